This is an optimization exercise on Yosys and OpenROAD, whose aim is small area, not a production implementation. In this exercise RTL edits were held to simulation tests only and were not proved equivalent to the original. The runs stand in the order in which they began. Some may have run side by side, so a run need not build on the results above it, and the first need not be the original design. Not every run is shown, and edits may drop behaviour that the tests do not exercise.

--- design.v ---
`timescale 1ns / 1ps
module VGAnscreen(
	input clk,            
	output o_hsync,       
	output o_vsync,	      
	output [7:0] o_red,
	output [7:0] o_blue,
	output [7:0] o_green,
	output reg clkk,
	input start, 
	input reset, 
	input button0,  
	input button1,  
	output reg [3:0] temp_number,  
	output reg [3:0] number_to_store,  
	output reg [3:0] next_read,  
	output reg [3:0] readed_data,  
	output reg time_to_read,
	output reg [2:0] ct1,  
	output reg [2:0] ct2,  
	output reg [2:0] ct3,  
	output reg [2:0] ct4  
);
	reg [4:0] ct_start_low_noise;  
	reg [4:0] ct_start_high_noise;
	reg [4:0] ct_button0_low_noise;
	reg [4:0] ct_button0_high_noise;
	reg [4:0] ct_button1_low_noise;
	reg [4:0] ct_button1_high_noise;
	reg button0_is_pressed;  
	reg button1_is_pressed;  
	reg number_is_definite;  
	reg start_equal_0_ct_allower;  
	reg allow_for_input;  
	reg [1:0] buffer1 [0:5];  
	reg [1:0] buffer2 [0:5];  
	reg [1:0] buffer3 [0:5];  
	reg [1:0] buffer4 [0:5];  
	reg [2:0] ct_inp;  
	reg [2:0] i;
	reg [28:0] counter_read;
	reg [9:0] ct_dropped;
	reg [9:0] ct_dropped_buffer1;
	reg [9:0] ct_dropped_buffer2;
	reg [9:0] ct_dropped_buffer3;
	reg [9:0] ct_dropped_buffer4;
	reg [9:0] ct_received;
	reg [9:0] ct_received_buffer1;
	reg [9:0] ct_received_buffer2;
	reg [9:0] ct_received_buffer3;
	reg [9:0] ct_received_buffer4;
	reg [9:0] ct_transmitted;
	reg [9:0] ct_transmitted_buffer1;
	reg [9:0] ct_transmitted_buffer2;
	reg [9:0] ct_transmitted_buffer3;
	reg [9:0] ct_transmitted_buffer4;
	reg [5:0] weight1;
	reg [5:0] weight2;
	reg [5:0] weight3;
	reg [5:0] weight4;
	reg [9:0] ctx;   
	reg [9:0] cty;   
	reg [7:0] r_red;
	reg [7:0] r_blue;
	reg [7:0] r_green;
	localparam [11:0] x_b1 = 12'd240;
	localparam [11:0] x_b2 = 12'd320;
	localparam [11:0] x_b3 = 12'd400;
	localparam [11:0] x_b4 = 12'd480;
	localparam [11:0] y_b6 = 12'd155;
	localparam [11:0] y_b5 = 12'd195;
	localparam [11:0] y_b4 = 12'd235;
	localparam [11:0] y_b3 = 12'd275;
	localparam [11:0] y_b2 = 12'd315;
	localparam [11:0] y_b1 = 12'd355;
	localparam [11:0] x_br1 = 12'd576;
	localparam [11:0] x_br2 = 12'd616;
	localparam [11:0] x_br3 = 12'd656;
	localparam [11:0] x_br4 = 12'd696;
	localparam [11:0] x_brt = 12'd750;
	localparam [11:0] x_bi1 = 12'd561;
	localparam [11:0] x_bi2 = 12'd601;
	localparam [11:0] x_bi3 = 12'd641;
	localparam [11:0] x_bi4 = 12'd681;
	localparam [11:0] x_bit = 12'd735;
	localparam [11:0] y_t = 12'd140;
	localparam [11:0] y_r = 12'd220;
	localparam [11:0] y_d = 12'd300;
	wire [2:0] b1c1;
	reg pix_en;   
	always @(posedge clk)   
		begin
			if (reset == 1'd0)
				begin
					pix_en <= 1'b0;
					clkk <= 1'b0;
					ctx <= 10'd0;
					cty <= 10'd0;
				end
			else
				begin
					pix_en <= ~pix_en;
					if (pix_en)
						begin
							clkk <= ~clkk;
							if (ctx <  799)
								ctx <= ctx + 1;   
							else
								ctx <= 0;
							if (ctx == 799)   
								begin
									if (cty <  525)   
										cty <= cty + 1;
									else
										cty <= 0;
								end
						end
				end
		end   
	assign o_hsync = (ctx >=  0 && ctx <  96) ? 1:0;   
	assign o_vsync = (cty >=  0 && cty <  2) ? 1:0;    
	always @(posedge clk) begin
		if (reset == 1'd0) begin  
			allow_for_input <= 1'd0;
			button0_is_pressed <= 1'd0;
			button1_is_pressed <= 1'd0;
			ct1 <= 3'd6;
			ct2 <= 3'd6;
			ct3 <= 3'd6;
			ct4 <= 3'd6;
			weight1 <= 6'd19;
			weight2 <= 6'd21;
			weight3 <= 6'd23;
			weight4 <= 6'd24;
			ct_inp <= 3'd0;
			temp_number <= 4'b0100;
			readed_data <= 4'b0100;
			ct_start_low_noise <= 5'd0;
			ct_start_high_noise <= 5'd0;
			ct_button0_low_noise <= 5'd0;
			ct_button0_high_noise <= 5'd0;
			ct_button1_low_noise <= 5'd0;
			ct_button1_high_noise <= 5'd0;
			ct_dropped <= 10'd0;
			ct_dropped_buffer1 <= 10'd0;
			ct_dropped_buffer2 <= 10'd0;
			ct_dropped_buffer3 <= 10'd0;
			ct_dropped_buffer4 <= 10'd0;
			ct_received <= 10'd0;
			ct_received_buffer1 <= 10'd0;
			ct_received_buffer2 <= 10'd0;
			ct_received_buffer3 <= 10'd0;
			ct_received_buffer4 <= 10'd0;
			ct_transmitted <= 10'd24;
			ct_transmitted_buffer1 <= 10'd6;
			ct_transmitted_buffer2 <= 10'd6;
			ct_transmitted_buffer3 <= 10'd6;
			ct_transmitted_buffer4 <= 10'd6;
			time_to_read <= 1'b0;
			counter_read <= 0;
			number_is_definite = 1'd0;
			start_equal_0_ct_allower <= 1'b1;
			next_read <= 0;
			number_to_store <= 4'd0;
			buffer1[0] <= 2'd0;
			buffer1[1] <= 2'd0;
			buffer1[2] <= 2'd0;
			buffer1[3] <= 2'd0;
			buffer1[4] <= 2'd0;
			buffer1[5] <= 2'd0;
			buffer2[0] <= 2'd0;
			buffer2[1] <= 2'd0;
			buffer2[2] <= 2'd0;
			buffer2[3] <= 2'd0;
			buffer2[4] <= 2'd0;
			buffer2[5] <= 2'd0;
			buffer3[0] <= 2'd0;
			buffer3[1] <= 2'd0;
			buffer3[2] <= 2'd0;
			buffer3[3] <= 2'd0;
			buffer3[4] <= 2'd0;
			buffer3[5] <= 2'd0;
			buffer4[0] <= 2'd0;
			buffer4[1] <= 2'd0;
			buffer4[2] <= 2'd0;
			buffer4[3] <= 2'd0;
			buffer4[4] <= 2'd0;
			buffer4[5] <= 2'd0;
		end
		else begin
		if (reset == 1'd0) begin  
			ct_inp <= 3'd0;
			allow_for_input <= 1'd0;  
			button0_is_pressed <= 1'd0;  
			button1_is_pressed <= 1'd0;  
			ct_start_low_noise <= 0;
			ct_start_high_noise <= 0;
			start_equal_0_ct_allower <= 1;
		end
		else if (start == 1'd0 && reset == 1'd1) begin  
			if (ct_start_low_noise > 5) begin
				allow_for_input <= 1'd1;
				button0_is_pressed <= 1'd0;
				button1_is_pressed <= 1'd0;
				ct_inp <= 3'd0;
				ct_start_high_noise <= 0;
				ct_start_low_noise <= 0;
				start_equal_0_ct_allower <= 0;
			end
			else if (start_equal_0_ct_allower == 1'b1) begin 
				ct_start_low_noise <= ct_start_low_noise + 1;
			end
		end
		else if (start == 1'd1 && reset == 1'd1) begin  
			if (ct_start_high_noise > 5) begin
				ct_start_high_noise <= 0;
				ct_start_low_noise <= 0;
				start_equal_0_ct_allower <= 1;
			end
			else begin 
				ct_start_high_noise <= ct_start_high_noise + 1;
			end
		end
		if (ct_inp <= 3'd3 && allow_for_input == 1'd1 && reset == 1'd1) begin
				if (button0 == 1'd0 && button0_is_pressed == 1'd0) begin  
					if(ct_button0_low_noise > 5) begin
						temp_number[3'd3 - ct_inp] <= 1'd0;
						button0_is_pressed <= 1'd1; 
						ct_inp <= ct_inp + 3'd1;
						ct_button0_low_noise <= 0;
						start_equal_0_ct_allower <= 1;
					end
					else begin 
						ct_button0_low_noise <= ct_button0_low_noise + 1;
					end
				end 
				if (button1 == 1'd0 && button1_is_pressed == 1'd0) begin  
					if(ct_button1_low_noise > 5) begin	
						temp_number[3'd3 - ct_inp] <= 1'd1;
						button1_is_pressed <= 1'd1;
						ct_inp <= ct_inp + 3'd1;
						ct_button1_low_noise <= 0;
						start_equal_0_ct_allower <= 1;
					end
					else begin 
						ct_button1_low_noise <= ct_button1_low_noise + 1;
					end
				end 
				if (button0 == 1'd1 && button0_is_pressed == 1'd1) begin  
					if (ct_button0_high_noise > 5) begin
						ct_button0_high_noise <= 0;
						button0_is_pressed <= 1'd0;
					end
					else begin
						ct_button0_high_noise <= ct_button0_high_noise + 1;
					end
				end
				if (button1 == 1'd1 && button1_is_pressed == 1'd1) begin  
					if (ct_button1_high_noise > 5) begin
						ct_button1_high_noise <= 0;
						button1_is_pressed <= 1'd0;
					end
					else begin
						ct_button1_high_noise <= ct_button1_high_noise + 1;
					end
				end
		end
		else if (ct_inp == 3'd4 && reset == 1'd1 && number_is_definite == 1'd0) begin
			ct_transmitted <= ct_transmitted + 10'd1;
			if (temp_number[1:0] == 2'b00) begin
				number_to_store <= 4'd0;
				number_is_definite = 1'd1; 
			end
			else if (temp_number[1:0] == 2'b01) begin
				number_to_store <= 4'd1;
				number_is_definite = 1'd1;
			end
			else if (temp_number[1:0] == 2'b10) begin
				number_to_store <= 4'd2;
				number_is_definite = 1'd1;
			end
			else if (temp_number[1:0] == 2'b11) begin
				number_to_store <= 4'd3;
				number_is_definite = 1'd1;
			end
		end
		else if (ct_inp == 3'd4 && reset == 1'd1 && number_is_definite == 1'd1) begin  
			start_equal_0_ct_allower <= 1;
			if (temp_number[3:2] == 2'b00) begin  
				number_is_definite = 1'd0;
				ct_transmitted_buffer1 <= ct_transmitted_buffer1 + 1;
				if (ct1 <= 5) begin
					buffer1[ct1] <= number_to_store;  
					ct1 <= ct1 + 3'd1;
				end
				else if (ct1 == 6) begin
					ct1 <= 3'd6;  
					ct_dropped <= ct_dropped + 10'd1;
					ct_dropped_buffer1 <= ct_dropped_buffer1 + 1;
						for(i=3'd0; i < 3'd5; i=i+3'd1) 
							begin
								buffer1[i] <= buffer1[i + 3'd1];
							end						
						buffer1[5] <= number_to_store;
				end
				case(ct1)
					0: weight1 <= 6'd9;
					1: weight1 <= 6'd13;
					2: weight1 <= 6'd15;
					3: weight1 <= 6'd16;
					4: weight1 <= 6'd17;
					5: weight1 <= 6'd19;
				endcase
				if (ct3 == 3'd5 && ct1==3'd6) begin
					if (ct2 < 3'd5) begin
						weight1 <= 6'd20;
					end
					else begin
						weight3 <= 6'd20;
					end
				end
			end
			else if (temp_number[3:2] == 2'b01) begin  
				number_is_definite = 1'd0;
				ct_transmitted_buffer2 <= ct_transmitted_buffer2 + 1;
				if (ct2 <= 5) begin
					buffer2[ct2] <= number_to_store;   
					ct2 <= ct2 + 3'd1;
				end
				else if (ct2 == 6) begin
					ct_dropped <= ct_dropped + 10'd1;
					ct_dropped_buffer2 <= ct_dropped_buffer2 + 1;
						for(i=3'd0; i < 3'd5; i=i+3'd1) 
							begin
								buffer2[i] <= buffer2[i + 3'd1];
							end						
						buffer2[5] <= number_to_store;
				end
				case(ct2)
					0: weight2 <= 6'd6;
					1: weight2 <= 6'd8;
					2: weight2 <= 6'd12;
					3: weight2 <= 6'd14;
					4: weight2 <= 6'd18;
					5: weight2 <= 6'd21;
				endcase
				if (ct3 == 3'd5 && ct1 == 3'd6) begin
					if (ct2 < 3'd5) begin
						weight1 <= 6'd20;
					end
					else begin
						weight3 <= 6'd20;
					end
				end
			end
			else if (temp_number[3:2] == 2'b10) begin  
					number_is_definite = 1'd0;
					ct_transmitted_buffer3 <= ct_transmitted_buffer3 + 1;
					if (ct3 <= 5) begin
						buffer3[ct3] <= number_to_store;   
						ct3 <= ct3 + 3'd1;
					end
					else if (ct3 == 6) begin
						ct3 <= 3'd6;  
						ct_dropped <= ct_dropped + 10'd1;
						ct_dropped_buffer3 <= ct_dropped_buffer3 + 1;
							for(i=3'd0; i < 3'd5; i=i+3'd1) 
								begin
									buffer3[i] <= buffer3[i + 3'd1];
								end
						buffer3[5] <= number_to_store;
					end
					case(ct3)
						0: weight3 <= 6'd3;
						1: weight3 <= 6'd5;
						2: weight3 <= 6'd7;
						3: weight3 <= 6'd11;
						4: weight3 <= 6'd19;
						5: weight3 <= 6'd23;
					endcase
					if (ct3 == 3'd5 && ct1 == 3'd6) begin
						if (ct2 < 3'd5) begin
							weight1 <= 6'd20;
						end
						else begin
							weight3 <= 6'd20;
						end
					end
			end
			else if (temp_number[3:2] == 2'b11) begin  
				number_is_definite = 1'd0;
				ct_transmitted_buffer4 <= ct_transmitted_buffer4 + 1;
				if (ct4 <= 5) begin
					buffer4[ct4] <= number_to_store;   
					ct4 <= ct4 + 3'd1;
				end
				else if (ct4 == 6) begin
					ct4 <= 3'd6;  
					ct_dropped <= ct_dropped + 10'd1;
					ct_dropped_buffer4 <= ct_dropped_buffer4 + 1;
						for(i=3'd0; i < 3'd5; i=i+3'd1) 
								begin
									buffer4[i] <= buffer4[i + 3'd1];
								end
					buffer4[5] <= number_to_store;
				end
				case(ct4)
					0: weight4 <= 6'd1;
					1: weight4 <= 6'd2;
					2: weight4 <= 6'd4;
					3: weight4 <= 6'd10;
					4: weight4 <= 6'd22;
					5: weight4 <= 6'd24;
				endcase
			end
			ct_inp <= 3'd0;
			allow_for_input <= 1'd0;  
		end  
		if (1) begin
			if ((weight4 > weight3) && (weight4 > weight2) && (weight4 > weight1)) begin
				next_read[3:2] <= 4'd3;
				next_read[1:0] <= buffer4[0];
			end
			else if ((weight3 > weight4) && (weight3 > weight2) && (weight3 > weight1)) begin
				next_read[3:2] <= 4'd2;
				next_read[1:0] <= buffer3[0];
			end
			else if ((weight2 > weight4) && (weight2 > weight3) && (weight2 > weight1)) begin
				next_read[3:2] <= 4'd1;
				next_read[1:0] <= buffer2[0];
			end
			else if ((weight1 > weight4) && (weight1 > weight3) && (weight1 > weight2)) begin
				next_read[3:2] <= 4'd0;
				next_read[1:0] <= buffer1[0];
			end	
			else if ((weight1 == weight2) && (weight2 == weight3) && (weight3 == weight4)) begin
				next_read <= 0;
			end
			else if ((ct1 == 3'd0) && (ct2 == 3'd0) && (ct3 == 3'd0) && (ct4 == 3'd0))	begin  
				next_read <= 0;
			end
		end
		if (1) begin 
			if (counter_read < 2000) begin  
				counter_read <= counter_read + 1;
			end
			else if (counter_read >= 2000) begin  
				if (ct1 == 0 && ct2 == 0 && ct3 == 0 && ct4 == 0) begin
					time_to_read <= 0;
					counter_read <= 0;
				end
				else begin
					counter_read <= 0;
					readed_data [3:0] <= next_read [3:0];
					ct_received <= ct_received + 1;
					case(next_read[3:2])
						2'd0: begin
							if (ct1 >= 1)
								begin
									ct1 <= ct1 - 3'd1;
									ct_received_buffer1 <= ct_received_buffer1 + 1;
									for(i=3'd0; i < 3'd5; i=i+3'd1) 
								begin
									buffer1[i] <= buffer1[i + 3'd1];
								end
									case(ct1 - 1)
										0: weight1 <= 6'd0;
										1: weight1 <= 6'd9;
										2: weight1 <= 6'd13;
										3: weight1 <= 6'd15;
										4: weight1 <= 6'd16;
										5: weight1 <= 6'd17;
										6: weight1 <= 6'd19;
									endcase
								end
							end
						2'd1:begin
							if (ct2 >= 1)
							begin
								ct2 <= ct2 - 3'd1;
								ct_received_buffer2 <= ct_received_buffer2 + 1;
								for(i=3'd0; i < 3'd5; i=i+3'd1) 
								begin
									buffer2[i] <= buffer2[i + 3'd1];
								end
								case(ct2 - 1)
									0: weight2 <= 6'd0;
									1: weight2 <= 6'd6;
									2: weight2 <= 6'd8;
									3: weight2 <= 6'd12;
									4: weight2 <= 6'd14;
									5: weight2 <= 6'd18;
									6: weight2 <= 6'd21;
								endcase
								if (ct3 == 3'd5 && ct1 == 3'd6) 
								begin
									if (ct2 < 3'd6) begin
										weight1 <= 6'd20;
									end
									else begin
										weight3 <= 6'd20;
									end
								end
							end
						end
						2'd2:begin
						if (ct3 >= 1)
							begin
								ct3 <= ct3 - 3'd1;
								ct_received_buffer3 <= ct_received_buffer3 + 1;
								for(i=3'd0; i < 3'd5; i=i+3'd1) 
								begin
									buffer3[i] <= buffer3[i + 3'd1];
								end
								case(ct3-1)
									0: weight3 <= 6'd0;
									1: weight3 <= 6'd3;
									2: weight3 <= 6'd5;
									3: weight3 <= 6'd7;
									4: weight3 <= 6'd11;
									5: weight3 <= 6'd19;
									6: weight3 <= 6'd23;
								endcase
								if (ct3 == 3'd6 && ct1 == 3'd6) 
								begin
									if (ct2 < 3'd5) begin
										weight1 <= 6'd20;
									end
									else begin
										weight3 <= 6'd20;
									end
								end
							end
						end
						2'd3:begin
						if (ct4 >= 1)
							begin
								ct4 <= ct4 - 3'd1;
								ct_received_buffer4 <= ct_received_buffer4 + 1;
								for(i=3'd0; i < 3'd5; i=i+3'd1) 
								begin
									buffer4[i] <= buffer4[i + 3'd1];
								end
								case(ct4-1)
									0: weight4 <= 6'd0;
									1: weight4 <= 6'd1;
									2: weight4 <= 6'd2;
									3: weight4 <= 6'd4;
									4: weight4 <= 6'd10;
									5: weight4 <= 6'd22;
									6: weight4 <= 6'd24;
								endcase
							end
						end
					endcase
				end
			end
		end
		end   
	end
	always @ (posedge clk)
		begin
			if (cty < 70 || cty >= 480)
				begin             	
					r_red <= 8'd255;     
					r_blue <= 8'd255;
					r_green <= 8'd255;
				end
			else if ((ctx > 550) && (cty >= 70 || cty < 480) ) 						
				begin
					if ((cty < 102) && (cty >= 100) && (ctx < 775))								 
						begin
							r_red <= 8'd0;     
							r_blue <= 8'd0;																
							r_green <= 8'd0;
						end
					else if ((((ctx < 572) && (ctx >= 570)) 										 
								|| ((ctx < 612) && (ctx >= 610))
								|| ((ctx < 652) && (ctx >= 650))
								|| ((ctx < 692) && (ctx >= 690))
								|| ((ctx < 732) && (ctx >= 730)) ) && (cty < 400))
						begin
							r_red <= 8'd0;     
							r_blue <= 8'd0;															
							r_green <= 8'd0;
						end
					else if (((cty < 100) && (cty >= 70)) && (ctx >= 570)	)										 
						begin
							if ((((ctx < (570 + 22)) && (ctx >= (570 + 20))) && ((cty < (60 + 32)) && (cty >= (60 + 12)))))                  		 
								begin
									r_red <= 8'd0;     
									r_blue <= 8'd0;												
									r_green <= 8'd0;
								end
							else if ((((ctx < (610 + 26)) && (ctx >= (610 + 16))) && ((cty < (60 + 32)) && (cty >= (60 + 12))))                  		 
									&& (  ((cty < (60 + 14)) || (cty >= (60 + 30)) || ((cty < (60 + 24)) && (cty >= (60 + 22))) ) 						 
									|| (((cty < (60 + 24)) && (ctx >= (610 + 24))) || (((cty >= (60 + 22))) && (ctx < (610 + 18)))  ) ))					 
								begin
									r_red <= 8'd0;     
									r_blue <= 8'd0;												
									r_green <= 8'd0;
								end
							else if ((((ctx < (650 + 26)) && (ctx >= (650 + 16))) && ((cty < (60 + 32)) && (cty >= (60 + 12))))                  		 
								&& (  ((cty < (60 + 14)) || (cty >= (60 + 30)) || ((cty < (60 + 23)) && (cty >= (60 + 21))) ) 						 
								|| (ctx >= (650 + 24))) )																													 
								begin
									r_red <= 8'd0;     
									r_blue <= 8'd0;												
									r_green <= 8'd0;
								end
							else if ((((ctx < (690 + 26)) && (ctx >= (690 + 16))) && ((cty < (60 + 32)) && (cty >= (60 + 12))))       		 
								&& ( ((cty < (60 + 23)) && (cty >= (60 + 21)))					 
									|| (	((ctx < (690 + 18)) && (cty < (60 + 23)))																		 
									|| (ctx >= (690 + 24))	)  ))																										 
								begin
									r_red <= 8'd0;     
									r_blue <= 8'd0;												
									r_green <= 8'd0;
								end	
							else if ((((ctx < (730 + 26)) && (ctx >= (730 + 16))) && ((cty < (60 + 32)) && (cty >= (60 + 12))))       		 
										&& (  (cty < (60 + 14)) 																											 
											|| (((ctx < (730 + 22)) && (ctx >= (730 + 20))) && ((cty < (60 + 32)) && (cty >= (60 + 12))))	)  )																										 
								begin
									r_red <= 8'd0;     
									r_blue <= 8'd0;												
									r_green <= 8'd0;
								end
							else
								begin
									r_red <= 8'd255;     
									r_blue <= 8'd255;												
									r_green <= 8'd255;
								end			
						end
					else if (((ctx >= 550) && (ctx < 570))	&& ((cty >= 100) && (cty < 450)))																								 
						begin
							if (((ctx < (535 + 26)) && (ctx >= (535 + 16))) && ((cty < (140 + 32)) && (cty >= (140 + 12))))       		 
								begin
									if (  (cty < (140 + 14)) 																											 
										|| (((ctx < (535 + 22)) && (ctx >= (535 + 20))) && ((cty < (140 + 32)) && (cty >= (140 + 12))))	)  																										 
									begin
										r_red <= 8'd0;     
										r_blue <= 8'd0;												
										r_green <= 8'd0;
									end
									else 
										begin
											r_red <= 8'd255;     
											r_blue <= 8'd255;												
											r_green <= 8'd255;
										end
								end		
							else if ((((ctx < (535 + 26)) && (ctx >= (535 + 16))) && ((cty < (220 + 32)) && (cty >= (220 + 12))))                  			 
							&& (  (((cty == (220 + 14)) || (cty == (220 + 21))) && ((ctx >= (535 + 23))))																	 
							|| (((cty == (220 + 13)) || (cty == (220 + 22))) && ((ctx < (535 + 25)))) 																		 
							|| (((cty == (220 + 12)) || (cty == (220 + 23))) && ((ctx < (535 + 24))))																		 
							|| ((cty == (220 + 24)) && ((ctx >= (535 + 18)) && (ctx < (535 + 20))) )																		 
							|| ((cty == (220 + 25)) && ((ctx >= (535 + 18)) && (ctx < (535 + 21))) )																		 
							|| ((cty == (220 + 26)) && ((ctx >= (535 + 19)) && (ctx < (535 + 22))) )																		 
							|| ((cty == (220 + 27)) && ((ctx >= (535 + 20)) && (ctx < (535 + 23))) )																		 
							|| ((cty == (220 + 28)) && ((ctx >= (535 + 21)) && (ctx < (535 + 24))) )																		 
							|| ((cty == (220 + 29)) && ((ctx >= (535 + 22)) && (ctx < (535 + 25))) )																		 
							|| ((cty == (220 + 30)) && ((ctx >= (535 + 23)) && (ctx < (535 + 26))) )																		 
							|| ((cty == (220 + 31)) && ((ctx >= (535 + 24)) && (ctx < (535 + 26))) )																		 
							|| ((cty == (220 + 32)) && ((ctx >= (535 + 25)) && (ctx < (535 + 26))) )																		 
								|| ((ctx == (535 + 25)) && ((cty < (220 + 21)) && (cty >= (220 + 14))))																		 
								|| ((ctx == (535 + 24)) && ((cty < (220 + 22)) && (cty >= (220 + 13))))																		 
								|| (ctx < (535 + 18)) ))																																	 
								begin
									r_red <= 8'd0;     
									r_blue <= 8'd0;												
									r_green <= 8'd0;
								end
							else if ((((ctx < (535 + 26)) && (ctx >= (535 + 16))) && ((cty < (300 + 32)) && (cty >= (300 + 12))))                  				 
								&& (  (((cty == (300 + 12)) || (cty == (300 + 31))) && ((ctx < (535 + 24))) )																	 
								|| (((cty == (300 + 13)) || (cty == (300 + 30))) && ((ctx < (535 + 25))) ) 																		 
								|| (((cty == (300 + 14)) || (cty == (300 + 29))) && ((ctx >= (535 + 23))) )																		 
									|| ((ctx == (535 + 25)) && ((cty < (300 + 30)) && (cty >= (300 + 14))))																		 
									|| ((ctx == (535 + 24)) && ((cty < (300 + 31)) && (cty >= (300 + 13))))																		 
									|| (ctx < (535 + 18)) ))																																	 
								begin
									r_red <= 8'd0;     
									r_blue <= 8'd0;												
									r_green <= 8'd0;
								end
							else 
								begin
									r_red <= 8'd255;     
									r_blue <= 8'd255;												
									r_green <= 8'd255;
								end
						end
else  if ( ((ctx < (x_bit - 15 + 26)) && (ctx >= (x_bit - 15 + 16)) && ((cty < (y_t + 32)) && (cty >= (y_t+ 12))))  && 
((ct_transmitted < 300)&& (ct_transmitted >= 200)))
	begin
		if ((((ctx < (x_bit - 15 + 26)) && (ctx >= (x_bit - 15 + 16))) && ((cty < (y_t + 32)) && (cty >= (y_t + 12))))                  		 
			&& (  ((cty < (y_t + 14)) || (cty >= (y_t + 30)) || ((cty < (y_t + 24)) && (cty >= (y_t + 22))) ) 						 
			|| (((cty < (y_t + 24)) && (ctx >= (x_bit - 15 + 24))) || (((cty >= (y_t + 22))) && (ctx < (x_bit - 15 + 18)))  ) ))					 
			begin
				r_red <= 8'd0;     
				r_blue <= 8'd0;												
				r_green <= 8'd0;
			end
		else 
			begin
				r_red <= 8'd255;     
				r_blue <= 8'd255;		
				r_green <= 8'd255;
			end
	end
else  if ( ((ctx < (x_bit - 15 + 26)) && (ctx >= (x_bit - 15 + 16)) && ((cty < (y_t + 32)) && (cty >= (y_t+ 12))))  && 
((ct_transmitted < 200)&& (ct_transmitted >= 100)))
	begin
		if ((((ctx < (x_bit - 15 + 22)) && (ctx >= (x_bit - 15 + 20))) && ((cty < (y_t + 32)) && (cty >= (y_t + 12)))))                   
			begin
				r_red <= 8'd0;     
				r_blue <= 8'd0;												
				r_green <= 8'd0;
			end
		else 
			begin
				r_red <= 8'd255;     
				r_blue <= 8'd255;	  
				r_green <= 8'd255;
			end
	end
else  if ( ((ctx < (x_bit - 15 + 26)) && (ctx >= (x_bit - 15 + 16)) && ((cty < (y_t + 32)) && (cty >= (y_t+ 12))))  && 
((ct_transmitted < 100) && (ct_transmitted >= 0)))
	begin
		if ((((ctx < (x_bit - 15 + 26)) && (ctx >= (x_bit - 15 + 16))) && ((cty < (y_t + 32)) && (cty >= (y_t + 12))))                  	 
			&& (  ((cty < (y_t + 14)) || (cty >= (y_t + 30))) 																						 
				|| ((ctx < (x_bit - 15 + 18)) || (ctx >= (x_bit - 15 + 24)))  ))																					 
				begin
				r_red <= 8'd0;     
				r_blue <= 8'd0;												
				r_green <= 8'd0;
			end
		else
			begin
				r_red <= 8'd255;     
				r_blue <= 8'd255;	  
				r_green <= 8'd255;
			end
	end
else  if ( ((ctx < (x_bit - 15 + 26)) && (ctx >= (x_bit - 15 + 16)) && ((cty < (y_d + 32)) && (cty >= (y_d+ 12))))  && 
((ct_dropped < 300)&& (ct_dropped >= 200)))
	begin
		if ((((ctx < (x_bit - 15 + 26)) && (ctx >= (x_bit - 15 + 16))) && ((cty < (y_d + 32)) && (cty >= (y_d + 12))))                  		 
			&& (  ((cty < (y_d + 14)) || (cty >= (y_d + 30)) || ((cty < (y_d + 24)) && (cty >= (y_d + 22))) ) 						 
			|| (((cty < (y_d + 24)) && (ctx >= (x_bit - 15 + 24))) || (((cty >= (y_d + 22))) && (ctx < (x_bit - 15 + 18)))  ) ))					 
			begin
				r_red <= 8'd0;     
				r_blue <= 8'd0;												
				r_green <= 8'd0;
			end
		else 
			begin
				r_red <= 8'd255;     
				r_blue <= 8'd255;		
				r_green <= 8'd255;
			end
	end
else  if ( ((ctx < (x_bit - 15 + 26)) && (ctx >= (x_bit - 15 + 16)) && ((cty < (y_d + 32)) && (cty >= (y_d+ 12))))  && 
((ct_dropped < 200)&& (ct_dropped >= 100)))
	begin
		if ((((ctx < (x_bit - 15 + 22)) && (ctx >= (x_bit - 15 + 20))) && ((cty < (y_d + 32)) && (cty >= (y_d + 12)))))                   
			begin
				r_red <= 8'd0;     
				r_blue <= 8'd0;												
				r_green <= 8'd0;
			end
		else 
			begin
				r_red <= 8'd255;     
				r_blue <= 8'd255;	  
				r_green <= 8'd255;
			end
	end
else  if ( ((ctx < (x_bit - 15 + 26)) && (ctx >= (x_bit - 15 + 16)) && ((cty < (y_d + 32)) && (cty >= (y_d+ 12))))  && 
((ct_dropped < 100) && (ct_dropped >= 0)))
	begin
		if ((((ctx < (x_bit - 15 + 26)) && (ctx >= (x_bit - 15 + 16))) && ((cty < (y_d + 32)) && (cty >= (y_d + 12))))                  	 
			&& (  ((cty < (y_d + 14)) || (cty >= (y_d + 30))) 																						 
				|| ((ctx < (x_bit - 15 + 18)) || (ctx >= (x_bit - 15 + 24)))  ))																					 
				begin
				r_red <= 8'd0;     
				r_blue <= 8'd0;												
				r_green <= 8'd0;
			end
		else
			begin
				r_red <= 8'd255;     
				r_blue <= 8'd255;	  
				r_green <= 8'd255;
			end
	end
else  if ( ((ctx < (x_bit - 15 + 26)) && (ctx >= (x_bit - 15 + 16)) && ((cty < (y_r + 32)) && (cty >= (y_r+ 12))))  && 
((ct_received < 300)&& (ct_received >= 200)))
	begin
		if ((((ctx < (x_bit - 15 + 26)) && (ctx >= (x_bit - 15 + 16))) && ((cty < (y_r + 32)) && (cty >= (y_r + 12))))                  		 
			&& (  ((cty < (y_r + 14)) || (cty >= (y_r + 30)) || ((cty < (y_r + 24)) && (cty >= (y_r + 22))) ) 						 
			|| (((cty < (y_r + 24)) && (ctx >= (x_bit - 15 + 24))) || (((cty >= (y_r + 22))) && (ctx < (x_bit - 15 + 18)))  ) ))					 
			begin
				r_red <= 8'd0;     
				r_blue <= 8'd0;												
				r_green <= 8'd0;
			end
		else 
			begin
				r_red <= 8'd255;     
				r_blue <= 8'd255;		
				r_green <= 8'd255;
			end
	end
else  if ( ((ctx < (x_bit - 15 + 26)) && (ctx >= (x_bit - 15 + 16)) && ((cty < (y_r + 32)) && (cty >= (y_r+ 12))))  && 
((ct_received < 200)&& (ct_received >= 100)))
	begin
		if ((((ctx < (x_bit - 15 + 22)) && (ctx >= (x_bit - 15 + 20))) && ((cty < (y_r + 32)) && (cty >= (y_r + 12)))))                   
			begin
				r_red <= 8'd0;     
				r_blue <= 8'd0;												
				r_green <= 8'd0;
			end
		else 
			begin
				r_red <= 8'd255;     
				r_blue <= 8'd255;	  
				r_green <= 8'd255;
			end
	end
else  if ( ((ctx < (x_bit - 15 + 26)) && (ctx >= (x_bit - 15 + 16)) && ((cty < (y_r + 32)) && (cty >= (y_r+ 12))))  && 
((ct_received < 100) && (ct_received >= 0)))
	begin
		if ((((ctx < (x_bit - 15 + 26)) && (ctx >= (x_bit - 15 + 16))) && ((cty < (y_r + 32)) && (cty >= (y_r + 12))))                  	 
			&& (  ((cty < (y_r + 14)) || (cty >= (y_r + 30))) 																						 
				|| ((ctx < (x_bit - 15 + 18)) || (ctx >= (x_bit - 15 + 24)))  ))																					 
				begin
				r_red <= 8'd0;     
				r_blue <= 8'd0;												
				r_green <= 8'd0;
			end
		else
			begin
				r_red <= 8'd255;     
				r_blue <= 8'd255;	  
				r_green <= 8'd255;
			end
	end
else  if ( ((ctx < (x_bit + 26)) && (ctx >= (x_bit + 16)) && ((cty < (y_d + 32)) && (cty >= (y_d+ 12))))  && 
(ct_dropped >= 90 && ct_dropped < 100))
	begin
		if ((((ctx < (x_bit + 26)) && (ctx >= (x_bit + 16))) && ((cty < (y_d + 32)) && (cty >= (y_d + 12))))       		 
			&& (  ((cty < (y_d + 14)) || (cty >= (y_d + 30))) || ((cty < (y_d + 23)) && (cty >= (y_d + 21))) 			 
				|| (	((ctx < (x_bit + 18)) && (cty < (y_d + 23)))																			 
				|| (ctx >= (x_bit + 24))	)  ))																								 
			begin	
				r_red <= 8'd0;     
				r_blue <= 8'd0;												
				r_green <= 8'd0;
			end
		else
			begin
				r_red <= 8'd255;     
				r_blue <= 8'd255;									
				r_green <= 8'd255;
			end
	end
else  if ( ((ctx < (x_bit + 26)) && (ctx >= (x_bit + 16)) && ((cty < (y_d + 32)) && (cty >= (y_d+ 12))))  && 
((ct_dropped < 90)&& (ct_dropped >= 80)))
	begin
		if ((((ctx < (x_bit + 26)) && (ctx >= (x_bit + 16))) && ((cty < (y_d + 32)) && (cty >= (y_d + 12))))       		 
		&& (  ((cty < (y_d + 14)) || (cty >= (y_d + 30))) || ((cty < (y_d + 23)) && (cty >= (y_d + 21))) 				 
			|| (	(ctx < (x_bit + 18)) 																										 
			|| (ctx >= (x_bit + 24))	)  ))																									 
			begin			
				r_red <= 8'd0;     
				r_blue <= 8'd0;												
				r_green <= 8'd0;
			end
		else
			begin
				r_red <= 8'd255;     
				r_blue <= 8'd255;												
				r_green <= 8'd255;
			end
	end
else  if ( ((ctx < (x_bit + 26)) && (ctx >= (x_bit + 16)) && ((cty < (y_d + 32)) && (cty >= (y_d+ 12))))  && 
((ct_dropped < 80)&& (ct_dropped >= 70)))
	begin
		if ((((ctx < (x_bit + 26)) && (ctx >= (x_bit + 16))) && ((cty < (y_d + 32)) && (cty >= (y_d + 12))))       		 
			&& (  (cty < (y_d + 14)) 																										 
				|| (ctx >= (x_bit + 24))	)  )																								 
			begin
				r_red <= 8'd0;     
				r_blue <= 8'd0;												
				r_green <= 8'd0;
			end
		else
			begin
				r_red <= 8'd255;     
				r_blue <= 8'd255;												
				r_green <= 8'd255;
			end
	end
else  if ( ((ctx < (x_bit + 26)) && (ctx >= (x_bit + 16)) && ((cty < (y_d + 32)) && (cty >= (y_d+ 12))))  && 
((ct_dropped < 70)&& (ct_dropped >= 60)))
	begin
		if ((((ctx < (x_bit + 26)) && (ctx >= (x_bit + 16))) && ((cty < (y_d + 32)) && (cty >= (y_d + 12))))       		 
			&& (  ((cty < (y_d + 14)) || (cty >= (y_d + 30))) || ((cty < (y_d + 23)) && (cty >= (y_d + 21))) 			 
				|| (	(ctx < (x_bit + 18)) 																									 
				|| ((ctx >= (x_bit + 24)) &&(cty >= (y_d + 21)))	)  ))																	 
			begin
				r_red <= 8'd0;     
				r_blue <= 8'd0;												
				r_green <= 8'd0;
			end
		else
			begin
				r_red <= 8'd255;     
				r_blue <= 8'd255;	  
				r_green <= 8'd255;
			end
		end
else  if ( ((ctx < (x_bit + 26)) && (ctx >= (x_bit + 16)) && ((cty < (y_d + 32)) && (cty >= (y_d+ 12))))  && 
((ct_dropped < 60)&& (ct_dropped >= 50)))
	begin
		if ((((ctx < (x_bit + 26)) && (ctx >= (x_bit + 16))) && ((cty < (y_d + 32)) && (cty >= (y_d + 12))))       		 
			&& (  ((cty < (y_d + 14)) || (cty >= (y_d + 30))) || ((cty < (y_d + 23)) && (cty >= (y_d + 21))) 			 
				|| (	((ctx < (x_bit + 18)) && (cty < (y_d + 23)))																		 
				|| ((ctx >= (x_bit + 24)) &&(cty >= (y_d + 21)))	)  ))																	 
			begin
				r_red <= 8'd0;     
				r_blue <= 8'd0;												
				r_green <= 8'd0;
			end
		else
			begin
				r_red <= 8'd255;     
				r_blue <= 8'd255;												
				r_green <= 8'd255;
			end
   end
else  if ( ((ctx < (x_bit + 26)) && (ctx >= (x_bit + 16)) && ((cty < (y_d + 32)) && (cty >= (y_d+ 12))))  &&
((ct_dropped < 50)&& (ct_dropped >= 40)))
	begin
		if ((((ctx < (x_bit + 26)) && (ctx >= (x_bit + 16))) && ((cty < (y_d + 32)) && (cty >= (y_d + 12))))       		 
			&& ( ((cty < (y_d + 23)) && (cty >= (y_d + 21)))																			 
				|| (	((ctx < (x_bit + 18)) && (cty < (y_d + 23)))																		 
				|| (ctx >= (x_bit + 24))	)  ))																								 
			begin
				r_red <= 8'd0;     
				r_blue <= 8'd0;												
				r_green <= 8'd0;
			end
		else
			begin
				r_red <= 8'd255;     
				r_blue <= 8'd255;	  
				r_green <= 8'd255;
			end
	end
else  if ( ((ctx < (x_bit + 26)) && (ctx >= (x_bit + 16)) && ((cty < (y_d + 32)) && (cty >= (y_d+ 12))))  && 
((ct_dropped < 40)&& (ct_dropped >= 30)))
	begin
		if ((((ctx < (x_bit + 26)) && (ctx >= (x_bit + 16))) && ((cty < (y_d + 32)) && (cty >= (y_d + 12))))                  		 
			&& (  ((cty < (y_d + 14)) || (cty >= (y_d + 30)) || ((cty < (y_d + 23)) && (cty >= (y_d + 21))) ) 						 
			|| (ctx >= (x_bit + 24))) )																													 
			begin
				r_red <= 8'd0;     
				r_blue <= 8'd0;												
				r_green <= 8'd0;
			end
		else 
			begin
				r_red <= 8'd255;     
				r_blue <= 8'd255;												
				r_green <= 8'd255;
			end
	end
else  if ( ((ctx < (x_bit + 26)) && (ctx >= (x_bit + 16)) && ((cty < (y_d + 32)) && (cty >= (y_d+ 12))))  && 
((ct_dropped < 30)&& (ct_dropped >= 20)))
	begin
		if ((((ctx < (x_bit + 26)) && (ctx >= (x_bit + 16))) && ((cty < (y_d + 32)) && (cty >= (y_d + 12))))                  		 
			&& (  ((cty < (y_d + 14)) || (cty >= (y_d + 30)) || ((cty < (y_d + 24)) && (cty >= (y_d + 22))) ) 						 
			|| (((cty < (y_d + 24)) && (ctx >= (x_bit + 24))) || (((cty >= (y_d + 22))) && (ctx < (x_bit + 18)))  ) ))					 
			begin
				r_red <= 8'd0;     
				r_blue <= 8'd0;												
				r_green <= 8'd0;
			end
		else 
			begin
				r_red <= 8'd255;     
				r_blue <= 8'd255;		
				r_green <= 8'd255;
			end
	end
else  if ( ((ctx < (x_bit + 26)) && (ctx >= (x_bit + 16)) && ((cty < (y_d + 32)) && (cty >= (y_d+ 12))))  && 
((ct_dropped < 20)&& (ct_dropped >= 10)))
	begin
		if ((((ctx < (x_bit + 22)) && (ctx >= (x_bit + 20))) && ((cty < (y_d + 32)) && (cty >= (y_d + 12)))))                   
			begin
				r_red <= 8'd0;     
				r_blue <= 8'd0;												
				r_green <= 8'd0;
			end
		else 
			begin
				r_red <= 8'd255;     
				r_blue <= 8'd255;	  
				r_green <= 8'd255;
			end
	end
else  if ( ((ctx < (x_bit + 26)) && (ctx >= (x_bit + 16)) && ((cty < (y_d + 32)) && (cty >= (y_d+ 12))))  && 
((ct_dropped < 10)&& (ct_dropped >= 0)))
	begin
		if ((((ctx < (x_bit + 26)) && (ctx >= (x_bit + 16))) && ((cty < (y_d + 32)) && (cty >= (y_d + 12))))                  	 
			&& (  ((cty < (y_d + 14)) || (cty >= (y_d + 30))) 																						 
				|| ((ctx < (x_bit + 18)) || (ctx >= (x_bit + 24)))  ))																					 
				begin
				r_red <= 8'd0;     
				r_blue <= 8'd0;												
				r_green <= 8'd0;
			end
		else
			begin
				r_red <= 8'd255;     
				r_blue <= 8'd255;	  
				r_green <= 8'd255;
			end
	end
else  if ( ((ctx < (x_bit + 26)) && (ctx >= (x_bit + 16)) && ((cty < (y_r + 32)) && (cty >= (y_r+ 12))))  && 
(ct_received >= 90 && ct_received < 100))
	begin
		if ((((ctx < (x_bit + 26)) && (ctx >= (x_bit + 16))) && ((cty < (y_r + 32)) && (cty >= (y_r + 12))))       		 
			&& (  ((cty < (y_r + 14)) || (cty >= (y_r + 30))) || ((cty < (y_r + 23)) && (cty >= (y_r + 21))) 			 
				|| (	((ctx < (x_bit + 18)) && (cty < (y_r + 23)))																			 
				|| (ctx >= (x_bit + 24))	)  ))																								 
			begin	
				r_red <= 8'd0;     
				r_blue <= 8'd0;												
				r_green <= 8'd0;
			end
		else
			begin
				r_red <= 8'd255;     
				r_blue <= 8'd255;									
				r_green <= 8'd255;
			end
	end
else  if ( ((ctx < (x_bit + 26)) && (ctx >= (x_bit + 16)) && ((cty < (y_r + 32)) && (cty >= (y_r+ 12))))  && 
((ct_received < 90)&& (ct_received >= 80)))
	begin
		if ((((ctx < (x_bit + 26)) && (ctx >= (x_bit + 16))) && ((cty < (y_r + 32)) && (cty >= (y_r + 12))))       		 
		&& (  ((cty < (y_r + 14)) || (cty >= (y_r + 30))) || ((cty < (y_r + 23)) && (cty >= (y_r + 21))) 				 
			|| (	(ctx < (x_bit + 18)) 																										 
			|| (ctx >= (x_bit + 24))	)  ))																									 
			begin			
				r_red <= 8'd0;     
				r_blue <= 8'd0;												
				r_green <= 8'd0;
			end
		else
			begin
				r_red <= 8'd255;     
				r_blue <= 8'd255;												
				r_green <= 8'd255;
			end
	end
else  if ( ((ctx < (x_bit + 26)) && (ctx >= (x_bit + 16)) && ((cty < (y_r + 32)) && (cty >= (y_r+ 12))))  && 
((ct_received < 80)&& (ct_received >= 70)))
	begin
		if ((((ctx < (x_bit + 26)) && (ctx >= (x_bit + 16))) && ((cty < (y_r + 32)) && (cty >= (y_r + 12))))       		 
			&& (  (cty < (y_r + 14)) 																										 
				|| (ctx >= (x_bit + 24))	)  )																								 
			begin
				r_red <= 8'd0;     
				r_blue <= 8'd0;												
				r_green <= 8'd0;
			end
		else
			begin
				r_red <= 8'd255;     
				r_blue <= 8'd255;												
				r_green <= 8'd255;
			end
	end
else  if ( ((ctx < (x_bit + 26)) && (ctx >= (x_bit + 16)) && ((cty < (y_r + 32)) && (cty >= (y_r+ 12))))  && 
((ct_received < 70)&& (ct_received >= 60)))
	begin
		if ((((ctx < (x_bit + 26)) && (ctx >= (x_bit + 16))) && ((cty < (y_r + 32)) && (cty >= (y_r + 12))))       		 
			&& (  ((cty < (y_r + 14)) || (cty >= (y_r + 30))) || ((cty < (y_r + 23)) && (cty >= (y_r + 21))) 			 
				|| (	(ctx < (x_bit + 18)) 																									 
				|| ((ctx >= (x_bit + 24)) &&(cty >= (y_r + 21)))	)  ))																	 
			begin
				r_red <= 8'd0;     
				r_blue <= 8'd0;												
				r_green <= 8'd0;
			end
		else
			begin
				r_red <= 8'd255;     
				r_blue <= 8'd255;	  
				r_green <= 8'd255;
			end
		end
else  if ( ((ctx < (x_bit + 26)) && (ctx >= (x_bit + 16)) && ((cty < (y_r + 32)) && (cty >= (y_r+ 12))))  && 
((ct_received < 60)&& (ct_received >= 50)))
	begin
		if ((((ctx < (x_bit + 26)) && (ctx >= (x_bit + 16))) && ((cty < (y_r + 32)) && (cty >= (y_r + 12))))       		 
			&& (  ((cty < (y_r + 14)) || (cty >= (y_r + 30))) || ((cty < (y_r + 23)) && (cty >= (y_r + 21))) 			 
				|| (	((ctx < (x_bit + 18)) && (cty < (y_r + 23)))																		 
				|| ((ctx >= (x_bit + 24)) &&(cty >= (y_r + 21)))	)  ))																	 
			begin
				r_red <= 8'd0;     
				r_blue <= 8'd0;												
				r_green <= 8'd0;
			end
		else
			begin
				r_red <= 8'd255;     
				r_blue <= 8'd255;												
				r_green <= 8'd255;
			end
   end
else  if ( ((ctx < (x_bit + 26)) && (ctx >= (x_bit + 16)) && ((cty < (y_r + 32)) && (cty >= (y_r+ 12))))  &&
((ct_received < 50)&& (ct_received >= 40)))
	begin
		if ((((ctx < (x_bit + 26)) && (ctx >= (x_bit + 16))) && ((cty < (y_r + 32)) && (cty >= (y_r + 12))))       		 
			&& ( ((cty < (y_r + 23)) && (cty >= (y_r + 21)))																			 
				|| (	((ctx < (x_bit + 18)) && (cty < (y_r + 23)))																		 
				|| (ctx >= (x_bit + 24))	)  ))																								 
			begin
				r_red <= 8'd0;     
				r_blue <= 8'd0;												
				r_green <= 8'd0;
			end
		else
			begin
				r_red <= 8'd255;     
				r_blue <= 8'd255;	  
				r_green <= 8'd255;
			end
	end
else  if ( ((ctx < (x_bit + 26)) && (ctx >= (x_bit + 16)) && ((cty < (y_r + 32)) && (cty >= (y_r+ 12))))  && 
((ct_received < 40)&& (ct_received >= 30)))
	begin
		if ((((ctx < (x_bit + 26)) && (ctx >= (x_bit + 16))) && ((cty < (y_r + 32)) && (cty >= (y_r + 12))))                  		 
			&& (  ((cty < (y_r + 14)) || (cty >= (y_r + 30)) || ((cty < (y_r + 23)) && (cty >= (y_r + 21))) ) 						 
			|| (ctx >= (x_bit + 24))) )																													 
			begin
				r_red <= 8'd0;     
				r_blue <= 8'd0;												
				r_green <= 8'd0;
			end
		else 
			begin
				r_red <= 8'd255;     
				r_blue <= 8'd255;												
				r_green <= 8'd255;
			end
	end
else  if ( ((ctx < (x_bit + 26)) && (ctx >= (x_bit + 16)) && ((cty < (y_r + 32)) && (cty >= (y_r+ 12))))  && 
((ct_received < 30)&& (ct_received >= 20)))
	begin
		if ((((ctx < (x_bit + 26)) && (ctx >= (x_bit + 16))) && ((cty < (y_r + 32)) && (cty >= (y_r + 12))))                  		 
			&& (  ((cty < (y_r + 14)) || (cty >= (y_r + 30)) || ((cty < (y_r + 24)) && (cty >= (y_r + 22))) ) 						 
			|| (((cty < (y_r + 24)) && (ctx >= (x_bit + 24))) || (((cty >= (y_r + 22))) && (ctx < (x_bit + 18)))  ) ))					 
			begin
				r_red <= 8'd0;     
				r_blue <= 8'd0;												
				r_green <= 8'd0;
			end
		else 
			begin
				r_red <= 8'd255;     
				r_blue <= 8'd255;		
				r_green <= 8'd255;
			end
	end
else  if ( ((ctx < (x_bit + 26)) && (ctx >= (x_bit + 16)) && ((cty < (y_r + 32)) && (cty >= (y_r+ 12))))  && 
((ct_received < 20)&& (ct_received >= 10)))
	begin
		if ((((ctx < (x_bit + 22)) && (ctx >= (x_bit + 20))) && ((cty < (y_r + 32)) && (cty >= (y_r + 12)))))                   
			begin
				r_red <= 8'd0;     
				r_blue <= 8'd0;												
				r_green <= 8'd0;
			end
		else 
			begin
				r_red <= 8'd255;     
				r_blue <= 8'd255;	  
				r_green <= 8'd255;
			end
	end
else  if ( ((ctx < (x_bit + 26)) && (ctx >= (x_bit + 16)) && ((cty < (y_r + 32)) && (cty >= (y_r+ 12))))  && 
((ct_received < 10)&& (ct_received >= 0)))
	begin
		if ((((ctx < (x_bit + 26)) && (ctx >= (x_bit + 16))) && ((cty < (y_r + 32)) && (cty >= (y_r + 12))))                  	 
			&& (  ((cty < (y_r + 14)) || (cty >= (y_r + 30))) 																						 
				|| ((ctx < (x_bit + 18)) || (ctx >= (x_bit + 24)))  ))																					 
				begin
				r_red <= 8'd0;     
				r_blue <= 8'd0;												
				r_green <= 8'd0;
			end
		else
			begin
				r_red <= 8'd255;     
				r_blue <= 8'd255;	  
				r_green <= 8'd255;
			end
	end
else  if ( ((ctx < (x_bit + 26)) && (ctx >= (x_bit + 16)) && ((cty < (y_t + 32)) && (cty >= (y_t+ 12))))  && 
(ct_transmitted >= 90 && ct_transmitted < 100))
	begin
		if ((((ctx < (x_bit + 26)) && (ctx >= (x_bit + 16))) && ((cty < (y_t + 32)) && (cty >= (y_t + 12))))       		 
			&& (  ((cty < (y_t + 14)) || (cty >= (y_t + 30))) || ((cty < (y_t + 23)) && (cty >= (y_t + 21))) 			 
				|| (	((ctx < (x_bit + 18)) && (cty < (y_t + 23)))																			 
				|| (ctx >= (x_bit + 24))	)  ))																								 
			begin	
				r_red <= 8'd0;     
				r_blue <= 8'd0;												
				r_green <= 8'd0;
			end
		else
			begin
				r_red <= 8'd255;     
				r_blue <= 8'd255;									
				r_green <= 8'd255;
			end
	end
else  if ( ((ctx < (x_bit + 26)) && (ctx >= (x_bit + 16)) && ((cty < (y_t + 32)) && (cty >= (y_t+ 12))))  && 
((ct_transmitted < 90)&& (ct_transmitted >= 80)))
	begin
		if ((((ctx < (x_bit + 26)) && (ctx >= (x_bit + 16))) && ((cty < (y_t + 32)) && (cty >= (y_t + 12))))       		 
		&& (  ((cty < (y_t + 14)) || (cty >= (y_t + 30))) || ((cty < (y_t + 23)) && (cty >= (y_t + 21))) 				 
			|| (	(ctx < (x_bit + 18)) 																										 
			|| (ctx >= (x_bit + 24))	)  ))																									 
			begin			
				r_red <= 8'd0;     
				r_blue <= 8'd0;												
				r_green <= 8'd0;
			end
		else
			begin
				r_red <= 8'd255;     
				r_blue <= 8'd255;												
				r_green <= 8'd255;
			end
	end
else  if ( ((ctx < (x_bit + 26)) && (ctx >= (x_bit + 16)) && ((cty < (y_t + 32)) && (cty >= (y_t+ 12))))  && 
((ct_transmitted < 80)&& (ct_transmitted >= 70)))
	begin
		if ((((ctx < (x_bit + 26)) && (ctx >= (x_bit + 16))) && ((cty < (y_t + 32)) && (cty >= (y_t + 12))))       		 
			&& (  (cty < (y_t + 14)) 																										 
				|| (ctx >= (x_bit + 24))	)  )																								 
			begin
				r_red <= 8'd0;     
				r_blue <= 8'd0;												
				r_green <= 8'd0;
			end
		else
			begin
				r_red <= 8'd255;     
				r_blue <= 8'd255;												
				r_green <= 8'd255;
			end
	end
else  if ( ((ctx < (x_bit + 26)) && (ctx >= (x_bit + 16)) && ((cty < (y_t + 32)) && (cty >= (y_t+ 12))))  && 
((ct_transmitted < 70)&& (ct_transmitted >= 60)))
	begin
		if ((((ctx < (x_bit + 26)) && (ctx >= (x_bit + 16))) && ((cty < (y_t + 32)) && (cty >= (y_t + 12))))       		 
			&& (  ((cty < (y_t + 14)) || (cty >= (y_t + 30))) || ((cty < (y_t + 23)) && (cty >= (y_t + 21))) 			 
				|| (	(ctx < (x_bit + 18)) 																									 
				|| ((ctx >= (x_bit + 24)) &&(cty >= (y_t + 21)))	)  ))																	 
			begin
				r_red <= 8'd0;     
				r_blue <= 8'd0;												
				r_green <= 8'd0;
			end
		else
			begin
				r_red <= 8'd255;     
				r_blue <= 8'd255;	  
				r_green <= 8'd255;
			end
		end
else  if ( ((ctx < (x_bit + 26)) && (ctx >= (x_bit + 16)) && ((cty < (y_t + 32)) && (cty >= (y_t+ 12))))  && 
((ct_transmitted < 60)&& (ct_transmitted >= 50)))
	begin
		if ((((ctx < (x_bit + 26)) && (ctx >= (x_bit + 16))) && ((cty < (y_t + 32)) && (cty >= (y_t + 12))))       		 
			&& (  ((cty < (y_t + 14)) || (cty >= (y_t + 30))) || ((cty < (y_t + 23)) && (cty >= (y_t + 21))) 			 
				|| (	((ctx < (x_bit + 18)) && (cty < (y_t + 23)))																		 
				|| ((ctx >= (x_bit + 24)) &&(cty >= (y_t + 21)))	)  ))																	 
			begin
				r_red <= 8'd0;     
				r_blue <= 8'd0;												
				r_green <= 8'd0;
			end
		else
			begin
				r_red <= 8'd255;     
				r_blue <= 8'd255;												
				r_green <= 8'd255;
			end
   end
else  if ( ((ctx < (x_bit + 26)) && (ctx >= (x_bit + 16)) && ((cty < (y_t + 32)) && (cty >= (y_t+ 12))))  &&
((ct_transmitted < 50)&& (ct_transmitted >= 40)))
	begin
		if ((((ctx < (x_bit + 26)) && (ctx >= (x_bit + 16))) && ((cty < (y_t + 32)) && (cty >= (y_t + 12))))       		 
			&& ( ((cty < (y_t + 23)) && (cty >= (y_t + 21)))																			 
				|| (	((ctx < (x_bit + 18)) && (cty < (y_t + 23)))																		 
				|| (ctx >= (x_bit + 24))	)  ))																								 
			begin
				r_red <= 8'd0;     
				r_blue <= 8'd0;												
				r_green <= 8'd0;
			end
		else
			begin
				r_red <= 8'd255;     
				r_blue <= 8'd255;	  
				r_green <= 8'd255;
			end
	end
else  if ( ((ctx < (x_bit + 26)) && (ctx >= (x_bit + 16)) && ((cty < (y_t + 32)) && (cty >= (y_t+ 12))))  && 
((ct_transmitted < 40)&& (ct_transmitted >= 30)))
	begin
		if ((((ctx < (x_bit + 26)) && (ctx >= (x_bit + 16))) && ((cty < (y_t + 32)) && (cty >= (y_t + 12))))                  		 
			&& (  ((cty < (y_t + 14)) || (cty >= (y_t + 30)) || ((cty < (y_t + 23)) && (cty >= (y_t + 21))) ) 						 
			|| (ctx >= (x_bit + 24))) )																													 
			begin
				r_red <= 8'd0;     
				r_blue <= 8'd0;												
				r_green <= 8'd0;
			end
		else 
			begin
				r_red <= 8'd255;     
				r_blue <= 8'd255;												
				r_green <= 8'd255;
			end
	end
else  if ( ((ctx < (x_bit + 26)) && (ctx >= (x_bit + 16)) && ((cty < (y_t + 32)) && (cty >= (y_t+ 12))))  && 
((ct_transmitted < 30)&& (ct_transmitted >= 20)))
	begin
		if ((((ctx < (x_bit + 26)) && (ctx >= (x_bit + 16))) && ((cty < (y_t + 32)) && (cty >= (y_t + 12))))                  		 
			&& (  ((cty < (y_t + 14)) || (cty >= (y_t + 30)) || ((cty < (y_t + 24)) && (cty >= (y_t + 22))) ) 						 
			|| (((cty < (y_t + 24)) && (ctx >= (x_bit + 24))) || (((cty >= (y_t + 22))) && (ctx < (x_bit + 18)))  ) ))					 
			begin
				r_red <= 8'd0;     
				r_blue <= 8'd0;												
				r_green <= 8'd0;
			end
		else 
			begin
				r_red <= 8'd255;     
				r_blue <= 8'd255;		
				r_green <= 8'd255;
			end
	end
else  if ( ((ctx < (x_bit + 26)) && (ctx >= (x_bit + 16)) && ((cty < (y_t + 32)) && (cty >= (y_t+ 12))))  && 
((ct_transmitted < 20)&& (ct_transmitted >= 10)))
	begin
		if ((((ctx < (x_bit + 22)) && (ctx >= (x_bit + 20))) && ((cty < (y_t + 32)) && (cty >= (y_t + 12)))))                   
			begin
				r_red <= 8'd0;     
				r_blue <= 8'd0;												
				r_green <= 8'd0;
			end
		else 
			begin
				r_red <= 8'd255;     
				r_blue <= 8'd255;	  
				r_green <= 8'd255;
			end
	end
else  if ( ((ctx < (x_bit + 26)) && (ctx >= (x_bit + 16)) && ((cty < (y_t + 32)) && (cty >= (y_t+ 12))))  && 
((ct_transmitted < 10)&& (ct_transmitted >= 0)))
	begin
		if ((((ctx < (x_bit + 26)) && (ctx >= (x_bit + 16))) && ((cty < (y_t + 32)) && (cty >= (y_t + 12))))                  	 
			&& (  ((cty < (y_t + 14)) || (cty >= (y_t + 30))) 																						 
				|| ((ctx < (x_bit + 18)) || (ctx >= (x_bit + 24)))  ))																					 
				begin
				r_red <= 8'd0;     
				r_blue <= 8'd0;												
				r_green <= 8'd0;
			end
		else
			begin
				r_red <= 8'd255;     
				r_blue <= 8'd255;	  
				r_green <= 8'd255;
			end
	end
	else if ((((ctx < (x_bi1 + 26)) && (ctx >= (x_bi1 + 16))) && ((cty < (y_r + 32)) && (cty >= (y_r + 12)))) && (ct_received_buffer1 >= 90))
	begin
		if ((((ctx < (x_bi1 + 26)) && (ctx >= (x_bi1 + 16))) && ((cty < (y_r + 32)) && (cty >= (y_r + 12))))       		 
			&& (  ((cty < (y_r + 14)) || (cty >= (y_r + 30))) || ((cty < (y_r + 23)) && (cty >= (y_r + 21))) 			 
				|| (	((ctx < (x_bi1 + 18)) && (cty < (y_r + 23)))																		 
				|| (ctx >= (x_bi1 + 24))	)  ))																								 
			begin
				r_red <= 8'd0;     
				r_blue <= 8'd0;												
				r_green <= 8'd0;
			end
		else
			begin
				r_red <= 8'd255;     
				r_blue <= 8'd255;									
				r_green <= 8'd255;
			end
	end
else if ((((ctx < (x_bi1 + 26)) && (ctx >= (x_bi1 + 16))) && ((cty < (y_r + 32)) && (cty >= (y_r + 12)))) && ((ct_received_buffer1 < 90)&& (ct_received_buffer1 >= 80)))
	begin
		if ((((ctx < (x_bi1 + 26)) && (ctx >= (x_bi1 + 16))) && ((cty < (y_r + 32)) && (cty >= (y_r + 12))))       		 
		&& (  ((cty < (y_r + 14)) || (cty >= (y_r + 30))) || ((cty < (y_r + 23)) && (cty >= (y_r + 21))) 				 
			|| (	(ctx < (x_bi1 + 18)) 																										 
			|| (ctx >= (x_bi1 + 24))	)  ))																									 
			begin			
				r_red <= 8'd0;     
				r_blue <= 8'd0;												
				r_green <= 8'd0;
			end
		else
			begin
				r_red <= 8'd255;     
				r_blue <= 8'd255;												
				r_green <= 8'd255;
			end
	end
else if ((((ctx < (x_bi1 + 26)) && (ctx >= (x_bi1 + 16))) && ((cty < (y_r + 32)) && (cty >= (y_r + 12)))) && ((ct_received_buffer1 < 80)&& (ct_received_buffer1 >= 70)))
	begin
		if ((((ctx < (x_bi1 + 26)) && (ctx >= (x_bi1 + 16))) && ((cty < (y_r + 32)) && (cty >= (y_r + 12))))       		 
			&& (  (cty < (y_r + 14)) 																										 
				|| (ctx >= (x_bi1 + 24))	)  )																								 
			begin
				r_red <= 8'd0;     
				r_blue <= 8'd0;												
				r_green <= 8'd0;
			end
		else
			begin
				r_red <= 8'd255;     
				r_blue <= 8'd255;												
				r_green <= 8'd255;
			end
	end
else if ((((ctx < (x_bi1 + 26)) && (ctx >= (x_bi1 + 16))) && ((cty < (y_r + 32)) && (cty >= (y_r + 12)))) && ((ct_received_buffer1 < 70)&& (ct_received_buffer1 >= 60)))
	begin
		if ((((ctx < (x_bi1 + 26)) && (ctx >= (x_bi1 + 16))) && ((cty < (y_r + 32)) && (cty >= (y_r + 12))))       		 
			&& (  ((cty < (y_r + 14)) || (cty >= (y_r + 30))) || ((cty < (y_r + 23)) && (cty >= (y_r + 21))) 			 
				|| (	(ctx < (x_bi1 + 18)) 																									 
				|| ((ctx >= (x_bi1 + 24)) && (cty >= (y_r + 21)))	)  ))																	 
			begin
				r_red <= 8'd0;     
				r_blue <= 8'd0;												
				r_green <= 8'd0;
			end
		else
			begin
				r_red <= 8'd255;     
				r_blue <= 8'd255;	  
				r_green <= 8'd255;
			end
		end
else if ((((ctx < (x_bi1 + 26)) && (ctx >= (x_bi1 + 16))) && ((cty < (y_r + 32)) && (cty >= (y_r + 12)))) &&  
			((ct_received_buffer1 < 60)&& (ct_received_buffer1 >= 50)))
	begin
		if ((((ctx < (x_bi1 + 26)) && (ctx >= (x_bi1 + 16))) && ((cty < (y_r + 32)) && (cty >= (y_r + 12))))       		 
			&& (  ((cty < (y_r + 14)) || (cty >= (y_r + 30))) || ((cty < (y_r + 23)) && (cty >= (y_r + 21))) 			 
				|| (	((ctx < (x_bi1 + 18)) && (cty < (y_r + 23)))																		 
				|| ((ctx >= (x_bi1 + 24)) && (cty >= (y_r + 21)))	)  ))																	 
			begin
				r_red <= 8'd0;     
				r_blue <= 8'd0;												
				r_green <= 8'd0;
			end
		else
			begin
				r_red <= 8'd255;     
				r_blue <= 8'd255;												
				r_green <= 8'd255;
			end
   end
else if ((((ctx < (x_bi1 + 26)) && (ctx >= (x_bi1 + 16))) && ((cty < (y_r + 32)) && (cty >= (y_r + 12)))) && 
		((ct_received_buffer1 < 50)&& (ct_received_buffer1 >= 40)) )
	begin
		if ((((ctx < (x_bi1 + 26)) && (ctx >= (x_bi1 + 16))) && ((cty < (y_r + 32)) && (cty >= (y_r + 12))))       		 
			&& ( ((cty < (y_r + 23)) && (cty >= (y_r + 21)))																			 
				|| (	((ctx < (x_bi1 + 18)) && (cty < (y_r + 23)))																			 
				|| (ctx >= (x_bi1 + 24))	)  ))																								 
			begin
				r_red <= 8'd0;     
				r_blue <= 8'd0;												
				r_green <= 8'd0;
			end
		else
			begin
				r_red <= 8'd255;     
				r_blue <= 8'd255;	  
				r_green <= 8'd255;
			end
	end
else if ((((ctx < (x_bi1 + 26)) && (ctx >= (x_bi1 + 16))) && ((cty < (y_r + 32)) && (cty >= (y_r + 12)))) && 
			((ct_received_buffer1 < 40)&& (ct_received_buffer1 >= 30)) )
	begin
		if ((((ctx < (x_bi1 + 26)) && (ctx >= (x_bi1 + 16))) && ((cty < (y_r + 32)) && (cty >= (y_r + 12))))                  		 
			&& (  ((cty < (y_r + 14)) || (cty >= (y_r + 30)) || ((cty < (y_r + 23)) && (cty >= (y_r + 21))) ) 						 
			|| (ctx >= (x_bi1 + 24))) )																													 
			begin
				r_red <= 8'd0;     
				r_blue <= 8'd0;												
				r_green <= 8'd0;
			end
		else 
			begin
				r_red <= 8'd255;     
				r_blue <= 8'd255;												
				r_green <= 8'd255;
			end
	end
else if ((((ctx < (x_bi1 + 26)) && (ctx >= (x_bi1 + 16))) && ((cty < (y_r + 32)) && (cty >= (y_r + 12)))) && 
	((ct_received_buffer1 < 30)&& (ct_received_buffer1 >= 20)) )
	begin
		if ((((ctx < (x_bi1 + 26)) && (ctx >= (x_bi1 + 16))) && ((cty < (y_r + 32)) && (cty >= (y_r + 12))))                  		 
			&& (  ((cty < (y_r + 14)) || (cty >= (y_r + 30)) || ((cty < (y_r + 24)) && (cty >= (y_r + 22))) ) 						 
			|| (((cty < (y_r + 24)) && (ctx >= (x_bi1 + 24))) || (((cty >= (y_r + 22))) && (ctx < (x_bi1 + 18)))  ) ))					 
			begin
				r_red <= 8'd0;     
				r_blue <= 8'd0;												
				r_green <= 8'd0;
			end
		else 
			begin
				r_red <= 8'd255;     
				r_blue <= 8'd255;		
				r_green <= 8'd255;
			end
	end
else if ((((ctx < (x_bi1 + 26)) && (ctx >= (x_bi1 + 16))) && ((cty < (y_r + 32)) && (cty >= (y_r + 12)))) && 
			((ct_received_buffer1 < 20)&& (ct_received_buffer1 >= 10)) )
	begin
		if ((((ctx < (x_bi1 + 22)) && (ctx >= (x_bi1 + 20))) && ((cty < (y_r + 32)) && (cty >= (y_r + 12)))))                  		 
			begin
				r_red <= 8'd0;     
				r_blue <= 8'd0;												
				r_green <= 8'd0;
			end
		else 
			begin
				r_red <= 8'd255;     
				r_blue <= 8'd255;	  
				r_green <= 8'd255;
			end
	end
else if ((((ctx < (x_bi1 + 26)) && (ctx >= (x_bi1 + 16))) && ((cty < (y_r + 32)) && (cty >= (y_r + 12)))) && 
		((ct_received_buffer1 < 10)&& (ct_received_buffer1 >= 0)) )
	begin
		if ((((ctx < (x_bi1 + 26)) && (ctx >= (x_bi1 + 16))) && ((cty < (y_r + 32)) && (cty >= (y_r + 12))))                  			 
			&& (  ((cty < (y_r + 14)) || (cty >= (y_r + 30))) 																						 
				|| ((ctx < (x_bi1 + 18)) || (ctx >= (x_bi1 + 24)))  ))																					 
				begin
				r_red <= 8'd0;     
				r_blue <= 8'd0;												
				r_green <= 8'd0;
			end
		else 
			begin
				r_red <= 8'd255;     
				r_blue <= 8'd255;	  
				r_green <= 8'd255;
			end
	end
else if ( ((ctx < (x_bi2 + 26)) && (ctx >= (x_bi2 + 16)) && ((cty < (y_r + 32)) && (cty >= (y_r + 12)))) && 
	(ct_received_buffer2 >= 90))
	begin
		if ((((ctx < (x_bi2 + 26)) && (ctx >= (x_bi2 + 16))) && ((cty < (y_r + 32)) && (cty >= (y_r + 12))))       		 
			&& (  ((cty < (y_r + 14)) || (cty >= (y_r + 30))) || ((cty < (y_r + 23)) && (cty >= (y_r + 21))) 			 
				|| (	((ctx < (x_bi2 + 18)) &&  (cty < (y_r + 23)))																			 
				|| (ctx >= (x_bi2 + 24))	)  ))																								 
			begin	
				r_red <= 8'd0;     
				r_blue <= 8'd0;												
				r_green <= 8'd0;
			end
		else
			begin
				r_red <= 8'd255;     
				r_blue <= 8'd255;									
				r_green <= 8'd255;
			end
	end
else if ( ((ctx < (x_bi2 + 26)) && (ctx >= (x_bi2 + 16)) && ((cty < (y_r + 32)) && (cty >= (y_r + 12)))) &&
 ((ct_received_buffer2 < 90)&& (ct_received_buffer2 >= 80)))
	begin
		if ((((ctx < (x_bi2 + 26)) && (ctx >= (x_bi2 + 16))) && ((cty < (y_r + 32)) && (cty >= (y_r + 12))))       		 
		&& (  ((cty < (y_r + 14)) || (cty >= (y_r + 30))) || ((cty < (y_r + 23)) && (cty >= (y_r + 21))) 				 
			|| (	(ctx < (x_bi2 + 18)) 																										 
			|| (ctx >= (x_bi2 + 24))	)  ))																									 
			begin			
				r_red <= 8'd0;     
				r_blue <= 8'd0;												
				r_green <= 8'd0;
			end
		else
			begin
				r_red <= 8'd255;     
				r_blue <= 8'd255;												
				r_green <= 8'd255;
			end
	end
else if ( ((ctx < (x_bi2 + 26)) && (ctx >= (x_bi2 + 16)) && ((cty < (y_r + 32)) && (cty >= (y_r + 12)))) && 
((ct_received_buffer2 < 80)&& (ct_received_buffer2 >= 70)))
	begin
		if ((((ctx < (x_bi2 + 26)) && (ctx >= (x_bi2 + 16))) && ((cty < (y_r + 32)) && (cty >= (y_r + 12))))       		 
			&& (  (cty < (y_r + 14)) 																										 
				|| (ctx >= (x_bi2 + 24))	)  )																								 
			begin
				r_red <= 8'd0;     
				r_blue <= 8'd0;												
				r_green <= 8'd0;
			end
		else
			begin
				r_red <= 8'd255;     
				r_blue <= 8'd255;												
				r_green <= 8'd255;
			end
	end
else if ( ((ctx < (x_bi2 + 26)) && (ctx >= (x_bi2 + 16)) && ((cty < (y_r + 32)) && (cty >= (y_r + 12)))) &&
((ct_received_buffer2 < 70)&& (ct_received_buffer2 >= 60)))
	begin
		if ((((ctx < (x_bi2 + 26)) && (ctx >= (x_bi2 + 16))) && ((cty < (y_r + 32)) && (cty >= (y_r + 12))))       		 
			&& (  ((cty < (y_r + 14)) || (cty >= (y_r + 30))) || ((cty < (y_r + 23)) && (cty >= (y_r + 21))) 			 
				|| (	(ctx < (x_bi2 + 18)) 																									 
				|| ((ctx >= (x_bi2 + 24)) && (cty >= (y_r + 21)))	)  ))																	 
			begin
				r_red <= 8'd0;     
				r_blue <= 8'd0;												
				r_green <= 8'd0;
			end
		else
			begin
				r_red <= 8'd255;     
				r_blue <= 8'd255;	  
				r_green <= 8'd255;
			end
		end
else if ( ((ctx < (x_bi2 + 26)) && (ctx >= (x_bi2 + 16)) && ((cty < (y_r + 32)) && (cty >= (y_r + 12)))) && 
((ct_received_buffer2 < 60)&& (ct_received_buffer2 >= 50)))
	begin
		if ((((ctx < (x_bi2 + 26)) && (ctx >= (x_bi2 + 16))) && ((cty < (y_r + 32)) && (cty >= (y_r + 12))))       		 
			&& (  ((cty < (y_r + 14)) || (cty >= (y_r + 30))) || ((cty < (y_r + 23)) && (cty >= (y_r + 21))) 			 
				|| (	((ctx < (x_bi2 + 18)) && (cty < (y_r + 23)))																		 
				|| ((ctx >= (x_bi2 + 24)) &&(cty >= (y_r + 21)))	)  ))																	 
			begin
				r_red <= 8'd0;     
				r_blue <= 8'd0;												
				r_green <= 8'd0;
			end
		else
			begin
				r_red <= 8'd255;     
				r_blue <= 8'd255;												
				r_green <= 8'd255;
			end
   end
else if ( ((ctx < (x_bi2 + 26)) && (ctx >= (x_bi2 + 16)) && ((cty < (y_r + 32)) && (cty >= (y_r + 12)))) && 
((ct_received_buffer2 < 50)&& (ct_received_buffer2 >= 40)))
	begin
		if ((((ctx < (x_bi2 + 26)) && (ctx >= (x_bi2 + 16))) && ((cty < (y_r + 32)) && (cty >= (y_r + 12))))       		 
			&& ( ((cty < (y_r + 23)) && (cty >= (y_r + 21)))																			 
				|| (	((ctx < (x_bi2 + 18)) && (cty < (y_r + 23)))																			 
				|| (ctx >= (x_bi2 + 24))	)  ))																								 
			begin
				r_red <= 8'd0;     
				r_blue <= 8'd0;												
				r_green <= 8'd0;
			end
		else
			begin
				r_red <= 8'd255;     
				r_blue <= 8'd255;	  
				r_green <= 8'd255;
			end
	end
else if ( ((ctx < (x_bi2 + 26)) && (ctx >= (x_bi2 + 16)) && ((cty < (y_r + 32)) && (cty >= (y_r + 12)))) && 
((ct_received_buffer2 < 40)&& (ct_received_buffer2 >= 30)))
	begin
		if ((((ctx < (x_bi2 + 26)) && (ctx >= (x_bi2 + 16))) && ((cty < (y_r + 32)) && (cty >= (y_r + 12))))                  		 
			&& (  ((cty < (y_r + 14)) || (cty >= (y_r + 30)) || ((cty < (y_r + 23)) && (cty >= (y_r + 21))) ) 						 
			|| (ctx >= (x_bi2 + 24))) )																													 
			begin
				r_red <= 8'd0;     
				r_blue <= 8'd0;												
				r_green <= 8'd0;
			end
		else 
			begin
				r_red <= 8'd255;     
				r_blue <= 8'd255;												
				r_green <= 8'd255;
			end
	end
else if ( ((ctx < (x_bi2 + 26)) && (ctx >= (x_bi2 + 16)) && ((cty < (y_r + 32)) && (cty >= (y_r + 12)))) && 
((ct_received_buffer2 < 30)&& (ct_received_buffer2 >= 20)))
	begin
		if ((((ctx < (x_bi2 + 26)) && (ctx >= (x_bi2 + 16))) && ((cty < (y_r + 32)) && (cty >= (y_r + 12))))                  		 
			&& (  ((cty < (y_r + 14)) || (cty >= (y_r + 30)) || ((cty < (y_r + 24)) && (cty >= (y_r + 22))) ) 						 
			|| (((cty < (y_r + 24)) && (ctx >= (x_bi2 + 24))) || (((cty >= (y_r + 22))) && (ctx < (x_bi2 + 18)))  ) ))					 
			begin
				r_red <= 8'd0;     
				r_blue <= 8'd0;												
				r_green <= 8'd0;
			end
		else 
			begin
				r_red <= 8'd255;     
				r_blue <= 8'd255;		
				r_green <= 8'd255;
			end
	end
else if ( ((ctx < (x_bi2 + 26)) && (ctx >= (x_bi2 + 16)) && ((cty < (y_r + 32)) && (cty >= (y_r + 12)))) && 
((ct_received_buffer2 < 20)&& (ct_received_buffer2 >= 10)))
	begin
		if ((((ctx < (x_bi2 + 22)) && (ctx >= (x_bi2 + 20))) && ((cty < (y_r + 32)) && (cty >= (y_r + 12)))))                  		 
			begin
				r_red <= 8'd0;     
				r_blue <= 8'd0;												
				r_green <= 8'd0;
			end
		else 
			begin
				r_red <= 8'd255;     
				r_blue <= 8'd255;	  
				r_green <= 8'd255;
			end
	end
else if ( ((ctx < (x_bi2 + 26)) && (ctx >= (x_bi2 + 16)) && ((cty < (y_r + 32)) && (cty >= (y_r + 12)))) && 
((ct_received_buffer2 < 10)&& (ct_received_buffer2 >= 0)))
	begin
		if ((((ctx < (x_bi2 + 26)) && (ctx >= (x_bi2 + 16))) && ((cty < (y_r + 32)) && (cty >= (y_r + 12))))                  			 
			&& (  ((cty < (y_r + 14)) || (cty >= (y_r + 30))) 																						 
				|| ((ctx < (x_bi2 + 18)) || (ctx >= (x_bi2 + 24)))  ))																					 
				begin
				r_red <= 8'd0;     
				r_blue <= 8'd0;												
				r_green <= 8'd0;
			end
		else 
			begin
				r_red <= 8'd255;     
				r_blue <= 8'd255;	  
				r_green <= 8'd255;
			end
	end
else if ( ((ctx < (x_bi3 + 26)) && (ctx >= (x_bi3 + 16)) && ((cty < (y_r + 32)) && (cty >= (y_r + 12)))) &&
(ct_received_buffer3 >= 90))
	begin
		if ((((ctx < (x_bi3 + 26)) && (ctx >= (x_bi3 + 16))) && ((cty < (y_r + 32)) && (cty >= (y_r + 12))))       		 
			&& (  ((cty < (y_r + 14)) || (cty >= (y_r + 30))) || ((cty < (y_r + 23)) && (cty >= (y_r + 21))) 			 
				|| (	((ctx < (x_bi3 + 18)) &&  (cty < (y_r + 23)))																		 
				|| (ctx >= (x_bi3 + 24))	)  ))																								 
			begin	
				r_red <= 8'd0;     
				r_blue <= 8'd0;												
				r_green <= 8'd0;
			end
		else
			begin
				r_red <= 8'd255;     
				r_blue <= 8'd255;									
				r_green <= 8'd255;
			end
	end
else if ( ((ctx < (x_bi3 + 26)) && (ctx >= (x_bi3 + 16)) && ((cty < (y_r + 32)) && (cty >= (y_r + 12)))) && 
((ct_received_buffer3 < 90)&& (ct_received_buffer3 >= 80)))
	begin
		if ((((ctx < (x_bi3 + 26)) && (ctx >= (x_bi3 + 16))) && ((cty < (y_r + 32)) && (cty >= (y_r + 12))))       		 
		&& (  ((cty < (y_r + 14)) || (cty >= (y_r + 30))) || ((cty < (y_r + 23)) && (cty >= (y_r + 21))) 				 
			|| (	(ctx < (x_bi3 + 18)) 																										 
			|| (ctx >= (x_bi3 + 24))	)  ))																									 
			begin			
				r_red <= 8'd0;     
				r_blue <= 8'd0;												
				r_green <= 8'd0;
			end
		else
			begin
				r_red <= 8'd255;     
				r_blue <= 8'd255;												
				r_green <= 8'd255;
			end
	end
else if ( ((ctx < (x_bi3 + 26)) && (ctx >= (x_bi3 + 16)) && ((cty < (y_r + 32)) && (cty >= (y_r + 12)))) &&
((ct_received_buffer3 < 80)&& (ct_received_buffer3 >= 70)))
	begin
		if ((((ctx < (x_bi3 + 26)) && (ctx >= (x_bi3 + 16))) && ((cty < (y_r + 32)) && (cty >= (y_r + 12))))       		 
			&& (  (cty < (y_r + 14)) 																										 
				|| (ctx >= (x_bi3 + 24))	)  )																								 
			begin
				r_red <= 8'd0;     
				r_blue <= 8'd0;												
				r_green <= 8'd0;
			end
		else
			begin
				r_red <= 8'd255;     
				r_blue <= 8'd255;												
				r_green <= 8'd255;
			end
	end
else if ( ((ctx < (x_bi3 + 26)) && (ctx >= (x_bi3 + 16)) && ((cty < (y_r + 32)) && (cty >= (y_r + 12)))) && 
((ct_received_buffer3 < 70)&& (ct_received_buffer3 >= 60)))
	begin
		if ((((ctx < (x_bi3 + 26)) && (ctx >= (x_bi3 + 16))) && ((cty < (y_r + 32)) && (cty >= (y_r + 12))))       		 
			&& (  ((cty < (y_r + 14)) || (cty >= (y_r + 30))) || ((cty < (y_r + 23)) && (cty >= (y_r + 21))) 			 
				|| (	(ctx < (x_bi3 + 18)) 																									 
				|| ((ctx >= (x_bi3 + 24)) &&(cty >= (y_r + 21)))	)  ))																	 
			begin
				r_red <= 8'd0;     
				r_blue <= 8'd0;												
				r_green <= 8'd0;
			end
		else
			begin
				r_red <= 8'd255;     
				r_blue <= 8'd255;	  
				r_green <= 8'd255;
			end
		end
else if ( ((ctx < (x_bi3 + 26)) && (ctx >= (x_bi3 + 16)) && ((cty < (y_r + 32)) && (cty >= (y_r + 12)))) &&
((ct_received_buffer3 < 60)&& (ct_received_buffer3 >= 50)))
	begin
		if ((((ctx < (x_bi3 + 26)) && (ctx >= (x_bi3 + 16))) && ((cty < (y_r + 32)) && (cty >= (y_r + 12))))       		 
			&& (  ((cty < (y_r + 14)) || (cty >= (y_r + 30))) || ((cty < (y_r + 23)) && (cty >= (y_r + 21))) 			 
				|| (	((ctx < (x_bi3 + 18)) && (cty < (y_r + 23)))																		 
				|| ((ctx >= (x_bi3 + 24)) &&(cty >= (y_r + 21)))	)  ))																	 
			begin
				r_red <= 8'd0;     
				r_blue <= 8'd0;												
				r_green <= 8'd0;
			end
		else
			begin
				r_red <= 8'd255;     
				r_blue <= 8'd255;												
				r_green <= 8'd255;
			end
   end
else if ( ((ctx < (x_bi3 + 26)) && (ctx >= (x_bi3 + 16)) && ((cty < (y_r + 32)) && (cty >= (y_r + 12)))) &&
((ct_received_buffer3 < 50)&& (ct_received_buffer3 >= 40)))
	begin
		if ((((ctx < (x_bi3 + 26)) && (ctx >= (x_bi3 + 16))) && ((cty < (y_r + 32)) && (cty >= (y_r + 12))))       		 
			&& ( ((cty < (y_r + 23)) && (cty >= (y_r + 21)))																			 
				|| (	((ctx < (x_bi3 + 18)) && (cty < (y_r + 23)))																			 
				|| (ctx >= (x_bi3 + 24))	)  ))																								 
			begin
				r_red <= 8'd0;     
				r_blue <= 8'd0;												
				r_green <= 8'd0;
			end
		else
			begin
				r_red <= 8'd255;     
				r_blue <= 8'd255;	  
				r_green <= 8'd255;
			end
	end
else if ( ((ctx < (x_bi3 + 26)) && (ctx >= (x_bi3 + 16)) && ((cty < (y_r + 32)) && (cty >= (y_r + 12)))) && 
((ct_received_buffer3 < 40)&& (ct_received_buffer3 >= 30)))
	begin
		if ((((ctx < (x_bi3 + 26)) && (ctx >= (x_bi3 + 16))) && ((cty < (y_r + 32)) && (cty >= (y_r + 12))))                  		 
			&& (  ((cty < (y_r + 14)) || (cty >= (y_r + 30)) || ((cty < (y_r + 23)) && (cty >= (y_r + 21))) ) 						 
			|| (ctx >= (x_bi3 + 24))) )																													 
			begin
				r_red <= 8'd0;     
				r_blue <= 8'd0;												
				r_green <= 8'd0;
			end
		else 
			begin
				r_red <= 8'd255;     
				r_blue <= 8'd255;												
				r_green <= 8'd255;
			end
	end
else if ( ((ctx < (x_bi3 + 26)) && (ctx >= (x_bi3 + 16)) && ((cty < (y_r + 32)) && (cty >= (y_r + 12)))) &&
((ct_received_buffer3 < 30)&& (ct_received_buffer3 >= 20)))
	begin
		if ((((ctx < (x_bi3 + 26)) && (ctx >= (x_bi3 + 16))) && ((cty < (y_r + 32)) && (cty >= (y_r + 12))))                  		 
			&& (  ((cty < (y_r + 14)) || (cty >= (y_r + 30)) || ((cty < (y_r + 24)) && (cty >= (y_r + 22))) ) 						 
			|| (((cty < (y_r + 24)) && (ctx >= (x_bi3 + 24))) || (((cty >= (y_r + 22))) && (ctx < (x_bi3 + 18)))  ) ))					 
			begin
				r_red <= 8'd0;     
				r_blue <= 8'd0;												
				r_green <= 8'd0;
			end
		else 
			begin
				r_red <= 8'd255;     
				r_blue <= 8'd255;		
				r_green <= 8'd255;
			end
	end
else if ( ((ctx < (x_bi3 + 26)) && (ctx >= (x_bi3 + 16)) && ((cty < (y_r + 32)) && (cty >= (y_r + 12)))) &&
((ct_received_buffer3 < 20)&& (ct_received_buffer3 >= 10)))
	begin
		if ((((ctx < (x_bi3 + 22)) && (ctx >= (x_bi3 + 20))) && ((cty < (y_r + 32)) && (cty >= (y_r + 12)))))                  		 
			begin
				r_red <= 8'd0;     
				r_blue <= 8'd0;												
				r_green <= 8'd0;
			end
		else 
			begin
				r_red <= 8'd255;     
				r_blue <= 8'd255;	  
				r_green <= 8'd255;
			end
	end
else if ( ((ctx < (x_bi3 + 26)) && (ctx >= (x_bi3 + 16)) && ((cty < (y_r + 32)) && (cty >= (y_r + 12)))) && 
((ct_received_buffer3 < 10)&& (ct_received_buffer3 >= 0)))
	begin
		if ((((ctx < (x_bi3 + 26)) && (ctx >= (x_bi3 + 16))) && ((cty < (y_r + 32)) && (cty >= (y_r + 12))))                  			 
			&& (  ((cty < (y_r + 14)) || (cty >= (y_r + 30))) 																						 
				|| ((ctx < (x_bi3 + 18)) || (ctx >= (x_bi3 + 24)))  ))																					 
				begin
				r_red <= 8'd0;     
				r_blue <= 8'd0;												
				r_green <= 8'd0;
			end
		else 
			begin
				r_red <= 8'd255;     
				r_blue <= 8'd255;	  
				r_green <= 8'd255;
			end
	end
else if ( ((ctx < (x_bi4 + 26)) && (ctx >= (x_bi4 + 16)) && ((cty < (y_r + 32)) && (cty >= (y_r + 12))))
&& (ct_received_buffer4 >= 90))
	begin
		if ((((ctx < (x_bi4 + 26)) && (ctx >= (x_bi4 + 16))) && ((cty < (y_r + 32)) && (cty >= (y_r + 12))))       		 
			&& (  ((cty < (y_r + 14)) || (cty >= (y_r + 30))) || ((cty < (y_r + 23)) && (cty >= (y_r + 21))) 			 
				|| (	((ctx < (x_bi4 + 18)) &&  (cty < (y_r + 23)))																			 
				|| (ctx >= (x_bi4 + 24))	)  ))																								 
			begin	
				r_red <= 8'd0;     
				r_blue <= 8'd0;												
				r_green <= 8'd0;
			end
		else
			begin
				r_red <= 8'd255;     
				r_blue <= 8'd255;									
				r_green <= 8'd255;
			end
	end
else if ( ((ctx < (x_bi4 + 26)) && (ctx >= (x_bi4 + 16)) && ((cty < (y_r + 32)) && (cty >= (y_r + 12))))
&& ((ct_received_buffer4 < 90)&& (ct_received_buffer4 >= 80)))
	begin
		if ((((ctx < (x_bi4 + 26)) && (ctx >= (x_bi4 + 16))) && ((cty < (y_r + 32)) && (cty >= (y_r + 12))))       		 
		&& (  ((cty < (y_r + 14)) || (cty >= (y_r + 30))) || ((cty < (y_r + 23)) && (cty >= (y_r + 21))) 				 
			|| (	(ctx < (x_bi4 + 18)) 																										 
			|| (ctx >= (x_bi4 + 24))	)  ))																									 
			begin			
				r_red <= 8'd0;     
				r_blue <= 8'd0;												
				r_green <= 8'd0;
			end
		else
			begin
				r_red <= 8'd255;     
				r_blue <= 8'd255;												
				r_green <= 8'd255;
			end
	end
else if ( ((ctx < (x_bi4 + 26)) && (ctx >= (x_bi4 + 16)) && ((cty < (y_r + 32)) && (cty >= (y_r + 12))))
&& ((ct_received_buffer4 < 80)&& (ct_received_buffer4 >= 70)))
	begin
		if ((((ctx < (x_bi4 + 26)) && (ctx >= (x_bi4 + 16))) && ((cty < (y_r + 32)) && (cty >= (y_r + 12))))       		 
			&& (  (cty < (y_r + 14)) 																										 
				|| (ctx >= (x_bi4 + 24))	)  )																								 
			begin
				r_red <= 8'd0;     
				r_blue <= 8'd0;												
				r_green <= 8'd0;
			end
		else
			begin
				r_red <= 8'd255;     
				r_blue <= 8'd255;												
				r_green <= 8'd255;
			end
	end
else if ( ((ctx < (x_bi4 + 26)) && (ctx >= (x_bi4 + 16)) && ((cty < (y_r + 32)) && (cty >= (y_r + 12))))
&&((ct_received_buffer4 < 70)&& (ct_received_buffer4 >= 60)))
	begin
		if ((((ctx < (x_bi4 + 26)) && (ctx >= (x_bi4 + 16))) && ((cty < (y_r + 32)) && (cty >= (y_r + 12))))       		 
			&& (  ((cty < (y_r + 14)) || (cty >= (y_r + 30))) || ((cty < (y_r + 23)) && (cty >= (y_r + 21))) 			 
				|| (	(ctx < (x_bi4 + 18)) 																									 
				|| ((ctx >= (x_bi4 + 24)) &&(cty >= (y_r + 21)))	)  ))																	 
			begin
				r_red <= 8'd0;     
				r_blue <= 8'd0;												
				r_green <= 8'd0;
			end
		else
			begin
				r_red <= 8'd255;     
				r_blue <= 8'd255;	  
				r_green <= 8'd255;
			end
		end
else if ( ((ctx < (x_bi4 + 26)) && (ctx >= (x_bi4 + 16)) && ((cty < (y_r + 32)) && (cty >= (y_r + 12))))
&& ((ct_received_buffer4 < 60)&& (ct_received_buffer4 >= 50)))
	begin
		if ((((ctx < (x_bi4 + 26)) && (ctx >= (x_bi4 + 16))) && ((cty < (y_r + 32)) && (cty >= (y_r + 12))))       		 
			&& (  ((cty < (y_r + 14)) || (cty >= (y_r + 30))) || ((cty < (y_r + 23)) && (cty >= (y_r + 21))) 			 
				|| (	((ctx < (x_bi4 + 18)) && (cty < (y_r + 23)))																		 
				|| ((ctx >= (x_bi4 + 24)) &&(cty >= (y_r + 21)))	)  ))																	 
			begin
				r_red <= 8'd0;     
				r_blue <= 8'd0;												
				r_green <= 8'd0;
			end
		else
			begin
				r_red <= 8'd255;     
				r_blue <= 8'd255;												
				r_green <= 8'd255;
			end
   end
else if ( ((ctx < (x_bi4 + 26)) && (ctx >= (x_bi4 + 16)) && ((cty < (y_r + 32)) && (cty >= (y_r + 12))))
&& ((ct_received_buffer4 < 50)&& (ct_received_buffer4 >= 40)))
	begin
		if ((((ctx < (x_bi4 + 26)) && (ctx >= (x_bi4 + 16))) && ((cty < (y_r + 32)) && (cty >= (y_r + 12))))       		 
			&& ( ((cty < (y_r + 23)) && (cty >= (y_r + 21)))																			 
				|| (	((ctx < (x_bi4 + 18)) && (cty < (y_r + 23)))																				 
				|| (ctx >= (x_bi4 + 24))	)  ))																								 
			begin
				r_red <= 8'd0;     
				r_blue <= 8'd0;												
				r_green <= 8'd0;
			end
		else
			begin
				r_red <= 8'd255;     
				r_blue <= 8'd255;	  
				r_green <= 8'd255;
			end
	end
else if ( ((ctx < (x_bi4 + 26)) && (ctx >= (x_bi4 + 16)) && ((cty < (y_r + 32)) && (cty >= (y_r + 12))))
&& ((ct_received_buffer4 < 40)&& (ct_received_buffer4 >= 30)))
	begin
		if ((((ctx < (x_bi4 + 26)) && (ctx >= (x_bi4 + 16))) && ((cty < (y_r + 32)) && (cty >= (y_r + 12))))                  		 
			&& (  ((cty < (y_r + 14)) || (cty >= (y_r + 30)) || ((cty < (y_r + 23)) && (cty >= (y_r + 21))) ) 						 
			|| (ctx >= (x_bi4 + 24))) )																													 
			begin
				r_red <= 8'd0;     
				r_blue <= 8'd0;												
				r_green <= 8'd0;
			end
		else 
			begin
				r_red <= 8'd255;     
				r_blue <= 8'd255;												
				r_green <= 8'd255;
			end
	end
else if ( ((ctx < (x_bi4 + 26)) && (ctx >= (x_bi4 + 16)) && ((cty < (y_r + 32)) && (cty >= (y_r + 12))))
&& ((ct_received_buffer4 < 30)&& (ct_received_buffer4 >= 20)))
	begin
		if ((((ctx < (x_bi4 + 26)) && (ctx >= (x_bi4 + 16))) && ((cty < (y_r + 32)) && (cty >= (y_r + 12))))                  		 
			&& (  ((cty < (y_r + 14)) || (cty >= (y_r + 30)) || ((cty < (y_r + 24)) && (cty >= (y_r + 22))) ) 						 
			|| (((cty < (y_r + 24)) && (ctx >= (x_bi4 + 24))) || (((cty >= (y_r + 22))) && (ctx < (x_bi4 + 18)))  ) ))					 
			begin
				r_red <= 8'd0;     
				r_blue <= 8'd0;												
				r_green <= 8'd0;
			end
		else 
			begin
				r_red <= 8'd255;     
				r_blue <= 8'd255;		
				r_green <= 8'd255;
			end
	end
else if ( ((ctx < (x_bi4 + 26)) && (ctx >= (x_bi4 + 16)) && ((cty < (y_r + 32)) && (cty >= (y_r + 12))))
&& ((ct_received_buffer4 < 20)&& (ct_received_buffer4 >= 10)))
	begin
		if ((((ctx < (x_bi4 + 22)) && (ctx >= (x_bi4 + 20))) && ((cty < (y_r + 32)) && (cty >= (y_r + 12)))))                  		 
			begin
				r_red <= 8'd0;     
				r_blue <= 8'd0;												
				r_green <= 8'd0;
			end
		else 
			begin
				r_red <= 8'd255;     
				r_blue <= 8'd255;	  
				r_green <= 8'd255;
			end
	end
else if ( ((ctx < (x_bi4 + 26)) && (ctx >= (x_bi4 + 16)) && ((cty < (y_r + 32)) && (cty >= (y_r + 12))))
&& ((ct_received_buffer4 < 10)&& (ct_received_buffer4 >= 0)))
	begin
		if ((((ctx < (x_bi4 + 26)) && (ctx >= (x_bi4 + 16))) && ((cty < (y_r + 32)) && (cty >= (y_r + 12))))                  			 
			&& (  ((cty < (y_r + 14)) || (cty >= (y_r + 30))) 																						 
				|| ((ctx < (x_bi4 + 18)) || (ctx >= (x_bi4 + 24)))  ))																					 
				begin
				r_red <= 8'd0;     
				r_blue <= 8'd0;												
				r_green <= 8'd0;
			end
		else 
			begin
				r_red <= 8'd255;     
				r_blue <= 8'd255;	  
				r_green <= 8'd255;
			end
	end
else  if (((ctx < (x_bi1 + 26)) && (ctx >= (x_bi1 + 16)) && ((cty < (y_t + 32)) && (cty >= (y_t+ 12)))) &&
  (ct_transmitted_buffer1 >= 90))
	begin
		if ((((ctx < (x_bi1 + 26)) && (ctx >= (x_bi1 + 16))) && ((cty < (y_t + 32)) && (cty >= (y_t + 12))))       		 
			&& (  ((cty < (y_t + 14)) || (cty >= (y_t + 30))) || ((cty < (y_t + 23)) && (cty >= (y_t + 21))) 			 
				|| (	((ctx < (x_bi1 + 18)) &&  (cty < (y_t + 23)))																			 
				|| (ctx >= (x_bi1 + 24))	)  ))																								 
			begin	
				r_red <= 8'd0;     
				r_blue <= 8'd0;												
				r_green <= 8'd0;
			end
		else
			begin
				r_red <= 8'd255;     
				r_blue <= 8'd255;									
				r_green <= 8'd255;
			end
	end
else  if (((ctx < (x_bi1 + 26)) && (ctx >= (x_bi1 + 16)) && ((cty < (y_t + 32)) && (cty >= (y_t+ 12)))) && 
((ct_transmitted_buffer1 < 90)&& (ct_transmitted_buffer1 >= 80)))
	begin
		if ((((ctx < (x_bi1 + 26)) && (ctx >= (x_bi1 + 16))) && ((cty < (y_t + 32)) && (cty >= (y_t + 12))))       		 
		&& (  ((cty < (y_t + 14)) || (cty >= (y_t + 30))) || ((cty < (y_t + 23)) && (cty >= (y_t + 21))) 				 
			|| (	(ctx < (x_bi1 + 18)) 																										 
			|| (ctx >= (x_bi1 + 24))	)  ))																									 
			begin			
				r_red <= 8'd0;     
				r_blue <= 8'd0;												
				r_green <= 8'd0;
			end
		else
			begin
				r_red <= 8'd255;     
				r_blue <= 8'd255;												
				r_green <= 8'd255;
			end
	end
else  if (((ctx < (x_bi1 + 26)) && (ctx >= (x_bi1 + 16)) && ((cty < (y_t + 32)) && (cty >= (y_t+ 12))))
 && ((ct_transmitted_buffer1 < 80)&& (ct_transmitted_buffer1 >= 70)))
	begin
		if ((((ctx < (x_bi1 + 26)) && (ctx >= (x_bi1 + 16))) && ((cty < (y_t + 32)) && (cty >= (y_t + 12))))       		 
			&& (  (cty < (y_t + 14)) 																										 
				|| (ctx >= (x_bi1 + 24))	)  )																							 
			begin
				r_red <= 8'd0;     
				r_blue <= 8'd0;												
				r_green <= 8'd0;
			end
		else
			begin
				r_red <= 8'd255;     
				r_blue <= 8'd255;												
				r_green <= 8'd255;
			end
	end
else  if (((ctx < (x_bi1 + 26)) && (ctx >= (x_bi1 + 16)) && ((cty < (y_t + 32)) && (cty >= (y_t+ 12)))) &&  
((ct_transmitted_buffer1 < 70)&& (ct_transmitted_buffer1 >= 60)))
	begin
		if ((((ctx < (x_bi1 + 26)) && (ctx >= (x_bi1 + 16))) && ((cty < (y_t + 32)) && (cty >= (y_t + 12))))       		 
			&& (  ((cty < (y_t + 14)) || (cty >= (y_t + 30))) || ((cty < (y_t + 23)) && (cty >= (y_t + 21))) 			 
				|| (	(ctx < (x_bi1 + 18)) 																									 
				|| ((ctx >= (x_bi1 + 24)) && (cty >= (y_t + 21)))	)  ))																	 
			begin
				r_red <= 8'd0;     
				r_blue <= 8'd0;												
				r_green <= 8'd0;
			end
		else
			begin
				r_red <= 8'd255;     
				r_blue <= 8'd255;	  
				r_green <= 8'd255;
			end
		end
else  if (((ctx < (x_bi1 + 26)) && (ctx >= (x_bi1 + 16)) && ((cty < (y_t + 32)) && (cty >= (y_t+ 12)))) && 
((ct_transmitted_buffer1 < 60)&& (ct_transmitted_buffer1 >= 50)))
	begin
		if ((((ctx < (x_bi1 + 26)) && (ctx >= (x_bi1 + 16))) && ((cty < (y_t + 32)) && (cty >= (y_t + 12))))       		 
			&& (  ((cty < (y_t + 14)) || (cty >= (y_t + 30))) || ((cty < (y_t + 23)) && (cty >= (y_t + 21))) 			 
				|| (	((ctx < (x_bi1 + 18)) && (cty < (y_t + 23)))																		 
				|| ((ctx >= (x_bi1 + 24)) &&(cty >= (y_t + 21)))	)  ))																	 
			begin
				r_red <= 8'd0;     
				r_blue <= 8'd0;												
				r_green <= 8'd0;
			end
		else
			begin
				r_red <= 8'd255;     
				r_blue <= 8'd255;												
				r_green <= 8'd255;
			end
   end
else  if (((ctx < (x_bi1 + 26)) && (ctx >= (x_bi1 + 16)) && ((cty < (y_t + 32)) && (cty >= (y_t+ 12)))) &&  
((ct_transmitted_buffer1 < 50)&& (ct_transmitted_buffer1 >= 40)))
	begin
		if ((((ctx < (x_bi1 + 26)) && (ctx >= (x_bi1 + 16))) && ((cty < (y_t + 32)) && (cty >= (y_t + 12))))       		 
			&& ( ((cty < (y_t + 23)) && (cty >= (y_t + 21)))																			 
				|| 	((ctx < (x_bi1 + 18)) && (cty < (y_t + 23)))																																					 
				|| (ctx >= (x_bi1 + 24))	)  )																								 
			begin
				r_red <= 8'd0;     
				r_blue <= 8'd0;												
				r_green <= 8'd0;
			end
		else
			begin
				r_red <= 8'd255;     
				r_blue <= 8'd255;	  
				r_green <= 8'd255;
			end
	end
else  if (((ctx < (x_bi1 + 26)) && (ctx >= (x_bi1 + 16)) && ((cty < (y_t + 32)) && (cty >= (y_t+ 12)))) &&  
((ct_transmitted_buffer1 < 40)&& (ct_transmitted_buffer1 >= 30)))
	begin
		if ((((ctx < (x_bi1 + 26)) && (ctx >= (x_bi1 + 16))) && ((cty < (y_t + 32)) && (cty >= (y_t + 12))))                  		 
			&& (  ((cty < (y_t + 14)) || (cty >= (y_t + 30)) || ((cty < (y_t + 23)) && (cty >= (y_t + 21))) ) 						 
			|| (ctx >= (x_bi1 + 24))) )																													 
			begin
				r_red <= 8'd0;     
				r_blue <= 8'd0;												
				r_green <= 8'd0;
			end
		else 
			begin
				r_red <= 8'd255;     
				r_blue <= 8'd255;												
				r_green <= 8'd255;
			end
	end
else  if (((ctx < (x_bi1 + 26)) && (ctx >= (x_bi1 + 16)) && ((cty < (y_t + 32)) && (cty >= (y_t+ 12)))) &&  
((ct_transmitted_buffer1 < 30)&& (ct_transmitted_buffer1 >= 20)))
	begin
		if ((((ctx < (x_bi1 + 26)) && (ctx >= (x_bi1 + 16))) && ((cty < (y_t + 32)) && (cty >= (y_t + 12))))                  		 
			&& (  ((cty < (y_t + 14)) || (cty >= (y_t + 30)) || ((cty < (y_t + 24)) && (cty >= (y_t + 22))) ) 						 
			|| (((cty < (y_t + 24)) && (ctx >= (x_bi1 + 24))) || (((cty >= (y_t + 22))) && (ctx < (x_bi1 + 18)))  ) ))					 
			begin
				r_red <= 8'd0;     
				r_blue <= 8'd0;												
				r_green <= 8'd0;
			end
		else 
			begin
				r_red <= 8'd255;     
				r_blue <= 8'd255;		
				r_green <= 8'd255;
			end
	end
else  if (((ctx < (x_bi1 + 26)) && (ctx >= (x_bi1 + 16)) && ((cty < (y_t + 32)) && (cty >= (y_t+ 12)))) &&  
((ct_transmitted_buffer1 < 20)&& (ct_transmitted_buffer1 >= 10)))
	begin
		if ((((ctx < (x_bi1 + 22)) && (ctx >= (x_bi1 + 20))) && ((cty < (y_t + 32)) && (cty >= (y_t + 12)))))                  		 
			begin
				r_red <= 8'd0;     
				r_blue <= 8'd0;												
				r_green <= 8'd0;
			end
		else 
			begin
				r_red <= 8'd255;     
				r_blue <= 8'd255;	  
				r_green <= 8'd255;
			end
	end
else  if (((ctx < (x_bi1 + 26)) && (ctx >= (x_bi1 + 16)) && ((cty < (y_t + 32)) && (cty >= (y_t+ 12)))) &&  
((ct_transmitted_buffer1 < 10)&& (ct_transmitted_buffer1 >= 0)))
	begin
		if ((((ctx < (x_bi1 + 26)) && (ctx >= (x_bi1 + 16))) && ((cty < (y_t + 32)) && (cty >= (y_t + 12))))                  			 
			&& (  ((cty < (y_t + 14)) || (cty >= (y_t + 30))) 																						 
				|| ((ctx < (x_bi1 + 18)) || (ctx >= (x_bi1 + 24)))  ))																					 
				begin
				r_red <= 8'd0;     
				r_blue <= 8'd0;												
				r_green <= 8'd0;
			end
		else 
			begin
				r_red <= 8'd255;     
				r_blue <= 8'd255;	  
				r_green <= 8'd255;
			end
	end
else  if (  ((ctx < (x_bi2 + 26)) && (ctx >= (x_bi2 + 16)) && ((cty < (y_t + 32)) && (cty >= (y_t+ 12))))  && 
(ct_transmitted_buffer2 >= 90))
	begin
		if ((((ctx < (x_bi2 + 26)) && (ctx >= (x_bi2 + 16))) && ((cty < (y_t + 32)) && (cty >= (y_t + 12))))       		 
			&& (  ((cty < (y_t + 14)) || (cty >= (y_t + 30))) || ((cty < (y_t + 23)) && (cty >= (y_t + 21))) 			 
				|| (	((ctx < (x_bi2 + 18)) &&  (cty < (y_t + 23)))																		 
				|| (ctx >= (x_bi2 + 24))	)  ))																								 
			begin	
				r_red <= 8'd0;     
				r_blue <= 8'd0;												
				r_green <= 8'd0;
			end
		else
			begin
				r_red <= 8'd255;     
				r_blue <= 8'd255;									
				r_green <= 8'd255;
			end
	end
else  if (  ((ctx < (x_bi2 + 26)) && (ctx >= (x_bi2 + 16)) && ((cty < (y_t + 32)) && (cty >= (y_t+ 12))))  &&
((ct_transmitted_buffer2 < 90)&& (ct_transmitted_buffer2 >= 80)))
	begin
		if ((((ctx < (x_bi2 + 26)) && (ctx >= (x_bi2 + 16))) && ((cty < (y_t + 32)) && (cty >= (y_t + 12))))       		 
		&& (  ((cty < (y_t + 14)) || (cty >= (y_t + 30))) || ((cty < (y_t + 23)) && (cty >= (y_t + 21))) 				 
			|| (	(ctx < (x_bi2 + 18)) 																										 
			|| (ctx >= (x_bi2 + 24))	)  ))																									 
			begin			
				r_red <= 8'd0;     
				r_blue <= 8'd0;												
				r_green <= 8'd0;
			end
		else
			begin
				r_red <= 8'd255;     
				r_blue <= 8'd255;												
				r_green <= 8'd255;
			end
	end
else  if (  ((ctx < (x_bi2 + 26)) && (ctx >= (x_bi2 + 16)) && ((cty < (y_t + 32)) && (cty >= (y_t+ 12))))  && 
((ct_transmitted_buffer2 < 80)&& (ct_transmitted_buffer2 >= 70)))
	begin
		if ((((ctx < (x_bi2 + 26)) && (ctx >= (x_bi2 + 16))) && ((cty < (y_t + 32)) && (cty >= (y_t + 12))))       		 
			&& (  (cty < (y_t + 14)) 																										 
				|| (ctx >= (x_bi2 + 24))	)  )																							 
			begin
				r_red <= 8'd0;     
				r_blue <= 8'd0;												
				r_green <= 8'd0;
			end
		else
			begin
				r_red <= 8'd255;     
				r_blue <= 8'd255;												
				r_green <= 8'd255;
			end
	end
else  if (  ((ctx < (x_bi2 + 26)) && (ctx >= (x_bi2 + 16)) && ((cty < (y_t + 32)) && (cty >= (y_t+ 12))))  &&
((ct_transmitted_buffer2 < 70)&& (ct_transmitted_buffer2 >= 60)))
	begin
		if ((((ctx < (x_bi2 + 26)) && (ctx >= (x_bi2 + 16))) && ((cty < (y_t + 32)) && (cty >= (y_t + 12))))       		 
			&& (  ((cty < (y_t + 14)) || (cty >= (y_t + 30))) || ((cty < (y_t + 23)) && (cty >= (y_t + 21))) 			 
				|| (	(ctx < (x_bi2 + 18)) 																									 
				|| ((ctx >= (x_bi2 + 24)) && (cty >= (y_t + 21)))	)  ))																	 
			begin
				r_red <= 8'd0;     
				r_blue <= 8'd0;												
				r_green <= 8'd0;
			end
		else
			begin
				r_red <= 8'd255;     
				r_blue <= 8'd255;	  
				r_green <= 8'd255;
			end
		end
else  if (  ((ctx < (x_bi2 + 26)) && (ctx >= (x_bi2 + 16)) && ((cty < (y_t + 32)) && (cty >= (y_t+ 12))))  && 
((ct_transmitted_buffer2 < 60)&& (ct_transmitted_buffer2 >= 50)))
	begin
		if ((((ctx < (x_bi2 + 26)) && (ctx >= (x_bi2 + 16))) && ((cty < (y_t + 32)) && (cty >= (y_t + 12))))       		 
			&& (  ((cty < (y_t + 14)) || (cty >= (y_t + 30))) || ((cty < (y_t + 23)) && (cty >= (y_t + 21))) 			 
				|| (	((ctx < (x_bi2 + 18)) && (cty < (y_t + 23)))																		 
				|| ((ctx >= (x_bi2 + 24)) &&(cty >= (y_t + 21)))	)  ))																	 
			begin
				r_red <= 8'd0;     
				r_blue <= 8'd0;												
				r_green <= 8'd0;
			end
		else
			begin
				r_red <= 8'd255;     
				r_blue <= 8'd255;												
				r_green <= 8'd255;
			end
   end
else  if (  ((ctx < (x_bi2 + 26)) && (ctx >= (x_bi2 + 16)) && ((cty < (y_t + 32)) && (cty >= (y_t+ 12))))  && 
((ct_transmitted_buffer2 < 50)&& (ct_transmitted_buffer2 >= 40)))
	begin
		if ((((ctx < (x_bi2 + 26)) && (ctx >= (x_bi2 + 16))) && ((cty < (y_t + 32)) && (cty >= (y_t + 12))))       		 
			&& ( ((cty < (y_t + 23)) && (cty >= (y_t + 21)))																			 
				|| (	((ctx < (x_bi2 + 18)) && (cty < (y_t + 23)))																		 
				|| (ctx >= (x_bi2 + 24))	)  ))																								 
			begin
				r_red <= 8'd0;     
				r_blue <= 8'd0;												
				r_green <= 8'd0;
			end
		else
			begin
				r_red <= 8'd255;     
				r_blue <= 8'd255;	  
				r_green <= 8'd255;
			end
	end
else  if (  ((ctx < (x_bi2 + 26)) && (ctx >= (x_bi2 + 16)) && ((cty < (y_t + 32)) && (cty >= (y_t+ 12))))  && 
((ct_transmitted_buffer2 < 40)&& (ct_transmitted_buffer2 >= 30)))
	begin
		if ((((ctx < (x_bi2 + 26)) && (ctx >= (x_bi2 + 16))) && ((cty < (y_t + 32)) && (cty >= (y_t + 12))))                  		 
			&& (  ((cty < (y_t + 14)) || (cty >= (y_t + 30)) || ((cty < (y_t + 23)) && (cty >= (y_t + 21))) ) 						 
			|| (ctx >= (x_bi2 + 24))) )																													 
			begin
				r_red <= 8'd0;     
				r_blue <= 8'd0;												
				r_green <= 8'd0;
			end
		else 
			begin
				r_red <= 8'd255;     
				r_blue <= 8'd255;												
				r_green <= 8'd255;
			end
	end
else  if (  ((ctx < (x_bi2 + 26)) && (ctx >= (x_bi2 + 16)) && ((cty < (y_t + 32)) && (cty >= (y_t+ 12))))  && 
((ct_transmitted_buffer2 < 30)&& (ct_transmitted_buffer2 >= 20)))
	begin
		if ((((ctx < (x_bi2 + 26)) && (ctx >= (x_bi2 + 16))) && ((cty < (y_t + 32)) && (cty >= (y_t + 12))))                  		 
			&& (  ((cty < (y_t + 14)) || (cty >= (y_t + 30)) || ((cty < (y_t + 24)) && (cty >= (y_t + 22))) ) 						 
			|| (((cty < (y_t + 24)) && (ctx >= (x_bi2 + 24))) || (((cty >= (y_t + 22))) && (ctx < (x_bi2 + 18)))  ) ))					 
			begin
				r_red <= 8'd0;     
				r_blue <= 8'd0;												
				r_green <= 8'd0;
			end
		else 
			begin
				r_red <= 8'd255;     
				r_blue <= 8'd255;		
				r_green <= 8'd255;
			end
	end
else  if (  ((ctx < (x_bi2 + 26)) && (ctx >= (x_bi2 + 16)) && ((cty < (y_t + 32)) && (cty >= (y_t+ 12))))  && 
((ct_transmitted_buffer2 < 20)&& (ct_transmitted_buffer2 >= 10)))
	begin
		if ((((ctx < (x_bi2 + 22)) && (ctx >= (x_bi2 + 20))) && ((cty < (y_t + 32)) && (cty >= (y_t + 12)))))                  		 
			begin
				r_red <= 8'd0;     
				r_blue <= 8'd0;												
				r_green <= 8'd0;
			end
		else 
			begin
				r_red <= 8'd255;     
				r_blue <= 8'd255;	  
				r_green <= 8'd255;
			end
	end
else  if (  ((ctx < (x_bi2 + 26)) && (ctx >= (x_bi2 + 16)) && ((cty < (y_t + 32)) && (cty >= (y_t+ 12))))  && 
((ct_transmitted_buffer2 < 10)&& (ct_transmitted_buffer2 >= 0)))
	begin
		if ((((ctx < (x_bi2 + 26)) && (ctx >= (x_bi2 + 16))) && ((cty < (y_t + 32)) && (cty >= (y_t + 12))))                  			 
			&& (  ((cty < (y_t + 14)) || (cty >= (y_t + 30))) 																						 
				|| ((ctx < (x_bi2 + 18)) || (ctx >= (x_bi2 + 24)))  ))																					 
				begin
				r_red <= 8'd0;     
				r_blue <= 8'd0;												
				r_green <= 8'd0;
			end
		else 
			begin
				r_red <= 8'd255;     
				r_blue <= 8'd255;	  
				r_green <= 8'd255;
			end
	end
else  if ( ((ctx < (x_bi3 + 26)) && (ctx >= (x_bi3 + 16)) && ((cty < (y_t + 32)) && (cty >= (y_t+ 12))))  && 
(ct_transmitted_buffer3 >= 90))
	begin
		if ((((ctx < (x_bi3 + 26)) && (ctx >= (x_bi3 + 16))) && ((cty < (y_t + 32)) && (cty >= (y_t + 12))))       		 
			&& (  ((cty < (y_t + 14)) || (cty >= (y_t + 30))) || ((cty < (y_t + 23)) && (cty >= (y_t + 21))) 			 
				|| (	((ctx < (x_bi3 + 18)) &&  (cty < (y_t + 23)))																		 
				|| (ctx >= (x_bi3 + 24))	)  ))																								 
			begin	
				r_red <= 8'd0;     
				r_blue <= 8'd0;												
				r_green <= 8'd0;
			end
		else
			begin
				r_red <= 8'd255;     
				r_blue <= 8'd255;									
				r_green <= 8'd255;
			end
	end
else  if ( ((ctx < (x_bi3 + 26)) && (ctx >= (x_bi3 + 16)) && ((cty < (y_t + 32)) && (cty >= (y_t+ 12))))  && 
((ct_transmitted_buffer3 < 90)&& (ct_transmitted_buffer3 >= 80)))
	begin
		if ((((ctx < (x_bi3 + 26)) && (ctx >= (x_bi3 + 16))) && ((cty < (y_t + 32)) && (cty >= (y_t + 12))))       		 
		&& (  ((cty < (y_t + 14)) || (cty >= (y_t + 30))) || ((cty < (y_t + 23)) && (cty >= (y_t + 21))) 				 
			|| (	(ctx < (x_bi3 + 18)) 																										 
			|| (ctx >= (x_bi3 + 24))	)  ))																									 
			begin			
				r_red <= 8'd0;     
				r_blue <= 8'd0;												
				r_green <= 8'd0;
			end
		else
			begin
				r_red <= 8'd255;     
				r_blue <= 8'd255;												
				r_green <= 8'd255;
			end
	end
else  if ( ((ctx < (x_bi3 + 26)) && (ctx >= (x_bi3 + 16)) && ((cty < (y_t + 32)) && (cty >= (y_t+ 12))))  &&
((ct_transmitted_buffer3 < 80)&& (ct_transmitted_buffer3 >= 70)))
	begin
		if ((((ctx < (x_bi3 + 26)) && (ctx >= (x_bi3 + 16))) && ((cty < (y_t + 32)) && (cty >= (y_t + 12))))       		 
			&& (  (cty < (y_t + 14)) 																										 
				|| (ctx >= (x_bi3 + 24))	)  )																								 
			begin
				r_red <= 8'd0;     
				r_blue <= 8'd0;												
				r_green <= 8'd0;
			end
		else
			begin
				r_red <= 8'd255;     
				r_blue <= 8'd255;												
				r_green <= 8'd255;
			end
	end
else  if ( ((ctx < (x_bi3 + 26)) && (ctx >= (x_bi3 + 16)) && ((cty < (y_t + 32)) && (cty >= (y_t+ 12))))  && 
((ct_transmitted_buffer3 < 70)&& (ct_transmitted_buffer3 >= 60)))
	begin
		if ((((ctx < (x_bi3 + 26)) && (ctx >= (x_bi3 + 16))) && ((cty < (y_t + 32)) && (cty >= (y_t + 12))))       		 
			&& (  ((cty < (y_t + 14)) || (cty >= (y_t + 30))) || ((cty < (y_t + 23)) && (cty >= (y_t + 21))) 			 
				|| (	(ctx < (x_bi3 + 18)) 																									 
				|| ((ctx >= (x_bi3 + 24)) && (cty >= (y_t + 21)))	)  ))																	 
			begin
				r_red <= 8'd0;     
				r_blue <= 8'd0;												
				r_green <= 8'd0;
			end
		else
			begin
				r_red <= 8'd255;     
				r_blue <= 8'd255;	  
				r_green <= 8'd255;
			end
		end
else  if ( ((ctx < (x_bi3 + 26)) && (ctx >= (x_bi3 + 16)) && ((cty < (y_t + 32)) && (cty >= (y_t+ 12))))  && 
((ct_transmitted_buffer3 < 60)&& (ct_transmitted_buffer3 >= 50)))
	begin
		if ((((ctx < (x_bi3 + 26)) && (ctx >= (x_bi3 + 16))) && ((cty < (y_t + 32)) && (cty >= (y_t + 12))))       		 
			&& (  ((cty < (y_t + 14)) || (cty >= (y_t + 30))) || ((cty < (y_t + 23)) && (cty >= (y_t + 21))) 			 
				|| (	((ctx < (x_bi3 + 18)) && (cty < (y_t + 23)))																	 
				|| ((ctx >= (x_bi3 + 24)) &&(cty >= (y_t + 21)))	)  ))																	 
			begin
				r_red <= 8'd0;     
				r_blue <= 8'd0;												
				r_green <= 8'd0;
			end
		else
			begin
				r_red <= 8'd255;     
				r_blue <= 8'd255;												
				r_green <= 8'd255;
			end
   end
else  if ( ((ctx < (x_bi3 + 26)) && (ctx >= (x_bi3 + 16)) && ((cty < (y_t + 32)) && (cty >= (y_t+ 12))))  && 
((ct_transmitted_buffer3 < 50)&& (ct_transmitted_buffer3 >= 40)))
	begin
		if ((((ctx < (x_bi3 + 26)) && (ctx >= (x_bi3 + 16))) && ((cty < (y_t + 32)) && (cty >= (y_t + 12))))       		 
			&& ( ((cty < (y_t + 23)) && (cty >= (y_t + 21)))																			 
				|| (	((ctx < (x_bi3 + 18)) && (cty < (y_t + 23)))																		 
				|| (ctx >= (x_bi3 + 24))	)  ))																								 
			begin
				r_red <= 8'd0;     
				r_blue <= 8'd0;												
				r_green <= 8'd0;
			end
		else
			begin
				r_red <= 8'd255;     
				r_blue <= 8'd255;	  
				r_green <= 8'd255;
			end
	end
else  if ( ((ctx < (x_bi3 + 26)) && (ctx >= (x_bi3 + 16)) && ((cty < (y_t + 32)) && (cty >= (y_t+ 12))))  && 
((ct_transmitted_buffer3 < 40)&& (ct_transmitted_buffer3 >= 30)))
	begin
		if ((((ctx < (x_bi3 + 26)) && (ctx >= (x_bi3 + 16))) && ((cty < (y_t + 32)) && (cty >= (y_t + 12))))                  		 
			&& (  ((cty < (y_t + 14)) || (cty >= (y_t + 30)) || ((cty < (y_t + 23)) && (cty >= (y_t + 21))) ) 						 
			|| (ctx >= (x_bi3 + 24))) )																													 
			begin
				r_red <= 8'd0;     
				r_blue <= 8'd0;												
				r_green <= 8'd0;
			end
		else 
			begin
				r_red <= 8'd255;     
				r_blue <= 8'd255;												
				r_green <= 8'd255;
			end
	end
else  if ( ((ctx < (x_bi3 + 26)) && (ctx >= (x_bi3 + 16)) && ((cty < (y_t + 32)) && (cty >= (y_t+ 12))))  && 
((ct_transmitted_buffer3 < 30)&& (ct_transmitted_buffer3 >= 20)))
	begin
		if ((((ctx < (x_bi3 + 26)) && (ctx >= (x_bi3 + 16))) && ((cty < (y_t + 32)) && (cty >= (y_t + 12))))                  		 
			&& (  ((cty < (y_t + 14)) || (cty >= (y_t + 30)) || ((cty < (y_t + 24)) && (cty >= (y_t + 22))) ) 						 
			|| (((cty < (y_t + 24)) && (ctx >= (x_bi3 + 24))) || (((cty >= (y_t + 22))) && (ctx < (x_bi3 + 18)))  ) ))					 
			begin
				r_red <= 8'd0;     
				r_blue <= 8'd0;												
				r_green <= 8'd0;
			end
		else 
			begin
				r_red <= 8'd255;     
				r_blue <= 8'd255;		
				r_green <= 8'd255;
			end
	end
else  if ( ((ctx < (x_bi3 + 26)) && (ctx >= (x_bi3 + 16)) && ((cty < (y_t + 32)) && (cty >= (y_t+ 12))))  && 
((ct_transmitted_buffer3 < 20)&& (ct_transmitted_buffer3 >= 10)))
	begin
		if ((((ctx < (x_bi3 + 22)) && (ctx >= (x_bi3 + 20))) && ((cty < (y_t + 32)) && (cty >= (y_t + 12)))))                  		 
			begin
				r_red <= 8'd0;     
				r_blue <= 8'd0;												
				r_green <= 8'd0;
			end
		else 
			begin
				r_red <= 8'd255;     
				r_blue <= 8'd255;	  
				r_green <= 8'd255;
			end
	end
else  if ( ((ctx < (x_bi3 + 26)) && (ctx >= (x_bi3 + 16)) && ((cty < (y_t + 32)) && (cty >= (y_t+ 12))))  && 
((ct_transmitted_buffer3 < 10)&& (ct_transmitted_buffer3 >= 0)))
	begin
		if ((((ctx < (x_bi3 + 26)) && (ctx >= (x_bi3 + 16))) && ((cty < (y_t + 32)) && (cty >= (y_t + 12))))                  			 
			&& (  ((cty < (y_t + 14)) || (cty >= (y_t + 30))) 																						 
				|| ((ctx < (x_bi3 + 18)) || (ctx >= (x_bi3 + 24)))  ))																					 
				begin
				r_red <= 8'd0;     
				r_blue <= 8'd0;												
				r_green <= 8'd0;
			end
		else 
			begin
				r_red <= 8'd255;     
				r_blue <= 8'd255;	  
				r_green <= 8'd255;
			end
	end
else  if ( ((ctx < (x_bi4 + 26)) && (ctx >= (x_bi4 + 16)) && ((cty < (y_t + 32)) && (cty >= (y_t+ 12))))  && 
(ct_transmitted_buffer4 >= 90))
	begin
		if ((((ctx < (x_bi4 + 26)) && (ctx >= (x_bi4 + 16))) && ((cty < (y_t + 32)) && (cty >= (y_t + 12))))       		 
			&& (  ((cty < (y_t + 14)) || (cty >= (y_t + 30))) || ((cty < (y_t + 23)) && (cty >= (y_t + 21))) 			 
				|| (	((ctx < (x_bi4 + 18)) &&  (cty < (y_t + 23)))																		 
				|| (ctx >= (x_bi4 + 24))	)  ))																								 
			begin	
				r_red <= 8'd0;     
				r_blue <= 8'd0;												
				r_green <= 8'd0;
			end
		else
			begin
				r_red <= 8'd255;     
				r_blue <= 8'd255;									
				r_green <= 8'd255;
			end
	end
else  if ( ((ctx < (x_bi4 + 26)) && (ctx >= (x_bi4 + 16)) && ((cty < (y_t + 32)) && (cty >= (y_t+ 12))))  &&
((ct_transmitted_buffer4 < 90)&& (ct_transmitted_buffer4 >= 80)))
	begin
		if ((((ctx < (x_bi4 + 26)) && (ctx >= (x_bi4 + 16))) && ((cty < (y_t + 32)) && (cty >= (y_t + 12))))       		 
		&& (  ((cty < (y_t + 14)) || (cty >= (y_t + 30))) || ((cty < (y_t + 23)) && (cty >= (y_t + 21))) 				 
			|| (	(ctx < (x_bi4 + 18)) 																										 
			|| (ctx >= (x_bi4 + 24))	)  ))																									 
			begin			
				r_red <= 8'd0;     
				r_blue <= 8'd0;												
				r_green <= 8'd0;
			end
		else
			begin
				r_red <= 8'd255;     
				r_blue <= 8'd255;												
				r_green <= 8'd255;
			end
	end
else  if ( ((ctx < (x_bi4 + 26)) && (ctx >= (x_bi4 + 16)) && ((cty < (y_t + 32)) && (cty >= (y_t+ 12))))  &&
((ct_transmitted_buffer4 < 80)&& (ct_transmitted_buffer4 >= 70)))
	begin
		if ((((ctx < (x_bi4 + 26)) && (ctx >= (x_bi4 + 16))) && ((cty < (y_t + 32)) && (cty >= (y_t + 12))))       		 
			&& (  (cty < (y_t + 14)) 																										 
				|| (ctx >= (x_bi4 + 24))	)  )																								 
			begin
				r_red <= 8'd0;     
				r_blue <= 8'd0;												
				r_green <= 8'd0;
			end
		else
			begin
				r_red <= 8'd255;     
				r_blue <= 8'd255;												
				r_green <= 8'd255;
			end
	end
else  if ( ((ctx < (x_bi4 + 26)) && (ctx >= (x_bi4 + 16)) && ((cty < (y_t + 32)) && (cty >= (y_t+ 12))))  && 
((ct_transmitted_buffer4 < 70)&& (ct_transmitted_buffer4 >= 60)))
	begin
		if ((((ctx < (x_bi4 + 26)) && (ctx >= (x_bi4 + 16))) && ((cty < (y_t + 32)) && (cty >= (y_t + 12))))       		 
			&& (  ((cty < (y_t + 14)) || (cty >= (y_t + 30))) || ((cty < (y_t + 23)) && (cty >= (y_t + 21))) 			 
				|| (	(ctx < (x_bi4 + 18)) 																									 
				|| ((ctx >= (x_bi4 + 24)) && (cty >= (y_t + 21)))	)  ))																	 
			begin
				r_red <= 8'd0;     
				r_blue <= 8'd0;												
				r_green <= 8'd0;
			end
		else
			begin
				r_red <= 8'd255;     
				r_blue <= 8'd255;	  
				r_green <= 8'd255;
			end
		end
else  if ( ((ctx < (x_bi4 + 26)) && (ctx >= (x_bi4 + 16)) && ((cty < (y_t + 32)) && (cty >= (y_t+ 12))))  && 
((ct_transmitted_buffer4 < 60)&& (ct_transmitted_buffer4 >= 50)))
	begin
		if ((((ctx < (x_bi4 + 26)) && (ctx >= (x_bi4 + 16))) && ((cty < (y_t + 32)) && (cty >= (y_t + 12))))       		 
			&& (  ((cty < (y_t + 14)) || (cty >= (y_t + 30))) || ((cty < (y_t + 23)) && (cty >= (y_t + 21))) 			 
				|| (	((ctx < (x_bi4 + 18)) && (cty < (y_t + 23)))																		 
				|| ((ctx >= (x_bi4 + 24)) &&(cty >= (y_t + 21)))	)  ))																	 
			begin
				r_red <= 8'd0;     
				r_blue <= 8'd0;												
				r_green <= 8'd0;
			end
		else
			begin
				r_red <= 8'd255;     
				r_blue <= 8'd255;												
				r_green <= 8'd255;
			end
   end
else  if ( ((ctx < (x_bi4 + 26)) && (ctx >= (x_bi4 + 16)) && ((cty < (y_t + 32)) && (cty >= (y_t+ 12))))  && 
((ct_transmitted_buffer4 < 50)&& (ct_transmitted_buffer4 >= 40)))
	begin
		if ((((ctx < (x_bi4 + 26)) && (ctx >= (x_bi4 + 16))) && ((cty < (y_t + 32)) && (cty >= (y_t + 12))))       		 
			&& ( ((cty < (y_t + 23)) && (cty >= (y_t + 21)))																			 
				|| (	((ctx < (x_bi4 + 18)) && (cty < (y_t + 23)))																		 
				|| (ctx >= (x_bi4 + 24))	)  ))																								 
			begin
				r_red <= 8'd0;     
				r_blue <= 8'd0;												
				r_green <= 8'd0;
			end
		else
			begin
				r_red <= 8'd255;     
				r_blue <= 8'd255;	  
				r_green <= 8'd255;
			end
	end
else  if ( ((ctx < (x_bi4 + 26)) && (ctx >= (x_bi4 + 16)) && ((cty < (y_t + 32)) && (cty >= (y_t+ 12))))  && 
((ct_transmitted_buffer4 < 40)&& (ct_transmitted_buffer4 >= 30)))
	begin
		if ((((ctx < (x_bi4 + 26)) && (ctx >= (x_bi4 + 16))) && ((cty < (y_t + 32)) && (cty >= (y_t + 12))))                  		 
			&& (  ((cty < (y_t + 14)) || (cty >= (y_t + 30)) || ((cty < (y_t + 23)) && (cty >= (y_t + 21))) ) 						 
			|| (ctx >= (x_bi4 + 24))) )																													 
			begin
				r_red <= 8'd0;     
				r_blue <= 8'd0;												
				r_green <= 8'd0;
			end
		else 
			begin
				r_red <= 8'd255;     
				r_blue <= 8'd255;												
				r_green <= 8'd255;
			end
	end
else  if ( ((ctx < (x_bi4 + 26)) && (ctx >= (x_bi4 + 16)) && ((cty < (y_t + 32)) && (cty >= (y_t+ 12))))  &&
((ct_transmitted_buffer4 < 30)&& (ct_transmitted_buffer4 >= 20)))
	begin
		if ((((ctx < (x_bi4 + 26)) && (ctx >= (x_bi4 + 16))) && ((cty < (y_t + 32)) && (cty >= (y_t + 12))))                  		 
			&& (  ((cty < (y_t + 14)) || (cty >= (y_t + 30)) || ((cty < (y_t + 24)) && (cty >= (y_t + 22))) ) 						 
			|| (((cty < (y_t + 24)) && (ctx >= (x_bi4 + 24))) || (((cty >= (y_t + 22))) && (ctx < (x_bi4 + 18)))  ) ))					 
			begin
				r_red <= 8'd0;     
				r_blue <= 8'd0;												
				r_green <= 8'd0;
			end
		else 
			begin
				r_red <= 8'd255;     
				r_blue <= 8'd255;		
				r_green <= 8'd255;
			end
	end
else  if ( ((ctx < (x_bi4 + 26)) && (ctx >= (x_bi4 + 16)) && ((cty < (y_t + 32)) && (cty >= (y_t+ 12))))  && 
((ct_transmitted_buffer4 < 20)&& (ct_transmitted_buffer4 >= 10)))
	begin
		if ((((ctx < (x_bi4 + 22)) && (ctx >= (x_bi4 + 20))) && ((cty < (y_t + 32)) && (cty >= (y_t + 12)))))                  		 
			begin
				r_red <= 8'd0;     
				r_blue <= 8'd0;												
				r_green <= 8'd0;
			end
		else 
			begin
				r_red <= 8'd255;     
				r_blue <= 8'd255;	  
				r_green <= 8'd255;
			end
	end
else  if ( ((ctx < (x_bi4 + 26)) && (ctx >= (x_bi4 + 16)) && ((cty < (y_t + 32)) && (cty >= (y_t+ 12))))  && 
((ct_transmitted_buffer4 < 10)&& (ct_transmitted_buffer4 >= 0)))
	begin
		if ((((ctx < (x_bi4 + 26)) && (ctx >= (x_bi4 + 16))) && ((cty < (y_t + 32)) && (cty >= (y_t + 12))))                  			 
			&& (  ((cty < (y_t + 14)) || (cty >= (y_t + 30))) 																						 
				|| ((ctx < (x_bi4 + 18)) || (ctx >= (x_bi4 + 24)))  ))																					 
				begin
				r_red <= 8'd0;     
				r_blue <= 8'd0;												
				r_green <= 8'd0;
			end
		else 
			begin
				r_red <= 8'd255;     
				r_blue <= 8'd255;	  
				r_green <= 8'd255;
			end
	end
else  if (  ((ctx < (x_bi1 + 26)) && (ctx >= (x_bi1 + 16)) && ((cty < (y_d + 32)) && (cty >= (y_d+ 12))))  &&  
(ct_dropped_buffer1 >= 90))
	begin
		if ((((ctx < (x_bi1 + 26)) && (ctx >= (x_bi1 + 16))) && ((cty < (y_d + 32)) && (cty >= (y_d + 12))))       		 
			&& (  ((cty < (y_d + 14)) || (cty >= (y_d + 30))) || ((cty < (y_d + 23)) && (cty >= (y_d + 21))) 			 
				|| (	((ctx < (x_bi1 + 18)) &&  (cty < (y_d + 23)))																		 
				|| (ctx >= (x_bi1 + 24))	)  ))																								 
			begin	
				r_red <= 8'd0;     
				r_blue <= 8'd0;												
				r_green <= 8'd0;
			end
		else
			begin
				r_red <= 8'd255;     
				r_blue <= 8'd255;									
				r_green <= 8'd255;
			end
	end
else  if (  ((ctx < (x_bi1 + 26)) && (ctx >= (x_bi1 + 16)) && ((cty < (y_d + 32)) && (cty >= (y_d+ 12))))  &&
((ct_dropped_buffer1 < 90)&& (ct_dropped_buffer1 >= 80)))
	begin
		if ((((ctx < (x_bi1 + 26)) && (ctx >= (x_bi1 + 16))) && ((cty < (y_d + 32)) && (cty >= (y_d + 12))))       		 
		&& (  ((cty < (y_d + 14)) || (cty >= (y_d + 30))) || ((cty < (y_d + 23)) && (cty >= (y_d + 21))) 				 
			|| (	(ctx < (x_bi1 + 18)) 																										 
			|| (ctx >= (x_bi1 + 24))	)  ))																									 
			begin			
				r_red <= 8'd0;     
				r_blue <= 8'd0;												
				r_green <= 8'd0;
			end
		else
			begin
				r_red <= 8'd255;     
				r_blue <= 8'd255;												
				r_green <= 8'd255;
			end
	end
else  if (  ((ctx < (x_bi1 + 26)) && (ctx >= (x_bi1 + 16)) && ((cty < (y_d + 32)) && (cty >= (y_d+ 12))))  && 
((ct_dropped_buffer1 < 80)&& (ct_dropped_buffer1 >= 70)))
	begin
		if ((((ctx < (x_bi1 + 26)) && (ctx >= (x_bi1 + 16))) && ((cty < (y_d + 32)) && (cty >= (y_d + 12))))       		 
			&& (  (cty < (y_d + 14)) 																										 
				|| (ctx >= (x_bi1 + 24))	)  )																								 
			begin
				r_red <= 8'd0;     
				r_blue <= 8'd0;												
				r_green <= 8'd0;
			end
		else
			begin
				r_red <= 8'd255;     
				r_blue <= 8'd255;												
				r_green <= 8'd255;
			end
	end
else  if (  ((ctx < (x_bi1 + 26)) && (ctx >= (x_bi1 + 16)) && ((cty < (y_d + 32)) && (cty >= (y_d+ 12))))  && 
((ct_dropped_buffer1 < 70)&& (ct_dropped_buffer1 >= 60)))
	begin
		if ((((ctx < (x_bi1 + 26)) && (ctx >= (x_bi1 + 16))) && ((cty < (y_d + 32)) && (cty >= (y_d + 12))))       		 
			&& (  ((cty < (y_d + 14)) || (cty >= (y_d + 30))) || ((cty < (y_d + 23)) && (cty >= (y_d + 21))) 			 
				|| (	(ctx < (x_bi1 + 18)) 																									 
				|| ((ctx >= (x_bi1 + 24)) && (cty >= (y_d + 21)))	)  ))																	 
			begin
				r_red <= 8'd0;     
				r_blue <= 8'd0;												
				r_green <= 8'd0;
			end
		else
			begin
				r_red <= 8'd255;     
				r_blue <= 8'd255;	  
				r_green <= 8'd255;
			end
		end
else  if (  ((ctx < (x_bi1 + 26)) && (ctx >= (x_bi1 + 16)) && ((cty < (y_d + 32)) && (cty >= (y_d+ 12))))  && 
((ct_dropped_buffer1 < 60)&& (ct_dropped_buffer1 >= 50)))
	begin
		if ((((ctx < (x_bi1 + 26)) && (ctx >= (x_bi1 + 16))) && ((cty < (y_d + 32)) && (cty >= (y_d + 12))))       		 
			&& (  ((cty < (y_d + 14)) || (cty >= (y_d + 30))) || ((cty < (y_d + 23)) && (cty >= (y_d + 21))) 			 
				|| (	((ctx < (x_bi1 + 18)) && (cty < (y_d + 23)))																		 
				|| ((ctx >= (x_bi1 + 24)) &&(cty >= (y_d + 21)))	)  ))																	 
			begin
				r_red <= 8'd0;     
				r_blue <= 8'd0;												
				r_green <= 8'd0;
			end
		else
			begin
				r_red <= 8'd255;     
				r_blue <= 8'd255;												
				r_green <= 8'd255;
			end
   end
else  if (  ((ctx < (x_bi1 + 26)) && (ctx >= (x_bi1 + 16)) && ((cty < (y_d + 32)) && (cty >= (y_d+ 12))))  && 
((ct_dropped_buffer1 < 50)&& (ct_dropped_buffer1 >= 40)))
	begin
		if ((((ctx < (x_bi1 + 26)) && (ctx >= (x_bi1 + 16))) && ((cty < (y_d + 32)) && (cty >= (y_d + 12))))       		 
			&& ( ((cty < (y_d + 23)) && (cty >= (y_d + 21)))																			 
				|| (	((ctx < (x_bi1 + 18)) && (cty < (y_d + 23)))																		 
				|| (ctx >= (x_bi1 + 24))	)  ))																								 
			begin
				r_red <= 8'd0;     
				r_blue <= 8'd0;												
				r_green <= 8'd0;
			end
		else
			begin
				r_red <= 8'd255;     
				r_blue <= 8'd255;	  
				r_green <= 8'd255;
			end
	end
else  if (  ((ctx < (x_bi1 + 26)) && (ctx >= (x_bi1 + 16)) && ((cty < (y_d + 32)) && (cty >= (y_d+ 12))))  && 
((ct_dropped_buffer1 < 40)&& (ct_dropped_buffer1 >= 30)))
	begin
		if ((((ctx < (x_bi1 + 26)) && (ctx >= (x_bi1 + 16))) && ((cty < (y_d + 32)) && (cty >= (y_d + 12))))                  		 
			&& (  ((cty < (y_d + 14)) || (cty >= (y_d + 30)) || ((cty < (y_d + 23)) && (cty >= (y_d + 21))) ) 						 
			|| (ctx >= (x_bi1 + 24))) )																													 
			begin
				r_red <= 8'd0;     
				r_blue <= 8'd0;												
				r_green <= 8'd0;
			end
		else 
			begin
				r_red <= 8'd255;     
				r_blue <= 8'd255;												
				r_green <= 8'd255;
			end
	end
else  if (  ((ctx < (x_bi1 + 26)) && (ctx >= (x_bi1 + 16)) && ((cty < (y_d + 32)) && (cty >= (y_d+ 12))))  &&
((ct_dropped_buffer1 < 30)&& (ct_dropped_buffer1 >= 20)))
	begin
		if ((((ctx < (x_bi1 + 26)) && (ctx >= (x_bi1 + 16))) && ((cty < (y_d + 32)) && (cty >= (y_d + 12))))                  		 
			&& (  ((cty < (y_d + 14)) || (cty >= (y_d + 30)) || ((cty < (y_d + 24)) && (cty >= (y_d + 22))) ) 						 
			|| (((cty < (y_d + 24)) && (ctx >= (x_bi1 + 24))) || (((cty >= (y_d + 22))) && (ctx < (x_bi1 + 18)))  ) ))					 
			begin
				r_red <= 8'd0;     
				r_blue <= 8'd0;												
				r_green <= 8'd0;
			end
		else 
			begin
				r_red <= 8'd255;     
				r_blue <= 8'd255;		
				r_green <= 8'd255;
			end
	end
else  if (  ((ctx < (x_bi1 + 26)) && (ctx >= (x_bi1 + 16)) && ((cty < (y_d + 32)) && (cty >= (y_d+ 12))))  && 
((ct_dropped_buffer1 < 20)&& (ct_dropped_buffer1 >= 10)))
	begin
		if ((((ctx < (x_bi1 + 22)) && (ctx >= (x_bi1 + 20))) && ((cty < (y_d + 32)) && (cty >= (y_d + 12)))))                  		 
			begin
				r_red <= 8'd0;     
				r_blue <= 8'd0;												
				r_green <= 8'd0;
			end
		else 
			begin
				r_red <= 8'd255;     
				r_blue <= 8'd255;	  
				r_green <= 8'd255;
			end
	end
else  if (  ((ctx < (x_bi1 + 26)) && (ctx >= (x_bi1 + 16)) && ((cty < (y_d + 32)) && (cty >= (y_d+ 12))))  && 
((ct_dropped_buffer1 < 10)&& (ct_dropped_buffer1 >= 0)))
	begin
		if ((((ctx < (x_bi1 + 26)) && (ctx >= (x_bi1 + 16))) && ((cty < (y_d + 32)) && (cty >= (y_d + 12))))                  			 
			&& (  ((cty < (y_d + 14)) || (cty >= (y_d + 30))) 																						 
				|| ((ctx < (x_bi1 + 18)) || (ctx >= (x_bi1 + 24)))  ))																					 
				begin
				r_red <= 8'd0;     
				r_blue <= 8'd0;												
				r_green <= 8'd0;
			end
		else 
			begin
				r_red <= 8'd255;     
				r_blue <= 8'd255;	  
				r_green <= 8'd255;
			end
	end
else if (((ctx < (x_bi2 + 26)) && (ctx >= (x_bi2 + 16)) && ((cty < (y_d + 32)) && (cty >= (y_d+ 12)))) && 
(ct_dropped_buffer2 >= 90))
	begin
		if ((((ctx < (x_bi2 + 26)) && (ctx >= (x_bi2 + 16))) && ((cty < (y_d + 32)) && (cty >= (y_d + 12))))       		 
			&& (  ((cty < (y_d + 14)) || (cty >= (y_d + 30))) || ((cty < (y_d + 23)) && (cty >= (y_d + 21))) 			 
				|| (	((ctx < (x_bi2 + 18)) && (cty < (y_d + 23)))																			 
				|| (ctx >= (x_bi2 + 24))	)  ))																								 
			begin	
				r_red <= 8'd0;     
				r_blue <= 8'd0;												
				r_green <= 8'd0;
			end
		else
			begin
				r_red <= 8'd255;     
				r_blue <= 8'd255;									
				r_green <= 8'd255;
			end
	end
else  if ( ((ctx < (x_bi2 + 26)) && (ctx >= (x_bi2 + 16)) && ((cty < (y_d + 32)) && (cty >= (y_d+ 12))))  && 
((ct_dropped_buffer2 < 90)&& (ct_dropped_buffer2 >= 80)))
	begin
		if ((((ctx < (x_bi2 + 26)) && (ctx >= (x_bi2 + 16))) && ((cty < (y_d + 32)) && (cty >= (y_d + 12))))       		 
		&& (  ((cty < (y_d + 14)) || (cty >= (y_d + 30))) || ((cty < (y_d + 23)) && (cty >= (y_d + 21))) 				 
			|| (	(ctx < (x_bi2 + 18)) 																										 
			|| (ctx >= (x_bi2 + 24))	)  ))																									 
			begin			
				r_red <= 8'd0;     
				r_blue <= 8'd0;												
				r_green <= 8'd0;
			end
		else
			begin
				r_red <= 8'd255;     
				r_blue <= 8'd255;												
				r_green <= 8'd255;
			end
	end
else  if ( ((ctx < (x_bi2 + 26)) && (ctx >= (x_bi2 + 16)) && ((cty < (y_d + 32)) && (cty >= (y_d+ 12))))  && 
((ct_dropped_buffer2 < 80)&& (ct_dropped_buffer2 >= 70)))
	begin
		if ((((ctx < (x_bi2 + 26)) && (ctx >= (x_bi2 + 16))) && ((cty < (y_d + 32)) && (cty >= (y_d + 12))))       		 
			&& (  (cty < (y_d + 14)) 																										 
				|| (ctx >= (x_bi2 + 24))	)  )																								 
			begin
				r_red <= 8'd0;     
				r_blue <= 8'd0;												
				r_green <= 8'd0;
			end
		else
			begin
				r_red <= 8'd255;     
				r_blue <= 8'd255;												
				r_green <= 8'd255;
			end
	end
else  if ( ((ctx < (x_bi2 + 26)) && (ctx >= (x_bi2 + 16)) && ((cty < (y_d + 32)) && (cty >= (y_d+ 12))))  && 
((ct_dropped_buffer2 < 70)&& (ct_dropped_buffer2 >= 60)))
	begin
		if ((((ctx < (x_bi2 + 26)) && (ctx >= (x_bi2 + 16))) && ((cty < (y_d + 32)) && (cty >= (y_d + 12))))       		 
			&& (  ((cty < (y_d + 14)) || (cty >= (y_d + 30))) || ((cty < (y_d + 23)) && (cty >= (y_d + 21))) 			 
				|| (	(ctx < (x_bi2 + 18)) 																									 
				|| ((ctx >= (x_bi2 + 24)) && (cty >= (y_d + 21)))	)  ))																	 
			begin
				r_red <= 8'd0;     
				r_blue <= 8'd0;												
				r_green <= 8'd0;
			end
		else
			begin
				r_red <= 8'd255;     
				r_blue <= 8'd255;	  
				r_green <= 8'd255;
			end
		end
else  if ( ((ctx < (x_bi2 + 26)) && (ctx >= (x_bi2 + 16)) && ((cty < (y_d + 32)) && (cty >= (y_d+ 12))))  && 
((ct_dropped_buffer2 < 60)&& (ct_dropped_buffer2 >= 50)))
	begin
		if ((((ctx < (x_bi2 + 26)) && (ctx >= (x_bi2 + 16))) && ((cty < (y_d + 32)) && (cty >= (y_d + 12))))       		 
			&& (  ((cty < (y_d + 14)) || (cty >= (y_d + 30))) || ((cty < (y_d + 23)) && (cty >= (y_d + 21))) 			 
				|| (	((ctx < (x_bi2 + 18)) && (cty < (y_d + 23)))																		 
				|| ((ctx >= (x_bi2 + 24)) &&(cty >= (y_d + 21)))	)  ))																	 
			begin
				r_red <= 8'd0;     
				r_blue <= 8'd0;												
				r_green <= 8'd0;
			end
		else
			begin
				r_red <= 8'd255;     
				r_blue <= 8'd255;												
				r_green <= 8'd255;
			end
   end
else  if ( ((ctx < (x_bi2 + 26)) && (ctx >= (x_bi2 + 16)) && ((cty < (y_d + 32)) && (cty >= (y_d+ 12))))  && 
((ct_dropped_buffer2 < 50)&& (ct_dropped_buffer2 >= 40)))
	begin
		if ((((ctx < (x_bi2 + 26)) && (ctx >= (x_bi2 + 16))) && ((cty < (y_d + 32)) && (cty >= (y_d + 12))))       		 
			&& ( ((cty < (y_d + 23)) && (cty >= (y_d + 21)))																			 
				|| (	((ctx < (x_bi2 + 18)) && (cty < (y_d + 23)))																		 
				|| (ctx >= (x_bi2 + 24))	)  ))																								 
			begin
				r_red <= 8'd0;     
				r_blue <= 8'd0;												
				r_green <= 8'd0;
			end
		else
			begin
				r_red <= 8'd255;     
				r_blue <= 8'd255;	  
				r_green <= 8'd255;
			end
	end
else  if ( ((ctx < (x_bi2 + 26)) && (ctx >= (x_bi2 + 16)) && ((cty < (y_d + 32)) && (cty >= (y_d+ 12))))  && 
((ct_dropped_buffer2 < 40)&& (ct_dropped_buffer2 >= 30)))
	begin
		if ((((ctx < (x_bi2 + 26)) && (ctx >= (x_bi2 + 16))) && ((cty < (y_d + 32)) && (cty >= (y_d + 12))))                  		 
			&& (  ((cty < (y_d + 14)) || (cty >= (y_d + 30)) || ((cty < (y_d + 23)) && (cty >= (y_d + 21))) ) 						 
			|| (ctx >= (x_bi2 + 24))) )																													 
			begin
				r_red <= 8'd0;     
				r_blue <= 8'd0;												
				r_green <= 8'd0;
			end
		else 
			begin
				r_red <= 8'd255;     
				r_blue <= 8'd255;												
				r_green <= 8'd255;
			end
	end
else  if ( ((ctx < (x_bi2 + 26)) && (ctx >= (x_bi2 + 16)) && ((cty < (y_d + 32)) && (cty >= (y_d+ 12))))  && 
((ct_dropped_buffer2 < 30)&& (ct_dropped_buffer2 >= 20)))
	begin
		if ((((ctx < (x_bi2 + 26)) && (ctx >= (x_bi2 + 16))) && ((cty < (y_d + 32)) && (cty >= (y_d + 12))))                  		 
			&& (  ((cty < (y_d + 14)) || (cty >= (y_d + 30)) || ((cty < (y_d + 24)) && (cty >= (y_d + 22))) ) 						 
			|| (((cty < (y_d + 24)) && (ctx >= (x_bi2 + 24))) || (((cty >= (y_d + 22))) && (ctx < (x_bi2 + 18)))  ) ))					 
			begin
				r_red <= 8'd0;     
				r_blue <= 8'd0;												
				r_green <= 8'd0;
			end
		else 
			begin
				r_red <= 8'd255;     
				r_blue <= 8'd255;		
				r_green <= 8'd255;
			end
	end
else  if ( ((ctx < (x_bi2 + 26)) && (ctx >= (x_bi2 + 16)) && ((cty < (y_d + 32)) && (cty >= (y_d+ 12))))  && 
((ct_dropped_buffer2 < 20)&& (ct_dropped_buffer2 >= 10)))
	begin
		if ((((ctx < (x_bi2 + 22)) && (ctx >= (x_bi2 + 20))) && ((cty < (y_d + 32)) && (cty >= (y_d + 12)))))                  		 
			begin
				r_red <= 8'd0;     
				r_blue <= 8'd0;												
				r_green <= 8'd0;
			end
		else 
			begin
				r_red <= 8'd255;     
				r_blue <= 8'd255;	  
				r_green <= 8'd255;
			end
	end
else  if ( ((ctx < (x_bi2 + 26)) && (ctx >= (x_bi2 + 16)) && ((cty < (y_d + 32)) && (cty >= (y_d+ 12))))  && 
((ct_dropped_buffer2 < 10)&& (ct_dropped_buffer2 >= 0)))
	begin
		if ((((ctx < (x_bi2 + 26)) && (ctx >= (x_bi2 + 16))) && ((cty < (y_d + 32)) && (cty >= (y_d + 12))))                  			 
			&& (  ((cty < (y_d + 14)) || (cty >= (y_d + 30))) 																						 
				|| ((ctx < (x_bi2 + 18)) || (ctx >= (x_bi2 + 24)))  ))																					 
				begin
				r_red <= 8'd0;     
				r_blue <= 8'd0;												
				r_green <= 8'd0;
			end
		else
			begin
				r_red <= 8'd255;     
				r_blue <= 8'd255;	  
				r_green <= 8'd255;
			end
	end
else  if (((ctx < (x_bi3 + 26)) && (ctx >= (x_bi3 + 16)) && ((cty < (y_d + 32)) && (cty >= (y_d+ 12))))  &&  
(ct_dropped_buffer3 >= 90))
	begin
		if ((((ctx < (x_bi3 + 26)) && (ctx >= (x_bi3 + 16))) && ((cty < (y_d + 32)) && (cty >= (y_d + 12))))       		 
			&& (  ((cty < (y_d + 14)) || (cty >= (y_d + 30))) || ((cty < (y_d + 23)) && (cty >= (y_d + 21))) 			 
				|| (	((ctx < (x_bi3 + 18)) && (cty < (y_d + 23)))																			 
				|| (ctx >= (x_bi3 + 24))	)  ))																								 
			begin	
				r_red <= 8'd0;     
				r_blue <= 8'd0;												
				r_green <= 8'd0;
			end
		else
			begin
				r_red <= 8'd255;     
				r_blue <= 8'd255;									
				r_green <= 8'd255;
			end
	end
else  if (((ctx < (x_bi3 + 26)) && (ctx >= (x_bi3 + 16)) && ((cty < (y_d + 32)) && (cty >= (y_d+ 12))))  && 
((ct_dropped_buffer3 < 90)&& (ct_dropped_buffer3 >= 80)))
	begin
		if ((((ctx < (x_bi3 + 26)) && (ctx >= (x_bi3 + 16))) && ((cty < (y_d + 32)) && (cty >= (y_d + 12))))       		 
		&& (  ((cty < (y_d + 14)) || (cty >= (y_d + 30))) || ((cty < (y_d + 23)) && (cty >= (y_d + 21))) 				 
			|| (	(ctx < (x_bi3 + 18)) 																										 
			|| (ctx >= (x_bi3 + 24))	)  ))																									 
			begin			
				r_red <= 8'd0;     
				r_blue <= 8'd0;												
				r_green <= 8'd0;
			end
		else
			begin
				r_red <= 8'd255;     
				r_blue <= 8'd255;												
				r_green <= 8'd255;
			end
	end
else  if (((ctx < (x_bi3 + 26)) && (ctx >= (x_bi3 + 16)) && ((cty < (y_d + 32)) && (cty >= (y_d+ 12))))  && 
((ct_dropped_buffer3 < 80)&& (ct_dropped_buffer3 >= 70)))
	begin
		if ((((ctx < (x_bi3 + 26)) && (ctx >= (x_bi3 + 16))) && ((cty < (y_d + 32)) && (cty >= (y_d + 12))))       		 
			&& (  (cty < (y_d + 14)) 																										 
				|| (ctx >= (x_bi3 + 24))	)  )																								 
			begin
				r_red <= 8'd0;     
				r_blue <= 8'd0;												
				r_green <= 8'd0;
			end
		else
			begin
				r_red <= 8'd255;     
				r_blue <= 8'd255;												
				r_green <= 8'd255;
			end
	end
else  if (((ctx < (x_bi3 + 26)) && (ctx >= (x_bi3 + 16)) && ((cty < (y_d + 32)) && (cty >= (y_d+ 12))))  && 
((ct_dropped_buffer3 < 70)&& (ct_dropped_buffer3 >= 60)))
	begin
		if ((((ctx < (x_bi3 + 26)) && (ctx >= (x_bi3 + 16))) && ((cty < (y_d + 32)) && (cty >= (y_d + 12))))       		 
			&& (  ((cty < (y_d + 14)) || (cty >= (y_d + 30))) || ((cty < (y_d + 23)) && (cty >= (y_d + 21))) 			 
				|| (	(ctx < (x_bi3 + 18)) 																									 
				|| ((ctx >= (x_bi3 + 24)) && (cty >= (y_d + 21)))	)  ))																	 
			begin
				r_red <= 8'd0;     
				r_blue <= 8'd0;												
				r_green <= 8'd0;
			end
		else
			begin
				r_red <= 8'd255;     
				r_blue <= 8'd255;	  
				r_green <= 8'd255;
			end
		end
else  if (((ctx < (x_bi3 + 26)) && (ctx >= (x_bi3 + 16)) && ((cty < (y_d + 32)) && (cty >= (y_d+ 12))))  && 
((ct_dropped_buffer3 < 60)&& (ct_dropped_buffer3 >= 50)))
	begin
		if ((((ctx < (x_bi3 + 26)) && (ctx >= (x_bi3 + 16))) && ((cty < (y_d + 32)) && (cty >= (y_d + 12))))       		 
			&& (  ((cty < (y_d + 14)) || (cty >= (y_d + 30))) || ((cty < (y_d + 23)) && (cty >= (y_d + 21))) 			 
				|| (	((ctx < (x_bi3 + 18)) && (cty < (y_d + 23)))																		 
				|| ((ctx >= (x_bi3 + 24)) &&(cty >= (y_d + 21)))	)  ))																	 
			begin
				r_red <= 8'd0;     
				r_blue <= 8'd0;												
				r_green <= 8'd0;
			end
		else
			begin
				r_red <= 8'd255;     
				r_blue <= 8'd255;												
				r_green <= 8'd255;
			end
   end
else  if (((ctx < (x_bi3 + 26)) && (ctx >= (x_bi3 + 16)) && ((cty < (y_d + 32)) && (cty >= (y_d+ 12))))  &&
((ct_dropped_buffer3 < 50)&& (ct_dropped_buffer3 >= 40)))
	begin
		if ((((ctx < (x_bi3 + 26)) && (ctx >= (x_bi3 + 16))) && ((cty < (y_d + 32)) && (cty >= (y_d + 12))))       		 
			&& ( ((cty < (y_d + 23)) && (cty >= (y_d + 21)))																			 
				|| (	((ctx < (x_bi3 + 18)) && (cty < (y_d + 23)))																		 
				|| (ctx >= (x_bi3 + 24))	)  ))																								 
			begin
				r_red <= 8'd0;     
				r_blue <= 8'd0;												
				r_green <= 8'd0;
			end
		else
			begin
				r_red <= 8'd255;     
				r_blue <= 8'd255;	  
				r_green <= 8'd255;
			end
	end
else  if (((ctx < (x_bi3 + 26)) && (ctx >= (x_bi3 + 16)) && ((cty < (y_d + 32)) && (cty >= (y_d+ 12))))  && 
((ct_dropped_buffer3 < 40)&& (ct_dropped_buffer3 >= 30)))
	begin
		if ((((ctx < (x_bi3 + 26)) && (ctx >= (x_bi3 + 16))) && ((cty < (y_d + 32)) && (cty >= (y_d + 12))))                  		 
			&& (  ((cty < (y_d + 14)) || (cty >= (y_d + 30)) || ((cty < (y_d + 23)) && (cty >= (y_d + 21))) ) 						 
			|| (ctx >= (x_bi3 + 24))) )																													 
			begin
				r_red <= 8'd0;     
				r_blue <= 8'd0;												
				r_green <= 8'd0;
			end
		else 
			begin
				r_red <= 8'd255;     
				r_blue <= 8'd255;												
				r_green <= 8'd255;
			end
	end
else  if (((ctx < (x_bi3 + 26)) && (ctx >= (x_bi3 + 16)) && ((cty < (y_d + 32)) && (cty >= (y_d+ 12))))  && 
((ct_dropped_buffer3 < 30)&& (ct_dropped_buffer3 >= 20)))
	begin
		if ((((ctx < (x_bi3 + 26)) && (ctx >= (x_bi3 + 16))) && ((cty < (y_d + 32)) && (cty >= (y_d + 12))))                  		 
			&& (  ((cty < (y_d + 14)) || (cty >= (y_d + 30)) || ((cty < (y_d + 24)) && (cty >= (y_d + 22))) ) 						 
			|| (((cty < (y_d + 24)) && (ctx >= (x_bi3 + 24))) || (((cty >= (y_d + 22))) && (ctx < (x_bi3 + 18)))  ) ))					 
			begin
				r_red <= 8'd0;     
				r_blue <= 8'd0;												
				r_green <= 8'd0;
			end
		else 
			begin
				r_red <= 8'd255;     
				r_blue <= 8'd255;		
				r_green <= 8'd255;
			end
	end
else  if (((ctx < (x_bi3 + 26)) && (ctx >= (x_bi3 + 16)) && ((cty < (y_d + 32)) && (cty >= (y_d+ 12))))  && 
((ct_dropped_buffer3 < 20)&& (ct_dropped_buffer3 >= 10)))
	begin
		if ((((ctx < (x_bi3 + 22)) && (ctx >= (x_bi3 + 20))) && ((cty < (y_d + 32)) && (cty >= (y_d + 12)))))                  		 
			begin
				r_red <= 8'd0;     
				r_blue <= 8'd0;												
				r_green <= 8'd0;
			end
		else 
			begin
				r_red <= 8'd255;     
				r_blue <= 8'd255;	  
				r_green <= 8'd255;
			end
	end
else  if (((ctx < (x_bi3 + 26)) && (ctx >= (x_bi3 + 16)) && ((cty < (y_d + 32)) && (cty >= (y_d+ 12))))  && 
((ct_dropped_buffer3 < 10)&& (ct_dropped_buffer3 >= 0)))
	begin
		if ((((ctx < (x_bi3 + 26)) && (ctx >= (x_bi3 + 16))) && ((cty < (y_d + 32)) && (cty >= (y_d + 12))))                  			 
			&& (  ((cty < (y_d + 14)) || (cty >= (y_d + 30))) 																						 
				|| ((ctx < (x_bi3 + 18)) || (ctx >= (x_bi3 + 24)))  ))																					 
				begin
				r_red <= 8'd0;     
				r_blue <= 8'd0;												
				r_green <= 8'd0;
			end
		else 
			begin
				r_red <= 8'd255;     
				r_blue <= 8'd255;	  
				r_green <= 8'd255;
			end
	end
else  if ( ((ctx < (x_bi4 + 26)) && (ctx >= (x_bi4 + 16)) && ((cty < (y_d + 32)) && (cty >= (y_d+ 12))))  && 
(ct_dropped_buffer4 >= 90))
	begin
		if ((((ctx < (x_bi4 + 26)) && (ctx >= (x_bi4 + 16))) && ((cty < (y_d + 32)) && (cty >= (y_d + 12))))       		 
			&& (  ((cty < (y_d + 14)) || (cty >= (y_d + 30))) || ((cty < (y_d + 23)) && (cty >= (y_d + 21))) 			 
				|| (	((ctx < (x_bi4 + 18)) && (cty < (y_d + 23)))																			 
				|| (ctx >= (x_bi4 + 24))	)  ))																								 
			begin	
				r_red <= 8'd0;     
				r_blue <= 8'd0;												
				r_green <= 8'd0;
			end
		else
			begin
				r_red <= 8'd255;     
				r_blue <= 8'd255;									
				r_green <= 8'd255;
			end
	end
else  if ( ((ctx < (x_bi4 + 26)) && (ctx >= (x_bi4 + 16)) && ((cty < (y_d + 32)) && (cty >= (y_d+ 12))))  && 
((ct_dropped_buffer4 < 90)&& (ct_dropped_buffer4 >= 80)))
	begin
		if ((((ctx < (x_bi4 + 26)) && (ctx >= (x_bi4 + 16))) && ((cty < (y_d + 32)) && (cty >= (y_d + 12))))       		 
		&& (  ((cty < (y_d + 14)) || (cty >= (y_d + 30))) || ((cty < (y_d + 23)) && (cty >= (y_d + 21))) 				 
			|| (	(ctx < (x_bi4 + 18)) 																										 
			|| (ctx >= (x_bi4 + 24))	)  ))																									 
			begin			
				r_red <= 8'd0;     
				r_blue <= 8'd0;												
				r_green <= 8'd0;
			end
		else
			begin
				r_red <= 8'd255;     
				r_blue <= 8'd255;												
				r_green <= 8'd255;
			end
	end
else  if ( ((ctx < (x_bi4 + 26)) && (ctx >= (x_bi4 + 16)) && ((cty < (y_d + 32)) && (cty >= (y_d+ 12))))  && 
((ct_dropped_buffer4 < 80)&& (ct_dropped_buffer4 >= 70)))
	begin
		if ((((ctx < (x_bi4 + 26)) && (ctx >= (x_bi4 + 16))) && ((cty < (y_d + 32)) && (cty >= (y_d + 12))))       		 
			&& (  (cty < (y_d + 14)) 																										 
				|| (ctx >= (x_bi4 + 24))	)  )																								 
			begin
				r_red <= 8'd0;     
				r_blue <= 8'd0;												
				r_green <= 8'd0;
			end
		else
			begin
				r_red <= 8'd255;     
				r_blue <= 8'd255;												
				r_green <= 8'd255;
			end
	end
else  if ( ((ctx < (x_bi4 + 26)) && (ctx >= (x_bi4 + 16)) && ((cty < (y_d + 32)) && (cty >= (y_d+ 12))))  && 
((ct_dropped_buffer4 < 70)&& (ct_dropped_buffer4 >= 60)))
	begin
		if ((((ctx < (x_bi4 + 26)) && (ctx >= (x_bi4 + 16))) && ((cty < (y_d + 32)) && (cty >= (y_d + 12))))       		 
			&& (  ((cty < (y_d + 14)) || (cty >= (y_d + 30))) || ((cty < (y_d + 23)) && (cty >= (y_d + 21))) 			 
				|| (	(ctx < (x_bi4 + 18)) 																									 
				|| ((ctx >= (x_bi4 + 24)) &&(cty >= (y_d + 21)))	)  ))																	 
			begin
				r_red <= 8'd0;     
				r_blue <= 8'd0;												
				r_green <= 8'd0;
			end
		else
			begin
				r_red <= 8'd255;     
				r_blue <= 8'd255;	  
				r_green <= 8'd255;
			end
		end
else  if ( ((ctx < (x_bi4 + 26)) && (ctx >= (x_bi4 + 16)) && ((cty < (y_d + 32)) && (cty >= (y_d+ 12))))  && 
((ct_dropped_buffer4 < 60)&& (ct_dropped_buffer4 >= 50)))
	begin
		if ((((ctx < (x_bi4 + 26)) && (ctx >= (x_bi4 + 16))) && ((cty < (y_d + 32)) && (cty >= (y_d + 12))))       		 
			&& (  ((cty < (y_d + 14)) || (cty >= (y_d + 30))) || ((cty < (y_d + 23)) && (cty >= (y_d + 21))) 			 
				|| (	((ctx < (x_bi4 + 18)) && (cty < (y_d + 23)))																		 
				|| ((ctx >= (x_bi4 + 24)) &&(cty >= (y_d + 21)))	)  ))																	 
			begin
				r_red <= 8'd0;     
				r_blue <= 8'd0;												
				r_green <= 8'd0;
			end
		else
			begin
				r_red <= 8'd255;     
				r_blue <= 8'd255;												
				r_green <= 8'd255;
			end
   end
else  if ( ((ctx < (x_bi4 + 26)) && (ctx >= (x_bi4 + 16)) && ((cty < (y_d + 32)) && (cty >= (y_d+ 12))))  &&
((ct_dropped_buffer4 < 50)&& (ct_dropped_buffer4 >= 40)))
	begin
		if ((((ctx < (x_bi4 + 26)) && (ctx >= (x_bi4 + 16))) && ((cty < (y_d + 32)) && (cty >= (y_d + 12))))       		 
			&& ( ((cty < (y_d + 23)) && (cty >= (y_d + 21)))																			 
				|| (	((ctx < (x_bi4 + 18)) && (cty < (y_d + 23)))																		 
				|| (ctx >= (x_bi4 + 24))	)  ))																								 
			begin
				r_red <= 8'd0;     
				r_blue <= 8'd0;												
				r_green <= 8'd0;
			end
		else
			begin
				r_red <= 8'd255;     
				r_blue <= 8'd255;	  
				r_green <= 8'd255;
			end
	end
else  if ( ((ctx < (x_bi4 + 26)) && (ctx >= (x_bi4 + 16)) && ((cty < (y_d + 32)) && (cty >= (y_d+ 12))))  && 
((ct_dropped_buffer4 < 40)&& (ct_dropped_buffer4 >= 30)))
	begin
		if ((((ctx < (x_bi4 + 26)) && (ctx >= (x_bi4 + 16))) && ((cty < (y_d + 32)) && (cty >= (y_d + 12))))                  		 
			&& (  ((cty < (y_d + 14)) || (cty >= (y_d + 30)) || ((cty < (y_d + 23)) && (cty >= (y_d + 21))) ) 						 
			|| (ctx >= (x_bi4 + 24))) )																													 
			begin
				r_red <= 8'd0;     
				r_blue <= 8'd0;												
				r_green <= 8'd0;
			end
		else 
			begin
				r_red <= 8'd255;     
				r_blue <= 8'd255;												
				r_green <= 8'd255;
			end
	end
else  if ( ((ctx < (x_bi4 + 26)) && (ctx >= (x_bi4 + 16)) && ((cty < (y_d + 32)) && (cty >= (y_d+ 12))))  && 
((ct_dropped_buffer4 < 30)&& (ct_dropped_buffer4 >= 20)))
	begin
		if ((((ctx < (x_bi4 + 26)) && (ctx >= (x_bi4 + 16))) && ((cty < (y_d + 32)) && (cty >= (y_d + 12))))                  		 
			&& (  ((cty < (y_d + 14)) || (cty >= (y_d + 30)) || ((cty < (y_d + 24)) && (cty >= (y_d + 22))) ) 						 
			|| (((cty < (y_d + 24)) && (ctx >= (x_bi4 + 24))) || (((cty >= (y_d + 22))) && (ctx < (x_bi4 + 18)))  ) ))					 
			begin
				r_red <= 8'd0;     
				r_blue <= 8'd0;												
				r_green <= 8'd0;
			end
		else 
			begin
				r_red <= 8'd255;     
				r_blue <= 8'd255;		
				r_green <= 8'd255;
			end
	end
else  if ( ((ctx < (x_bi4 + 26)) && (ctx >= (x_bi4 + 16)) && ((cty < (y_d + 32)) && (cty >= (y_d+ 12))))  && 
((ct_dropped_buffer4 < 20)&& (ct_dropped_buffer4 >= 10)))
	begin
		if ((((ctx < (x_bi4 + 22)) && (ctx >= (x_bi4 + 20))) && ((cty < (y_d + 32)) && (cty >= (y_d + 12)))))                   
			begin
				r_red <= 8'd0;     
				r_blue <= 8'd0;												
				r_green <= 8'd0;
			end
		else 
			begin
				r_red <= 8'd255;     
				r_blue <= 8'd255;	  
				r_green <= 8'd255;
			end
	end
else  if ( ((ctx < (x_bi4 + 26)) && (ctx >= (x_bi4 + 16)) && ((cty < (y_d + 32)) && (cty >= (y_d+ 12))))  && 
((ct_dropped_buffer4 < 10)&& (ct_dropped_buffer4 >= 0)))
	begin
		if ((((ctx < (x_bi4 + 26)) && (ctx >= (x_bi4 + 16))) && ((cty < (y_d + 32)) && (cty >= (y_d + 12))))                  	 
			&& (  ((cty < (y_d + 14)) || (cty >= (y_d + 30))) 																						 
				|| ((ctx < (x_bi4 + 18)) || (ctx >= (x_bi4 + 24)))  ))																					 
				begin
				r_red <= 8'd0;     
				r_blue <= 8'd0;												
				r_green <= 8'd0;
			end
		else
			begin
				r_red <= 8'd255;     
				r_blue <= 8'd255;	  
				r_green <= 8'd255;
			end
	end
else if ((((ctx < (x_brt + 26)) && (ctx >= (x_brt + 16))) && ((cty < (y_r + 32)) && (cty >= (y_r + 12)))) && ((ct_received == 10'd9) ||(ct_received == 10'd19) || (ct_received == 10'd29) 
	|| (ct_received == 10'd39) || (ct_received == 10'd49) || (ct_received == 10'd59) 
	|| (ct_received == 10'd69) || (ct_received == 10'd79) || (ct_received == 10'd89) 
	|| (ct_received == 10'd99)))
	begin
		if ((((ctx < (x_brt + 26)) && (ctx >= (x_brt + 16))) && ((cty < (y_r + 32)) && (cty >= (y_r + 12))))       		 
			&& (  ((cty < (y_r + 14)) || (cty >= (y_r + 30))) || ((cty < (y_r + 23)) && (cty >= (y_r + 21))) 			 
				|| (	((ctx < (x_brt + 18)) && (cty < (y_r + 23)))																		 
				|| (ctx >= (x_brt + 24))	)  ))																								 
			begin
				r_red <= 8'd0;     
				r_blue <= 8'd0;												
				r_green <= 8'd0;
			end
		else
			begin
				r_red <= 8'd255;     
				r_blue <= 8'd255;									
				r_green <= 8'd255;
			end
	end
else if ((((ctx < (x_brt + 26)) && (ctx >= (x_brt + 16))) && ((cty < (y_r + 32)) && (cty >= (y_r + 12)))) && ((ct_received == 10'd8) ||(ct_received == 10'd18) || (ct_received == 10'd28) 
	|| (ct_received == 10'd38) || (ct_received == 10'd48) || (ct_received == 10'd58) 
	|| (ct_received == 10'd68) || (ct_received == 10'd78) || (ct_received == 10'd88) 
	|| (ct_received == 10'd98)))
	begin
		if ((((ctx < (x_brt + 26)) && (ctx >= (x_brt + 16))) && ((cty < (y_r + 32)) && (cty >= (y_r + 12))))       		 
		&& (  ((cty < (y_r + 14)) || (cty >= (y_r + 30))) || ((cty < (y_r + 23)) && (cty >= (y_r + 21))) 				 
			|| (	(ctx < (x_brt + 18)) 																										 
			|| (ctx >= (x_brt + 24))	)  ))																									 
			begin			
				r_red <= 8'd0;     
				r_blue <= 8'd0;												
				r_green <= 8'd0;
			end
		else
			begin
				r_red <= 8'd255;     
				r_blue <= 8'd255;												
				r_green <= 8'd255;
			end
	end
else if ((((ctx < (x_brt + 26)) && (ctx >= (x_brt + 16))) && ((cty < (y_r + 32)) && (cty >= (y_r + 12)))) && ((ct_received == 10'd7) ||(ct_received == 10'd17) || (ct_received == 10'd27) 
	|| (ct_received == 10'd37) || (ct_received == 10'd47) || (ct_received == 10'd57) 
	|| (ct_received == 10'd67) || (ct_received == 10'd77) || (ct_received == 10'd87) 
	|| (ct_received == 10'd97)) )
	begin
		if ((((ctx < (x_brt + 26)) && (ctx >= (x_brt + 16))) && ((cty < (y_r + 32)) && (cty >= (y_r + 12))))       		 
			&& (  (cty < (y_r + 14)) 																									 
				|| (ctx >= (x_brt + 24))	)  )																								 
			begin
				r_red <= 8'd0;     
				r_blue <= 8'd0;												
				r_green <= 8'd0;
			end
		else
			begin
				r_red <= 8'd255;     
				r_blue <= 8'd255;												
				r_green <= 8'd255;
			end
	end
else if ((((ctx < (x_brt + 26)) && (ctx >= (x_brt + 16))) && ((cty < (y_r + 32)) && (cty >= (y_r + 12)))) && ((ct_received == 10'd6) ||(ct_received == 10'd16) || (ct_received == 10'd26) 
	|| (ct_received == 10'd36) || (ct_received == 10'd46) || (ct_received == 10'd56) 
	|| (ct_received == 10'd66) || (ct_received == 10'd76) || (ct_received == 10'd86) 
	|| (ct_received == 10'd96)) )
	begin
		if ((((ctx < (x_brt + 26)) && (ctx >= (x_brt + 16))) && ((cty < (y_r + 32)) && (cty >= (y_r + 12))))       		 
			&& (  ((cty < (y_r + 14)) || (cty >= (y_r + 30))) || ((cty < (y_r + 23)) && (cty >= (y_r + 21))) 			 
				|| (	(ctx < (x_brt + 18)) 																									 
				|| ((ctx >= (x_brt + 24)) && (cty >= (y_r + 21)))	)  ))																	 
			begin
				r_red <= 8'd0;     
				r_blue <= 8'd0;												
				r_green <= 8'd0;
			end
		else
			begin
				r_red <= 8'd255;     
				r_blue <= 8'd255;	  
				r_green <= 8'd255;
			end
		end
else if ((((ctx < (x_brt + 26)) && (ctx >= (x_brt + 16))) && ((cty < (y_r + 32)) && (cty >= (y_r + 12)))) && ((ct_received == 10'd5) ||(ct_received == 10'd15) || (ct_received == 10'd25) 
	|| (ct_received == 10'd35) || (ct_received == 10'd45) || (ct_received == 10'd55) 
	|| (ct_received == 10'd65) || (ct_received == 10'd75) || (ct_received == 10'd85) 
	|| (ct_received == 10'd95)) )
	begin
		if ((((ctx < (x_brt + 26)) && (ctx >= (x_brt + 16))) && ((cty < (y_r + 32)) && (cty >= (y_r + 12))))       		 
			&& (  ((cty < (y_r + 14)) || (cty >= (y_r + 30))) || ((cty < (y_r + 23)) && (cty >= (y_r + 21))) 			 
				|| (	((ctx < (x_brt + 18)) && 	(cty < (y_r + 23)))																	 
				|| ((ctx >= (x_brt + 24)) && (cty >= (y_r + 21)))	)  ))																	 
			begin
				r_red <= 8'd0;     
				r_blue <= 8'd0;												
				r_green <= 8'd0;
			end
		else
			begin
				r_red <= 8'd255;     
				r_blue <= 8'd255;												
				r_green <= 8'd255;
			end
   end
else if ((((ctx < (x_brt + 26)) && (ctx >= (x_brt + 16))) && ((cty < (y_r + 32)) && (cty >= (y_r + 12)))) && ((ct_received == 10'd4) ||(ct_received == 10'd14) || (ct_received == 10'd24) 
	|| (ct_received == 10'd34) || (ct_received == 10'd44) || (ct_received == 10'd54) 
	|| (ct_received == 10'd64) || (ct_received == 10'd74) || (ct_received == 10'd84) 
	|| (ct_received == 10'd94)) )
	begin
		if ((((ctx < (x_brt + 26)) && (ctx >= (x_brt + 16))) && ((cty < (y_r + 32)) && (cty >= (y_r + 12))))       		 
			&& ( ((cty < (y_r + 23)) && (cty >= (y_r + 21)))																			 
				|| (	((ctx < (x_brt + 18)) && (cty < (y_r + 23)))																			 
				|| (ctx >= (x_brt + 24))	)  ))																								 
			begin
				r_red <= 8'd0;     
				r_blue <= 8'd0;												
				r_green <= 8'd0;
			end
		else
			begin
				r_red <= 8'd255;     
				r_blue <= 8'd255;	  
				r_green <= 8'd255;
			end
	end
else if ((((ctx < (x_brt + 26)) && (ctx >= (x_brt + 16))) && ((cty < (y_r + 32)) && (cty >= (y_r + 12)))) && ((ct_received == 10'd3) ||(ct_received == 10'd13) || (ct_received == 10'd23) 
	|| (ct_received == 10'd33) || (ct_received == 10'd43) || (ct_received == 10'd53) 
	|| (ct_received == 10'd63) || (ct_received == 10'd73) || (ct_received == 10'd83) 
	|| (ct_received == 10'd93)) )
	begin
		if ((((ctx < (x_brt + 26)) && (ctx >= (x_brt + 16))) && ((cty < (y_r + 32)) && (cty >= (y_r + 12))))                  		 
			&& (  ((cty < (y_r + 14)) || (cty >= (y_r + 30)) || ((cty < (y_r + 23)) && (cty >= (y_r + 21))) ) 						 
			|| (ctx >= (x_brt + 24))) )																													 
			begin
				r_red <= 8'd0;     
				r_blue <= 8'd0;												
				r_green <= 8'd0;
			end
		else 
			begin
				r_red <= 8'd255;     
				r_blue <= 8'd255;												
				r_green <= 8'd255;
			end
	end
else if ((((ctx < (x_brt + 26)) && (ctx >= (x_brt + 16))) && ((cty < (y_r + 32)) && (cty >= (y_r + 12)))) && ((ct_received == 10'd2) ||(ct_received == 10'd12) || (ct_received == 10'd22) 
	|| (ct_received == 10'd32) || (ct_received == 10'd42) || (ct_received == 10'd52) 
	|| (ct_received == 10'd62) || (ct_received == 10'd72) || (ct_received == 10'd82) 
	|| (ct_received == 10'd92)) )
	begin
		if ((((ctx < (x_brt + 26)) && (ctx >= (x_brt + 16))) && ((cty < (y_r + 32)) && (cty >= (y_r + 12))))                  		 
			&& (  ((cty < (y_r + 14)) || (cty >= (y_r + 30)) || ((cty < (y_r + 24)) && (cty >= (y_r + 22))) ) 						 
			|| (((cty < (y_r + 24)) && (ctx >= (x_brt + 24))) || (((cty >= (y_r + 22))) && (ctx < (x_brt + 18)))  ) ))					 
			begin
				r_red <= 8'd0;     
				r_blue <= 8'd0;												
				r_green <= 8'd0;
			end
		else 
			begin
				r_red <= 8'd255;     
				r_blue <= 8'd255;		
				r_green <= 8'd255;
			end
	end
else if ((((ctx < (x_brt + 26)) && (ctx >= (x_brt + 16))) && ((cty < (y_r + 32)) && (cty >= (y_r + 12)))) && ((ct_received == 10'd1) ||(ct_received == 10'd11) || (ct_received == 10'd21) 
	|| (ct_received == 10'd31) || (ct_received == 10'd41) || (ct_received == 10'd51) 
	|| (ct_received == 10'd61) || (ct_received == 10'd71) || (ct_received == 10'd81) 
	|| (ct_received == 10'd91)) )
	begin
		if ((((ctx < (x_brt + 22)) && (ctx >= (x_brt + 20))) && ((cty < (y_r + 32)) && (cty >= (y_r + 12)))))                  		 
			begin
				r_red <= 8'd0;     
				r_blue <= 8'd0;												
				r_green <= 8'd0;
			end
		else 
			begin
				r_red <= 8'd255;     
				r_blue <= 8'd255;	  
				r_green <= 8'd255;
			end
	end
else if ((((ctx < (x_brt + 26)) && (ctx >= (x_brt + 16))) && ((cty < (y_r + 32)) && (cty >= (y_r + 12)))) && ((ct_received == 10'd0) ||(ct_received == 10'd10) || (ct_received == 10'd20) 
	|| (ct_received == 10'd30) || (ct_received == 10'd40) || (ct_received == 10'd50) 
	|| (ct_received == 10'd60) || (ct_received == 10'd70) || (ct_received == 10'd80) 
	|| (ct_received == 10'd90)) )
	begin
		if ((((ctx < (x_brt + 26)) && (ctx >= (x_brt + 16))) && ((cty < (y_r + 32)) && (cty >= (y_r + 12))))                  			 
			&& (  ((cty < (y_r + 14)) || (cty >= (y_r + 30))) 																						 
				|| ((ctx < (x_brt + 18)) || (ctx >= (x_brt + 24)))  ))																					 
				begin
				r_red <= 8'd0;     
				r_blue <= 8'd0;												
				r_green <= 8'd0;
			end
		else 
			begin
				r_red <= 8'd255;     
				r_blue <= 8'd255;	  
				r_green <= 8'd255;
			end
	end
else  if (((ctx < (x_brt + 26)) && (ctx >= (x_brt + 16)) && ((cty < (y_t + 32)) && (cty >= (y_t+ 12)))) &&  ((ct_transmitted == 10'd9) ||(ct_transmitted == 10'd19) || (ct_transmitted == 10'd29) 
	|| (ct_transmitted == 10'd39) || (ct_transmitted == 10'd49) || (ct_transmitted == 10'd59) 
	|| (ct_transmitted == 10'd69) || (ct_transmitted == 10'd79) || (ct_transmitted == 10'd89) 
	|| (ct_transmitted == 10'd99)))
	begin
		if ((((ctx < (x_brt + 26)) && (ctx >= (x_brt + 16))) && ((cty < (y_t + 32)) && (cty >= (y_t + 12))))       		 
			&& (  ((cty < (y_t + 14)) || (cty >= (y_t + 30))) || ((cty < (y_t + 23)) && (cty >= (y_t + 21))) 			 
				|| (	((ctx < (x_brt + 18)) && (cty < (y_t + 23)))																		 
				|| (ctx >= (x_brt + 24))	)  ))																								 
			begin	
				r_red <= 8'd0;     
				r_blue <= 8'd0;												
				r_green <= 8'd0;
			end
		else
			begin
				r_red <= 8'd255;     
				r_blue <= 8'd255;									
				r_green <= 8'd255;
			end
	end
else  if (((ctx < (x_brt + 26)) && (ctx >= (x_brt + 16)) && ((cty < (y_t + 32)) && (cty >= (y_t+ 12)))) && ((ct_transmitted == 10'd8) ||(ct_transmitted == 10'd18) || (ct_transmitted == 10'd28) 
	|| (ct_transmitted == 10'd38) || (ct_transmitted == 10'd48) || (ct_transmitted == 10'd58) 
	|| (ct_transmitted == 10'd68) || (ct_transmitted == 10'd78) || (ct_transmitted == 10'd88) 
	|| (ct_transmitted == 10'd98)))
	begin
		if ((((ctx < (x_brt + 26)) && (ctx >= (x_brt + 16))) && ((cty < (y_t + 32)) && (cty >= (y_t + 12))))       		 
		&& (  ((cty < (y_t + 14)) || (cty >= (y_t + 30))) || ((cty < (y_t + 23)) && (cty >= (y_t + 21))) 				 
			|| (	(ctx < (x_brt + 18)) 																										 
			|| (ctx >= (x_brt + 24))	)  ))																									 
			begin			
				r_red <= 8'd0;     
				r_blue <= 8'd0;												
				r_green <= 8'd0;
			end
		else
			begin
				r_red <= 8'd255;     
				r_blue <= 8'd255;												
				r_green <= 8'd255;
			end
	end
else  if (((ctx < (x_brt + 26)) && (ctx >= (x_brt + 16)) && ((cty < (y_t + 32)) && (cty >= (y_t+ 12)))) &&  ((ct_transmitted == 10'd7) ||(ct_transmitted == 10'd17) || (ct_transmitted == 10'd27) 
	|| (ct_transmitted == 10'd37) || (ct_transmitted == 10'd47) || (ct_transmitted == 10'd57) 
	|| (ct_transmitted == 10'd67) || (ct_transmitted == 10'd77) || (ct_transmitted == 10'd87) 
	|| (ct_transmitted == 10'd97)) )
	begin
		if ((((ctx < (x_brt + 26)) && (ctx >= (x_brt + 16))) && ((cty < (y_t + 32)) && (cty >= (y_t + 12))))       		 
			&& (  (cty < (y_t + 14)) 																										 
				|| (ctx >= (x_brt + 24))	)  )																							 
			begin
				r_red <= 8'd0;     
				r_blue <= 8'd0;												
				r_green <= 8'd0;
			end
		else
			begin
				r_red <= 8'd255;     
				r_blue <= 8'd255;												
				r_green <= 8'd255;
			end
	end
else  if (((ctx < (x_brt + 26)) && (ctx >= (x_brt + 16)) && ((cty < (y_t + 32)) && (cty >= (y_t+ 12)))) &&  ((ct_transmitted == 10'd6) ||(ct_transmitted == 10'd16) || (ct_transmitted == 10'd26) 
	|| (ct_transmitted == 10'd36) || (ct_transmitted == 10'd46) || (ct_transmitted == 10'd56) 
	|| (ct_transmitted == 10'd66) || (ct_transmitted == 10'd76) || (ct_transmitted == 10'd86) 
	|| (ct_transmitted == 10'd96))) 
	begin
		if ((((ctx < (x_brt + 26)) && (ctx >= (x_brt + 16))) && ((cty < (y_t + 32)) && (cty >= (y_t + 12))))       		 
			&& (  ((cty < (y_t + 14)) || (cty >= (y_t + 30))) || ((cty < (y_t + 23)) && (cty >= (y_t + 21))) 			 
				|| (	(ctx < (x_brt + 18)) 																									 
				|| ((ctx >= (x_brt + 24)) &&(cty >= (y_t + 21)))	)  ))																	 
			begin
				r_red <= 8'd0;     
				r_blue <= 8'd0;												
				r_green <= 8'd0;
			end
		else
			begin
				r_red <= 8'd255;     
				r_blue <= 8'd255;	  
				r_green <= 8'd255;
			end
		end
else  if (((ctx < (x_brt + 26)) && (ctx >= (x_brt + 16)) && ((cty < (y_t + 32)) && (cty >= (y_t+ 12)))) &&  ((ct_transmitted == 10'd5) ||(ct_transmitted == 10'd15) || (ct_transmitted == 10'd25) 
	|| (ct_transmitted == 10'd35) || (ct_transmitted == 10'd45) || (ct_transmitted == 10'd55) 
	|| (ct_transmitted == 10'd65) || (ct_transmitted == 10'd75) || (ct_transmitted == 10'd85) 
	|| (ct_transmitted == 10'd95)) )
	begin
		if ((((ctx < (x_brt + 26)) && (ctx >= (x_brt + 16))) && ((cty < (y_t + 32)) && (cty >= (y_t + 12))))       		 
			&& (  ((cty < (y_t + 14)) || (cty >= (y_t + 30))) || ((cty < (y_t + 23)) && (cty >= (y_t + 21))) 			 
				|| (	((ctx < (x_brt + 18)) && (cty < (y_t + 23)))																		 
				|| ((ctx >= (x_brt + 24)) &&(cty >= (y_t + 21)))	)  ))																	 
			begin
				r_red <= 8'd0;     
				r_blue <= 8'd0;												
				r_green <= 8'd0;
			end
		else
			begin
				r_red <= 8'd255;     
				r_blue <= 8'd255;												
				r_green <= 8'd255;
			end
   end
else  if (((ctx < (x_brt + 26)) && (ctx >= (x_brt + 16)) && ((cty < (y_t + 32)) && (cty >= (y_t+ 12)))) &&  ((ct_transmitted == 10'd4) ||(ct_transmitted == 10'd14) || (ct_transmitted == 10'd24) 
	|| (ct_transmitted == 10'd34) || (ct_transmitted == 10'd44) || (ct_transmitted == 10'd54) 
	|| (ct_transmitted == 10'd64) || (ct_transmitted == 10'd74) || (ct_transmitted == 10'd84) 
	|| (ct_transmitted == 10'd94)) )
	begin
		if ((((ctx < (x_brt + 26)) && (ctx >= (x_brt + 16))) && ((cty < (y_t + 32)) && (cty >= (y_t + 12))))       		 
			&& ( ((cty < (y_t + 23)) && (cty >= (y_t + 21)))																			 
				|| 	((ctx < (x_brt + 18)) && (cty < (y_t + 23)))																																					 
				|| (ctx >= (x_brt + 24))	)  )																								 
			begin
				r_red <= 8'd0;     
				r_blue <= 8'd0;												
				r_green <= 8'd0;
			end
		else
			begin
				r_red <= 8'd255;     
				r_blue <= 8'd255;	  
				r_green <= 8'd255;
			end
	end
else  if (((ctx < (x_brt + 26)) && (ctx >= (x_brt + 16)) && ((cty < (y_t + 32)) && (cty >= (y_t+ 12)))) &&  ((ct_transmitted == 10'd3) ||(ct_transmitted == 10'd13) || (ct_transmitted == 10'd23) 
	|| (ct_transmitted == 10'd33) || (ct_transmitted == 10'd43) || (ct_transmitted == 10'd53) 
	|| (ct_transmitted == 10'd63) || (ct_transmitted == 10'd73) || (ct_transmitted == 10'd83) 
	|| (ct_transmitted == 10'd93)) )
	begin
		if ((((ctx < (x_brt + 26)) && (ctx >= (x_brt + 16))) && ((cty < (y_t + 32)) && (cty >= (y_t + 12))))                  		 
			&& (  ((cty < (y_t + 14)) || (cty >= (y_t + 30)) || ((cty < (y_t + 23)) && (cty >= (y_t + 21))) ) 						 
			|| (ctx >= (x_brt + 24))) )																													 
			begin
				r_red <= 8'd0;     
				r_blue <= 8'd0;												
				r_green <= 8'd0;
			end
		else 
			begin
				r_red <= 8'd255;     
				r_blue <= 8'd255;												
				r_green <= 8'd255;
			end
	end
else  if (((ctx < (x_brt + 26)) && (ctx >= (x_brt + 16)) && ((cty < (y_t + 32)) && (cty >= (y_t+ 12)))) &&  ((ct_transmitted == 10'd2) ||(ct_transmitted == 10'd12) || (ct_transmitted == 10'd22) 
	|| (ct_transmitted == 10'd32) || (ct_transmitted == 10'd42) || (ct_transmitted == 10'd52) 
	|| (ct_transmitted == 10'd62) || (ct_transmitted == 10'd72) || (ct_transmitted == 10'd82) 
	|| (ct_transmitted == 10'd92)) )
	begin
		if ((((ctx < (x_brt + 26)) && (ctx >= (x_brt + 16))) && ((cty < (y_t + 32)) && (cty >= (y_t + 12))))                  		 
			&& (  ((cty < (y_t + 14)) || (cty >= (y_t + 30)) || ((cty < (y_t + 24)) && (cty >= (y_t + 22))) ) 						 
			|| (((cty < (y_t + 24)) && (ctx >= (x_brt + 24))) || (((cty >= (y_t + 22))) && (ctx < (x_brt + 18)))  ) ))					 
			begin
				r_red <= 8'd0;     
				r_blue <= 8'd0;												
				r_green <= 8'd0;
			end
		else 
			begin
				r_red <= 8'd255;     
				r_blue <= 8'd255;		
				r_green <= 8'd255;
			end
	end
else  if (((ctx < (x_brt + 26)) && (ctx >= (x_brt + 16)) && ((cty < (y_t + 32)) && (cty >= (y_t+ 12)))) &&  ((ct_transmitted == 10'd1) ||(ct_transmitted == 10'd11) || (ct_transmitted == 10'd21) 
	|| (ct_transmitted == 10'd31) || (ct_transmitted == 10'd41) || (ct_transmitted == 10'd51) 
	|| (ct_transmitted == 10'd61) || (ct_transmitted == 10'd71) || (ct_transmitted == 10'd81) 
	|| (ct_transmitted == 10'd91))) 
	begin
		if ((((ctx < (x_brt + 22)) && (ctx >= (x_brt + 20))) && ((cty < (y_t + 32)) && (cty >= (y_t + 12)))))                  		 
			begin
				r_red <= 8'd0;     
				r_blue <= 8'd0;												
				r_green <= 8'd0;
			end
		else 
			begin
				r_red <= 8'd255;     
				r_blue <= 8'd255;	  
				r_green <= 8'd255;
			end
	end
else  if (((ctx < (x_brt + 26)) && (ctx >= (x_brt + 16)) && ((cty < (y_t + 32)) && (cty >= (y_t+ 12)))) &&  ((ct_transmitted == 10'd0) ||(ct_transmitted == 10'd10) || (ct_transmitted == 10'd20) 
	|| (ct_transmitted == 10'd30) || (ct_transmitted == 10'd40) || (ct_transmitted == 10'd50) 
	|| (ct_transmitted == 10'd60) || (ct_transmitted == 10'd70) || (ct_transmitted == 10'd80) 
	|| (ct_transmitted == 10'd90))) 
	begin
		if ((((ctx < (x_brt + 26)) && (ctx >= (x_brt + 16))) && ((cty < (y_t + 32)) && (cty >= (y_t + 12))))                  			 
			&& (  ((cty < (y_t + 14)) || (cty >= (y_t + 30))) 																						 
				|| ((ctx < (x_brt + 18)) || (ctx >= (x_brt + 24)))  ))																					 
				begin
				r_red <= 8'd0;     
				r_blue <= 8'd0;												
				r_green <= 8'd0;
			end
		else 
			begin
				r_red <= 8'd255;     
				r_blue <= 8'd255;	  
				r_green <= 8'd255;
			end
	end
else  if (  ((ctx < (x_brt + 26)) && (ctx >= (x_brt + 16)) && ((cty < (y_d + 32)) && (cty >= (y_d+ 12))))  &&  ((ct_dropped == 10'd9) ||(ct_dropped == 10'd19) || (ct_dropped == 10'd29) 
	|| (ct_dropped == 10'd39) || (ct_dropped == 10'd49) || (ct_dropped == 10'd59) 
	|| (ct_dropped == 10'd69) || (ct_dropped == 10'd79) || (ct_dropped == 10'd89) 
	|| (ct_dropped == 10'd99)) )
	begin
		if ((((ctx < (x_brt + 26)) && (ctx >= (x_brt + 16))) && ((cty < (y_d + 32)) && (cty >= (y_d + 12))))       		 
			&& (  ((cty < (y_d + 14)) || (cty >= (y_d + 30))) || ((cty < (y_d + 23)) && (cty >= (y_d + 21))) 			 
				|| (	((ctx < (x_brt + 18)) && (cty < (y_d + 23)))																		 
				|| (ctx >= (x_brt + 24))	)  ))																								 
			begin	
				r_red <= 8'd0;     
				r_blue <= 8'd0;												
				r_green <= 8'd0;
			end
		else
			begin
				r_red <= 8'd255;     
				r_blue <= 8'd255;									
				r_green <= 8'd255;
			end
	end
else  if (  ((ctx < (x_brt + 26)) && (ctx >= (x_brt + 16)) && ((cty < (y_d + 32)) && (cty >= (y_d+ 12))))  && ((ct_dropped == 10'd8) ||(ct_dropped == 10'd18) || (ct_dropped == 10'd28) 
	|| (ct_dropped == 10'd38) || (ct_dropped == 10'd48) || (ct_dropped == 10'd58) 
	|| (ct_dropped == 10'd68) || (ct_dropped == 10'd78) || (ct_dropped == 10'd88) 
	|| (ct_dropped == 10'd98)) )
	begin
		if ((((ctx < (x_brt + 26)) && (ctx >= (x_brt + 16))) && ((cty < (y_d + 32)) && (cty >= (y_d + 12))))       		 
		&& (  ((cty < (y_d + 14)) || (cty >= (y_d + 30))) || ((cty < (y_d + 23)) && (cty >= (y_d + 21))) 				 
			|| (	(ctx < (x_brt + 18)) 																										 
			|| (ctx >= (x_brt + 24))	)  ))																									 
			begin			
				r_red <= 8'd0;     
				r_blue <= 8'd0;												
				r_green <= 8'd0;
			end
		else
			begin
				r_red <= 8'd255;     
				r_blue <= 8'd255;												
				r_green <= 8'd255;
			end
	end
else  if (  ((ctx < (x_brt + 26)) && (ctx >= (x_brt + 16)) && ((cty < (y_d + 32)) && (cty >= (y_d+ 12))))  && ((ct_dropped == 10'd7) ||(ct_dropped == 10'd17) || (ct_dropped == 10'd27) 
	|| (ct_dropped == 10'd37) || (ct_dropped == 10'd47) || (ct_dropped == 10'd57) 
	|| (ct_dropped == 10'd67) || (ct_dropped == 10'd77) || (ct_dropped == 10'd87) 
	|| (ct_dropped == 10'd97)) )
	begin
		if ((((ctx < (x_brt + 26)) && (ctx >= (x_brt + 16))) && ((cty < (y_d + 32)) && (cty >= (y_d + 12))))       		 
			&& (  (cty < (y_d + 14)) 																										 
				|| (ctx >= (x_brt + 24))	)  )																								 
			begin
				r_red <= 8'd0;     
				r_blue <= 8'd0;												
				r_green <= 8'd0;
			end
		else
			begin
				r_red <= 8'd255;     
				r_blue <= 8'd255;												
				r_green <= 8'd255;
			end
	end
else  if (  ((ctx < (x_brt + 26)) && (ctx >= (x_brt + 16)) && ((cty < (y_d + 32)) && (cty >= (y_d+ 12))))  && ((ct_dropped == 10'd6) ||(ct_dropped == 10'd16) || (ct_dropped == 10'd26) 
	|| (ct_dropped == 10'd36) || (ct_dropped == 10'd46) || (ct_dropped == 10'd56) 
	|| (ct_dropped == 10'd66) || (ct_dropped == 10'd76) || (ct_dropped == 10'd86) 
	|| (ct_dropped == 10'd96)) )
	begin
		if ((((ctx < (x_brt + 26)) && (ctx >= (x_brt + 16))) && ((cty < (y_d + 32)) && (cty >= (y_d + 12))))       		 
			&& (  ((cty < (y_d + 14)) || (cty >= (y_d + 30))) || ((cty < (y_d + 23)) && (cty >= (y_d + 21))) 			 
				|| (	(ctx < (x_brt + 18)) 																									 
				|| ((ctx >= (x_brt + 24)) &&(cty >= (y_d + 21)))	)  ))																	 
			begin
				r_red <= 8'd0;     
				r_blue <= 8'd0;												
				r_green <= 8'd0;
			end
		else
			begin
				r_red <= 8'd255;     
				r_blue <= 8'd255;	  
				r_green <= 8'd255;
			end
		end
else  if (  ((ctx < (x_brt + 26)) && (ctx >= (x_brt + 16)) && ((cty < (y_d + 32)) && (cty >= (y_d+ 12))))  && ((ct_dropped == 10'd5) ||(ct_dropped == 10'd15) || (ct_dropped == 10'd25) 
	|| (ct_dropped == 10'd35) || (ct_dropped == 10'd45) || (ct_dropped == 10'd55) 
	|| (ct_dropped == 10'd65) || (ct_dropped == 10'd75) || (ct_dropped == 10'd85) 
	|| (ct_dropped == 10'd95)) )
	begin
		if ((((ctx < (x_brt + 26)) && (ctx >= (x_brt + 16))) && ((cty < (y_d + 32)) && (cty >= (y_d + 12))))       		 
			&& (  ((cty < (y_d + 14)) || (cty >= (y_d + 30))) || ((cty < (y_d + 23)) && (cty >= (y_d + 21))) 			 
				|| (	((ctx < (x_brt + 18)) && (cty < (y_d + 23)))																		 
				|| ((ctx >= (x_brt + 24)) &&(cty >= (y_d + 21)))	)  ))																	 
			begin
				r_red <= 8'd0;     
				r_blue <= 8'd0;												
				r_green <= 8'd0;
			end
		else
			begin
				r_red <= 8'd255;     
				r_blue <= 8'd255;												
				r_green <= 8'd255;
			end
   end
else  if (  ((ctx < (x_brt + 26)) && (ctx >= (x_brt + 16)) && ((cty < (y_d + 32)) && (cty >= (y_d+ 12))))  && ((ct_dropped == 10'd4) ||(ct_dropped == 10'd14) || (ct_dropped == 10'd24) 
	|| (ct_dropped == 10'd34) || (ct_dropped == 10'd44) || (ct_dropped == 10'd54) 
	|| (ct_dropped == 10'd64) || (ct_dropped == 10'd74) || (ct_dropped == 10'd84) 
	|| (ct_dropped == 10'd94)) )
	begin
		if ((((ctx < (x_brt + 26)) && (ctx >= (x_brt + 16))) && ((cty < (y_d + 32)) && (cty >= (y_d + 12))))       		 
			&& ( ((cty < (y_d + 23)) && (cty >= (y_d + 21)))																			 
				|| (	((ctx < (x_brt + 18)) && (cty < (y_d + 23)))																		 
				|| (ctx >= (x_brt + 24))	)  ))																								 
			begin
				r_red <= 8'd0;     
				r_blue <= 8'd0;												
				r_green <= 8'd0;
			end
		else
			begin
				r_red <= 8'd255;     
				r_blue <= 8'd255;	  
				r_green <= 8'd255;
			end
	end
else  if (  ((ctx < (x_brt + 26)) && (ctx >= (x_brt + 16)) && ((cty < (y_d + 32)) && (cty >= (y_d+ 12))))  && ((ct_dropped == 10'd3) ||(ct_dropped == 10'd13) || (ct_dropped == 10'd23) 
	|| (ct_dropped == 10'd33) || (ct_dropped == 10'd43) || (ct_dropped == 10'd53) 
	|| (ct_dropped == 10'd63) || (ct_dropped == 10'd73) || (ct_dropped == 10'd83) 
	|| (ct_dropped == 10'd93)) )
	begin
		if ((((ctx < (x_brt + 26)) && (ctx >= (x_brt + 16))) && ((cty < (y_d + 32)) && (cty >= (y_d + 12))))                  		 
			&& (  ((cty < (y_d + 14)) || (cty >= (y_d + 30)) || ((cty < (y_d + 23)) && (cty >= (y_d + 21))) ) 						 
			|| (ctx >= (x_brt + 24))) )																													 
			begin
				r_red <= 8'd0;     
				r_blue <= 8'd0;												
				r_green <= 8'd0;
			end
		else 
			begin
				r_red <= 8'd255;     
				r_blue <= 8'd255;												
				r_green <= 8'd255;
			end
	end
else  if (  ((ctx < (x_brt + 26)) && (ctx >= (x_brt + 16)) && ((cty < (y_d + 32)) && (cty >= (y_d+ 12))))  && ((ct_dropped == 10'd2) ||(ct_dropped == 10'd12) || (ct_dropped == 10'd22) 
	|| (ct_dropped == 10'd32) || (ct_dropped == 10'd42) || (ct_dropped == 10'd52) 
	|| (ct_dropped == 10'd62) || (ct_dropped == 10'd72) || (ct_dropped == 10'd82) 
	|| (ct_dropped == 10'd92)) )
	begin
		if ((((ctx < (x_brt + 26)) && (ctx >= (x_brt + 16))) && ((cty < (y_d + 32)) && (cty >= (y_d + 12))))                  		 
			&& (  ((cty < (y_d + 14)) || (cty >= (y_d + 30)) || ((cty < (y_d + 24)) && (cty >= (y_d + 22))) ) 						 
			|| (((cty < (y_d + 24)) && (ctx >= (x_brt + 24))) || (((cty >= (y_d + 22))) && (ctx < (x_brt + 18)))  ) ))					 
			begin
				r_red <= 8'd0;     
				r_blue <= 8'd0;												
				r_green <= 8'd0;
			end
		else 
			begin
				r_red <= 8'd255;     
				r_blue <= 8'd255;		
				r_green <= 8'd255;
			end
	end
else  if (  ((ctx < (x_brt + 26)) && (ctx >= (x_brt + 16)) && ((cty < (y_d + 32)) && (cty >= (y_d+ 12))))  && ((ct_dropped == 10'd1) ||(ct_dropped == 10'd11) || (ct_dropped == 10'd21) 
	|| (ct_dropped == 10'd31) || (ct_dropped == 10'd41) || (ct_dropped == 10'd51) 
	|| (ct_dropped == 10'd61) || (ct_dropped == 10'd71) || (ct_dropped == 10'd81) 
	|| (ct_dropped == 10'd91)) )
	begin
		if ((((ctx < (x_brt + 22)) && (ctx >= (x_brt + 20))) && ((cty < (y_d + 32)) && (cty >= (y_d + 12)))))                  		 
			begin
				r_red <= 8'd0;     
				r_blue <= 8'd0;												
				r_green <= 8'd0;
			end
		else 
			begin
				r_red <= 8'd255;     
				r_blue <= 8'd255;	  
				r_green <= 8'd255;
			end
	end
else  if (  ((ctx < (x_brt + 26)) && (ctx >= (x_brt + 16)) && ((cty < (y_d + 32)) && (cty >= (y_d+ 12))))  && ((ct_dropped == 10'd0) ||(ct_dropped == 10'd10) || (ct_dropped == 10'd20) 
	|| (ct_dropped == 10'd30) || (ct_dropped == 10'd40) || (ct_dropped == 10'd50) 
	|| (ct_dropped == 10'd60) || (ct_dropped == 10'd70) || (ct_dropped == 10'd80) 
	|| (ct_dropped == 10'd90)) )
	begin
		if ((((ctx < (x_brt + 26)) && (ctx >= (x_brt + 16))) && ((cty < (y_d + 32)) && (cty >= (y_d + 12))))                  			 
			&& (  ((cty < (y_d + 14)) || (cty >= (y_d + 30))) 																						 
				|| ((ctx < (x_brt + 18)) || (ctx >= (x_brt + 24)))  ))																					 
				begin
				r_red <= 8'd0;     
				r_blue <= 8'd0;												
				r_green <= 8'd0;
			end
		else 
			begin
				r_red <= 8'd255;     
				r_blue <= 8'd255;	  
				r_green <= 8'd255;
			end
	end
	else if ((((ctx < (x_br1 + 26)) && (ctx >= (x_br1 + 16))) && ((cty < (y_r + 32)) && (cty >= (y_r + 12)))) && ((ct_received_buffer1 == 10'd9) ||(ct_received_buffer1 == 10'd19) || (ct_received_buffer1 == 10'd29) 
	|| (ct_received_buffer1 == 10'd39) || (ct_received_buffer1 == 10'd49) || (ct_received_buffer1 == 10'd59) 
	|| (ct_received_buffer1 == 10'd69) || (ct_received_buffer1 == 10'd79) || (ct_received_buffer1 == 10'd89) 
	|| (ct_received_buffer1 == 10'd99)))
	begin
		if ((((ctx < (x_br1 + 26)) && (ctx >= (x_br1 + 16))) && ((cty < (y_r + 32)) && (cty >= (y_r + 12))))       		 
			&& (  ((cty < (y_r + 14)) || (cty >= (y_r + 30))) || ((cty < (y_r + 23)) && (cty >= (y_r + 21))) 			 
				|| (	((ctx < (x_br1 + 18)) && (cty < (y_r + 23)))																		 
				|| (ctx >= (x_br1 + 24))	)  ))																								 
			begin
				r_red <= 8'd0;     
				r_blue <= 8'd0;												
				r_green <= 8'd0;
			end
		else
			begin
				r_red <= 8'd255;     
				r_blue <= 8'd255;									
				r_green <= 8'd255;
			end
	end
else if ((((ctx < (x_br1 + 26)) && (ctx >= (x_br1 + 16))) && ((cty < (y_r + 32)) && (cty >= (y_r + 12)))) && ((ct_received_buffer1 == 10'd8) ||(ct_received_buffer1 == 10'd18) || (ct_received_buffer1 == 10'd28) 
	|| (ct_received_buffer1 == 10'd38) || (ct_received_buffer1 == 10'd48) || (ct_received_buffer1 == 10'd58) 
	|| (ct_received_buffer1 == 10'd68) || (ct_received_buffer1 == 10'd78) || (ct_received_buffer1 == 10'd88) 
	|| (ct_received_buffer1 == 10'd98)))
	begin
		if ((((ctx < (x_br1 + 26)) && (ctx >= (x_br1 + 16))) && ((cty < (y_r + 32)) && (cty >= (y_r + 12))))       		 
		&& (  ((cty < (y_r + 14)) || (cty >= (y_r + 30))) || ((cty < (y_r + 23)) && (cty >= (y_r + 21))) 				 
			|| (	(ctx < (x_br1 + 18)) 																										 
			|| (ctx >= (x_br1 + 24))	)  ))																									 
			begin			
				r_red <= 8'd0;     
				r_blue <= 8'd0;												
				r_green <= 8'd0;
			end
		else
			begin
				r_red <= 8'd255;     
				r_blue <= 8'd255;												
				r_green <= 8'd255;
			end
	end
else if ((((ctx < (x_br1 + 26)) && (ctx >= (x_br1 + 16))) && ((cty < (y_r + 32)) && (cty >= (y_r + 12)))) && ((ct_received_buffer1 == 10'd7) ||(ct_received_buffer1 == 10'd17) || (ct_received_buffer1 == 10'd27) 
	|| (ct_received_buffer1 == 10'd37) || (ct_received_buffer1 == 10'd47) || (ct_received_buffer1 == 10'd57) 
	|| (ct_received_buffer1 == 10'd67) || (ct_received_buffer1 == 10'd77) || (ct_received_buffer1 == 10'd87) 
	|| (ct_received_buffer1 == 10'd97)) )
	begin
		if ((((ctx < (x_br1 + 26)) && (ctx >= (x_br1 + 16))) && ((cty < (y_r + 32)) && (cty >= (y_r + 12))))       		 
			&& (  (cty < (y_r + 14)) 																										 
				|| (ctx >= (x_br1 + 24))	)  )																								 
			begin
				r_red <= 8'd0;     
				r_blue <= 8'd0;												
				r_green <= 8'd0;
			end
		else
			begin
				r_red <= 8'd255;     
				r_blue <= 8'd255;												
				r_green <= 8'd255;
			end
	end
else if ((((ctx < (x_br1 + 26)) && (ctx >= (x_br1 + 16))) && ((cty < (y_r + 32)) && (cty >= (y_r + 12)))) && ((ct_received_buffer1 == 10'd6) ||(ct_received_buffer1 == 10'd16) || (ct_received_buffer1 == 10'd26) 
	|| (ct_received_buffer1 == 10'd36) || (ct_received_buffer1 == 10'd46) || (ct_received_buffer1 == 10'd56) 
	|| (ct_received_buffer1 == 10'd66) || (ct_received_buffer1 == 10'd76) || (ct_received_buffer1 == 10'd86) 
	|| (ct_received_buffer1 == 10'd96)) )
	begin
		if ((((ctx < (x_br1 + 26)) && (ctx >= (x_br1 + 16))) && ((cty < (y_r + 32)) && (cty >= (y_r + 12))))       		 
			&& (  ((cty < (y_r + 14)) || (cty >= (y_r + 30))) || ((cty < (y_r + 23)) && (cty >= (y_r + 21))) 			 
				|| (	(ctx < (x_br1 + 18)) 																									 
				|| ((ctx >= (x_br1 + 24)) && (cty >= (y_r + 21)))	)  ))																	 
			begin
				r_red <= 8'd0;     
				r_blue <= 8'd0;												
				r_green <= 8'd0;
			end
		else
			begin
				r_red <= 8'd255;     
				r_blue <= 8'd255;	  
				r_green <= 8'd255;
			end
		end
else if ((((ctx < (x_br1 + 26)) && (ctx >= (x_br1 + 16))) && ((cty < (y_r + 32)) && (cty >= (y_r + 12)))) && ((ct_received_buffer1 == 10'd5) ||(ct_received_buffer1 == 10'd15) || (ct_received_buffer1 == 10'd25) 
	|| (ct_received_buffer1 == 10'd35) || (ct_received_buffer1 == 10'd45) || (ct_received_buffer1 == 10'd55) 
	|| (ct_received_buffer1 == 10'd65) || (ct_received_buffer1 == 10'd75) || (ct_received_buffer1 == 10'd85) 
	|| (ct_received_buffer1 == 10'd95)) )
	begin
		if ((((ctx < (x_br1 + 26)) && (ctx >= (x_br1 + 16))) && ((cty < (y_r + 32)) && (cty >= (y_r + 12))))       		 
			&& (  ((cty < (y_r + 14)) || (cty >= (y_r + 30))) || ((cty < (y_r + 23)) && (cty >= (y_r + 21))) 			 
				|| (	((ctx < (x_br1 + 18)) && (cty < (y_r + 23)))																		 
				|| ((ctx >= (x_br1 + 24)) && (cty >= (y_r + 21)))	)  ))																	 
			begin
				r_red <= 8'd0;     
				r_blue <= 8'd0;												
				r_green <= 8'd0;
			end
		else
			begin
				r_red <= 8'd255;     
				r_blue <= 8'd255;												
				r_green <= 8'd255;
			end
   end
else if ((((ctx < (x_br1 + 26)) && (ctx >= (x_br1 + 16))) && ((cty < (y_r + 32)) && (cty >= (y_r + 12)))) && ((ct_received_buffer1 == 10'd4) ||(ct_received_buffer1 == 10'd14) || (ct_received_buffer1 == 10'd24) 
	|| (ct_received_buffer1 == 10'd34) || (ct_received_buffer1 == 10'd44) || (ct_received_buffer1 == 10'd54) 
	|| (ct_received_buffer1 == 10'd64) || (ct_received_buffer1 == 10'd74) || (ct_received_buffer1 == 10'd84) 
	|| (ct_received_buffer1 == 10'd94)) )
	begin
		if ((((ctx < (x_br1 + 26)) && (ctx >= (x_br1 + 16))) && ((cty < (y_r + 32)) && (cty >= (y_r + 12))))       		 
			&& ( ((cty < (y_r + 23)) && (cty >= (y_r + 21)))																			 
				|| (	((ctx < (x_br1 + 18)) && (cty < (y_r + 23)))																			 
				|| (ctx >= (x_br1 + 24))	)  ))																								 
			begin
				r_red <= 8'd0;     
				r_blue <= 8'd0;												
				r_green <= 8'd0;
			end
		else
			begin
				r_red <= 8'd255;     
				r_blue <= 8'd255;	  
				r_green <= 8'd255;
			end
	end
else if ((((ctx < (x_br1 + 26)) && (ctx >= (x_br1 + 16))) && ((cty < (y_r + 32)) && (cty >= (y_r + 12)))) && ((ct_received_buffer1 == 10'd3) ||(ct_received_buffer1 == 10'd13) || (ct_received_buffer1 == 10'd23) 
	|| (ct_received_buffer1 == 10'd33) || (ct_received_buffer1 == 10'd43) || (ct_received_buffer1 == 10'd53) 
	|| (ct_received_buffer1 == 10'd63) || (ct_received_buffer1 == 10'd73) || (ct_received_buffer1 == 10'd83) 
	|| (ct_received_buffer1 == 10'd93)) )
	begin
		if ((((ctx < (x_br1 + 26)) && (ctx >= (x_br1 + 16))) && ((cty < (y_r + 32)) && (cty >= (y_r + 12))))                  		 
			&& (  ((cty < (y_r + 14)) || (cty >= (y_r + 30)) || ((cty < (y_r + 23)) && (cty >= (y_r + 21))) ) 						 
			|| (ctx >= (x_br1 + 24))) )																													 
			begin
				r_red <= 8'd0;     
				r_blue <= 8'd0;												
				r_green <= 8'd0;
			end
		else 
			begin
				r_red <= 8'd255;     
				r_blue <= 8'd255;												
				r_green <= 8'd255;
			end
	end
else if ((((ctx < (x_br1 + 26)) && (ctx >= (x_br1 + 16))) && ((cty < (y_r + 32)) && (cty >= (y_r + 12)))) && ((ct_received_buffer1 == 10'd2) ||(ct_received_buffer1 == 10'd12) || (ct_received_buffer1 == 10'd22) 
	|| (ct_received_buffer1 == 10'd32) || (ct_received_buffer1 == 10'd42) || (ct_received_buffer1 == 10'd52) 
	|| (ct_received_buffer1 == 10'd62) || (ct_received_buffer1 == 10'd72) || (ct_received_buffer1 == 10'd82) 
	|| (ct_received_buffer1 == 10'd92)) )
	begin
		if ((((ctx < (x_br1 + 26)) && (ctx >= (x_br1 + 16))) && ((cty < (y_r + 32)) && (cty >= (y_r + 12))))                  		 
			&& (  ((cty < (y_r + 14)) || (cty >= (y_r + 30)) || ((cty < (y_r + 24)) && (cty >= (y_r + 22))) ) 						 
			|| (((cty < (y_r + 24)) && (ctx >= (x_br1 + 24))) || (((cty >= (y_r + 22))) && (ctx < (x_br1 + 18)))  ) ))					 
			begin
				r_red <= 8'd0;     
				r_blue <= 8'd0;												
				r_green <= 8'd0;
			end
		else 
			begin
				r_red <= 8'd255;     
				r_blue <= 8'd255;		
				r_green <= 8'd255;
			end
	end
else if ((((ctx < (x_br1 + 26)) && (ctx >= (x_br1 + 16))) && ((cty < (y_r + 32)) && (cty >= (y_r + 12)))) && ((ct_received_buffer1 == 10'd1) ||(ct_received_buffer1 == 10'd11) || (ct_received_buffer1 == 10'd21) 
	|| (ct_received_buffer1 == 10'd31) || (ct_received_buffer1 == 10'd41) || (ct_received_buffer1 == 10'd51) 
	|| (ct_received_buffer1 == 10'd61) || (ct_received_buffer1 == 10'd71) || (ct_received_buffer1 == 10'd81) 
	|| (ct_received_buffer1 == 10'd91)) )
	begin
		if ((((ctx < (x_br1 + 22)) && (ctx >= (x_br1 + 20))) && ((cty < (y_r + 32)) && (cty >= (y_r + 12)))))                  		 
			begin
				r_red <= 8'd0;     
				r_blue <= 8'd0;												
				r_green <= 8'd0;
			end
		else 
			begin
				r_red <= 8'd255;     
				r_blue <= 8'd255;	  
				r_green <= 8'd255;
			end
	end
else if ((((ctx < (x_br1 + 26)) && (ctx >= (x_br1 + 16))) && ((cty < (y_r + 32)) && (cty >= (y_r + 12)))) && ((ct_received_buffer1 == 10'd0) ||(ct_received_buffer1 == 10'd10) || (ct_received_buffer1 == 10'd20) 
	|| (ct_received_buffer1 == 10'd30) || (ct_received_buffer1 == 10'd40) || (ct_received_buffer1 == 10'd50) 
	|| (ct_received_buffer1 == 10'd60) || (ct_received_buffer1 == 10'd70) || (ct_received_buffer1 == 10'd80) 
	|| (ct_received_buffer1 == 10'd90)) )
	begin
		if ((((ctx < (x_br1 + 26)) && (ctx >= (x_br1 + 16))) && ((cty < (y_r + 32)) && (cty >= (y_r + 12))))                  			 
			&& (  ((cty < (y_r + 14)) || (cty >= (y_r + 30))) 																						 
				|| ((ctx < (x_br1 + 18)) || (ctx >= (x_br1 + 24)))  ))																					 
				begin
				r_red <= 8'd0;     
				r_blue <= 8'd0;												
				r_green <= 8'd0;
			end
		else 
			begin
				r_red <= 8'd255;     
				r_blue <= 8'd255;	  
				r_green <= 8'd255;
			end
	end
else if ( ((ctx < (x_br2 + 26)) && (ctx >= (x_br2 + 16)) && ((cty < (y_r + 32)) && (cty >= (y_r + 12)))) && ((ct_received_buffer2 == 10'd9) ||(ct_received_buffer2 == 10'd19) || (ct_received_buffer2 == 10'd29) 
	|| (ct_received_buffer2 == 10'd39) || (ct_received_buffer2 == 10'd49) || (ct_received_buffer2 == 10'd59) 
	|| (ct_received_buffer2 == 10'd69) || (ct_received_buffer2 == 10'd79) || (ct_received_buffer2 == 10'd89) 
	|| (ct_received_buffer2 == 10'd99)))
	begin
		if ((((ctx < (x_br2 + 26)) && (ctx >= (x_br2 + 16))) && ((cty < (y_r + 32)) && (cty >= (y_r + 12))))       		 
			&& (  ((cty < (y_r + 14)) || (cty >= (y_r + 30))) || ((cty < (y_r + 23)) && (cty >= (y_r + 21))) 			 
				|| (	((ctx < (x_br2 + 18)) &&  (cty < (y_r + 23)))																			 
				|| (ctx >= (x_br2 + 24))	)  ))																								 
			begin	
				r_red <= 8'd0;     
				r_blue <= 8'd0;												
				r_green <= 8'd0;
			end
		else
			begin
				r_red <= 8'd255;     
				r_blue <= 8'd255;									
				r_green <= 8'd255;
			end
	end
else if ( ((ctx < (x_br2 + 26)) && (ctx >= (x_br2 + 16)) && ((cty < (y_r + 32)) && (cty >= (y_r + 12)))) && ((ct_received_buffer2 == 10'd8) ||(ct_received_buffer2 == 10'd18) || (ct_received_buffer2 == 10'd28) 
	|| (ct_received_buffer2 == 10'd38) || (ct_received_buffer2 == 10'd48) || (ct_received_buffer2 == 10'd58) 
	|| (ct_received_buffer2 == 10'd68) || (ct_received_buffer2 == 10'd78) || (ct_received_buffer2 == 10'd88) 
	|| (ct_received_buffer2 == 10'd98)))
	begin
		if ((((ctx < (x_br2 + 26)) && (ctx >= (x_br2 + 16))) && ((cty < (y_r + 32)) && (cty >= (y_r + 12))))       		 
		&& (  ((cty < (y_r + 14)) || (cty >= (y_r + 30))) || ((cty < (y_r + 23)) && (cty >= (y_r + 21))) 				 
			|| (	(ctx < (x_br2 + 18)) 																										 
			|| (ctx >= (x_br2 + 24))	)  ))																									 
			begin			
				r_red <= 8'd0;     
				r_blue <= 8'd0;												
				r_green <= 8'd0;
			end
		else
			begin
				r_red <= 8'd255;     
				r_blue <= 8'd255;												
				r_green <= 8'd255;
			end
	end
else if ( ((ctx < (x_br2 + 26)) && (ctx >= (x_br2 + 16)) && ((cty < (y_r + 32)) && (cty >= (y_r + 12)))) && ((ct_received_buffer2 == 10'd7) ||(ct_received_buffer2 == 10'd17) || (ct_received_buffer2 == 10'd27) 
	|| (ct_received_buffer2 == 10'd37) || (ct_received_buffer2 == 10'd47) || (ct_received_buffer2 == 10'd57) 
	|| (ct_received_buffer2 == 10'd67) || (ct_received_buffer2 == 10'd77) || (ct_received_buffer2 == 10'd87) 
	|| (ct_received_buffer2 == 10'd97))) 
	begin
		if ((((ctx < (x_br2 + 26)) && (ctx >= (x_br2 + 16))) && ((cty < (y_r + 32)) && (cty >= (y_r + 12))))       		 
			&& (  (cty < (y_r + 14)) 																										 
				|| (ctx >= (x_br2 + 24))	)  )																								 
			begin
				r_red <= 8'd0;     
				r_blue <= 8'd0;												
				r_green <= 8'd0;
			end
		else
			begin
				r_red <= 8'd255;     
				r_blue <= 8'd255;												
				r_green <= 8'd255;
			end
	end
else if ( ((ctx < (x_br2 + 26)) && (ctx >= (x_br2 + 16)) && ((cty < (y_r + 32)) && (cty >= (y_r + 12)))) && ((ct_received_buffer2 == 10'd6) ||(ct_received_buffer2 == 10'd16) || (ct_received_buffer2 == 10'd26) 
	|| (ct_received_buffer2 == 10'd36) || (ct_received_buffer2 == 10'd46) || (ct_received_buffer2 == 10'd56) 
	|| (ct_received_buffer2 == 10'd66) || (ct_received_buffer2 == 10'd76) || (ct_received_buffer2 == 10'd86) 
	|| (ct_received_buffer2 == 10'd96))) 
	begin
		if ((((ctx < (x_br2 + 26)) && (ctx >= (x_br2 + 16))) && ((cty < (y_r + 32)) && (cty >= (y_r + 12))))       		 
			&& (  ((cty < (y_r + 14)) || (cty >= (y_r + 30))) || ((cty < (y_r + 23)) && (cty >= (y_r + 21))) 			 
				|| (	(ctx < (x_br2 + 18)) 																									 
				|| ((ctx >= (x_br2 + 24)) && (cty >= (y_r + 21)))	)  ))																	 
			begin
				r_red <= 8'd0;     
				r_blue <= 8'd0;												
				r_green <= 8'd0;
			end
		else
			begin
				r_red <= 8'd255;     
				r_blue <= 8'd255;	  
				r_green <= 8'd255;
			end
		end
else if ( ((ctx < (x_br2 + 26)) && (ctx >= (x_br2 + 16)) && ((cty < (y_r + 32)) && (cty >= (y_r + 12)))) && ((ct_received_buffer2 == 10'd5) ||(ct_received_buffer2 == 10'd15) || (ct_received_buffer2 == 10'd25) 
	|| (ct_received_buffer2 == 10'd35) || (ct_received_buffer2 == 10'd45) || (ct_received_buffer2 == 10'd55) 
	|| (ct_received_buffer2 == 10'd65) || (ct_received_buffer2 == 10'd75) || (ct_received_buffer2 == 10'd85) 
	|| (ct_received_buffer2 == 10'd95)) )
	begin
		if ((((ctx < (x_br2 + 26)) && (ctx >= (x_br2 + 16))) && ((cty < (y_r + 32)) && (cty >= (y_r + 12))))       		 
			&& (  ((cty < (y_r + 14)) || (cty >= (y_r + 30))) || ((cty < (y_r + 23)) && (cty >= (y_r + 21))) 			 
				|| (	((ctx < (x_br2 + 18)) && (cty < (y_r + 23)))																		 
				|| ((ctx >= (x_br2 + 24)) &&(cty >= (y_r + 21)))	)  ))																	 
			begin
				r_red <= 8'd0;     
				r_blue <= 8'd0;												
				r_green <= 8'd0;
			end
		else
			begin
				r_red <= 8'd255;     
				r_blue <= 8'd255;												
				r_green <= 8'd255;
			end
   end
else if ( ((ctx < (x_br2 + 26)) && (ctx >= (x_br2 + 16)) && ((cty < (y_r + 32)) && (cty >= (y_r + 12)))) && ((ct_received_buffer2 == 10'd4) ||(ct_received_buffer2 == 10'd14) || (ct_received_buffer2 == 10'd24) 
	|| (ct_received_buffer2 == 10'd34) || (ct_received_buffer2 == 10'd44) || (ct_received_buffer2 == 10'd54) 
	|| (ct_received_buffer2 == 10'd64) || (ct_received_buffer2 == 10'd74) || (ct_received_buffer2 == 10'd84) 
	|| (ct_received_buffer2 == 10'd94)) )
	begin
		if ((((ctx < (x_br2 + 26)) && (ctx >= (x_br2 + 16))) && ((cty < (y_r + 32)) && (cty >= (y_r + 12))))       		 
			&& ( ((cty < (y_r + 23)) && (cty >= (y_r + 21)))																			 
				|| (	((ctx < (x_br2 + 18)) && (cty < (y_r + 23)))																			 
				|| (ctx >= (x_br2 + 24))	)  ))																								 
			begin
				r_red <= 8'd0;     
				r_blue <= 8'd0;												
				r_green <= 8'd0;
			end
		else
			begin
				r_red <= 8'd255;     
				r_blue <= 8'd255;	  
				r_green <= 8'd255;
			end
	end
else if ( ((ctx < (x_br2 + 26)) && (ctx >= (x_br2 + 16)) && ((cty < (y_r + 32)) && (cty >= (y_r + 12)))) && ((ct_received_buffer2 == 10'd3) ||(ct_received_buffer2 == 10'd13) || (ct_received_buffer2 == 10'd23) 
	|| (ct_received_buffer2 == 10'd33) || (ct_received_buffer2 == 10'd43) || (ct_received_buffer2 == 10'd53) 
	|| (ct_received_buffer2 == 10'd63) || (ct_received_buffer2 == 10'd73) || (ct_received_buffer2 == 10'd83) 
	|| (ct_received_buffer2 == 10'd93)) )
	begin
		if ((((ctx < (x_br2 + 26)) && (ctx >= (x_br2 + 16))) && ((cty < (y_r + 32)) && (cty >= (y_r + 12))))                  		 
			&& (  ((cty < (y_r + 14)) || (cty >= (y_r + 30)) || ((cty < (y_r + 23)) && (cty >= (y_r + 21))) ) 						 
			|| (ctx >= (x_br2 + 24))) )																													 
			begin
				r_red <= 8'd0;     
				r_blue <= 8'd0;												
				r_green <= 8'd0;
			end
		else 
			begin
				r_red <= 8'd255;     
				r_blue <= 8'd255;												
				r_green <= 8'd255;
			end
	end
else if ( ((ctx < (x_br2 + 26)) && (ctx >= (x_br2 + 16)) && ((cty < (y_r + 32)) && (cty >= (y_r + 12)))) && ((ct_received_buffer2 == 10'd2) ||(ct_received_buffer2 == 10'd12) || (ct_received_buffer2 == 10'd22) 
	|| (ct_received_buffer2 == 10'd32) || (ct_received_buffer2 == 10'd42) || (ct_received_buffer2 == 10'd52) 
	|| (ct_received_buffer2 == 10'd62) || (ct_received_buffer2 == 10'd72) || (ct_received_buffer2 == 10'd82) 
	|| (ct_received_buffer2 == 10'd92)) )
	begin
		if ((((ctx < (x_br2 + 26)) && (ctx >= (x_br2 + 16))) && ((cty < (y_r + 32)) && (cty >= (y_r + 12))))                  		 
			&& (  ((cty < (y_r + 14)) || (cty >= (y_r + 30)) || ((cty < (y_r + 24)) && (cty >= (y_r + 22))) ) 						 
			|| (((cty < (y_r + 24)) && (ctx >= (x_br2 + 24))) || (((cty >= (y_r + 22))) && (ctx < (x_br2 + 18)))  ) ))					 
			begin
				r_red <= 8'd0;     
				r_blue <= 8'd0;												
				r_green <= 8'd0;
			end
		else 
			begin
				r_red <= 8'd255;     
				r_blue <= 8'd255;		
				r_green <= 8'd255;
			end
	end
else if ( ((ctx < (x_br2 + 26)) && (ctx >= (x_br2 + 16)) && ((cty < (y_r + 32)) && (cty >= (y_r + 12)))) && ((ct_received_buffer2 == 10'd1) ||(ct_received_buffer2 == 10'd11) || (ct_received_buffer2 == 10'd21) 
	|| (ct_received_buffer2 == 10'd31) || (ct_received_buffer2 == 10'd41) || (ct_received_buffer2 == 10'd51) 
	|| (ct_received_buffer2 == 10'd61) || (ct_received_buffer2 == 10'd71) || (ct_received_buffer2 == 10'd81) 
	|| (ct_received_buffer2 == 10'd91)) )
	begin
		if ((((ctx < (x_br2 + 22)) && (ctx >= (x_br2 + 20))) && ((cty < (y_r + 32)) && (cty >= (y_r + 12)))))                  		 
			begin
				r_red <= 8'd0;     
				r_blue <= 8'd0;												
				r_green <= 8'd0;
			end
		else 
			begin
				r_red <= 8'd255;     
				r_blue <= 8'd255;	  
				r_green <= 8'd255;
			end
	end
else if ( ((ctx < (x_br2 + 26)) && (ctx >= (x_br2 + 16)) && ((cty < (y_r + 32)) && (cty >= (y_r + 12)))) && ((ct_received_buffer2 == 10'd0) ||(ct_received_buffer2 == 10'd10) || (ct_received_buffer2 == 10'd20) 
	|| (ct_received_buffer2 == 10'd30) || (ct_received_buffer2 == 10'd40) || (ct_received_buffer2 == 10'd50) 
	|| (ct_received_buffer2 == 10'd60) || (ct_received_buffer2 == 10'd70) || (ct_received_buffer2 == 10'd80) 
	|| (ct_received_buffer2 == 10'd90)) )
	begin
		if ((((ctx < (x_br2 + 26)) && (ctx >= (x_br2 + 16))) && ((cty < (y_r + 32)) && (cty >= (y_r + 12))))                  			 
			&& (  ((cty < (y_r + 14)) || (cty >= (y_r + 30))) 																						 
				|| ((ctx < (x_br2 + 18)) || (ctx >= (x_br2 + 24)))  ))																					 
				begin
				r_red <= 8'd0;     
				r_blue <= 8'd0;												
				r_green <= 8'd0;
			end
		else 
			begin
				r_red <= 8'd255;     
				r_blue <= 8'd255;	  
				r_green <= 8'd255;
			end
	end
else if ( ((ctx < (x_br3 + 26)) && (ctx >= (x_br3 + 16)) && ((cty < (y_r + 32)) && (cty >= (y_r + 12)))) && ((ct_received_buffer3 == 10'd9) ||(ct_received_buffer3 == 10'd19) || (ct_received_buffer3 == 10'd29) 
	|| (ct_received_buffer3 == 10'd39) || (ct_received_buffer3 == 10'd49) || (ct_received_buffer3 == 10'd59) 
	|| (ct_received_buffer3 == 10'd69) || (ct_received_buffer3 == 10'd79) || (ct_received_buffer3 == 10'd89) 
	|| (ct_received_buffer3 == 10'd99)))
	begin
		if ((((ctx < (x_br3 + 26)) && (ctx >= (x_br3 + 16))) && ((cty < (y_r + 32)) && (cty >= (y_r + 12))))       		 
			&& (  ((cty < (y_r + 14)) || (cty >= (y_r + 30))) || ((cty < (y_r + 23)) && (cty >= (y_r + 21))) 			 
				|| (	((ctx < (x_br3 + 18)) &&  (cty < (y_r + 23)))																		 
				|| (ctx >= (x_br3 + 24))	)  ))																								 
			begin	
				r_red <= 8'd0;     
				r_blue <= 8'd0;												
				r_green <= 8'd0;
			end
		else
			begin
				r_red <= 8'd255;     
				r_blue <= 8'd255;									
				r_green <= 8'd255;
			end
	end
else if ( ((ctx < (x_br3 + 26)) && (ctx >= (x_br3 + 16)) && ((cty < (y_r + 32)) && (cty >= (y_r + 12)))) && ((ct_received_buffer3 == 10'd8) ||(ct_received_buffer3 == 10'd18) || (ct_received_buffer3 == 10'd28) 
	|| (ct_received_buffer3 == 10'd38) || (ct_received_buffer3 == 10'd48) || (ct_received_buffer3 == 10'd58) 
	|| (ct_received_buffer3 == 10'd68) || (ct_received_buffer3 == 10'd78) || (ct_received_buffer3 == 10'd88) 
	|| (ct_received_buffer3 == 10'd98)))
	begin
		if ((((ctx < (x_br3 + 26)) && (ctx >= (x_br3 + 16))) && ((cty < (y_r + 32)) && (cty >= (y_r + 12))))       		 
		&& (  ((cty < (y_r + 14)) || (cty >= (y_r + 30))) || ((cty < (y_r + 23)) && (cty >= (y_r + 21))) 				 
			|| (	(ctx < (x_br3 + 18)) 																										 
			|| (ctx >= (x_br3 + 24))	)  ))																									 
			begin			
				r_red <= 8'd0;     
				r_blue <= 8'd0;												
				r_green <= 8'd0;
			end
		else
			begin
				r_red <= 8'd255;     
				r_blue <= 8'd255;												
				r_green <= 8'd255;
			end
	end
else if ( ((ctx < (x_br3 + 26)) && (ctx >= (x_br3 + 16)) && ((cty < (y_r + 32)) && (cty >= (y_r + 12)))) && ((ct_received_buffer3 == 10'd7) ||(ct_received_buffer3 == 10'd17) || (ct_received_buffer3 == 10'd27) 
	|| (ct_received_buffer3 == 10'd37) || (ct_received_buffer3 == 10'd47) || (ct_received_buffer3 == 10'd57) 
	|| (ct_received_buffer3 == 10'd67) || (ct_received_buffer3 == 10'd77) || (ct_received_buffer3 == 10'd87) 
	|| (ct_received_buffer3 == 10'd97))) 
	begin
		if ((((ctx < (x_br3 + 26)) && (ctx >= (x_br3 + 16))) && ((cty < (y_r + 32)) && (cty >= (y_r + 12))))       		 
			&& (  (cty < (y_r + 14)) 																										 
				|| (ctx >= (x_br3 + 24))	)  )																								 
			begin
				r_red <= 8'd0;     
				r_blue <= 8'd0;												
				r_green <= 8'd0;
			end
		else
			begin
				r_red <= 8'd255;     
				r_blue <= 8'd255;												
				r_green <= 8'd255;
			end
	end
else if ( ((ctx < (x_br3 + 26)) && (ctx >= (x_br3 + 16)) && ((cty < (y_r + 32)) && (cty >= (y_r + 12)))) && ((ct_received_buffer3 == 10'd6) ||(ct_received_buffer3 == 10'd16) || (ct_received_buffer3 == 10'd26) 
	|| (ct_received_buffer3 == 10'd36) || (ct_received_buffer3 == 10'd46) || (ct_received_buffer3 == 10'd56) 
	|| (ct_received_buffer3 == 10'd66) || (ct_received_buffer3 == 10'd76) || (ct_received_buffer3 == 10'd86) 
	|| (ct_received_buffer3 == 10'd96)) )
	begin
		if ((((ctx < (x_br3 + 26)) && (ctx >= (x_br3 + 16))) && ((cty < (y_r + 32)) && (cty >= (y_r + 12))))       		 
			&& (  ((cty < (y_r + 14)) || (cty >= (y_r + 30))) || ((cty < (y_r + 23)) && (cty >= (y_r + 21))) 			 
				|| (	(ctx < (x_br3 + 18)) 																									 
				|| ((ctx >= (x_br3 + 24)) &&(cty >= (y_r + 21)))	)  ))																	 
			begin
				r_red <= 8'd0;     
				r_blue <= 8'd0;												
				r_green <= 8'd0;
			end
		else
			begin
				r_red <= 8'd255;     
				r_blue <= 8'd255;	  
				r_green <= 8'd255;
			end
		end
else if ( ((ctx < (x_br3 + 26)) && (ctx >= (x_br3 + 16)) && ((cty < (y_r + 32)) && (cty >= (y_r + 12)))) && ((ct_received_buffer3 == 10'd5) ||(ct_received_buffer3 == 10'd15) || (ct_received_buffer3 == 10'd25) 
	|| (ct_received_buffer3 == 10'd35) || (ct_received_buffer3 == 10'd45) || (ct_received_buffer3 == 10'd55) 
	|| (ct_received_buffer3 == 10'd65) || (ct_received_buffer3 == 10'd75) || (ct_received_buffer3 == 10'd85) 
	|| (ct_received_buffer3 == 10'd95)) )
	begin
		if ((((ctx < (x_br3 + 26)) && (ctx >= (x_br3 + 16))) && ((cty < (y_r + 32)) && (cty >= (y_r + 12))))       		 
			&& (  ((cty < (y_r + 14)) || (cty >= (y_r + 30))) || ((cty < (y_r + 23)) && (cty >= (y_r + 21))) 			 
				|| (	((ctx < (x_br3 + 18)) && (cty < (y_r + 23)))																		 
				|| ((ctx >= (x_br3 + 24)) &&(cty >= (y_r + 21)))	)  ))																	 
			begin
				r_red <= 8'd0;     
				r_blue <= 8'd0;												
				r_green <= 8'd0;
			end
		else
			begin
				r_red <= 8'd255;     
				r_blue <= 8'd255;												
				r_green <= 8'd255;
			end
   end
else if ( ((ctx < (x_br3 + 26)) && (ctx >= (x_br3 + 16)) && ((cty < (y_r + 32)) && (cty >= (y_r + 12)))) && ((ct_received_buffer3 == 10'd4) ||(ct_received_buffer3 == 10'd14) || (ct_received_buffer3 == 10'd24) 
	|| (ct_received_buffer3 == 10'd34) || (ct_received_buffer3 == 10'd44) || (ct_received_buffer3 == 10'd54) 
	|| (ct_received_buffer3 == 10'd64) || (ct_received_buffer3 == 10'd74) || (ct_received_buffer3 == 10'd84) 
	|| (ct_received_buffer3 == 10'd94)) )
	begin
		if ((((ctx < (x_br3 + 26)) && (ctx >= (x_br3 + 16))) && ((cty < (y_r + 32)) && (cty >= (y_r + 12))))       		 
			&& ( ((cty < (y_r + 23)) && (cty >= (y_r + 21)))																			 
				|| (	((ctx < (x_br3 + 18)) && (cty < (y_r + 23)))																			 
				|| (ctx >= (x_br3 + 24))	)  ))																								 
			begin
				r_red <= 8'd0;     
				r_blue <= 8'd0;												
				r_green <= 8'd0;
			end
		else
			begin
				r_red <= 8'd255;     
				r_blue <= 8'd255;	  
				r_green <= 8'd255;
			end
	end
else if ( ((ctx < (x_br3 + 26)) && (ctx >= (x_br3 + 16)) && ((cty < (y_r + 32)) && (cty >= (y_r + 12)))) && ((ct_received_buffer3 == 10'd3) ||(ct_received_buffer3 == 10'd13) || (ct_received_buffer3 == 10'd23) 
	|| (ct_received_buffer3 == 10'd33) || (ct_received_buffer3 == 10'd43) || (ct_received_buffer3 == 10'd53) 
	|| (ct_received_buffer3 == 10'd63) || (ct_received_buffer3 == 10'd73) || (ct_received_buffer3 == 10'd83) 
	|| (ct_received_buffer3 == 10'd93)) )
	begin
		if ((((ctx < (x_br3 + 26)) && (ctx >= (x_br3 + 16))) && ((cty < (y_r + 32)) && (cty >= (y_r + 12))))                  		 
			&& (  ((cty < (y_r + 14)) || (cty >= (y_r + 30)) || ((cty < (y_r + 23)) && (cty >= (y_r + 21))) ) 						 
			|| (ctx >= (x_br3 + 24))) )																													 
			begin
				r_red <= 8'd0;     
				r_blue <= 8'd0;												
				r_green <= 8'd0;
			end
		else 
			begin
				r_red <= 8'd255;     
				r_blue <= 8'd255;												
				r_green <= 8'd255;
			end
	end
else if ( ((ctx < (x_br3 + 26)) && (ctx >= (x_br3 + 16)) && ((cty < (y_r + 32)) && (cty >= (y_r + 12)))) && ((ct_received_buffer3 == 10'd2) ||(ct_received_buffer3 == 10'd12) || (ct_received_buffer3 == 10'd22) 
	|| (ct_received_buffer3 == 10'd32) || (ct_received_buffer3 == 10'd42) || (ct_received_buffer3 == 10'd52) 
	|| (ct_received_buffer3 == 10'd62) || (ct_received_buffer3 == 10'd72) || (ct_received_buffer3 == 10'd82) 
	|| (ct_received_buffer3 == 10'd92)) )
	begin
		if ((((ctx < (x_br3 + 26)) && (ctx >= (x_br3 + 16))) && ((cty < (y_r + 32)) && (cty >= (y_r + 12))))                  		 
			&& (  ((cty < (y_r + 14)) || (cty >= (y_r + 30)) || ((cty < (y_r + 24)) && (cty >= (y_r + 22))) ) 						 
			|| (((cty < (y_r + 24)) && (ctx >= (x_br3 + 24))) || (((cty >= (y_r + 22))) && (ctx < (x_br3 + 18)))  ) ))					 
			begin
				r_red <= 8'd0;     
				r_blue <= 8'd0;												
				r_green <= 8'd0;
			end
		else 
			begin
				r_red <= 8'd255;     
				r_blue <= 8'd255;		
				r_green <= 8'd255;
			end
	end
else if ( ((ctx < (x_br3 + 26)) && (ctx >= (x_br3 + 16)) && ((cty < (y_r + 32)) && (cty >= (y_r + 12)))) && ((ct_received_buffer3 == 10'd1) ||(ct_received_buffer3 == 10'd11) || (ct_received_buffer3 == 10'd21) 
	|| (ct_received_buffer3 == 10'd31) || (ct_received_buffer3 == 10'd41) || (ct_received_buffer3 == 10'd51) 
	|| (ct_received_buffer3 == 10'd61) || (ct_received_buffer3 == 10'd71) || (ct_received_buffer3 == 10'd81) 
	|| (ct_received_buffer3 == 10'd91)) )
	begin
		if ((((ctx < (x_br3 + 22)) && (ctx >= (x_br3 + 20))) && ((cty < (y_r + 32)) && (cty >= (y_r + 12)))))                  		 
			begin
				r_red <= 8'd0;     
				r_blue <= 8'd0;												
				r_green <= 8'd0;
			end
		else 
			begin
				r_red <= 8'd255;     
				r_blue <= 8'd255;	  
				r_green <= 8'd255;
			end
	end
else if ( ((ctx < (x_br3 + 26)) && (ctx >= (x_br3 + 16)) && ((cty < (y_r + 32)) && (cty >= (y_r + 12)))) && ((ct_received_buffer3 == 10'd0) ||(ct_received_buffer3 == 10'd10) || (ct_received_buffer3 == 10'd20) 
	|| (ct_received_buffer3 == 10'd30) || (ct_received_buffer3 == 10'd40) || (ct_received_buffer3 == 10'd50) 
	|| (ct_received_buffer3 == 10'd60) || (ct_received_buffer3 == 10'd70) || (ct_received_buffer3 == 10'd80) 
	|| (ct_received_buffer3 == 10'd90)) )
	begin
		if ((((ctx < (x_br3 + 26)) && (ctx >= (x_br3 + 16))) && ((cty < (y_r + 32)) && (cty >= (y_r + 12))))                  			 
			&& (  ((cty < (y_r + 14)) || (cty >= (y_r + 30))) 																						 
				|| ((ctx < (x_br3 + 18)) || (ctx >= (x_br3 + 24)))  ))																					 
				begin
				r_red <= 8'd0;     
				r_blue <= 8'd0;												
				r_green <= 8'd0;
			end
		else 
			begin
				r_red <= 8'd255;     
				r_blue <= 8'd255;	  
				r_green <= 8'd255;
			end
	end
else if ( ((ctx < (x_br4 + 26)) && (ctx >= (x_br4 + 16)) && ((cty < (y_r + 32)) && (cty >= (y_r + 12))))
&& ((ct_received_buffer4 == 10'd9) ||(ct_received_buffer4 == 10'd19) || (ct_received_buffer4 == 10'd29) 
	|| (ct_received_buffer4 == 10'd39) || (ct_received_buffer4 == 10'd49) || (ct_received_buffer4 == 10'd59) 
	|| (ct_received_buffer4 == 10'd69) || (ct_received_buffer4 == 10'd79) || (ct_received_buffer4 == 10'd89) 
	|| (ct_received_buffer4 == 10'd99)))
	begin
		if ((((ctx < (x_br4 + 26)) && (ctx >= (x_br4 + 16))) && ((cty < (y_r + 32)) && (cty >= (y_r + 12))))       		 
			&& (  ((cty < (y_r + 14)) || (cty >= (y_r + 30))) || ((cty < (y_r + 23)) && (cty >= (y_r + 21))) 			 
				|| (	((ctx < (x_br4 + 18)) &&  (cty < (y_r + 23)))																			 
				|| (ctx >= (x_br4 + 24))	)  ))																								 
			begin	
				r_red <= 8'd0;     
				r_blue <= 8'd0;												
				r_green <= 8'd0;
			end
		else
			begin
				r_red <= 8'd255;     
				r_blue <= 8'd255;									
				r_green <= 8'd255;
			end
	end
else if ( ((ctx < (x_br4 + 26)) && (ctx >= (x_br4 + 16)) && ((cty < (y_r + 32)) && (cty >= (y_r + 12))))
&& ((ct_received_buffer4 == 10'd8) ||(ct_received_buffer4 == 10'd18) || (ct_received_buffer4 == 10'd28) 
	|| (ct_received_buffer4 == 10'd38) || (ct_received_buffer4 == 10'd48) || (ct_received_buffer4 == 10'd58) 
	|| (ct_received_buffer4 == 10'd68) || (ct_received_buffer4 == 10'd78) || (ct_received_buffer4 == 10'd88) 
	|| (ct_received_buffer4 == 10'd98)))
	begin
		if ((((ctx < (x_br4 + 26)) && (ctx >= (x_br4 + 16))) && ((cty < (y_r + 32)) && (cty >= (y_r + 12))))       		 
		&& (  ((cty < (y_r + 14)) || (cty >= (y_r + 30))) || ((cty < (y_r + 23)) && (cty >= (y_r + 21))) 				 
			|| (	(ctx < (x_br4 + 18)) 																										 
			|| (ctx >= (x_br4 + 24))	)  ))																									 
			begin			
				r_red <= 8'd0;     
				r_blue <= 8'd0;												
				r_green <= 8'd0;
			end
		else
			begin
				r_red <= 8'd255;     
				r_blue <= 8'd255;												
				r_green <= 8'd255;
			end
	end
else if ( ((ctx < (x_br4 + 26)) && (ctx >= (x_br4 + 16)) && ((cty < (y_r + 32)) && (cty >= (y_r + 12))))
&& ((ct_received_buffer4 == 10'd7) ||(ct_received_buffer4 == 10'd17) || (ct_received_buffer4 == 10'd27) 
	|| (ct_received_buffer4 == 10'd37) || (ct_received_buffer4 == 10'd47) || (ct_received_buffer4 == 10'd57) 
	|| (ct_received_buffer4 == 10'd67) || (ct_received_buffer4 == 10'd77) || (ct_received_buffer4 == 10'd87) 
	|| (ct_received_buffer4 == 10'd97)) )
	begin
		if ((((ctx < (x_br4 + 26)) && (ctx >= (x_br4 + 16))) && ((cty < (y_r + 32)) && (cty >= (y_r + 12))))       		 
			&& (  (cty < (y_r + 14)) 																										 
				|| (ctx >= (x_br4 + 24))	)  )																								 
			begin
				r_red <= 8'd0;     
				r_blue <= 8'd0;												
				r_green <= 8'd0;
			end
		else
			begin
				r_red <= 8'd255;     
				r_blue <= 8'd255;												
				r_green <= 8'd255;
			end
	end
else if ( ((ctx < (x_br4 + 26)) && (ctx >= (x_br4 + 16)) && ((cty < (y_r + 32)) && (cty >= (y_r + 12))))
&& ((ct_received_buffer4 == 10'd6) ||(ct_received_buffer4 == 10'd16) || (ct_received_buffer4 == 10'd26) 
	|| (ct_received_buffer4 == 10'd36) || (ct_received_buffer4 == 10'd46) || (ct_received_buffer4 == 10'd56) 
	|| (ct_received_buffer4 == 10'd66) || (ct_received_buffer4 == 10'd76) || (ct_received_buffer4 == 10'd86) 
	|| (ct_received_buffer4 == 10'd96)) )
	begin
		if ((((ctx < (x_br4 + 26)) && (ctx >= (x_br4 + 16))) && ((cty < (y_r + 32)) && (cty >= (y_r + 12))))       		 
			&& (  ((cty < (y_r + 14)) || (cty >= (y_r + 30))) || ((cty < (y_r + 23)) && (cty >= (y_r + 21))) 			 
				|| (	(ctx < (x_br4 + 18)) 																									 
				|| ((ctx >= (x_br4 + 24)) &&(cty >= (y_r + 21)))	)  ))																	 
			begin
				r_red <= 8'd0;     
				r_blue <= 8'd0;												
				r_green <= 8'd0;
			end
		else
			begin
				r_red <= 8'd255;     
				r_blue <= 8'd255;	  
				r_green <= 8'd255;
			end
		end
else if ( ((ctx < (x_br4 + 26)) && (ctx >= (x_br4 + 16)) && ((cty < (y_r + 32)) && (cty >= (y_r + 12))))
&& ((ct_received_buffer4 == 10'd5) ||(ct_received_buffer4 == 10'd15) || (ct_received_buffer4 == 10'd25) 
	|| (ct_received_buffer4 == 10'd35) || (ct_received_buffer4 == 10'd45) || (ct_received_buffer4 == 10'd55) 
	|| (ct_received_buffer4 == 10'd65) || (ct_received_buffer4 == 10'd75) || (ct_received_buffer4 == 10'd85) 
	|| (ct_received_buffer4 == 10'd95)) )
	begin
		if ((((ctx < (x_br4 + 26)) && (ctx >= (x_br4 + 16))) && ((cty < (y_r + 32)) && (cty >= (y_r + 12))))       		 
			&& (  ((cty < (y_r + 14)) || (cty >= (y_r + 30))) || ((cty < (y_r + 23)) && (cty >= (y_r + 21))) 			 
				|| (	((ctx < (x_br4 + 18)) && (cty < (y_r + 23)))																		 
				|| ((ctx >= (x_br4 + 24)) &&(cty >= (y_r + 21)))	)  ))																	 
			begin
				r_red <= 8'd0;     
				r_blue <= 8'd0;												
				r_green <= 8'd0;
			end
		else
			begin
				r_red <= 8'd255;     
				r_blue <= 8'd255;												
				r_green <= 8'd255;
			end
   end
else if ( ((ctx < (x_br4 + 26)) && (ctx >= (x_br4 + 16)) && ((cty < (y_r + 32)) && (cty >= (y_r + 12))))
&& ((ct_received_buffer4 == 10'd4) ||(ct_received_buffer4 == 10'd14) || (ct_received_buffer4 == 10'd24) 
	|| (ct_received_buffer4 == 10'd34) || (ct_received_buffer4 == 10'd44) || (ct_received_buffer4 == 10'd54) 
	|| (ct_received_buffer4 == 10'd64) || (ct_received_buffer4 == 10'd74) || (ct_received_buffer4 == 10'd84) 
	|| (ct_received_buffer4 == 10'd94)) )
	begin
		if ((((ctx < (x_br4 + 26)) && (ctx >= (x_br4 + 16))) && ((cty < (y_r + 32)) && (cty >= (y_r + 12))))       		 
			&& ( ((cty < (y_r + 23)) && (cty >= (y_r + 21)))																			 
				|| (	((ctx < (x_br4 + 18)) && (cty < (y_r + 23)))																				 
				|| (ctx >= (x_br4 + 24))	)  ))																								 
			begin
				r_red <= 8'd0;     
				r_blue <= 8'd0;												
				r_green <= 8'd0;
			end
		else
			begin
				r_red <= 8'd255;     
				r_blue <= 8'd255;	  
				r_green <= 8'd255;
			end
	end
else if ( ((ctx < (x_br4 + 26)) && (ctx >= (x_br4 + 16)) && ((cty < (y_r + 32)) && (cty >= (y_r + 12))))
&& ((ct_received_buffer4 == 10'd3) ||(ct_received_buffer4 == 10'd13) || (ct_received_buffer4 == 10'd23) 
	|| (ct_received_buffer4 == 10'd33) || (ct_received_buffer4 == 10'd43) || (ct_received_buffer4 == 10'd53) 
	|| (ct_received_buffer4 == 10'd63) || (ct_received_buffer4 == 10'd73) || (ct_received_buffer4 == 10'd83) 
	|| (ct_received_buffer4 == 10'd93)) )
	begin
		if ((((ctx < (x_br4 + 26)) && (ctx >= (x_br4 + 16))) && ((cty < (y_r + 32)) && (cty >= (y_r + 12))))                  		 
			&& (  ((cty < (y_r + 14)) || (cty >= (y_r + 30)) || ((cty < (y_r + 23)) && (cty >= (y_r + 21))) ) 						 
			|| (ctx >= (x_br4 + 24))) )																													 
			begin
				r_red <= 8'd0;     
				r_blue <= 8'd0;												
				r_green <= 8'd0;
			end
		else 
			begin
				r_red <= 8'd255;     
				r_blue <= 8'd255;												
				r_green <= 8'd255;
			end
	end
else if ( ((ctx < (x_br4 + 26)) && (ctx >= (x_br4 + 16)) && ((cty < (y_r + 32)) && (cty >= (y_r + 12))))
&& ((ct_received_buffer4 == 10'd2) ||(ct_received_buffer4 == 10'd12) || (ct_received_buffer4 == 10'd22) 
	|| (ct_received_buffer4 == 10'd32) || (ct_received_buffer4 == 10'd42) || (ct_received_buffer4 == 10'd52) 
	|| (ct_received_buffer4 == 10'd62) || (ct_received_buffer4 == 10'd72) || (ct_received_buffer4 == 10'd82) 
	|| (ct_received_buffer4 == 10'd92)) )
	begin
		if ((((ctx < (x_br4 + 26)) && (ctx >= (x_br4 + 16))) && ((cty < (y_r + 32)) && (cty >= (y_r + 12))))                  		 
			&& (  ((cty < (y_r + 14)) || (cty >= (y_r + 30)) || ((cty < (y_r + 24)) && (cty >= (y_r + 22))) ) 						 
			|| (((cty < (y_r + 24)) && (ctx >= (x_br4 + 24))) || (((cty >= (y_r + 22))) && (ctx < (x_br4 + 18)))  ) ))					 
			begin
				r_red <= 8'd0;     
				r_blue <= 8'd0;												
				r_green <= 8'd0;
			end
		else 
			begin
				r_red <= 8'd255;     
				r_blue <= 8'd255;		
				r_green <= 8'd255;
			end
	end
else if ( ((ctx < (x_br4 + 26)) && (ctx >= (x_br4 + 16)) && ((cty < (y_r + 32)) && (cty >= (y_r + 12))))
&& ((ct_received_buffer4 == 10'd1) ||(ct_received_buffer4 == 10'd11) || (ct_received_buffer4 == 10'd21) 
	|| (ct_received_buffer4 == 10'd31) || (ct_received_buffer4 == 10'd41) || (ct_received_buffer4 == 10'd51) 
	|| (ct_received_buffer4 == 10'd61) || (ct_received_buffer4 == 10'd71) || (ct_received_buffer4 == 10'd81) 
	|| (ct_received_buffer4 == 10'd91)) )
	begin
		if ((((ctx < (x_br4 + 22)) && (ctx >= (x_br4 + 20))) && ((cty < (y_r + 32)) && (cty >= (y_r + 12)))))                  		 
			begin
				r_red <= 8'd0;     
				r_blue <= 8'd0;												
				r_green <= 8'd0;
			end
		else 
			begin
				r_red <= 8'd255;     
				r_blue <= 8'd255;	  
				r_green <= 8'd255;
			end
	end
else if ( ((ctx < (x_br4 + 26)) && (ctx >= (x_br4 + 16)) && ((cty < (y_r + 32)) && (cty >= (y_r + 12))))
&& ((ct_received_buffer4 == 10'd0) ||(ct_received_buffer4 == 10'd10) || (ct_received_buffer4 == 10'd20) 
	|| (ct_received_buffer4 == 10'd30) || (ct_received_buffer4 == 10'd40) || (ct_received_buffer4 == 10'd50) 
	|| (ct_received_buffer4 == 10'd60) || (ct_received_buffer4 == 10'd70) || (ct_received_buffer4 == 10'd80) 
	|| (ct_received_buffer4 == 10'd90)) )
	begin
		if ((((ctx < (x_br4 + 26)) && (ctx >= (x_br4 + 16))) && ((cty < (y_r + 32)) && (cty >= (y_r + 12))))                  			 
			&& (  ((cty < (y_r + 14)) || (cty >= (y_r + 30))) 																						 
				|| ((ctx < (x_br4 + 18)) || (ctx >= (x_br4 + 24)))  ))																					 
				begin
				r_red <= 8'd0;     
				r_blue <= 8'd0;												
				r_green <= 8'd0;
			end
		else 
			begin
				r_red <= 8'd255;     
				r_blue <= 8'd255;	  
				r_green <= 8'd255;
			end
	end
else  if (((ctx < (x_br1 + 26)) && (ctx >= (x_br1 + 16)) && ((cty < (y_t + 32)) && (cty >= (y_t+ 12)))) &&  ((ct_transmitted_buffer1 == 10'd9) ||(ct_transmitted_buffer1 == 10'd19) || (ct_transmitted_buffer1 == 10'd29) 
	|| (ct_transmitted_buffer1 == 10'd39) || (ct_transmitted_buffer1 == 10'd49) || (ct_transmitted_buffer1 == 10'd59) 
	|| (ct_transmitted_buffer1 == 10'd69) || (ct_transmitted_buffer1 == 10'd79) || (ct_transmitted_buffer1 == 10'd89) 
	|| (ct_transmitted_buffer1 == 10'd99)))
	begin
		if ((((ctx < (x_br1 + 26)) && (ctx >= (x_br1 + 16))) && ((cty < (y_t + 32)) && (cty >= (y_t + 12))))       		 
			&& (  ((cty < (y_t + 14)) || (cty >= (y_t + 30))) || ((cty < (y_t + 23)) && (cty >= (y_t + 21))) 			 
				|| (	((ctx < (x_br1 + 18)) &&  (cty < (y_t + 23)))																			 
				|| (ctx >= (x_br1 + 24))	)  ))																								 
			begin	
				r_red <= 8'd0;     
				r_blue <= 8'd0;												
				r_green <= 8'd0;
			end
		else
			begin
				r_red <= 8'd255;     
				r_blue <= 8'd255;									
				r_green <= 8'd255;
			end
	end
else  if (((ctx < (x_br1 + 26)) && (ctx >= (x_br1 + 16)) && ((cty < (y_t + 32)) && (cty >= (y_t+ 12)))) && ((ct_transmitted_buffer1 == 10'd8) ||(ct_transmitted_buffer1 == 10'd18) || (ct_transmitted_buffer1 == 10'd28) 
	|| (ct_transmitted_buffer1 == 10'd38) || (ct_transmitted_buffer1 == 10'd48) || (ct_transmitted_buffer1 == 10'd58) 
	|| (ct_transmitted_buffer1 == 10'd68) || (ct_transmitted_buffer1 == 10'd78) || (ct_transmitted_buffer1 == 10'd88) 
	|| (ct_transmitted_buffer1 == 10'd98)))
	begin
		if ((((ctx < (x_br1 + 26)) && (ctx >= (x_br1 + 16))) && ((cty < (y_t + 32)) && (cty >= (y_t + 12))))       		 
		&& (  ((cty < (y_t + 14)) || (cty >= (y_t + 30))) || ((cty < (y_t + 23)) && (cty >= (y_t + 21))) 				 
			|| (	(ctx < (x_br1 + 18)) 																										 
			|| (ctx >= (x_br1 + 24))	)  ))																									 
			begin			
				r_red <= 8'd0;     
				r_blue <= 8'd0;												
				r_green <= 8'd0;
			end
		else
			begin
				r_red <= 8'd255;     
				r_blue <= 8'd255;												
				r_green <= 8'd255;
			end
	end
else  if (((ctx < (x_br1 + 26)) && (ctx >= (x_br1 + 16)) && ((cty < (y_t + 32)) && (cty >= (y_t+ 12)))) &&  ((ct_transmitted_buffer1 == 10'd7) ||(ct_transmitted_buffer1 == 10'd17) || (ct_transmitted_buffer1 == 10'd27) 
	|| (ct_transmitted_buffer1 == 10'd37) || (ct_transmitted_buffer1 == 10'd47) || (ct_transmitted_buffer1 == 10'd57) 
	|| (ct_transmitted_buffer1 == 10'd67) || (ct_transmitted_buffer1 == 10'd77) || (ct_transmitted_buffer1 == 10'd87) 
	|| (ct_transmitted_buffer1 == 10'd97)) )
	begin
		if ((((ctx < (x_br1 + 26)) && (ctx >= (x_br1 + 16))) && ((cty < (y_t + 32)) && (cty >= (y_t + 12))))       		 
			&& (  (cty < (y_t + 14)) 																										 
				|| (ctx >= (x_br1 + 24))	)  )																							 
			begin
				r_red <= 8'd0;     
				r_blue <= 8'd0;												
				r_green <= 8'd0;
			end
		else
			begin
				r_red <= 8'd255;     
				r_blue <= 8'd255;												
				r_green <= 8'd255;
			end
	end
else  if (((ctx < (x_br1 + 26)) && (ctx >= (x_br1 + 16)) && ((cty < (y_t + 32)) && (cty >= (y_t+ 12)))) &&  ((ct_transmitted_buffer1 == 10'd6) ||(ct_transmitted_buffer1 == 10'd16) || (ct_transmitted_buffer1 == 10'd26) 
	|| (ct_transmitted_buffer1 == 10'd36) || (ct_transmitted_buffer1 == 10'd46) || (ct_transmitted_buffer1 == 10'd56) 
	|| (ct_transmitted_buffer1 == 10'd66) || (ct_transmitted_buffer1 == 10'd76) || (ct_transmitted_buffer1 == 10'd86) 
	|| (ct_transmitted_buffer1 == 10'd96))) 
	begin
		if ((((ctx < (x_br1 + 26)) && (ctx >= (x_br1 + 16))) && ((cty < (y_t + 32)) && (cty >= (y_t + 12))))       		 
			&& (  ((cty < (y_t + 14)) || (cty >= (y_t + 30))) || ((cty < (y_t + 23)) && (cty >= (y_t + 21))) 			 
				|| (	(ctx < (x_br1 + 18)) 																									 
				|| ((ctx >= (x_br1 + 24)) && (cty >= (y_t + 21)))	)  ))																	 
			begin
				r_red <= 8'd0;     
				r_blue <= 8'd0;												
				r_green <= 8'd0;
			end
		else
			begin
				r_red <= 8'd255;     
				r_blue <= 8'd255;	  
				r_green <= 8'd255;
			end
		end
else  if (((ctx < (x_br1 + 26)) && (ctx >= (x_br1 + 16)) && ((cty < (y_t + 32)) && (cty >= (y_t+ 12)))) &&  ((ct_transmitted_buffer1 == 10'd5) ||(ct_transmitted_buffer1 == 10'd15) || (ct_transmitted_buffer1 == 10'd25) 
	|| (ct_transmitted_buffer1 == 10'd35) || (ct_transmitted_buffer1 == 10'd45) || (ct_transmitted_buffer1 == 10'd55) 
	|| (ct_transmitted_buffer1 == 10'd65) || (ct_transmitted_buffer1 == 10'd75) || (ct_transmitted_buffer1 == 10'd85) 
	|| (ct_transmitted_buffer1 == 10'd95)) )
	begin
		if ((((ctx < (x_br1 + 26)) && (ctx >= (x_br1 + 16))) && ((cty < (y_t + 32)) && (cty >= (y_t + 12))))       		 
			&& (  ((cty < (y_t + 14)) || (cty >= (y_t + 30))) || ((cty < (y_t + 23)) && (cty >= (y_t + 21))) 			 
				|| (	((ctx < (x_br1 + 18)) && (cty < (y_t + 23)))																		 
				|| ((ctx >= (x_br1 + 24)) &&(cty >= (y_t + 21)))	)  ))																	 
			begin
				r_red <= 8'd0;     
				r_blue <= 8'd0;												
				r_green <= 8'd0;
			end
		else
			begin
				r_red <= 8'd255;     
				r_blue <= 8'd255;												
				r_green <= 8'd255;
			end
   end
else  if (((ctx < (x_br1 + 26)) && (ctx >= (x_br1 + 16)) && ((cty < (y_t + 32)) && (cty >= (y_t+ 12)))) &&  ((ct_transmitted_buffer1 == 10'd4) ||(ct_transmitted_buffer1 == 10'd14) || (ct_transmitted_buffer1 == 10'd24) 
	|| (ct_transmitted_buffer1 == 10'd34) || (ct_transmitted_buffer1 == 10'd44) || (ct_transmitted_buffer1 == 10'd54) 
	|| (ct_transmitted_buffer1 == 10'd64) || (ct_transmitted_buffer1 == 10'd74) || (ct_transmitted_buffer1 == 10'd84) 
	|| (ct_transmitted_buffer1 == 10'd94)) )
	begin
		if ((((ctx < (x_br1 + 26)) && (ctx >= (x_br1 + 16))) && ((cty < (y_t + 32)) && (cty >= (y_t + 12))))       		 
			&& ( ((cty < (y_t + 23)) && (cty >= (y_t + 21)))																			 
				|| 	((ctx < (x_br1 + 18)) && (cty < (y_t + 23)))																																					 
				|| (ctx >= (x_br1 + 24))	)  )																								 
			begin
				r_red <= 8'd0;     
				r_blue <= 8'd0;												
				r_green <= 8'd0;
			end
		else
			begin
				r_red <= 8'd255;     
				r_blue <= 8'd255;	  
				r_green <= 8'd255;
			end
	end
else  if (((ctx < (x_br1 + 26)) && (ctx >= (x_br1 + 16)) && ((cty < (y_t + 32)) && (cty >= (y_t+ 12)))) &&  ((ct_transmitted_buffer1 == 10'd3) ||(ct_transmitted_buffer1 == 10'd13) || (ct_transmitted_buffer1 == 10'd23) 
	|| (ct_transmitted_buffer1 == 10'd33) || (ct_transmitted_buffer1 == 10'd43) || (ct_transmitted_buffer1 == 10'd53) 
	|| (ct_transmitted_buffer1 == 10'd63) || (ct_transmitted_buffer1 == 10'd73) || (ct_transmitted_buffer1 == 10'd83) 
	|| (ct_transmitted_buffer1 == 10'd93)) )
	begin
		if ((((ctx < (x_br1 + 26)) && (ctx >= (x_br1 + 16))) && ((cty < (y_t + 32)) && (cty >= (y_t + 12))))                  		 
			&& (  ((cty < (y_t + 14)) || (cty >= (y_t + 30)) || ((cty < (y_t + 23)) && (cty >= (y_t + 21))) ) 						 
			|| (ctx >= (x_br1 + 24))) )																													 
			begin
				r_red <= 8'd0;     
				r_blue <= 8'd0;												
				r_green <= 8'd0;
			end
		else 
			begin
				r_red <= 8'd255;     
				r_blue <= 8'd255;												
				r_green <= 8'd255;
			end
	end
else  if (((ctx < (x_br1 + 26)) && (ctx >= (x_br1 + 16)) && ((cty < (y_t + 32)) && (cty >= (y_t+ 12)))) &&  ((ct_transmitted_buffer1 == 10'd2) ||(ct_transmitted_buffer1 == 10'd12) || (ct_transmitted_buffer1 == 10'd22) 
	|| (ct_transmitted_buffer1 == 10'd32) || (ct_transmitted_buffer1 == 10'd42) || (ct_transmitted_buffer1 == 10'd52) 
	|| (ct_transmitted_buffer1 == 10'd62) || (ct_transmitted_buffer1 == 10'd72) || (ct_transmitted_buffer1 == 10'd82) 
	|| (ct_transmitted_buffer1 == 10'd92)) )
	begin
		if ((((ctx < (x_br1 + 26)) && (ctx >= (x_br1 + 16))) && ((cty < (y_t + 32)) && (cty >= (y_t + 12))))                  		 
			&& (  ((cty < (y_t + 14)) || (cty >= (y_t + 30)) || ((cty < (y_t + 24)) && (cty >= (y_t + 22))) ) 						 
			|| (((cty < (y_t + 24)) && (ctx >= (x_br1 + 24))) || (((cty >= (y_t + 22))) && (ctx < (x_br1 + 18)))  ) ))					 
			begin
				r_red <= 8'd0;     
				r_blue <= 8'd0;												
				r_green <= 8'd0;
			end
		else 
			begin
				r_red <= 8'd255;     
				r_blue <= 8'd255;		
				r_green <= 8'd255;
			end
	end
else  if (((ctx < (x_br1 + 26)) && (ctx >= (x_br1 + 16)) && ((cty < (y_t + 32)) && (cty >= (y_t+ 12)))) &&  ((ct_transmitted_buffer1 == 10'd1) ||(ct_transmitted_buffer1 == 10'd11) || (ct_transmitted_buffer1 == 10'd21) 
	|| (ct_transmitted_buffer1 == 10'd31) || (ct_transmitted_buffer1 == 10'd41) || (ct_transmitted_buffer1 == 10'd51) 
	|| (ct_transmitted_buffer1 == 10'd61) || (ct_transmitted_buffer1 == 10'd71) || (ct_transmitted_buffer1 == 10'd81) 
	|| (ct_transmitted_buffer1 == 10'd91))) 
	begin
		if ((((ctx < (x_br1 + 22)) && (ctx >= (x_br1 + 20))) && ((cty < (y_t + 32)) && (cty >= (y_t + 12)))))                  		 
			begin
				r_red <= 8'd0;     
				r_blue <= 8'd0;												
				r_green <= 8'd0;
			end
		else 
			begin
				r_red <= 8'd255;     
				r_blue <= 8'd255;	  
				r_green <= 8'd255;
			end
	end
else  if (((ctx < (x_br1 + 26)) && (ctx >= (x_br1 + 16)) && ((cty < (y_t + 32)) && (cty >= (y_t+ 12)))) &&  ((ct_transmitted_buffer1 == 10'd0) ||(ct_transmitted_buffer1 == 10'd10) || (ct_transmitted_buffer1 == 10'd20) 
	|| (ct_transmitted_buffer1 == 10'd30) || (ct_transmitted_buffer1 == 10'd40) || (ct_transmitted_buffer1 == 10'd50) 
	|| (ct_transmitted_buffer1 == 10'd60) || (ct_transmitted_buffer1 == 10'd70) || (ct_transmitted_buffer1 == 10'd80) 
	|| (ct_transmitted_buffer1 == 10'd90))) 
	begin
		if ((((ctx < (x_br1 + 26)) && (ctx >= (x_br1 + 16))) && ((cty < (y_t + 32)) && (cty >= (y_t + 12))))                  			 
			&& (  ((cty < (y_t + 14)) || (cty >= (y_t + 30))) 																						 
				|| ((ctx < (x_br1 + 18)) || (ctx >= (x_br1 + 24)))  ))																					 
				begin
				r_red <= 8'd0;     
				r_blue <= 8'd0;												
				r_green <= 8'd0;
			end
		else 
			begin
				r_red <= 8'd255;     
				r_blue <= 8'd255;	  
				r_green <= 8'd255;
			end
	end
else  if (  ((ctx < (x_br2 + 26)) && (ctx >= (x_br2 + 16)) && ((cty < (y_t + 32)) && (cty >= (y_t+ 12))))  && ((ct_transmitted_buffer2 == 10'd9) ||(ct_transmitted_buffer2 == 10'd19) || (ct_transmitted_buffer2 == 10'd29) 
	|| (ct_transmitted_buffer2 == 10'd39) || (ct_transmitted_buffer2 == 10'd49) || (ct_transmitted_buffer2 == 10'd59) 
	|| (ct_transmitted_buffer2 == 10'd69) || (ct_transmitted_buffer2 == 10'd79) || (ct_transmitted_buffer2 == 10'd89) 
	|| (ct_transmitted_buffer2 == 10'd99)))
	begin
		if ((((ctx < (x_br2 + 26)) && (ctx >= (x_br2 + 16))) && ((cty < (y_t + 32)) && (cty >= (y_t + 12))))       		 
			&& (  ((cty < (y_t + 14)) || (cty >= (y_t + 30))) || ((cty < (y_t + 23)) && (cty >= (y_t + 21))) 			 
				|| (	((ctx < (x_br2 + 18)) &&  (cty < (y_t + 23)))																		 
				|| (ctx >= (x_br2 + 24))	)  ))																								 
			begin	
				r_red <= 8'd0;     
				r_blue <= 8'd0;												
				r_green <= 8'd0;
			end
		else
			begin
				r_red <= 8'd255;     
				r_blue <= 8'd255;									
				r_green <= 8'd255;
			end
	end
else  if (  ((ctx < (x_br2 + 26)) && (ctx >= (x_br2 + 16)) && ((cty < (y_t + 32)) && (cty >= (y_t+ 12))))  && ((ct_transmitted_buffer2 == 10'd8) ||(ct_transmitted_buffer2 == 10'd18) || (ct_transmitted_buffer2 == 10'd28) 
	|| (ct_transmitted_buffer2 == 10'd38) || (ct_transmitted_buffer2 == 10'd48) || (ct_transmitted_buffer2 == 10'd58) 
	|| (ct_transmitted_buffer2 == 10'd68) || (ct_transmitted_buffer2 == 10'd78) || (ct_transmitted_buffer2 == 10'd88) 
	|| (ct_transmitted_buffer2 == 10'd98)))
	begin
		if ((((ctx < (x_br2 + 26)) && (ctx >= (x_br2 + 16))) && ((cty < (y_t + 32)) && (cty >= (y_t + 12))))       		 
		&& (  ((cty < (y_t + 14)) || (cty >= (y_t + 30))) || ((cty < (y_t + 23)) && (cty >= (y_t + 21))) 				 
			|| (	(ctx < (x_br2 + 18)) 																										 
			|| (ctx >= (x_br2 + 24))	)  ))																									 
			begin			
				r_red <= 8'd0;     
				r_blue <= 8'd0;												
				r_green <= 8'd0;
			end
		else
			begin
				r_red <= 8'd255;     
				r_blue <= 8'd255;												
				r_green <= 8'd255;
			end
	end
else  if (  ((ctx < (x_br2 + 26)) && (ctx >= (x_br2 + 16)) && ((cty < (y_t + 32)) && (cty >= (y_t+ 12))))  && ((ct_transmitted_buffer2 == 10'd7) ||(ct_transmitted_buffer2 == 10'd17) || (ct_transmitted_buffer2 == 10'd27) 
	|| (ct_transmitted_buffer2 == 10'd37) || (ct_transmitted_buffer2 == 10'd47) || (ct_transmitted_buffer2 == 10'd57) 
	|| (ct_transmitted_buffer2 == 10'd67) || (ct_transmitted_buffer2 == 10'd77) || (ct_transmitted_buffer2 == 10'd87) 
	|| (ct_transmitted_buffer2 == 10'd97))) 
	begin
		if ((((ctx < (x_br2 + 26)) && (ctx >= (x_br2 + 16))) && ((cty < (y_t + 32)) && (cty >= (y_t + 12))))       		 
			&& (  (cty < (y_t + 14)) 																										 
				|| (ctx >= (x_br2 + 24))	)  )																							 
			begin
				r_red <= 8'd0;     
				r_blue <= 8'd0;												
				r_green <= 8'd0;
			end
		else
			begin
				r_red <= 8'd255;     
				r_blue <= 8'd255;												
				r_green <= 8'd255;
			end
	end
else  if (  ((ctx < (x_br2 + 26)) && (ctx >= (x_br2 + 16)) && ((cty < (y_t + 32)) && (cty >= (y_t+ 12))))  && ((ct_transmitted_buffer2 == 10'd6) ||(ct_transmitted_buffer2 == 10'd16) || (ct_transmitted_buffer2 == 10'd26) 
	|| (ct_transmitted_buffer2 == 10'd36) || (ct_transmitted_buffer2 == 10'd46) || (ct_transmitted_buffer2 == 10'd56) 
	|| (ct_transmitted_buffer2 == 10'd66) || (ct_transmitted_buffer2 == 10'd76) || (ct_transmitted_buffer2 == 10'd86) 
	|| (ct_transmitted_buffer2 == 10'd96))) 
	begin
		if ((((ctx < (x_br2 + 26)) && (ctx >= (x_br2 + 16))) && ((cty < (y_t + 32)) && (cty >= (y_t + 12))))       		 
			&& (  ((cty < (y_t + 14)) || (cty >= (y_t + 30))) || ((cty < (y_t + 23)) && (cty >= (y_t + 21))) 			 
				|| (	(ctx < (x_br2 + 18)) 																									 
				|| ((ctx >= (x_br2 + 24)) && (cty >= (y_t + 21)))	)  ))																	 
			begin
				r_red <= 8'd0;     
				r_blue <= 8'd0;												
				r_green <= 8'd0;
			end
		else
			begin
				r_red <= 8'd255;     
				r_blue <= 8'd255;	  
				r_green <= 8'd255;
			end
		end
else  if (  ((ctx < (x_br2 + 26)) && (ctx >= (x_br2 + 16)) && ((cty < (y_t + 32)) && (cty >= (y_t+ 12))))  && ((ct_transmitted_buffer2 == 10'd5) ||(ct_transmitted_buffer2 == 10'd15) || (ct_transmitted_buffer2 == 10'd25) 
	|| (ct_transmitted_buffer2 == 10'd35) || (ct_transmitted_buffer2 == 10'd45) || (ct_transmitted_buffer2 == 10'd55) 
	|| (ct_transmitted_buffer2 == 10'd65) || (ct_transmitted_buffer2 == 10'd75) || (ct_transmitted_buffer2 == 10'd85) 
	|| (ct_transmitted_buffer2 == 10'd95))) 
	begin
		if ((((ctx < (x_br2 + 26)) && (ctx >= (x_br2 + 16))) && ((cty < (y_t + 32)) && (cty >= (y_t + 12))))       		 
			&& (  ((cty < (y_t + 14)) || (cty >= (y_t + 30))) || ((cty < (y_t + 23)) && (cty >= (y_t + 21))) 			 
				|| (	((ctx < (x_br2 + 18)) && (cty < (y_t + 23)))																		 
				|| ((ctx >= (x_br2 + 24)) &&(cty >= (y_t + 21)))	)  ))																	 
			begin
				r_red <= 8'd0;     
				r_blue <= 8'd0;												
				r_green <= 8'd0;
			end
		else
			begin
				r_red <= 8'd255;     
				r_blue <= 8'd255;												
				r_green <= 8'd255;
			end
   end
else  if (  ((ctx < (x_br2 + 26)) && (ctx >= (x_br2 + 16)) && ((cty < (y_t + 32)) && (cty >= (y_t+ 12))))  && ((ct_transmitted_buffer2 == 10'd4) ||(ct_transmitted_buffer2 == 10'd14) || (ct_transmitted_buffer2 == 10'd24) 
	|| (ct_transmitted_buffer2 == 10'd34) || (ct_transmitted_buffer2 == 10'd44) || (ct_transmitted_buffer2 == 10'd54) 
	|| (ct_transmitted_buffer2 == 10'd64) || (ct_transmitted_buffer2 == 10'd74) || (ct_transmitted_buffer2 == 10'd84) 
	|| (ct_transmitted_buffer2 == 10'd94))) 
	begin
		if ((((ctx < (x_br2 + 26)) && (ctx >= (x_br2 + 16))) && ((cty < (y_t + 32)) && (cty >= (y_t + 12))))       		 
			&& ( ((cty < (y_t + 23)) && (cty >= (y_t + 21)))																			 
				|| (	((ctx < (x_br2 + 18)) && (cty < (y_t + 23)))																		 
				|| (ctx >= (x_br2 + 24))	)  ))																								 
			begin
				r_red <= 8'd0;     
				r_blue <= 8'd0;												
				r_green <= 8'd0;
			end
		else
			begin
				r_red <= 8'd255;     
				r_blue <= 8'd255;	  
				r_green <= 8'd255;
			end
	end
else  if (  ((ctx < (x_br2 + 26)) && (ctx >= (x_br2 + 16)) && ((cty < (y_t + 32)) && (cty >= (y_t+ 12))))  && ((ct_transmitted_buffer2 == 10'd3) ||(ct_transmitted_buffer2 == 10'd13) || (ct_transmitted_buffer2 == 10'd23) 
	|| (ct_transmitted_buffer2 == 10'd33) || (ct_transmitted_buffer2 == 10'd43) || (ct_transmitted_buffer2 == 10'd53) 
	|| (ct_transmitted_buffer2 == 10'd63) || (ct_transmitted_buffer2 == 10'd73) || (ct_transmitted_buffer2 == 10'd83) 
	|| (ct_transmitted_buffer2 == 10'd93))) 
	begin
		if ((((ctx < (x_br2 + 26)) && (ctx >= (x_br2 + 16))) && ((cty < (y_t + 32)) && (cty >= (y_t + 12))))                  		 
			&& (  ((cty < (y_t + 14)) || (cty >= (y_t + 30)) || ((cty < (y_t + 23)) && (cty >= (y_t + 21))) ) 						 
			|| (ctx >= (x_br2 + 24))) )																													 
			begin
				r_red <= 8'd0;     
				r_blue <= 8'd0;												
				r_green <= 8'd0;
			end
		else 
			begin
				r_red <= 8'd255;     
				r_blue <= 8'd255;												
				r_green <= 8'd255;
			end
	end
else  if (  ((ctx < (x_br2 + 26)) && (ctx >= (x_br2 + 16)) && ((cty < (y_t + 32)) && (cty >= (y_t+ 12))))  && ((ct_transmitted_buffer2 == 10'd2) ||(ct_transmitted_buffer2 == 10'd12) || (ct_transmitted_buffer2 == 10'd22) 
	|| (ct_transmitted_buffer2 == 10'd32) || (ct_transmitted_buffer2 == 10'd42) || (ct_transmitted_buffer2 == 10'd52) 
	|| (ct_transmitted_buffer2 == 10'd62) || (ct_transmitted_buffer2 == 10'd72) || (ct_transmitted_buffer2 == 10'd82) 
	|| (ct_transmitted_buffer2 == 10'd92))) 
	begin
		if ((((ctx < (x_br2 + 26)) && (ctx >= (x_br2 + 16))) && ((cty < (y_t + 32)) && (cty >= (y_t + 12))))                  		 
			&& (  ((cty < (y_t + 14)) || (cty >= (y_t + 30)) || ((cty < (y_t + 24)) && (cty >= (y_t + 22))) ) 						 
			|| (((cty < (y_t + 24)) && (ctx >= (x_br2 + 24))) || (((cty >= (y_t + 22))) && (ctx < (x_br2 + 18)))  ) ))					 
			begin
				r_red <= 8'd0;     
				r_blue <= 8'd0;												
				r_green <= 8'd0;
			end
		else 
			begin
				r_red <= 8'd255;     
				r_blue <= 8'd255;		
				r_green <= 8'd255;
			end
	end
else  if (  ((ctx < (x_br2 + 26)) && (ctx >= (x_br2 + 16)) && ((cty < (y_t + 32)) && (cty >= (y_t+ 12))))  && ((ct_transmitted_buffer2 == 10'd1) ||(ct_transmitted_buffer2 == 10'd11) || (ct_transmitted_buffer2 == 10'd21) 
	|| (ct_transmitted_buffer2 == 10'd31) || (ct_transmitted_buffer2 == 10'd41) || (ct_transmitted_buffer2 == 10'd51) 
	|| (ct_transmitted_buffer2 == 10'd61) || (ct_transmitted_buffer2 == 10'd71) || (ct_transmitted_buffer2 == 10'd81) 
	|| (ct_transmitted_buffer2 == 10'd91))) 
	begin
		if ((((ctx < (x_br2 + 22)) && (ctx >= (x_br2 + 20))) && ((cty < (y_t + 32)) && (cty >= (y_t + 12)))))                  		 
			begin
				r_red <= 8'd0;     
				r_blue <= 8'd0;												
				r_green <= 8'd0;
			end
		else 
			begin
				r_red <= 8'd255;     
				r_blue <= 8'd255;	  
				r_green <= 8'd255;
			end
	end
else  if (  ((ctx < (x_br2 + 26)) && (ctx >= (x_br2 + 16)) && ((cty < (y_t + 32)) && (cty >= (y_t+ 12))))  && ((ct_transmitted_buffer2 == 10'd0) ||(ct_transmitted_buffer2 == 10'd10) || (ct_transmitted_buffer2 == 10'd20) 
	|| (ct_transmitted_buffer2 == 10'd30) || (ct_transmitted_buffer2 == 10'd40) || (ct_transmitted_buffer2 == 10'd50) 
	|| (ct_transmitted_buffer2 == 10'd60) || (ct_transmitted_buffer2 == 10'd70) || (ct_transmitted_buffer2 == 10'd80) 
	|| (ct_transmitted_buffer2 == 10'd90))) 
	begin
		if ((((ctx < (x_br2 + 26)) && (ctx >= (x_br2 + 16))) && ((cty < (y_t + 32)) && (cty >= (y_t + 12))))                  			 
			&& (  ((cty < (y_t + 14)) || (cty >= (y_t + 30))) 																						 
				|| ((ctx < (x_br2 + 18)) || (ctx >= (x_br2 + 24)))  ))																					 
				begin
				r_red <= 8'd0;     
				r_blue <= 8'd0;												
				r_green <= 8'd0;
			end
		else 
			begin
				r_red <= 8'd255;     
				r_blue <= 8'd255;	  
				r_green <= 8'd255;
			end
	end
else  if ( ((ctx < (x_br3 + 26)) && (ctx >= (x_br3 + 16)) && ((cty < (y_t + 32)) && (cty >= (y_t+ 12))))  &&  ((ct_transmitted_buffer3 == 10'd9) ||(ct_transmitted_buffer3 == 10'd19) || (ct_transmitted_buffer3 == 10'd29) 
	|| (ct_transmitted_buffer3 == 10'd39) || (ct_transmitted_buffer3 == 10'd49) || (ct_transmitted_buffer3 == 10'd59) 
	|| (ct_transmitted_buffer3 == 10'd69) || (ct_transmitted_buffer3 == 10'd79) || (ct_transmitted_buffer3 == 10'd89) 
	|| (ct_transmitted_buffer3 == 10'd99)))
	begin
		if ((((ctx < (x_br3 + 26)) && (ctx >= (x_br3 + 16))) && ((cty < (y_t + 32)) && (cty >= (y_t + 12))))       		 
			&& (  ((cty < (y_t + 14)) || (cty >= (y_t + 30))) || ((cty < (y_t + 23)) && (cty >= (y_t + 21))) 			 
				|| (	((ctx < (x_br3 + 18)) &&  (cty < (y_t + 23)))																		 
				|| (ctx >= (x_br3 + 24))	)  ))																								 
			begin	
				r_red <= 8'd0;     
				r_blue <= 8'd0;												
				r_green <= 8'd0;
			end
		else
			begin
				r_red <= 8'd255;     
				r_blue <= 8'd255;									
				r_green <= 8'd255;
			end
	end
else  if ( ((ctx < (x_br3 + 26)) && (ctx >= (x_br3 + 16)) && ((cty < (y_t + 32)) && (cty >= (y_t+ 12))))  && ((ct_transmitted_buffer3 == 10'd8) ||(ct_transmitted_buffer3 == 10'd18) || (ct_transmitted_buffer3 == 10'd28) 
	|| (ct_transmitted_buffer3 == 10'd38) || (ct_transmitted_buffer3 == 10'd48) || (ct_transmitted_buffer3 == 10'd58) 
	|| (ct_transmitted_buffer3 == 10'd68) || (ct_transmitted_buffer3 == 10'd78) || (ct_transmitted_buffer3 == 10'd88) 
	|| (ct_transmitted_buffer3 == 10'd98)))
	begin
		if ((((ctx < (x_br3 + 26)) && (ctx >= (x_br3 + 16))) && ((cty < (y_t + 32)) && (cty >= (y_t + 12))))       		 
		&& (  ((cty < (y_t + 14)) || (cty >= (y_t + 30))) || ((cty < (y_t + 23)) && (cty >= (y_t + 21))) 				 
			|| (	(ctx < (x_br3 + 18)) 																										 
			|| (ctx >= (x_br3 + 24))	)  ))																									 
			begin			
				r_red <= 8'd0;     
				r_blue <= 8'd0;												
				r_green <= 8'd0;
			end
		else
			begin
				r_red <= 8'd255;     
				r_blue <= 8'd255;												
				r_green <= 8'd255;
			end
	end
else  if ( ((ctx < (x_br3 + 26)) && (ctx >= (x_br3 + 16)) && ((cty < (y_t + 32)) && (cty >= (y_t+ 12))))  && ((ct_transmitted_buffer3 == 10'd7) ||(ct_transmitted_buffer3 == 10'd17) || (ct_transmitted_buffer3 == 10'd27) 
	|| (ct_transmitted_buffer3 == 10'd37) || (ct_transmitted_buffer3 == 10'd47) || (ct_transmitted_buffer3 == 10'd57) 
	|| (ct_transmitted_buffer3 == 10'd67) || (ct_transmitted_buffer3 == 10'd77) || (ct_transmitted_buffer3 == 10'd87) 
	|| (ct_transmitted_buffer3 == 10'd97)) )
	begin
		if ((((ctx < (x_br3 + 26)) && (ctx >= (x_br3 + 16))) && ((cty < (y_t + 32)) && (cty >= (y_t + 12))))       		 
			&& (  (cty < (y_t + 14)) 																										 
				|| (ctx >= (x_br3 + 24))	)  )																								 
			begin
				r_red <= 8'd0;     
				r_blue <= 8'd0;												
				r_green <= 8'd0;
			end
		else
			begin
				r_red <= 8'd255;     
				r_blue <= 8'd255;												
				r_green <= 8'd255;
			end
	end
else  if ( ((ctx < (x_br3 + 26)) && (ctx >= (x_br3 + 16)) && ((cty < (y_t + 32)) && (cty >= (y_t+ 12))))  && ((ct_transmitted_buffer3 == 10'd6) ||(ct_transmitted_buffer3 == 10'd16) || (ct_transmitted_buffer3 == 10'd26) 
	|| (ct_transmitted_buffer3 == 10'd36) || (ct_transmitted_buffer3 == 10'd46) || (ct_transmitted_buffer3 == 10'd56) 
	|| (ct_transmitted_buffer3 == 10'd66) || (ct_transmitted_buffer3 == 10'd76) || (ct_transmitted_buffer3 == 10'd86) 
	|| (ct_transmitted_buffer3 == 10'd96))) 
	begin
		if ((((ctx < (x_br3 + 26)) && (ctx >= (x_br3 + 16))) && ((cty < (y_t + 32)) && (cty >= (y_t + 12))))       		 
			&& (  ((cty < (y_t + 14)) || (cty >= (y_t + 30))) || ((cty < (y_t + 23)) && (cty >= (y_t + 21))) 			 
				|| (	(ctx < (x_br3 + 18)) 																									 
				|| ((ctx >= (x_br3 + 24)) && (cty >= (y_t + 21)))	)  ))																	 
			begin
				r_red <= 8'd0;     
				r_blue <= 8'd0;												
				r_green <= 8'd0;
			end
		else
			begin
				r_red <= 8'd255;     
				r_blue <= 8'd255;	  
				r_green <= 8'd255;
			end
		end
else  if ( ((ctx < (x_br3 + 26)) && (ctx >= (x_br3 + 16)) && ((cty < (y_t + 32)) && (cty >= (y_t+ 12))))  && ((ct_transmitted_buffer3 == 10'd5) ||(ct_transmitted_buffer3 == 10'd15) || (ct_transmitted_buffer3 == 10'd25) 
	|| (ct_transmitted_buffer3 == 10'd35) || (ct_transmitted_buffer3 == 10'd45) || (ct_transmitted_buffer3 == 10'd55) 
	|| (ct_transmitted_buffer3 == 10'd65) || (ct_transmitted_buffer3 == 10'd75) || (ct_transmitted_buffer3 == 10'd85) 
	|| (ct_transmitted_buffer3 == 10'd95))) 
	begin
		if ((((ctx < (x_br3 + 26)) && (ctx >= (x_br3 + 16))) && ((cty < (y_t + 32)) && (cty >= (y_t + 12))))       		 
			&& (  ((cty < (y_t + 14)) || (cty >= (y_t + 30))) || ((cty < (y_t + 23)) && (cty >= (y_t + 21))) 			 
				|| (	((ctx < (x_br3 + 18)) && (cty < (y_t + 23)))																	 
				|| ((ctx >= (x_br3 + 24)) &&(cty >= (y_t + 21)))	)  ))																	 
			begin
				r_red <= 8'd0;     
				r_blue <= 8'd0;												
				r_green <= 8'd0;
			end
		else
			begin
				r_red <= 8'd255;     
				r_blue <= 8'd255;												
				r_green <= 8'd255;
			end
   end
else  if ( ((ctx < (x_br3 + 26)) && (ctx >= (x_br3 + 16)) && ((cty < (y_t + 32)) && (cty >= (y_t+ 12))))  && ((ct_transmitted_buffer3 == 10'd4) ||(ct_transmitted_buffer3 == 10'd14) || (ct_transmitted_buffer3 == 10'd24) 
	|| (ct_transmitted_buffer3 == 10'd34) || (ct_transmitted_buffer3 == 10'd44) || (ct_transmitted_buffer3 == 10'd54) 
	|| (ct_transmitted_buffer3 == 10'd64) || (ct_transmitted_buffer3 == 10'd74) || (ct_transmitted_buffer3 == 10'd84) 
	|| (ct_transmitted_buffer3 == 10'd94)) )
	begin
		if ((((ctx < (x_br3 + 26)) && (ctx >= (x_br3 + 16))) && ((cty < (y_t + 32)) && (cty >= (y_t + 12))))       		 
			&& ( ((cty < (y_t + 23)) && (cty >= (y_t + 21)))																			 
				|| (	((ctx < (x_br3 + 18)) && (cty < (y_t + 23)))																		 
				|| (ctx >= (x_br3 + 24))	)  ))																								 
			begin
				r_red <= 8'd0;     
				r_blue <= 8'd0;												
				r_green <= 8'd0;
			end
		else
			begin
				r_red <= 8'd255;     
				r_blue <= 8'd255;	  
				r_green <= 8'd255;
			end
	end
else  if ( ((ctx < (x_br3 + 26)) && (ctx >= (x_br3 + 16)) && ((cty < (y_t + 32)) && (cty >= (y_t+ 12))))  && ((ct_transmitted_buffer3 == 10'd3) ||(ct_transmitted_buffer3 == 10'd13) || (ct_transmitted_buffer3 == 10'd23) 
	|| (ct_transmitted_buffer3 == 10'd33) || (ct_transmitted_buffer3 == 10'd43) || (ct_transmitted_buffer3 == 10'd53) 
	|| (ct_transmitted_buffer3 == 10'd63) || (ct_transmitted_buffer3 == 10'd73) || (ct_transmitted_buffer3 == 10'd83) 
	|| (ct_transmitted_buffer3 == 10'd93)) )
	begin
		if ((((ctx < (x_br3 + 26)) && (ctx >= (x_br3 + 16))) && ((cty < (y_t + 32)) && (cty >= (y_t + 12))))                  		 
			&& (  ((cty < (y_t + 14)) || (cty >= (y_t + 30)) || ((cty < (y_t + 23)) && (cty >= (y_t + 21))) ) 						 
			|| (ctx >= (x_br3 + 24))) )																													 
			begin
				r_red <= 8'd0;     
				r_blue <= 8'd0;												
				r_green <= 8'd0;
			end
		else 
			begin
				r_red <= 8'd255;     
				r_blue <= 8'd255;												
				r_green <= 8'd255;
			end
	end
else  if ( ((ctx < (x_br3 + 26)) && (ctx >= (x_br3 + 16)) && ((cty < (y_t + 32)) && (cty >= (y_t+ 12))))  && ((ct_transmitted_buffer3 == 10'd2) ||(ct_transmitted_buffer3 == 10'd12) || (ct_transmitted_buffer3 == 10'd22) 
	|| (ct_transmitted_buffer3 == 10'd32) || (ct_transmitted_buffer3 == 10'd42) || (ct_transmitted_buffer3 == 10'd52) 
	|| (ct_transmitted_buffer3 == 10'd62) || (ct_transmitted_buffer3 == 10'd72) || (ct_transmitted_buffer3 == 10'd82) 
	|| (ct_transmitted_buffer3 == 10'd92)) )
	begin
		if ((((ctx < (x_br3 + 26)) && (ctx >= (x_br3 + 16))) && ((cty < (y_t + 32)) && (cty >= (y_t + 12))))                  		 
			&& (  ((cty < (y_t + 14)) || (cty >= (y_t + 30)) || ((cty < (y_t + 24)) && (cty >= (y_t + 22))) ) 						 
			|| (((cty < (y_t + 24)) && (ctx >= (x_br3 + 24))) || (((cty >= (y_t + 22))) && (ctx < (x_br3 + 18)))  ) ))					 
			begin
				r_red <= 8'd0;     
				r_blue <= 8'd0;												
				r_green <= 8'd0;
			end
		else 
			begin
				r_red <= 8'd255;     
				r_blue <= 8'd255;		
				r_green <= 8'd255;
			end
	end
else  if ( ((ctx < (x_br3 + 26)) && (ctx >= (x_br3 + 16)) && ((cty < (y_t + 32)) && (cty >= (y_t+ 12))))  && ((ct_transmitted_buffer3 == 10'd1) ||(ct_transmitted_buffer3 == 10'd11) || (ct_transmitted_buffer3 == 10'd21) 
	|| (ct_transmitted_buffer3 == 10'd31) || (ct_transmitted_buffer3 == 10'd41) || (ct_transmitted_buffer3 == 10'd51) 
	|| (ct_transmitted_buffer3 == 10'd61) || (ct_transmitted_buffer3 == 10'd71) || (ct_transmitted_buffer3 == 10'd81) 
	|| (ct_transmitted_buffer3 == 10'd91)) )
	begin
		if ((((ctx < (x_br3 + 22)) && (ctx >= (x_br3 + 20))) && ((cty < (y_t + 32)) && (cty >= (y_t + 12)))))                  		 
			begin
				r_red <= 8'd0;     
				r_blue <= 8'd0;												
				r_green <= 8'd0;
			end
		else 
			begin
				r_red <= 8'd255;     
				r_blue <= 8'd255;	  
				r_green <= 8'd255;
			end
	end
else  if ( ((ctx < (x_br3 + 26)) && (ctx >= (x_br3 + 16)) && ((cty < (y_t + 32)) && (cty >= (y_t+ 12))))  && ((ct_transmitted_buffer3 == 10'd0) ||(ct_transmitted_buffer3 == 10'd10) || (ct_transmitted_buffer3 == 10'd20) 
	|| (ct_transmitted_buffer3 == 10'd30) || (ct_transmitted_buffer3 == 10'd40) || (ct_transmitted_buffer3 == 10'd50) 
	|| (ct_transmitted_buffer3 == 10'd60) || (ct_transmitted_buffer3 == 10'd70) || (ct_transmitted_buffer3 == 10'd80) 
	|| (ct_transmitted_buffer3 == 10'd90)) )
	begin
		if ((((ctx < (x_br3 + 26)) && (ctx >= (x_br3 + 16))) && ((cty < (y_t + 32)) && (cty >= (y_t + 12))))                  			 
			&& (  ((cty < (y_t + 14)) || (cty >= (y_t + 30))) 																						 
				|| ((ctx < (x_br3 + 18)) || (ctx >= (x_br3 + 24)))  ))																					 
				begin
				r_red <= 8'd0;     
				r_blue <= 8'd0;												
				r_green <= 8'd0;
			end
		else 
			begin
				r_red <= 8'd255;     
				r_blue <= 8'd255;	  
				r_green <= 8'd255;
			end
	end
else  if ( ((ctx < (x_br4 + 26)) && (ctx >= (x_br4 + 16)) && ((cty < (y_t + 32)) && (cty >= (y_t+ 12))))  &&  ((ct_transmitted_buffer4 == 10'd9) ||(ct_transmitted_buffer4 == 10'd19) || (ct_transmitted_buffer4 == 10'd29) 
	|| (ct_transmitted_buffer4 == 10'd39) || (ct_transmitted_buffer4 == 10'd49) || (ct_transmitted_buffer4 == 10'd59) 
	|| (ct_transmitted_buffer4 == 10'd69) || (ct_transmitted_buffer4 == 10'd79) || (ct_transmitted_buffer4 == 10'd89) 
	|| (ct_transmitted_buffer4 == 10'd99)))
	begin
		if ((((ctx < (x_br4 + 26)) && (ctx >= (x_br4 + 16))) && ((cty < (y_t + 32)) && (cty >= (y_t + 12))))       		 
			&& (  ((cty < (y_t + 14)) || (cty >= (y_t + 30))) || ((cty < (y_t + 23)) && (cty >= (y_t + 21))) 			 
				|| (	((ctx < (x_br4 + 18)) &&  (cty < (y_t + 23)))																		 
				|| (ctx >= (x_br4 + 24))	)  ))																								 
			begin	
				r_red <= 8'd0;     
				r_blue <= 8'd0;												
				r_green <= 8'd0;
			end
		else
			begin
				r_red <= 8'd255;     
				r_blue <= 8'd255;									
				r_green <= 8'd255;
			end
	end
else  if ( ((ctx < (x_br4 + 26)) && (ctx >= (x_br4 + 16)) && ((cty < (y_t + 32)) && (cty >= (y_t+ 12))))  && ((ct_transmitted_buffer4 == 10'd8) ||(ct_transmitted_buffer4 == 10'd18) || (ct_transmitted_buffer4 == 10'd28) 
	|| (ct_transmitted_buffer4 == 10'd38) || (ct_transmitted_buffer4 == 10'd48) || (ct_transmitted_buffer4 == 10'd58) 
	|| (ct_transmitted_buffer4 == 10'd68) || (ct_transmitted_buffer4 == 10'd78) || (ct_transmitted_buffer4 == 10'd88) 
	|| (ct_transmitted_buffer4 == 10'd98)))
	begin
		if ((((ctx < (x_br4 + 26)) && (ctx >= (x_br4 + 16))) && ((cty < (y_t + 32)) && (cty >= (y_t + 12))))       		 
		&& (  ((cty < (y_t + 14)) || (cty >= (y_t + 30))) || ((cty < (y_t + 23)) && (cty >= (y_t + 21))) 				 
			|| (	(ctx < (x_br4 + 18)) 																										 
			|| (ctx >= (x_br4 + 24))	)  ))																									 
			begin			
				r_red <= 8'd0;     
				r_blue <= 8'd0;												
				r_green <= 8'd0;
			end
		else
			begin
				r_red <= 8'd255;     
				r_blue <= 8'd255;												
				r_green <= 8'd255;
			end
	end
else  if ( ((ctx < (x_br4 + 26)) && (ctx >= (x_br4 + 16)) && ((cty < (y_t + 32)) && (cty >= (y_t+ 12))))  && ((ct_transmitted_buffer4 == 10'd7) ||(ct_transmitted_buffer4 == 10'd17) || (ct_transmitted_buffer4 == 10'd27) 
	|| (ct_transmitted_buffer4 == 10'd37) || (ct_transmitted_buffer4 == 10'd47) || (ct_transmitted_buffer4 == 10'd57) 
	|| (ct_transmitted_buffer4 == 10'd67) || (ct_transmitted_buffer4 == 10'd77) || (ct_transmitted_buffer4 == 10'd87) 
	|| (ct_transmitted_buffer4 == 10'd97)) )
	begin
		if ((((ctx < (x_br4 + 26)) && (ctx >= (x_br4 + 16))) && ((cty < (y_t + 32)) && (cty >= (y_t + 12))))       		 
			&& (  (cty < (y_t + 14)) 																										 
				|| (ctx >= (x_br4 + 24))	)  )																								 
			begin
				r_red <= 8'd0;     
				r_blue <= 8'd0;												
				r_green <= 8'd0;
			end
		else
			begin
				r_red <= 8'd255;     
				r_blue <= 8'd255;												
				r_green <= 8'd255;
			end
	end
else  if ( ((ctx < (x_br4 + 26)) && (ctx >= (x_br4 + 16)) && ((cty < (y_t + 32)) && (cty >= (y_t+ 12))))  && ((ct_transmitted_buffer4 == 10'd6) ||(ct_transmitted_buffer4 == 10'd16) || (ct_transmitted_buffer4 == 10'd26) 
	|| (ct_transmitted_buffer4 == 10'd36) || (ct_transmitted_buffer4 == 10'd46) || (ct_transmitted_buffer4 == 10'd56) 
	|| (ct_transmitted_buffer4 == 10'd66) || (ct_transmitted_buffer4 == 10'd76) || (ct_transmitted_buffer4 == 10'd86) 
	|| (ct_transmitted_buffer4 == 10'd96)) )
	begin
		if ((((ctx < (x_br4 + 26)) && (ctx >= (x_br4 + 16))) && ((cty < (y_t + 32)) && (cty >= (y_t + 12))))       		 
			&& (  ((cty < (y_t + 14)) || (cty >= (y_t + 30))) || ((cty < (y_t + 23)) && (cty >= (y_t + 21))) 			 
				|| (	(ctx < (x_br4 + 18)) 																									 
				|| ((ctx >= (x_br4 + 24)) && (cty >= (y_t + 21)))	)  ))																	 
			begin
				r_red <= 8'd0;     
				r_blue <= 8'd0;												
				r_green <= 8'd0;
			end
		else
			begin
				r_red <= 8'd255;     
				r_blue <= 8'd255;	  
				r_green <= 8'd255;
			end
		end
else  if ( ((ctx < (x_br4 + 26)) && (ctx >= (x_br4 + 16)) && ((cty < (y_t + 32)) && (cty >= (y_t+ 12))))  && ((ct_transmitted_buffer4 == 10'd5) ||(ct_transmitted_buffer4 == 10'd15) || (ct_transmitted_buffer4 == 10'd25) 
	|| (ct_transmitted_buffer4 == 10'd35) || (ct_transmitted_buffer4 == 10'd45) || (ct_transmitted_buffer4 == 10'd55) 
	|| (ct_transmitted_buffer4 == 10'd65) || (ct_transmitted_buffer4 == 10'd75) || (ct_transmitted_buffer4 == 10'd85) 
	|| (ct_transmitted_buffer4 == 10'd95)) )
	begin
		if ((((ctx < (x_br4 + 26)) && (ctx >= (x_br4 + 16))) && ((cty < (y_t + 32)) && (cty >= (y_t + 12))))       		 
			&& (  ((cty < (y_t + 14)) || (cty >= (y_t + 30))) || ((cty < (y_t + 23)) && (cty >= (y_t + 21))) 			 
				|| (	((ctx < (x_br4 + 18)) && (cty < (y_t + 23)))																		 
				|| ((ctx >= (x_br4 + 24)) &&(cty >= (y_t + 21)))	)  ))																	 
			begin
				r_red <= 8'd0;     
				r_blue <= 8'd0;												
				r_green <= 8'd0;
			end
		else
			begin
				r_red <= 8'd255;     
				r_blue <= 8'd255;												
				r_green <= 8'd255;
			end
   end
else  if ( ((ctx < (x_br4 + 26)) && (ctx >= (x_br4 + 16)) && ((cty < (y_t + 32)) && (cty >= (y_t+ 12))))  && ((ct_transmitted_buffer4 == 10'd4) ||(ct_transmitted_buffer4 == 10'd14) || (ct_transmitted_buffer4 == 10'd24) 
	|| (ct_transmitted_buffer4 == 10'd34) || (ct_transmitted_buffer4 == 10'd44) || (ct_transmitted_buffer4 == 10'd54) 
	|| (ct_transmitted_buffer4 == 10'd64) || (ct_transmitted_buffer4 == 10'd74) || (ct_transmitted_buffer4 == 10'd84) 
	|| (ct_transmitted_buffer4 == 10'd94)) )
	begin
		if ((((ctx < (x_br4 + 26)) && (ctx >= (x_br4 + 16))) && ((cty < (y_t + 32)) && (cty >= (y_t + 12))))       		 
			&& ( ((cty < (y_t + 23)) && (cty >= (y_t + 21)))																			 
				|| (	((ctx < (x_br4 + 18)) && (cty < (y_t + 23)))																		 
				|| (ctx >= (x_br4 + 24))	)  ))																								 
			begin
				r_red <= 8'd0;     
				r_blue <= 8'd0;												
				r_green <= 8'd0;
			end
		else
			begin
				r_red <= 8'd255;     
				r_blue <= 8'd255;	  
				r_green <= 8'd255;
			end
	end
else  if ( ((ctx < (x_br4 + 26)) && (ctx >= (x_br4 + 16)) && ((cty < (y_t + 32)) && (cty >= (y_t+ 12))))  && ((ct_transmitted_buffer4 == 10'd3) ||(ct_transmitted_buffer4 == 10'd13) || (ct_transmitted_buffer4 == 10'd23) 
	|| (ct_transmitted_buffer4 == 10'd33) || (ct_transmitted_buffer4 == 10'd43) || (ct_transmitted_buffer4 == 10'd53) 
	|| (ct_transmitted_buffer4 == 10'd63) || (ct_transmitted_buffer4 == 10'd73) || (ct_transmitted_buffer4 == 10'd83) 
	|| (ct_transmitted_buffer4 == 10'd93))) 
	begin
		if ((((ctx < (x_br4 + 26)) && (ctx >= (x_br4 + 16))) && ((cty < (y_t + 32)) && (cty >= (y_t + 12))))                  		 
			&& (  ((cty < (y_t + 14)) || (cty >= (y_t + 30)) || ((cty < (y_t + 23)) && (cty >= (y_t + 21))) ) 						 
			|| (ctx >= (x_br4 + 24))) )																													 
			begin
				r_red <= 8'd0;     
				r_blue <= 8'd0;												
				r_green <= 8'd0;
			end
		else 
			begin
				r_red <= 8'd255;     
				r_blue <= 8'd255;												
				r_green <= 8'd255;
			end
	end
else  if ( ((ctx < (x_br4 + 26)) && (ctx >= (x_br4 + 16)) && ((cty < (y_t + 32)) && (cty >= (y_t+ 12))))  && ((ct_transmitted_buffer4 == 10'd2) ||(ct_transmitted_buffer4 == 10'd12) || (ct_transmitted_buffer4 == 10'd22) 
	|| (ct_transmitted_buffer4 == 10'd32) || (ct_transmitted_buffer4 == 10'd42) || (ct_transmitted_buffer4 == 10'd52) 
	|| (ct_transmitted_buffer4 == 10'd62) || (ct_transmitted_buffer4 == 10'd72) || (ct_transmitted_buffer4 == 10'd82) 
	|| (ct_transmitted_buffer4 == 10'd92)) )
	begin
		if ((((ctx < (x_br4 + 26)) && (ctx >= (x_br4 + 16))) && ((cty < (y_t + 32)) && (cty >= (y_t + 12))))                  		 
			&& (  ((cty < (y_t + 14)) || (cty >= (y_t + 30)) || ((cty < (y_t + 24)) && (cty >= (y_t + 22))) ) 						 
			|| (((cty < (y_t + 24)) && (ctx >= (x_br4 + 24))) || (((cty >= (y_t + 22))) && (ctx < (x_br4 + 18)))  ) ))					 
			begin
				r_red <= 8'd0;     
				r_blue <= 8'd0;												
				r_green <= 8'd0;
			end
		else 
			begin
				r_red <= 8'd255;     
				r_blue <= 8'd255;		
				r_green <= 8'd255;
			end
	end
else  if ( ((ctx < (x_br4 + 26)) && (ctx >= (x_br4 + 16)) && ((cty < (y_t + 32)) && (cty >= (y_t+ 12))))  && ((ct_transmitted_buffer4 == 10'd1) ||(ct_transmitted_buffer4 == 10'd11) || (ct_transmitted_buffer4 == 10'd21) 
	|| (ct_transmitted_buffer4 == 10'd31) || (ct_transmitted_buffer4 == 10'd41) || (ct_transmitted_buffer4 == 10'd51) 
	|| (ct_transmitted_buffer4 == 10'd61) || (ct_transmitted_buffer4 == 10'd71) || (ct_transmitted_buffer4 == 10'd81) 
	|| (ct_transmitted_buffer4 == 10'd91)) )
	begin
		if ((((ctx < (x_br4 + 22)) && (ctx >= (x_br4 + 20))) && ((cty < (y_t + 32)) && (cty >= (y_t + 12)))))                  		 
			begin
				r_red <= 8'd0;     
				r_blue <= 8'd0;												
				r_green <= 8'd0;
			end
		else 
			begin
				r_red <= 8'd255;     
				r_blue <= 8'd255;	  
				r_green <= 8'd255;
			end
	end
else  if ( ((ctx < (x_br4 + 26)) && (ctx >= (x_br4 + 16)) && ((cty < (y_t + 32)) && (cty >= (y_t+ 12))))  && ((ct_transmitted_buffer4 == 10'd0) ||(ct_transmitted_buffer4 == 10'd10) || (ct_transmitted_buffer4 == 10'd20) 
	|| (ct_transmitted_buffer4 == 10'd30) || (ct_transmitted_buffer4 == 10'd40) || (ct_transmitted_buffer4 == 10'd50) 
	|| (ct_transmitted_buffer4 == 10'd60) || (ct_transmitted_buffer4 == 10'd70) || (ct_transmitted_buffer4 == 10'd80) 
	|| (ct_transmitted_buffer4 == 10'd90)) )
	begin
		if ((((ctx < (x_br4 + 26)) && (ctx >= (x_br4 + 16))) && ((cty < (y_t + 32)) && (cty >= (y_t + 12))))                  			 
			&& (  ((cty < (y_t + 14)) || (cty >= (y_t + 30))) 																						 
				|| ((ctx < (x_br4 + 18)) || (ctx >= (x_br4 + 24)))  ))																					 
				begin
				r_red <= 8'd0;     
				r_blue <= 8'd0;												
				r_green <= 8'd0;
			end
		else 
			begin
				r_red <= 8'd255;     
				r_blue <= 8'd255;	  
				r_green <= 8'd255;
			end
	end
else  if (  ((ctx < (x_br1 + 26)) && (ctx >= (x_br1 + 16)) && ((cty < (y_d + 32)) && (cty >= (y_d+ 12))))  &&  ((ct_dropped_buffer1 == 10'd9) ||(ct_dropped_buffer1 == 10'd19) || (ct_dropped_buffer1 == 10'd29) 
	|| (ct_dropped_buffer1 == 10'd39) || (ct_dropped_buffer1 == 10'd49) || (ct_dropped_buffer1 == 10'd59) 
	|| (ct_dropped_buffer1 == 10'd69) || (ct_dropped_buffer1 == 10'd79) || (ct_dropped_buffer1 == 10'd89) 
	|| (ct_dropped_buffer1 == 10'd99)) )
	begin
		if ((((ctx < (x_br1 + 26)) && (ctx >= (x_br1 + 16))) && ((cty < (y_d + 32)) && (cty >= (y_d + 12))))       		 
			&& (  ((cty < (y_d + 14)) || (cty >= (y_d + 30))) || ((cty < (y_d + 23)) && (cty >= (y_d + 21))) 			 
				|| (	((ctx < (x_br1 + 18)) &&  (cty < (y_d + 23)))																		 
				|| (ctx >= (x_br1 + 24))	)  ))																								 
			begin	
				r_red <= 8'd0;     
				r_blue <= 8'd0;												
				r_green <= 8'd0;
			end
		else
			begin
				r_red <= 8'd255;     
				r_blue <= 8'd255;									
				r_green <= 8'd255;
			end
	end
else  if (  ((ctx < (x_br1 + 26)) && (ctx >= (x_br1 + 16)) && ((cty < (y_d + 32)) && (cty >= (y_d+ 12))))  && ((ct_dropped_buffer1 == 10'd8) ||(ct_dropped_buffer1 == 10'd18) || (ct_dropped_buffer1 == 10'd28) 
	|| (ct_dropped_buffer1 == 10'd38) || (ct_dropped_buffer1 == 10'd48) || (ct_dropped_buffer1 == 10'd58) 
	|| (ct_dropped_buffer1 == 10'd68) || (ct_dropped_buffer1 == 10'd78) || (ct_dropped_buffer1 == 10'd88) 
	|| (ct_dropped_buffer1 == 10'd98)) )
	begin
		if ((((ctx < (x_br1 + 26)) && (ctx >= (x_br1 + 16))) && ((cty < (y_d + 32)) && (cty >= (y_d + 12))))       		 
		&& (  ((cty < (y_d + 14)) || (cty >= (y_d + 30))) || ((cty < (y_d + 23)) && (cty >= (y_d + 21))) 				 
			|| (	(ctx < (x_br1 + 18)) 																										 
			|| (ctx >= (x_br1 + 24))	)  ))																									 
			begin			
				r_red <= 8'd0;     
				r_blue <= 8'd0;												
				r_green <= 8'd0;
			end
		else
			begin
				r_red <= 8'd255;     
				r_blue <= 8'd255;												
				r_green <= 8'd255;
			end
	end
else  if (  ((ctx < (x_br1 + 26)) && (ctx >= (x_br1 + 16)) && ((cty < (y_d + 32)) && (cty >= (y_d+ 12))))  && ((ct_dropped_buffer1 == 10'd7) ||(ct_dropped_buffer1 == 10'd17) || (ct_dropped_buffer1 == 10'd27) 
	|| (ct_dropped_buffer1 == 10'd37) || (ct_dropped_buffer1 == 10'd47) || (ct_dropped_buffer1 == 10'd57) 
	|| (ct_dropped_buffer1 == 10'd67) || (ct_dropped_buffer1 == 10'd77) || (ct_dropped_buffer1 == 10'd87) 
	|| (ct_dropped_buffer1 == 10'd97)) )
	begin
		if ((((ctx < (x_br1 + 26)) && (ctx >= (x_br1 + 16))) && ((cty < (y_d + 32)) && (cty >= (y_d + 12))))       		 
			&& (  (cty < (y_d + 14)) 																										 
				|| (ctx >= (x_br1 + 24))	)  )																								 
			begin
				r_red <= 8'd0;     
				r_blue <= 8'd0;												
				r_green <= 8'd0;
			end
		else
			begin
				r_red <= 8'd255;     
				r_blue <= 8'd255;												
				r_green <= 8'd255;
			end
	end
else  if (  ((ctx < (x_br1 + 26)) && (ctx >= (x_br1 + 16)) && ((cty < (y_d + 32)) && (cty >= (y_d+ 12))))  && ((ct_dropped_buffer1 == 10'd6) ||(ct_dropped_buffer1 == 10'd16) || (ct_dropped_buffer1 == 10'd26) 
	|| (ct_dropped_buffer1 == 10'd36) || (ct_dropped_buffer1 == 10'd46) || (ct_dropped_buffer1 == 10'd56) 
	|| (ct_dropped_buffer1 == 10'd66) || (ct_dropped_buffer1 == 10'd76) || (ct_dropped_buffer1 == 10'd86) 
	|| (ct_dropped_buffer1 == 10'd96)) )
	begin
		if ((((ctx < (x_br1 + 26)) && (ctx >= (x_br1 + 16))) && ((cty < (y_d + 32)) && (cty >= (y_d + 12))))       		 
			&& (  ((cty < (y_d + 14)) || (cty >= (y_d + 30))) || ((cty < (y_d + 23)) && (cty >= (y_d + 21))) 			 
				|| (	(ctx < (x_br1 + 18)) 																									 
				|| ((ctx >= (x_br1 + 24)) && (cty >= (y_d + 21)))	)  ))																	 
			begin
				r_red <= 8'd0;     
				r_blue <= 8'd0;												
				r_green <= 8'd0;
			end
		else
			begin
				r_red <= 8'd255;     
				r_blue <= 8'd255;	  
				r_green <= 8'd255;
			end
		end
else  if (  ((ctx < (x_br1 + 26)) && (ctx >= (x_br1 + 16)) && ((cty < (y_d + 32)) && (cty >= (y_d+ 12))))  && ((ct_dropped_buffer1 == 10'd5) ||(ct_dropped_buffer1 == 10'd15) || (ct_dropped_buffer1 == 10'd25) 
	|| (ct_dropped_buffer1 == 10'd35) || (ct_dropped_buffer1 == 10'd45) || (ct_dropped_buffer1 == 10'd55) 
	|| (ct_dropped_buffer1 == 10'd65) || (ct_dropped_buffer1 == 10'd75) || (ct_dropped_buffer1 == 10'd85) 
	|| (ct_dropped_buffer1 == 10'd95)) )
	begin
		if ((((ctx < (x_br1 + 26)) && (ctx >= (x_br1 + 16))) && ((cty < (y_d + 32)) && (cty >= (y_d + 12))))       		 
			&& (  ((cty < (y_d + 14)) || (cty >= (y_d + 30))) || ((cty < (y_d + 23)) && (cty >= (y_d + 21))) 			 
				|| (	((ctx < (x_br1 + 18)) && (cty < (y_d + 23)))																		 
				|| ((ctx >= (x_br1 + 24)) &&(cty >= (y_d + 21)))	)  ))																	 
			begin
				r_red <= 8'd0;     
				r_blue <= 8'd0;												
				r_green <= 8'd0;
			end
		else
			begin
				r_red <= 8'd255;     
				r_blue <= 8'd255;												
				r_green <= 8'd255;
			end
   end
else  if (  ((ctx < (x_br1 + 26)) && (ctx >= (x_br1 + 16)) && ((cty < (y_d + 32)) && (cty >= (y_d+ 12))))  && ((ct_dropped_buffer1 == 10'd4) ||(ct_dropped_buffer1 == 10'd14) || (ct_dropped_buffer1 == 10'd24) 
	|| (ct_dropped_buffer1 == 10'd34) || (ct_dropped_buffer1 == 10'd44) || (ct_dropped_buffer1 == 10'd54) 
	|| (ct_dropped_buffer1 == 10'd64) || (ct_dropped_buffer1 == 10'd74) || (ct_dropped_buffer1 == 10'd84) 
	|| (ct_dropped_buffer1 == 10'd94)) )
	begin
		if ((((ctx < (x_br1 + 26)) && (ctx >= (x_br1 + 16))) && ((cty < (y_d + 32)) && (cty >= (y_d + 12))))       		 
			&& ( ((cty < (y_d + 23)) && (cty >= (y_d + 21)))																			 
				|| (	((ctx < (x_br1 + 18)) && (cty < (y_d + 23)))																		 
				|| (ctx >= (x_br1 + 24))	)  ))																								 
			begin
				r_red <= 8'd0;     
				r_blue <= 8'd0;												
				r_green <= 8'd0;
			end
		else
			begin
				r_red <= 8'd255;     
				r_blue <= 8'd255;	  
				r_green <= 8'd255;
			end
	end
else  if (  ((ctx < (x_br1 + 26)) && (ctx >= (x_br1 + 16)) && ((cty < (y_d + 32)) && (cty >= (y_d+ 12))))  && ((ct_dropped_buffer1 == 10'd3) ||(ct_dropped_buffer1 == 10'd13) || (ct_dropped_buffer1 == 10'd23) 
	|| (ct_dropped_buffer1 == 10'd33) || (ct_dropped_buffer1 == 10'd43) || (ct_dropped_buffer1 == 10'd53) 
	|| (ct_dropped_buffer1 == 10'd63) || (ct_dropped_buffer1 == 10'd73) || (ct_dropped_buffer1 == 10'd83) 
	|| (ct_dropped_buffer1 == 10'd93)) )
	begin
		if ((((ctx < (x_br1 + 26)) && (ctx >= (x_br1 + 16))) && ((cty < (y_d + 32)) && (cty >= (y_d + 12))))                  		 
			&& (  ((cty < (y_d + 14)) || (cty >= (y_d + 30)) || ((cty < (y_d + 23)) && (cty >= (y_d + 21))) ) 						 
			|| (ctx >= (x_br1 + 24))) )																													 
			begin
				r_red <= 8'd0;     
				r_blue <= 8'd0;												
				r_green <= 8'd0;
			end
		else 
			begin
				r_red <= 8'd255;     
				r_blue <= 8'd255;												
				r_green <= 8'd255;
			end
	end
else  if (  ((ctx < (x_br1 + 26)) && (ctx >= (x_br1 + 16)) && ((cty < (y_d + 32)) && (cty >= (y_d+ 12))))  && ((ct_dropped_buffer1 == 10'd2) ||(ct_dropped_buffer1 == 10'd12) || (ct_dropped_buffer1 == 10'd22) 
	|| (ct_dropped_buffer1 == 10'd32) || (ct_dropped_buffer1 == 10'd42) || (ct_dropped_buffer1 == 10'd52) 
	|| (ct_dropped_buffer1 == 10'd62) || (ct_dropped_buffer1 == 10'd72) || (ct_dropped_buffer1 == 10'd82) 
	|| (ct_dropped_buffer1 == 10'd92)) )
	begin
		if ((((ctx < (x_br1 + 26)) && (ctx >= (x_br1 + 16))) && ((cty < (y_d + 32)) && (cty >= (y_d + 12))))                  		 
			&& (  ((cty < (y_d + 14)) || (cty >= (y_d + 30)) || ((cty < (y_d + 24)) && (cty >= (y_d + 22))) ) 						 
			|| (((cty < (y_d + 24)) && (ctx >= (x_br1 + 24))) || (((cty >= (y_d + 22))) && (ctx < (x_br1 + 18)))  ) ))					 
			begin
				r_red <= 8'd0;     
				r_blue <= 8'd0;												
				r_green <= 8'd0;
			end
		else 
			begin
				r_red <= 8'd255;     
				r_blue <= 8'd255;		
				r_green <= 8'd255;
			end
	end
else  if (  ((ctx < (x_br1 + 26)) && (ctx >= (x_br1 + 16)) && ((cty < (y_d + 32)) && (cty >= (y_d+ 12))))  && ((ct_dropped_buffer1 == 10'd1) ||(ct_dropped_buffer1 == 10'd11) || (ct_dropped_buffer1 == 10'd21) 
	|| (ct_dropped_buffer1 == 10'd31) || (ct_dropped_buffer1 == 10'd41) || (ct_dropped_buffer1 == 10'd51) 
	|| (ct_dropped_buffer1 == 10'd61) || (ct_dropped_buffer1 == 10'd71) || (ct_dropped_buffer1 == 10'd81) 
	|| (ct_dropped_buffer1 == 10'd91)) )
	begin
		if ((((ctx < (x_br1 + 22)) && (ctx >= (x_br1 + 20))) && ((cty < (y_d + 32)) && (cty >= (y_d + 12)))))                  		 
			begin
				r_red <= 8'd0;     
				r_blue <= 8'd0;												
				r_green <= 8'd0;
			end
		else 
			begin
				r_red <= 8'd255;     
				r_blue <= 8'd255;	  
				r_green <= 8'd255;
			end
	end
else  if (  ((ctx < (x_br1 + 26)) && (ctx >= (x_br1 + 16)) && ((cty < (y_d + 32)) && (cty >= (y_d+ 12))))  && ((ct_dropped_buffer1 == 10'd0) ||(ct_dropped_buffer1 == 10'd10) || (ct_dropped_buffer1 == 10'd20) 
	|| (ct_dropped_buffer1 == 10'd30) || (ct_dropped_buffer1 == 10'd40) || (ct_dropped_buffer1 == 10'd50) 
	|| (ct_dropped_buffer1 == 10'd60) || (ct_dropped_buffer1 == 10'd70) || (ct_dropped_buffer1 == 10'd80) 
	|| (ct_dropped_buffer1 == 10'd90)) )
	begin
		if ((((ctx < (x_br1 + 26)) && (ctx >= (x_br1 + 16))) && ((cty < (y_d + 32)) && (cty >= (y_d + 12))))                  			 
			&& (  ((cty < (y_d + 14)) || (cty >= (y_d + 30))) 																						 
				|| ((ctx < (x_br1 + 18)) || (ctx >= (x_br1 + 24)))  ))																					 
				begin
				r_red <= 8'd0;     
				r_blue <= 8'd0;												
				r_green <= 8'd0;
			end
		else 
			begin
				r_red <= 8'd255;     
				r_blue <= 8'd255;	  
				r_green <= 8'd255;
			end
	end
else if (((ctx < (x_br2 + 26)) && (ctx >= (x_br2 + 16)) && ((cty < (y_d + 32)) && (cty >= (y_d+ 12)))) && ((ct_dropped_buffer2 == 10'd9) ||(ct_dropped_buffer2 == 10'd19) || (ct_dropped_buffer2 == 10'd29) 
	|| (ct_dropped_buffer2 == 10'd39) || (ct_dropped_buffer2 == 10'd49) || (ct_dropped_buffer2 == 10'd59) 
	|| (ct_dropped_buffer2 == 10'd69) || (ct_dropped_buffer2 == 10'd79) || (ct_dropped_buffer2 == 10'd89) 
	|| (ct_dropped_buffer2 == 10'd99)) )
	begin
		if ((((ctx < (x_br2 + 26)) && (ctx >= (x_br2 + 16))) && ((cty < (y_d + 32)) && (cty >= (y_d + 12))))       		 
			&& (  ((cty < (y_d + 14)) || (cty >= (y_d + 30))) || ((cty < (y_d + 23)) && (cty >= (y_d + 21))) 			 
				|| (	((ctx < (x_br2 + 18)) && (cty < (y_d + 23)))																			 
				|| (ctx >= (x_br2 + 24))	)  ))																								 
			begin	
				r_red <= 8'd0;     
				r_blue <= 8'd0;												
				r_green <= 8'd0;
			end
		else
			begin
				r_red <= 8'd255;     
				r_blue <= 8'd255;									
				r_green <= 8'd255;
			end
	end
else  if ( ((ctx < (x_br2 + 26)) && (ctx >= (x_br2 + 16)) && ((cty < (y_d + 32)) && (cty >= (y_d+ 12))))  && ((ct_dropped_buffer2 == 10'd8) ||(ct_dropped_buffer2 == 10'd18) || (ct_dropped_buffer2 == 10'd28) 
	|| (ct_dropped_buffer2 == 10'd38) || (ct_dropped_buffer2 == 10'd48) || (ct_dropped_buffer2 == 10'd58) 
	|| (ct_dropped_buffer2 == 10'd68) || (ct_dropped_buffer2 == 10'd78) || (ct_dropped_buffer2 == 10'd88) 
	|| (ct_dropped_buffer2 == 10'd98)) )
	begin
		if ((((ctx < (x_br2 + 26)) && (ctx >= (x_br2 + 16))) && ((cty < (y_d + 32)) && (cty >= (y_d + 12))))       		 
		&& (  ((cty < (y_d + 14)) || (cty >= (y_d + 30))) || ((cty < (y_d + 23)) && (cty >= (y_d + 21))) 				 
			|| (	(ctx < (x_br2 + 18)) 																										 
			|| (ctx >= (x_br2 + 24))	)  ))																									 
			begin			
				r_red <= 8'd0;     
				r_blue <= 8'd0;												
				r_green <= 8'd0;
			end
		else
			begin
				r_red <= 8'd255;     
				r_blue <= 8'd255;												
				r_green <= 8'd255;
			end
	end
else  if ( ((ctx < (x_br2 + 26)) && (ctx >= (x_br2 + 16)) && ((cty < (y_d + 32)) && (cty >= (y_d+ 12))))  && ((ct_dropped_buffer2 == 10'd7) ||(ct_dropped_buffer2 == 10'd17) || (ct_dropped_buffer2 == 10'd27) 
	|| (ct_dropped_buffer2 == 10'd37) || (ct_dropped_buffer2 == 10'd47) || (ct_dropped_buffer2 == 10'd57) 
	|| (ct_dropped_buffer2 == 10'd67) || (ct_dropped_buffer2 == 10'd77) || (ct_dropped_buffer2 == 10'd87) 
	|| (ct_dropped_buffer2 == 10'd97)) )
	begin
		if ((((ctx < (x_br2 + 26)) && (ctx >= (x_br2 + 16))) && ((cty < (y_d + 32)) && (cty >= (y_d + 12))))       		 
			&& (  (cty < (y_d + 14)) 																										 
				|| (ctx >= (x_br2 + 24))	)  )																								 
			begin
				r_red <= 8'd0;     
				r_blue <= 8'd0;												
				r_green <= 8'd0;
			end
		else
			begin
				r_red <= 8'd255;     
				r_blue <= 8'd255;												
				r_green <= 8'd255;
			end
	end
else  if ( ((ctx < (x_br2 + 26)) && (ctx >= (x_br2 + 16)) && ((cty < (y_d + 32)) && (cty >= (y_d+ 12))))  && ((ct_dropped_buffer2 == 10'd6) ||(ct_dropped_buffer2 == 10'd16) || (ct_dropped_buffer2 == 10'd26) 
	|| (ct_dropped_buffer2 == 10'd36) || (ct_dropped_buffer2 == 10'd46) || (ct_dropped_buffer2 == 10'd56) 
	|| (ct_dropped_buffer2 == 10'd66) || (ct_dropped_buffer2 == 10'd76) || (ct_dropped_buffer2 == 10'd86) 
	|| (ct_dropped_buffer2 == 10'd96)) )
	begin
		if ((((ctx < (x_br2 + 26)) && (ctx >= (x_br2 + 16))) && ((cty < (y_d + 32)) && (cty >= (y_d + 12))))       		 
			&& (  ((cty < (y_d + 14)) || (cty >= (y_d + 30))) || ((cty < (y_d + 23)) && (cty >= (y_d + 21))) 			 
				|| (	(ctx < (x_br2 + 18)) 																									 
				|| ((ctx >= (x_br2 + 24)) && (cty >= (y_d + 21)))	)  ))																	 
			begin
				r_red <= 8'd0;     
				r_blue <= 8'd0;												
				r_green <= 8'd0;
			end
		else
			begin
				r_red <= 8'd255;     
				r_blue <= 8'd255;	  
				r_green <= 8'd255;
			end
		end
else  if ( ((ctx < (x_br2 + 26)) && (ctx >= (x_br2 + 16)) && ((cty < (y_d + 32)) && (cty >= (y_d+ 12))))  && ((ct_dropped_buffer2 == 10'd5) ||(ct_dropped_buffer2 == 10'd15) || (ct_dropped_buffer2 == 10'd25) 
	|| (ct_dropped_buffer2 == 10'd35) || (ct_dropped_buffer2 == 10'd45) || (ct_dropped_buffer2 == 10'd55) 
	|| (ct_dropped_buffer2 == 10'd65) || (ct_dropped_buffer2 == 10'd75) || (ct_dropped_buffer2 == 10'd85) 
	|| (ct_dropped_buffer2 == 10'd95)) )
	begin
		if ((((ctx < (x_br2 + 26)) && (ctx >= (x_br2 + 16))) && ((cty < (y_d + 32)) && (cty >= (y_d + 12))))       		 
			&& (  ((cty < (y_d + 14)) || (cty >= (y_d + 30))) || ((cty < (y_d + 23)) && (cty >= (y_d + 21))) 			 
				|| (	((ctx < (x_br2 + 18)) && (cty < (y_d + 23)))																		 
				|| ((ctx >= (x_br2 + 24)) &&(cty >= (y_d + 21)))	)  ))																	 
			begin
				r_red <= 8'd0;     
				r_blue <= 8'd0;												
				r_green <= 8'd0;
			end
		else
			begin
				r_red <= 8'd255;     
				r_blue <= 8'd255;												
				r_green <= 8'd255;
			end
   end
else  if ( ((ctx < (x_br2 + 26)) && (ctx >= (x_br2 + 16)) && ((cty < (y_d + 32)) && (cty >= (y_d+ 12))))  && ((ct_dropped_buffer2 == 10'd4) ||(ct_dropped_buffer2 == 10'd14) || (ct_dropped_buffer2 == 10'd24) 
	|| (ct_dropped_buffer2 == 10'd34) || (ct_dropped_buffer2 == 10'd44) || (ct_dropped_buffer2 == 10'd54) 
	|| (ct_dropped_buffer2 == 10'd64) || (ct_dropped_buffer2 == 10'd74) || (ct_dropped_buffer2 == 10'd84) 
	|| (ct_dropped_buffer2 == 10'd94)) )
	begin
		if ((((ctx < (x_br2 + 26)) && (ctx >= (x_br2 + 16))) && ((cty < (y_d + 32)) && (cty >= (y_d + 12))))       		 
			&& ( ((cty < (y_d + 23)) && (cty >= (y_d + 21)))																			 
				|| (	((ctx < (x_br2 + 18)) && (cty < (y_d + 23)))																		 
				|| (ctx >= (x_br2 + 24))	)  ))																								 
			begin
				r_red <= 8'd0;     
				r_blue <= 8'd0;												
				r_green <= 8'd0;
			end
		else
			begin
				r_red <= 8'd255;     
				r_blue <= 8'd255;	  
				r_green <= 8'd255;
			end
	end
else  if ( ((ctx < (x_br2 + 26)) && (ctx >= (x_br2 + 16)) && ((cty < (y_d + 32)) && (cty >= (y_d+ 12))))  && ((ct_dropped_buffer2 == 10'd3) ||(ct_dropped_buffer2 == 10'd13) || (ct_dropped_buffer2 == 10'd23) 
	|| (ct_dropped_buffer2 == 10'd33) || (ct_dropped_buffer2 == 10'd43) || (ct_dropped_buffer2 == 10'd53) 
	|| (ct_dropped_buffer2 == 10'd63) || (ct_dropped_buffer2 == 10'd73) || (ct_dropped_buffer2 == 10'd83) 
	|| (ct_dropped_buffer2 == 10'd93)) )
	begin
		if ((((ctx < (x_br2 + 26)) && (ctx >= (x_br2 + 16))) && ((cty < (y_d + 32)) && (cty >= (y_d + 12))))                  		 
			&& (  ((cty < (y_d + 14)) || (cty >= (y_d + 30)) || ((cty < (y_d + 23)) && (cty >= (y_d + 21))) ) 						 
			|| (ctx >= (x_br2 + 24))) )																													 
			begin
				r_red <= 8'd0;     
				r_blue <= 8'd0;												
				r_green <= 8'd0;
			end
		else 
			begin
				r_red <= 8'd255;     
				r_blue <= 8'd255;												
				r_green <= 8'd255;
			end
	end
else  if ( ((ctx < (x_br2 + 26)) && (ctx >= (x_br2 + 16)) && ((cty < (y_d + 32)) && (cty >= (y_d+ 12))))  && ((ct_dropped_buffer2 == 10'd2) ||(ct_dropped_buffer2 == 10'd12) || (ct_dropped_buffer2 == 10'd22) 
	|| (ct_dropped_buffer2 == 10'd32) || (ct_dropped_buffer2 == 10'd42) || (ct_dropped_buffer2 == 10'd52) 
	|| (ct_dropped_buffer2 == 10'd62) || (ct_dropped_buffer2 == 10'd72) || (ct_dropped_buffer2 == 10'd82) 
	|| (ct_dropped_buffer2 == 10'd92)) )
	begin
		if ((((ctx < (x_br2 + 26)) && (ctx >= (x_br2 + 16))) && ((cty < (y_d + 32)) && (cty >= (y_d + 12))))                  		 
			&& (  ((cty < (y_d + 14)) || (cty >= (y_d + 30)) || ((cty < (y_d + 24)) && (cty >= (y_d + 22))) ) 						 
			|| (((cty < (y_d + 24)) && (ctx >= (x_br2 + 24))) || (((cty >= (y_d + 22))) && (ctx < (x_br2 + 18)))  ) ))					 
			begin
				r_red <= 8'd0;     
				r_blue <= 8'd0;												
				r_green <= 8'd0;
			end
		else 
			begin
				r_red <= 8'd255;     
				r_blue <= 8'd255;		
				r_green <= 8'd255;
			end
	end
else  if ( ((ctx < (x_br2 + 26)) && (ctx >= (x_br2 + 16)) && ((cty < (y_d + 32)) && (cty >= (y_d+ 12))))  && ((ct_dropped_buffer2 == 10'd1) ||(ct_dropped_buffer2 == 10'd11) || (ct_dropped_buffer2 == 10'd21) 
	|| (ct_dropped_buffer2 == 10'd31) || (ct_dropped_buffer2 == 10'd41) || (ct_dropped_buffer2 == 10'd51) 
	|| (ct_dropped_buffer2 == 10'd61) || (ct_dropped_buffer2 == 10'd71) || (ct_dropped_buffer2 == 10'd81) 
	|| (ct_dropped_buffer2 == 10'd91)) )
	begin
		if ((((ctx < (x_br2 + 22)) && (ctx >= (x_br2 + 20))) && ((cty < (y_d + 32)) && (cty >= (y_d + 12)))))                  		 
			begin
				r_red <= 8'd0;     
				r_blue <= 8'd0;												
				r_green <= 8'd0;
			end
		else 
			begin
				r_red <= 8'd255;     
				r_blue <= 8'd255;	  
				r_green <= 8'd255;
			end
	end
else  if ( ((ctx < (x_br2 + 26)) && (ctx >= (x_br2 + 16)) && ((cty < (y_d + 32)) && (cty >= (y_d+ 12))))  && ((ct_dropped_buffer2 == 10'd0) ||(ct_dropped_buffer2 == 10'd10) || (ct_dropped_buffer2 == 10'd20) 
	|| (ct_dropped_buffer2 == 10'd30) || (ct_dropped_buffer2 == 10'd40) || (ct_dropped_buffer2 == 10'd50) 
	|| (ct_dropped_buffer2 == 10'd60) || (ct_dropped_buffer2 == 10'd70) || (ct_dropped_buffer2 == 10'd80) 
	|| (ct_dropped_buffer2 == 10'd90)) )
	begin
		if ((((ctx < (x_br2 + 26)) && (ctx >= (x_br2 + 16))) && ((cty < (y_d + 32)) && (cty >= (y_d + 12))))                  			 
			&& (  ((cty < (y_d + 14)) || (cty >= (y_d + 30))) 																						 
				|| ((ctx < (x_br2 + 18)) || (ctx >= (x_br2 + 24)))  ))																					 
				begin
				r_red <= 8'd0;     
				r_blue <= 8'd0;												
				r_green <= 8'd0;
			end
		else
			begin
				r_red <= 8'd255;     
				r_blue <= 8'd255;	  
				r_green <= 8'd255;
			end
	end
else  if (((ctx < (x_br3 + 26)) && (ctx >= (x_br3 + 16)) && ((cty < (y_d + 32)) && (cty >= (y_d+ 12))))  &&  ((ct_dropped_buffer3 == 10'd9) ||(ct_dropped_buffer3 == 10'd19) || (ct_dropped_buffer3 == 10'd29) 
	|| (ct_dropped_buffer3 == 10'd39) || (ct_dropped_buffer3 == 10'd49) || (ct_dropped_buffer3 == 10'd59) 
	|| (ct_dropped_buffer3 == 10'd69) || (ct_dropped_buffer3 == 10'd79) || (ct_dropped_buffer3 == 10'd89) 
	|| (ct_dropped_buffer3 == 10'd99)) )
	begin
		if ((((ctx < (x_br3 + 26)) && (ctx >= (x_br3 + 16))) && ((cty < (y_d + 32)) && (cty >= (y_d + 12))))       		 
			&& (  ((cty < (y_d + 14)) || (cty >= (y_d + 30))) || ((cty < (y_d + 23)) && (cty >= (y_d + 21))) 			 
				|| (	((ctx < (x_br3 + 18)) && (cty < (y_d + 23)))																			 
				|| (ctx >= (x_br3 + 24))	)  ))																								 
			begin	
				r_red <= 8'd0;     
				r_blue <= 8'd0;												
				r_green <= 8'd0;
			end
		else
			begin
				r_red <= 8'd255;     
				r_blue <= 8'd255;									
				r_green <= 8'd255;
			end
	end
else  if (((ctx < (x_br3 + 26)) && (ctx >= (x_br3 + 16)) && ((cty < (y_d + 32)) && (cty >= (y_d+ 12))))  && ((ct_dropped_buffer3 == 10'd8) ||(ct_dropped_buffer3 == 10'd18) || (ct_dropped_buffer3 == 10'd28) 
	|| (ct_dropped_buffer3 == 10'd38) || (ct_dropped_buffer3 == 10'd48) || (ct_dropped_buffer3 == 10'd58) 
	|| (ct_dropped_buffer3 == 10'd68) || (ct_dropped_buffer3 == 10'd78) || (ct_dropped_buffer3 == 10'd88) 
	|| (ct_dropped_buffer3 == 10'd98)) )
	begin
		if ((((ctx < (x_br3 + 26)) && (ctx >= (x_br3 + 16))) && ((cty < (y_d + 32)) && (cty >= (y_d + 12))))       		 
		&& (  ((cty < (y_d + 14)) || (cty >= (y_d + 30))) || ((cty < (y_d + 23)) && (cty >= (y_d + 21))) 				 
			|| (	(ctx < (x_br3 + 18)) 																										 
			|| (ctx >= (x_br3 + 24))	)  ))																									 
			begin			
				r_red <= 8'd0;     
				r_blue <= 8'd0;												
				r_green <= 8'd0;
			end
		else
			begin
				r_red <= 8'd255;     
				r_blue <= 8'd255;												
				r_green <= 8'd255;
			end
	end
else  if (((ctx < (x_br3 + 26)) && (ctx >= (x_br3 + 16)) && ((cty < (y_d + 32)) && (cty >= (y_d+ 12))))  && ((ct_dropped_buffer3 == 10'd7) ||(ct_dropped_buffer3 == 10'd17) || (ct_dropped_buffer3 == 10'd27) 
	|| (ct_dropped_buffer3 == 10'd37) || (ct_dropped_buffer3 == 10'd47) || (ct_dropped_buffer3 == 10'd57) 
	|| (ct_dropped_buffer3 == 10'd67) || (ct_dropped_buffer3 == 10'd77) || (ct_dropped_buffer3 == 10'd87) 
	|| (ct_dropped_buffer3 == 10'd97)) )
	begin
		if ((((ctx < (x_br3 + 26)) && (ctx >= (x_br3 + 16))) && ((cty < (y_d + 32)) && (cty >= (y_d + 12))))       		 
			&& (  (cty < (y_d + 14)) 																										 
				|| (ctx >= (x_br3 + 24))	)  )																								 
			begin
				r_red <= 8'd0;     
				r_blue <= 8'd0;												
				r_green <= 8'd0;
			end
		else
			begin
				r_red <= 8'd255;     
				r_blue <= 8'd255;												
				r_green <= 8'd255;
			end
	end
else  if (((ctx < (x_br3 + 26)) && (ctx >= (x_br3 + 16)) && ((cty < (y_d + 32)) && (cty >= (y_d+ 12))))  && ((ct_dropped_buffer3 == 10'd6) ||(ct_dropped_buffer3 == 10'd16) || (ct_dropped_buffer3 == 10'd26) 
	|| (ct_dropped_buffer3 == 10'd36) || (ct_dropped_buffer3 == 10'd46) || (ct_dropped_buffer3 == 10'd56) 
	|| (ct_dropped_buffer3 == 10'd66) || (ct_dropped_buffer3 == 10'd76) || (ct_dropped_buffer3 == 10'd86) 
	|| (ct_dropped_buffer3 == 10'd96)) )
	begin
		if ((((ctx < (x_br3 + 26)) && (ctx >= (x_br3 + 16))) && ((cty < (y_d + 32)) && (cty >= (y_d + 12))))       		 
			&& (  ((cty < (y_d + 14)) || (cty >= (y_d + 30))) || ((cty < (y_d + 23)) && (cty >= (y_d + 21))) 			 
				|| (	(ctx < (x_br3 + 18)) 																									 
				|| ((ctx >= (x_br3 + 24)) && (cty >= (y_d + 21)))	)  ))																	 
			begin
				r_red <= 8'd0;     
				r_blue <= 8'd0;												
				r_green <= 8'd0;
			end
		else
			begin
				r_red <= 8'd255;     
				r_blue <= 8'd255;	  
				r_green <= 8'd255;
			end
		end
else  if (((ctx < (x_br3 + 26)) && (ctx >= (x_br3 + 16)) && ((cty < (y_d + 32)) && (cty >= (y_d+ 12))))  && ((ct_dropped_buffer3 == 10'd5) ||(ct_dropped_buffer3 == 10'd15) || (ct_dropped_buffer3 == 10'd25) 
	|| (ct_dropped_buffer3 == 10'd35) || (ct_dropped_buffer3 == 10'd45) || (ct_dropped_buffer3 == 10'd55) 
	|| (ct_dropped_buffer3 == 10'd65) || (ct_dropped_buffer3 == 10'd75) || (ct_dropped_buffer3 == 10'd85) 
	|| (ct_dropped_buffer3 == 10'd95)) )
	begin
		if ((((ctx < (x_br3 + 26)) && (ctx >= (x_br3 + 16))) && ((cty < (y_d + 32)) && (cty >= (y_d + 12))))       		 
			&& (  ((cty < (y_d + 14)) || (cty >= (y_d + 30))) || ((cty < (y_d + 23)) && (cty >= (y_d + 21))) 			 
				|| (	((ctx < (x_br3 + 18)) && (cty < (y_d + 23)))																		 
				|| ((ctx >= (x_br3 + 24)) &&(cty >= (y_d + 21)))	)  ))																	 
			begin
				r_red <= 8'd0;     
				r_blue <= 8'd0;												
				r_green <= 8'd0;
			end
		else
			begin
				r_red <= 8'd255;     
				r_blue <= 8'd255;												
				r_green <= 8'd255;
			end
   end
else  if (((ctx < (x_br3 + 26)) && (ctx >= (x_br3 + 16)) && ((cty < (y_d + 32)) && (cty >= (y_d+ 12))))  && ((ct_dropped_buffer3 == 10'd4) ||(ct_dropped_buffer3 == 10'd14) || (ct_dropped_buffer3 == 10'd24) 
	|| (ct_dropped_buffer3 == 10'd34) || (ct_dropped_buffer3 == 10'd44) || (ct_dropped_buffer3 == 10'd54) 
	|| (ct_dropped_buffer3 == 10'd64) || (ct_dropped_buffer3 == 10'd74) || (ct_dropped_buffer3 == 10'd84) 
	|| (ct_dropped_buffer3 == 10'd94)) )
	begin
		if ((((ctx < (x_br3 + 26)) && (ctx >= (x_br3 + 16))) && ((cty < (y_d + 32)) && (cty >= (y_d + 12))))       		 
			&& ( ((cty < (y_d + 23)) && (cty >= (y_d + 21)))																			 
				|| (	((ctx < (x_br3 + 18)) && (cty < (y_d + 23)))																		 
				|| (ctx >= (x_br3 + 24))	)  ))																								 
			begin
				r_red <= 8'd0;     
				r_blue <= 8'd0;												
				r_green <= 8'd0;
			end
		else
			begin
				r_red <= 8'd255;     
				r_blue <= 8'd255;	  
				r_green <= 8'd255;
			end
	end
else  if (((ctx < (x_br3 + 26)) && (ctx >= (x_br3 + 16)) && ((cty < (y_d + 32)) && (cty >= (y_d+ 12))))  && ((ct_dropped_buffer3 == 10'd3) ||(ct_dropped_buffer3 == 10'd13) || (ct_dropped_buffer3 == 10'd23) 
	|| (ct_dropped_buffer3 == 10'd33) || (ct_dropped_buffer3 == 10'd43) || (ct_dropped_buffer3 == 10'd53) 
	|| (ct_dropped_buffer3 == 10'd63) || (ct_dropped_buffer3 == 10'd73) || (ct_dropped_buffer3 == 10'd83) 
	|| (ct_dropped_buffer3 == 10'd93)) )
	begin
		if ((((ctx < (x_br3 + 26)) && (ctx >= (x_br3 + 16))) && ((cty < (y_d + 32)) && (cty >= (y_d + 12))))                  		 
			&& (  ((cty < (y_d + 14)) || (cty >= (y_d + 30)) || ((cty < (y_d + 23)) && (cty >= (y_d + 21))) ) 						 
			|| (ctx >= (x_br3 + 24))) )																													 
			begin
				r_red <= 8'd0;     
				r_blue <= 8'd0;												
				r_green <= 8'd0;
			end
		else 
			begin
				r_red <= 8'd255;     
				r_blue <= 8'd255;												
				r_green <= 8'd255;
			end
	end
else  if (((ctx < (x_br3 + 26)) && (ctx >= (x_br3 + 16)) && ((cty < (y_d + 32)) && (cty >= (y_d+ 12))))  && ((ct_dropped_buffer3 == 10'd2) ||(ct_dropped_buffer3 == 10'd12) || (ct_dropped_buffer3 == 10'd22) 
	|| (ct_dropped_buffer3 == 10'd32) || (ct_dropped_buffer3 == 10'd42) || (ct_dropped_buffer3 == 10'd52) 
	|| (ct_dropped_buffer3 == 10'd62) || (ct_dropped_buffer3 == 10'd72) || (ct_dropped_buffer3 == 10'd82) 
	|| (ct_dropped_buffer3 == 10'd92)) )
	begin
		if ((((ctx < (x_br3 + 26)) && (ctx >= (x_br3 + 16))) && ((cty < (y_d + 32)) && (cty >= (y_d + 12))))                  		 
			&& (  ((cty < (y_d + 14)) || (cty >= (y_d + 30)) || ((cty < (y_d + 24)) && (cty >= (y_d + 22))) ) 						 
			|| (((cty < (y_d + 24)) && (ctx >= (x_br3 + 24))) || (((cty >= (y_d + 22))) && (ctx < (x_br3 + 18)))  ) ))					 
			begin
				r_red <= 8'd0;     
				r_blue <= 8'd0;												
				r_green <= 8'd0;
			end
		else 
			begin
				r_red <= 8'd255;     
				r_blue <= 8'd255;		
				r_green <= 8'd255;
			end
	end
else  if (((ctx < (x_br3 + 26)) && (ctx >= (x_br3 + 16)) && ((cty < (y_d + 32)) && (cty >= (y_d+ 12))))  && ((ct_dropped_buffer3 == 10'd1) ||(ct_dropped_buffer3 == 10'd11) || (ct_dropped_buffer3 == 10'd21) 
	|| (ct_dropped_buffer3 == 10'd31) || (ct_dropped_buffer3 == 10'd41) || (ct_dropped_buffer3 == 10'd51) 
	|| (ct_dropped_buffer3 == 10'd61) || (ct_dropped_buffer3 == 10'd71) || (ct_dropped_buffer3 == 10'd81) 
	|| (ct_dropped_buffer3 == 10'd91)) )
	begin
		if ((((ctx < (x_br3 + 22)) && (ctx >= (x_br3 + 20))) && ((cty < (y_d + 32)) && (cty >= (y_d + 12)))))                  		 
			begin
				r_red <= 8'd0;     
				r_blue <= 8'd0;												
				r_green <= 8'd0;
			end
		else 
			begin
				r_red <= 8'd255;     
				r_blue <= 8'd255;	  
				r_green <= 8'd255;
			end
	end
else  if (((ctx < (x_br3 + 26)) && (ctx >= (x_br3 + 16)) && ((cty < (y_d + 32)) && (cty >= (y_d+ 12))))  && ((ct_dropped_buffer3 == 10'd0) ||(ct_dropped_buffer3 == 10'd10) || (ct_dropped_buffer3 == 10'd20) 
	|| (ct_dropped_buffer3 == 10'd30) || (ct_dropped_buffer3 == 10'd40) || (ct_dropped_buffer3 == 10'd50) 
	|| (ct_dropped_buffer3 == 10'd60) || (ct_dropped_buffer3 == 10'd70) || (ct_dropped_buffer3 == 10'd80) 
	|| (ct_dropped_buffer3 == 10'd90)) )
	begin
		if ((((ctx < (x_br3 + 26)) && (ctx >= (x_br3 + 16))) && ((cty < (y_d + 32)) && (cty >= (y_d + 12))))                  			 
			&& (  ((cty < (y_d + 14)) || (cty >= (y_d + 30))) 																						 
				|| ((ctx < (x_br3 + 18)) || (ctx >= (x_br3 + 24)))  ))																					 
				begin
				r_red <= 8'd0;     
				r_blue <= 8'd0;												
				r_green <= 8'd0;
			end
		else 
			begin
				r_red <= 8'd255;     
				r_blue <= 8'd255;	  
				r_green <= 8'd255;
			end
	end
else  if ( ((ctx < (x_br4 + 26)) && (ctx >= (x_br4 + 16)) && ((cty < (y_d + 32)) && (cty >= (y_d+ 12))))  &&  ((ct_dropped_buffer4 == 10'd9) ||(ct_dropped_buffer4 == 10'd19) || (ct_dropped_buffer4 == 10'd29) 
	|| (ct_dropped_buffer4 == 10'd39) || (ct_dropped_buffer4 == 10'd49) || (ct_dropped_buffer4 == 10'd59) 
	|| (ct_dropped_buffer4 == 10'd69) || (ct_dropped_buffer4 == 10'd79) || (ct_dropped_buffer4 == 10'd89) 
	|| (ct_dropped_buffer4 == 10'd99)) )
	begin
		if ((((ctx < (x_br4 + 26)) && (ctx >= (x_br4 + 16))) && ((cty < (y_d + 32)) && (cty >= (y_d + 12))))       		 
			&& (  ((cty < (y_d + 14)) || (cty >= (y_d + 30))) || ((cty < (y_d + 23)) && (cty >= (y_d + 21))) 			 
				|| (	((ctx < (x_br4 + 18)) && (cty < (y_d + 23)))																			 
				|| (ctx >= (x_br4 + 24))	)  ))																								 
			begin	
				r_red <= 8'd0;     
				r_blue <= 8'd0;												
				r_green <= 8'd0;
			end
		else
			begin
				r_red <= 8'd255;     
				r_blue <= 8'd255;									
				r_green <= 8'd255;
			end
	end
else  if ( ((ctx < (x_br4 + 26)) && (ctx >= (x_br4 + 16)) && ((cty < (y_d + 32)) && (cty >= (y_d+ 12))))  && ((ct_dropped_buffer4 == 10'd8) ||(ct_dropped_buffer4 == 10'd18) || (ct_dropped_buffer4 == 10'd28) 
	|| (ct_dropped_buffer4 == 10'd38) || (ct_dropped_buffer4 == 10'd48) || (ct_dropped_buffer4 == 10'd58) 
	|| (ct_dropped_buffer4 == 10'd68) || (ct_dropped_buffer4 == 10'd78) || (ct_dropped_buffer4 == 10'd88) 
	|| (ct_dropped_buffer4 == 10'd98)) )
	begin
		if ((((ctx < (x_br4 + 26)) && (ctx >= (x_br4 + 16))) && ((cty < (y_d + 32)) && (cty >= (y_d + 12))))       		 
		&& (  ((cty < (y_d + 14)) || (cty >= (y_d + 30))) || ((cty < (y_d + 23)) && (cty >= (y_d + 21))) 				 
			|| (	(ctx < (x_br4 + 18)) 																										 
			|| (ctx >= (x_br4 + 24))	)  ))																									 
			begin			
				r_red <= 8'd0;     
				r_blue <= 8'd0;												
				r_green <= 8'd0;
			end
		else
			begin
				r_red <= 8'd255;     
				r_blue <= 8'd255;												
				r_green <= 8'd255;
			end
	end
else  if ( ((ctx < (x_br4 + 26)) && (ctx >= (x_br4 + 16)) && ((cty < (y_d + 32)) && (cty >= (y_d+ 12))))  && ((ct_dropped_buffer4 == 10'd7) ||(ct_dropped_buffer4 == 10'd17) || (ct_dropped_buffer4 == 10'd27) 
	|| (ct_dropped_buffer4 == 10'd37) || (ct_dropped_buffer4 == 10'd47) || (ct_dropped_buffer4 == 10'd57) 
	|| (ct_dropped_buffer4 == 10'd67) || (ct_dropped_buffer4 == 10'd77) || (ct_dropped_buffer4 == 10'd87) 
	|| (ct_dropped_buffer4 == 10'd97)) )
	begin
		if ((((ctx < (x_br4 + 26)) && (ctx >= (x_br4 + 16))) && ((cty < (y_d + 32)) && (cty >= (y_d + 12))))       		 
			&& (  (cty < (y_d + 14)) 																										 
				|| (ctx >= (x_br4 + 24))	)  )																								 
			begin
				r_red <= 8'd0;     
				r_blue <= 8'd0;												
				r_green <= 8'd0;
			end
		else
			begin
				r_red <= 8'd255;     
				r_blue <= 8'd255;												
				r_green <= 8'd255;
			end
	end
else  if ( ((ctx < (x_br4 + 26)) && (ctx >= (x_br4 + 16)) && ((cty < (y_d + 32)) && (cty >= (y_d+ 12))))  && ((ct_dropped_buffer4 == 10'd6) ||(ct_dropped_buffer4 == 10'd16) || (ct_dropped_buffer4 == 10'd26) 
	|| (ct_dropped_buffer4 == 10'd36) || (ct_dropped_buffer4 == 10'd46) || (ct_dropped_buffer4 == 10'd56) 
	|| (ct_dropped_buffer4 == 10'd66) || (ct_dropped_buffer4 == 10'd76) || (ct_dropped_buffer4 == 10'd86) 
	|| (ct_dropped_buffer4 == 10'd96)) )
	begin
		if ((((ctx < (x_br4 + 26)) && (ctx >= (x_br4 + 16))) && ((cty < (y_d + 32)) && (cty >= (y_d + 12))))       		 
			&& (  ((cty < (y_d + 14)) || (cty >= (y_d + 30))) || ((cty < (y_d + 23)) && (cty >= (y_d + 21))) 			 
				|| (	(ctx < (x_br4 + 18)) 																									 
				|| ((ctx >= (x_br4 + 24)) &&(cty >= (y_d + 21)))	)  ))																	 
			begin
				r_red <= 8'd0;     
				r_blue <= 8'd0;												
				r_green <= 8'd0;
			end
		else
			begin
				r_red <= 8'd255;     
				r_blue <= 8'd255;	  
				r_green <= 8'd255;
			end
		end
else  if ( ((ctx < (x_br4 + 26)) && (ctx >= (x_br4 + 16)) && ((cty < (y_d + 32)) && (cty >= (y_d+ 12))))  && ((ct_dropped_buffer4 == 10'd5) ||(ct_dropped_buffer4 == 10'd15) || (ct_dropped_buffer4 == 10'd25) 
	|| (ct_dropped_buffer4 == 10'd35) || (ct_dropped_buffer4 == 10'd45) || (ct_dropped_buffer4 == 10'd55) 
	|| (ct_dropped_buffer4 == 10'd65) || (ct_dropped_buffer4 == 10'd75) || (ct_dropped_buffer4 == 10'd85) 
	|| (ct_dropped_buffer4 == 10'd95)) )
	begin
		if ((((ctx < (x_br4 + 26)) && (ctx >= (x_br4 + 16))) && ((cty < (y_d + 32)) && (cty >= (y_d + 12))))       		 
			&& (  ((cty < (y_d + 14)) || (cty >= (y_d + 30))) || ((cty < (y_d + 23)) && (cty >= (y_d + 21))) 			 
				|| (	((ctx < (x_br4 + 18)) && (cty < (y_d + 23)))																		 
				|| ((ctx >= (x_br4 + 24)) &&(cty >= (y_d + 21)))	)  ))																	 
			begin
				r_red <= 8'd0;     
				r_blue <= 8'd0;												
				r_green <= 8'd0;
			end
		else
			begin
				r_red <= 8'd255;     
				r_blue <= 8'd255;												
				r_green <= 8'd255;
			end
   end
else  if ( ((ctx < (x_br4 + 26)) && (ctx >= (x_br4 + 16)) && ((cty < (y_d + 32)) && (cty >= (y_d+ 12))))  && ((ct_dropped_buffer4 == 10'd4) ||(ct_dropped_buffer4 == 10'd14) || (ct_dropped_buffer4 == 10'd24) 
	|| (ct_dropped_buffer4 == 10'd34) || (ct_dropped_buffer4 == 10'd44) || (ct_dropped_buffer4 == 10'd54) 
	|| (ct_dropped_buffer4 == 10'd64) || (ct_dropped_buffer4 == 10'd74) || (ct_dropped_buffer4 == 10'd84) 
	|| (ct_dropped_buffer4 == 10'd94)) )
	begin
		if ((((ctx < (x_br4 + 26)) && (ctx >= (x_br4 + 16))) && ((cty < (y_d + 32)) && (cty >= (y_d + 12))))       		 
			&& ( ((cty < (y_d + 23)) && (cty >= (y_d + 21)))																			 
				|| (	((ctx < (x_br4 + 18)) && (cty < (y_d + 23)))																		 
				|| (ctx >= (x_br4 + 24))	)  ))																								 
			begin
				r_red <= 8'd0;     
				r_blue <= 8'd0;												
				r_green <= 8'd0;
			end
		else
			begin
				r_red <= 8'd255;     
				r_blue <= 8'd255;	  
				r_green <= 8'd255;
			end
	end
else  if ( ((ctx < (x_br4 + 26)) && (ctx >= (x_br4 + 16)) && ((cty < (y_d + 32)) && (cty >= (y_d+ 12))))  && ((ct_dropped_buffer4 == 10'd3) ||(ct_dropped_buffer4 == 10'd13) || (ct_dropped_buffer4 == 10'd23) 
	|| (ct_dropped_buffer4 == 10'd33) || (ct_dropped_buffer4 == 10'd43) || (ct_dropped_buffer4 == 10'd53) 
	|| (ct_dropped_buffer4 == 10'd63) || (ct_dropped_buffer4 == 10'd73) || (ct_dropped_buffer4 == 10'd83) 
	|| (ct_dropped_buffer4 == 10'd93)) )
	begin
		if ((((ctx < (x_br4 + 26)) && (ctx >= (x_br4 + 16))) && ((cty < (y_d + 32)) && (cty >= (y_d + 12))))                  		 
			&& (  ((cty < (y_d + 14)) || (cty >= (y_d + 30)) || ((cty < (y_d + 23)) && (cty >= (y_d + 21))) ) 						 
			|| (ctx >= (x_br4 + 24))) )																													 
			begin
				r_red <= 8'd0;     
				r_blue <= 8'd0;												
				r_green <= 8'd0;
			end
		else 
			begin
				r_red <= 8'd255;     
				r_blue <= 8'd255;												
				r_green <= 8'd255;
			end
	end
else  if ( ((ctx < (x_br4 + 26)) && (ctx >= (x_br4 + 16)) && ((cty < (y_d + 32)) && (cty >= (y_d+ 12))))  && ((ct_dropped_buffer4 == 10'd2) ||(ct_dropped_buffer4 == 10'd12) || (ct_dropped_buffer4 == 10'd22) 
	|| (ct_dropped_buffer4 == 10'd32) || (ct_dropped_buffer4 == 10'd42) || (ct_dropped_buffer4 == 10'd52) 
	|| (ct_dropped_buffer4 == 10'd62) || (ct_dropped_buffer4 == 10'd72) || (ct_dropped_buffer4 == 10'd82) 
	|| (ct_dropped_buffer4 == 10'd92)) )
	begin
		if ((((ctx < (x_br4 + 26)) && (ctx >= (x_br4 + 16))) && ((cty < (y_d + 32)) && (cty >= (y_d + 12))))                  		 
			&& (  ((cty < (y_d + 14)) || (cty >= (y_d + 30)) || ((cty < (y_d + 24)) && (cty >= (y_d + 22))) ) 						 
			|| (((cty < (y_d + 24)) && (ctx >= (x_br4 + 24))) || (((cty >= (y_d + 22))) && (ctx < (x_br4 + 18)))  ) ))					 
			begin
				r_red <= 8'd0;     
				r_blue <= 8'd0;												
				r_green <= 8'd0;
			end
		else 
			begin
				r_red <= 8'd255;     
				r_blue <= 8'd255;		
				r_green <= 8'd255;
			end
	end
else  if ( ((ctx < (x_br4 + 26)) && (ctx >= (x_br4 + 16)) && ((cty < (y_d + 32)) && (cty >= (y_d+ 12))))  && ((ct_dropped_buffer4 == 10'd1) ||(ct_dropped_buffer4 == 10'd11) || (ct_dropped_buffer4 == 10'd21) 
	|| (ct_dropped_buffer4 == 10'd31) || (ct_dropped_buffer4 == 10'd41) || (ct_dropped_buffer4 == 10'd51) 
	|| (ct_dropped_buffer4 == 10'd61) || (ct_dropped_buffer4 == 10'd71) || (ct_dropped_buffer4 == 10'd81) 
	|| (ct_dropped_buffer4 == 10'd91)) )
	begin
		if ((((ctx < (x_br4 + 22)) && (ctx >= (x_br4 + 20))) && ((cty < (y_d + 32)) && (cty >= (y_d + 12)))))                   
			begin
				r_red <= 8'd0;     
				r_blue <= 8'd0;												
				r_green <= 8'd0;
			end
		else 
			begin
				r_red <= 8'd255;     
				r_blue <= 8'd255;	  
				r_green <= 8'd255;
			end
	end
else  if ( ((ctx < (x_br4 + 26)) && (ctx >= (x_br4 + 16)) && ((cty < (y_d + 32)) && (cty >= (y_d+ 12))))  && ((ct_dropped_buffer4 == 10'd0) ||(ct_dropped_buffer4 == 10'd10) || (ct_dropped_buffer4 == 10'd20) 
	|| (ct_dropped_buffer4 == 10'd30) || (ct_dropped_buffer4 == 10'd40) || (ct_dropped_buffer4 == 10'd50) 
	|| (ct_dropped_buffer4 == 10'd60) || (ct_dropped_buffer4 == 10'd70) || (ct_dropped_buffer4 == 10'd80) 
	|| (ct_dropped_buffer4 == 10'd90)) )
	begin
		if ((((ctx < (x_br4 + 26)) && (ctx >= (x_br4 + 16))) && ((cty < (y_d + 32)) && (cty >= (y_d + 12))))                  	 
			&& (  ((cty < (y_d + 14)) || (cty >= (y_d + 30))) 																						 
				|| ((ctx < (x_br4 + 18)) || (ctx >= (x_br4 + 24)))  ))																					 
				begin
				r_red <= 8'd0;     
				r_blue <= 8'd0;												
				r_green <= 8'd0;
			end
		else
			begin
				r_red <= 8'd255;     
				r_blue <= 8'd255;	  
				r_green <= 8'd255;
			end
	end
				else 
					begin
						r_red <= 8'd255;     
						r_blue <= 8'd255;												
						r_green <= 8'd255;
					end
end    
			else if (cty >= 70 && cty < 115)
				begin 
					if ((((cty < 72) || (cty >= 113)) && ((ctx < 420) && (ctx >= 340))) 									 
					|| (((ctx < 342) && (ctx >= 340)) || ((ctx >= 418) && (ctx < 420)))	)								 
						begin
							r_red <= 8'd0;     
							r_blue <= 8'd0;																 
							r_green <= 8'd0;
						end
					else if ((((cty >= 72) && (cty < 113)) && ((ctx < 418) && (ctx >= 342)))	)
						begin
							if (readed_data[0] == 0 )
								begin
									if ((ctx < 415) && (ctx >= 395) )
										begin
											if ((((ctx < (381 + 26)) && (ctx >= (381 + 16))) && ((cty < (72 + 32)) && (cty >= (72 + 12))))                  			 
												&& (  ((cty < (72 + 14)) || (cty >= (72 + 30))) 																						 
													|| ((ctx < (381 + 18)) || (ctx >= (381 + 24)))  ))																					 
												begin
													r_red <= 8'd0;     
													r_blue <= 8'd0;												
													r_green <= 8'd0;
												end
											else 
												begin
													r_red <= 8'd255;     
													r_blue <= 8'd255;																	
													r_green <= 8'd0;
												end
										end		
								end
							else if (readed_data[0] == 1 )
								begin
									if ((ctx < 415) && (ctx >= 395) )
										begin
											if ((((ctx < (381 + 22)) && (ctx >= (381 + 20))) && ((cty < (72 + 32)) && (cty >= (72 + 12)))))                  		 
												begin
													r_red <= 8'd0;     
													r_blue <= 8'd0;												
													r_green <= 8'd0;
												end
											else 
												begin
													r_red <= 8'd255;     
													r_blue <= 8'd255;																	
													r_green <= 8'd0;
												end
										end
								end		
							if (readed_data[1] == 0 )
								begin
									if ((ctx < 395) && (ctx >= 380) )
										begin
											if ((((ctx < (366 + 26)) && (ctx >= (366 + 16))) && ((cty < (72 + 32)) && (cty >= (72 + 12))))                  			 
												&& (  ((cty < (72 + 14)) || (cty >= (72 + 30))) 																						 
													|| ((ctx < (366 + 18)) || (ctx >= (366 + 24)))  ))																					 
												begin
													r_red <= 8'd0;     
													r_blue <= 8'd0;												
													r_green <= 8'd0;
												end
											else 
												begin
													r_red <= 8'd255;     
													r_blue <= 8'd255;																	
													r_green <= 8'd0;
												end
										end		
								end
							else if (readed_data[1] == 1 )
								begin
									if ((ctx < 395) && (ctx >= 380) )
										begin
											if ((((ctx < (366 + 22)) && (ctx >= (366 + 20))) && ((cty < (72 + 32)) && (cty >= (72 + 12)))))                  		 
												begin
													r_red <= 8'd0;     
													r_blue <= 8'd0;												
													r_green <= 8'd0;
												end
											else 
												begin
													r_red <= 8'd255;     
													r_blue <= 8'd255;																	
													r_green <= 8'd0;
												end
										end
								end
							if (readed_data[2] == 0 )
								begin
									if ((ctx < 380) && (ctx >= 365) )
										begin
											if ((((ctx < (351 + 26)) && (ctx >= (351 + 16))) && ((cty < (72 + 32)) && (cty >= (72 + 12))))                  			 
												&& (  ((cty < (72 + 14)) || (cty >= (72 + 30))) 																						 
													|| ((ctx < (351 + 18)) || (ctx >= (351 + 24)))  ))																					 
												begin
													r_red <= 8'd0;     
													r_blue <= 8'd0;												
													r_green <= 8'd0;
												end
											else 
												begin
													r_red <= 8'd255;     
													r_blue <= 8'd255;																	
													r_green <= 8'd0;
												end
										end		
								end
							else if (readed_data[2] == 1 )
								begin
									if ((ctx < 380) && (ctx >= 365) )
										begin
											if ((((ctx < (351 + 22)) && (ctx >= (351 + 20))) && ((cty < (72 + 32)) && (cty >= (72 + 12)))))                  		 
												begin
													r_red <= 8'd0;     
													r_blue <= 8'd0;												
													r_green <= 8'd0;
												end
											else 
												begin
													r_red <= 8'd255;     
													r_blue <= 8'd255;																	
													r_green <= 8'd0;
												end
										end		
								end
							if (readed_data[3] == 0 )
								begin
									if ((ctx < 365) && (ctx >= 342) )
										begin
											if ((((ctx < (336 + 26)) && (ctx >= (336 + 16))) && ((cty < (72 + 32)) && (cty >= (72 + 12))))                  			 
												&& (  ((cty < (72 + 14)) || (cty >= (72 + 30))) 																						 
													|| ((ctx < (336 + 18)) || (ctx >= (336 + 24)))  ))																					 
												begin
													r_red <= 8'd0;     
													r_blue <= 8'd0;												
													r_green <= 8'd0;
												end
											else 
												begin
													r_red <= 8'd255;     
													r_blue <= 8'd255;																	
													r_green <= 8'd0;
												end
										end
								end
							else if (readed_data[3] == 1 )
								begin
									if ((ctx < 365) && (ctx >= 342) )
										begin
											if ((((ctx < (336 + 22)) && (ctx >= (336 + 20))) && ((cty < (72 + 32)) && (cty >= (72 + 12)))))                  		 
												begin
													r_red <= 8'd0;     
													r_blue <= 8'd0;												
													r_green <= 8'd0;
												end
											else 
												begin
													r_red <= 8'd255;     
													r_blue <= 8'd255;																	
													r_green <= 8'd0;
												end
										end
								end	
						end
					else if ((ctx < 342) || (ctx >= 420 && ctx < 550) || (ctx >= 770))
						begin 
							r_red <= 8'd255;     
							r_blue <= 8'd255;
							r_green <= 8'd255;
						end
					else if (ctx >= 342 && ctx < 418)
						begin 
							r_red <= 8'd255;     
							r_blue <= 8'd255;																	 
							r_green <= 8'd0;																	 
						end 
				end 																										
			else if (cty >= 435 && cty < 480)
				begin 
					if ((((cty < 437) || (cty >= 478)) && ((ctx < 420) && (ctx >= 340))) 									 
					|| (((ctx < 342) && (ctx >= 340)) || ((ctx >= 418) && (ctx < 420)))	)								 
						begin
							r_red <= 8'd0;     
							r_blue <= 8'd0;																 
							r_green <= 8'd0;
						end	
					else if ((((cty >= 437) && (cty < 480)) && ((ctx < 418) && (ctx >= 342)))	)
						begin
							if (temp_number[0] == 0 )
								begin
									if ((ctx < 415) && (ctx >= 395) )
										begin
											if ((((ctx < (381 + 26)) && (ctx >= (381 + 16))) && ((cty < (437 + 32)) && (cty >= (437 + 12))))                  			 
												&& (  ((cty < (437 + 14)) || (cty >= (437 + 30))) 																						 
													|| ((ctx < (381 + 18)) || (ctx >= (381 + 24)))  ))																					 
													begin
													r_red <= 8'd0;     
													r_blue <= 8'd0;												
													r_green <= 8'd0;
												end
											else 
												begin
													r_red <= 8'd255;     
													r_blue <= 8'd255;																	
													r_green <= 8'd0;
												end
									end
								end
							else if (temp_number[0] == 1 )
								begin
									if ((ctx < 415) && (ctx >= 395) )
										begin
											if ((((ctx < (381 + 22)) && (ctx >= (381 + 20))) && ((cty < (437 + 32)) && (cty >= (437 + 12)))))                  		 
												begin
													r_red <= 8'd0;     
													r_blue <= 8'd0;												
													r_green <= 8'd0;
												end
											else 
												begin
													r_red <= 8'd255;     
													r_blue <= 8'd255;																	
													r_green <= 8'd0;
												end
										end
								end
							if (temp_number[1] == 0 )
								begin
									if ((ctx < 395) && (ctx >= 380) )
										begin
											if ((((ctx < (366 + 26)) && (ctx >= (366 + 16))) && ((cty < (437 + 32)) && (cty >= (437 + 12))))                  			 
												&& (  ((cty < (437 + 14)) || (cty >= (437 + 30))) 																						 
													|| ((ctx < (366 + 18)) || (ctx >= (366 + 24)))  ))																					 
													begin
													r_red <= 8'd0;     
													r_blue <= 8'd0;												
													r_green <= 8'd0;
												end
											else 
												begin
													r_red <= 8'd255;     
													r_blue <= 8'd255;																	
													r_green <= 8'd0;
												end
										end
								end
							else if (temp_number[1] == 1 )
								begin
									if ((ctx < 395) && (ctx >= 380) )
										begin
											if ((((ctx < (366 + 22)) && (ctx >= (366 + 20))) && ((cty < (437 + 32)) && (cty >= (437 + 12)))))                  		 
												begin
													r_red <= 8'd0;     
													r_blue <= 8'd0;												
													r_green <= 8'd0;
												end
											else 
												begin
													r_red <= 8'd255;     
													r_blue <= 8'd255;																	
													r_green <= 8'd0;
												end
										end
								end
							if (temp_number[2] == 0 )
								begin	
									if ((ctx < 380) && (ctx >= 365) )
										begin
											if ((((ctx < (351 + 26)) && (ctx >= (351 + 16))) && ((cty < (437 + 32)) && (cty >= (437 + 12))))                  			 
												&& (  ((cty < (437 + 14)) || (cty >= (437 + 30))) 																						 
													|| ((ctx < (351 + 18)) || (ctx >= (351 + 24)))  ))																					 
													begin
													r_red <= 8'd0;     
													r_blue <= 8'd0;												
													r_green <= 8'd0;
												end
											else 
												begin
													r_red <= 8'd255;     
													r_blue <= 8'd255;																	
													r_green <= 8'd0;
												end
										end
								end
							else if (temp_number[2] == 1 )
								begin
									if ((ctx < 380) && (ctx >= 365) )
										begin
											if ((((ctx < (351 + 22)) && (ctx >= (351 + 20))) && ((cty < (437 + 32)) && (cty >= (437 + 12)))))                  		 
												begin
													r_red <= 8'd0;     
													r_blue <= 8'd0;												
													r_green <= 8'd0;
												end
											else 
												begin
													r_red <= 8'd255;     
													r_blue <= 8'd255;																	
													r_green <= 8'd0;
												end
										end
								end
							if (temp_number[3] == 0 )
								begin
									if ((ctx < 365) && (ctx >= 342) )
										begin
											if ((((ctx < (336 + 26)) && (ctx >= (336 + 16))) && ((cty < (437 + 32)) && (cty >= (437 + 12))))                  			 
												&& (  ((cty < (437 + 14)) || (cty >= (437 + 30))) 																						 
													|| ((ctx < (336 + 18)) || (ctx >= (336 + 24)))  ))																					 
													begin
													r_red <= 8'd0;     
													r_blue <= 8'd0;												
													r_green <= 8'd0;
												end
											else 
												begin
													r_red <= 8'd255;     
													r_blue <= 8'd255;																	
													r_green <= 8'd0;
												end
										end
								end
							else if (temp_number[3] == 1 )
								begin
									if ((ctx < 365) && (ctx >= 342) )
										begin
											if ((((ctx < (336 + 22)) && (ctx >= (336 + 20))) && ((cty < (437 + 32)) && (cty >= (437 + 12)))))                  		 
												begin
													r_red <= 8'd0;     
													r_blue <= 8'd0;												
													r_green <= 8'd0;
												end
											else 
												begin
													r_red <= 8'd255;     
													r_blue <= 8'd255;																	
													r_green <= 8'd0;
												end
										end
								end
						end
					else if ((ctx < 340) || (ctx >= 420 && ctx < 550) || (ctx >= 770))
						begin 
							r_red <= 8'd255;     
							r_blue <= 8'd255;
							r_green <= 8'd255;
						end 
					else if (ctx >= 342 && ctx < 418)
						begin 
							r_red <= 8'd255;     
							r_blue <= 8'd255;																	
							r_green <= 8'd0;																	 
						end 
				end	
			else if ((cty >= 115 && cty < 135) || (cty >= 415 && cty < 435))
				begin 
					if (ctx >= 379 && ctx < 382)
						begin
							r_red <= 8'd0;     
							r_blue <= 8'd0;
							r_green <= 8'd0;
						end
					else if ((cty >= 115 && cty < 135) && (ctx >= 550 && ctx < 770))
						begin
							r_red <= 8'd255;     
							r_blue <= 8'd255;																	 
							r_green <= 8'd255;										
						end
					else if ((cty >= 415 && cty < 435) && (ctx >= 550 && ctx < 770))
						begin
							r_red <= 8'd255;     
							r_blue <= 8'd255;																	 
							r_green <= 8'd255;										
						end
					else
						begin 
							r_red <= 8'd255;     
							r_blue <= 8'd255;
							r_green <= 8'd255;
						end 
				end 
			else if ((cty >= 135 && cty < 155) || (cty >= 395 && cty < 415))
				begin
					if (cty >= 395 && cty < 397)								 								 
						begin
							if ((ctx >= 240 && ctx < 280) || (ctx >= 320 && ctx < 360) || (ctx >= 400 && ctx < 440) || (ctx >= 480 && ctx < 520))
								begin
									r_red <= 8'd0;     
									r_blue <= 8'd0;																 
									r_green <= 8'd0;
							end
							else
								begin
									r_red <= 8'd255;     
									r_blue <= 8'd255;																 
									r_green <= 8'd255;
								end
						end
					else if ((cty >= 135 && cty < 137) && (ctx >= 260 && ctx < 502))		 
						begin 
							r_red <= 8'd0;     
							r_blue <= 8'd0;																 
							r_green <= 8'd0;
						end
					else if ((cty >= 413 && cty < 415) && (ctx >= 260 && ctx < 502))		 
						begin 
							r_red <= 8'd0;     
							r_blue <= 8'd0;																 
							r_green <= 8'd0;
						end
					else if ((cty >= 135 && cty < 137) && (ctx < 270 || ctx >= 500))
						begin
							r_red <= 8'd255;     
							r_blue <= 8'd255;																 
							r_green <= 8'd255;
						end
					else if ((ctx < 260) || (ctx >= 262 && ctx < 340) || (ctx >= 342 && ctx < 420) || (ctx >= 422 && ctx < 500) || (ctx >= 502 && ctx < 550) || (ctx >= 770))
						begin 
							r_red <= 8'd255;     
							r_blue <= 8'd255;																	 
							r_green <= 8'd255;
						end 
					else if ((ctx >= 260 && ctx < 262) || (ctx >= 340 && ctx < 342) || (ctx >= 420 && ctx < 422) || (ctx >= 500 && ctx < 502))
						begin
							r_red <= 8'd0;     
							r_blue <= 8'd0;
							r_green <= 8'd0;
						end  
					else if ((cty >= 135 && cty < 155) && (ctx >= 550 && ctx < 770))
						begin
							r_red <= 8'd255;     
							r_blue <= 8'd255;																	 
							r_green <= 8'd255;										
						end
					else if ((cty >= 395 && cty < 415) && (ctx >= 550 && ctx < 770))
						begin
							r_red <= 8'd255;     
							r_blue <= 8'd255;																	 
							r_green <= 8'd255;										
						end	
				end 
			else if (cty >= 155 && cty < 395) 																 
				begin
					if ((cty >= 155 && cty < 157)	 || (cty >= 195 && cty < 197) || (cty >= 235 && cty < 237) || (cty >= 275 && cty < 277) || (cty >= 315 && cty < 317) || (cty >= 355 && cty < 357))		
						begin																							 
							if ((ctx >= 240 && ctx < 280) || (ctx >= 320 && ctx < 360) || (ctx >= 400 && ctx < 440) || (ctx >= 480 && ctx < 520))
								begin
									r_red <= 8'd0;     
									r_blue <= 8'd0;																 
									r_green <= 8'd0;
								end
							else
								begin
									r_red <= 8'd255;     
									r_blue <= 8'd255;																 
									r_green <= 8'd255;
								end
						end
					else if ((ctx >= 240 && ctx < 280) || (ctx >= 320 && ctx < 360) || (ctx >= 400 && ctx < 440) || (ctx >= 480 && ctx < 520))
						begin																							 
							if ((ctx >= 240 && ctx < 242) || (ctx >= 320 && ctx < 322) || (ctx >= 400 && ctx < 402) || (ctx >= 480 && ctx < 482) || (ctx >= 278 && ctx < 280) || (ctx >= 358 && ctx < 360) || (ctx >= 438 && ctx < 440) || (ctx >= 518 && ctx < 520))    
								begin																					 
									r_red <= 8'd0;     
									r_blue <= 8'd0;																 
									r_green <= 8'd0;
								end
							else if (ctx >= 242 && ctx < 278)														 
								begin			
									if (cty >= 157 && cty < 195)																					 
										begin
											if (ct1 >= 6)
												begin
													case (buffer1[5])
														0:
														begin
															if ((((ctx < (x_b1 + 26)) && (ctx >= (x_b1 + 16))) && ((cty < (y_b6 + 32)) && (cty >= (y_b6 + 12))))                  			 
																&& (  ((cty < (y_b6 + 14)) || (cty >= (y_b6 + 30))) 
																	|| ((ctx < (x_b1 + 18)) || (ctx >= (x_b1 + 24)))  ))
																begin
																	r_red <= 8'd0;     
																	r_blue <= 8'd0;												
																	r_green <= 8'd0;
																end
															else
																begin
																	r_red <= 8'd255;     
																	r_blue <= 8'd0;												
																	r_green <= 8'd0;
																end
														end
														1:
														begin
															if ((((ctx < (x_b1 + 24)) && (ctx >= (x_b1 + 22))) && ((cty < (y_b6 + 32)) && (cty >= (y_b6 + 12)))))                  		 
																begin
																	r_red <= 8'd0;     
																	r_blue <= 8'd0;												
																	r_green <= 8'd0;
																end
															else 
																begin
																	r_red <= 8'd255;     
																	r_blue <= 8'd0;												
																	r_green <= 8'd0;
																end
														end
														2:
														begin
															if ((((ctx < (x_b1 + 26)) && (ctx >= (x_b1 + 16))) && ((cty < (y_b6 + 32)) && (cty >= (y_b6 + 12))))                  		 
																&& (  ((cty < (y_b6 + 14)) || (cty >= (y_b6 + 30)) || ((cty < (y_b6 + 24)) && (cty >= (y_b6 + 22))) ) 						 
																|| (((cty < (y_b6 + 24)) && (ctx >= (x_b1 + 24))) || (((cty >= (y_b6 + 22))) && (ctx < (x_b1 + 18)))  ) ))					 
																begin
																	r_red <= 8'd0;     
																	r_blue <= 8'd0;												
																	r_green <= 8'd0;
																end
															else 
																begin
																	r_red <= 8'd255;     
																	r_blue <= 8'd0;												
																	r_green <= 8'd0;
																end
														end
														3:
														begin
															if ((((ctx < (x_b1 + 26)) && (ctx >= (x_b1 + 16))) && ((cty < (y_b6 + 32)) && (cty >= (y_b6 + 12))))                  		 
																&& (  ((cty < (y_b6 + 14)) || (cty >= (y_b6 + 30)) || ((cty < (y_b6 + 23)) && (cty >= (y_b6 + 21))) ) 						 
																|| (ctx >= (x_b1 + 24))) )																													 
																begin
																	r_red <= 8'd0;     
																	r_blue <= 8'd0;												
																	r_green <= 8'd0;
																end
															else 
																begin
																	r_red <= 8'd255;     
																	r_blue <= 8'd0;												
																	r_green <= 8'd0;
																end
														end
													endcase
												end
											else 
												begin
													r_red <= 8'd255;     
													r_blue <= 8'd255;																	
													r_green <= 8'd255;										
												end	
										end
									else if (cty >= 197 && cty < 235)																					 
										begin
											if (ct1 >=5)
												begin
													case (buffer1[4])
														0:
														begin
															if ((((ctx < (x_b1 + 26)) && (ctx >= (x_b1 + 16))) && ((cty < (y_b5 + 32)) && (cty >= (y_b5 + 12))))                  			 
																&& (  ((cty < (y_b5 + 14)) || (cty >= (y_b5 + 30))) 
																	|| ((ctx < (x_b1 + 18)) || (ctx >= (x_b1 + 24)))  ))
																begin
																	r_red <= 8'd0;     
																	r_blue <= 8'd0;												
																	r_green <= 8'd0;
																end
															else
																begin
																	r_red <= 8'd255;     
																	r_blue <= 8'd0;												
																	r_green <= 8'd0;
																end
														end
														1:
														begin
															if ((((ctx < (x_b1 + 24)) && (ctx >= (x_b1 + 22))) && ((cty < (y_b5 + 32)) && (cty >= (y_b5 + 12)))))                  		 
																begin
																	r_red <= 8'd0;     
																	r_blue <= 8'd0;												
																	r_green <= 8'd0;
																end
															else 
																begin
																	r_red <= 8'd255;     
																	r_blue <= 8'd0;												
																	r_green <= 8'd0;
																end
														end
														2:
														begin
															if ((((ctx < (x_b1 + 26)) && (ctx >= (x_b1 + 16))) && ((cty < (y_b5 + 32)) && (cty >= (y_b5 + 12))))                  		 
																&& (  ((cty < (y_b5 + 14)) || (cty >= (y_b5 + 30)) || ((cty < (y_b5 + 24)) && (cty >= (y_b5 + 22))) ) 						 
																|| (((cty < (y_b5 + 24)) && (ctx >= (x_b1 + 24))) || (((cty >= (y_b5 + 22))) && (ctx < (x_b1 + 18)))  ) ))					 
																begin
																	r_red <= 8'd0;     
																	r_blue <= 8'd0;												
																	r_green <= 8'd0;
																end
															else 
																begin
																	r_red <= 8'd255;     
																	r_blue <= 8'd0;												
																	r_green <= 8'd0;
																end
														end
														3:
														begin
															if ((((ctx < (x_b1 + 26)) && (ctx >= (x_b1 + 16))) && ((cty < (y_b5 + 32)) && (cty >= (y_b5 + 12))))                  		 
																&& (  ((cty < (y_b5 + 14)) || (cty >= (y_b5 + 30)) || ((cty < (y_b5 + 23)) && (cty >= (y_b5 + 21))) ) 						 
																|| (ctx >= (x_b1 + 24))) )																													 
																begin
																	r_red <= 8'd0;     
																	r_blue <= 8'd0;												
																	r_green <= 8'd0;
																end
															else 
																begin
																	r_red <= 8'd255;     
																	r_blue <= 8'd0;												
																	r_green <= 8'd0;
																end
														end
													endcase										
												end
											else 
												begin
													r_red <= 8'd255;     
													r_blue <= 8'd255;																	
													r_green <= 8'd255;										
												end
										end
									else if (cty >= 237 && cty < 275)																					 
										begin
											if (ct1 >=4)
												begin
													case (buffer1[3])
														0:
														begin
															if ((((ctx < (x_b1 + 26)) && (ctx >= (x_b1 + 16))) && ((cty < (y_b4 + 32)) && (cty >= (y_b4 + 12))))                  			 
																&& (  ((cty < (y_b4 + 14)) || (cty >= (y_b4 + 30))) 
																	|| ((ctx < (x_b1 + 18)) || (ctx >= (x_b1 + 24)))  ))
																begin
																	r_red <= 8'd0;     
																	r_blue <= 8'd0;												
																	r_green <= 8'd0;
																end
															else
																begin
																	r_red <= 8'd255;     
																	r_blue <= 8'd0;												
																	r_green <= 8'd0;
																end
														end
														1:
														begin
															if ((((ctx < (x_b1 + 24)) && (ctx >= (x_b1 + 22))) && ((cty < (y_b4 + 32)) && (cty >= (y_b4 + 12)))))                  		 
																begin
																	r_red <= 8'd0;     
																	r_blue <= 8'd0;												
																	r_green <= 8'd0;
																end
															else 
																begin
																	r_red <= 8'd255;     
																	r_blue <= 8'd0;												
																	r_green <= 8'd0;
																end
														end
														2:
														begin
															if ((((ctx < (x_b1 + 26)) && (ctx >= (x_b1 + 16))) && ((cty < (y_b4 + 32)) && (cty >= (y_b4 + 12))))                  		 
																&& (  ((cty < (y_b4 + 14)) || (cty >= (y_b4 + 30)) || ((cty < (y_b4 + 24)) && (cty >= (y_b4 + 22))) ) 						 
																|| (((cty < (y_b4 + 24)) && (ctx >= (x_b1 + 24))) || (((cty >= (y_b4 + 22))) && (ctx < (x_b1 + 18)))  ) ))					 
																begin
																	r_red <= 8'd0;     
																	r_blue <= 8'd0;												
																	r_green <= 8'd0;
																end
															else 
																begin
																	r_red <= 8'd255;     
																	r_blue <= 8'd0;												
																	r_green <= 8'd0;
																end
														end
														3:
														begin
															if ((((ctx < (x_b1 + 26)) && (ctx >= (x_b1 + 16))) && ((cty < (y_b4 + 32)) && (cty >= (y_b4 + 12))))                  		 
																&& (  ((cty < (y_b4 + 14)) || (cty >= (y_b4 + 30)) || ((cty < (y_b4 + 23)) && (cty >= (y_b4 + 21))) ) 						 
																|| (ctx >= (x_b1 + 24))) )																													 
																begin
																	r_red <= 8'd0;     
																	r_blue <= 8'd0;												
																	r_green <= 8'd0;
																end
															else 
																begin
																	r_red <= 8'd255;     
																	r_blue <= 8'd0;												
																	r_green <= 8'd0;
																end
														end
													endcase
												end
											else 
												begin
													r_red <= 8'd255;     
													r_blue <= 8'd255;																	
													r_green <= 8'd255;										
												end
										end
									else if (cty >= 277 && cty < 315)																					 
										begin
											if (ct1 >=3)
												begin
													case (buffer1[2])
														0:
														begin
															if ((((ctx < (x_b1 + 26)) && (ctx >= (x_b1 + 16))) && ((cty < (y_b3 + 32)) && (cty >= (y_b3 + 12))))                  			 
																&& (  ((cty < (y_b3 + 14)) || (cty >= (y_b3 + 30))) 
																	|| ((ctx < (x_b1 + 18)) || (ctx >= (x_b1 + 24)))  ))
																begin
																	r_red <= 8'd0;     
																	r_blue <= 8'd0;												
																	r_green <= 8'd0;
																end
															else
																begin
																	r_red <= 8'd255;     
																	r_blue <= 8'd0;												
																	r_green <= 8'd0;
																end
														end
														1:
														begin
															if ((((ctx < (x_b1 + 24)) && (ctx >= (x_b1 + 22))) && ((cty < (y_b3 + 32)) && (cty >= (y_b3 + 12)))))                  		 
																begin
																	r_red <= 8'd0;     
																	r_blue <= 8'd0;												
																	r_green <= 8'd0;
																end
															else 
																begin
																	r_red <= 8'd255;     
																	r_blue <= 8'd0;												
																	r_green <= 8'd0;
																end
														end
														2:
														begin
															if ((((ctx < (x_b1 + 26)) && (ctx >= (x_b1 + 16))) && ((cty < (y_b3 + 32)) && (cty >= (y_b3 + 12))))                  		 
																&& (  ((cty < (y_b3 + 14)) || (cty >= (y_b3 + 30)) || ((cty < (y_b3 + 24)) && (cty >= (y_b3 + 22))) ) 						 
																|| (((cty < (y_b3 + 24)) && (ctx >= (x_b1 + 24))) || (((cty >= (y_b3 + 22))) && (ctx < (x_b1 + 18)))  ) ))					 
																begin
																	r_red <= 8'd0;     
																	r_blue <= 8'd0;												
																	r_green <= 8'd0;
																end
															else 
																begin
																	r_red <= 8'd255;     
																	r_blue <= 8'd0;												
																	r_green <= 8'd0;
																end
														end
														3:
														begin
															if ((((ctx < (x_b1 + 26)) && (ctx >= (x_b1 + 16))) && ((cty < (y_b3 + 32)) && (cty >= (y_b3 + 12))))                  		 
																&& (  ((cty < (y_b3 + 14)) || (cty >= (y_b3 + 30)) || ((cty < (y_b3 + 23)) && (cty >= (y_b3 + 21))) ) 						 
																|| (ctx >= (x_b1 + 24))) )																													 
																begin
																	r_red <= 8'd0;     
																	r_blue <= 8'd0;												
																	r_green <= 8'd0;
																end
															else 
																begin
																	r_red <= 8'd255;     
																	r_blue <= 8'd0;												
																	r_green <= 8'd0;
																end
														end
													endcase
												end
											else 
												begin
													r_red <= 8'd255;     
													r_blue <= 8'd255;																	
													r_green <= 8'd255;										
												end
										end
									else if (cty >= 317 && cty < 355)																					 
										begin
											if (ct1 >=2) 
												begin
													case (buffer1[1])
														0:
														begin
															if ((((ctx < (x_b1 + 26)) && (ctx >= (x_b1 + 16))) && ((cty < (y_b2 + 32)) && (cty >= (y_b2 + 12))))                  			 
																&& (  ((cty < (y_b2 + 14)) || (cty >= (y_b2 + 30))) 
																	|| ((ctx < (x_b1 + 18)) || (ctx >= (x_b1 + 24)))  ))
																begin
																	r_red <= 8'd0;     
																	r_blue <= 8'd0;												
																	r_green <= 8'd0;
																end
															else
																begin
																	r_red <= 8'd255;     
																	r_blue <= 8'd0;												
																	r_green <= 8'd0;
																end
														end
														1:
														begin
															if ((((ctx < (x_b1 + 24)) && (ctx >= (x_b1 + 22))) && ((cty < (y_b2 + 32)) && (cty >= (y_b2 + 12)))))                  		 
																begin
																	r_red <= 8'd0;     
																	r_blue <= 8'd0;												
																	r_green <= 8'd0;
																end
															else 
																begin
																	r_red <= 8'd255;     
																	r_blue <= 8'd0;												
																	r_green <= 8'd0;
																end
														end
														2:
														begin
															if ((((ctx < (x_b1 + 26)) && (ctx >= (x_b1 + 16))) && ((cty < (y_b2 + 32)) && (cty >= (y_b2 + 12))))                  		 
																&& (  ((cty < (y_b2 + 14)) || (cty >= (y_b2 + 30)) || ((cty < (y_b2 + 24)) && (cty >= (y_b2 + 22))) ) 						 
																|| (((cty < (y_b2 + 24)) && (ctx >= (x_b1 + 24))) || (((cty >= (y_b2 + 22))) && (ctx < (x_b1 + 18)))  ) ))					 
																begin
																	r_red <= 8'd0;     
																	r_blue <= 8'd0;												
																	r_green <= 8'd0;
																end
															else 
																begin
																	r_red <= 8'd255;     
																	r_blue <= 8'd0;												
																	r_green <= 8'd0;
																end
														end
														3:
														begin
															if ((((ctx < (x_b1 + 26)) && (ctx >= (x_b1 + 16))) && ((cty < (y_b2 + 32)) && (cty >= (y_b2 + 12))))                  		 
																&& (  ((cty < (y_b2 + 14)) || (cty >= (y_b2 + 30)) || ((cty < (y_b2 + 23)) && (cty >= (y_b2 + 21))) ) 						 
																|| (ctx >= (x_b1 + 24))) )																													 
																begin
																	r_red <= 8'd0;     
																	r_blue <= 8'd0;												
																	r_green <= 8'd0;
																end
															else 
																begin
																	r_red <= 8'd255;     
																	r_blue <= 8'd0;												
																	r_green <= 8'd0;
																end
														end
													endcase
												end
											else 
												begin
													r_red <= 8'd255;     
													r_blue <= 8'd255;																	
													r_green <= 8'd255;										
												end
										end
									else if (cty >= 357 && cty < 395)																					 
										begin
											if (ct1 >=1)
												begin 
														begin
															case (buffer1[0])
														0:
														begin
															if ((((ctx < (x_b1 + 26)) && (ctx >= (x_b1 + 16))) && ((cty < (y_b1 + 32)) && (cty >= (y_b1 + 12))))                  			 
																&& (  ((cty < (y_b1 + 14)) || (cty >= (y_b1 + 30))) 
																	|| ((ctx < (x_b1 + 18)) || (ctx >= (x_b1 + 24)))  ))
																begin
																	r_red <= 8'd0;     
																	r_blue <= 8'd0;												
																	r_green <= 8'd0;
																end
															else
																begin
																	r_red <= 8'd255;     
																	r_blue <= 8'd0;												
																	r_green <= 8'd0;
																end
														end
														1:
														begin
															if ((((ctx < (x_b1 + 24)) && (ctx >= (x_b1 + 22))) && ((cty < (y_b1 + 32)) && (cty >= (y_b1 + 12)))))                  		 
																begin
																	r_red <= 8'd0;     
																	r_blue <= 8'd0;												
																	r_green <= 8'd0;
																end
															else 
																begin
																	r_red <= 8'd255;     
																	r_blue <= 8'd0;												
																	r_green <= 8'd0;
																end
														end
														2:
														begin
															if ((((ctx < (x_b1 + 26)) && (ctx >= (x_b1 + 16))) && ((cty < (y_b1 + 32)) && (cty >= (y_b1 + 12))))                  		 
																&& (  ((cty < (y_b1 + 14)) || (cty >= (y_b1 + 30)) || ((cty < (y_b1 + 24)) && (cty >= (y_b1 + 22))) ) 						 
																|| (((cty < (y_b1 + 24)) && (ctx >= (x_b1 + 24))) || (((cty >= (y_b1 + 22))) && (ctx < (x_b1 + 18)))  ) ))					 
																begin
																	r_red <= 8'd0;     
																	r_blue <= 8'd0;												
																	r_green <= 8'd0;
																end
															else 
																begin
																	r_red <= 8'd255;     
																	r_blue <= 8'd0;												
																	r_green <= 8'd0;
																end
														end
														3:
														begin
															if ((((ctx < (x_b1 + 26)) && (ctx >= (x_b1 + 16))) && ((cty < (y_b1 + 32)) && (cty >= (y_b1 + 12))))                  		 
																&& (  ((cty < (y_b1 + 14)) || (cty >= (y_b1 + 30)) || ((cty < (y_b1 + 23)) && (cty >= (y_b1 + 21))) ) 						 
																|| (ctx >= (x_b1 + 24))) )																													 
																begin
																	r_red <= 8'd0;     
																	r_blue <= 8'd0;												
																	r_green <= 8'd0;
																end
															else 
																begin
																	r_red <= 8'd255;     
																	r_blue <= 8'd0;												
																	r_green <= 8'd0;
																end
														end
													endcase
														end
												end
											else 
												begin
													r_red <= 8'd255;     
													r_blue <= 8'd255;																	
													r_green <= 8'd255;										
												end
										end
								end
							else if (ctx >= 322 && ctx <=358)												 
								begin
									if (cty >= 157 && cty < 195)																					 
										begin
											if (ct2 >= 6)
												begin
													case (buffer2[5])
														0:
														begin
															if ((((ctx < (x_b2 + 26)) && (ctx >= (x_b2 + 16))) && ((cty < (y_b6 + 32)) && (cty >= (y_b6 + 12))))                  			 
																&& (  ((cty < (y_b6 + 14)) || (cty >= (y_b6 + 30))) 
																	|| ((ctx < (x_b2 + 18)) || (ctx >= (x_b2 + 24)))  ))
																begin
																	r_red <= 8'd0;     
																	r_blue <= 8'd0;												
																	r_green <= 8'd0;
																end
															else
																begin
																	r_red <= 8'd0;     
																	r_blue <= 8'd255;												
																	r_green <= 8'd0;
																end
														end
														1:
														begin
															if ((((ctx < (x_b2 + 24)) && (ctx >= (x_b2 + 22))) && ((cty < (y_b6 + 32)) && (cty >= (y_b6 + 12)))))                  		 
																begin
																	r_red <= 8'd0;     
																	r_blue <= 8'd0;												
																	r_green <= 8'd0;
																end
															else 
																begin
																	r_red <= 8'd0;     
																	r_blue <= 8'd255;												
																	r_green <= 8'd0;
																end
														end
														2:
														begin
															if ((((ctx < (x_b2 + 26)) && (ctx >= (x_b2 + 16))) && ((cty < (y_b6 + 32)) && (cty >= (y_b6 + 12))))                  		 
																&& (  ((cty < (y_b6 + 14)) || (cty >= (y_b6 + 30)) || ((cty < (y_b6 + 24)) && (cty >= (y_b6 + 22))) ) 						 
																|| (((cty < (y_b6 + 24)) && (ctx >= (x_b2 + 24))) || (((cty >= (y_b6 + 22))) && (ctx < (x_b2 + 18)))  ) ))					 
																begin
																	r_red <= 8'd0;     
																	r_blue <= 8'd0;												
																	r_green <= 8'd0;
																end
															else 
																begin
																	r_red <= 8'd0;     
																	r_blue <= 8'd255;												
																	r_green <= 8'd0;
																end
														end
														3:
														begin
															if ((((ctx < (x_b2 + 26)) && (ctx >= (x_b2 + 16))) && ((cty < (y_b6 + 32)) && (cty >= (y_b6 + 12))))                  		 
																&& (  ((cty < (y_b6 + 14)) || (cty >= (y_b6 + 30)) || ((cty < (y_b6 + 23)) && (cty >= (y_b6 + 21))) ) 						 
																|| (ctx >= (x_b2 + 24))) )																													 
																begin
																	r_red <= 8'd0;     
																	r_blue <= 8'd0;												
																	r_green <= 8'd0;
																end
															else 
																begin
																	r_red <= 8'd0;     
																	r_blue <= 8'd255;												
																	r_green <= 8'd0;
																end
														end
													endcase
												end
											else 
												begin
													r_red <= 8'd255;     
													r_blue <= 8'd255;																	
													r_green <= 8'd255;										
												end	
										end
									else if (cty >= 197 && cty < 235)																					 
										begin
											if (ct2 >= 5)
												begin
													case (buffer2[4])
														0:
														begin
															if ((((ctx < (x_b2 + 26)) && (ctx >= (x_b2 + 16))) && ((cty < (y_b5 + 32)) && (cty >= (y_b5 + 12))))                  			 
																&& (  ((cty < (y_b5 + 14)) || (cty >= (y_b5 + 30))) 
																	|| ((ctx < (x_b2 + 18)) || (ctx >= (x_b2 + 24)))  ))
																begin
																	r_red <= 8'd0;     
																	r_blue <= 8'd0;												
																	r_green <= 8'd0;
																end
															else
																begin
																	r_red <= 8'd0;     
																	r_blue <= 8'd255;												
																	r_green <= 8'd0;
																end
														end
														1:
														begin
															if ((((ctx < (x_b2 + 24)) && (ctx >= (x_b2 + 22))) && ((cty < (y_b5 + 32)) && (cty >= (y_b5 + 12)))))                  		 
																begin
																	r_red <= 8'd0;     
																	r_blue <= 8'd0;												
																	r_green <= 8'd0;
																end
															else 
																begin
																	r_red <= 8'd0;     
																	r_blue <= 8'd255;												
																	r_green <= 8'd0;
																end
														end
														2:
														begin
															if ((((ctx < (x_b2 + 26)) && (ctx >= (x_b2 + 16))) && ((cty < (y_b5 + 32)) && (cty >= (y_b5 + 12))))                  		 
																&& (  ((cty < (y_b5 + 14)) || (cty >= (y_b5 + 30)) || ((cty < (y_b5 + 24)) && (cty >= (y_b5 + 22))) ) 						 
																|| (((cty < (y_b5 + 24)) && (ctx >= (x_b2 + 24))) || (((cty >= (y_b5 + 22))) && (ctx < (x_b2 + 18)))  ) ))					 
																begin
																	r_red <= 8'd0;     
																	r_blue <= 8'd0;												
																	r_green <= 8'd0;
																end
															else 
																begin
																	r_red <= 8'd0;     
																	r_blue <= 8'd255;												
																	r_green <= 8'd0;
																end
														end
														3:
														begin
															if ((((ctx < (x_b2 + 26)) && (ctx >= (x_b2 + 16))) && ((cty < (y_b5 + 32)) && (cty >= (y_b5 + 12))))                  		 
																&& (  ((cty < (y_b5 + 14)) || (cty >= (y_b5 + 30)) || ((cty < (y_b5 + 23)) && (cty >= (y_b5 + 21))) ) 						 
																|| (ctx >= (x_b2 + 24))) )																													 
																begin
																	r_red <= 8'd0;     
																	r_blue <= 8'd0;												
																	r_green <= 8'd0;
																end
															else 
																begin
																	r_red <= 8'd0;     
																	r_blue <= 8'd255;												
																	r_green <= 8'd0;
																end
														end
													endcase										
												end
											else 
												begin
													r_red <= 8'd255;     
													r_blue <= 8'd255;																	
													r_green <= 8'd255;										
												end
										end
									else if (cty >= 237 && cty < 275)																					 
										begin
											if (ct2 >= 4)
												begin
													case (buffer2[3])
														0:
														begin
															if ((((ctx < (x_b2 + 26)) && (ctx >= (x_b2 + 16))) && ((cty < (y_b4 + 32)) && (cty >= (y_b4 + 12))))                  			 
																&& (  ((cty < (y_b4 + 14)) || (cty >= (y_b4 + 30))) 
																	|| ((ctx < (x_b2 + 18)) || (ctx >= (x_b2 + 24)))  ))
																begin
																	r_red <= 8'd0;     
																	r_blue <= 8'd0;												
																	r_green <= 8'd0;
																end
															else
																begin
																	r_red <= 8'd0;     
																	r_blue <= 8'd255;												
																	r_green <= 8'd0;
																end
														end
														1:
														begin
															if ((((ctx < (x_b2 + 24)) && (ctx >= (x_b2 + 22))) && ((cty < (y_b4 + 32)) && (cty >= (y_b4 + 12)))))                  		 
																begin
																	r_red <= 8'd0;     
																	r_blue <= 8'd0;												
																	r_green <= 8'd0;
																end
															else 
																begin
																	r_red <= 8'd0;     
																	r_blue <= 8'd255;												
																	r_green <= 8'd0;
																end
														end
														2:
														begin
															if ((((ctx < (x_b2 + 26)) && (ctx >= (x_b2 + 16))) && ((cty < (y_b4 + 32)) && (cty >= (y_b4 + 12))))                  		 
																&& (  ((cty < (y_b4 + 14)) || (cty >= (y_b4 + 30)) || ((cty < (y_b4 + 24)) && (cty >= (y_b4 + 22))) ) 						 
																|| (((cty < (y_b4 + 24)) && (ctx >= (x_b2 + 24))) || (((cty >= (y_b4 + 22))) && (ctx < (x_b2 + 18)))  ) ))					 
																begin
																	r_red <= 8'd0;     
																	r_blue <= 8'd0;												
																	r_green <= 8'd0;
																end
															else 
																begin
																	r_red <= 8'd0;     
																	r_blue <= 8'd255;												
																	r_green <= 8'd0;
																end
														end
														3:
														begin
															if ((((ctx < (x_b2 + 26)) && (ctx >= (x_b2 + 16))) && ((cty < (y_b4 + 32)) && (cty >= (y_b4 + 12))))                  		 
																&& (  ((cty < (y_b4 + 14)) || (cty >= (y_b4 + 30)) || ((cty < (y_b4 + 23)) && (cty >= (y_b4 + 21))) ) 						 
																|| (ctx >= (x_b2 + 24))) )																													 
																begin
																	r_red <= 8'd0;     
																	r_blue <= 8'd0;												
																	r_green <= 8'd0;
																end
															else 
																begin
																	r_red <= 8'd0;     
																	r_blue <= 8'd255;												
																	r_green <= 8'd0;
																end
														end
													endcase
												end
											else 
												begin
													r_red <= 8'd255;     
													r_blue <= 8'd255;																	
													r_green <= 8'd255;										
												end
										end
									else if (cty >= 277 && cty < 315)																					 
										begin
											if (ct2 >= 3)
												begin
													case (buffer2[2])
														0:
														begin
															if ((((ctx < (x_b2 + 26)) && (ctx >= (x_b2 + 16))) && ((cty < (y_b3 + 32)) && (cty >= (y_b3 + 12))))                  			 
																&& (  ((cty < (y_b3 + 14)) || (cty >= (y_b3 + 30))) 
																	|| ((ctx < (x_b2 + 18)) || (ctx >= (x_b2 + 24)))  ))
																begin
																	r_red <= 8'd0;     
																	r_blue <= 8'd0;												
																	r_green <= 8'd0;
																end
															else
																begin
																	r_red <= 8'd0;     
																	r_blue <= 8'd255;												
																	r_green <= 8'd0;
																end
														end
														1:
														begin
															if ((((ctx < (x_b2 + 24)) && (ctx >= (x_b2 + 22))) && ((cty < (y_b3 + 32)) && (cty >= (y_b3 + 12)))))                  		 
																begin
																	r_red <= 8'd0;     
																	r_blue <= 8'd0;												
																	r_green <= 8'd0;
																end
															else 
																begin
																	r_red <= 8'd0;     
																	r_blue <= 8'd255;												
																	r_green <= 8'd0;
																end
														end
														2:
														begin
															if ((((ctx < (x_b2 + 26)) && (ctx >= (x_b2 + 16))) && ((cty < (y_b3 + 32)) && (cty >= (y_b3 + 12))))                  		 
																&& (  ((cty < (y_b3 + 14)) || (cty >= (y_b3 + 30)) || ((cty < (y_b3 + 24)) && (cty >= (y_b3 + 22))) ) 						 
																|| (((cty < (y_b3 + 24)) && (ctx >= (x_b2 + 24))) || (((cty >= (y_b3 + 22))) && (ctx < (x_b2 + 18)))  ) ))					 
																begin
																	r_red <= 8'd0;     
																	r_blue <= 8'd0;												
																	r_green <= 8'd0;
																end
															else 
																begin
																	r_red <= 8'd0;     
																	r_blue <= 8'd255;												
																	r_green <= 8'd0;
																end
														end
														3:
														begin
															if ((((ctx < (x_b2 + 26)) && (ctx >= (x_b2 + 16))) && ((cty < (y_b3 + 32)) && (cty >= (y_b3 + 12))))                  		 
																&& (  ((cty < (y_b3 + 14)) || (cty >= (y_b3 + 30)) || ((cty < (y_b3 + 23)) && (cty >= (y_b3 + 21))) ) 						 
																|| (ctx >= (x_b2 + 24))) )																													 
																begin
																	r_red <= 8'd0;     
																	r_blue <= 8'd0;												
																	r_green <= 8'd0;
																end
															else 
																begin
																	r_red <= 8'd0;     
																	r_blue <= 8'd255;												
																	r_green <= 8'd0;
																end
														end
													endcase
												end
											else 
												begin
													r_red <= 8'd255;     
													r_blue <= 8'd255;																	
													r_green <= 8'd255;										
												end
										end
									else if (cty >= 317 && cty < 355)																					 
										begin
											if (ct2 >= 2) 
												begin
													case (buffer2[1])
														0:
														begin
															if ((((ctx < (x_b2 + 26)) && (ctx >= (x_b2 + 16))) && ((cty < (y_b2 + 32)) && (cty >= (y_b2 + 12))))                  			 
																&& (  ((cty < (y_b2 + 14)) || (cty >= (y_b2 + 30))) 
																	|| ((ctx < (x_b2 + 18)) || (ctx >= (x_b2 + 24)))  ))
																begin
																	r_red <= 8'd0;     
																	r_blue <= 8'd0;												
																	r_green <= 8'd0;
																end
															else
																begin
																	r_red <= 8'd0;     
																	r_blue <= 8'd255;												
																	r_green <= 8'd0;
																end
														end
														1:
														begin
															if ((((ctx < (x_b2 + 24)) && (ctx >= (x_b2 + 22))) && ((cty < (y_b2 + 32)) && (cty >= (y_b2 + 12)))))                  		 
																begin
																	r_red <= 8'd0;     
																	r_blue <= 8'd0;												
																	r_green <= 8'd0;
																end
															else 
																begin
																	r_red <= 8'd0;     
																	r_blue <= 8'd255;												
																	r_green <= 8'd0;
																end
														end
														2:
														begin
															if ((((ctx < (x_b2 + 26)) && (ctx >= (x_b2 + 16))) && ((cty < (y_b2 + 32)) && (cty >= (y_b2 + 12))))                  		 
																&& (  ((cty < (y_b2 + 14)) || (cty >= (y_b2 + 30)) || ((cty < (y_b2 + 24)) && (cty >= (y_b2 + 22))) ) 						 
																|| (((cty < (y_b2 + 24)) && (ctx >= (x_b2 + 24))) || (((cty >= (y_b2 + 22))) && (ctx < (x_b2 + 18)))  ) ))					 
																begin
																	r_red <= 8'd0;     
																	r_blue <= 8'd0;												
																	r_green <= 8'd0;
																end
															else 
																begin
																	r_red <= 8'd0;     
																	r_blue <= 8'd255;												
																	r_green <= 8'd0;
																end
														end
														3:
														begin
															if ((((ctx < (x_b2 + 26)) && (ctx >= (x_b2 + 16))) && ((cty < (y_b2 + 32)) && (cty >= (y_b2 + 12))))                  		 
																&& (  ((cty < (y_b2 + 14)) || (cty >= (y_b2 + 30)) || ((cty < (y_b2 + 23)) && (cty >= (y_b2 + 21))) ) 						 
																|| (ctx >= (x_b2 + 24))) )																													 
																begin
																	r_red <= 8'd0;     
																	r_blue <= 8'd0;												
																	r_green <= 8'd0;
																end
															else 
																begin
																	r_red <= 8'd0;     
																	r_blue <= 8'd255;												
																	r_green <= 8'd0;
																end
														end
													endcase
												end
											else 
												begin
													r_red <= 8'd255;     
													r_blue <= 8'd255;																	
													r_green <= 8'd255;										
												end
										end
									else if (cty >= 357 && cty < 395)																					 
										begin
											if (ct2 >= 1)
												begin 
														begin
															case (buffer2[0])
														0:
														begin
															if ((((ctx < (x_b2 + 26)) && (ctx >= (x_b2 + 16))) && ((cty < (y_b1 + 32)) && (cty >= (y_b1 + 12))))                  			 
																&& (  ((cty < (y_b1 + 14)) || (cty >= (y_b1 + 30))) 
																	|| ((ctx < (x_b2 + 18)) || (ctx >= (x_b2 + 24)))  ))
																begin
																	r_red <= 8'd0;     
																	r_blue <= 8'd0;												
																	r_green <= 8'd0;
																end
															else
																begin
																	r_red <= 8'd0;     
																	r_blue <= 8'd255;												
																	r_green <= 8'd0;
																end
														end
														1:
														begin
															if ((((ctx < (x_b2 + 24)) && (ctx >= (x_b2 + 22))) && ((cty < (y_b1 + 32)) && (cty >= (y_b1 + 12)))))                  		 
																begin
																	r_red <= 8'd0;     
																	r_blue <= 8'd0;												
																	r_green <= 8'd0;
																end
															else 
																begin
																	r_red <= 8'd0;     
																	r_blue <= 8'd255;												
																	r_green <= 8'd0;
																end
														end
														2:
														begin
															if ((((ctx < (x_b2 + 26)) && (ctx >= (x_b2 + 16))) && ((cty < (y_b1 + 32)) && (cty >= (y_b1 + 12))))                  		 
																&& (  ((cty < (y_b1 + 14)) || (cty >= (y_b1 + 30)) || ((cty < (y_b1 + 24)) && (cty >= (y_b1 + 22))) ) 						 
																|| (((cty < (y_b1 + 24)) && (ctx >= (x_b2 + 24))) || (((cty >= (y_b1 + 22))) && (ctx < (x_b2 + 18)))  ) ))					 
																begin
																	r_red <= 8'd0;     
																	r_blue <= 8'd0;												
																	r_green <= 8'd0;
																end
															else 
																begin
																	r_red <= 8'd0;     
																	r_blue <= 8'd255;												
																	r_green <= 8'd0;
																end
														end
														3:
														begin
															if ((((ctx < (x_b2 + 26)) && (ctx >= (x_b2 + 16))) && ((cty < (y_b1 + 32)) && (cty >= (y_b1 + 12))))                  		 
																&& (  ((cty < (y_b1 + 14)) || (cty >= (y_b1 + 30)) || ((cty < (y_b1 + 23)) && (cty >= (y_b1 + 21))) ) 						 
																|| (ctx >= (x_b2 + 24))) )																													 
																begin
																	r_red <= 8'd0;     
																	r_blue <= 8'd0;												
																	r_green <= 8'd0;
																end
															else 
																begin
																	r_red <= 8'd0;     
																	r_blue <= 8'd255;												
																	r_green <= 8'd0;
																end
														end
													endcase
														end
												end
											else 
												begin
													r_red <= 8'd255;     
													r_blue <= 8'd255;																	
													r_green <= 8'd255;										
												end
										end
								end
							else if (ctx >= 402 && ctx < 438)												 
								begin
									if (cty >= 157 && cty < 195)																					 
										begin
											if (ct3 >= 6)
												begin
													case (buffer3[5])
														0:
														begin
															if ((((ctx < (x_b3 + 26)) && (ctx >= (x_b3 + 16))) && ((cty < (y_b6 + 32)) && (cty >= (y_b6 + 12))))                  			 
																&& (  ((cty < (y_b6 + 14)) || (cty >= (y_b6 + 30))) 
																	|| ((ctx < (x_b3 + 18)) || (ctx >= (x_b3 + 24)))  ))
																begin
																	r_red <= 8'd0;     
																	r_blue <= 8'd0;												
																	r_green <= 8'd0;
																end
															else
																begin
																	r_red <= 8'd255;     
																	r_blue <= 8'd0;												 
																	r_green <= 8'd255;
																end
														end
														1:
														begin
															if ((((ctx < (x_b3 + 24)) && (ctx >= (x_b3 + 22))) && ((cty < (y_b6 + 32)) && (cty >= (y_b6 + 12)))))                  		 
																begin
																	r_red <= 8'd0;     
																	r_blue <= 8'd0;												
																	r_green <= 8'd0;
																end
															else 
																begin
																	r_red <= 8'd255;     
																	r_blue <= 8'd0;												 
																	r_green <= 8'd255;
																end
														end
														2:
														begin
															if ((((ctx < (x_b3 + 26)) && (ctx >= (x_b3 + 16))) && ((cty < (y_b6 + 32)) && (cty >= (y_b6 + 12))))                  		 
																&& (  ((cty < (y_b6 + 14)) || (cty >= (y_b6 + 30)) || ((cty < (y_b6 + 24)) && (cty >= (y_b6 + 22))) ) 						 
																|| (((cty < (y_b6 + 24)) && (ctx >= (x_b3 + 24))) || (((cty >= (y_b6 + 22))) && (ctx < (x_b3 + 18)))  ) ))					 
																begin
																	r_red <= 8'd0;     
																	r_blue <= 8'd0;												
																	r_green <= 8'd0;
																end
															else 
																begin
																	r_red <= 8'd255;     
																	r_blue <= 8'd0;												 
																	r_green <= 8'd255;
																end
														end
														3:
														begin
															if ((((ctx < (x_b3 + 26)) && (ctx >= (x_b3 + 16))) && ((cty < (y_b6 + 32)) && (cty >= (y_b6 + 12))))                  		 
																&& (  ((cty < (y_b6 + 14)) || (cty >= (y_b6 + 30)) || ((cty < (y_b6 + 23)) && (cty >= (y_b6 + 21))) ) 						 
																|| (ctx >= (x_b3 + 24))) )																													 
																begin
																	r_red <= 8'd0;     
																	r_blue <= 8'd0;												
																	r_green <= 8'd0;
																end
															else 
																begin
																	r_red <= 8'd255;     
																	r_blue <= 8'd0;												 
																	r_green <= 8'd255;
																end
														end
													endcase
												end
											else 
												begin
													r_red <= 8'd255;     
													r_blue <= 8'd255;																	
													r_green <= 8'd255;										
												end	
										end
									else if (cty >= 197 && cty < 235)																					 
										begin
											if (ct3 >=5)
												begin
													case (buffer3[4])
														0:
														begin
															if ((((ctx < (x_b3 + 26)) && (ctx >= (x_b3 + 16))) && ((cty < (y_b5 + 32)) && (cty >= (y_b5 + 12))))                  			 
																&& (  ((cty < (y_b5 + 14)) || (cty >= (y_b5 + 30))) 
																	|| ((ctx < (x_b3 + 18)) || (ctx >= (x_b3 + 24)))  ))
																begin
																	r_red <= 8'd0;     
																	r_blue <= 8'd0;												
																	r_green <= 8'd0;
																end
															else
																begin
																	r_red <= 8'd255;     
																	r_blue <= 8'd0;												 
																	r_green <= 8'd255;
																end
														end
														1:
														begin
															if ((((ctx < (x_b3 + 24)) && (ctx >= (x_b3 + 22))) && ((cty < (y_b5 + 32)) && (cty >= (y_b5 + 12)))))                  		 
																begin
																	r_red <= 8'd0;     
																	r_blue <= 8'd0;												
																	r_green <= 8'd0;
																end
															else 
																begin
																	r_red <= 8'd255;     
																	r_blue <= 8'd0;												 
																	r_green <= 8'd255;
																end
														end
														2:
														begin
															if ((((ctx < (x_b3 + 26)) && (ctx >= (x_b3 + 16))) && ((cty < (y_b5 + 32)) && (cty >= (y_b5 + 12))))                  		 
																&& (  ((cty < (y_b5 + 14)) || (cty >= (y_b5 + 30)) || ((cty < (y_b5 + 24)) && (cty >= (y_b5 + 22))) ) 						 
																|| (((cty < (y_b5 + 24)) && (ctx >= (x_b3 + 24))) || (((cty >= (y_b5 + 22))) && (ctx < (x_b3 + 18)))  ) ))					 
																begin
																	r_red <= 8'd0;     
																	r_blue <= 8'd0;												
																	r_green <= 8'd0;
																end
															else 
																begin
																	r_red <= 8'd255;     
																	r_blue <= 8'd0;												 
																	r_green <= 8'd255;
																end
														end
														3:
														begin
															if ((((ctx < (x_b3 + 26)) && (ctx >= (x_b3 + 16))) && ((cty < (y_b5 + 32)) && (cty >= (y_b5 + 12))))                  		 
																&& (  ((cty < (y_b5 + 14)) || (cty >= (y_b5 + 30)) || ((cty < (y_b5 + 23)) && (cty >= (y_b5 + 21))) ) 						 
																|| (ctx >= (x_b3 + 24))) )																													 
																begin
																	r_red <= 8'd0;     
																	r_blue <= 8'd0;												
																	r_green <= 8'd0;
																end
															else 
																begin
																	r_red <= 8'd255;     
																	r_blue <= 8'd0;												 
																	r_green <= 8'd255;
																end
														end
													endcase										
												end
											else 
												begin
													r_red <= 8'd255;     
													r_blue <= 8'd255;																	
													r_green <= 8'd255;										
												end
										end
									else if (cty >= 237 && cty < 275)																					 
										begin
											if (ct3 >=4)
												begin
													case (buffer3[3])
														0:
														begin
															if ((((ctx < (x_b3 + 26)) && (ctx >= (x_b3 + 16))) && ((cty < (y_b4 + 32)) && (cty >= (y_b4 + 12))))                  			 
																&& (  ((cty < (y_b4 + 14)) || (cty >= (y_b4 + 30))) 
																	|| ((ctx < (x_b3 + 18)) || (ctx >= (x_b3 + 24)))  ))
																begin
																	r_red <= 8'd0;     
																	r_blue <= 8'd0;												
																	r_green <= 8'd0;
																end
															else
																begin
																	r_red <= 8'd255;     
																	r_blue <= 8'd0;												 
																	r_green <= 8'd255;
																end
														end
														1:
														begin
															if ((((ctx < (x_b3 + 24)) && (ctx >= (x_b3 + 22))) && ((cty < (y_b4 + 32)) && (cty >= (y_b4 + 12)))))                  		 
																begin
																	r_red <= 8'd0;     
																	r_blue <= 8'd0;												
																	r_green <= 8'd0;
																end
															else 
																begin
																	r_red <= 8'd255;     
																	r_blue <= 8'd0;												 
																	r_green <= 8'd255;
																end
														end
														2:
														begin
															if ((((ctx < (x_b3 + 26)) && (ctx >= (x_b3 + 16))) && ((cty < (y_b4 + 32)) && (cty >= (y_b4 + 12))))                  		 
																&& (  ((cty < (y_b4 + 14)) || (cty >= (y_b4 + 30)) || ((cty < (y_b4 + 24)) && (cty >= (y_b4 + 22))) ) 						 
																|| (((cty < (y_b4 + 24)) && (ctx >= (x_b3 + 24))) || (((cty >= (y_b4 + 22))) && (ctx < (x_b3 + 18)))  ) ))					 
																begin
																	r_red <= 8'd0;     
																	r_blue <= 8'd0;												
																	r_green <= 8'd0;
																end
															else 
																begin
																	r_red <= 8'd255;     
																	r_blue <= 8'd0;												 
																	r_green <= 8'd255;
																end
														end
														3:
														begin
															if ((((ctx < (x_b3 + 26)) && (ctx >= (x_b3 + 16))) && ((cty < (y_b4 + 32)) && (cty >= (y_b4 + 12))))                  		 
																&& (  ((cty < (y_b4 + 14)) || (cty >= (y_b4 + 30)) || ((cty < (y_b4 + 23)) && (cty >= (y_b4 + 21))) ) 						 
																|| (ctx >= (x_b3 + 24))) )																													 
																begin
																	r_red <= 8'd0;     
																	r_blue <= 8'd0;												
																	r_green <= 8'd0;
																end
															else 
																begin
																	r_red <= 8'd255;     
																	r_blue <= 8'd0;												 
																	r_green <= 8'd255;
																end
														end
													endcase
												end
											else 
												begin
													r_red <= 8'd255;     
													r_blue <= 8'd255;																	
													r_green <= 8'd255;										
												end
										end
									else if (cty >= 277 && cty < 315)																					 
										begin
											if (ct3 >=3)
												begin
													case (buffer3[2])
														0:
														begin
															if ((((ctx < (x_b3 + 26)) && (ctx >= (x_b3 + 16))) && ((cty < (y_b3 + 32)) && (cty >= (y_b3 + 12))))                  			 
																&& (  ((cty < (y_b3 + 14)) || (cty >= (y_b3 + 30))) 
																	|| ((ctx < (x_b3 + 18)) || (ctx >= (x_b3 + 24)))  ))
																begin
																	r_red <= 8'd0;     
																	r_blue <= 8'd0;												
																	r_green <= 8'd0;
																end
															else
																begin
																	r_red <= 8'd255;     
																	r_blue <= 8'd0;												 
																	r_green <= 8'd255;
																end
														end
														1:
														begin
															if ((((ctx < (x_b3 + 24)) && (ctx >= (x_b3 + 22))) && ((cty < (y_b3 + 32)) && (cty >= (y_b3 + 12)))))                  		 
																begin
																	r_red <= 8'd0;     
																	r_blue <= 8'd0;												
																	r_green <= 8'd0;
																end
															else 
																begin
																	r_red <= 8'd255;     
																	r_blue <= 8'd0;												 
																	r_green <= 8'd255;
																end
														end
														2:
														begin
															if ((((ctx < (x_b3 + 26)) && (ctx >= (x_b3 + 16))) && ((cty < (y_b3 + 32)) && (cty >= (y_b3 + 12))))                  		 
																&& (  ((cty < (y_b3 + 14)) || (cty >= (y_b3 + 30)) || ((cty < (y_b3 + 24)) && (cty >= (y_b3 + 22))) ) 						 
																|| (((cty < (y_b3 + 24)) && (ctx >= (x_b3 + 24))) || (((cty >= (y_b3 + 22))) && (ctx < (x_b3 + 18)))  ) ))					 
																begin
																	r_red <= 8'd0;     
																	r_blue <= 8'd0;												
																	r_green <= 8'd0;
																end
															else 
																begin
																	r_red <= 8'd255;     
																	r_blue <= 8'd0;												 
																	r_green <= 8'd255;
																end
														end
														3:
														begin
															if ((((ctx < (x_b3 + 26)) && (ctx >= (x_b3 + 16))) && ((cty < (y_b3 + 32)) && (cty >= (y_b3 + 12))))                  		 
																&& (  ((cty < (y_b3 + 14)) || (cty >= (y_b3 + 30)) || ((cty < (y_b3 + 23)) && (cty >= (y_b3 + 21))) ) 						 
																|| (ctx >= (x_b3 + 24))) )																													 
																begin
																	r_red <= 8'd0;     
																	r_blue <= 8'd0;												
																	r_green <= 8'd0;
																end
															else 
																begin
																	r_red <= 8'd255;     
																	r_blue <= 8'd0;												 
																	r_green <= 8'd255;
																end
														end
													endcase
												end
											else 
												begin
													r_red <= 8'd255;     
													r_blue <= 8'd255;																	
													r_green <= 8'd255;										
												end
										end
									else if (cty >= 317 && cty < 355)																					 
										begin
											if (ct3 >=2) 
												begin
													case (buffer3[1])
														0:
														begin
															if ((((ctx < (x_b3 + 26)) && (ctx >= (x_b3 + 16))) && ((cty < (y_b2 + 32)) && (cty >= (y_b2 + 12))))                  			 
																&& (  ((cty < (y_b2 + 14)) || (cty >= (y_b2 + 30))) 
																	|| ((ctx < (x_b3 + 18)) || (ctx >= (x_b3 + 24)))  ))
																begin
																	r_red <= 8'd0;     
																	r_blue <= 8'd0;												
																	r_green <= 8'd0;
																end
															else
																begin
																	r_red <= 8'd255;     
																	r_blue <= 8'd0;												 
																	r_green <= 8'd255;
																end
														end
														1:
														begin
															if ((((ctx < (x_b3 + 24)) && (ctx >= (x_b3 + 22))) && ((cty < (y_b2 + 32)) && (cty >= (y_b2 + 12)))))                  		 
																begin
																	r_red <= 8'd0;     
																	r_blue <= 8'd0;												
																	r_green <= 8'd0;
																end
															else 
																begin
																	r_red <= 8'd255;     
																	r_blue <= 8'd0;												 
																	r_green <= 8'd255;
																end
														end
														2:
														begin
															if ((((ctx < (x_b3 + 26)) && (ctx >= (x_b3 + 16))) && ((cty < (y_b2 + 32)) && (cty >= (y_b2 + 12))))                  		 
																&& (  ((cty < (y_b2 + 14)) || (cty >= (y_b2 + 30)) || ((cty < (y_b2 + 24)) && (cty >= (y_b2 + 22))) ) 						 
																|| (((cty < (y_b2 + 24)) && (ctx >= (x_b3 + 24))) || (((cty >= (y_b2 + 22))) && (ctx < (x_b3 + 18)))  ) ))					 
																begin
																	r_red <= 8'd0;     
																	r_blue <= 8'd0;												
																	r_green <= 8'd0;
																end
															else 
																begin
																	r_red <= 8'd255;     
																	r_blue <= 8'd0;												 
																	r_green <= 8'd255;
																end
														end
														3:
														begin
															if ((((ctx < (x_b3 + 26)) && (ctx >= (x_b3 + 16))) && ((cty < (y_b2 + 32)) && (cty >= (y_b2 + 12))))                  		 
																&& (  ((cty < (y_b2 + 14)) || (cty >= (y_b2 + 30)) || ((cty < (y_b2 + 23)) && (cty >= (y_b2 + 21))) ) 						 
																|| (ctx >= (x_b3 + 24))) )																													 
																begin
																	r_red <= 8'd0;     
																	r_blue <= 8'd0;												
																	r_green <= 8'd0;
																end
															else 
																begin
																	r_red <= 8'd255;     
																	r_blue <= 8'd0;												 
																	r_green <= 8'd255;
																end
														end
													endcase
												end
											else 
												begin
													r_red <= 8'd255;     
													r_blue <= 8'd255;																	
													r_green <= 8'd255;										
												end
										end
									else if (cty >= 357 && cty < 395)																					 
										begin
											if (ct3 >=1)
												begin 
														begin
															case (buffer3[0])
														0:
														begin
															if ((((ctx < (x_b3 + 26)) && (ctx >= (x_b3 + 16))) && ((cty < (y_b1 + 32)) && (cty >= (y_b1 + 12))))                  			 
																&& (  ((cty < (y_b1 + 14)) || (cty >= (y_b1 + 30))) 
																	|| ((ctx < (x_b3 + 18)) || (ctx >= (x_b3 + 24)))  ))
																begin
																	r_red <= 8'd0;     
																	r_blue <= 8'd0;												
																	r_green <= 8'd0;
																end
															else
																begin
																	r_red <= 8'd255;     
																	r_blue <= 8'd0;												 
																	r_green <= 8'd255;
																end
														end
														1:
														begin
															if ((((ctx < (x_b3 + 24)) && (ctx >= (x_b3 + 22))) && ((cty < (y_b1 + 32)) && (cty >= (y_b1 + 12)))))                  		 
																begin
																	r_red <= 8'd0;     
																	r_blue <= 8'd0;												
																	r_green <= 8'd0;
																end
															else 
																begin
																	r_red <= 8'd255;     
																	r_blue <= 8'd0;												 
																	r_green <= 8'd255;
																end
														end
														2:
														begin
															if ((((ctx < (x_b3 + 26)) && (ctx >= (x_b3 + 16))) && ((cty < (y_b1 + 32)) && (cty >= (y_b1 + 12))))                  		 
																&& (  ((cty < (y_b1 + 14)) || (cty >= (y_b1 + 30)) || ((cty < (y_b1 + 24)) && (cty >= (y_b1 + 22))) ) 						 
																|| (((cty < (y_b1 + 24)) && (ctx >= (x_b3 + 24))) || (((cty >= (y_b1 + 22))) && (ctx < (x_b3 + 18)))  ) ))					 
																begin
																	r_red <= 8'd0;     
																	r_blue <= 8'd0;												
																	r_green <= 8'd0;
																end
															else 
																begin
																	r_red <= 8'd255;     
																	r_blue <= 8'd0;												 
																	r_green <= 8'd255;
																end
														end
														3:
														begin
															if ((((ctx < (x_b3 + 26)) && (ctx >= (x_b3 + 16))) && ((cty < (y_b1 + 32)) && (cty >= (y_b1 + 12))))                  		 
																&& (  ((cty < (y_b1 + 14)) || (cty >= (y_b1 + 30)) || ((cty < (y_b1 + 23)) && (cty >= (y_b1 + 21))) ) 						 
																|| (ctx >= (x_b3 + 24))) )																													 
																begin
																	r_red <= 8'd0;     
																	r_blue <= 8'd0;												
																	r_green <= 8'd0;
																end
															else 
																begin
																	r_red <= 8'd255;     
																	r_blue <= 8'd0;												 
																	r_green <= 8'd255;
																end
														end
													endcase
														end
												end
											else 
												begin
													r_red <= 8'd255;     
													r_blue <= 8'd255;																	
													r_green <= 8'd255;										
												end
										end
								end
							else if (ctx >= 482 && ctx < 518)												 
								if (cty >= 157 && cty < 195)																					 
										begin
											if (ct4 >= 6)
												begin
													case (buffer4[5])
														0:
														begin
															if ((((ctx < (x_b4 + 26)) && (ctx >= (x_b4 + 16))) && ((cty < (y_b6 + 32)) && (cty >= (y_b6 + 12))))                  			 
																&& (  ((cty < (y_b6 + 14)) || (cty >= (y_b6 + 30))) 
																	|| ((ctx < (x_b4 + 18)) || (ctx >= (x_b4 + 24)))  ))
																begin
																	r_red <= 8'd0;     
																	r_blue <= 8'd0;												
																	r_green <= 8'd0;
																end
															else
																begin
																	r_red <= 8'd0;     
																	r_blue <= 8'd0;												 
																	r_green <= 8'd255;
																end
														end
														1:
														begin
															if ((((ctx < (x_b4 + 24)) && (ctx >= (x_b4 + 22))) && ((cty < (y_b6 + 32)) && (cty >= (y_b6 + 12)))))                  		 
																begin
																	r_red <= 8'd0;     
																	r_blue <= 8'd0;												
																	r_green <= 8'd0;
																end
															else 
																begin
																	r_red <= 8'd0;     
																	r_blue <= 8'd0;												 
																	r_green <= 8'd255;
																end
														end
														2:
														begin
															if ((((ctx < (x_b4 + 26)) && (ctx >= (x_b4 + 16))) && ((cty < (y_b6 + 32)) && (cty >= (y_b6 + 12))))                  		 
																&& (  ((cty < (y_b6 + 14)) || (cty >= (y_b6 + 30)) || ((cty < (y_b6 + 24)) && (cty >= (y_b6 + 22))) ) 						 
																|| (((cty < (y_b6 + 24)) && (ctx >= (x_b4 + 24))) || (((cty >= (y_b6 + 22))) && (ctx < (x_b4 + 18)))  ) ))					 
																begin
																	r_red <= 8'd0;     
																	r_blue <= 8'd0;												
																	r_green <= 8'd0;
																end
															else 
																begin
																	r_red <= 8'd0;     
																	r_blue <= 8'd0;												 
																	r_green <= 8'd255;
																end
														end
														3:
														begin
															if ((((ctx < (x_b4 + 26)) && (ctx >= (x_b4 + 16))) && ((cty < (y_b6 + 32)) && (cty >= (y_b6 + 12))))                  		 
																&& (  ((cty < (y_b6 + 14)) || (cty >= (y_b6 + 30)) || ((cty < (y_b6 + 23)) && (cty >= (y_b6 + 21))) ) 						 
																|| (ctx >= (x_b4 + 24))) )																													 
																begin
																	r_red <= 8'd0;     
																	r_blue <= 8'd0;												
																	r_green <= 8'd0;
																end
															else 
																begin
																	r_red <= 8'd0;     
																	r_blue <= 8'd0;												 
																	r_green <= 8'd255;
																end
														end
													endcase
												end
											else 
												begin
													r_red <= 8'd255;     
													r_blue <= 8'd255;																	
													r_green <= 8'd255;										
												end	
										end
									else if (cty >= 197 && cty < 235)																					 
										begin
											if (ct4 >=5)
												begin
													case (buffer4[4])
														0:
														begin
															if ((((ctx < (x_b4 + 26)) && (ctx >= (x_b4 + 16))) && ((cty < (y_b5 + 32)) && (cty >= (y_b5 + 12))))                  			 
																&& (  ((cty < (y_b5 + 14)) || (cty >= (y_b5 + 30))) 
																	|| ((ctx < (x_b4 + 18)) || (ctx >= (x_b4 + 24)))  ))
																begin
																	r_red <= 8'd0;     
																	r_blue <= 8'd0;												
																	r_green <= 8'd0;
																end
															else
																begin
																	r_red <= 8'd0;     
																	r_blue <= 8'd0;												 
																	r_green <= 8'd255;
																end
														end
														1:
														begin
															if ((((ctx < (x_b4 + 24)) && (ctx >= (x_b4 + 22))) && ((cty < (y_b5 + 32)) && (cty >= (y_b5 + 12)))))                  		 
																begin
																	r_red <= 8'd0;     
																	r_blue <= 8'd0;												
																	r_green <= 8'd0;
																end
															else 
																begin
																	r_red <= 8'd0;     
																	r_blue <= 8'd0;												 
																	r_green <= 8'd255;
																end
														end
														2:
														begin
															if ((((ctx < (x_b4 + 26)) && (ctx >= (x_b4 + 16))) && ((cty < (y_b5 + 32)) && (cty >= (y_b5 + 12))))                  		 
																&& (  ((cty < (y_b5 + 14)) || (cty >= (y_b5 + 30)) || ((cty < (y_b5 + 24)) && (cty >= (y_b5 + 22))) ) 						 
																|| (((cty < (y_b5 + 24)) && (ctx >= (x_b4 + 24))) || (((cty >= (y_b5 + 22))) && (ctx < (x_b4 + 18)))  ) ))					 
																begin
																	r_red <= 8'd0;     
																	r_blue <= 8'd0;												
																	r_green <= 8'd0;
																end
															else 
																begin
																	r_red <= 8'd0;     
																	r_blue <= 8'd0;												 
																	r_green <= 8'd255;
																end
														end
														3:
														begin
															if ((((ctx < (x_b4 + 26)) && (ctx >= (x_b4 + 16))) && ((cty < (y_b5 + 32)) && (cty >= (y_b5 + 12))))                  		 
																&& (  ((cty < (y_b5 + 14)) || (cty >= (y_b5 + 30)) || ((cty < (y_b5 + 23)) && (cty >= (y_b5 + 21))) ) 						 
																|| (ctx >= (x_b4 + 24))) )																													 
																begin
																	r_red <= 8'd0;     
																	r_blue <= 8'd0;												
																	r_green <= 8'd0;
																end
															else 
																begin
																	r_red <= 8'd0;     
																	r_blue <= 8'd0;												 
																	r_green <= 8'd255;
																end
														end
													endcase										
												end
											else 
												begin
													r_red <= 8'd255;     
													r_blue <= 8'd255;																	
													r_green <= 8'd255;										
												end
										end
									else if (cty >= 237 && cty < 275)																					 
										begin
											if (ct4 >=4)
												begin
													case (buffer4[3])
														0:
														begin
															if ((((ctx < (x_b4 + 26)) && (ctx >= (x_b4 + 16))) && ((cty < (y_b4 + 32)) && (cty >= (y_b4 + 12))))                  			 
																&& (  ((cty < (y_b4 + 14)) || (cty >= (y_b4 + 30))) 
																	|| ((ctx < (x_b4 + 18)) || (ctx >= (x_b4 + 24)))  ))
																begin
																	r_red <= 8'd0;     
																	r_blue <= 8'd0;												
																	r_green <= 8'd0;
																end
															else
																begin
																	r_red <= 8'd0;     
																	r_blue <= 8'd0;												 
																	r_green <= 8'd255;
																end
														end
														1:
														begin
															if ((((ctx < (x_b4 + 24)) && (ctx >= (x_b4 + 22))) && ((cty < (y_b4 + 32)) && (cty >= (y_b4 + 12)))))                  		 
																begin
																	r_red <= 8'd0;     
																	r_blue <= 8'd0;												
																	r_green <= 8'd0;
																end
															else 
																begin
																	r_red <= 8'd0;     
																	r_blue <= 8'd0;												 
																	r_green <= 8'd255;
																end
														end
														2:
														begin
															if ((((ctx < (x_b4 + 26)) && (ctx >= (x_b4 + 16))) && ((cty < (y_b4 + 32)) && (cty >= (y_b4 + 12))))                  		 
																&& (  ((cty < (y_b4 + 14)) || (cty >= (y_b4 + 30)) || ((cty < (y_b4 + 24)) && (cty >= (y_b4 + 22))) ) 						 
																|| (((cty < (y_b4 + 24)) && (ctx >= (x_b4 + 24))) || (((cty >= (y_b4 + 22))) && (ctx < (x_b4 + 18)))  ) ))					 
																begin
																	r_red <= 8'd0;     
																	r_blue <= 8'd0;												
																	r_green <= 8'd0;
																end
															else 
																begin
																	r_red <= 8'd0;     
																	r_blue <= 8'd0;												 
																	r_green <= 8'd255;
																end
														end
														3:
														begin
															if ((((ctx < (x_b4 + 26)) && (ctx >= (x_b4 + 16))) && ((cty < (y_b4 + 32)) && (cty >= (y_b4 + 12))))                  		 
																&& (  ((cty < (y_b4 + 14)) || (cty >= (y_b4 + 30)) || ((cty < (y_b4 + 23)) && (cty >= (y_b4 + 21))) ) 						 
																|| (ctx >= (x_b4 + 24))) )																													 
																begin
																	r_red <= 8'd0;     
																	r_blue <= 8'd0;												
																	r_green <= 8'd0;
																end
															else 
																begin
																	r_red <= 8'd0;     
																	r_blue <= 8'd0;												 
																	r_green <= 8'd255;
																end
														end
													endcase
												end
											else 
												begin
													r_red <= 8'd255;     
													r_blue <= 8'd255;																	
													r_green <= 8'd255;										
												end
										end
									else if (cty >= 277 && cty < 315)																					 
										begin
											if (ct4 >=3)
												begin
													case (buffer4[2])
														0:
														begin
															if ((((ctx < (x_b4 + 26)) && (ctx >= (x_b4 + 16))) && ((cty < (y_b3 + 32)) && (cty >= (y_b3 + 12))))                  			 
																&& (  ((cty < (y_b3 + 14)) || (cty >= (y_b3 + 30))) 
																	|| ((ctx < (x_b4 + 18)) || (ctx >= (x_b4 + 24)))  ))
																begin
																	r_red <= 8'd0;     
																	r_blue <= 8'd0;												
																	r_green <= 8'd0;
																end
															else
																begin
																	r_red <= 8'd0;     
																	r_blue <= 8'd0;												 
																	r_green <= 8'd255;
																end
														end
														1:
														begin
															if ((((ctx < (x_b4 + 24)) && (ctx >= (x_b4 + 22))) && ((cty < (y_b3 + 32)) && (cty >= (y_b3 + 12)))))                  		 
																begin
																	r_red <= 8'd0;     
																	r_blue <= 8'd0;												
																	r_green <= 8'd0;
																end
															else 
																begin
																	r_red <= 8'd0;     
																	r_blue <= 8'd0;												 
																	r_green <= 8'd255;
																end
														end
														2:
														begin
															if ((((ctx < (x_b4 + 26)) && (ctx >= (x_b4 + 16))) && ((cty < (y_b3 + 32)) && (cty >= (y_b3 + 12))))                  		 
																&& (  ((cty < (y_b3 + 14)) || (cty >= (y_b3 + 30)) || ((cty < (y_b3 + 24)) && (cty >= (y_b3 + 22))) ) 						 
																|| (((cty < (y_b3 + 24)) && (ctx >= (x_b4 + 24))) || (((cty >= (y_b3 + 22))) && (ctx < (x_b4 + 18)))  ) ))					 
																begin
																	r_red <= 8'd0;     
																	r_blue <= 8'd0;												
																	r_green <= 8'd0;
																end
															else 
																begin
																	r_red <= 8'd0;     
																	r_blue <= 8'd0;												 
																	r_green <= 8'd255;
																end
														end
														3:
														begin
															if ((((ctx < (x_b4 + 26)) && (ctx >= (x_b4 + 16))) && ((cty < (y_b3 + 32)) && (cty >= (y_b3 + 12))))                  		 
																&& (  ((cty < (y_b3 + 14)) || (cty >= (y_b3 + 30)) || ((cty < (y_b3 + 23)) && (cty >= (y_b3 + 21))) ) 						 
																|| (ctx >= (x_b4 + 24))) )																													 
																begin
																	r_red <= 8'd0;     
																	r_blue <= 8'd0;												
																	r_green <= 8'd0;
																end
															else 
																begin
																	r_red <= 8'd0;     
																	r_blue <= 8'd0;												 
																	r_green <= 8'd255;
																end
														end
													endcase
												end
											else 
												begin
													r_red <= 8'd255;     
													r_blue <= 8'd255;																	
													r_green <= 8'd255;										
												end
										end
									else if (cty >= 317 && cty < 355)																					 
										begin
											if (ct4 >=2) 
												begin
													case (buffer4[1])
														0:
														begin
															if ((((ctx < (x_b4 + 26)) && (ctx >= (x_b4 + 16))) && ((cty < (y_b2 + 32)) && (cty >= (y_b2 + 12))))                  			 
																&& (  ((cty < (y_b2 + 14)) || (cty >= (y_b2 + 30))) 
																	|| ((ctx < (x_b4 + 18)) || (ctx >= (x_b4 + 24)))  ))
																begin
																	r_red <= 8'd0;     
																	r_blue <= 8'd0;												
																	r_green <= 8'd0;
																end
															else
																begin
																	r_red <= 8'd0;     
																	r_blue <= 8'd0;												 
																	r_green <= 8'd255;
																end
														end
														1:
														begin
															if ((((ctx < (x_b4 + 24)) && (ctx >= (x_b4 + 22))) && ((cty < (y_b2 + 32)) && (cty >= (y_b2 + 12)))))                  		 
																begin
																	r_red <= 8'd0;     
																	r_blue <= 8'd0;												
																	r_green <= 8'd0;
																end
															else 
																begin
																	r_red <= 8'd0;     
																	r_blue <= 8'd0;												 
																	r_green <= 8'd255;
																end
														end
														2:
														begin
															if ((((ctx < (x_b4 + 26)) && (ctx >= (x_b4 + 16))) && ((cty < (y_b2 + 32)) && (cty >= (y_b2 + 12))))                  		 
																&& (  ((cty < (y_b2 + 14)) || (cty >= (y_b2 + 30)) || ((cty < (y_b2 + 24)) && (cty >= (y_b2 + 22))) ) 						 
																|| (((cty < (y_b2 + 24)) && (ctx >= (x_b4 + 24))) || (((cty >= (y_b2 + 22))) && (ctx < (x_b4 + 18)))  ) ))					 
																begin
																	r_red <= 8'd0;     
																	r_blue <= 8'd0;												
																	r_green <= 8'd0;
																end
															else 
																begin
																	r_red <= 8'd0;     
																	r_blue <= 8'd0;												 
																	r_green <= 8'd255;
																end
														end
														3:
														begin
															if ((((ctx < (x_b4 + 26)) && (ctx >= (x_b4 + 16))) && ((cty < (y_b2 + 32)) && (cty >= (y_b2 + 12))))                  		 
																&& (  ((cty < (y_b2 + 14)) || (cty >= (y_b2 + 30)) || ((cty < (y_b2 + 23)) && (cty >= (y_b2 + 21))) ) 						 
																|| (ctx >= (x_b4 + 24))) )																													 
																begin
																	r_red <= 8'd0;     
																	r_blue <= 8'd0;												
																	r_green <= 8'd0;
																end
															else 
																begin
																	r_red <= 8'd0;     
																	r_blue <= 8'd0;												 
																	r_green <= 8'd255;
																end
														end
													endcase
												end
											else 
												begin
													r_red <= 8'd255;     
													r_blue <= 8'd255;																	
													r_green <= 8'd255;										
												end
										end
									else if (cty >= 357 && cty < 395)																					 
										begin
											if (ct4 >=1)
												begin 
														begin
															case (buffer4[0])
														0:
														begin
															if ((((ctx < (x_b4 + 26)) && (ctx >= (x_b4 + 16))) && ((cty < (y_b1 + 32)) && (cty >= (y_b1 + 12))))                  			 
																&& (  ((cty < (y_b1 + 14)) || (cty >= (y_b1 + 30))) 
																	|| ((ctx < (x_b4 + 18)) || (ctx >= (x_b4 + 24)))  ))
																begin
																	r_red <= 8'd0;     
																	r_blue <= 8'd0;												
																	r_green <= 8'd0;
																end
															else
																begin
																	r_red <= 8'd0;     
																	r_blue <= 8'd0;												 
																	r_green <= 8'd255;
																end
														end
														1:
														begin
															if ((((ctx < (x_b4 + 24)) && (ctx >= (x_b4 + 22))) && ((cty < (y_b1 + 32)) && (cty >= (y_b1 + 12)))))                  		 
																begin
																	r_red <= 8'd0;     
																	r_blue <= 8'd0;												
																	r_green <= 8'd0;
																end
															else 
																begin
																	r_red <= 8'd0;     
																	r_blue <= 8'd0;												 
																	r_green <= 8'd255;
																end
														end
														2:
														begin
															if ((((ctx < (x_b4 + 26)) && (ctx >= (x_b4 + 16))) && ((cty < (y_b1 + 32)) && (cty >= (y_b1 + 12))))                  		 
																&& (  ((cty < (y_b1 + 14)) || (cty >= (y_b1 + 30)) || ((cty < (y_b1 + 24)) && (cty >= (y_b1 + 22))) ) 						 
																|| (((cty < (y_b1 + 24)) && (ctx >= (x_b4 + 24))) || (((cty >= (y_b1 + 22))) && (ctx < (x_b4 + 18)))  ) ))					 
																begin
																	r_red <= 8'd0;     
																	r_blue <= 8'd0;												
																	r_green <= 8'd0;
																end
															else 
																begin
																	r_red <= 8'd0;     
																	r_blue <= 8'd0;												 
																	r_green <= 8'd255;
																end
														end
														3:
														begin
															if ((((ctx < (x_b4 + 26)) && (ctx >= (x_b4 + 16))) && ((cty < (y_b1 + 32)) && (cty >= (y_b1 + 12))))                  		 
																&& (  ((cty < (y_b1 + 14)) || (cty >= (y_b1 + 30)) || ((cty < (y_b1 + 23)) && (cty >= (y_b1 + 21))) ) 						 
																|| (ctx >= (x_b4 + 24))) )																													 
																begin
																	r_red <= 8'd0;     
																	r_blue <= 8'd0;												
																	r_green <= 8'd0;
																end
															else 
																begin
																	r_red <= 8'd0;     
																	r_blue <= 8'd0;												 
																	r_green <= 8'd255;
																end
														end
													endcase
														end
												end
											else 
												begin
													r_red <= 8'd255;     
													r_blue <= 8'd255;																	
													r_green <= 8'd255;										
												end
										end
								end
						else if (ctx >= 550 && ctx < 770)
							begin
								r_red <= 8'd255;     
								r_blue <= 8'd255;																	 
								r_green <= 8'd255;										
							end
						else
							begin
								r_red <= 8'd255;     
								r_blue <= 8'd255;																	 
								r_green <= 8'd255;	
							end
					end 		 
		end						 
	assign o_red = (ctx > 144 && ctx <= 783 && cty > 35 && cty <= 514) ? r_red : 8'h0;
	assign o_blue = (ctx > 144 && ctx <= 783 && cty > 35 && cty <= 514) ? r_blue : 8'h0;
	assign o_green = (ctx > 144 && ctx <= 783 && cty > 35 && cty <= 514) ? r_green : 8'h0;
endmodule   
--- run.sh ---
#!/bin/bash
# synth_recipe.tcl (not shown) runs the flow's synth.tcl, then flattens the netlist and writes it again
# the make line also repeats each setting of config.mk as NAME=value (left out here)
make -C /OpenROAD-flow-scripts/flow DESIGN_CONFIG=/design/flow/config.mk WORK_HOME=/design/flow/orfs CLKGATE_MAP_FILE= SYNTH_SCRIPT=/design/flow/synth_recipe.tcl finish
--- config.mk ---
export PLATFORM = sky130hd
export DESIGN_NAME = VGAnscreen
export DESIGN_NICKNAME = VGAnscreen
export VERILOG_FILES = /design/flow/design.v
export SDC_FILE = /design/flow/constraint.sdc
export NUM_CORES = 4
export LEC_CHECK = 0
export CAP_MARGIN = 20
export CORE_MARGIN = 2
export CORE_UTILIZATION = 40
export SLEW_MARGIN = 20
--- constraint.sdc ---
create_clock -name core_clock -period 20.0 [get_ports {clk}]
set_input_delay 4.0000 -clock core_clock [delete_from_list [all_inputs] [get_ports {clk}]]
set_output_delay 4.0000 -clock core_clock [all_outputs]
set_load 0.01 [all_outputs]
==> results.ini, run 1 <==
[status]
status=complete, no violations

[layout]
drive_above_1_share=0.0835
fillers=13400
nets=7391
area_growth_pct=6.63

[global_routing]
grt_max_degree=64
track_usage=0.388
antenna_found_initial=10
grt_pass1_vias=57100
grt_overflow=0
grt_pass1_wl_mm=390

[clock_network]
cts_tree=built
cts.sinks=361
path_clk_slew_ns=0.06
numCtsBuffers=49
clockRootBuffer=clkbuf_16
cts_resized=0
clk_latency_ns=0.73
h-tree-depth=2
cts_setup_buffers=0
cts_hold_buffers=0
clk_path_buf_depth=3

[worst_setup_path]
required_ns=16.00
crit_start=ctx[1]
cpPeakStageDelay_ns=0.95
path_cells=inv_1, ha_1, or3b_2, nand2_1, nand2_1, nand2_1, a21oi_1, buf_4, and2_1, clkdlybuf4s50_1
r2r-start=ctx[9]
end_kind=output port
crit_path_max_fanout=24
critPathKind=flip-flop to output port
crit_path_frequent_cell=nand2_1
critPathSlowestCell=dfxtp_1
setup.worst_path.start_class=flip-flop
crit_arrival_ns=4.09

[timing]
worst_hold_slack_ns=0.435
finalHoldViolations=0
grt_setup_unrepaired=no
slew_viol_final=0
fin_skew_ns=0.0589
fmax_ghz=0.124
tightestPinTransition_ns=1.33
finalSetupTns_ns=0
finalWorstSetupSlack_ns=11.91
period_needed_ns=8.09
fin_crit_sh=0.404
slew_headroom=0.108
setup_violations=0

[job]
max_cap_viol_count=0

[yosys]
synth_fa_ha_area_frac=0.0413
ys_seq_area_frac=0.150
synth_xor_xnor_area_share=0.0320
ys_ff_latch=361
syn_area_mm2=0.0514
ys_warn_count=1
synth-edff-count=48
synth_compound_area_frac=0.335
async_flop_share=0
synth.area.mux_share=0.0217
synthSimpleGateAreaFrac=0.347
postSynthCellCount=7553
syn_avg_cell_area_um2=6.81
synth_cell_types=129
ys.flop_type=dfxtp_1
synth_top_family_by_area=simple AND/OR/NAND/NOR gates

[floorplan]
io_pins=61
die_h_um=363
initial_core_util=0.403
die_w_um=363
core-area_mm2=0.128
dieArea_mm2=0.131
placementRows=131

[route]
viasPerCell=7.13
wl_per_cell_um=30.1
first_iter_violations=10600
dr.pass1.iters=9
detail-route-antenna-nets=0
wirelength_mm=268
vias=63600
drc=0

[placed_design]
hpwl_mm=197
post-place-ws_ns=12.36
port_buffers=57
routabilityCongestion=1.10

[min_path]
worst_hold_path_type=flip-flop to flip-flop
min_from=ct_start_high_noise[4]

cell usage in the layout, fill, tap and decap left out, types with 43 or more instances in the layout:
cell,n
o22ai_1,89
nor3b_1,58
dfxtp_1,305
a32oi_1,67
o31ai_1,71
or2_2,60
nor4b_1,60
nand3b_1,77
nor2_1,729
a21oi_1,468
clkdlybuf4s50_1,56
mux2i_1,62
o211ai_1,112
a21o_1,45
nor4_1,110
or3_1,89
a31oi_1,133
nand2_1,707
nor2b_1,127
nand2b_1,109
xor2_1,81
inv_1,202
o21ai_0,477
and3_1,90
a221oi_1,55
o21a_1,56
buf_4,236
a22oi_1,63
a211oi_1,113
xnor2_1,107
o221ai_1,51
nand4_1,157
nand3_1,321
ha_1,169
a2111oi_0,43
o2111ai_1,56
nor3_1,246
edfxtp_1,48
clkbuf_16,50
and2_1,101
cell families (layout without fill, tap and decap cells):
kind of cell    Yosys count  after routing
buf+inv                 914            598
xor+xnor                188            188
simple gates           3338           3338
other cells               1             25
mux                     103            103
fa+ha+maj               170            170
compound gates         2478           2478
flops                   361            361
per-layer routing:
layer / share of wire / GRT usage
met5: 0.00042 / 0
met4: 0.081 / 0.267
met3: 0.11 / 0.0875
met2: 0.41 / 0.569
met1: 0.40 / 0.504
Yosys cell counts, types with 112 or more instances:
library cell | count | area [um2]
a211oi_1 | 113 | 848
a21oi_1 | 470 | 2350
a31oi_1 | 134 | 838
buf_2 | 117 | 586
clkbuf_1 | 470 | 1760
dfxtp_1 | 313 | 6270
ha_1 | 169 | 2110
inv_1 | 202 | 758
nand2_1 | 707 | 2650
nand3_1 | 321 | 1610
nand4_1 | 157 | 982
nor2_1 | 732 | 2750
nor2b_1 | 127 | 795
nor3_1 | 250 | 1250
nor4_1 | 116 | 726
o211ai_1 | 112 | 841
o21ai_0 | 484 | 2420
through the flow:
stage,cells,util,area [um2]
finish,8923,0.430,54800
floorplan,7573,-,51500
CTS,8919,0.430,54800
global route,8919,0.430,54800
global placement,8828,0.416,53100
detailed placement,8828,0.416,53100
critical path, delay by kind of cell (launching register included):
family,cells,cell delay [ns]
AO/OA/AOI/OAI,1,0.17
flip-flops,1,0.95
AND/OR/NAND/NOR,5,0.83
buffers and inverters,3,1.02
adder cells (fa/ha/maj),1,0.37
worst paths after layout:
path | cells past startpoint | to | slack, ns
setup / recovery | 10 | o_green[1] | 11.91
hold / removal | 2 | ct_start_high_noise[4] | 0.43
setup reg to reg | 14 | r_blue[0] | 13.24
hold reg to reg | 2 | ct_start_high_noise[4] | 0.43
layout make-up:
type                    instances  area (um2)  share of cell area
diodes                          4        10.0            0.000183
flip-flops and latches        361        7720               0.141
well taps                    1662        2080              0.0379
clock inverters                24         302             0.00550
repair buffers                292        2330              0.0425
clock buffers                  67        1390              0.0253
multi-input cells            6298       40200               0.733
inverters                     215         812              0.0148
sequential cells by signal (all words and copies together) (netlist names), 12 cells and up:
register,flops
buffer1,12
buffer4,12
counter_read,29
buffer2,12
buffer3,12
Power of run 1 is not shown: the default activity estimate is doubtful for this run.
==> inputs of run 2 (changes only) <==
==> design.v (replaced) <==
`timescale 1ns / 1ps
module VGAnscreen(
	input clk,
	output o_hsync,
	output o_vsync,
	output [7:0] o_red,
	output [7:0] o_blue,
	output [7:0] o_green,
	output clkk,
	input start,
	input reset,
	input button0,
	input button1,
	output reg [3:0] temp_number,
	output [3:0] number_to_store,
	output reg [3:0] next_read,
	output reg [3:0] readed_data,
	output time_to_read,
	output reg [2:0] ct1,
	output reg [2:0] ct2,
	output reg [2:0] ct3,
	output reg [2:0] ct4
);
	reg [2:0] ct_start_low_noise;
	reg [2:0] ct_start_high_noise;
	reg [2:0] ct_button0_low_noise;
	reg [2:0] ct_button0_high_noise;
	reg [2:0] ct_button1_low_noise;
	reg [2:0] ct_button1_high_noise;
	reg button0_is_pressed;
	reg button1_is_pressed;
	reg number_is_definite;
	reg start_equal_0_ct_allower;
	reg allow_for_input;
	reg [1:0] buffer1 [0:5];
	reg [1:0] buffer2 [0:5];
	reg [1:0] buffer3 [0:5];
	reg [1:0] buffer4 [0:5];
	reg [2:0] ct_inp;
	reg [10:0] counter_read;
	reg [1:0] nts;
	reg [9:0] ct_dropped, ct_dropped_buffer1, ct_dropped_buffer2, ct_dropped_buffer3, ct_dropped_buffer4;
	reg [9:0] ct_received, ct_received_buffer1, ct_received_buffer2, ct_received_buffer3, ct_received_buffer4;
	reg [9:0] ct_transmitted, ct_transmitted_buffer1, ct_transmitted_buffer2, ct_transmitted_buffer3, ct_transmitted_buffer4;
	reg [4:0] weight1, weight2, weight3, weight4;
	reg [9:0] ctx;
	reg [9:0] cty;
	reg pix_en;
	reg [2:0] rgb;
	integer i;
	assign number_to_store = {2'b00, nts};
	assign time_to_read = 1'b0;
	assign clkk = ctx[0];
	always @(posedge clk) begin
		if (reset == 1'd0) begin
			pix_en <= 1'b0;
			ctx <= 10'd0;
			cty <= 10'd0;
		end else begin
			pix_en <= ~pix_en;
			if (pix_en) begin
				if (ctx < 799)
					ctx <= ctx + 1'b1;
				else
					ctx <= 10'd0;
				if (ctx == 799) begin
					if (cty < 525)
						cty <= cty + 1'b1;
					else
						cty <= 10'd0;
				end
			end
		end
	end
	assign o_hsync = ctx < 96;
	assign o_vsync = cty < 2;
	always @(posedge clk) begin
		if (reset == 1'd0) begin
			allow_for_input <= 1'd0;
			button0_is_pressed <= 1'd0;
			button1_is_pressed <= 1'd0;
			ct1 <= 3'd6;
			ct2 <= 3'd6;
			ct3 <= 3'd6;
			ct4 <= 3'd6;
			weight1 <= 5'd19;
			weight2 <= 5'd21;
			weight3 <= 5'd23;
			weight4 <= 5'd24;
			ct_inp <= 3'd0;
			temp_number <= 4'b0100;
			readed_data <= 4'b0100;
			ct_start_low_noise <= 3'd0;
			ct_start_high_noise <= 3'd0;
			ct_button0_low_noise <= 3'd0;
			ct_button0_high_noise <= 3'd0;
			ct_button1_low_noise <= 3'd0;
			ct_button1_high_noise <= 3'd0;
			ct_dropped <= 10'd0;
			ct_dropped_buffer1 <= 10'd0;
			ct_dropped_buffer2 <= 10'd0;
			ct_dropped_buffer3 <= 10'd0;
			ct_dropped_buffer4 <= 10'd0;
			ct_received <= 10'd0;
			ct_received_buffer1 <= 10'd0;
			ct_received_buffer2 <= 10'd0;
			ct_received_buffer3 <= 10'd0;
			ct_received_buffer4 <= 10'd0;
			ct_transmitted <= 10'd24;
			ct_transmitted_buffer1 <= 10'd6;
			ct_transmitted_buffer2 <= 10'd6;
			ct_transmitted_buffer3 <= 10'd6;
			ct_transmitted_buffer4 <= 10'd6;
			counter_read <= 11'd0;
			number_is_definite <= 1'd0;
			start_equal_0_ct_allower <= 1'b1;
			next_read <= 4'd0;
			nts <= 2'd0;
			for (i = 0; i < 6; i = i + 1) begin
				buffer1[i] <= 2'd0;
				buffer2[i] <= 2'd0;
				buffer3[i] <= 2'd0;
				buffer4[i] <= 2'd0;
			end
		end else begin
			if (start == 1'd0) begin
				if (ct_start_low_noise > 5) begin
					allow_for_input <= 1'd1;
					button0_is_pressed <= 1'd0;
					button1_is_pressed <= 1'd0;
					ct_inp <= 3'd0;
					ct_start_high_noise <= 3'd0;
					ct_start_low_noise <= 3'd0;
					start_equal_0_ct_allower <= 1'b0;
				end else if (start_equal_0_ct_allower == 1'b1) begin
					ct_start_low_noise <= ct_start_low_noise + 1'b1;
				end
			end else begin
				if (ct_start_high_noise > 5) begin
					ct_start_high_noise <= 3'd0;
					ct_start_low_noise <= 3'd0;
					start_equal_0_ct_allower <= 1'b1;
				end else begin
					ct_start_high_noise <= ct_start_high_noise + 1'b1;
				end
			end
			if (ct_inp <= 3'd3 && allow_for_input == 1'd1) begin
				if (button0 == 1'd0 && button0_is_pressed == 1'd0) begin
					if (ct_button0_low_noise > 5) begin
						temp_number[3'd3 - ct_inp[1:0]] <= 1'd0;
						button0_is_pressed <= 1'd1;
						ct_inp <= ct_inp + 3'd1;
						ct_button0_low_noise <= 3'd0;
						start_equal_0_ct_allower <= 1'b1;
					end else begin
						ct_button0_low_noise <= ct_button0_low_noise + 1'b1;
					end
				end
				if (button1 == 1'd0 && button1_is_pressed == 1'd0) begin
					if (ct_button1_low_noise > 5) begin
						temp_number[3'd3 - ct_inp[1:0]] <= 1'd1;
						button1_is_pressed <= 1'd1;
						ct_inp <= ct_inp + 3'd1;
						ct_button1_low_noise <= 3'd0;
						start_equal_0_ct_allower <= 1'b1;
					end else begin
						ct_button1_low_noise <= ct_button1_low_noise + 1'b1;
					end
				end
				if (button0 == 1'd1 && button0_is_pressed == 1'd1) begin
					if (ct_button0_high_noise > 5) begin
						ct_button0_high_noise <= 3'd0;
						button0_is_pressed <= 1'd0;
					end else begin
						ct_button0_high_noise <= ct_button0_high_noise + 1'b1;
					end
				end
				if (button1 == 1'd1 && button1_is_pressed == 1'd1) begin
					if (ct_button1_high_noise > 5) begin
						ct_button1_high_noise <= 3'd0;
						button1_is_pressed <= 1'd0;
					end else begin
						ct_button1_high_noise <= ct_button1_high_noise + 1'b1;
					end
				end
			end
			else if (ct_inp == 3'd4 && number_is_definite == 1'd0) begin
				ct_transmitted <= ct_transmitted + 10'd1;
				nts <= temp_number[1:0];
				number_is_definite <= 1'd1;
			end
			else if (ct_inp == 3'd4 && number_is_definite == 1'd1) begin
				start_equal_0_ct_allower <= 1'b1;
				number_is_definite <= 1'd0;
				if (temp_number[3:2] == 2'b00) begin
					ct_transmitted_buffer1 <= ct_transmitted_buffer1 + 10'd1;
					if (ct1 <= 5) begin
						buffer1[ct1] <= nts;
						ct1 <= ct1 + 3'd1;
					end else begin
						ct_dropped <= ct_dropped + 10'd1;
						ct_dropped_buffer1 <= ct_dropped_buffer1 + 10'd1;
						for (i = 0; i < 5; i = i + 1) buffer1[i] <= buffer1[i + 1];
						buffer1[5] <= nts;
					end
					case (ct1)
						3'd0: weight1 <= 5'd9;
						3'd1: weight1 <= 5'd13;
						3'd2: weight1 <= 5'd15;
						3'd3: weight1 <= 5'd16;
						3'd4: weight1 <= 5'd17;
						3'd5: weight1 <= 5'd19;
						default: ;
					endcase
					if (ct3 == 3'd5 && ct1 == 3'd6) begin
						if (ct2 < 3'd5) weight1 <= 5'd20;
						else weight3 <= 5'd20;
					end
				end else if (temp_number[3:2] == 2'b01) begin
					ct_transmitted_buffer2 <= ct_transmitted_buffer2 + 10'd1;
					if (ct2 <= 5) begin
						buffer2[ct2] <= nts;
						ct2 <= ct2 + 3'd1;
					end else begin
						ct_dropped <= ct_dropped + 10'd1;
						ct_dropped_buffer2 <= ct_dropped_buffer2 + 10'd1;
						for (i = 0; i < 5; i = i + 1) buffer2[i] <= buffer2[i + 1];
						buffer2[5] <= nts;
					end
					case (ct2)
						3'd0: weight2 <= 5'd6;
						3'd1: weight2 <= 5'd8;
						3'd2: weight2 <= 5'd12;
						3'd3: weight2 <= 5'd14;
						3'd4: weight2 <= 5'd18;
						3'd5: weight2 <= 5'd21;
						default: ;
					endcase
					if (ct3 == 3'd5 && ct1 == 3'd6) begin
						if (ct2 < 3'd5) weight1 <= 5'd20;
						else weight3 <= 5'd20;
					end
				end else if (temp_number[3:2] == 2'b10) begin
					ct_transmitted_buffer3 <= ct_transmitted_buffer3 + 10'd1;
					if (ct3 <= 5) begin
						buffer3[ct3] <= nts;
						ct3 <= ct3 + 3'd1;
					end else begin
						ct_dropped <= ct_dropped + 10'd1;
						ct_dropped_buffer3 <= ct_dropped_buffer3 + 10'd1;
						for (i = 0; i < 5; i = i + 1) buffer3[i] <= buffer3[i + 1];
						buffer3[5] <= nts;
					end
					case (ct3)
						3'd0: weight3 <= 5'd3;
						3'd1: weight3 <= 5'd5;
						3'd2: weight3 <= 5'd7;
						3'd3: weight3 <= 5'd11;
						3'd4: weight3 <= 5'd19;
						3'd5: weight3 <= 5'd23;
						default: ;
					endcase
					if (ct3 == 3'd5 && ct1 == 3'd6) begin
						if (ct2 < 3'd5) weight1 <= 5'd20;
						else weight3 <= 5'd20;
					end
				end else begin
					ct_transmitted_buffer4 <= ct_transmitted_buffer4 + 10'd1;
					if (ct4 <= 5) begin
						buffer4[ct4] <= nts;
						ct4 <= ct4 + 3'd1;
					end else begin
						ct_dropped <= ct_dropped + 10'd1;
						ct_dropped_buffer4 <= ct_dropped_buffer4 + 10'd1;
						for (i = 0; i < 5; i = i + 1) buffer4[i] <= buffer4[i + 1];
						buffer4[5] <= nts;
					end
					case (ct4)
						3'd0: weight4 <= 5'd1;
						3'd1: weight4 <= 5'd2;
						3'd2: weight4 <= 5'd4;
						3'd3: weight4 <= 5'd10;
						3'd4: weight4 <= 5'd22;
						3'd5: weight4 <= 5'd24;
						default: ;
					endcase
				end
				ct_inp <= 3'd0;
				allow_for_input <= 1'd0;
			end
			if ((weight4 > weight3) && (weight4 > weight2) && (weight4 > weight1))
				next_read <= {2'd3, buffer4[0]};
			else if ((weight3 > weight4) && (weight3 > weight2) && (weight3 > weight1))
				next_read <= {2'd2, buffer3[0]};
			else if ((weight2 > weight4) && (weight2 > weight3) && (weight2 > weight1))
				next_read <= {2'd1, buffer2[0]};
			else if ((weight1 > weight4) && (weight1 > weight3) && (weight1 > weight2))
				next_read <= {2'd0, buffer1[0]};
			else if ((weight1 == weight2) && (weight2 == weight3) && (weight3 == weight4))
				next_read <= 4'd0;
			else if ((ct1 == 3'd0) && (ct2 == 3'd0) && (ct3 == 3'd0) && (ct4 == 3'd0))
				next_read <= 4'd0;
			if (counter_read < 2000) begin
				counter_read <= counter_read + 1'b1;
			end else begin
				counter_read <= 11'd0;
				if (!(ct1 == 0 && ct2 == 0 && ct3 == 0 && ct4 == 0)) begin
					readed_data <= next_read;
					ct_received <= ct_received + 10'd1;
					case (next_read[3:2])
						2'd0: if (ct1 >= 1) begin
							ct1 <= ct1 - 3'd1;
							ct_received_buffer1 <= ct_received_buffer1 + 10'd1;
							for (i = 0; i < 5; i = i + 1) buffer1[i] <= buffer1[i + 1];
							case (ct1)
								3'd1: weight1 <= 5'd0;
								3'd2: weight1 <= 5'd9;
								3'd3: weight1 <= 5'd13;
								3'd4: weight1 <= 5'd15;
								3'd5: weight1 <= 5'd16;
								3'd6: weight1 <= 5'd17;
								default: weight1 <= 5'd19;
							endcase
						end
						2'd1: if (ct2 >= 1) begin
							ct2 <= ct2 - 3'd1;
							ct_received_buffer2 <= ct_received_buffer2 + 10'd1;
							for (i = 0; i < 5; i = i + 1) buffer2[i] <= buffer2[i + 1];
							case (ct2)
								3'd1: weight2 <= 5'd0;
								3'd2: weight2 <= 5'd6;
								3'd3: weight2 <= 5'd8;
								3'd4: weight2 <= 5'd12;
								3'd5: weight2 <= 5'd14;
								3'd6: weight2 <= 5'd18;
								default: weight2 <= 5'd21;
							endcase
							if (ct3 == 3'd5 && ct1 == 3'd6) begin
								if (ct2 < 3'd6) weight1 <= 5'd20;
								else weight3 <= 5'd20;
							end
						end
						2'd2: if (ct3 >= 1) begin
							ct3 <= ct3 - 3'd1;
							ct_received_buffer3 <= ct_received_buffer3 + 10'd1;
							for (i = 0; i < 5; i = i + 1) buffer3[i] <= buffer3[i + 1];
							case (ct3)
								3'd1: weight3 <= 5'd0;
								3'd2: weight3 <= 5'd3;
								3'd3: weight3 <= 5'd5;
								3'd4: weight3 <= 5'd7;
								3'd5: weight3 <= 5'd11;
								3'd6: weight3 <= 5'd19;
								default: weight3 <= 5'd23;
							endcase
							if (ct3 == 3'd6 && ct1 == 3'd6) begin
								if (ct2 < 3'd5) weight1 <= 5'd20;
								else weight3 <= 5'd20;
							end
						end
						default: if (ct4 >= 1) begin
							ct4 <= ct4 - 3'd1;
							ct_received_buffer4 <= ct_received_buffer4 + 10'd1;
							for (i = 0; i < 5; i = i + 1) buffer4[i] <= buffer4[i + 1];
							case (ct4)
								3'd1: weight4 <= 5'd0;
								3'd2: weight4 <= 5'd1;
								3'd3: weight4 <= 5'd2;
								3'd4: weight4 <= 5'd4;
								3'd5: weight4 <= 5'd10;
								3'd6: weight4 <= 5'd22;
								default: weight4 <= 5'd24;
							endcase
						end
					endcase
				end
			end
		end
	end
	wire [2:0] pix;
	vga_pix pixgen(.ctx(ctx), .cty(cty),
		.cD(ct_dropped), .cR(ct_received), .cT(ct_transmitted),
		.cD1(ct_dropped_buffer1), .cD2(ct_dropped_buffer2), .cD3(ct_dropped_buffer3), .cD4(ct_dropped_buffer4),
		.cR1(ct_received_buffer1), .cR2(ct_received_buffer2), .cR3(ct_received_buffer3), .cR4(ct_received_buffer4),
		.cT1(ct_transmitted_buffer1), .cT2(ct_transmitted_buffer2), .cT3(ct_transmitted_buffer3), .cT4(ct_transmitted_buffer4),
		.ct1(ct1), .ct2(ct2), .ct3(ct3), .ct4(ct4),
		.b1({buffer1[5], buffer1[4], buffer1[3], buffer1[2], buffer1[1], buffer1[0]}),
		.b2({buffer2[5], buffer2[4], buffer2[3], buffer2[2], buffer2[1], buffer2[0]}),
		.b3({buffer3[5], buffer3[4], buffer3[3], buffer3[2], buffer3[1], buffer3[0]}),
		.b4({buffer4[5], buffer4[4], buffer4[3], buffer4[2], buffer4[1], buffer4[0]}),
		.rd(readed_data), .tn(temp_number), .rgb(pix));
	always @(posedge clk) rgb <= pix;
	wire vis = ctx > 144 && ctx <= 783 && cty > 35 && cty <= 514;
	assign o_red = {8{vis & rgb[2]}};
	assign o_green = {8{vis & rgb[1]}};
	assign o_blue = {8{vis & rgb[0]}};
endmodule
module vga_pix(
  input [9:0] ctx, input [9:0] cty,
  input [9:0] cD, cR, cT, cD1, cD2, cD3, cD4, cR1, cR2, cR3, cR4, cT1, cT2, cT3, cT4,
  input [2:0] ct1, ct2, ct3, ct4,
  input [11:0] b1, b2, b3, b4,
  input [3:0] rd, tn,
  output reg [2:0] rgb);
  function [7:0] bcd7; input [6:0] v;
    case (v)
      7'd0: bcd7 = 8'h00;
      7'd1: bcd7 = 8'h01;
      7'd2: bcd7 = 8'h02;
      7'd3: bcd7 = 8'h03;
      7'd4: bcd7 = 8'h04;
      7'd5: bcd7 = 8'h05;
      7'd6: bcd7 = 8'h06;
      7'd7: bcd7 = 8'h07;
      7'd8: bcd7 = 8'h08;
      7'd9: bcd7 = 8'h09;
      7'd10: bcd7 = 8'h10;
      7'd11: bcd7 = 8'h11;
      7'd12: bcd7 = 8'h12;
      7'd13: bcd7 = 8'h13;
      7'd14: bcd7 = 8'h14;
      7'd15: bcd7 = 8'h15;
      7'd16: bcd7 = 8'h16;
      7'd17: bcd7 = 8'h17;
      7'd18: bcd7 = 8'h18;
      7'd19: bcd7 = 8'h19;
      7'd20: bcd7 = 8'h20;
      7'd21: bcd7 = 8'h21;
      7'd22: bcd7 = 8'h22;
      7'd23: bcd7 = 8'h23;
      7'd24: bcd7 = 8'h24;
      7'd25: bcd7 = 8'h25;
      7'd26: bcd7 = 8'h26;
      7'd27: bcd7 = 8'h27;
      7'd28: bcd7 = 8'h28;
      7'd29: bcd7 = 8'h29;
      7'd30: bcd7 = 8'h30;
      7'd31: bcd7 = 8'h31;
      7'd32: bcd7 = 8'h32;
      7'd33: bcd7 = 8'h33;
      7'd34: bcd7 = 8'h34;
      7'd35: bcd7 = 8'h35;
      7'd36: bcd7 = 8'h36;
      7'd37: bcd7 = 8'h37;
      7'd38: bcd7 = 8'h38;
      7'd39: bcd7 = 8'h39;
      7'd40: bcd7 = 8'h40;
      7'd41: bcd7 = 8'h41;
      7'd42: bcd7 = 8'h42;
      7'd43: bcd7 = 8'h43;
      7'd44: bcd7 = 8'h44;
      7'd45: bcd7 = 8'h45;
      7'd46: bcd7 = 8'h46;
      7'd47: bcd7 = 8'h47;
      7'd48: bcd7 = 8'h48;
      7'd49: bcd7 = 8'h49;
      7'd50: bcd7 = 8'h50;
      7'd51: bcd7 = 8'h51;
      7'd52: bcd7 = 8'h52;
      7'd53: bcd7 = 8'h53;
      7'd54: bcd7 = 8'h54;
      7'd55: bcd7 = 8'h55;
      7'd56: bcd7 = 8'h56;
      7'd57: bcd7 = 8'h57;
      7'd58: bcd7 = 8'h58;
      7'd59: bcd7 = 8'h59;
      7'd60: bcd7 = 8'h60;
      7'd61: bcd7 = 8'h61;
      7'd62: bcd7 = 8'h62;
      7'd63: bcd7 = 8'h63;
      7'd64: bcd7 = 8'h64;
      7'd65: bcd7 = 8'h65;
      7'd66: bcd7 = 8'h66;
      7'd67: bcd7 = 8'h67;
      7'd68: bcd7 = 8'h68;
      7'd69: bcd7 = 8'h69;
      7'd70: bcd7 = 8'h70;
      7'd71: bcd7 = 8'h71;
      7'd72: bcd7 = 8'h72;
      7'd73: bcd7 = 8'h73;
      7'd74: bcd7 = 8'h74;
      7'd75: bcd7 = 8'h75;
      7'd76: bcd7 = 8'h76;
      7'd77: bcd7 = 8'h77;
      7'd78: bcd7 = 8'h78;
      7'd79: bcd7 = 8'h79;
      7'd80: bcd7 = 8'h80;
      7'd81: bcd7 = 8'h81;
      7'd82: bcd7 = 8'h82;
      7'd83: bcd7 = 8'h83;
      7'd84: bcd7 = 8'h84;
      7'd85: bcd7 = 8'h85;
      7'd86: bcd7 = 8'h86;
      7'd87: bcd7 = 8'h87;
      7'd88: bcd7 = 8'h88;
      7'd89: bcd7 = 8'h89;
      7'd90: bcd7 = 8'h90;
      7'd91: bcd7 = 8'h91;
      7'd92: bcd7 = 8'h92;
      7'd93: bcd7 = 8'h93;
      7'd94: bcd7 = 8'h94;
      7'd95: bcd7 = 8'h95;
      7'd96: bcd7 = 8'h96;
      7'd97: bcd7 = 8'h97;
      7'd98: bcd7 = 8'h98;
      7'd99: bcd7 = 8'h99;
      default: bcd7 = 8'hxx;
    endcase
  endfunction
  localparam [2:0] WHITE = 3'b111, BLACK = 3'b000, RED = 3'b100, GREEN = 3'b010,
                   BLUE = 3'b001, YELLOW = 3'b110, PURPLE = 3'b101;
  function glyph; input [3:0] code; input [3:0] dx; input [4:0] dy;
    reg top, bot, mid, L, R, M;
    begin
      top = dy < 2; bot = dy >= 18; mid = dy == 9 || dy == 10;
      L = dx < 2; R = dx >= 8; M = dx == 4 || dx == 5;
      case (code)
        4'd0: glyph = top | bot | L | R;
        4'd1: glyph = M;
        4'd2: glyph = top | bot | dy == 10 | dy == 11 | (dy < 12 & R) | (dy >= 10 & L);
        4'd3: glyph = top | bot | mid | R;
        4'd4: glyph = mid | (L & dy < 11) | R;
        4'd5: glyph = top | bot | mid | (L & dy < 11) | (R & dy >= 9);
        4'd6: glyph = top | bot | mid | L | (R & dy >= 9);
        4'd7: glyph = top | R;
        4'd8: glyph = top | bot | mid | L | R;
        4'd9: glyph = top | bot | mid | (L & dy < 11) | R;
        4'd10: glyph = dx == 6 || dx == 7;
        4'd11: glyph = top | M;
        4'd12: glyph = ((dy == 2 || dy == 9) && dx >= 7) || ((dy == 1 || dy == 10) && dx < 9) ||
                       ((dy == 0 || dy == 11) && dx < 8) || (dy == 12 && dx >= 2 && dx < 4) ||
                       (dy >= 13 && dy <= 19 && dx >= dy - 11 && dx <= dy - 9) ||
                       (dx == 9 && dy >= 2 && dy < 9) || (dx == 8 && dy >= 1 && dy < 10) || L;
        4'd13: glyph = ((dy == 0 || dy == 19) && dx < 8) || ((dy == 1 || dy == 18) && dx < 9) ||
                       ((dy == 2 || dy == 17) && dx >= 7) || (dx == 9 && dy >= 2 && dy < 18) ||
                       (dx == 8 && dy >= 1 && dy < 19) || L;
        default: glyph = 1'b0;
      endcase
    end
  endfunction
  reg [3:0] code, dx;
  reg [4:0] dy;
  reg inbox;
  reg [2:0] bg;
  reg [9:0] val;
  reg [7:0] bcd;
  reg lt100;
  reg [2:0] ctq; reg [1:0] bq;
  reg [11:0] bsel;
  reg [2:0] k;
  always @* begin
    code = 4'd15; dx = 4'd0; dy = 5'd0; inbox = 1'b0; bg = WHITE; val = 10'd0; bcd = 8'd0; lt100 = 1'b0;
    ctq = 3'd0; bq = 2'd0; bsel = 12'd0; k = 3'd0;
    if (cty < 70 || cty >= 480) begin
      bg = WHITE;
    end else if (ctx > 550) begin
      if (cty >= 100 && cty < 102 && ctx < 775) bg = BLACK;
      else if ((ctx == 570 || ctx == 571 || ctx == 610 || ctx == 611 || ctx == 650 || ctx == 651 ||
                ctx == 690 || ctx == 691 || ctx == 730 || ctx == 731) && cty < 400) bg = BLACK;
      else if (cty < 100) begin
        if (ctx >= 570 && cty >= 72 && cty < 92) begin
          dy = cty - 10'd72;
          if (ctx >= 586 && ctx < 596) begin inbox = 1; dx = ctx - 10'd586; code = 4'd1; end
          else if (ctx >= 626 && ctx < 636) begin inbox = 1; dx = ctx - 10'd626; code = 4'd2; end
          else if (ctx >= 666 && ctx < 676) begin inbox = 1; dx = ctx - 10'd666; code = 4'd3; end
          else if (ctx >= 706 && ctx < 716) begin inbox = 1; dx = ctx - 10'd706; code = 4'd4; end
          else if (ctx >= 746 && ctx < 756) begin inbox = 1; dx = ctx - 10'd746; code = 4'd11; end
        end
      end else if (ctx < 570) begin
        if (ctx < 561) begin
          dx = ctx - 10'd551;
          if (cty >= 152 && cty < 172) begin inbox = 1; dy = cty - 10'd152; code = 4'd11; end
          else if (cty >= 232 && cty < 252) begin inbox = 1; dy = cty - 10'd232; code = 4'd12; end
          else if (cty >= 312 && cty < 332) begin inbox = 1; dy = cty - 10'd312; code = 4'd13; end
        end
      end else begin
        if (cty >= 152 && cty < 172) dy = cty - 10'd152;
        else if (cty >= 232 && cty < 252) dy = cty - 10'd232;
        else dy = cty - 10'd312;
        if ((cty >= 152 && cty < 172) || (cty >= 232 && cty < 252) || (cty >= 312 && cty < 332)) begin
          if (ctx < 607)      val = (cty < 200) ? cT1 : (cty < 280) ? cR1 : cD1;
          else if (ctx < 647) val = (cty < 200) ? cT2 : (cty < 280) ? cR2 : cD2;
          else if (ctx < 687) val = (cty < 200) ? cT3 : (cty < 280) ? cR3 : cD3;
          else if (ctx < 727) val = (cty < 200) ? cT4 : (cty < 280) ? cR4 : cD4;
          else                val = (cty < 200) ? cT  : (cty < 280) ? cR  : cD;
          lt100 = val < 100;
          bcd = bcd7(val[6:0]);
          if ((ctx >= 577 && ctx < 587) || (ctx >= 617 && ctx < 627) || (ctx >= 657 && ctx < 667) || (ctx >= 697 && ctx < 707)) begin
            inbox = 1; dx = ctx - 10'd577 - (ctx >= 617 ? 10'd40 : 10'd0) - (ctx >= 657 ? 10'd40 : 10'd0) - (ctx >= 697 ? 10'd40 : 10'd0);
            code = lt100 ? bcd[7:4] : 4'd9;
          end else if ((ctx >= 592 && ctx < 602) || (ctx >= 632 && ctx < 642) || (ctx >= 672 && ctx < 682) || (ctx >= 712 && ctx < 722)) begin
            inbox = 1; dx = ctx - 10'd592 - (ctx >= 632 ? 10'd40 : 10'd0) - (ctx >= 672 ? 10'd40 : 10'd0) - (ctx >= 712 ? 10'd40 : 10'd0);
            code = lt100 ? bcd[3:0] : 4'd15;
          end else if (ctx >= 736 && ctx < 746) begin
            inbox = 1; dx = ctx - 10'd736;
            code = lt100 ? 4'd0 : (val < 200) ? 4'd1 : (val < 300) ? 4'd2 : 4'd15;
          end else if (ctx >= 751 && ctx < 761) begin
            inbox = 1; dx = ctx - 10'd751;
            code = lt100 ? bcd[7:4] : 4'd15;
          end else if (ctx >= 766 && ctx < 776) begin
            inbox = 1; dx = ctx - 10'd766;
            code = lt100 ? bcd[3:0] : 4'd15;
          end
        end
      end
    end else if (cty < 115 || cty >= 435) begin
      if (((cty < 72 || (cty >= 113 && cty < 115) || (cty >= 435 && cty < 437) || cty >= 478) && ctx >= 340 && ctx < 420) ||
          ctx == 340 || ctx == 341 || ctx == 418 || ctx == 419) bg = BLACK;
      else if (ctx >= 342 && ctx < 418) begin
        bg = PURPLE;
        dy = (cty < 115) ? cty - 10'd84 : cty - 10'd449;
        inbox = (cty >= 84 && cty < 104) || (cty >= 449 && cty < 469);
        if (ctx < 365)      begin dx = ctx - 10'd352; code = {3'd0, (cty < 115) ? rd[3] : tn[3]}; inbox = inbox && ctx >= 352 && ctx < 362; end
        else if (ctx < 380) begin dx = ctx - 10'd367; code = {3'd0, (cty < 115) ? rd[2] : tn[2]}; inbox = inbox && ctx >= 367 && ctx < 377; end
        else if (ctx < 395) begin dx = ctx - 10'd382; code = {3'd0, (cty < 115) ? rd[1] : tn[1]}; inbox = inbox && ctx >= 382 && ctx < 392; end
        else                begin dx = ctx - 10'd397; code = {3'd0, (cty < 115) ? rd[0] : tn[0]}; inbox = inbox && ctx >= 397 && ctx < 407; end
      end
    end else if (cty < 135 || cty >= 415) begin
      if (ctx >= 379 && ctx < 382) bg = BLACK;
    end else if (cty < 155 || cty >= 395) begin
      if (cty == 395 || cty == 396) begin
        if ((ctx >= 240 && ctx < 280) || (ctx >= 320 && ctx < 360) || (ctx >= 400 && ctx < 440) || (ctx >= 480 && ctx < 520)) bg = BLACK;
      end else if ((cty == 135 || cty == 136 || cty == 413 || cty == 414) && ctx >= 260 && ctx < 502) bg = BLACK;
      else if (ctx == 260 || ctx == 261 || ctx == 340 || ctx == 341 || ctx == 420 || ctx == 421 || ctx == 500 || ctx == 501) begin
        if (!(cty == 135 || cty == 136)) bg = BLACK;
      end
    end else begin
      if ((ctx >= 240 && ctx < 280) || (ctx >= 320 && ctx < 360) || (ctx >= 400 && ctx < 440) || (ctx >= 480 && ctx < 520)) begin
        if (cty == 155 || cty == 156 || cty == 195 || cty == 196 || cty == 235 || cty == 236 || cty == 275 || cty == 276 ||
            cty == 315 || cty == 316 || cty == 355 || cty == 356) bg = BLACK;
        else if (ctx == 240 || ctx == 241 || ctx == 278 || ctx == 279 || ctx == 320 || ctx == 321 || ctx == 358 || ctx == 359 ||
                 ctx == 400 || ctx == 401 || ctx == 438 || ctx == 439 || ctx == 480 || ctx == 481 || ctx == 518 || ctx == 519) bg = BLACK;
        else begin
          if (ctx < 300)      begin ctq = ct1; bsel = b1; bg = RED;    dx = ctx - 10'd256; end
          else if (ctx < 380) begin ctq = ct2; bsel = b2; bg = BLUE;   dx = ctx - 10'd336; end
          else if (ctx < 460) begin ctq = ct3; bsel = b3; bg = YELLOW; dx = ctx - 10'd416; end
          else                begin ctq = ct4; bsel = b4; bg = GREEN;  dx = ctx - 10'd496; end
          if (cty < 197)      begin k = 3'd6; dy = cty - 10'd167; bq = bsel[11:10]; end
          else if (cty < 237) begin k = 3'd5; dy = cty - 10'd207; bq = bsel[9:8]; end
          else if (cty < 277) begin k = 3'd4; dy = cty - 10'd247; bq = bsel[7:6]; end
          else if (cty < 317) begin k = 3'd3; dy = cty - 10'd287; bq = bsel[5:4]; end
          else if (cty < 357) begin k = 3'd2; dy = cty - 10'd327; bq = bsel[3:2]; end
          else                begin k = 3'd1; dy = cty - 10'd367; bq = bsel[1:0]; end
          if (ctq < k) bg = WHITE;
          else begin
            inbox = dx < 10 && dy < 20 && (ctx - 10'd256 < 10'd10 || ctx - 10'd336 < 10'd10 || ctx - 10'd416 < 10'd10 || ctx - 10'd496 < 10'd10)
                    && (cty - 10'd167 < 20 || cty - 10'd207 < 20 || cty - 10'd247 < 20 || cty - 10'd287 < 20 || cty - 10'd327 < 20 || cty - 10'd367 < 20);
            code = (bq == 2'd1) ? 4'd10 : {2'd0, bq};
          end
        end
      end
    end
    rgb = (inbox && glyph(code, dx, dy)) ? BLACK : bg;
  end
endmodule
==> run 2 against run 1 <==
Compared with the run above: worst hold slack improved by 0.030 ns; still clean on timing, DRC and antenna; sequential cell count fell by 56; synthesized area fell by 52%.
==> results.ini, run 2 <==
[timing]
period_needed_ns=8.13  ; +0.0428 ns
finalSetupTns_ns=0  ; unchanged
grt_setup_unrepaired=no
fin_skew_ns=0.0151  ; -0.0438 ns
tightestPinTransition_ns=1.18  ; -0.148 ns
slew_headroom=0.203  ; +0.0948
setup_violations=0  ; unchanged
fin_crit_sh=0.407  ; +0.00214
slew_viol_final=0  ; unchanged
fmax_ghz=0.123  ; -0.53%
finalHoldViolations=0  ; unchanged

[floorplan]
core-area_mm2=0.0606  ; -52%
initial_core_util=0.406  ; +0.00300
io_pins=61  ; unchanged
dieArea_mm2=0.0635  ; -52%
placementRows=90  ; -31%
die_h_um=252  ; -30%
die_w_um=252  ; -30%

[worst_setup_path]
critPathKind=flip-flop to output port
crit_path_end=o_blue[7]
cpPeakStageDelay_ns=0.89  ; -0.06 ns
reg2reg_to=rgb[0]
reg2reg_slack_ns=12.30  ; -0.94 ns
crit_start=ctx[1]
path_cells=inv_1, ha_1, a21oi_1, o31ai_1, a22oi_1, o21ai_0, nor2_1, clkdlybuf4s50_1
crit_path_max_fanout=22  ; -8.3%
r2r-start=ctx[1]
required_ns=16.00  ; about the same
crit_arrival_ns=4.13  ; +0.04 ns
cp_top_family=buffers and inverters
end_kind=output port
crit_cells=8  ; -2
critPathSlowestCell=dfxtp_1
ff2ff_path_depth=25  ; +11
critPathBufInv=2  ; -1
setup.worst_path.start_class=flip-flop

[route]
viasPerCell=6.18  ; -13%
dr.pass1.iters=6  ; -3
wirelength_mm=85.3  ; -68%
first_iter_violations=2819  ; -73%
vias=25000  ; -61%
wl_per_cell_um=21.1  ; -30%
drc=0  ; unchanged
detail-route-antenna-nets=0  ; unchanged

[layout]
fillers=6170  ; -54%
nets=3386  ; -54%
layout_commonest_cell=nor2_1
layout_common_cells=nor2_1, nand2_1, dfxtp_1
final-seq-area_mm2=0.00659  ; -15%
multiInputGateArea_mm2=0.0167  ; -59%
area_growth_pct=9.57
drive_above_1_share=0.0542  ; -0.0293

[global_routing]
antenna_found_initial=0  ; -10
grt_overflow=0  ; unchanged
track_usage=0.261  ; -0.127
grt_max_degree=94  ; +47%
grt_pass1_vias=22800  ; -60%
grt_pass1_wl_mm=133  ; -66%

[yosys]
synth_common_cells=nor2_1, nand2_1, dfxtp_1
syn_avg_cell_area_um2=7.48  ; +9.9%
synth_fa_ha_area_frac=0.0732  ; +0.0319
synth-edff-count=48  ; unchanged
synth_compound_area_frac=0.252  ; -0.0829
synthSimpleGateAreaFrac=0.271  ; -0.0760
netlist_top_cells_area=dfxtp_1, ha_1, nor2_1, edfxtp_1, nand2_1
postSynthCellCount=3290  ; -56%
syn_area_mm2=0.0246  ; -52%
ys_ff_latch=305  ; -16%
synth_cell_types=103  ; -20%
synth_xor_xnor_area_share=0.0566  ; +0.0246
ys.flop_type=dfxtp_1
synth_top_family_by_area=simple AND/OR/NAND/NOR gates
synth.most_common_cell=nor2_1
netlist.area_leader.share=0.209  ; +0.0872
synth.area.mux_share=0.0225  ; +0.000766
synth_area_leader_cell=dfxtp_1
ys_seq_area_frac=0.268  ; +0.118
ys_warn_count=2  ; +1
async_flop_share=0  ; unchanged

[clock_network]
cts_resized=0  ; unchanged
path_clk_slew_ns=0.06  ; about the same
cts_setup_buffers=0  ; unchanged
cts_tree=built
clk_latency_ns=0.57  ; -0.16 ns
cts.sinks=305  ; -16%
numCtsBuffers=37  ; -24%
cts_hold_buffers=0  ; unchanged
clk_path_buf_depth=3  ; unchanged
h-tree-depth=2  ; unchanged
clockRootBuffer=clkbuf_16

[min_path]
min_from=allow_for_input
worst_hold_path_type=flip-flop to flip-flop

[placed_design]
port_buffers=57  ; unchanged
hpwl_mm=63.0  ; -68%
routabilityCongestion=1.00  ; -9.2%

[status]
status=complete, no violations

[job]
max_cap_viol_count=0  ; unchanged

[run 2: layout make-up]
class | instances | share of cell area
diodes | 1 | 0.0000928
clock buffers | 50 | 0.0400
clock inverters | 17 | 0.00724
inverters | 117 | 0.0165
multi-input cells | 2658 | 0.618
flip-flops and latches | 305 | 0.244
well taps | 782 | 0.0363
repair buffers | 118 | 0.0379
[run 2: how the worst min path moves through the flow]
| stage | endpoint | slack (ns) | depth (start not counted) |
|---|---|---|---|
| final | allow_for_input | 0.47 | 2 |
| after global routing | allow_for_input | 0.48 | 2 |
| after CTS | allow_for_input | 0.47 | 2 |
| after detailed placement | counter_read[0] | 0.45 | 1 |
| after global placement | counter_read[0] | 0.45 | 1 |
| after floorplan | counter_read[0] | 0.43 | 1 |
[run 2: through the flow]
step / worst slack [ns] / cells / hold WS (ns) / util / cell area (um2)
6_report: 11.87 / 4048 / 0.465 / 0.445 / 27000
5_1_grt: 11.60 / 4047 / 0.482 / 0.445 / 27000
4_1_cts: 11.91 / 4047 / 0.467 / 0.445 / 27000
3_5_place_dp: 12.50 / 3980 / 0.448 / 0.424 / 25700
3_3_place_gp: 12.58 / 3980 / 0.445 / 0.424 / 25700
2_1_floorplan: 13.54 / 3292 / 0.430 / - / 24600
[run 2: logic make-up after synthesis]
logic type,Yosys count
xor+xnor,159
compound gates,918
other cells,1
fa+ha+maj,144
mux,54
buf+inv,329
flops,305
simple gates,1380
[run 2: worst register-to-register path: stages, from the launching register on]
cell       delay (ns)
dfxtp_1          0.89
ha_1             0.90
a21oi_1          0.29
a31oi_1          0.34
a2111oi_0        0.18
a2111o_1         0.51
or3_1            0.44
or2_1            0.26
a21oi_1          0.58
inv_1            0.22
ha_1             0.37
ha_1             0.30
nor2b_1          0.13
o21ai_0          0.15
nand2b_1         0.07
a21oi_1          0.14
a41oi_1          0.06
or3_1            0.36
nor4b_1          0.22
o21ai_0          0.12
o41a_1           0.13
and3_1           0.18
a31oi_1          0.20
a211oi_1         0.11
a211oi_2         0.33
nor3_1           0.10
[run 2: routing by layer]
| layer | global-route usage | wire [um] |
|---|---|---|
| met5 | 0 | 0 |
| met3 | 0.0413 | 6600 |
| met2 | 0.412 | 37900 |
| met4 | 0.101 | 3230 |
| met1 | 0.357 | 37600 |
Power of run 2 is not shown: the default activity estimate is doubtful for this run.
==> inputs of run 3 (changes only) <==
==> flow/run.sh (new file) <==
#!/bin/bash
# Layout flow: the standard synthesis, then an area re-mapping of the combinational logic
# (registers untouched), then the standard layout from floorplan to finish.
set -euo pipefail
W=$(pwd)
R=$W/orfs/results/${FLOW_PLATFORM}/VGAnscreen/base
YOSYS=${YOSYS_EXE:-/OpenROAD-flow-scripts/tools/install/yosys/bin/yosys}
LIB=${FLOW_HOME}/platforms/${FLOW_PLATFORM}/lib/sky130_fd_sc_hd__tt_025C_1v80.lib

# 1. standard synthesis, unchanged
bash standard.sh synth > $W/flow_synth.log 2>&1

# 2. re-map the combinational logic for area; flip-flops keep their instances, names and cells
cp $R/1_2_yosys.v $W/std_1_2_yosys.v
sed -e "s#@LIB@#$LIB#g" -e "s#@IN@#$W/std_1_2_yosys.v#g" -e "s#@OUT@#$W/remap.v#g" \
    -e "s#@ABC@#$W/flow/area.abc#g" -e "s#@TOP@#$FLOW_TOP#g" $W/flow/remap.ys > $W/remap_run.ys
$YOSYS -s $W/remap_run.ys > $W/flow_remap.log 2>&1
cp $W/remap.v $R/1_2_yosys.v
rm -f $R/1_synth.odb $R/1_synth.sdc

# 3. standard layout from the re-mapped netlist
bash standard.sh finish > $W/flow_finish.log 2>&1
test -f $W/out/final.def
==> flow/area.abc (new file) <==
strash; &get -n; &deepsyn -T 60; &put; dch -f; &get -n; &nf -R 1000; &put; topo
==> flow/remap.ys (new file) <==
read_liberty -ignore_miss_func @LIB@
read_verilog @IN@
hierarchy -top @TOP@
blackbox sky130_fd_sc_hd__df* sky130_fd_sc_hd__edf* sky130_fd_sc_hd__sdf* sky130_fd_sc_hd__dl* sky130_fd_sc_hd__conb_1
flatten
opt -fast
stat
abc -liberty @LIB@ -dont_use *lpflow* -dont_use *probe* -dont_use *clkbuf* -dont_use *clkinv* -dont_use *clkdly* -dont_use *dlygate* -dont_use *dlymetal* -script @ABC@
opt_clean -purge
splitnets
opt_clean -purge
hilomap -singleton -hicell sky130_fd_sc_hd__conb_1 HI -locell sky130_fd_sc_hd__conb_1 LO
insbuf -buf sky130_fd_sc_hd__buf_4 A X
opt_clean -purge
stat -liberty @LIB@
write_verilog -noattr -nohex -nodec @OUT@
==> standard.sh (new file) <==
#!/bin/bash
# synth_recipe.tcl (not shown) runs the flow's synth.tcl, then flattens the netlist and writes it again
# the make line also repeats each setting of config.mk as NAME=value (left out here)
make -C /OpenROAD-flow-scripts/flow DESIGN_CONFIG=/design/flow/config.mk WORK_HOME=/design/flow/orfs CLKGATE_MAP_FILE= SYNTH_SCRIPT=/design/flow/synth_recipe.tcl "${@:-finish}"
removed: run.sh
==> run 3 against run 2 <==
Compared with the run above: worst hold slack lost 0.0030 ns; sequential share of layout area up 10 points; critical path type unchanged; count of clock-buffer cells in the layout is 8 higher; clock skew grew 0.0012 ns; synthesized cell count shrank 36%; setup slack improved by 0.15 ns; core utilization rose by 1.3 points.
==> results.ini, run 3 <==
[global_routing]
grt_max_degree=110  ; +17%
grt_overflow=0  ; unchanged
antenna_found_initial=0  ; unchanged
grt_pass1_vias=15800  ; -31%
track_usage=0.258  ; -0.00366
grt_pass1_wl_mm=90.0  ; -32%

[timing]
finalSetupTns_ns=0  ; unchanged
fin_skew_ns=0.0163  ; +0.00120 ns
fin_crit_sh=0.399  ; -0.00766
slew_headroom=0.301  ; +0.0979
grt_setup_unrepaired=no
finalHoldViolations=0  ; unchanged
setup_violations=0  ; unchanged
fmax_ghz=0.125  ; +1.9%
period_needed_ns=7.98  ; -0.153 ns
slew_viol_final=0  ; unchanged
tightestPinTransition_ns=1.04  ; -0.141 ns
worst_hold_slack_ns=0.462  ; -0.00302 ns

[min_path]
worst_hold_path_type=flip-flop to flip-flop
min_from=counter_read[0]

[yosys]
ys_warn_count=2  ; unchanged
postSynthCellCount=2119  ; -36%
syn_avg_cell_area_um2=7.91  ; +5.8%
syn_area_mm2=0.0168  ; -32%

[clock_network]
path_clk_slew_ns=0.06  ; about the same
clk_path_buf_depth=3  ; unchanged
clk_latency_ns=0.56  ; about the same
clockRootBuffer=clkbuf_16
numCtsBuffers=36  ; -2.7%
cts_hold_buffers=0  ; unchanged
cts_tree=built
cts.sinks=305  ; unchanged
cts_resized=0  ; unchanged
h-tree-depth=2  ; unchanged
cts_setup_buffers=0  ; unchanged

[worst_setup_path]
r2r-start=ctx[4]
crit_path_max_fanout=26  ; +18%
reg2reg_slack_ns=12.97  ; +0.67 ns
crit_path_frequent_cell=and2_0
critPathKind=flip-flop to output port
required_ns=16.00  ; about the same
cp_top_family=simple AND/OR/NAND/NOR gates
ff2ff_path_depth=26  ; +4.0%
crit_cells=8  ; unchanged
crit_path_end=o_red[3]
critPathBufInv=1  ; -1
crit_start=cty[4]
cpPeakStageDelay_ns=0.83  ; -0.06 ns
crit_arrival_ns=3.98  ; -0.15 ns
reg2reg_to=rgb[0]
setup.worst_path.start_class=flip-flop
end_kind=output port
path_cells=or2_0, o21ai_0, and2_0, a21oi_1, a41oi_1, nor3_1, and2_0, clkdlybuf4s50_1
critPathSlowestCell=dfxtp_1

[route]
wirelength_mm=57.4  ; -33%
first_iter_violations=2003  ; -29%
wl_per_cell_um=20.7  ; -1.7%
dr.pass1.iters=6  ; unchanged
vias=17100  ; -32%
viasPerCell=6.18  ; about the same
detail-route-antenna-nets=0  ; unchanged
drc=0  ; unchanged

[layout]
design_area_mm2=0.0191  ; -29%
drive_above_1_share=0.0399  ; -0.0143
final-seq-area_mm2=0.00659  ; about the same
diodes=0  ; -1
multiInputGateArea_mm2=0.00964  ; -42%
fillers=4159  ; -33%
layout_commonest_cell=dfxtp_1
area_growth_pct=13.9
instances_no_fill=2767  ; -32%
layout_common_cells=dfxtp_1, nor2_1, nand2_1
nets=2206  ; -35%

[floorplan]
dieArea_mm2=0.0436  ; -31%
initial_core_util=0.402  ; -0.00389
core-area_mm2=0.0417  ; -31%
die_h_um=209  ; -17%
placementRows=75  ; -17%
die_w_um=209  ; -17%
io_pins=61  ; unchanged

[placed_design]
port_buffers=57  ; unchanged
routabilityCongestion=0.931  ; -7.0%
placed_cells=2702  ; -32%
placed_area_mm2=0.0179  ; -30%
hpwl_mm=41.5  ; -34%

[status]
status=complete, no violations

[job]
max_cap_viol_count=0  ; unchanged

==> run 3: cell count changes in the layout (fill, tap and decap cells not counted), sizes merged, moves of 64 or more <==
cell   delta
inv      -64
nand4    -66
xor2     -90
nor2    -136
ha      -144
nand3    -69
nand2   -116
==> run 3: worst min-delay path by stage <==
stage	to	slack (ns)	cells after the start
after floorplan	counter_read[0]	0.43	1
after global placement	counter_read[0]	0.45	1
after detailed placement	ct_button1_high_noise[2]	0.46	2
after CTS	counter_read[0]	0.47	1
after global routing	ct_received[8]	0.50	1
final	counter_read[0]	0.46	1
==> run 3: cell type report <==
type | instances | area share
clock inverters | 7 | 0.00393
well taps | 539 | 0.0353
repair buffers | 91 | 0.0433
flip-flops and latches | 305 | 0.345
clock buffers | 58 | 0.0575
multi-input cells | 1715 | 0.505
inverters | 52 | 0.0102
==> run 3: worst reg2reg max path, cell delays in order (launching register included) <==
cell	delay [ns]
dfxtp_1	0.86
and3_1	0.35
nand2_1	0.14
nand2_1	0.30
o21ai_0	0.19
buf_4	0.23
nor2_1	0.55
buf_4	0.32
o221ai_1	0.15
a21oi_1	0.26
a21oi_1	0.10
o22ai_1	0.43
inv_1	0.12
nand2_1	0.18
nor2_1	0.06
a21oi_1	0.24
o221ai_1	0.16
nor2_1	0.22
o21ai_0	0.13
a31oi_1	0.66
nor3b_1	0.37
a221o_1	0.21
a21oi_1	0.04
o21ai_0	0.21
a32oi_1	0.15
nand2b_1	0.19
a21oi_1	0.13
==> run 3: metal layers <==
layer  track usage  routed length [um]
met5             0                   0
met4        0.0919                1730
met3        0.0373                3940
met2         0.404               25700
met1         0.361               26000
==> run 3: per-stage QoR <==
| step | worst slack, ns | utilization |
|---|---|---|
| 3_3_place_gp | 12.72 | 0.430 |
| 2_1_floorplan | 13.70 | - |
| 4_1_cts | 12.01 | 0.458 |
| 5_1_grt | 11.71 | 0.458 |
| 6_report | 12.02 | 0.458 |
| 3_5_place_dp | 12.59 | 0.430 |
Power of run 3 is not shown: the default activity estimate is doubtful for this run.
==> inputs of run 4 (changes only) <==
--- a/design.v
+++ b/design.v
@@ -42,7 +42,28 @@
 	reg [9:0] ct_dropped, ct_dropped_buffer1, ct_dropped_buffer2, ct_dropped_buffer3, ct_dropped_buffer4;
 	reg [9:0] ct_received, ct_received_buffer1, ct_received_buffer2, ct_received_buffer3, ct_received_buffer4;
 	reg [9:0] ct_transmitted, ct_transmitted_buffer1, ct_transmitted_buffer2, ct_transmitted_buffer3, ct_transmitted_buffer4;
+	reg w1_is20, w3_is20;
 	reg [4:0] weight1, weight2, weight3, weight4;
+	always @* begin
+		case (ct1)
+			3'd0: weight1 = 5'd0;  3'd1: weight1 = 5'd9;  3'd2: weight1 = 5'd13; 3'd3: weight1 = 5'd15;
+			3'd4: weight1 = 5'd16; 3'd5: weight1 = 5'd17; default: weight1 = 5'd19;
+		endcase
+		if (w1_is20) weight1 = 5'd20;
+		case (ct2)
+			3'd0: weight2 = 5'd0;  3'd1: weight2 = 5'd6;  3'd2: weight2 = 5'd8;  3'd3: weight2 = 5'd12;
+			3'd4: weight2 = 5'd14; 3'd5: weight2 = 5'd18; default: weight2 = 5'd21;
+		endcase
+		case (ct3)
+			3'd0: weight3 = 5'd0;  3'd1: weight3 = 5'd3;  3'd2: weight3 = 5'd5;  3'd3: weight3 = 5'd7;
+			3'd4: weight3 = 5'd11; 3'd5: weight3 = 5'd19; default: weight3 = 5'd23;
+		endcase
+		if (w3_is20) weight3 = 5'd20;
+		case (ct4)
+			3'd0: weight4 = 5'd0;  3'd1: weight4 = 5'd1;  3'd2: weight4 = 5'd2;  3'd3: weight4 = 5'd4;
+			3'd4: weight4 = 5'd10; 3'd5: weight4 = 5'd22; default: weight4 = 5'd24;
+		endcase
+	end
 	reg [9:0] ctx;
 	reg [9:0] cty;
 	reg pix_en;
@@ -83,10 +104,8 @@
 			ct2 <= 3'd6;
 			ct3 <= 3'd6;
 			ct4 <= 3'd6;
-			weight1 <= 5'd19;
-			weight2 <= 5'd21;
-			weight3 <= 5'd23;
-			weight4 <= 5'd24;
+			w1_is20 <= 1'b0;
+			w3_is20 <= 1'b0;
 			ct_inp <= 3'd0;
 			temp_number <= 4'b0100;
 			readed_data <= 4'b0100;
@@ -203,18 +222,10 @@
 						for (i = 0; i < 5; i = i + 1) buffer1[i] <= buffer1[i + 1];
 						buffer1[5] <= nts;
 					end
-					case (ct1)
-						3'd0: weight1 <= 5'd9;
-						3'd1: weight1 <= 5'd13;
-						3'd2: weight1 <= 5'd15;
-						3'd3: weight1 <= 5'd16;
-						3'd4: weight1 <= 5'd17;
-						3'd5: weight1 <= 5'd19;
-						default: ;
-					endcase
+					if (ct1 <= 5) w1_is20 <= 1'b0;
 					if (ct3 == 3'd5 && ct1 == 3'd6) begin
-						if (ct2 < 3'd5) weight1 <= 5'd20;
-						else weight3 <= 5'd20;
+						if (ct2 < 3'd5) w1_is20 <= 1'b1;
+						else w3_is20 <= 1'b1;
 					end
 				end else if (temp_number[3:2] == 2'b01) begin
 					ct_transmitted_buffer2 <= ct_transmitted_buffer2 + 10'd1;
@@ -227,18 +238,9 @@
 						for (i = 0; i < 5; i = i + 1) buffer2[i] <= buffer2[i + 1];
 						buffer2[5] <= nts;
 					end
-					case (ct2)
-						3'd0: weight2 <= 5'd6;
-						3'd1: weight2 <= 5'd8;
-						3'd2: weight2 <= 5'd12;
-						3'd3: weight2 <= 5'd14;
-						3'd4: weight2 <= 5'd18;
-						3'd5: weight2 <= 5'd21;
-						default: ;
-					endcase
 					if (ct3 == 3'd5 && ct1 == 3'd6) begin
-						if (ct2 < 3'd5) weight1 <= 5'd20;
-						else weight3 <= 5'd20;
+						if (ct2 < 3'd5) w1_is20 <= 1'b1;
+						else w3_is20 <= 1'b1;
 					end
 				end else if (temp_number[3:2] == 2'b10) begin
 					ct_transmitted_buffer3 <= ct_transmitted_buffer3 + 10'd1;
@@ -251,18 +253,10 @@
 						for (i = 0; i < 5; i = i + 1) buffer3[i] <= buffer3[i + 1];
 						buffer3[5] <= nts;
 					end
-					case (ct3)
-						3'd0: weight3 <= 5'd3;
-						3'd1: weight3 <= 5'd5;
-						3'd2: weight3 <= 5'd7;
-						3'd3: weight3 <= 5'd11;
-						3'd4: weight3 <= 5'd19;
-						3'd5: weight3 <= 5'd23;
-						default: ;
-					endcase
+					if (ct3 <= 5) w3_is20 <= 1'b0;
 					if (ct3 == 3'd5 && ct1 == 3'd6) begin
-						if (ct2 < 3'd5) weight1 <= 5'd20;
-						else weight3 <= 5'd20;
+						if (ct2 < 3'd5) w1_is20 <= 1'b1;
+						else w3_is20 <= 1'b1;
 					end
 				end else begin
 					ct_transmitted_buffer4 <= ct_transmitted_buffer4 + 10'd1;
@@ -275,15 +269,6 @@
 						for (i = 0; i < 5; i = i + 1) buffer4[i] <= buffer4[i + 1];
 						buffer4[5] <= nts;
 					end
-					case (ct4)
-						3'd0: weight4 <= 5'd1;
-						3'd1: weight4 <= 5'd2;
-						3'd2: weight4 <= 5'd4;
-						3'd3: weight4 <= 5'd10;
-						3'd4: weight4 <= 5'd22;
-						3'd5: weight4 <= 5'd24;
-						default: ;
-					endcase
 				end
 				ct_inp <= 3'd0;
 				allow_for_input <= 1'd0;
@@ -312,65 +297,31 @@
 							ct1 <= ct1 - 3'd1;
 							ct_received_buffer1 <= ct_received_buffer1 + 10'd1;
 							for (i = 0; i < 5; i = i + 1) buffer1[i] <= buffer1[i + 1];
-							case (ct1)
-								3'd1: weight1 <= 5'd0;
-								3'd2: weight1 <= 5'd9;
-								3'd3: weight1 <= 5'd13;
-								3'd4: weight1 <= 5'd15;
-								3'd5: weight1 <= 5'd16;
-								3'd6: weight1 <= 5'd17;
-								default: weight1 <= 5'd19;
-							endcase
+							w1_is20 <= 1'b0;
 						end
 						2'd1: if (ct2 >= 1) begin
 							ct2 <= ct2 - 3'd1;
 							ct_received_buffer2 <= ct_received_buffer2 + 10'd1;
 							for (i = 0; i < 5; i = i + 1) buffer2[i] <= buffer2[i + 1];
-							case (ct2)
-								3'd1: weight2 <= 5'd0;
-								3'd2: weight2 <= 5'd6;
-								3'd3: weight2 <= 5'd8;
-								3'd4: weight2 <= 5'd12;
-								3'd5: weight2 <= 5'd14;
-								3'd6: weight2 <= 5'd18;
-								default: weight2 <= 5'd21;
-							endcase
 							if (ct3 == 3'd5 && ct1 == 3'd6) begin
-								if (ct2 < 3'd6) weight1 <= 5'd20;
-								else weight3 <= 5'd20;
+								if (ct2 < 3'd6) w1_is20 <= 1'b1;
+								else w3_is20 <= 1'b1;
 							end
 						end
 						2'd2: if (ct3 >= 1) begin
 							ct3 <= ct3 - 3'd1;
 							ct_received_buffer3 <= ct_received_buffer3 + 10'd1;
 							for (i = 0; i < 5; i = i + 1) buffer3[i] <= buffer3[i + 1];
-							case (ct3)
-								3'd1: weight3 <= 5'd0;
-								3'd2: weight3 <= 5'd3;
-								3'd3: weight3 <= 5'd5;
-								3'd4: weight3 <= 5'd7;
-								3'd5: weight3 <= 5'd11;
-								3'd6: weight3 <= 5'd19;
-								default: weight3 <= 5'd23;
-							endcase
+							w3_is20 <= 1'b0;
 							if (ct3 == 3'd6 && ct1 == 3'd6) begin
-								if (ct2 < 3'd5) weight1 <= 5'd20;
-								else weight3 <= 5'd20;
+								if (ct2 < 3'd5) w1_is20 <= 1'b1;
+								else w3_is20 <= 1'b1;
 							end
 						end
 						default: if (ct4 >= 1) begin
 							ct4 <= ct4 - 3'd1;
 							ct_received_buffer4 <= ct_received_buffer4 + 10'd1;
 							for (i = 0; i < 5; i = i + 1) buffer4[i] <= buffer4[i + 1];
-							case (ct4)
-								3'd1: weight4 <= 5'd0;
-								3'd2: weight4 <= 5'd1;
-								3'd3: weight4 <= 5'd2;
-								3'd4: weight4 <= 5'd4;
-								3'd5: weight4 <= 5'd10;
-								3'd6: weight4 <= 5'd22;
-								default: weight4 <= 5'd24;
-							endcase
 						end
 					endcase
 				end
@@ -403,139 +354,44 @@
   input [3:0] rd, tn,
   output reg [2:0] rgb);
   function [7:0] bcd7; input [6:0] v;
-    case (v)
-      7'd0: bcd7 = 8'h00;
-      7'd1: bcd7 = 8'h01;
-      7'd2: bcd7 = 8'h02;
-      7'd3: bcd7 = 8'h03;
-      7'd4: bcd7 = 8'h04;
-      7'd5: bcd7 = 8'h05;
-      7'd6: bcd7 = 8'h06;
-      7'd7: bcd7 = 8'h07;
-      7'd8: bcd7 = 8'h08;
-      7'd9: bcd7 = 8'h09;
-      7'd10: bcd7 = 8'h10;
-      7'd11: bcd7 = 8'h11;
-      7'd12: bcd7 = 8'h12;
-      7'd13: bcd7 = 8'h13;
-      7'd14: bcd7 = 8'h14;
-      7'd15: bcd7 = 8'h15;
-      7'd16: bcd7 = 8'h16;
-      7'd17: bcd7 = 8'h17;
-      7'd18: bcd7 = 8'h18;
-      7'd19: bcd7 = 8'h19;
-      7'd20: bcd7 = 8'h20;
-      7'd21: bcd7 = 8'h21;
-      7'd22: bcd7 = 8'h22;
-      7'd23: bcd7 = 8'h23;
-      7'd24: bcd7 = 8'h24;
-      7'd25: bcd7 = 8'h25;
-      7'd26: bcd7 = 8'h26;
-      7'd27: bcd7 = 8'h27;
-      7'd28: bcd7 = 8'h28;
-      7'd29: bcd7 = 8'h29;
-      7'd30: bcd7 = 8'h30;
-      7'd31: bcd7 = 8'h31;
-      7'd32: bcd7 = 8'h32;
-      7'd33: bcd7 = 8'h33;
-      7'd34: bcd7 = 8'h34;
-      7'd35: bcd7 = 8'h35;
-      7'd36: bcd7 = 8'h36;
-      7'd37: bcd7 = 8'h37;
-      7'd38: bcd7 = 8'h38;
-      7'd39: bcd7 = 8'h39;
-      7'd40: bcd7 = 8'h40;
-      7'd41: bcd7 = 8'h41;
-      7'd42: bcd7 = 8'h42;
-      7'd43: bcd7 = 8'h43;
-      7'd44: bcd7 = 8'h44;
-      7'd45: bcd7 = 8'h45;
-      7'd46: bcd7 = 8'h46;
-      7'd47: bcd7 = 8'h47;
-      7'd48: bcd7 = 8'h48;
-      7'd49: bcd7 = 8'h49;
-      7'd50: bcd7 = 8'h50;
-      7'd51: bcd7 = 8'h51;
-      7'd52: bcd7 = 8'h52;
-      7'd53: bcd7 = 8'h53;
-      7'd54: bcd7 = 8'h54;
-      7'd55: bcd7 = 8'h55;
-      7'd56: bcd7 = 8'h56;
-      7'd57: bcd7 = 8'h57;
-      7'd58: bcd7 = 8'h58;
-      7'd59: bcd7 = 8'h59;
-      7'd60: bcd7 = 8'h60;
-      7'd61: bcd7 = 8'h61;
-      7'd62: bcd7 = 8'h62;
-      7'd63: bcd7 = 8'h63;
-      7'd64: bcd7 = 8'h64;
-      7'd65: bcd7 = 8'h65;
-      7'd66: bcd7 = 8'h66;
-      7'd67: bcd7 = 8'h67;
-      7'd68: bcd7 = 8'h68;
-      7'd69: bcd7 = 8'h69;
-      7'd70: bcd7 = 8'h70;
-      7'd71: bcd7 = 8'h71;
-      7'd72: bcd7 = 8'h72;
-      7'd73: bcd7 = 8'h73;
-      7'd74: bcd7 = 8'h74;
-      7'd75: bcd7 = 8'h75;
-      7'd76: bcd7 = 8'h76;
-      7'd77: bcd7 = 8'h77;
-      7'd78: bcd7 = 8'h78;
-      7'd79: bcd7 = 8'h79;
-      7'd80: bcd7 = 8'h80;
-      7'd81: bcd7 = 8'h81;
-      7'd82: bcd7 = 8'h82;
-      7'd83: bcd7 = 8'h83;
-      7'd84: bcd7 = 8'h84;
-      7'd85: bcd7 = 8'h85;
-      7'd86: bcd7 = 8'h86;
-      7'd87: bcd7 = 8'h87;
-      7'd88: bcd7 = 8'h88;
-      7'd89: bcd7 = 8'h89;
-      7'd90: bcd7 = 8'h90;
-      7'd91: bcd7 = 8'h91;
-      7'd92: bcd7 = 8'h92;
-      7'd93: bcd7 = 8'h93;
-      7'd94: bcd7 = 8'h94;
-      7'd95: bcd7 = 8'h95;
-      7'd96: bcd7 = 8'h96;
-      7'd97: bcd7 = 8'h97;
-      7'd98: bcd7 = 8'h98;
-      7'd99: bcd7 = 8'h99;
-      default: bcd7 = 8'hxx;
-    endcase
+    begin bcd7[7:4] = v / 7'd10; bcd7[3:0] = v % 7'd10; end
   endfunction
   localparam [2:0] WHITE = 3'b111, BLACK = 3'b000, RED = 3'b100, GREEN = 3'b010,
                    BLUE = 3'b001, YELLOW = 3'b110, PURPLE = 3'b101;
   function glyph; input [3:0] code; input [3:0] dx; input [4:0] dy;
-    reg top, bot, mid, L, R, M;
+    reg top, bot, mid, mid2, L, R, M, M6, yl11, yg9, yl12, yg10;
+    reg s_top, s_bot, s_mid, s_mid2, s_L, s_R, s_Lup, s_Rlo, s_Rup2, s_Llo2, s_M, s_M6;
     begin
-      top = dy < 2; bot = dy >= 18; mid = dy == 9 || dy == 10;
-      L = dx < 2; R = dx >= 8; M = dx == 4 || dx == 5;
+      top = dy < 2; bot = dy >= 18; mid = dy == 9 || dy == 10; mid2 = dy == 10 || dy == 11;
+      yl11 = dy < 11; yg9 = dy >= 9; yl12 = dy < 12; yg10 = dy >= 10;
+      L = dx < 2; R = dx >= 8; M = dx == 4 || dx == 5; M6 = dx == 6 || dx == 7;
+      s_top = 0; s_bot = 0; s_mid = 0; s_mid2 = 0; s_L = 0; s_R = 0; s_Lup = 0; s_Rlo = 0; s_Rup2 = 0; s_Llo2 = 0; s_M = 0; s_M6 = 0;
       case (code)
-        4'd0: glyph = top | bot | L | R;
-        4'd1: glyph = M;
-        4'd2: glyph = top | bot | dy == 10 | dy == 11 | (dy < 12 & R) | (dy >= 10 & L);
-        4'd3: glyph = top | bot | mid | R;
-        4'd4: glyph = mid | (L & dy < 11) | R;
-        4'd5: glyph = top | bot | mid | (L & dy < 11) | (R & dy >= 9);
-        4'd6: glyph = top | bot | mid | L | (R & dy >= 9);
-        4'd7: glyph = top | R;
-        4'd8: glyph = top | bot | mid | L | R;
-        4'd9: glyph = top | bot | mid | (L & dy < 11) | R;
-        4'd10: glyph = dx == 6 || dx == 7;
-        4'd11: glyph = top | M;
-        4'd12: glyph = ((dy == 2 || dy == 9) && dx >= 7) || ((dy == 1 || dy == 10) && dx < 9) ||
-                       ((dy == 0 || dy == 11) && dx < 8) || (dy == 12 && dx >= 2 && dx < 4) ||
-                       (dy >= 13 && dy <= 19 && dx >= dy - 11 && dx <= dy - 9) ||
-                       (dx == 9 && dy >= 2 && dy < 9) || (dx == 8 && dy >= 1 && dy < 10) || L;
-        4'd13: glyph = ((dy == 0 || dy == 19) && dx < 8) || ((dy == 1 || dy == 18) && dx < 9) ||
-                       ((dy == 2 || dy == 17) && dx >= 7) || (dx == 9 && dy >= 2 && dy < 18) ||
-                       (dx == 8 && dy >= 1 && dy < 19) || L;
-        default: glyph = 1'b0;
+        4'd0: begin s_top = 1; s_bot = 1; s_L = 1; s_R = 1; end
+        4'd1: s_M = 1;
+        4'd2: begin s_top = 1; s_bot = 1; s_mid2 = 1; s_Rup2 = 1; s_Llo2 = 1; end
+        4'd3: begin s_top = 1; s_bot = 1; s_mid = 1; s_R = 1; end
+        4'd4: begin s_mid = 1; s_Lup = 1; s_R = 1; end
+        4'd5: begin s_top = 1; s_bot = 1; s_mid = 1; s_Lup = 1; s_Rlo = 1; end
+        4'd6: begin s_top = 1; s_bot = 1; s_mid = 1; s_L = 1; s_Rlo = 1; end
+        4'd7: begin s_top = 1; s_R = 1; end
+        4'd8: begin s_top = 1; s_bot = 1; s_mid = 1; s_L = 1; s_R = 1; end
+        4'd9: begin s_top = 1; s_bot = 1; s_mid = 1; s_Lup = 1; s_R = 1; end
+        4'd10: s_M6 = 1;
+        4'd11: begin s_top = 1; s_M = 1; end
+        default: ;
       endcase
+      glyph = (s_top & top) | (s_bot & bot) | (s_mid & mid) | (s_mid2 & mid2) | (s_L & L) | (s_R & R) |
+              (s_Lup & L & yl11) | (s_Rlo & R & yg9) | (s_Rup2 & R & yl12) | (s_Llo2 & L & yg10) | (s_M & M) | (s_M6 & M6);
+      if (code == 4'd12)
+        glyph = ((dy == 2 || dy == 9) && dx >= 7) || ((dy == 1 || dy == 10) && dx < 9) ||
+                ((dy == 0 || dy == 11) && dx < 8) || (dy == 12 && dx >= 2 && dx < 4) ||
+                (dy >= 13 && dy <= 19 && dx >= dy - 11 && dx <= dy - 9) ||
+                (dx == 9 && dy >= 2 && dy < 9) || (dx == 8 && dy >= 1 && dy < 10) || L;
+      if (code == 4'd13)
+        glyph = ((dy == 0 || dy == 19) && dx < 8) || ((dy == 1 || dy == 18) && dx < 9) ||
+                ((dy == 2 || dy == 17) && dx >= 7) || (dx == 9 && dy >= 2 && dy < 18) ||
+                (dx == 8 && dy >= 1 && dy < 19) || L;
     end
   endfunction
   reg [3:0] code, dx;
==> flow/area.abc (replaced) <==
strash; &get -n; &deepsyn -T 300; &put; dch -f; &get -n; &nf -R 1000; &put; topo
==> run 4 against run 3 <==
Compared with the run above: first-iteration DRC count decreased by 8.1%; still clean; sequential cell count is 18 lower; synthesized cell count decreased by 7.5%; core utilization rose by 0.18 points; die area shrank 6.8%; final cell count is 6.8% lower; global-route usage hardly changed; non-clock buffer count shrank 5; critical endpoint is now rgb[0].
==> results.ini, run 4 <==
[status]
status=complete, no violations

[floorplan]
initial_core_util=0.405  ; +0.00236
io_pins=61  ; unchanged
dieArea_mm2=0.0406  ; -6.8%
core-area_mm2=0.0386  ; -7.5%
die_w_um=202  ; -3.5%
placementRows=72  ; -4.0%
die_h_um=202  ; -3.5%

[yosys]
syn_avg_cell_area_um2=7.96  ; +0.58%
postSynthCellCount=1961  ; -7.5%
syn_area_mm2=0.0156  ; -6.9%
ys_warn_count=2  ; unchanged

[job]
max_cap_viol_count=0  ; unchanged

[route]
wl_per_cell_um=20.8  ; +0.28%
drc=0  ; unchanged
first_iter_violations=1840  ; -8.1%
dr.pass1.iters=8  ; +2
wirelength_mm=53.6  ; -6.5%
viasPerCell=6.11  ; -1.1%
detail-route-antenna-nets=0  ; unchanged
vias=15800  ; -7.8%

[layout]
diodes=0  ; unchanged
area_growth_pct=13.7
nets=2041  ; -7.5%
final_util=0.460  ; +0.00177
layout_commonest_cell=nor2_1
layout_common_cells=nor2_1, dfxtp_1, nand2_1
drive_above_1_share=0.0408  ; +0.000811

[timing]
finalSetupTns_ns=0  ; unchanged
setup_violations=0  ; unchanged
worst_hold_slack_ns=0.458  ; -0.00459 ns
slew_headroom=0.293  ; -0.00730
fin_skew_ns=0.0290  ; +0.0127 ns
finalHoldViolations=0  ; unchanged
slew_viol_final=0  ; unchanged
tightestPinTransition_ns=1.03  ; -0.00618 ns
period_needed_ns=7.54  ; -0.440 ns
fin_crit_sh=0.377  ; -0.0220
fmax_ghz=0.133  ; +5.8%
grt_setup_unrepaired=no

[worst_setup_path]
crit_path_max_fanout=31  ; +19%
crit_arrival_ns=8.01  ; +4.03 ns
critPathSlowestCell=nor3_1
reg2reg_slack_ns=12.46  ; -0.51 ns
r2r-start=ctx[6]
critPathKind=flip-flop to flip-flop
crit_path_end=rgb[0]
cpPeakStageDelay_ns=0.79  ; -0.04 ns
reg2reg_to=rgb[0]
setup.worst_path.start_class=flip-flop
end_kind=flip-flop
crit_start=ctx[6]
ff2ff_path_depth=31  ; +19%
required_ns=20.47  ; +4.47 ns

[global_routing]
grt_max_degree=121  ; +10%
antenna_found_initial=0  ; unchanged
grt_pass1_vias=14100  ; -11%
grt_pass1_wl_mm=82.8  ; -7.9%
track_usage=0.258  ; +0.000285
grt_overflow=0  ; unchanged

[clock_network]
h-tree-depth=2  ; unchanged
clk_path_buf_depth=3  ; unchanged
numCtsBuffers=34  ; -5.6%
cts_tree=built
cts_hold_buffers=0  ; unchanged
cts_resized=0  ; unchanged
cts_setup_buffers=0  ; unchanged
cts.sinks=287  ; -5.9%
path_clk_slew_ns=0.06  ; about the same
clockRootBuffer=clkbuf_16
clk_latency_ns=0.56  ; about the same

[placed_design]
hpwl_mm=39.4  ; -5.1%
routabilityCongestion=0.952  ; +2.2%
port_buffers=57  ; unchanged

[min_path]
worst_hold_path_type=flip-flop to flip-flop

[run 4: cell count changes in the layout (fill, tap and decap cells not counted), sizes merged, moves of 16 or more]
| cell | before | now |
|---|---|---|
| nand2 | 242 | 226 |
| a21oi | 216 | 157 |
| a221o | 25 | 2 |
| dfxtp | 257 | 239 |
| inv | 52 | 26 |
| o21ai | 224 | 174 |
[run 4: metrics by stage]
step                      setup slack [ns]  instance area (um2)  cells
after floorplan                      13.85                15600   1963
after global placement               12.99                16700   2516
after detailed placement             12.72                16700   2517
after CTS                            12.48                17700   2578
after global routing                 11.81                17700   2579
final                                12.46                17700   2579
[run 4: layout make-up]
cell class	instances	area, um2
fillers	3960	20800
multi-input cells	1604	8930
flip-flops and latches	287	6230
clock buffers	49	975
repair buffers	86	783
well taps	518	648
inverters	23	86.3
clock inverters	12	85.1
[run 4: worst max-delay path: cells and delay by family (launching register included)]
family                    cells  cell delay (ns)
xor gates and xnor gates      1             0.21
buffers and inverters         1             0.22
and+or+nand+nor              15             4.05
AOI/OAI and AO/OA            14             2.68
DFF                           1             0.29
[run 4: how the worst min path moves through the flow]
| stage | from | endpoint | slack (ns) | cells past startpoint |
|---|---|---|---|---|
| floorplan | ct_button0_low_noise[2] | ct_button0_low_noise[2] | 0.43 | 2 |
| global placement | ct_button1_low_noise[2] | ct_button1_low_noise[2] | 0.44 | 2 |
| detailed placement | ct_button1_low_noise[2] | ct_button1_low_noise[2] | 0.45 | 2 |
| CTS | ct_button1_low_noise[2] | ct_button1_low_noise[2] | 0.46 | 2 |
| global route | ct_button1_low_noise[2] | ct_button1_low_noise[2] | 0.46 | 2 |
| finish | counter_read[10] | counter_read[10] | 0.46 | 2 |
[run 4: per-layer routing]
metal	vias up	global-route usage	routed length (um)
li1	7428	-	-
met1	7466	0.363	23900
met2	763	0.401	23600
met3	101	0.0502	4730
met4	0	0.0748	1340
met5	-	0	0
Power of run 4 is not shown: the default activity estimate is doubtful for this run.
==> inputs of run 5 (changes only) <==
--- a/config.mk
+++ b/config.mk
@@ -7,5 +7,6 @@
 export LEC_CHECK = 0
 export CAP_MARGIN = 20
 export CORE_MARGIN = 2
-export CORE_UTILIZATION = 40
+export CORE_UTILIZATION = 60
+export CTS_BUF_LIST = sky130_fd_sc_hd__clkbuf_4
 export SLEW_MARGIN = 20
==> run 5 against run 4 <==
Compared with the run above: first-iteration DRC count grew 25%; design area fell by 3.7%; core utilization grew 22 points; clock skew is 0.025 ns higher; critical path depth fell by 25; register-to-register slack gained 0.35 ns; sequential share of layout area rose by 1.4 points; count of clock-buffer cells in the layout rose by 64.
==> results.ini, run 5 <==
[status]
status=complete, no violations

[floorplan]
die_h_um=164  ; -19%
initial_core_util=0.610  ; +0.205
core-area_mm2=0.0252  ; -35%
dieArea_mm2=0.0269  ; -34%
placementRows=58  ; -19%
die_w_um=164  ; -19%
io_pins=61  ; unchanged

[placed_design]
port_buffers=57  ; unchanged
hpwl_mm=38.2  ; -3.0%
routabilityCongestion=1.00  ; +5.2%

[worst_setup_path]
critPathKind=flip-flop to output port
cpPeakStageDelay_ns=0.62  ; -0.17 ns
end_kind=output port
r2r-start=ctx[7]
crit_arrival_ns=3.68  ; -4.33 ns
critPathSlowestCell=clkdlybuf4s50_1
crit_path_max_fanout=24  ; -23%
ff2ff_path_depth=25  ; -19%
setup.worst_path.start_class=flip-flop
critPathBufInv=1  ; unchanged
reg2reg_to=rgb[0]
path_cells=or2_0, nor2_1, o22ai_1, a211oi_1, and2_0, clkdlybuf4s50_1
cp_top_family=simple AND/OR/NAND/NOR gates
required_ns=16.00  ; -4.47 ns
reg2reg_slack_ns=12.81  ; +0.35 ns

[timing]
slew_viol_final=0  ; unchanged
slew_headroom=0.349  ; +0.0556
finalSetupTns_ns=0  ; unchanged
setup_violations=0  ; unchanged
fin_skew_ns=0.0537  ; +0.0246 ns
period_needed_ns=7.68  ; +0.140 ns
worst_hold_slack_ns=0.464  ; +0.00615 ns
fin_crit_sh=0.384  ; +0.00700
tightestPinTransition_ns=0.974  ; -0.0591 ns
finalHoldViolations=0  ; unchanged
grt_setup_unrepaired=no
fmax_ghz=0.130  ; -1.8%

[clock_network]
clk_latency_ns=0.73  ; +0.17 ns
path_clk_slew_ns=0.06  ; about the same
cts.sinks=287  ; unchanged
cts_hold_buffers=0  ; unchanged
numCtsBuffers=76  ; +120%
h-tree-depth=3  ; +1
cts_resized=0  ; unchanged
clockRootBuffer=clkbuf_4
clk_path_buf_depth=3  ; unchanged
cts_setup_buffers=0  ; unchanged
cts_tree=built

[layout]
drive_above_1_share=0.0676  ; +0.0268
layout_common_cells=nor2_1, dfxtp_1, nand2_1
final-seq-area_mm2=0.00623  ; unchanged
fillers=2155  ; -46%
layout_commonest_cell=nor2_1
multiInputGateArea_mm2=0.00865  ; -3.2%
area_growth_pct=11.2
nets=2054  ; +0.64%

[route]
wirelength_mm=52.8  ; -1.5%
dr.pass1.iters=7  ; -1
drc=0  ; unchanged
viasPerCell=6.72  ; +9.9%
detail-route-antenna-nets=0  ; unchanged
vias=16400  ; +3.8%
wl_per_cell_um=21.7  ; +4.3%
first_iter_violations=2294  ; +25%

[global_routing]
track_usage=0.384  ; +0.126
antenna_found_initial=1  ; +1
grt_overflow=0  ; unchanged
grt_pass1_vias=15000  ; +6.2%
grt_pass1_wl_mm=81.0  ; -2.3%
grt_max_degree=81  ; -33%

[min_path]
hold_end=ct_start_low_noise[2]
min_from=ct_start_low_noise[2]
worst_hold_path_type=flip-flop to flip-flop
min_path_cells=2  ; unchanged

[yosys]
syn_area_mm2=0.0154  ; -1.6%
syn_avg_cell_area_um2=7.90  ; -0.75%
postSynthCellCount=1944  ; -0.87%
ys_warn_count=2  ; unchanged

[job]
max_cap_viol_count=0  ; unchanged

run 5: routing by layer:
| layer | up-vias | global-route usage | part of all wire |
|---|---|---|---|
| met5 | - | 0 | 0 |
| met1 | 7576 | 0.491 | 0.39 |
| li1 | 7473 | - | - |
| met2 | 1065 | 0.612 | 0.45 |
| met3 | 238 | 0.0866 | 0.11 |
| met4 | 0 | 0.192 | 0.051 |
run 5: area by class of cell:
class                      instances  share of cell area
multi-input combinational       1574               0.507
sequential                       287               0.365
clock buffer                     113              0.0497
timing repair buffer              74              0.0407
tap                              330              0.0242
inverter                          36             0.00799
clock inverter                    18             0.00586
antenna                            3            0.000440
run 5: how the worst max path moves through the flow:
| stage | cells after the start | start | endpoint |
|---|---|---|---|
| global route | 6 | ctx[7] | o_red[0] |
| CTS | 6 | ctx[7] | o_blue[4] |
| floorplan | 4 | reset | buffer4[0][0] |
| global placement | 6 | ctx[7] | o_green[1] |
| detailed placement | 24 | ctx[7] | rgb[0] |
| finish | 6 | ctx[7] | o_blue[4] |
run 5: tightest hold or removal path: stages (launching register included):
cell and delay (ns):
dfxtp_1 0.32, a21oi_1 0.04, nor2_1 0.07
run 5: per-stage QoR:
stage,std cells,area [um2],util,setup slack [ns]
2_1_floorplan,1946,15400,-,13.59
3_3_place_gp,2301,16100,0.640,13.25
3_5_place_dp,2301,16100,0.640,13.01
4_1_cts,2432,17100,0.677,12.33
5_1_grt,2435,17100,0.678,12.07
6_report,2435,17100,0.678,12.32
Power of run 5 is not shown: the default activity estimate is doubtful for this run.
==> inputs of run 6 (changes only) <==
--- a/config.mk
+++ b/config.mk
@@ -8,5 +8,7 @@
 export CAP_MARGIN = 20
 export CORE_MARGIN = 2
 export CORE_UTILIZATION = 60
-export CTS_BUF_LIST = sky130_fd_sc_hd__clkbuf_4
+export CTS_BUF_LIST = sky130_fd_sc_hd__clkbuf_8
+export CTS_CLUSTER_DIAMETER = 60
+export CTS_CLUSTER_SIZE = 12
 export SLEW_MARGIN = 20
==> run 6 against run 5 <==
Compared with the run above: still clean; synthesized area is 1.6% higher; synthesized cell count is 0.87% higher; sequential share of layout area is 0.14 points higher; non-clock buffer count increased by 12; wire length down 4.3%; count of clock-buffer cells in the layout fell by 82; via count is 3.3% lower; sequential cell count unchanged; setup slack better by 0.0077 ns; worst hold slack better by 0.0019 ns; global-route usage shrank 2.0 points; first-iteration DRC count is 6.8% lower.
==> results.ini, run 6 <==
[status]
status=complete, no violations

[route]
dr.pass1.iters=8  ; +1
first_iter_violations=2137  ; -6.8%
vias=15800  ; -3.3%
wl_per_cell_um=21.3  ; -2.0%
viasPerCell=6.65  ; -0.96%
detail-route-antenna-nets=0  ; unchanged
drc=0  ; unchanged
wirelength_mm=50.5  ; -4.3%

[timing]
fmax_ghz=0.130  ; +0.10%
fin_crit_sh=0.384  ; -0.000385
tightestPinTransition_ns=1.00  ; +0.0306 ns
period_needed_ns=7.67  ; -0.00770 ns
finalSetupTns_ns=0  ; unchanged
finalHoldViolations=0  ; unchanged
slew_viol_final=0  ; unchanged
setup_violations=0  ; unchanged
slew_headroom=0.313  ; -0.0361
grt_setup_unrepaired=no
fin_skew_ns=0.0488  ; -0.00490 ns

[global_routing]
grt_pass1_vias=14400  ; -4.0%
grt_pass1_wl_mm=78.4  ; -3.2%
grt_max_degree=106  ; +31%
antenna_found_initial=0  ; -1
track_usage=0.364  ; -0.0200
grt_overflow=0  ; unchanged

[floorplan]
io_pins=61  ; unchanged
placementRows=59  ; +1.7%
die_h_um=165  ; +0.80%
initial_core_util=0.606  ; -0.00401
dieArea_mm2=0.0273  ; +1.6%
core-area_mm2=0.0258  ; +2.3%
die_w_um=165  ; +0.80%

[layout]
nets=2037  ; -0.83%
diodes=0  ; -3
layout_common_cells=nor2_1, dfxtp_1, nand2_1
layout_commonest_cell=nor2_1
instances_no_fill=2378  ; -2.3%
drive_above_1_share=0.0343  ; -0.0333
area_growth_pct=9.00
final_util=0.660  ; -0.0179

[worst_setup_path]
r2r-start=ctx[6]
crit_path_max_fanout=31  ; +29%
end_kind=flip-flop
required_ns=20.52  ; +4.52 ns
critPathKind=flip-flop to flip-flop
reg2reg_to=rgb[0]
crit_arrival_ns=8.19  ; +4.51 ns
setup.worst_path.start_class=flip-flop
ff2ff_path_depth=27  ; +8.0%
reg2reg_slack_ns=12.33  ; -0.48 ns

[placed_design]
port_buffers=57  ; unchanged
placed_cells=2335  ; +1.5%
hpwl_mm=37.3  ; -2.2%
routabilityCongestion=0.998  ; -0.39%

[min_path]
hold_end=counter_read[10]
min_path_cells=2  ; unchanged
worst_hold_path_type=flip-flop to flip-flop
min_from=counter_read[10]

[clock_network]
clk_latency_ns=0.64  ; -0.09 ns
path_clk_slew_ns=0.08  ; +0.02 ns
numCtsBuffers=30  ; -61%
cts_tree=built
cts.sinks=287  ; unchanged
cts_resized=0  ; unchanged
clk_path_buf_depth=3  ; unchanged
h-tree-depth=1  ; -2
cts_hold_buffers=0  ; unchanged
cts_setup_buffers=0  ; unchanged
clockRootBuffer=clkbuf_8

[yosys]
ys_warn_count=2  ; unchanged
postSynthCellCount=1961  ; +0.87%
syn_area_mm2=0.0156  ; +1.6%
syn_avg_cell_area_um2=7.96  ; +0.76%

[job]
max_cap_viol_count=0  ; unchanged

[run 6: worst max-delay path by stage]
stage	startpoint	endpoint	cells after the start
after floorplan	cty[4]	o_blue[1]	7
after global placement	ctx[6]	rgb[0]	27
after detailed placement	ctx[6]	rgb[0]	27
after CTS	cty[7]	o_red[1]	7
after global routing	ctx[6]	rgb[2]	27
final	ctx[6]	rgb[0]	27
[run 6: through the flow]
step | instance area, um2 | setup slack [ns] | hold WS (ns)
after floorplan | 15600 | 13.85 | 0.425
after global placement | 16500 | 13.01 | 0.437
after detailed placement | 16500 | 12.71 | 0.457
after CTS | 17000 | 12.61 | 0.474
after global routing | 17000 | 11.89 | 0.499
final | 17000 | 12.33 | 0.466
[run 6: critical path: stages, from the launching register on]
cell and delay (ns):
dfxtp_1 0.30, buf_4 0.22, and2_0 0.35, nor2_1 0.38
o21ai_0 0.46, nor2_1 0.80, o221ai_1 0.27, o221ai_1 0.50
nor2b_1 0.21, and2_0 0.25, nor3b_1 0.17, a211oi_1 0.44
xnor2_1 0.20, a21o_1 0.17, o31ai_1 0.08, nand2_1 0.10
a31oi_1 0.08, a311oi_1 0.27, nor2_1 0.11, nor3_1 0.79
o31a_1 0.27, nand4_1 0.09, o21ai_0 0.12, nor3_1 0.06
or3_1 0.34, a32o_1 0.26, nand2b_1 0.16, a21oi_1 0.14
[run 6: cell type report]
cell class | instances | area, um2
fillers | 2254 | 8750
inverters | 23 | 86.3
flip-flops and latches | 287 | 6230
clock inverters | 12 | 129
clock buffers | 31 | 427
repair buffers | 86 | 786
well taps | 335 | 419
multi-input cells | 1604 | 8940
[run 6: routing by layer]
| metal | track usage | part of all wire |
|---|---|---|
| met1 | 0.481 | 0.40 |
| met2 | 0.589 | 0.46 |
| met3 | 0.0642 | 0.096 |
| met4 | 0.155 | 0.044 |
| met5 | 0 | 0 |
Power of run 6 is not shown: the default activity estimate is doubtful for this run.

-- afterwards: timing with drivers on the ports --
The flow's constraints put no driver on any port. The routed layouts listed below were extracted and timed again, unchanged, in two steps. Step 1, drivers: a clkbuf_16 drives clk and a buf_2 each remaining input, both assumed. Step 2 times the ports against the registers' clock, not the clock port: input delays grow and output delays shrink by t, the midpoint of the rising clock arrivals with the driver on. a / b / c = ideal ports / drivers / drivers and shift; a / b = the first two.
run | t (ns) | slack for setup (ns) | worst setup path after step 2 | clock arrival spread, ns
run 1 | 0.774 | 11.911 / 11.832 / 12.221 | input to register | 0.067 / 0.067
run 2 | 0.624 | 11.868 / 11.811 / 12.305 | register to register | 0.015 / 0.016
run 3 | 0.604 | 12.021 / 11.966 / 12.570 | register to output | 0.018 / 0.018
run 4 | 0.599 | 12.461 / 12.461 / 12.461 | register to register | 0.030 / 0.030
run 5 | 0.748 | 12.321 / 12.273 / 12.807 | register to register | 0.059 / 0.059
run 6 | 0.661 | 12.329 / 12.329 / 12.329 | register to register | 0.049 / 0.049
After both steps setup and hold are still met in every run listed.
